Background: an optimization exercise with open tools, aiming at small area, a short achievable clock period and few clock cycles. Do not read the settings as production practice. RTL that was checked went through simulation tests only; none was proved equivalent to the original. Runs are listed by start time; runs that overlapped did not see each other's results, and the first one shown may already differ from the original design. Some runs may be left out. An edit can pass the tests and still lose a function that they never use. The RTL of runs 2, 5, 7 to 9, 14 to 16, 21 and 22 was laid out without a check of its function.

## config.mk

```make
export PLATFORM = sky130hd
export DESIGN_NAME = CONVCOR
export DESIGN_NICKNAME = CONVCOR
export VERILOG_FILES = /design/flow/design.v
export SDC_FILE = /design/flow/constraint.sdc
export NUM_CORES = 4
export LEC_CHECK = 0
export CAP_MARGIN = 20
export CORE_MARGIN = 2
export CORE_UTILIZATION = 40
export SLEW_MARGIN = 20
```

## constraint.sdc

```tcl
create_clock -name core_clock -period 10.0 [get_ports {clk}]
set_input_delay 2.0000 -clock core_clock [delete_from_list [all_inputs] [get_ports {clk}]]
set_output_delay 2.0000 -clock core_clock [all_outputs]
set_load 0.01 [all_outputs]
```

## run.sh

```bash
#!/bin/bash
# synth_recipe.tcl (not shown) runs the flow's synth.tcl, then flattens the netlist and writes it again
# the make line also repeats each setting of config.mk as NAME=value (left out here)
make -C /OpenROAD-flow-scripts/flow DESIGN_CONFIG=/design/flow/config.mk WORK_HOME=/design/flow/orfs CLKGATE_MAP_FILE= SYNTH_SCRIPT=/design/flow/synth_recipe.tcl finish
```

## design.v

```verilog
module CONVCOR(	
	clk, 
	rst_n, 
	in_valid, 
	in_a,
	in_b,
	in_mode,	
	out_valid, 
	out
);
input              clk;
input              rst_n;
input              in_valid;
input 	[15:0]     in_a;
input 	[15:0]     in_b;
input 	           in_mode;
output  reg        out_valid;
output  reg [35:0] out;
reg signed [7:0] a_real, a_img, b_real, b_img;
reg signed [7:0] a0_real, a0_img, a1_real, a1_img, a2_real, a2_img, a3_real, a3_img, a4_real, a4_img;
reg signed [7:0] b0_real, b0_img, b1_real, b1_img, b2_real, b2_img;
reg signed [17:0] out_real, out_img;
reg mode, mode_chk;
reg a_chk, b_chk, a0_chk, a1_chk, a2_chk, a3_chk, a4_chk, b0_chk, b1_chk, b2_chk;
reg cal_valid, clear;
reg signed [35:0] out_tmp;
always @( posedge clk ) 
begin
	if (!rst_n) 
	begin
		out <= 0;
		out_valid <= 0;
		out_tmp <= 0;
		cal_valid <= 0;
		clear <= 0;
		mode <= 0;
		mode_chk <= 0;
		{a_real,a_img} <= 0;
		{b_real,b_img} <= 0;
		{out_real,out_img} <= 0;
		{a0_real,a0_img} <= 0;
		{a1_real,a1_img} <= 0;
		{a2_real,a2_img} <= 0;
		{a3_real,a3_img} <= 0;
		{a4_real,a4_img} <= 0;
		{b0_real,b0_img} <= 0;
		{b1_real,b1_img} <= 0;
		{b2_real,b2_img} <= 0;
		a_chk <= 0;
		b_chk <= 0;
		a0_chk <= 0;
		a1_chk <= 0;
		a2_chk <= 0;
		a3_chk <= 0;
		a4_chk <= 0;
		b0_chk <= 0;
		b1_chk <= 0;
		b2_chk <= 0;
	end
	else
	begin
	if (in_valid) 
	begin
		{a_real,a_img,a_chk} <= {in_a,1'b1};
		{b_real,b_img,b_chk} <= {in_b,1'b1};
	end
	else if (!cal_valid)
	begin
		out_valid <= 0;
		out <= 0;
	end
	else if (cal_valid)
	begin
		out <= {out_real,out_img};
		out_valid <= 1;
	end
	if (mode==1 && mode_chk==1)
	begin
		out_real <= out_real + ((a_real*b_real)-(a_img*-b_img));
		out_img <= out_img + ((a_real*-b_img)+(a_img*b_real));
		if (!in_valid)
		begin
			cal_valid <= 1;
			clear <= 1;
		end
	end
	else if (mode==0 && mode_chk==1)
	begin
		if (!(b2_chk))
		begin
			{a0_real,a0_img,a0_chk} <= {a_real,a_img,a_chk};
			{a1_real,a1_img,a1_chk} <= {a0_real,a0_img,a0_chk};
			{a2_real,a2_img,a2_chk} <= {a1_real,a1_img,a1_chk};
			{b0_real,b0_img,b0_chk} <= {b_real,b_img,b_chk};
			{b1_real,b1_img,b1_chk} <= {b0_real,b0_img,b0_chk};
			{b2_real,b2_img,b2_chk} <= {b1_real,b1_img,b1_chk};
		end
		else if (b2_chk)
		begin
			out_real <= ( ((a2_real*b2_real)-(a2_img*b2_img))+((a3_real*b1_real)-(a3_img*b1_img))+((a4_real*b0_real)-(a4_img*b0_img)) );
			out_img <= ( ((a2_img*b2_real)+(a2_real*b2_img))+((a3_img*b1_real)+(a3_real*b1_img))+((a4_img*b0_real)+(a4_real*b0_img)) );
			{a0_real,a0_img,a0_chk} <= 0;
			{a1_real,a1_img,a1_chk} <= {a0_real,a0_img,a0_chk};
			{a2_real,a2_img,a2_chk} <= {a1_real,a1_img,a1_chk};
			{a3_real,a3_img,a3_chk} <= {a2_real,a2_img,a2_chk};
			{a4_real,a4_img,a4_chk} <= {a3_real,a3_img,a3_chk};
			if (a2_chk||a3_chk||a4_chk) 
			begin
				cal_valid <= 1;
			end
			else 
			begin
				cal_valid <= 0;
				clear <= 1;
			end
		end 
	end
	if (in_valid && !mode_chk) 
	begin
		mode <= in_mode;
		mode_chk <= 1;
	end
	if (clear)
	begin
		cal_valid <= 0;
		mode <= 0;
		mode_chk <= 0;
		{a_real,a_img,a_chk} <= 0;
		{b_real,b_img,b_chk} <= 0;
		{a0_real,a0_img,a0_chk} <= 0;
		{a1_real,a1_img,a1_chk} <= 0;
		{a2_real,a2_img,a2_chk} <= 0;
		{a3_real,a3_img,a3_chk} <= 0;
		{a4_real,a4_img,a4_chk} <= 0;
		{b0_real,b0_img,b0_chk} <= 0;
		{b1_real,b1_img,b1_chk} <= 0;
		{b2_real,b2_img,b2_chk} <= 0;
		{out_real,out_img} <= 0;
		clear <= 0;
	end
	end
end
endmodule
```

==> out/qor.tcl, run 1 <==
set qor(synth_seq_area_share_pct) 8.89
set qor(rows) 136
set qor(cp_data_arrival_time_ps) 9110
set qor(postCtsResizedCells) 0
set qor(cell_internal_pwr_mw) 3.17
set qor(holdBufCountCts) 0
set qor(globalRouteTotalUtil_pct) 24.0
set qor(final_max_slew_viol_count) 0
set qor(drt_wl_total_um) 162000
set qor(core-area_mm2) 0.137
set qor(layout-area-overhead-vs-synth_pct) 7.20
set qor(synth.yosys.warnings) 1
set qor(worst_hold_slack_ps) 449
set qor(num_io_pins) 73
set qor(setup_total_negative_slack_ps) 0
set qor(clock_path_buffers) 3
set qor(share_seq_of_total_power_pct) 17.9
set qor(synth_top_flop_cell) {sky130_fd_sc_hd__dfxtp_1}
set qor(buffer_ports.inserted) 72
set qor(clock_tree.htree_level_count) 1
set qor(syn-num-nets) 7684
set qor(fraction_of_power_consumed_by_the_clock_network_pct) 20.2
set qor(report.final.hold_viol_count) 0
set qor(floorplan.die.height_um) 376
set qor(synth_async_sr_flop_share_pct) 0
set qor(root_buffer_cell) {sky130_fd_sc_hd__clkbuf_16}
set qor(grt_start_max_net_pins) 77
set qor(dp_cells) 7611
set qor(setup.worst_path.end_class) {register}
set qor(first_pass_iters) 6
set qor(cts_buffers) 31
set qor(critPathLaunchType) {register}
set qor(effective_utilization_at_floorplan_pct) 40.3
set qor(first_iter_violations) 2776
set qor(crit_path_frequent_cell) {sky130_fd_sc_hd__fa_1}
set qor(via_count_of_the_first_global_routing_pass) 42000
set qor(ir_worst_vdd_v) 0.000288
set qor(synthDistinctLibCells) 53
set qor(crit_fanout) 18
set qor(finalCoreUtilization_pct) 43.2
set qor(cp_slowest_cell) {sky130_fd_sc_hd__dfxtp_1}
set qor(largest_register_ffs) 36
set qor(dpl_worst_slack_ps) 1430
set qor(x_dimension_of_the_die_um) 376
set qor(hold_class) {reg2reg}
set qor(drt-wirelength-per-cell_um) 21.1
set qor(fin_skew_ps) 27.6
set qor(syn_inst) 5887
set qor(cts.sink_count) 246
set qor(drv.max_cap_violation_count) 0
set qor(worst-slew-pin-transition_ps) 1200
set qor(net-switching-power_mw) 2.78
set qor(finalCritPeriodShare_pct) 86.2
set qor(routed-via-count) 38500
set qor(final_cell_mix) {1428 x sky130_fd_sc_hd__inv_1, 1337 x sky130_fd_sc_hd__fa_1, 701 x sky130_fd_sc_hd__nand2_1}
set qor(route.detailed.drc) 0
set qor(cp_data_required_time_ps) 10490
set qor(layout_commonest_cell) {sky130_fd_sc_hd__inv_1}
set qor(synth-seq-cells) 246
set qor(insertion_delay_ps) 620
set qor(gp_routability_congestion) 0.929
set qor(power.share.switching_pct) 46.8
set qor(post_cts_buffers) 0
set qor(antenna_found_initial) 3
set qor(rsz_0062_raised_after_global_routing) {false}
set qor(fmaxAchievable_ghz) 0.116
set qor(final_layout_size_suffix_gt1_share_pct) 3.27
set qor(grt_first_pass_wirelength_um) 256000
set qor(registers_with_the_most_flip_flops) {out: 36 flops, out_img: 18 flops, out_real: 18 flops}
set qor(cellLeakagePower_nw) 28.9
set qor(avgViaCountPerCell) 5.02
set qor(globalRouteOverflowTotal) 0
set qor(fill_cells) 13400
set qor(p_per_area_mw_per_mm2) 100
set qor(cts.clk_slew.worst_paths_ps) 60
set qor(fin_nets) 7647
set qor(avgSynthCellArea_um2) 9.41
set qor(timing.setup.critical_path_class) {reg2reg}
set qor(maxSlewHeadroom_pct) 20.1
set qor(final.min_clock_period_ps) 8620
set qor(critical_path.top_delay_family) {adder cells}
set qor(instances_no_fill) 7668
set qor(registers.top_by_ff_count) {out}
set qor(totalPowerFinal_mw) 5.95
set qor(synth_edf_count) 0
set qor(die_area_mm2) 0.142
set qor(worstPathBufferInverterCount) 5
set qor(tritoncts) {built}
set qor(status) {no timing/DRC/antenna violations}
set qor(post-dp-hpwl_um) 131000
set qor(comb_power_share_pct) 61.9
set qor(finish.instance_area_mm2) 0.0594
set qor(slowest_delay_ps) 1010
set qor(final-setup-viol-count) 0
set qor(place_area_mm2) 0.0583
set qor(antenna_violating_nets_post_route) 0
set qor(setup_ws_ps) 1380
set qor(netlist_area_mm2) 0.0554
[synthesized netlist by cell type (3+ instances only)]
cell type                  count  share of area, %
sky130_fd_sc_hd__a211o_1       3             0.047
sky130_fd_sc_hd__a211oi_1     12              0.16
sky130_fd_sc_hd__a21o_1       13              0.18
sky130_fd_sc_hd__a21oi_1     197               1.8
sky130_fd_sc_hd__a22oi_1      35              0.47
sky130_fd_sc_hd__a311oi_1      3             0.047
sky130_fd_sc_hd__a31oi_1       8             0.090
sky130_fd_sc_hd__and2_1      564               6.4
sky130_fd_sc_hd__and3_1        6             0.068
sky130_fd_sc_hd__buf_1         3             0.020
sky130_fd_sc_hd__clkbuf_1    256               1.7
sky130_fd_sc_hd__dfxtp_1     246               8.9
sky130_fd_sc_hd__fa_1       1337                48
sky130_fd_sc_hd__ha_1        424               9.6
sky130_fd_sc_hd__inv_1      1428               9.7
sky130_fd_sc_hd__mux2i_1      33              0.60
sky130_fd_sc_hd__nand2_1     702               4.8
sky130_fd_sc_hd__nand2b_1     72              0.81
sky130_fd_sc_hd__nand3_1      13              0.12
sky130_fd_sc_hd__nand3b_1     18              0.24
sky130_fd_sc_hd__nor2_1      111              0.75
sky130_fd_sc_hd__nor2b_1     102               1.2
sky130_fd_sc_hd__nor3_1       22              0.20
sky130_fd_sc_hd__o211ai_1      6             0.081
sky130_fd_sc_hd__o21a_1        8              0.11
sky130_fd_sc_hd__o21ai_0      47              0.42
sky130_fd_sc_hd__o21ai_1      11             0.099
sky130_fd_sc_hd__o21bai_1      8              0.11
sky130_fd_sc_hd__o221ai_1      5             0.079
sky130_fd_sc_hd__o22ai_1       8             0.090
sky130_fd_sc_hd__or2_2         3             0.034
sky130_fd_sc_hd__or3_1         3             0.034
sky130_fd_sc_hd__xnor2_1     128               2.0
sky130_fd_sc_hd__xor2_1       29              0.46
[layout make-up]
cell class | count | area [um^2] | area share (%)
sequential | 246 | 4930 | 8.29
multi-input combinational | 3952 | 44200 | 74.4
inverter | 1428 | 5360 | 9.02
tap | 1794 | 2240 | 3.78
clock inverter | 11 | 154 | 0.259
antenna | 2 | 5.00 | 0.00843
timing repair buffer | 191 | 1610 | 2.71
clock buffer | 44 | 895 | 1.51
[final timing paths]
check | start | endpoint | slack [ps] | depth (start not counted)
worst min-delay path | a0_img[7] | a1_img[7] | 450 | 2
worst min register to register | a0_img[7] | a1_img[7] | 450 | 2
worst max register to register | b0_real[0] | out_img[17] | 1380 | 25
worst max-delay path | b0_real[0] | out_img[17] | 1380 | 25
[power groups by stage]
stage	combinational (mW)	clock, mW	sequential (mW)
after floorplan	2.62	0	1.04
after global placement	3.66	0	1.09
after detailed placement	3.69	0	1.09
after CTS	3.72	1.22	1.06
after global routing	4.14	1.25	1.07
final	3.68	1.20	1.06
[kinds of logic after synthesis]
kind of cell    count (synthesis)  synth area share [%]
compound gates                379                  4.08
xor+xnor                      157                  2.48
fa+ha+maj                    1761                  57.9
buf+inv                      1689                  11.4
flops                         246                  8.89
mux                            34                 0.616
simple gates                 1621                  14.6
[worst min-delay path, cell delays in order, from the launching register on]
cell,delay [ps]
sky130_fd_sc_hd__dfxtp_1,310
sky130_fd_sc_hd__nand2_1,50
sky130_fd_sc_hd__a21oi_1,50
[metal layers]
metal / track usage [%] / up-vias / part of all wire (%)
li1: - / 17000 / -
met1: 33.7 / 20000 / 43
met2: 38.2 / 1274 / 46
met3: 3.14 / 195 / 7.0
met4: 8.07 / 2 / 4.1
met5: 0 / - / 0.0080
Testbench counts, summed over its fixed seeds: cycles 20,290.
==> run 2: changes to the inputs <==
==> design.v (replaced) <==
module CONVCOR(
  input             clk,
  input             rst_n,
  input             in_valid,
  input      [15:0] in_a,
  input      [15:0] in_b,
  input             in_mode,
  output            out_valid,
  output     [35:0] out
);
reg  [3:0]  cnt;
reg         mode;
reg  [15:0] a0, a1, a2, b0, b1, b2;
reg  [35:0] acc, hold, res;
reg         ov, ovn, ovc;
reg  [2:0]  sx, sy;           
reg         uacc, o_sum, o_h, o_acc, h_en;
wire        start  = (cnt == 4'd0) & in_valid;
wire        swp    = start ? in_mode : mode;
wire [15:0] a_in   = swp ? {in_a[7:0], in_a[15:8]} : in_a;
reg  [3:0]  cnt_nx;
reg         mode_nx;
always @(*) begin
  mode_nx = start ? in_mode : mode;
  if (!rst_n)                                          cnt_nx = 4'd0;
  else if (cnt == 4'd0)                                cnt_nx = in_valid ? 4'd2 : 4'd0;
  else if ((mode && cnt == 4'd5) || (!mode && cnt == 4'd11)) cnt_nx = 4'd0;
  else                                                 cnt_nx = cnt + 4'd1;
end
reg [2:0] sx_nx, sy_nx;
reg       uacc_nx, o_sum_nx, o_h_nx, o_acc_nx, h_en_nx, ov_nx;
always @(*) begin
  sx_nx = 3'b001; sy_nx = 3'b001;
  uacc_nx = 1'b0; o_sum_nx = 1'b0; o_h_nx = 1'b0; o_acc_nx = 1'b0; h_en_nx = 1'b0; ov_nx = 1'b0;
  if (mode_nx) begin
    case (cnt_nx)
      4'd2: begin sx_nx = 3'b001; sy_nx = 3'b001; end
      4'd3: begin sx_nx = 3'b010; sy_nx = 3'b010; uacc_nx = 1'b1; end
      4'd4: begin sx_nx = 3'b100; sy_nx = 3'b100; uacc_nx = 1'b1; o_sum_nx = 1'b1; end
      4'd5: ov_nx = 1'b1;
      default: ;
    endcase
  end else begin
    case (cnt_nx)
      4'd2:  begin sx_nx = 3'b001; sy_nx = 3'b001; o_sum_nx = 1'b1; end
      4'd3:  begin sx_nx = 3'b001; sy_nx = 3'b010; end
      4'd4:  begin sx_nx = 3'b010; sy_nx = 3'b001; uacc_nx = 1'b1; h_en_nx = 1'b1; end
      4'd5:  begin sx_nx = 3'b010; sy_nx = 3'b010; end
      4'd6:  begin sx_nx = 3'b001; sy_nx = 3'b100; uacc_nx = 1'b1; end
      4'd7:  begin sx_nx = 3'b100; sy_nx = 3'b001; uacc_nx = 1'b1; o_h_nx = 1'b1; ov_nx = 1'b1; end
      4'd8:  begin sx_nx = 3'b010; sy_nx = 3'b100; o_acc_nx = 1'b1; ov_nx = 1'b1; end
      4'd9:  begin sx_nx = 3'b100; sy_nx = 3'b010; uacc_nx = 1'b1; o_sum_nx = 1'b1; ov_nx = 1'b1; end
      4'd10: begin sx_nx = 3'b100; sy_nx = 3'b100; o_sum_nx = 1'b1; ov_nx = 1'b1; end
      4'd11: ov_nx = 1'b1;
      default: ;
    endcase
  end
end
always @(posedge clk) begin
  cnt  <= cnt_nx;
  mode <= mode_nx;
  sx <= sx_nx; sy <= sy_nx;
  uacc <= uacc_nx; o_sum <= o_sum_nx; o_h <= o_h_nx; o_acc <= o_acc_nx; h_en <= h_en_nx;
  ov  <= ov_nx;
  ovn <= ov_nx & ~mode_nx;
  ovc <= ov_nx & mode_nx;
end
always @(posedge clk) begin
  if (start)           begin a0 <= a_in; b0 <= in_b; end
  if (cnt == 4'd2)     begin a1 <= a_in; b1 <= in_b; end
  if (cnt == 4'd3)     begin a2 <= a_in; b2 <= in_b; end
end
wire [15:0] x = ({16{sx[0]}} & a0) | ({16{sx[1]}} & a1) | ({16{sx[2]}} & a2);
wire [15:0] y = ({16{sy[0]}} & b0) | ({16{sy[1]}} & b1) | ({16{sy[2]}} & b2);
wire [35:0] accg = {36{uacc}} & acc;
wire [17:0] sr, si;
cmac u_mac (.xr(x[15:8]), .xi(x[7:0]), .yr(y[15:8]), .yi(y[7:0]),
            .accr(accg[35:18]), .acci(accg[17:0]), .sr(sr), .si(si));
wire [35:0] sum = {sr, si};
always @(posedge clk) begin
  acc <= sum;
  if (h_en) hold <= sum;
  if (o_sum)      res <= sum;
  else if (o_h)   res <= hold;
  else if (o_acc) res <= acc;
end
assign out_valid = ov;
assign out = ({36{ovn}} & res) | ({36{ovc}} & {res[17:0], res[35:18]});
endmodule
module cmac(
  input  [7:0] xr, input [7:0] xi, input [7:0] yr, input [7:0] yi,
  input  [17:0] accr, input [17:0] acci,
  output [17:0] sr, output [17:0] si
);
  wire yr_one0 = yr[0] ^ 1'b0;
  wire yr_two0 = (yr[1] & ~yr[0] & ~1'b0) | (~yr[1] & yr[0] & 1'b0);
  wire yr_neg0 = yr[1];
  wire yr_one1 = yr[2] ^ yr[1];
  wire yr_two1 = (yr[3] & ~yr[2] & ~yr[1]) | (~yr[3] & yr[2] & yr[1]);
  wire yr_neg1 = yr[3];
  wire yr_one2 = yr[4] ^ yr[3];
  wire yr_two2 = (yr[5] & ~yr[4] & ~yr[3]) | (~yr[5] & yr[4] & yr[3]);
  wire yr_neg2 = yr[5];
  wire yr_one3 = yr[6] ^ yr[5];
  wire yr_two3 = (yr[7] & ~yr[6] & ~yr[5]) | (~yr[7] & yr[6] & yr[5]);
  wire yr_neg3 = yr[7];
  wire yi_one0 = yi[0] ^ 1'b0;
  wire yi_two0 = (yi[1] & ~yi[0] & ~1'b0) | (~yi[1] & yi[0] & 1'b0);
  wire yi_neg0 = yi[1];
  wire yi_one1 = yi[2] ^ yi[1];
  wire yi_two1 = (yi[3] & ~yi[2] & ~yi[1]) | (~yi[3] & yi[2] & yi[1]);
  wire yi_neg1 = yi[3];
  wire yi_one2 = yi[4] ^ yi[3];
  wire yi_two2 = (yi[5] & ~yi[4] & ~yi[3]) | (~yi[5] & yi[4] & yi[3]);
  wire yi_neg2 = yi[5];
  wire yi_one3 = yi[6] ^ yi[5];
  wire yi_two3 = (yi[7] & ~yi[6] & ~yi[5]) | (~yi[7] & yi[6] & yi[5]);
  wire yi_neg3 = yi[7];
  wire n_w1 = (yr_one0 & xr[0]) ^ yr_neg0;
  wire n_w2 = ((yr_one0 & xr[1]) | (yr_two0 & xr[0])) ^ yr_neg0;
  wire n_w3 = ((yr_one0 & xr[2]) | (yr_two0 & xr[1])) ^ yr_neg0;
  wire n_w4 = ((yr_one0 & xr[3]) | (yr_two0 & xr[2])) ^ yr_neg0;
  wire n_w5 = ((yr_one0 & xr[4]) | (yr_two0 & xr[3])) ^ yr_neg0;
  wire n_w6 = ((yr_one0 & xr[5]) | (yr_two0 & xr[4])) ^ yr_neg0;
  wire n_w7 = ((yr_one0 & xr[6]) | (yr_two0 & xr[5])) ^ yr_neg0;
  wire n_w8 = ((yr_one0 & xr[7]) | (yr_two0 & xr[6])) ^ yr_neg0;
  wire n_w9 = ((yr_one0 & xr[7]) | (yr_two0 & xr[7])) ^ yr_neg0;
  wire n_w10 = ~n_w9;
  wire n_w11 = yr_neg0;
  wire n_w12 = (yr_one1 & xr[0]) ^ yr_neg1;
  wire n_w13 = ((yr_one1 & xr[1]) | (yr_two1 & xr[0])) ^ yr_neg1;
  wire n_w14 = ((yr_one1 & xr[2]) | (yr_two1 & xr[1])) ^ yr_neg1;
  wire n_w15 = ((yr_one1 & xr[3]) | (yr_two1 & xr[2])) ^ yr_neg1;
  wire n_w16 = ((yr_one1 & xr[4]) | (yr_two1 & xr[3])) ^ yr_neg1;
  wire n_w17 = ((yr_one1 & xr[5]) | (yr_two1 & xr[4])) ^ yr_neg1;
  wire n_w18 = ((yr_one1 & xr[6]) | (yr_two1 & xr[5])) ^ yr_neg1;
  wire n_w19 = ((yr_one1 & xr[7]) | (yr_two1 & xr[6])) ^ yr_neg1;
  wire n_w20 = ((yr_one1 & xr[7]) | (yr_two1 & xr[7])) ^ yr_neg1;
  wire n_w21 = ~n_w20;
  wire n_w22 = yr_neg1;
  wire n_w23 = (yr_one2 & xr[0]) ^ yr_neg2;
  wire n_w24 = ((yr_one2 & xr[1]) | (yr_two2 & xr[0])) ^ yr_neg2;
  wire n_w25 = ((yr_one2 & xr[2]) | (yr_two2 & xr[1])) ^ yr_neg2;
  wire n_w26 = ((yr_one2 & xr[3]) | (yr_two2 & xr[2])) ^ yr_neg2;
  wire n_w27 = ((yr_one2 & xr[4]) | (yr_two2 & xr[3])) ^ yr_neg2;
  wire n_w28 = ((yr_one2 & xr[5]) | (yr_two2 & xr[4])) ^ yr_neg2;
  wire n_w29 = ((yr_one2 & xr[6]) | (yr_two2 & xr[5])) ^ yr_neg2;
  wire n_w30 = ((yr_one2 & xr[7]) | (yr_two2 & xr[6])) ^ yr_neg2;
  wire n_w31 = ((yr_one2 & xr[7]) | (yr_two2 & xr[7])) ^ yr_neg2;
  wire n_w32 = ~n_w31;
  wire n_w33 = yr_neg2;
  wire n_w34 = (yr_one3 & xr[0]) ^ yr_neg3;
  wire n_w35 = ((yr_one3 & xr[1]) | (yr_two3 & xr[0])) ^ yr_neg3;
  wire n_w36 = ((yr_one3 & xr[2]) | (yr_two3 & xr[1])) ^ yr_neg3;
  wire n_w37 = ((yr_one3 & xr[3]) | (yr_two3 & xr[2])) ^ yr_neg3;
  wire n_w38 = ((yr_one3 & xr[4]) | (yr_two3 & xr[3])) ^ yr_neg3;
  wire n_w39 = ((yr_one3 & xr[5]) | (yr_two3 & xr[4])) ^ yr_neg3;
  wire n_w40 = ((yr_one3 & xr[6]) | (yr_two3 & xr[5])) ^ yr_neg3;
  wire n_w41 = ((yr_one3 & xr[7]) | (yr_two3 & xr[6])) ^ yr_neg3;
  wire n_w42 = ((yr_one3 & xr[7]) | (yr_two3 & xr[7])) ^ yr_neg3;
  wire n_w43 = ~n_w42;
  wire n_w44 = yr_neg3;
  wire n_w45 = (yi_one0 & xi[0]) ^ ~yi_neg0;
  wire n_w46 = ((yi_one0 & xi[1]) | (yi_two0 & xi[0])) ^ ~yi_neg0;
  wire n_w47 = ((yi_one0 & xi[2]) | (yi_two0 & xi[1])) ^ ~yi_neg0;
  wire n_w48 = ((yi_one0 & xi[3]) | (yi_two0 & xi[2])) ^ ~yi_neg0;
  wire n_w49 = ((yi_one0 & xi[4]) | (yi_two0 & xi[3])) ^ ~yi_neg0;
  wire n_w50 = ((yi_one0 & xi[5]) | (yi_two0 & xi[4])) ^ ~yi_neg0;
  wire n_w51 = ((yi_one0 & xi[6]) | (yi_two0 & xi[5])) ^ ~yi_neg0;
  wire n_w52 = ((yi_one0 & xi[7]) | (yi_two0 & xi[6])) ^ ~yi_neg0;
  wire n_w53 = ((yi_one0 & xi[7]) | (yi_two0 & xi[7])) ^ ~yi_neg0;
  wire n_w54 = ~n_w53;
  wire n_w55 = ~yi_neg0;
  wire n_w56 = (yi_one1 & xi[0]) ^ ~yi_neg1;
  wire n_w57 = ((yi_one1 & xi[1]) | (yi_two1 & xi[0])) ^ ~yi_neg1;
  wire n_w58 = ((yi_one1 & xi[2]) | (yi_two1 & xi[1])) ^ ~yi_neg1;
  wire n_w59 = ((yi_one1 & xi[3]) | (yi_two1 & xi[2])) ^ ~yi_neg1;
  wire n_w60 = ((yi_one1 & xi[4]) | (yi_two1 & xi[3])) ^ ~yi_neg1;
  wire n_w61 = ((yi_one1 & xi[5]) | (yi_two1 & xi[4])) ^ ~yi_neg1;
  wire n_w62 = ((yi_one1 & xi[6]) | (yi_two1 & xi[5])) ^ ~yi_neg1;
  wire n_w63 = ((yi_one1 & xi[7]) | (yi_two1 & xi[6])) ^ ~yi_neg1;
  wire n_w64 = ((yi_one1 & xi[7]) | (yi_two1 & xi[7])) ^ ~yi_neg1;
  wire n_w65 = ~n_w64;
  wire n_w66 = ~yi_neg1;
  wire n_w67 = (yi_one2 & xi[0]) ^ ~yi_neg2;
  wire n_w68 = ((yi_one2 & xi[1]) | (yi_two2 & xi[0])) ^ ~yi_neg2;
  wire n_w69 = ((yi_one2 & xi[2]) | (yi_two2 & xi[1])) ^ ~yi_neg2;
  wire n_w70 = ((yi_one2 & xi[3]) | (yi_two2 & xi[2])) ^ ~yi_neg2;
  wire n_w71 = ((yi_one2 & xi[4]) | (yi_two2 & xi[3])) ^ ~yi_neg2;
  wire n_w72 = ((yi_one2 & xi[5]) | (yi_two2 & xi[4])) ^ ~yi_neg2;
  wire n_w73 = ((yi_one2 & xi[6]) | (yi_two2 & xi[5])) ^ ~yi_neg2;
  wire n_w74 = ((yi_one2 & xi[7]) | (yi_two2 & xi[6])) ^ ~yi_neg2;
  wire n_w75 = ((yi_one2 & xi[7]) | (yi_two2 & xi[7])) ^ ~yi_neg2;
  wire n_w76 = ~n_w75;
  wire n_w77 = ~yi_neg2;
  wire n_w78 = (yi_one3 & xi[0]) ^ ~yi_neg3;
  wire n_w79 = ((yi_one3 & xi[1]) | (yi_two3 & xi[0])) ^ ~yi_neg3;
  wire n_w80 = ((yi_one3 & xi[2]) | (yi_two3 & xi[1])) ^ ~yi_neg3;
  wire n_w81 = ((yi_one3 & xi[3]) | (yi_two3 & xi[2])) ^ ~yi_neg3;
  wire n_w82 = ((yi_one3 & xi[4]) | (yi_two3 & xi[3])) ^ ~yi_neg3;
  wire n_w83 = ((yi_one3 & xi[5]) | (yi_two3 & xi[4])) ^ ~yi_neg3;
  wire n_w84 = ((yi_one3 & xi[6]) | (yi_two3 & xi[5])) ^ ~yi_neg3;
  wire n_w85 = ((yi_one3 & xi[7]) | (yi_two3 & xi[6])) ^ ~yi_neg3;
  wire n_w86 = ((yi_one3 & xi[7]) | (yi_two3 & xi[7])) ^ ~yi_neg3;
  wire n_w87 = ~n_w86;
  wire n_w88 = ~yi_neg3;
  wire r_w89 = n_w7 ^ n_w16 ^ n_w25;
  wire r_w90 = (n_w7 & n_w16) | (n_w7 & n_w25) | (n_w16 & n_w25);
  wire r_w91 = n_w8 ^ n_w17;
  wire r_w92 = n_w8 & n_w17;
  wire r_w93 = n_w10 ^ n_w18;
  wire r_w94 = n_w10 & n_w18;
  wire r_w95 = n_w3 ^ n_w12;
  wire r_w96 = n_w3 & n_w12;
  wire r_w97 = n_w5 ^ n_w14 ^ n_w23;
  wire r_w98 = (n_w5 & n_w14) | (n_w5 & n_w23) | (n_w14 & n_w23);
  wire r_w99 = n_w33 ^ n_w49;
  wire r_w100 = n_w33 & n_w49;
  wire r_w101 = n_w6 ^ n_w15 ^ n_w24;
  wire r_w102 = (n_w6 & n_w15) | (n_w6 & n_w24) | (n_w15 & n_w24);
  wire r_w103 = n_w50 ^ n_w59;
  wire r_w104 = n_w50 & n_w59;
  wire r_w105 = n_w34 ^ n_w44 ^ n_w51;
  wire r_w106 = (n_w34 & n_w44) | (n_w34 & n_w51) | (n_w44 & n_w51);
  wire r_w107 = n_w60 ^ n_w69 ^ n_w78;
  wire r_w108 = (n_w60 & n_w69) | (n_w60 & n_w78) | (n_w69 & n_w78);
  wire r_w109 = n_w88 ^ accr[6];
  wire r_w110 = n_w88 & accr[6];
  wire r_w111 = n_w26 ^ n_w35 ^ n_w52;
  wire r_w112 = (n_w26 & n_w35) | (n_w26 & n_w52) | (n_w35 & n_w52);
  wire r_w113 = n_w61 ^ n_w70 ^ n_w79;
  wire r_w114 = (n_w61 & n_w70) | (n_w61 & n_w79) | (n_w70 & n_w79);
  wire r_w115 = accr[7] ^ r_w91 ^ r_w90;
  wire r_w116 = (accr[7] & r_w91) | (accr[7] & r_w90) | (r_w91 & r_w90);
  wire r_w117 = n_w27 ^ n_w36 ^ n_w54;
  wire r_w118 = (n_w27 & n_w36) | (n_w27 & n_w54) | (n_w36 & n_w54);
  wire r_w119 = n_w62 ^ n_w71 ^ n_w80;
  wire r_w120 = (n_w62 & n_w71) | (n_w62 & n_w80) | (n_w71 & n_w80);
  wire r_w121 = accr[8] ^ r_w93 ^ r_w92;
  wire r_w122 = (accr[8] & r_w93) | (accr[8] & r_w92) | (r_w93 & r_w92);
  wire r_w123 = n_w19 ^ n_w28 ^ n_w37;
  wire r_w124 = (n_w19 & n_w28) | (n_w19 & n_w37) | (n_w28 & n_w37);
  wire r_w125 = n_w63 ^ n_w72 ^ n_w81;
  wire r_w126 = (n_w63 & n_w72) | (n_w63 & n_w81) | (n_w72 & n_w81);
  wire r_w127 = accr[9] ^ 1'b1 ^ r_w94;
  wire r_w128 = (accr[9] & 1'b1) | (accr[9] & r_w94) | (1'b1 & r_w94);
  wire r_w129 = n_w21 ^ n_w29 ^ n_w38;
  wire r_w130 = (n_w21 & n_w29) | (n_w21 & n_w38) | (n_w29 & n_w38);
  wire r_w131 = n_w65 ^ n_w73 ^ n_w82;
  wire r_w132 = (n_w65 & n_w73) | (n_w65 & n_w82) | (n_w73 & n_w82);
  wire r_w133 = accr[10] ^ 1'b1;
  wire r_w134 = accr[10] & 1'b1;
  wire r_w135 = n_w30 ^ n_w39 ^ n_w74;
  wire r_w136 = (n_w30 & n_w39) | (n_w30 & n_w74) | (n_w39 & n_w74);
  wire r_w137 = n_w32 ^ n_w40;
  wire r_w138 = n_w32 & n_w40;
  wire r_w139 = n_w1 ^ n_w11;
  wire r_w140 = n_w1 & n_w11;
  wire r_w141 = n_w22 ^ n_w47 ^ n_w56;
  wire r_w142 = (n_w22 & n_w47) | (n_w22 & n_w56) | (n_w47 & n_w56);
  wire r_w143 = n_w4 ^ n_w13 ^ n_w48;
  wire r_w144 = (n_w4 & n_w13) | (n_w4 & n_w48) | (n_w13 & n_w48);
  wire r_w145 = n_w57 ^ accr[3];
  wire r_w146 = n_w57 & accr[3];
  wire r_w147 = n_w58 ^ n_w67 ^ n_w77;
  wire r_w148 = (n_w58 & n_w67) | (n_w58 & n_w77) | (n_w67 & n_w77);
  wire r_w149 = accr[4] ^ r_w97 ^ r_w99;
  wire r_w150 = (accr[4] & r_w97) | (accr[4] & r_w99) | (r_w97 & r_w99);
  wire r_w151 = n_w68 ^ accr[5] ^ r_w101;
  wire r_w152 = (n_w68 & accr[5]) | (n_w68 & r_w101) | (accr[5] & r_w101);
  wire r_w153 = r_w103 ^ r_w98 ^ r_w100;
  wire r_w154 = (r_w103 & r_w98) | (r_w103 & r_w100) | (r_w98 & r_w100);
  wire r_w155 = r_w89 ^ r_w105 ^ r_w107;
  wire r_w156 = (r_w89 & r_w105) | (r_w89 & r_w107) | (r_w105 & r_w107);
  wire r_w157 = r_w109 ^ r_w102 ^ r_w104;
  wire r_w158 = (r_w109 & r_w102) | (r_w109 & r_w104) | (r_w102 & r_w104);
  wire r_w159 = r_w111 ^ r_w113 ^ r_w115;
  wire r_w160 = (r_w111 & r_w113) | (r_w111 & r_w115) | (r_w113 & r_w115);
  wire r_w161 = r_w106 ^ r_w108 ^ r_w110;
  wire r_w162 = (r_w106 & r_w108) | (r_w106 & r_w110) | (r_w108 & r_w110);
  wire r_w163 = r_w117 ^ r_w119 ^ r_w121;
  wire r_w164 = (r_w117 & r_w119) | (r_w117 & r_w121) | (r_w119 & r_w121);
  wire r_w165 = r_w112 ^ r_w114 ^ r_w116;
  wire r_w166 = (r_w112 & r_w114) | (r_w112 & r_w116) | (r_w114 & r_w116);
  wire r_w167 = r_w123 ^ r_w125 ^ r_w127;
  wire r_w168 = (r_w123 & r_w125) | (r_w123 & r_w127) | (r_w125 & r_w127);
  wire r_w169 = r_w118 ^ r_w120 ^ r_w122;
  wire r_w170 = (r_w118 & r_w120) | (r_w118 & r_w122) | (r_w120 & r_w122);
  wire r_w171 = r_w129 ^ r_w131 ^ r_w133;
  wire r_w172 = (r_w129 & r_w131) | (r_w129 & r_w133) | (r_w131 & r_w133);
  wire r_w173 = r_w124 ^ r_w126 ^ r_w128;
  wire r_w174 = (r_w124 & r_w126) | (r_w124 & r_w128) | (r_w126 & r_w128);
  wire r_w175 = n_w83 ^ accr[11] ^ r_w135;
  wire r_w176 = (n_w83 & accr[11]) | (n_w83 & r_w135) | (accr[11] & r_w135);
  wire r_w177 = r_w130 ^ r_w132 ^ r_w134;
  wire r_w178 = (r_w130 & r_w132) | (r_w130 & r_w134) | (r_w132 & r_w134);
  wire r_w179 = n_w76 ^ n_w84 ^ accr[12];
  wire r_w180 = (n_w76 & n_w84) | (n_w76 & accr[12]) | (n_w84 & accr[12]);
  wire r_w181 = 1'b1 ^ r_w137 ^ r_w136;
  wire r_w182 = (1'b1 & r_w137) | (1'b1 & r_w136) | (r_w137 & r_w136);
  wire r_w183 = n_w41 ^ n_w85 ^ accr[13];
  wire r_w184 = (n_w41 & n_w85) | (n_w41 & accr[13]) | (n_w85 & accr[13]);
  wire r_w185 = n_w43 ^ n_w87;
  wire r_w186 = n_w43 & n_w87;
  wire r_w187 = n_w45 ^ n_w55;
  wire r_w188 = n_w45 & n_w55;
  wire r_w189 = n_w2 ^ n_w46 ^ accr[1];
  wire r_w190 = (n_w2 & n_w46) | (n_w2 & accr[1]) | (n_w46 & accr[1]);
  wire r_w191 = n_w66 ^ accr[2] ^ r_w95;
  wire r_w192 = (n_w66 & accr[2]) | (n_w66 & r_w95) | (accr[2] & r_w95);
  wire r_w193 = r_w96 ^ r_w143 ^ r_w145;
  wire r_w194 = (r_w96 & r_w143) | (r_w96 & r_w145) | (r_w143 & r_w145);
  wire r_w195 = r_w147 ^ r_w149 ^ r_w144;
  wire r_w196 = (r_w147 & r_w149) | (r_w147 & r_w144) | (r_w149 & r_w144);
  wire r_w197 = r_w151 ^ r_w153 ^ r_w148;
  wire r_w198 = (r_w151 & r_w153) | (r_w151 & r_w148) | (r_w153 & r_w148);
  wire r_w199 = r_w155 ^ r_w157 ^ r_w152;
  wire r_w200 = (r_w155 & r_w157) | (r_w155 & r_w152) | (r_w157 & r_w152);
  wire r_w201 = r_w159 ^ r_w161 ^ r_w156;
  wire r_w202 = (r_w159 & r_w161) | (r_w159 & r_w156) | (r_w161 & r_w156);
  wire r_w203 = r_w163 ^ r_w165 ^ r_w160;
  wire r_w204 = (r_w163 & r_w165) | (r_w163 & r_w160) | (r_w165 & r_w160);
  wire r_w205 = r_w167 ^ r_w169 ^ r_w164;
  wire r_w206 = (r_w167 & r_w169) | (r_w167 & r_w164) | (r_w169 & r_w164);
  wire r_w207 = r_w171 ^ r_w173 ^ r_w168;
  wire r_w208 = (r_w171 & r_w173) | (r_w171 & r_w168) | (r_w173 & r_w168);
  wire r_w209 = r_w175 ^ r_w177 ^ r_w172;
  wire r_w210 = (r_w175 & r_w177) | (r_w175 & r_w172) | (r_w177 & r_w172);
  wire r_w211 = r_w179 ^ r_w181 ^ r_w176;
  wire r_w212 = (r_w179 & r_w181) | (r_w179 & r_w176) | (r_w181 & r_w176);
  wire r_w213 = r_w138 ^ r_w183 ^ r_w180;
  wire r_w214 = (r_w138 & r_w183) | (r_w138 & r_w180) | (r_w183 & r_w180);
  wire r_w215 = accr[14] ^ 1'b1 ^ r_w185;
  wire r_w216 = (accr[14] & 1'b1) | (accr[14] & r_w185) | (1'b1 & r_w185);
  wire r_w217 = accr[0] ^ r_w139;
  wire r_w218 = accr[0] & r_w139;
  wire r_w219 = r_w140 ^ r_w189 ^ r_w188;
  wire r_w220 = (r_w140 & r_w189) | (r_w140 & r_w188) | (r_w189 & r_w188);
  wire r_w221 = r_w141 ^ r_w191 ^ r_w190;
  wire r_w222 = (r_w141 & r_w191) | (r_w141 & r_w190) | (r_w191 & r_w190);
  wire r_w223 = r_w142 ^ r_w193 ^ r_w192;
  wire r_w224 = (r_w142 & r_w193) | (r_w142 & r_w192) | (r_w193 & r_w192);
  wire r_w225 = r_w146 ^ r_w195 ^ r_w194;
  wire r_w226 = (r_w146 & r_w195) | (r_w146 & r_w194) | (r_w195 & r_w194);
  wire r_w227 = r_w150 ^ r_w197 ^ r_w196;
  wire r_w228 = (r_w150 & r_w197) | (r_w150 & r_w196) | (r_w197 & r_w196);
  wire r_w229 = r_w154 ^ r_w199 ^ r_w198;
  wire r_w230 = (r_w154 & r_w199) | (r_w154 & r_w198) | (r_w199 & r_w198);
  wire r_w231 = r_w158 ^ r_w201 ^ r_w200;
  wire r_w232 = (r_w158 & r_w201) | (r_w158 & r_w200) | (r_w201 & r_w200);
  wire r_w233 = r_w162 ^ r_w203 ^ r_w202;
  wire r_w234 = (r_w162 & r_w203) | (r_w162 & r_w202) | (r_w203 & r_w202);
  wire r_w235 = r_w166 ^ r_w205 ^ r_w204;
  wire r_w236 = (r_w166 & r_w205) | (r_w166 & r_w204) | (r_w205 & r_w204);
  wire r_w237 = r_w170 ^ r_w207 ^ r_w206;
  wire r_w238 = (r_w170 & r_w207) | (r_w170 & r_w206) | (r_w207 & r_w206);
  wire r_w239 = r_w174 ^ r_w209 ^ r_w208;
  wire r_w240 = (r_w174 & r_w209) | (r_w174 & r_w208) | (r_w209 & r_w208);
  wire r_w241 = r_w178 ^ r_w211 ^ r_w210;
  wire r_w242 = (r_w178 & r_w211) | (r_w178 & r_w210) | (r_w211 & r_w210);
  wire r_w243 = r_w182 ^ r_w213 ^ r_w212;
  wire r_w244 = (r_w182 & r_w213) | (r_w182 & r_w212) | (r_w213 & r_w212);
  wire r_w245 = r_w184 ^ r_w215 ^ r_w214;
  wire r_w246 = (r_w184 & r_w215) | (r_w184 & r_w214) | (r_w215 & r_w214);
  wire r_w247 = accr[15] ^ r_w186 ^ r_w216;
  wire r_w248 = (accr[15] & r_w186) | (accr[15] & r_w216) | (r_w186 & r_w216);
  wire r_w249 = accr[16] ^ 1'b1;
  wire r_w250 = accr[16] & 1'b1;
  wire r_w251 = accr[17] ^ 1'b1;
  wire r_w252 = accr[17] & 1'b1;
  wire [17:0] r_ra = {r_w251, r_w249, r_w247, r_w245, r_w243, r_w241, r_w239, r_w237, r_w235, r_w233, r_w231, r_w229, r_w227, r_w225, r_w223, r_w221, r_w219, r_w187};
  wire [17:0] r_rb = {r_w250, r_w248, r_w246, r_w244, r_w242, r_w240, r_w238, r_w236, r_w234, r_w232, r_w230, r_w228, r_w226, r_w224, r_w222, r_w220, r_w218, r_w217};
  assign sr = r_ra + r_rb;
  wire r_w253 = (yi_one0 & xr[0]) ^ yi_neg0;
  wire r_w254 = ((yi_one0 & xr[1]) | (yi_two0 & xr[0])) ^ yi_neg0;
  wire r_w255 = ((yi_one0 & xr[2]) | (yi_two0 & xr[1])) ^ yi_neg0;
  wire r_w256 = ((yi_one0 & xr[3]) | (yi_two0 & xr[2])) ^ yi_neg0;
  wire r_w257 = ((yi_one0 & xr[4]) | (yi_two0 & xr[3])) ^ yi_neg0;
  wire r_w258 = ((yi_one0 & xr[5]) | (yi_two0 & xr[4])) ^ yi_neg0;
  wire r_w259 = ((yi_one0 & xr[6]) | (yi_two0 & xr[5])) ^ yi_neg0;
  wire r_w260 = ((yi_one0 & xr[7]) | (yi_two0 & xr[6])) ^ yi_neg0;
  wire r_w261 = ((yi_one0 & xr[7]) | (yi_two0 & xr[7])) ^ yi_neg0;
  wire r_w262 = ~r_w261;
  wire r_w263 = yi_neg0;
  wire r_w264 = (yi_one1 & xr[0]) ^ yi_neg1;
  wire r_w265 = ((yi_one1 & xr[1]) | (yi_two1 & xr[0])) ^ yi_neg1;
  wire r_w266 = ((yi_one1 & xr[2]) | (yi_two1 & xr[1])) ^ yi_neg1;
  wire r_w267 = ((yi_one1 & xr[3]) | (yi_two1 & xr[2])) ^ yi_neg1;
  wire r_w268 = ((yi_one1 & xr[4]) | (yi_two1 & xr[3])) ^ yi_neg1;
  wire r_w269 = ((yi_one1 & xr[5]) | (yi_two1 & xr[4])) ^ yi_neg1;
  wire r_w270 = ((yi_one1 & xr[6]) | (yi_two1 & xr[5])) ^ yi_neg1;
  wire r_w271 = ((yi_one1 & xr[7]) | (yi_two1 & xr[6])) ^ yi_neg1;
  wire r_w272 = ((yi_one1 & xr[7]) | (yi_two1 & xr[7])) ^ yi_neg1;
  wire r_w273 = ~r_w272;
  wire r_w274 = yi_neg1;
  wire r_w275 = (yi_one2 & xr[0]) ^ yi_neg2;
  wire r_w276 = ((yi_one2 & xr[1]) | (yi_two2 & xr[0])) ^ yi_neg2;
  wire r_w277 = ((yi_one2 & xr[2]) | (yi_two2 & xr[1])) ^ yi_neg2;
  wire r_w278 = ((yi_one2 & xr[3]) | (yi_two2 & xr[2])) ^ yi_neg2;
  wire r_w279 = ((yi_one2 & xr[4]) | (yi_two2 & xr[3])) ^ yi_neg2;
  wire r_w280 = ((yi_one2 & xr[5]) | (yi_two2 & xr[4])) ^ yi_neg2;
  wire r_w281 = ((yi_one2 & xr[6]) | (yi_two2 & xr[5])) ^ yi_neg2;
  wire r_w282 = ((yi_one2 & xr[7]) | (yi_two2 & xr[6])) ^ yi_neg2;
  wire r_w283 = ((yi_one2 & xr[7]) | (yi_two2 & xr[7])) ^ yi_neg2;
  wire r_w284 = ~r_w283;
  wire r_w285 = yi_neg2;
  wire r_w286 = (yi_one3 & xr[0]) ^ yi_neg3;
  wire r_w287 = ((yi_one3 & xr[1]) | (yi_two3 & xr[0])) ^ yi_neg3;
  wire r_w288 = ((yi_one3 & xr[2]) | (yi_two3 & xr[1])) ^ yi_neg3;
  wire r_w289 = ((yi_one3 & xr[3]) | (yi_two3 & xr[2])) ^ yi_neg3;
  wire r_w290 = ((yi_one3 & xr[4]) | (yi_two3 & xr[3])) ^ yi_neg3;
  wire r_w291 = ((yi_one3 & xr[5]) | (yi_two3 & xr[4])) ^ yi_neg3;
  wire r_w292 = ((yi_one3 & xr[6]) | (yi_two3 & xr[5])) ^ yi_neg3;
  wire r_w293 = ((yi_one3 & xr[7]) | (yi_two3 & xr[6])) ^ yi_neg3;
  wire r_w294 = ((yi_one3 & xr[7]) | (yi_two3 & xr[7])) ^ yi_neg3;
  wire r_w295 = ~r_w294;
  wire r_w296 = yi_neg3;
  wire r_w297 = (yr_one0 & xi[0]) ^ yr_neg0;
  wire r_w298 = ((yr_one0 & xi[1]) | (yr_two0 & xi[0])) ^ yr_neg0;
  wire r_w299 = ((yr_one0 & xi[2]) | (yr_two0 & xi[1])) ^ yr_neg0;
  wire r_w300 = ((yr_one0 & xi[3]) | (yr_two0 & xi[2])) ^ yr_neg0;
  wire r_w301 = ((yr_one0 & xi[4]) | (yr_two0 & xi[3])) ^ yr_neg0;
  wire r_w302 = ((yr_one0 & xi[5]) | (yr_two0 & xi[4])) ^ yr_neg0;
  wire r_w303 = ((yr_one0 & xi[6]) | (yr_two0 & xi[5])) ^ yr_neg0;
  wire r_w304 = ((yr_one0 & xi[7]) | (yr_two0 & xi[6])) ^ yr_neg0;
  wire r_w305 = ((yr_one0 & xi[7]) | (yr_two0 & xi[7])) ^ yr_neg0;
  wire r_w306 = ~r_w305;
  wire r_w307 = yr_neg0;
  wire r_w308 = (yr_one1 & xi[0]) ^ yr_neg1;
  wire r_w309 = ((yr_one1 & xi[1]) | (yr_two1 & xi[0])) ^ yr_neg1;
  wire r_w310 = ((yr_one1 & xi[2]) | (yr_two1 & xi[1])) ^ yr_neg1;
  wire r_w311 = ((yr_one1 & xi[3]) | (yr_two1 & xi[2])) ^ yr_neg1;
  wire r_w312 = ((yr_one1 & xi[4]) | (yr_two1 & xi[3])) ^ yr_neg1;
  wire r_w313 = ((yr_one1 & xi[5]) | (yr_two1 & xi[4])) ^ yr_neg1;
  wire r_w314 = ((yr_one1 & xi[6]) | (yr_two1 & xi[5])) ^ yr_neg1;
  wire r_w315 = ((yr_one1 & xi[7]) | (yr_two1 & xi[6])) ^ yr_neg1;
  wire r_w316 = ((yr_one1 & xi[7]) | (yr_two1 & xi[7])) ^ yr_neg1;
  wire r_w317 = ~r_w316;
  wire r_w318 = yr_neg1;
  wire r_w319 = (yr_one2 & xi[0]) ^ yr_neg2;
  wire r_w320 = ((yr_one2 & xi[1]) | (yr_two2 & xi[0])) ^ yr_neg2;
  wire r_w321 = ((yr_one2 & xi[2]) | (yr_two2 & xi[1])) ^ yr_neg2;
  wire r_w322 = ((yr_one2 & xi[3]) | (yr_two2 & xi[2])) ^ yr_neg2;
  wire r_w323 = ((yr_one2 & xi[4]) | (yr_two2 & xi[3])) ^ yr_neg2;
  wire r_w324 = ((yr_one2 & xi[5]) | (yr_two2 & xi[4])) ^ yr_neg2;
  wire r_w325 = ((yr_one2 & xi[6]) | (yr_two2 & xi[5])) ^ yr_neg2;
  wire r_w326 = ((yr_one2 & xi[7]) | (yr_two2 & xi[6])) ^ yr_neg2;
  wire r_w327 = ((yr_one2 & xi[7]) | (yr_two2 & xi[7])) ^ yr_neg2;
  wire r_w328 = ~r_w327;
  wire r_w329 = yr_neg2;
  wire r_w330 = (yr_one3 & xi[0]) ^ yr_neg3;
  wire r_w331 = ((yr_one3 & xi[1]) | (yr_two3 & xi[0])) ^ yr_neg3;
  wire r_w332 = ((yr_one3 & xi[2]) | (yr_two3 & xi[1])) ^ yr_neg3;
  wire r_w333 = ((yr_one3 & xi[3]) | (yr_two3 & xi[2])) ^ yr_neg3;
  wire r_w334 = ((yr_one3 & xi[4]) | (yr_two3 & xi[3])) ^ yr_neg3;
  wire r_w335 = ((yr_one3 & xi[5]) | (yr_two3 & xi[4])) ^ yr_neg3;
  wire r_w336 = ((yr_one3 & xi[6]) | (yr_two3 & xi[5])) ^ yr_neg3;
  wire r_w337 = ((yr_one3 & xi[7]) | (yr_two3 & xi[6])) ^ yr_neg3;
  wire r_w338 = ((yr_one3 & xi[7]) | (yr_two3 & xi[7])) ^ yr_neg3;
  wire r_w339 = ~r_w338;
  wire r_w340 = yr_neg3;
  wire i_w341 = r_w259 ^ r_w268 ^ r_w277;
  wire i_w342 = (r_w259 & r_w268) | (r_w259 & r_w277) | (r_w268 & r_w277);
  wire i_w343 = r_w260 ^ r_w269;
  wire i_w344 = r_w260 & r_w269;
  wire i_w345 = r_w262 ^ r_w270;
  wire i_w346 = r_w262 & r_w270;
  wire i_w347 = r_w255 ^ r_w264;
  wire i_w348 = r_w255 & r_w264;
  wire i_w349 = r_w257 ^ r_w266 ^ r_w275;
  wire i_w350 = (r_w257 & r_w266) | (r_w257 & r_w275) | (r_w266 & r_w275);
  wire i_w351 = r_w285 ^ r_w301;
  wire i_w352 = r_w285 & r_w301;
  wire i_w353 = r_w258 ^ r_w267 ^ r_w276;
  wire i_w354 = (r_w258 & r_w267) | (r_w258 & r_w276) | (r_w267 & r_w276);
  wire i_w355 = r_w302 ^ r_w311;
  wire i_w356 = r_w302 & r_w311;
  wire i_w357 = r_w286 ^ r_w296 ^ r_w303;
  wire i_w358 = (r_w286 & r_w296) | (r_w286 & r_w303) | (r_w296 & r_w303);
  wire i_w359 = r_w312 ^ r_w321 ^ r_w330;
  wire i_w360 = (r_w312 & r_w321) | (r_w312 & r_w330) | (r_w321 & r_w330);
  wire i_w361 = r_w340 ^ acci[6];
  wire i_w362 = r_w340 & acci[6];
  wire i_w363 = r_w278 ^ r_w287 ^ r_w304;
  wire i_w364 = (r_w278 & r_w287) | (r_w278 & r_w304) | (r_w287 & r_w304);
  wire i_w365 = r_w313 ^ r_w322 ^ r_w331;
  wire i_w366 = (r_w313 & r_w322) | (r_w313 & r_w331) | (r_w322 & r_w331);
  wire i_w367 = acci[7] ^ i_w343 ^ i_w342;
  wire i_w368 = (acci[7] & i_w343) | (acci[7] & i_w342) | (i_w343 & i_w342);
  wire i_w369 = r_w279 ^ r_w288 ^ r_w306;
  wire i_w370 = (r_w279 & r_w288) | (r_w279 & r_w306) | (r_w288 & r_w306);
  wire i_w371 = r_w314 ^ r_w323 ^ r_w332;
  wire i_w372 = (r_w314 & r_w323) | (r_w314 & r_w332) | (r_w323 & r_w332);
  wire i_w373 = acci[8] ^ i_w345 ^ i_w344;
  wire i_w374 = (acci[8] & i_w345) | (acci[8] & i_w344) | (i_w345 & i_w344);
  wire i_w375 = r_w271 ^ r_w280 ^ r_w289;
  wire i_w376 = (r_w271 & r_w280) | (r_w271 & r_w289) | (r_w280 & r_w289);
  wire i_w377 = r_w315 ^ r_w324 ^ r_w333;
  wire i_w378 = (r_w315 & r_w324) | (r_w315 & r_w333) | (r_w324 & r_w333);
  wire i_w379 = acci[9] ^ 1'b1 ^ i_w346;
  wire i_w380 = (acci[9] & 1'b1) | (acci[9] & i_w346) | (1'b1 & i_w346);
  wire i_w381 = r_w273 ^ r_w281 ^ r_w290;
  wire i_w382 = (r_w273 & r_w281) | (r_w273 & r_w290) | (r_w281 & r_w290);
  wire i_w383 = r_w317 ^ r_w325 ^ r_w334;
  wire i_w384 = (r_w317 & r_w325) | (r_w317 & r_w334) | (r_w325 & r_w334);
  wire i_w385 = acci[10] ^ 1'b1;
  wire i_w386 = acci[10] & 1'b1;
  wire i_w387 = r_w282 ^ r_w291 ^ r_w326;
  wire i_w388 = (r_w282 & r_w291) | (r_w282 & r_w326) | (r_w291 & r_w326);
  wire i_w389 = r_w284 ^ r_w292;
  wire i_w390 = r_w284 & r_w292;
  wire i_w391 = r_w253 ^ r_w263;
  wire i_w392 = r_w253 & r_w263;
  wire i_w393 = r_w274 ^ r_w299 ^ r_w308;
  wire i_w394 = (r_w274 & r_w299) | (r_w274 & r_w308) | (r_w299 & r_w308);
  wire i_w395 = r_w256 ^ r_w265 ^ r_w300;
  wire i_w396 = (r_w256 & r_w265) | (r_w256 & r_w300) | (r_w265 & r_w300);
  wire i_w397 = r_w309 ^ acci[3];
  wire i_w398 = r_w309 & acci[3];
  wire i_w399 = r_w310 ^ r_w319 ^ r_w329;
  wire i_w400 = (r_w310 & r_w319) | (r_w310 & r_w329) | (r_w319 & r_w329);
  wire i_w401 = acci[4] ^ i_w349 ^ i_w351;
  wire i_w402 = (acci[4] & i_w349) | (acci[4] & i_w351) | (i_w349 & i_w351);
  wire i_w403 = r_w320 ^ acci[5] ^ i_w353;
  wire i_w404 = (r_w320 & acci[5]) | (r_w320 & i_w353) | (acci[5] & i_w353);
  wire i_w405 = i_w355 ^ i_w350 ^ i_w352;
  wire i_w406 = (i_w355 & i_w350) | (i_w355 & i_w352) | (i_w350 & i_w352);
  wire i_w407 = i_w341 ^ i_w357 ^ i_w359;
  wire i_w408 = (i_w341 & i_w357) | (i_w341 & i_w359) | (i_w357 & i_w359);
  wire i_w409 = i_w361 ^ i_w354 ^ i_w356;
  wire i_w410 = (i_w361 & i_w354) | (i_w361 & i_w356) | (i_w354 & i_w356);
  wire i_w411 = i_w363 ^ i_w365 ^ i_w367;
  wire i_w412 = (i_w363 & i_w365) | (i_w363 & i_w367) | (i_w365 & i_w367);
  wire i_w413 = i_w358 ^ i_w360 ^ i_w362;
  wire i_w414 = (i_w358 & i_w360) | (i_w358 & i_w362) | (i_w360 & i_w362);
  wire i_w415 = i_w369 ^ i_w371 ^ i_w373;
  wire i_w416 = (i_w369 & i_w371) | (i_w369 & i_w373) | (i_w371 & i_w373);
  wire i_w417 = i_w364 ^ i_w366 ^ i_w368;
  wire i_w418 = (i_w364 & i_w366) | (i_w364 & i_w368) | (i_w366 & i_w368);
  wire i_w419 = i_w375 ^ i_w377 ^ i_w379;
  wire i_w420 = (i_w375 & i_w377) | (i_w375 & i_w379) | (i_w377 & i_w379);
  wire i_w421 = i_w370 ^ i_w372 ^ i_w374;
  wire i_w422 = (i_w370 & i_w372) | (i_w370 & i_w374) | (i_w372 & i_w374);
  wire i_w423 = i_w381 ^ i_w383 ^ i_w385;
  wire i_w424 = (i_w381 & i_w383) | (i_w381 & i_w385) | (i_w383 & i_w385);
  wire i_w425 = i_w376 ^ i_w378 ^ i_w380;
  wire i_w426 = (i_w376 & i_w378) | (i_w376 & i_w380) | (i_w378 & i_w380);
  wire i_w427 = r_w335 ^ acci[11] ^ i_w387;
  wire i_w428 = (r_w335 & acci[11]) | (r_w335 & i_w387) | (acci[11] & i_w387);
  wire i_w429 = i_w382 ^ i_w384 ^ i_w386;
  wire i_w430 = (i_w382 & i_w384) | (i_w382 & i_w386) | (i_w384 & i_w386);
  wire i_w431 = r_w328 ^ r_w336 ^ acci[12];
  wire i_w432 = (r_w328 & r_w336) | (r_w328 & acci[12]) | (r_w336 & acci[12]);
  wire i_w433 = 1'b1 ^ i_w389 ^ i_w388;
  wire i_w434 = (1'b1 & i_w389) | (1'b1 & i_w388) | (i_w389 & i_w388);
  wire i_w435 = r_w293 ^ r_w337 ^ acci[13];
  wire i_w436 = (r_w293 & r_w337) | (r_w293 & acci[13]) | (r_w337 & acci[13]);
  wire i_w437 = r_w295 ^ r_w339;
  wire i_w438 = r_w295 & r_w339;
  wire i_w439 = r_w297 ^ r_w307;
  wire i_w440 = r_w297 & r_w307;
  wire i_w441 = r_w254 ^ r_w298 ^ acci[1];
  wire i_w442 = (r_w254 & r_w298) | (r_w254 & acci[1]) | (r_w298 & acci[1]);
  wire i_w443 = r_w318 ^ acci[2] ^ i_w347;
  wire i_w444 = (r_w318 & acci[2]) | (r_w318 & i_w347) | (acci[2] & i_w347);
  wire i_w445 = i_w348 ^ i_w395 ^ i_w397;
  wire i_w446 = (i_w348 & i_w395) | (i_w348 & i_w397) | (i_w395 & i_w397);
  wire i_w447 = i_w399 ^ i_w401 ^ i_w396;
  wire i_w448 = (i_w399 & i_w401) | (i_w399 & i_w396) | (i_w401 & i_w396);
  wire i_w449 = i_w403 ^ i_w405 ^ i_w400;
  wire i_w450 = (i_w403 & i_w405) | (i_w403 & i_w400) | (i_w405 & i_w400);
  wire i_w451 = i_w407 ^ i_w409 ^ i_w404;
  wire i_w452 = (i_w407 & i_w409) | (i_w407 & i_w404) | (i_w409 & i_w404);
  wire i_w453 = i_w411 ^ i_w413 ^ i_w408;
  wire i_w454 = (i_w411 & i_w413) | (i_w411 & i_w408) | (i_w413 & i_w408);
  wire i_w455 = i_w415 ^ i_w417 ^ i_w412;
  wire i_w456 = (i_w415 & i_w417) | (i_w415 & i_w412) | (i_w417 & i_w412);
  wire i_w457 = i_w419 ^ i_w421 ^ i_w416;
  wire i_w458 = (i_w419 & i_w421) | (i_w419 & i_w416) | (i_w421 & i_w416);
  wire i_w459 = i_w423 ^ i_w425 ^ i_w420;
  wire i_w460 = (i_w423 & i_w425) | (i_w423 & i_w420) | (i_w425 & i_w420);
  wire i_w461 = i_w427 ^ i_w429 ^ i_w424;
  wire i_w462 = (i_w427 & i_w429) | (i_w427 & i_w424) | (i_w429 & i_w424);
  wire i_w463 = i_w431 ^ i_w433 ^ i_w428;
  wire i_w464 = (i_w431 & i_w433) | (i_w431 & i_w428) | (i_w433 & i_w428);
  wire i_w465 = i_w390 ^ i_w435 ^ i_w432;
  wire i_w466 = (i_w390 & i_w435) | (i_w390 & i_w432) | (i_w435 & i_w432);
  wire i_w467 = acci[14] ^ 1'b1 ^ i_w437;
  wire i_w468 = (acci[14] & 1'b1) | (acci[14] & i_w437) | (1'b1 & i_w437);
  wire i_w469 = acci[0] ^ i_w391;
  wire i_w470 = acci[0] & i_w391;
  wire i_w471 = i_w392 ^ i_w441 ^ i_w440;
  wire i_w472 = (i_w392 & i_w441) | (i_w392 & i_w440) | (i_w441 & i_w440);
  wire i_w473 = i_w393 ^ i_w443 ^ i_w442;
  wire i_w474 = (i_w393 & i_w443) | (i_w393 & i_w442) | (i_w443 & i_w442);
  wire i_w475 = i_w394 ^ i_w445 ^ i_w444;
  wire i_w476 = (i_w394 & i_w445) | (i_w394 & i_w444) | (i_w445 & i_w444);
  wire i_w477 = i_w398 ^ i_w447 ^ i_w446;
  wire i_w478 = (i_w398 & i_w447) | (i_w398 & i_w446) | (i_w447 & i_w446);
  wire i_w479 = i_w402 ^ i_w449 ^ i_w448;
  wire i_w480 = (i_w402 & i_w449) | (i_w402 & i_w448) | (i_w449 & i_w448);
  wire i_w481 = i_w406 ^ i_w451 ^ i_w450;
  wire i_w482 = (i_w406 & i_w451) | (i_w406 & i_w450) | (i_w451 & i_w450);
  wire i_w483 = i_w410 ^ i_w453 ^ i_w452;
  wire i_w484 = (i_w410 & i_w453) | (i_w410 & i_w452) | (i_w453 & i_w452);
  wire i_w485 = i_w414 ^ i_w455 ^ i_w454;
  wire i_w486 = (i_w414 & i_w455) | (i_w414 & i_w454) | (i_w455 & i_w454);
  wire i_w487 = i_w418 ^ i_w457 ^ i_w456;
  wire i_w488 = (i_w418 & i_w457) | (i_w418 & i_w456) | (i_w457 & i_w456);
  wire i_w489 = i_w422 ^ i_w459 ^ i_w458;
  wire i_w490 = (i_w422 & i_w459) | (i_w422 & i_w458) | (i_w459 & i_w458);
  wire i_w491 = i_w426 ^ i_w461 ^ i_w460;
  wire i_w492 = (i_w426 & i_w461) | (i_w426 & i_w460) | (i_w461 & i_w460);
  wire i_w493 = i_w430 ^ i_w463 ^ i_w462;
  wire i_w494 = (i_w430 & i_w463) | (i_w430 & i_w462) | (i_w463 & i_w462);
  wire i_w495 = i_w434 ^ i_w465 ^ i_w464;
  wire i_w496 = (i_w434 & i_w465) | (i_w434 & i_w464) | (i_w465 & i_w464);
  wire i_w497 = i_w436 ^ i_w467 ^ i_w466;
  wire i_w498 = (i_w436 & i_w467) | (i_w436 & i_w466) | (i_w467 & i_w466);
  wire i_w499 = acci[15] ^ i_w438 ^ i_w468;
  wire i_w500 = (acci[15] & i_w438) | (acci[15] & i_w468) | (i_w438 & i_w468);
  wire i_w501 = acci[16] ^ 1'b1;
  wire i_w502 = acci[16] & 1'b1;
  wire i_w503 = acci[17] ^ 1'b1;
  wire i_w504 = acci[17] & 1'b1;
  wire [17:0] i_ra = {i_w503, i_w501, i_w499, i_w497, i_w495, i_w493, i_w491, i_w489, i_w487, i_w485, i_w483, i_w481, i_w479, i_w477, i_w475, i_w473, i_w471, i_w439};
  wire [17:0] i_rb = {i_w502, i_w500, i_w498, i_w496, i_w494, i_w492, i_w490, i_w488, i_w486, i_w484, i_w482, i_w480, i_w478, i_w476, i_w474, i_w472, i_w470, i_w469};
  assign si = i_ra + i_rb;
endmodule
==> run 2 against run 1 <==
Still clean on timing, DRC and antenna. Critical path depth fell by 6. Clock skew fell by 10 ps. Non-clock buffer count shrank 86. Hold slack improved by 170 ps. Design area down 67%. Critical endpoint is now res[34].
==> out/qor.tcl, run 2 <==
set qor(status) {no timing/DRC/antenna violations}
set qor(dpl_worst_slack_ps) 2650
set qor(clock_path_buffers) 3
set qor(maxSlewHeadroom_pct) 27.7
set qor(synth.most_common_cell) {sky130_fd_sc_hd__nand2_1}
set qor(finalCoreUtilization_pct) 44.5
set qor(final-setup-viol-count) 0
set qor(worstHoldEndpoint) {res[4]}
set qor(top_layer_used) {met4}
set qor(cp_data_required_time_ps) 10280
set qor(hold_class) {reg2reg}
set qor(yosysTopAreaCell) {sky130_fd_sc_hd__edfxtp_1}
set qor(first_iter_violations) 1381
set qor(clock_tree.htree_level_count) 1
set qor(worst-slew-pin-transition_ps) 1080
set qor(fill_cells) 4371
set qor(synth_async_sr_flop_share_pct) 0
set qor(wl_met3_um) 4880
set qor(finalCritPeriodShare_pct) 74.5
set qor(timing.setup.critical_path_class) {reg2reg}
set qor(postCtsResizedCells) 0
set qor(finish.instance_area_mm2) 0.0196
set qor(tritoncts) {built}
set qor(route.met2.wl_um) 24900
set qor(x_dimension_of_the_die_um) 215
set qor(layout-area-overhead-vs-synth_pct) 9.80
set qor(buffer_ports.inserted) 72
set qor(synth-seq-cells) 223
set qor(gp_routability_congestion) 0.986
set qor(setup.worst_path.end_class) {register}
set qor(drt_wl_total_um) 55500
set qor(antenna_violating_nets_post_route) 0
set qor(hold_path_startpoint) {hold[4]}
set qor(report.final.hold_viol_count) 0
set qor(regToRegStartpoint) {sy[0]}
set qor(core-area_mm2) 0.0441
set qor(fmaxAchievable_ghz) 0.134
set qor(synth_edf_count) 168
set qor(insertion_delay_ps) 540
set qor(synth_top_cell_area_share_pct) 28.2
set qor(syn-num-nets) 2151
set qor(netlist_top_cells_area) {sky130_fd_sc_hd__edfxtp_1 28%, sky130_fd_sc_hd__fa_1 14%, sky130_fd_sc_hd__dfxtp_1 6.2%}
set qor(fin_nets) 2110
set qor(post_cts_buffers) 0
set qor(die_area_mm2) 0.0464
set qor(detail_route.wirelength.met1_um) 23300
set qor(synth_seq_area_share_pct) 34.4
set qor(cts.clk_slew.worst_paths_ps) 60
set qor(final_layout_size_suffix_gt1_share_pct) 5.07
set qor(effective_utilization_at_floorplan_pct) 40.5
set qor(final_cell_mix) {205 x sky130_fd_sc_hd__nand2_1, 168 x sky130_fd_sc_hd__edfxtp_1, 158 x sky130_fd_sc_hd__inv_1}
set qor(syn_inst) 1916
set qor(regToRegEndpoint) {res[34]}
set qor(n_antenna_cell) 0
set qor(holdBufCountCts) 0
set qor(post_synth_most_frequent_cells) {205 x sky130_fd_sc_hd__nand2_1, 168 x sky130_fd_sc_hd__edfxtp_1, 158 x sky130_fd_sc_hd__inv_1}
set qor(post-dp-hpwl_um) 40300
set qor(setup_total_negative_slack_ps) 0
set qor(registers_with_the_most_flip_flops) {acc: 36 flops, hold: 36 flops, res: 36 flops}
set qor(cts.sink_count) 223
set qor(critPathLaunchType) {register}
set qor(rows) 77
set qor(grt_first_pass_wirelength_um) 84400
set qor(layout_commonest_cell) {sky130_fd_sc_hd__nand2_1}
set qor(holdPathStages) 2
set qor(synthDistinctLibCells) 69
set qor(synth_top_flop_cell) {sky130_fd_sc_hd__edfxtp_1}
set qor(routed-via-count) 14500
set qor(drv.max_cap_violation_count) 0
set qor(route.detailed.drc) 0
set qor(drt-wirelength-per-cell_um) 22.3
set qor(place_area_mm2) 0.0189
set qor(via_count_of_the_first_global_routing_pass) 14200
set qor(setup_ws_ps) 2550
set qor(multi_input_comb_area_mm2) 0.0104
set qor(final_max_slew_viol_count) 0
set qor(sequential_area_mm2) 0.00615
set qor(avgSynthCellArea_um2) 9.33
set qor(synth.yosys.warnings) 1
set qor(final.min_clock_period_ps) 7450
set qor(first_pass_iters) 6
set qor(worst-r2r-cell-count) 19
set qor(crit_fanout) 34
set qor(globalRouteOverflowTotal) 0
set qor(netlist_area_mm2) 0.0179
set qor(floorplan.die.height_um) 215
set qor(grt_start_max_net_pins) 66
set qor(antenna_found_initial) 1
set qor(fin_skew_ps) 17.2
set qor(cp_data_arrival_time_ps) 7730
set qor(num_io_pins) 73
set qor(setup.reg_to_reg.worst_slack_ps) 2550
set qor(avgViaCountPerCell) 5.85
set qor(rsz_0062_raised_after_global_routing) {false}
set qor(cts_buffers) 25
set qor(globalRouteTotalUtil_pct) 23.6
set qor(root_buffer_cell) {sky130_fd_sc_hd__clkbuf_16}
==> run 2: how the worst max path moves through the flow <==
stage	slack (ps)	to	from	cells past startpoint
5_1_grt	2190	res[13]	sy[2]	20
3_5_place_dp	2650	res[30]	sy[2]	19
6_report	2550	res[34]	sy[0]	19
3_3_place_gp	2740	res[13]	sy[2]	20
2_1_floorplan	4170	res[34]	sy[1]	22
4_1_cts	2650	res[30]	sy[0]	19
==> run 2: critical path, cell delays in order, from the launching register on <==
cell and delay [ps]:
sky130_fd_sc_hd__dfxtp_1 500, sky130_fd_sc_hd__a22oi_1 230, sky130_fd_sc_hd__and2_1 560, sky130_fd_sc_hd__inv_2 410, sky130_fd_sc_hd__nor2_1 930, sky130_fd_sc_hd__a221oi_1 360, sky130_fd_sc_hd__fa_1 520, sky130_fd_sc_hd__fa_1 520
sky130_fd_sc_hd__fa_1 450, sky130_fd_sc_hd__fa_1 550, sky130_fd_sc_hd__inv_1 50, sky130_fd_sc_hd__fa_1 500, sky130_fd_sc_hd__inv_1 40, sky130_fd_sc_hd__ha_1 390, sky130_fd_sc_hd__a21oi_1 270, sky130_fd_sc_hd__o221a_2 220
sky130_fd_sc_hd__o21a_1 190, sky130_fd_sc_hd__a211o_1 150, sky130_fd_sc_hd__nand3_1 150, sky130_fd_sc_hd__o21a_1 220
==> run 2: final cells by class <==
class	count	share of cell area (%)
Clock inverter	14	0.542
Clock buffer	32	3.37
Sequential cell	223	31.3
Timing Repair Buffer	105	4.93
Tap cell	592	3.77
Multi-Input combinational cell	1359	53.0
Inverter	161	3.08
==> run 2: cells by family after synthesis <==
group                      after synthesis  synth area share (%)
AOI/OAI and AO/OA                      627                  22.8
and+or+nand+nor                        427                  10.7
buffers and inverters                  334                  7.46
DFF                                    223                  34.4
adders and majority gates              205                  19.5
xor gates and xnor gates                58                  2.84
muxes                                   42                  2.38
==> run 2: per-stage QoR <==
step                instances  hold slack (ps)
floorplan                1916              566
global placement         2440              592
detailed placement       2440              608
CTS                      2486              618
global route             2486              647
finish                   2486              614
==> run 2: metal layers <==
metal / track usage (%) / vias to the layer above
li1: - / 6768
met1: 32.0 / 6977
met2: 36.8 / 658
met3: 5.06 / 145
met4: 9.82 / 0
met5: 0 / -
Power of run 2 is left out: the tool's default activity adds up to more than one toggle a clock period on the data nets, which glitch-free logic cannot reach.
==> run 3: changes to the inputs <==
--- a/design.v
+++ b/design.v
@@ -10,16 +10,16 @@
 );
-reg  [3:0]  cnt;
+reg  [3:0]  cnt;           
 reg         mode;
 reg  [15:0] a0, a1, a2, b0, b1, b2;
-reg  [35:0] acc, hold, res;
-reg         ov, ovn, ovc;
-reg  [2:0]  sx, sy;           
-reg         uacc, o_sum, o_h, o_acc, h_en;
+reg  [15:0] x;             
+reg  [3:0]  yr_one, yr_two, yr_neg, yi_one, yi_two, yi_neg;
+reg  [35:0] acc, r, q;
+reg         uacc;          
+reg         ld_r, ld_q;
+reg         ov, o_r, o_q, o_a, o_s;
 wire        start  = (cnt == 4'd0) & in_valid;
-wire        swp    = start ? in_mode : mode;
-wire [15:0] a_in   = swp ? {in_a[7:0], in_a[15:8]} : in_a;
+wire        mode_nx = start ? in_mode : mode;
+wire [15:0] a_in   = mode_nx ? {in_a[7:0], in_a[15:8]} : in_a;
 reg  [3:0]  cnt_nx;
-reg         mode_nx;
 always @(*) begin
-  mode_nx = start ? in_mode : mode;
   if (!rst_n)                                          cnt_nx = 4'd0;
@@ -29,13 +29,13 @@
 end
-reg [2:0] sx_nx, sy_nx;
-reg       uacc_nx, o_sum_nx, o_h_nx, o_acc_nx, h_en_nx, ov_nx;
+reg [1:0] xs, ys;
+reg       uacc_nx, ld_r_nx, ld_q_nx, ov_nx, o_r_nx, o_q_nx, o_a_nx, o_s_nx;
 always @(*) begin
-  sx_nx = 3'b001; sy_nx = 3'b001;
-  uacc_nx = 1'b0; o_sum_nx = 1'b0; o_h_nx = 1'b0; o_acc_nx = 1'b0; h_en_nx = 1'b0; ov_nx = 1'b0;
+  xs = 2'd3; ys = 2'd3;
+  uacc_nx = 1'b0; ld_r_nx = 1'b0; ld_q_nx = 1'b0;
+  ov_nx = 1'b0; o_r_nx = 1'b0; o_q_nx = 1'b0; o_a_nx = 1'b0; o_s_nx = 1'b0;
   if (mode_nx) begin
     case (cnt_nx)
-      4'd2: begin sx_nx = 3'b001; sy_nx = 3'b001; end
-      4'd3: begin sx_nx = 3'b010; sy_nx = 3'b010; uacc_nx = 1'b1; end
-      4'd4: begin sx_nx = 3'b100; sy_nx = 3'b100; uacc_nx = 1'b1; o_sum_nx = 1'b1; end
-      4'd5: ov_nx = 1'b1;
+      4'd3: uacc_nx = 1'b1;
+      4'd4: uacc_nx = 1'b1;
+      4'd5: begin ov_nx = 1'b1; o_s_nx = 1'b1; end
       default: ;
@@ -44,12 +44,12 @@
     case (cnt_nx)
-      4'd2:  begin sx_nx = 3'b001; sy_nx = 3'b001; o_sum_nx = 1'b1; end
-      4'd3:  begin sx_nx = 3'b001; sy_nx = 3'b010; end
-      4'd4:  begin sx_nx = 3'b010; sy_nx = 3'b001; uacc_nx = 1'b1; h_en_nx = 1'b1; end
-      4'd5:  begin sx_nx = 3'b010; sy_nx = 3'b010; end
-      4'd6:  begin sx_nx = 3'b001; sy_nx = 3'b100; uacc_nx = 1'b1; end
-      4'd7:  begin sx_nx = 3'b100; sy_nx = 3'b001; uacc_nx = 1'b1; o_h_nx = 1'b1; ov_nx = 1'b1; end
-      4'd8:  begin sx_nx = 3'b010; sy_nx = 3'b100; o_acc_nx = 1'b1; ov_nx = 1'b1; end
-      4'd9:  begin sx_nx = 3'b100; sy_nx = 3'b010; uacc_nx = 1'b1; o_sum_nx = 1'b1; ov_nx = 1'b1; end
-      4'd10: begin sx_nx = 3'b100; sy_nx = 3'b100; o_sum_nx = 1'b1; ov_nx = 1'b1; end
-      4'd11: ov_nx = 1'b1;
+      4'd2:  begin ld_r_nx = 1'b1; end
+      4'd3:  begin xs = 2'd0; end
+      4'd4:  begin xs = 2'd1; ys = 2'd0; uacc_nx = 1'b1; ld_q_nx = 1'b1; end
+      4'd5:  begin xs = 2'd1; ys = 2'd1; end
+      4'd6:  begin xs = 2'd0; ys = 2'd2; uacc_nx = 1'b1; end
+      4'd7:  begin xs = 2'd2; ys = 2'd0; uacc_nx = 1'b1; ld_r_nx = 1'b1; ov_nx = 1'b1; o_r_nx = 1'b1; end
+      4'd8:  begin xs = 2'd1; ys = 2'd2; ov_nx = 1'b1; o_q_nx = 1'b1; end
+      4'd9:  begin xs = 2'd2; ys = 2'd1; uacc_nx = 1'b1; ld_q_nx = 1'b1; ov_nx = 1'b1; o_r_nx = 1'b1; end
+      4'd10: begin xs = 2'd2; ys = 2'd2; ov_nx = 1'b1; o_q_nx = 1'b1; end
+      4'd11: begin ov_nx = 1'b1; o_a_nx = 1'b1; end
       default: ;
@@ -61,7 +61,4 @@
   mode <= mode_nx;
-  sx <= sx_nx; sy <= sy_nx;
-  uacc <= uacc_nx; o_sum <= o_sum_nx; o_h <= o_h_nx; o_acc <= o_acc_nx; h_en <= h_en_nx;
-  ov  <= ov_nx;
-  ovn <= ov_nx & ~mode_nx;
-  ovc <= ov_nx & mode_nx;
+  uacc <= uacc_nx; ld_r <= ld_r_nx; ld_q <= ld_q_nx;
+  ov  <= ov_nx; o_r <= o_r_nx; o_q <= o_q_nx; o_a <= o_a_nx; o_s <= o_s_nx;
 end
@@ -72,8 +69,30 @@
 end
-wire [15:0] x = ({16{sx[0]}} & a0) | ({16{sx[1]}} & a1) | ({16{sx[2]}} & a2);
-wire [15:0] y = ({16{sy[0]}} & b0) | ({16{sy[1]}} & b1) | ({16{sy[2]}} & b2);
+wire [15:0] x_nx = (xs == 2'd0) ? a0 : (xs == 2'd1) ? a1 : (xs == 2'd2) ? a2 : a_in;
+wire [15:0] y_nx = (ys == 2'd0) ? b0 : (ys == 2'd1) ? b1 : (ys == 2'd2) ? b2 : in_b;
+function [11:0] booth;   
+  input [7:0] v;
+  integer k;
+  reg b2, b1, b0;
+  begin
+    for (k = 0; k < 4; k = k + 1) begin
+      b2 = v[2*k+1]; b1 = v[2*k]; b0 = (k == 0) ? 1'b0 : v[2*k-1];
+      booth[k]     = b1 ^ b0;
+      booth[4+k]   = (b2 & ~b1 & ~b0) | (~b2 & b1 & b0);
+      booth[8+k]   = b2;
+    end
+  end
+endfunction
+wire [11:0] eyr = booth(y_nx[15:8]);
+wire [11:0] eyi = booth(y_nx[7:0]);
+always @(posedge clk) begin
+  x <= x_nx;
+  {yr_neg[3:0], yr_two[3:0], yr_one[3:0]} <= eyr;
+  {yi_neg[3:0], yi_two[3:0], yi_one[3:0]} <= eyi;
+end
 wire [35:0] accg = {36{uacc}} & acc;
 wire [17:0] sr, si;
-cmac u_mac (.xr(x[15:8]), .xi(x[7:0]), .yr(y[15:8]), .yi(y[7:0]),
-            .accr(accg[35:18]), .acci(accg[17:0]), .sr(sr), .si(si));
+cmac_e u_mac (.xr(x[15:8]), .xi(x[7:0]),
+              .yr_one(yr_one[3:0]), .yr_two(yr_two[3:0]), .yr_neg(yr_neg[3:0]),
+              .yi_one(yi_one[3:0]), .yi_two(yi_two[3:0]), .yi_neg(yi_neg[3:0]),
+              .accr(accg[35:18]), .acci(accg[17:0]), .sr(sr), .si(si));
 wire [35:0] sum = {sr, si};
@@ -81,12 +100,13 @@
   acc <= sum;
-  if (h_en) hold <= sum;
-  if (o_sum)      res <= sum;
-  else if (o_h)   res <= hold;
-  else if (o_acc) res <= acc;
+  if (ld_r) r <= sum;
+  if (ld_q) q <= sum;
 end
 assign out_valid = ov;
-assign out = ({36{ovn}} & res) | ({36{ovc}} & {res[17:0], res[35:18]});
+assign out = ({36{o_r}} & r) | ({36{o_q}} & q) | ({36{o_a}} & acc) |
+             ({36{o_s}} & {acc[17:0], acc[35:18]});
 endmodule
-module cmac(
-  input  [7:0] xr, input [7:0] xi, input [7:0] yr, input [7:0] yi,
+module cmac_e(
+  input  [7:0] xr, input [7:0] xi,
+  input [3:0] yr_one, input [3:0] yr_two, input [3:0] yr_neg,
+  input [3:0] yi_one, input [3:0] yi_two, input [3:0] yi_neg,
   input  [17:0] accr, input [17:0] acci,
@@ -94,114 +114,90 @@
 );
-  wire yr_one0 = yr[0] ^ 1'b0;
-  wire yr_two0 = (yr[1] & ~yr[0] & ~1'b0) | (~yr[1] & yr[0] & 1'b0);
-  wire yr_neg0 = yr[1];
-  wire yr_one1 = yr[2] ^ yr[1];
-  wire yr_two1 = (yr[3] & ~yr[2] & ~yr[1]) | (~yr[3] & yr[2] & yr[1]);
-  wire yr_neg1 = yr[3];
-  wire yr_one2 = yr[4] ^ yr[3];
-  wire yr_two2 = (yr[5] & ~yr[4] & ~yr[3]) | (~yr[5] & yr[4] & yr[3]);
-  wire yr_neg2 = yr[5];
-  wire yr_one3 = yr[6] ^ yr[5];
-  wire yr_two3 = (yr[7] & ~yr[6] & ~yr[5]) | (~yr[7] & yr[6] & yr[5]);
-  wire yr_neg3 = yr[7];
-  wire yi_one0 = yi[0] ^ 1'b0;
-  wire yi_two0 = (yi[1] & ~yi[0] & ~1'b0) | (~yi[1] & yi[0] & 1'b0);
-  wire yi_neg0 = yi[1];
-  wire yi_one1 = yi[2] ^ yi[1];
-  wire yi_two1 = (yi[3] & ~yi[2] & ~yi[1]) | (~yi[3] & yi[2] & yi[1]);
-  wire yi_neg1 = yi[3];
-  wire yi_one2 = yi[4] ^ yi[3];
-  wire yi_two2 = (yi[5] & ~yi[4] & ~yi[3]) | (~yi[5] & yi[4] & yi[3]);
-  wire yi_neg2 = yi[5];
-  wire yi_one3 = yi[6] ^ yi[5];
-  wire yi_two3 = (yi[7] & ~yi[6] & ~yi[5]) | (~yi[7] & yi[6] & yi[5]);
-  wire yi_neg3 = yi[7];
-  wire n_w1 = (yr_one0 & xr[0]) ^ yr_neg0;
-  wire n_w2 = ((yr_one0 & xr[1]) | (yr_two0 & xr[0])) ^ yr_neg0;
-  wire n_w3 = ((yr_one0 & xr[2]) | (yr_two0 & xr[1])) ^ yr_neg0;
-  wire n_w4 = ((yr_one0 & xr[3]) | (yr_two0 & xr[2])) ^ yr_neg0;
-  wire n_w5 = ((yr_one0 & xr[4]) | (yr_two0 & xr[3])) ^ yr_neg0;
-  wire n_w6 = ((yr_one0 & xr[5]) | (yr_two0 & xr[4])) ^ yr_neg0;
-  wire n_w7 = ((yr_one0 & xr[6]) | (yr_two0 & xr[5])) ^ yr_neg0;
-  wire n_w8 = ((yr_one0 & xr[7]) | (yr_two0 & xr[6])) ^ yr_neg0;
-  wire n_w9 = ((yr_one0 & xr[7]) | (yr_two0 & xr[7])) ^ yr_neg0;
+  wire n_w1 = (yr_one[0] & xr[0]) ^ yr_neg[0];
+  wire n_w2 = ((yr_one[0] & xr[1]) | (yr_two[0] & xr[0])) ^ yr_neg[0];
+  wire n_w3 = ((yr_one[0] & xr[2]) | (yr_two[0] & xr[1])) ^ yr_neg[0];
+  wire n_w4 = ((yr_one[0] & xr[3]) | (yr_two[0] & xr[2])) ^ yr_neg[0];
+  wire n_w5 = ((yr_one[0] & xr[4]) | (yr_two[0] & xr[3])) ^ yr_neg[0];
+  wire n_w6 = ((yr_one[0] & xr[5]) | (yr_two[0] & xr[4])) ^ yr_neg[0];
+  wire n_w7 = ((yr_one[0] & xr[6]) | (yr_two[0] & xr[5])) ^ yr_neg[0];
+  wire n_w8 = ((yr_one[0] & xr[7]) | (yr_two[0] & xr[6])) ^ yr_neg[0];
+  wire n_w9 = ((yr_one[0] & xr[7]) | (yr_two[0] & xr[7])) ^ yr_neg[0];
   wire n_w10 = ~n_w9;
-  wire n_w11 = yr_neg0;
-  wire n_w12 = (yr_one1 & xr[0]) ^ yr_neg1;
-  wire n_w13 = ((yr_one1 & xr[1]) | (yr_two1 & xr[0])) ^ yr_neg1;
-  wire n_w14 = ((yr_one1 & xr[2]) | (yr_two1 & xr[1])) ^ yr_neg1;
-  wire n_w15 = ((yr_one1 & xr[3]) | (yr_two1 & xr[2])) ^ yr_neg1;
-  wire n_w16 = ((yr_one1 & xr[4]) | (yr_two1 & xr[3])) ^ yr_neg1;
-  wire n_w17 = ((yr_one1 & xr[5]) | (yr_two1 & xr[4])) ^ yr_neg1;
-  wire n_w18 = ((yr_one1 & xr[6]) | (yr_two1 & xr[5])) ^ yr_neg1;
-  wire n_w19 = ((yr_one1 & xr[7]) | (yr_two1 & xr[6])) ^ yr_neg1;
-  wire n_w20 = ((yr_one1 & xr[7]) | (yr_two1 & xr[7])) ^ yr_neg1;
+  wire n_w11 = yr_neg[0];
+  wire n_w12 = (yr_one[1] & xr[0]) ^ yr_neg[1];
+  wire n_w13 = ((yr_one[1] & xr[1]) | (yr_two[1] & xr[0])) ^ yr_neg[1];
+  wire n_w14 = ((yr_one[1] & xr[2]) | (yr_two[1] & xr[1])) ^ yr_neg[1];
+  wire n_w15 = ((yr_one[1] & xr[3]) | (yr_two[1] & xr[2])) ^ yr_neg[1];
+  wire n_w16 = ((yr_one[1] & xr[4]) | (yr_two[1] & xr[3])) ^ yr_neg[1];
+  wire n_w17 = ((yr_one[1] & xr[5]) | (yr_two[1] & xr[4])) ^ yr_neg[1];
+  wire n_w18 = ((yr_one[1] & xr[6]) | (yr_two[1] & xr[5])) ^ yr_neg[1];
+  wire n_w19 = ((yr_one[1] & xr[7]) | (yr_two[1] & xr[6])) ^ yr_neg[1];
+  wire n_w20 = ((yr_one[1] & xr[7]) | (yr_two[1] & xr[7])) ^ yr_neg[1];
   wire n_w21 = ~n_w20;
-  wire n_w22 = yr_neg1;
-  wire n_w23 = (yr_one2 & xr[0]) ^ yr_neg2;
-  wire n_w24 = ((yr_one2 & xr[1]) | (yr_two2 & xr[0])) ^ yr_neg2;
-  wire n_w25 = ((yr_one2 & xr[2]) | (yr_two2 & xr[1])) ^ yr_neg2;
-  wire n_w26 = ((yr_one2 & xr[3]) | (yr_two2 & xr[2])) ^ yr_neg2;
-  wire n_w27 = ((yr_one2 & xr[4]) | (yr_two2 & xr[3])) ^ yr_neg2;
-  wire n_w28 = ((yr_one2 & xr[5]) | (yr_two2 & xr[4])) ^ yr_neg2;
-  wire n_w29 = ((yr_one2 & xr[6]) | (yr_two2 & xr[5])) ^ yr_neg2;
-  wire n_w30 = ((yr_one2 & xr[7]) | (yr_two2 & xr[6])) ^ yr_neg2;
-  wire n_w31 = ((yr_one2 & xr[7]) | (yr_two2 & xr[7])) ^ yr_neg2;
+  wire n_w22 = yr_neg[1];
+  wire n_w23 = (yr_one[2] & xr[0]) ^ yr_neg[2];
+  wire n_w24 = ((yr_one[2] & xr[1]) | (yr_two[2] & xr[0])) ^ yr_neg[2];
+  wire n_w25 = ((yr_one[2] & xr[2]) | (yr_two[2] & xr[1])) ^ yr_neg[2];
+  wire n_w26 = ((yr_one[2] & xr[3]) | (yr_two[2] & xr[2])) ^ yr_neg[2];
+  wire n_w27 = ((yr_one[2] & xr[4]) | (yr_two[2] & xr[3])) ^ yr_neg[2];
+  wire n_w28 = ((yr_one[2] & xr[5]) | (yr_two[2] & xr[4])) ^ yr_neg[2];
+  wire n_w29 = ((yr_one[2] & xr[6]) | (yr_two[2] & xr[5])) ^ yr_neg[2];
+  wire n_w30 = ((yr_one[2] & xr[7]) | (yr_two[2] & xr[6])) ^ yr_neg[2];
+  wire n_w31 = ((yr_one[2] & xr[7]) | (yr_two[2] & xr[7])) ^ yr_neg[2];
   wire n_w32 = ~n_w31;
-  wire n_w33 = yr_neg2;
-  wire n_w34 = (yr_one3 & xr[0]) ^ yr_neg3;
-  wire n_w35 = ((yr_one3 & xr[1]) | (yr_two3 & xr[0])) ^ yr_neg3;
-  wire n_w36 = ((yr_one3 & xr[2]) | (yr_two3 & xr[1])) ^ yr_neg3;
-  wire n_w37 = ((yr_one3 & xr[3]) | (yr_two3 & xr[2])) ^ yr_neg3;
-  wire n_w38 = ((yr_one3 & xr[4]) | (yr_two3 & xr[3])) ^ yr_neg3;
-  wire n_w39 = ((yr_one3 & xr[5]) | (yr_two3 & xr[4])) ^ yr_neg3;
-  wire n_w40 = ((yr_one3 & xr[6]) | (yr_two3 & xr[5])) ^ yr_neg3;
-  wire n_w41 = ((yr_one3 & xr[7]) | (yr_two3 & xr[6])) ^ yr_neg3;
-  wire n_w42 = ((yr_one3 & xr[7]) | (yr_two3 & xr[7])) ^ yr_neg3;
+  wire n_w33 = yr_neg[2];
+  wire n_w34 = (yr_one[3] & xr[0]) ^ yr_neg[3];
+  wire n_w35 = ((yr_one[3] & xr[1]) | (yr_two[3] & xr[0])) ^ yr_neg[3];
+  wire n_w36 = ((yr_one[3] & xr[2]) | (yr_two[3] & xr[1])) ^ yr_neg[3];
+  wire n_w37 = ((yr_one[3] & xr[3]) | (yr_two[3] & xr[2])) ^ yr_neg[3];
+  wire n_w38 = ((yr_one[3] & xr[4]) | (yr_two[3] & xr[3])) ^ yr_neg[3];
+  wire n_w39 = ((yr_one[3] & xr[5]) | (yr_two[3] & xr[4])) ^ yr_neg[3];
+  wire n_w40 = ((yr_one[3] & xr[6]) | (yr_two[3] & xr[5])) ^ yr_neg[3];
+  wire n_w41 = ((yr_one[3] & xr[7]) | (yr_two[3] & xr[6])) ^ yr_neg[3];
+  wire n_w42 = ((yr_one[3] & xr[7]) | (yr_two[3] & xr[7])) ^ yr_neg[3];
   wire n_w43 = ~n_w42;
-  wire n_w44 = yr_neg3;
-  wire n_w45 = (yi_one0 & xi[0]) ^ ~yi_neg0;
-  wire n_w46 = ((yi_one0 & xi[1]) | (yi_two0 & xi[0])) ^ ~yi_neg0;
-  wire n_w47 = ((yi_one0 & xi[2]) | (yi_two0 & xi[1])) ^ ~yi_neg0;
-  wire n_w48 = ((yi_one0 & xi[3]) | (yi_two0 & xi[2])) ^ ~yi_neg0;
-  wire n_w49 = ((yi_one0 & xi[4]) | (yi_two0 & xi[3])) ^ ~yi_neg0;
-  wire n_w50 = ((yi_one0 & xi[5]) | (yi_two0 & xi[4])) ^ ~yi_neg0;
-  wire n_w51 = ((yi_one0 & xi[6]) | (yi_two0 & xi[5])) ^ ~yi_neg0;
-  wire n_w52 = ((yi_one0 & xi[7]) | (yi_two0 & xi[6])) ^ ~yi_neg0;
-  wire n_w53 = ((yi_one0 & xi[7]) | (yi_two0 & xi[7])) ^ ~yi_neg0;
+  wire n_w44 = yr_neg[3];
+  wire n_w45 = (yi_one[0] & xi[0]) ^ ~yi_neg[0];
+  wire n_w46 = ((yi_one[0] & xi[1]) | (yi_two[0] & xi[0])) ^ ~yi_neg[0];
+  wire n_w47 = ((yi_one[0] & xi[2]) | (yi_two[0] & xi[1])) ^ ~yi_neg[0];
+  wire n_w48 = ((yi_one[0] & xi[3]) | (yi_two[0] & xi[2])) ^ ~yi_neg[0];
+  wire n_w49 = ((yi_one[0] & xi[4]) | (yi_two[0] & xi[3])) ^ ~yi_neg[0];
+  wire n_w50 = ((yi_one[0] & xi[5]) | (yi_two[0] & xi[4])) ^ ~yi_neg[0];
+  wire n_w51 = ((yi_one[0] & xi[6]) | (yi_two[0] & xi[5])) ^ ~yi_neg[0];
+  wire n_w52 = ((yi_one[0] & xi[7]) | (yi_two[0] & xi[6])) ^ ~yi_neg[0];
+  wire n_w53 = ((yi_one[0] & xi[7]) | (yi_two[0] & xi[7])) ^ ~yi_neg[0];
   wire n_w54 = ~n_w53;
-  wire n_w55 = ~yi_neg0;
-  wire n_w56 = (yi_one1 & xi[0]) ^ ~yi_neg1;
-  wire n_w57 = ((yi_one1 & xi[1]) | (yi_two1 & xi[0])) ^ ~yi_neg1;
-  wire n_w58 = ((yi_one1 & xi[2]) | (yi_two1 & xi[1])) ^ ~yi_neg1;
-  wire n_w59 = ((yi_one1 & xi[3]) | (yi_two1 & xi[2])) ^ ~yi_neg1;
-  wire n_w60 = ((yi_one1 & xi[4]) | (yi_two1 & xi[3])) ^ ~yi_neg1;
-  wire n_w61 = ((yi_one1 & xi[5]) | (yi_two1 & xi[4])) ^ ~yi_neg1;
-  wire n_w62 = ((yi_one1 & xi[6]) | (yi_two1 & xi[5])) ^ ~yi_neg1;
-  wire n_w63 = ((yi_one1 & xi[7]) | (yi_two1 & xi[6])) ^ ~yi_neg1;
-  wire n_w64 = ((yi_one1 & xi[7]) | (yi_two1 & xi[7])) ^ ~yi_neg1;
+  wire n_w55 = ~yi_neg[0];
+  wire n_w56 = (yi_one[1] & xi[0]) ^ ~yi_neg[1];
+  wire n_w57 = ((yi_one[1] & xi[1]) | (yi_two[1] & xi[0])) ^ ~yi_neg[1];
+  wire n_w58 = ((yi_one[1] & xi[2]) | (yi_two[1] & xi[1])) ^ ~yi_neg[1];
+  wire n_w59 = ((yi_one[1] & xi[3]) | (yi_two[1] & xi[2])) ^ ~yi_neg[1];
+  wire n_w60 = ((yi_one[1] & xi[4]) | (yi_two[1] & xi[3])) ^ ~yi_neg[1];
+  wire n_w61 = ((yi_one[1] & xi[5]) | (yi_two[1] & xi[4])) ^ ~yi_neg[1];
+  wire n_w62 = ((yi_one[1] & xi[6]) | (yi_two[1] & xi[5])) ^ ~yi_neg[1];
+  wire n_w63 = ((yi_one[1] & xi[7]) | (yi_two[1] & xi[6])) ^ ~yi_neg[1];
+  wire n_w64 = ((yi_one[1] & xi[7]) | (yi_two[1] & xi[7])) ^ ~yi_neg[1];
   wire n_w65 = ~n_w64;
-  wire n_w66 = ~yi_neg1;
-  wire n_w67 = (yi_one2 & xi[0]) ^ ~yi_neg2;
-  wire n_w68 = ((yi_one2 & xi[1]) | (yi_two2 & xi[0])) ^ ~yi_neg2;
-  wire n_w69 = ((yi_one2 & xi[2]) | (yi_two2 & xi[1])) ^ ~yi_neg2;
-  wire n_w70 = ((yi_one2 & xi[3]) | (yi_two2 & xi[2])) ^ ~yi_neg2;
-  wire n_w71 = ((yi_one2 & xi[4]) | (yi_two2 & xi[3])) ^ ~yi_neg2;
-  wire n_w72 = ((yi_one2 & xi[5]) | (yi_two2 & xi[4])) ^ ~yi_neg2;
-  wire n_w73 = ((yi_one2 & xi[6]) | (yi_two2 & xi[5])) ^ ~yi_neg2;
-  wire n_w74 = ((yi_one2 & xi[7]) | (yi_two2 & xi[6])) ^ ~yi_neg2;
-  wire n_w75 = ((yi_one2 & xi[7]) | (yi_two2 & xi[7])) ^ ~yi_neg2;
+  wire n_w66 = ~yi_neg[1];
+  wire n_w67 = (yi_one[2] & xi[0]) ^ ~yi_neg[2];
+  wire n_w68 = ((yi_one[2] & xi[1]) | (yi_two[2] & xi[0])) ^ ~yi_neg[2];
+  wire n_w69 = ((yi_one[2] & xi[2]) | (yi_two[2] & xi[1])) ^ ~yi_neg[2];
+  wire n_w70 = ((yi_one[2] & xi[3]) | (yi_two[2] & xi[2])) ^ ~yi_neg[2];
+  wire n_w71 = ((yi_one[2] & xi[4]) | (yi_two[2] & xi[3])) ^ ~yi_neg[2];
+  wire n_w72 = ((yi_one[2] & xi[5]) | (yi_two[2] & xi[4])) ^ ~yi_neg[2];
+  wire n_w73 = ((yi_one[2] & xi[6]) | (yi_two[2] & xi[5])) ^ ~yi_neg[2];
+  wire n_w74 = ((yi_one[2] & xi[7]) | (yi_two[2] & xi[6])) ^ ~yi_neg[2];
+  wire n_w75 = ((yi_one[2] & xi[7]) | (yi_two[2] & xi[7])) ^ ~yi_neg[2];
   wire n_w76 = ~n_w75;
-  wire n_w77 = ~yi_neg2;
-  wire n_w78 = (yi_one3 & xi[0]) ^ ~yi_neg3;
-  wire n_w79 = ((yi_one3 & xi[1]) | (yi_two3 & xi[0])) ^ ~yi_neg3;
-  wire n_w80 = ((yi_one3 & xi[2]) | (yi_two3 & xi[1])) ^ ~yi_neg3;
-  wire n_w81 = ((yi_one3 & xi[3]) | (yi_two3 & xi[2])) ^ ~yi_neg3;
-  wire n_w82 = ((yi_one3 & xi[4]) | (yi_two3 & xi[3])) ^ ~yi_neg3;
-  wire n_w83 = ((yi_one3 & xi[5]) | (yi_two3 & xi[4])) ^ ~yi_neg3;
-  wire n_w84 = ((yi_one3 & xi[6]) | (yi_two3 & xi[5])) ^ ~yi_neg3;
-  wire n_w85 = ((yi_one3 & xi[7]) | (yi_two3 & xi[6])) ^ ~yi_neg3;
-  wire n_w86 = ((yi_one3 & xi[7]) | (yi_two3 & xi[7])) ^ ~yi_neg3;
+  wire n_w77 = ~yi_neg[2];
+  wire n_w78 = (yi_one[3] & xi[0]) ^ ~yi_neg[3];
+  wire n_w79 = ((yi_one[3] & xi[1]) | (yi_two[3] & xi[0])) ^ ~yi_neg[3];
+  wire n_w80 = ((yi_one[3] & xi[2]) | (yi_two[3] & xi[1])) ^ ~yi_neg[3];
+  wire n_w81 = ((yi_one[3] & xi[3]) | (yi_two[3] & xi[2])) ^ ~yi_neg[3];
+  wire n_w82 = ((yi_one[3] & xi[4]) | (yi_two[3] & xi[3])) ^ ~yi_neg[3];
+  wire n_w83 = ((yi_one[3] & xi[5]) | (yi_two[3] & xi[4])) ^ ~yi_neg[3];
+  wire n_w84 = ((yi_one[3] & xi[6]) | (yi_two[3] & xi[5])) ^ ~yi_neg[3];
+  wire n_w85 = ((yi_one[3] & xi[7]) | (yi_two[3] & xi[6])) ^ ~yi_neg[3];
+  wire n_w86 = ((yi_one[3] & xi[7]) | (yi_two[3] & xi[7])) ^ ~yi_neg[3];
   wire n_w87 = ~n_w86;
-  wire n_w88 = ~yi_neg3;
+  wire n_w88 = ~yi_neg[3];
   wire r_w89 = n_w7 ^ n_w16 ^ n_w25;
@@ -373,90 +369,90 @@
   assign sr = r_ra + r_rb;
-  wire r_w253 = (yi_one0 & xr[0]) ^ yi_neg0;
-  wire r_w254 = ((yi_one0 & xr[1]) | (yi_two0 & xr[0])) ^ yi_neg0;
-  wire r_w255 = ((yi_one0 & xr[2]) | (yi_two0 & xr[1])) ^ yi_neg0;
-  wire r_w256 = ((yi_one0 & xr[3]) | (yi_two0 & xr[2])) ^ yi_neg0;
-  wire r_w257 = ((yi_one0 & xr[4]) | (yi_two0 & xr[3])) ^ yi_neg0;
-  wire r_w258 = ((yi_one0 & xr[5]) | (yi_two0 & xr[4])) ^ yi_neg0;
-  wire r_w259 = ((yi_one0 & xr[6]) | (yi_two0 & xr[5])) ^ yi_neg0;
-  wire r_w260 = ((yi_one0 & xr[7]) | (yi_two0 & xr[6])) ^ yi_neg0;
-  wire r_w261 = ((yi_one0 & xr[7]) | (yi_two0 & xr[7])) ^ yi_neg0;
+  wire r_w253 = (yi_one[0] & xr[0]) ^ yi_neg[0];
+  wire r_w254 = ((yi_one[0] & xr[1]) | (yi_two[0] & xr[0])) ^ yi_neg[0];
+  wire r_w255 = ((yi_one[0] & xr[2]) | (yi_two[0] & xr[1])) ^ yi_neg[0];
+  wire r_w256 = ((yi_one[0] & xr[3]) | (yi_two[0] & xr[2])) ^ yi_neg[0];
+  wire r_w257 = ((yi_one[0] & xr[4]) | (yi_two[0] & xr[3])) ^ yi_neg[0];
+  wire r_w258 = ((yi_one[0] & xr[5]) | (yi_two[0] & xr[4])) ^ yi_neg[0];
+  wire r_w259 = ((yi_one[0] & xr[6]) | (yi_two[0] & xr[5])) ^ yi_neg[0];
+  wire r_w260 = ((yi_one[0] & xr[7]) | (yi_two[0] & xr[6])) ^ yi_neg[0];
+  wire r_w261 = ((yi_one[0] & xr[7]) | (yi_two[0] & xr[7])) ^ yi_neg[0];
   wire r_w262 = ~r_w261;
-  wire r_w263 = yi_neg0;
-  wire r_w264 = (yi_one1 & xr[0]) ^ yi_neg1;
-  wire r_w265 = ((yi_one1 & xr[1]) | (yi_two1 & xr[0])) ^ yi_neg1;
-  wire r_w266 = ((yi_one1 & xr[2]) | (yi_two1 & xr[1])) ^ yi_neg1;
-  wire r_w267 = ((yi_one1 & xr[3]) | (yi_two1 & xr[2])) ^ yi_neg1;
-  wire r_w268 = ((yi_one1 & xr[4]) | (yi_two1 & xr[3])) ^ yi_neg1;
-  wire r_w269 = ((yi_one1 & xr[5]) | (yi_two1 & xr[4])) ^ yi_neg1;
-  wire r_w270 = ((yi_one1 & xr[6]) | (yi_two1 & xr[5])) ^ yi_neg1;
-  wire r_w271 = ((yi_one1 & xr[7]) | (yi_two1 & xr[6])) ^ yi_neg1;
-  wire r_w272 = ((yi_one1 & xr[7]) | (yi_two1 & xr[7])) ^ yi_neg1;
+  wire r_w263 = yi_neg[0];
+  wire r_w264 = (yi_one[1] & xr[0]) ^ yi_neg[1];
+  wire r_w265 = ((yi_one[1] & xr[1]) | (yi_two[1] & xr[0])) ^ yi_neg[1];
+  wire r_w266 = ((yi_one[1] & xr[2]) | (yi_two[1] & xr[1])) ^ yi_neg[1];
+  wire r_w267 = ((yi_one[1] & xr[3]) | (yi_two[1] & xr[2])) ^ yi_neg[1];
+  wire r_w268 = ((yi_one[1] & xr[4]) | (yi_two[1] & xr[3])) ^ yi_neg[1];
+  wire r_w269 = ((yi_one[1] & xr[5]) | (yi_two[1] & xr[4])) ^ yi_neg[1];
+  wire r_w270 = ((yi_one[1] & xr[6]) | (yi_two[1] & xr[5])) ^ yi_neg[1];
+  wire r_w271 = ((yi_one[1] & xr[7]) | (yi_two[1] & xr[6])) ^ yi_neg[1];
+  wire r_w272 = ((yi_one[1] & xr[7]) | (yi_two[1] & xr[7])) ^ yi_neg[1];
   wire r_w273 = ~r_w272;
-  wire r_w274 = yi_neg1;
-  wire r_w275 = (yi_one2 & xr[0]) ^ yi_neg2;
-  wire r_w276 = ((yi_one2 & xr[1]) | (yi_two2 & xr[0])) ^ yi_neg2;
-  wire r_w277 = ((yi_one2 & xr[2]) | (yi_two2 & xr[1])) ^ yi_neg2;
-  wire r_w278 = ((yi_one2 & xr[3]) | (yi_two2 & xr[2])) ^ yi_neg2;
-  wire r_w279 = ((yi_one2 & xr[4]) | (yi_two2 & xr[3])) ^ yi_neg2;
-  wire r_w280 = ((yi_one2 & xr[5]) | (yi_two2 & xr[4])) ^ yi_neg2;
-  wire r_w281 = ((yi_one2 & xr[6]) | (yi_two2 & xr[5])) ^ yi_neg2;
-  wire r_w282 = ((yi_one2 & xr[7]) | (yi_two2 & xr[6])) ^ yi_neg2;
-  wire r_w283 = ((yi_one2 & xr[7]) | (yi_two2 & xr[7])) ^ yi_neg2;
+  wire r_w274 = yi_neg[1];
+  wire r_w275 = (yi_one[2] & xr[0]) ^ yi_neg[2];
+  wire r_w276 = ((yi_one[2] & xr[1]) | (yi_two[2] & xr[0])) ^ yi_neg[2];
+  wire r_w277 = ((yi_one[2] & xr[2]) | (yi_two[2] & xr[1])) ^ yi_neg[2];
+  wire r_w278 = ((yi_one[2] & xr[3]) | (yi_two[2] & xr[2])) ^ yi_neg[2];
+  wire r_w279 = ((yi_one[2] & xr[4]) | (yi_two[2] & xr[3])) ^ yi_neg[2];
+  wire r_w280 = ((yi_one[2] & xr[5]) | (yi_two[2] & xr[4])) ^ yi_neg[2];
+  wire r_w281 = ((yi_one[2] & xr[6]) | (yi_two[2] & xr[5])) ^ yi_neg[2];
+  wire r_w282 = ((yi_one[2] & xr[7]) | (yi_two[2] & xr[6])) ^ yi_neg[2];
+  wire r_w283 = ((yi_one[2] & xr[7]) | (yi_two[2] & xr[7])) ^ yi_neg[2];
   wire r_w284 = ~r_w283;
-  wire r_w285 = yi_neg2;
-  wire r_w286 = (yi_one3 & xr[0]) ^ yi_neg3;
-  wire r_w287 = ((yi_one3 & xr[1]) | (yi_two3 & xr[0])) ^ yi_neg3;
-  wire r_w288 = ((yi_one3 & xr[2]) | (yi_two3 & xr[1])) ^ yi_neg3;
-  wire r_w289 = ((yi_one3 & xr[3]) | (yi_two3 & xr[2])) ^ yi_neg3;
-  wire r_w290 = ((yi_one3 & xr[4]) | (yi_two3 & xr[3])) ^ yi_neg3;
-  wire r_w291 = ((yi_one3 & xr[5]) | (yi_two3 & xr[4])) ^ yi_neg3;
-  wire r_w292 = ((yi_one3 & xr[6]) | (yi_two3 & xr[5])) ^ yi_neg3;
-  wire r_w293 = ((yi_one3 & xr[7]) | (yi_two3 & xr[6])) ^ yi_neg3;
-  wire r_w294 = ((yi_one3 & xr[7]) | (yi_two3 & xr[7])) ^ yi_neg3;
+  wire r_w285 = yi_neg[2];
+  wire r_w286 = (yi_one[3] & xr[0]) ^ yi_neg[3];
+  wire r_w287 = ((yi_one[3] & xr[1]) | (yi_two[3] & xr[0])) ^ yi_neg[3];
+  wire r_w288 = ((yi_one[3] & xr[2]) | (yi_two[3] & xr[1])) ^ yi_neg[3];
+  wire r_w289 = ((yi_one[3] & xr[3]) | (yi_two[3] & xr[2])) ^ yi_neg[3];
+  wire r_w290 = ((yi_one[3] & xr[4]) | (yi_two[3] & xr[3])) ^ yi_neg[3];
+  wire r_w291 = ((yi_one[3] & xr[5]) | (yi_two[3] & xr[4])) ^ yi_neg[3];
+  wire r_w292 = ((yi_one[3] & xr[6]) | (yi_two[3] & xr[5])) ^ yi_neg[3];
+  wire r_w293 = ((yi_one[3] & xr[7]) | (yi_two[3] & xr[6])) ^ yi_neg[3];
+  wire r_w294 = ((yi_one[3] & xr[7]) | (yi_two[3] & xr[7])) ^ yi_neg[3];
   wire r_w295 = ~r_w294;
-  wire r_w296 = yi_neg3;
-  wire r_w297 = (yr_one0 & xi[0]) ^ yr_neg0;
-  wire r_w298 = ((yr_one0 & xi[1]) | (yr_two0 & xi[0])) ^ yr_neg0;
-  wire r_w299 = ((yr_one0 & xi[2]) | (yr_two0 & xi[1])) ^ yr_neg0;
-  wire r_w300 = ((yr_one0 & xi[3]) | (yr_two0 & xi[2])) ^ yr_neg0;
-  wire r_w301 = ((yr_one0 & xi[4]) | (yr_two0 & xi[3])) ^ yr_neg0;
-  wire r_w302 = ((yr_one0 & xi[5]) | (yr_two0 & xi[4])) ^ yr_neg0;
-  wire r_w303 = ((yr_one0 & xi[6]) | (yr_two0 & xi[5])) ^ yr_neg0;
-  wire r_w304 = ((yr_one0 & xi[7]) | (yr_two0 & xi[6])) ^ yr_neg0;
-  wire r_w305 = ((yr_one0 & xi[7]) | (yr_two0 & xi[7])) ^ yr_neg0;
+  wire r_w296 = yi_neg[3];
+  wire r_w297 = (yr_one[0] & xi[0]) ^ yr_neg[0];
+  wire r_w298 = ((yr_one[0] & xi[1]) | (yr_two[0] & xi[0])) ^ yr_neg[0];
+  wire r_w299 = ((yr_one[0] & xi[2]) | (yr_two[0] & xi[1])) ^ yr_neg[0];
+  wire r_w300 = ((yr_one[0] & xi[3]) | (yr_two[0] & xi[2])) ^ yr_neg[0];
+  wire r_w301 = ((yr_one[0] & xi[4]) | (yr_two[0] & xi[3])) ^ yr_neg[0];
+  wire r_w302 = ((yr_one[0] & xi[5]) | (yr_two[0] & xi[4])) ^ yr_neg[0];
+  wire r_w303 = ((yr_one[0] & xi[6]) | (yr_two[0] & xi[5])) ^ yr_neg[0];
+  wire r_w304 = ((yr_one[0] & xi[7]) | (yr_two[0] & xi[6])) ^ yr_neg[0];
+  wire r_w305 = ((yr_one[0] & xi[7]) | (yr_two[0] & xi[7])) ^ yr_neg[0];
   wire r_w306 = ~r_w305;
-  wire r_w307 = yr_neg0;
-  wire r_w308 = (yr_one1 & xi[0]) ^ yr_neg1;
-  wire r_w309 = ((yr_one1 & xi[1]) | (yr_two1 & xi[0])) ^ yr_neg1;
-  wire r_w310 = ((yr_one1 & xi[2]) | (yr_two1 & xi[1])) ^ yr_neg1;
-  wire r_w311 = ((yr_one1 & xi[3]) | (yr_two1 & xi[2])) ^ yr_neg1;
-  wire r_w312 = ((yr_one1 & xi[4]) | (yr_two1 & xi[3])) ^ yr_neg1;
-  wire r_w313 = ((yr_one1 & xi[5]) | (yr_two1 & xi[4])) ^ yr_neg1;
-  wire r_w314 = ((yr_one1 & xi[6]) | (yr_two1 & xi[5])) ^ yr_neg1;
-  wire r_w315 = ((yr_one1 & xi[7]) | (yr_two1 & xi[6])) ^ yr_neg1;
-  wire r_w316 = ((yr_one1 & xi[7]) | (yr_two1 & xi[7])) ^ yr_neg1;
+  wire r_w307 = yr_neg[0];
+  wire r_w308 = (yr_one[1] & xi[0]) ^ yr_neg[1];
+  wire r_w309 = ((yr_one[1] & xi[1]) | (yr_two[1] & xi[0])) ^ yr_neg[1];
+  wire r_w310 = ((yr_one[1] & xi[2]) | (yr_two[1] & xi[1])) ^ yr_neg[1];
+  wire r_w311 = ((yr_one[1] & xi[3]) | (yr_two[1] & xi[2])) ^ yr_neg[1];
+  wire r_w312 = ((yr_one[1] & xi[4]) | (yr_two[1] & xi[3])) ^ yr_neg[1];
+  wire r_w313 = ((yr_one[1] & xi[5]) | (yr_two[1] & xi[4])) ^ yr_neg[1];
+  wire r_w314 = ((yr_one[1] & xi[6]) | (yr_two[1] & xi[5])) ^ yr_neg[1];
+  wire r_w315 = ((yr_one[1] & xi[7]) | (yr_two[1] & xi[6])) ^ yr_neg[1];
+  wire r_w316 = ((yr_one[1] & xi[7]) | (yr_two[1] & xi[7])) ^ yr_neg[1];
   wire r_w317 = ~r_w316;
-  wire r_w318 = yr_neg1;
-  wire r_w319 = (yr_one2 & xi[0]) ^ yr_neg2;
-  wire r_w320 = ((yr_one2 & xi[1]) | (yr_two2 & xi[0])) ^ yr_neg2;
-  wire r_w321 = ((yr_one2 & xi[2]) | (yr_two2 & xi[1])) ^ yr_neg2;
-  wire r_w322 = ((yr_one2 & xi[3]) | (yr_two2 & xi[2])) ^ yr_neg2;
-  wire r_w323 = ((yr_one2 & xi[4]) | (yr_two2 & xi[3])) ^ yr_neg2;
-  wire r_w324 = ((yr_one2 & xi[5]) | (yr_two2 & xi[4])) ^ yr_neg2;
-  wire r_w325 = ((yr_one2 & xi[6]) | (yr_two2 & xi[5])) ^ yr_neg2;
-  wire r_w326 = ((yr_one2 & xi[7]) | (yr_two2 & xi[6])) ^ yr_neg2;
-  wire r_w327 = ((yr_one2 & xi[7]) | (yr_two2 & xi[7])) ^ yr_neg2;
+  wire r_w318 = yr_neg[1];
+  wire r_w319 = (yr_one[2] & xi[0]) ^ yr_neg[2];
+  wire r_w320 = ((yr_one[2] & xi[1]) | (yr_two[2] & xi[0])) ^ yr_neg[2];
+  wire r_w321 = ((yr_one[2] & xi[2]) | (yr_two[2] & xi[1])) ^ yr_neg[2];
+  wire r_w322 = ((yr_one[2] & xi[3]) | (yr_two[2] & xi[2])) ^ yr_neg[2];
+  wire r_w323 = ((yr_one[2] & xi[4]) | (yr_two[2] & xi[3])) ^ yr_neg[2];
+  wire r_w324 = ((yr_one[2] & xi[5]) | (yr_two[2] & xi[4])) ^ yr_neg[2];
+  wire r_w325 = ((yr_one[2] & xi[6]) | (yr_two[2] & xi[5])) ^ yr_neg[2];
+  wire r_w326 = ((yr_one[2] & xi[7]) | (yr_two[2] & xi[6])) ^ yr_neg[2];
+  wire r_w327 = ((yr_one[2] & xi[7]) | (yr_two[2] & xi[7])) ^ yr_neg[2];
   wire r_w328 = ~r_w327;
-  wire r_w329 = yr_neg2;
-  wire r_w330 = (yr_one3 & xi[0]) ^ yr_neg3;
-  wire r_w331 = ((yr_one3 & xi[1]) | (yr_two3 & xi[0])) ^ yr_neg3;
-  wire r_w332 = ((yr_one3 & xi[2]) | (yr_two3 & xi[1])) ^ yr_neg3;
-  wire r_w333 = ((yr_one3 & xi[3]) | (yr_two3 & xi[2])) ^ yr_neg3;
-  wire r_w334 = ((yr_one3 & xi[4]) | (yr_two3 & xi[3])) ^ yr_neg3;
-  wire r_w335 = ((yr_one3 & xi[5]) | (yr_two3 & xi[4])) ^ yr_neg3;
-  wire r_w336 = ((yr_one3 & xi[6]) | (yr_two3 & xi[5])) ^ yr_neg3;
-  wire r_w337 = ((yr_one3 & xi[7]) | (yr_two3 & xi[6])) ^ yr_neg3;
-  wire r_w338 = ((yr_one3 & xi[7]) | (yr_two3 & xi[7])) ^ yr_neg3;
+  wire r_w329 = yr_neg[2];
+  wire r_w330 = (yr_one[3] & xi[0]) ^ yr_neg[3];
+  wire r_w331 = ((yr_one[3] & xi[1]) | (yr_two[3] & xi[0])) ^ yr_neg[3];
+  wire r_w332 = ((yr_one[3] & xi[2]) | (yr_two[3] & xi[1])) ^ yr_neg[3];
+  wire r_w333 = ((yr_one[3] & xi[3]) | (yr_two[3] & xi[2])) ^ yr_neg[3];
+  wire r_w334 = ((yr_one[3] & xi[4]) | (yr_two[3] & xi[3])) ^ yr_neg[3];
+  wire r_w335 = ((yr_one[3] & xi[5]) | (yr_two[3] & xi[4])) ^ yr_neg[3];
+  wire r_w336 = ((yr_one[3] & xi[6]) | (yr_two[3] & xi[5])) ^ yr_neg[3];
+  wire r_w337 = ((yr_one[3] & xi[7]) | (yr_two[3] & xi[6])) ^ yr_neg[3];
+  wire r_w338 = ((yr_one[3] & xi[7]) | (yr_two[3] & xi[7])) ^ yr_neg[3];
   wire r_w339 = ~r_w338;
-  wire r_w340 = yr_neg3;
+  wire r_w340 = yr_neg[3];
   wire i_w341 = r_w259 ^ r_w268 ^ r_w277;
==> run 3 against run 2 <==
Core utilization rose by 0.86 points. Register-to-register slack improved by 390 ps. Synthesized cell count fell by 15%. Critical path depth fell by 6. Cell count fell by 9.6%. Fmax rose by 5.5%. Still clean. First-iteration DRC count fell by 32%. Via count fell by 16%. Die area fell by 2.1%. Critical endpoint is now r[17]. Design area fell by 0.26%. Critical path type unchanged.
==> out/qor.tcl, run 3 <==
set qor(status) {no timing/DRC/antenna violations}
set qor(final-setup-viol-count) 0
set qor(n_antenna_cell) 0
set qor(critical_path.cell_chain) {clkinv_1 -> xnor2_1 -> fa_1 -> fa_1 -> inv_1 -> fa_1 -> fa_1 -> ha_1 -> a2111oi_0 -> a211oi_1 -> o41ai_1 -> mux2i_1 -> a2111oi_0}
set qor(antenna_violating_nets_post_route) 0
set qor(cts.sink_count) 257
set qor(synth_top_cell_area_share_pct) 28.8
set qor(post-dp-hpwl_um) 31000
set qor(buffer_ports.inserted) 72
set qor(layout_commonest_cell) {sky130_fd_sc_hd__a22oi_1}
set qor(rsz_0062_raised_after_global_routing) {false}
set qor(report.final.hold_viol_count) 0
set qor(finalCritPeriodShare_pct) 70.6
set qor(tritoncts) {built}
set qor(core-area_mm2) 0.0432
set qor(floorplan.die.height_um) 213
set qor(synth_async_sr_flop_share_pct) 0
set qor(fin_nets) 1875
set qor(registers_with_the_most_flip_flops) {acc: 36 flops, q: 36 flops, r: 36 flops}
set qor(final_layout_size_suffix_gt1_share_pct) 5.11
set qor(clock_path_buffers) 3
set qor(slowest_delay_ps) 1020
set qor(insertion_delay_ps) 560
set qor(critPathLaunchType) {register}
set qor(instances_no_fill) 2248
set qor(yosysTopAreaCell) {sky130_fd_sc_hd__edfxtp_1}
set qor(post_synth_most_frequent_cells) {184 x sky130_fd_sc_hd__a22oi_1, 168 x sky130_fd_sc_hd__edfxtp_1, 156 x sky130_fd_sc_hd__inv_1}
set qor(synth_seq_area_share_pct) 39.0
set qor(drt_wl_total_um) 43900
set qor(gp_routability_congestion) 0.852
set qor(first_iter_violations) 941
set qor(maxSlewHeadroom_pct) 28.9
set qor(final_cell_mix) {184 x sky130_fd_sc_hd__a22oi_1, 168 x sky130_fd_sc_hd__edfxtp_1, 156 x sky130_fd_sc_hd__inv_1}
set qor(setup_total_negative_slack_ps) 0
set qor(globalRouteOverflowTotal) 0
set qor(fin_skew_ps) 10.4
set qor(routed-via-count) 12200
set qor(fill_cells) 4093
set qor(postCtsResizedCells) 0
set qor(grt_start_max_net_pins) 37
set qor(netlist_area_mm2) 0.0175
set qor(crit_fanout) 15
set qor(root_buffer_cell) {sky130_fd_sc_hd__clkbuf_16}
set qor(synthDistinctLibCells) 68
set qor(synth_edf_count) 168
set qor(rows) 76
set qor(final.min_clock_period_ps) 7060
set qor(cts_buffers) 27
set qor(via_count_of_the_first_global_routing_pass) 12400
set qor(first_pass_iters) 5
set qor(drt-wirelength-per-cell_um) 19.5
set qor(cp_slowest_cell) {sky130_fd_sc_hd__dfxtp_1}
set qor(synth-seq-cells) 257
set qor(synth_top_flop_cell) {sky130_fd_sc_hd__edfxtp_1}
set qor(synth.yosys.warnings) 1
set qor(antenna_found_initial) 0
set qor(syn_inst) 1634
set qor(multi_input_comb_area_mm2) 0.00965
set qor(grt_first_pass_wirelength_um) 70100
set qor(dp_cells) 2198
set qor(syn-num-nets) 1866
set qor(worst-slew-pin-transition_ps) 1070
set qor(layout-area-overhead-vs-synth_pct) 11.9
set qor(cp_data_arrival_time_ps) 7300
set qor(timing.setup.critical_path_class) {reg2reg}
set qor(crit_path_frequent_cell) {sky130_fd_sc_hd__fa_1}
set qor(avgSynthCellArea_um2) 10.7
set qor(route.detailed.drc) 0
set qor(drv.max_cap_violation_count) 0
set qor(clock_tree.htree_level_count) 1
set qor(cts.clk_slew.worst_paths_ps) 60
set qor(holdBufCountCts) 0
set qor(x_dimension_of_the_die_um) 213
set qor(fmaxAchievable_ghz) 0.142
set qor(netlist_top_cells_area) {sky130_fd_sc_hd__edfxtp_1 29%, sky130_fd_sc_hd__fa_1 14%, sky130_fd_sc_hd__dfxtp_1 10%}
set qor(effective_utilization_at_floorplan_pct) 40.5
set qor(final_max_slew_viol_count) 0
set qor(die_area_mm2) 0.0454
set qor(setup.worst_path.end_class) {register}
set qor(post_cts_buffers) 0
set qor(cp_data_required_time_ps) 10250
set qor(globalRouteTotalUtil_pct) 19.8
set qor(hold_class) {reg2reg}
set qor(sequential_area_mm2) 0.00683
set qor(synth.most_common_cell) {sky130_fd_sc_hd__a22oi_1}
set qor(num_io_pins) 73
set qor(avgViaCountPerCell) 5.41
[run 3: cell types whose count changed after synthesis, moves of 37 or more]
cell	change
sky130_fd_sc_hd__a22o_1	-37
sky130_fd_sc_hd__a22oi_1	+138
sky130_fd_sc_hd__nand2_1	-61
sky130_fd_sc_hd__o21ai_0	-103
sky130_fd_sc_hd__o22ai_1	-73
sky130_fd_sc_hd__nor2_1	-64
sky130_fd_sc_hd__a21oi_1	-122
sky130_fd_sc_hd__o221ai_1	-47
sky130_fd_sc_hd__xnor2_1	+88
[run 3: cell families after synthesis]
logic type	synth area share [%]
DFF	39.0
muxes	3.51
buffers and inverters	5.98
and+or+nand+nor	9.01
xor gates and xnor gates	8.71
adders and majority gates	19.4
AOI/OAI and AO/OA	14.4
[run 3: layout make-up]
| class | instances | area share (%) |
|---|---|---|
| clock buffer | 31 | 3.58 |
| clock inverter | 18 | 0.895 |
| inverter | 160 | 3.07 |
| multi-input combinational | 1104 | 49.3 |
| sequential | 257 | 34.9 |
| tap | 585 | 3.74 |
| timing repair buffer | 93 | 4.52 |
[run 3: worst paths after layout]
kind | start | to | slack [ps] | cells past startpoint
worst max-delay path | yr_neg[1] | r[17] | 2940 | 13
worst min-delay path | a2[15] | x[15] | 510 | 2
worst max register to register | yr_neg[1] | r[17] | 2940 | 13
worst min register to register | a2[15] | x[15] | 510 | 2
[run 3: routing by layer]
metal	up-vias	track usage [%]	share of wire (%)
met5	-	0	0
met4	0	4.93	2.2
met3	67	2.66	6.1
met2	402	31.6	45
met1	5971	28.4	47
li1	5726	-	-
[run 3: stage by stage]
step                      instance area (um^2)  util, %  setup slack (ps)  hold WS [ps]
after floorplan                          17500        -              3880           440
after global placement                   18700     43.2              3030           482
after detailed placement                 18700     43.2              2750           494
after CTS                                19500     45.3              2940           509
after global routing                     19600     45.3              2480           539
final                                    19600     45.3              2940           510
[run 3: critical path: cells and delay by family (launching register included)]
family | cells | cell delay (ps)
flops | 1 | 1020
buf+inv | 2 | 650
fa+ha+maj | 5 | 2280
xor+xnor | 1 | 310
mux | 1 | 130
compound gates | 4 | 2360
Testbench counts for the RTL of run 3, summed over its fixed seeds: cycles 19,068.
Power of run 3 is left out for the same reason.
==> run 4: changes to the inputs <==
--- a/config.mk
+++ b/config.mk
@@ -10,2 +10,3 @@
 export CORE_UTILIZATION = 40
+export SETUP_SLACK_MARGIN = 5
 export SLEW_MARGIN = 20
==> run 4 against run 3 <==
Still clean on timing, DRC and antenna. Die area is the same. Sequential share of layout area shrank 1.7 points. Via count grew 3.8%. Clock skew grew 13 ps. Global-route usage grew 1.1 points. Synthesized cell count is the same. Design area grew 7.0%. Clock-buffer cell count grew 3. Critical path type unchanged. Critical endpoint is now q[17].
==> out/qor.tcl, run 4 <==
set qor(status) {no timing/DRC/antenna violations}
set qor(insertion_delay_ps) 560
set qor(place_area_mm2) 0.0188
set qor(avgSynthCellArea_um2) 10.7
set qor(synth_async_sr_flop_share_pct) 0
set qor(syn_inst) 1634
set qor(drt-wirelength-per-cell_um) 20.3
set qor(registers_with_the_most_flip_flops) {acc: 36 flops, q: 36 flops, r: 36 flops}
set qor(synth.most_common_cell) {sky130_fd_sc_hd__a22oi_1}
set qor(yosysTopAreaCell) {sky130_fd_sc_hd__edfxtp_1}
set qor(worstPathBufferInverterCount) 4
set qor(globalRouteOverflowTotal) 0
set qor(cts.clk_slew.worst_paths_ps) 60
set qor(fin_skew_ps) 23.0
set qor(n_antenna_cell) 0
set qor(worst-r2r-cell-count) 17
set qor(first_iter_violations) 990
set qor(die_area_mm2) 0.0454
set qor(first_pass_iters) 6
set qor(antenna_found_initial) 0
set qor(hold_path_startpoint) {b0[7]}
set qor(tritoncts) {built}
set qor(num_io_pins) 73
set qor(layout_commonest_cell) {sky130_fd_sc_hd__a22oi_1}
set qor(setup.worst_path.end_class) {register}
set qor(final_cell_mix) {173 x sky130_fd_sc_hd__a22oi_1, 168 x sky130_fd_sc_hd__edfxtp_1, 145 x sky130_fd_sc_hd__inv_1}
set qor(clock_path_buffers) 3
set qor(gp_routability_congestion) 0.851
set qor(final_layout_size_suffix_gt1_share_pct) 16.2
set qor(fin_nets) 1943
set qor(rows) 76
set qor(via_count_of_the_first_global_routing_pass) 12900
set qor(setup.reg_to_reg.worst_slack_ps) 4970
set qor(setup_total_negative_slack_ps) 0
set qor(drt_wl_total_um) 47200
set qor(grt_start_max_net_pins) 37
set qor(worstHoldEndpoint) {yi_neg[3]}
set qor(netlist_top_cells_area) {sky130_fd_sc_hd__edfxtp_1 29%, sky130_fd_sc_hd__fa_1 14%, sky130_fd_sc_hd__dfxtp_1 10%}
set qor(synthDistinctLibCells) 68
set qor(avgViaCountPerCell) 5.45
set qor(clock_tree.htree_level_count) 1
set qor(layout-area-overhead-vs-synth_pct) 19.7
set qor(hold_class) {reg2reg}
set qor(antenna_violating_nets_post_route) 0
set qor(synth_edf_count) 168
set qor(instances_no_fill) 2318
set qor(cp_data_required_time_ps) 10330
set qor(routed-via-count) 12600
set qor(synth_top_cell_area_share_pct) 28.8
set qor(report.final.hold_viol_count) 0
set qor(fmaxAchievable_ghz) 0.199
set qor(post-dp-hpwl_um) 31400
set qor(synth_seq_area_share_pct) 39.0
set qor(globalRouteTotalUtil_pct) 20.9
set qor(worst-slew-pin-transition_ps) 1060
set qor(rsz_0062_raised_after_global_routing) {true}
set qor(finalCoreUtilization_pct) 48.5
set qor(drv.max_cap_violation_count) 0
set qor(cts_buffers) 28
set qor(regToRegStartpoint) {x[13]}
set qor(cts.sink_count) 257
set qor(x_dimension_of_the_die_um) 213
set qor(regToRegEndpoint) {q[17]}
set qor(buffer_ports.inserted) 72
set qor(syn-num-nets) 1866
set qor(critical_path.cell_chain) {a22oi_2 -> xnor2_2 -> ha_1 -> inv_2 -> fa_1 -> inv_2 -> fa_1 -> inv_2 -> fa_1 -> inv_2 -> fa_1 -> ha_4 -> a2111oi_4 -> a211oi_2 -> o41ai_4 -> mux2i_2 -> a2111oi_4}
set qor(route.detailed.drc) 0
set qor(final-setup-viol-count) 0
set qor(floorplan.die.height_um) 213
set qor(cp_slowest_cell) {sky130_fd_sc_hd__fa_1}
set qor(holdPathStages) 2
set qor(final.min_clock_period_ps) 5030
set qor(critPathLaunchType) {register}
set qor(slowest_delay_ps) 540
set qor(synth_top_flop_cell) {sky130_fd_sc_hd__edfxtp_1}
set qor(cp_data_arrival_time_ps) 5370
set qor(critical_path.top_delay_family) {adder cells}
set qor(synth-seq-cells) 257
set qor(synth.yosys.warnings) 1
set qor(timing.setup.critical_path_class) {reg2reg}
set qor(finalCritPeriodShare_pct) 50.3
set qor(post_synth_most_frequent_cells) {184 x sky130_fd_sc_hd__a22oi_1, 168 x sky130_fd_sc_hd__edfxtp_1, 156 x sky130_fd_sc_hd__inv_1}
set qor(core-area_mm2) 0.0432
set qor(dp_cells) 2191
set qor(grt_first_pass_wirelength_um) 73200
set qor(final_max_slew_viol_count) 0
set qor(netlist_area_mm2) 0.0175
set qor(finish.instance_area_mm2) 0.0209
set qor(crit_fanout) 6
set qor(maxSlewHeadroom_pct) 29.3
set qor(root_buffer_cell) {sky130_fd_sc_hd__clkbuf_16}
set qor(effective_utilization_at_floorplan_pct) 40.5
==> run 4: cell counts after synthesis <==
Identical to the previous run, type by type.
==> run 4: logic make-up after synthesis <==
kind of cell	synth area share [%]
AO/OA/AOI/OAI	14.4
XOR/XNOR	8.71
adder cells (fa/ha/maj)	19.4
buffers and inverters	5.98
flip-flops	39.0
multiplexers	3.51
AND/OR/NAND/NOR	9.01
==> run 4: worst reg2reg max path, stage by stage (launching register included) <==
cell                        delay [ps]
sky130_fd_sc_hd__dfxtp_4           380
sky130_fd_sc_hd__a22oi_2           250
sky130_fd_sc_hd__xnor2_2           110
sky130_fd_sc_hd__ha_1              300
sky130_fd_sc_hd__inv_2              40
sky130_fd_sc_hd__fa_1              510
sky130_fd_sc_hd__inv_2              40
sky130_fd_sc_hd__fa_1              490
sky130_fd_sc_hd__inv_2              50
sky130_fd_sc_hd__fa_1              540
sky130_fd_sc_hd__inv_2              40
sky130_fd_sc_hd__fa_1              540
sky130_fd_sc_hd__ha_4              220
sky130_fd_sc_hd__a2111oi_4         370
sky130_fd_sc_hd__a211oi_2          160
sky130_fd_sc_hd__o41ai_4           300
sky130_fd_sc_hd__mux2i_2           130
sky130_fd_sc_hd__a2111oi_4         350
==> run 4: through the flow <==
stage / setup slack (ps) / hold WS (ps)
floorplan: 4180 / 440
detailed placement: 2860 / 477
CTS: 4780 / 498
global route: 4760 / 532
finish: 4970 / 501
global placement: 3010 / 495
==> run 4: repair_timing <==
| item | in CTS | in global routing |
|---|---|---|
| resized for setup | 121 | 63 |
| endpoints found under the setup margin | 114 | 56 |
| hold buffers | 0 | 0 |
| setup buffers | 53 | 19 |
| pin swaps | 23 | 14 |
| cloned | 2 | 1 |
==> run 4: area by class of cell <==
type	instances	area [um^2]
tap	585	732
timing repair inverter	1	5.00
fill	3969	22200
timing repair buffer	158	1460
clock buffer	34	723
inverter	160	613
clock inverter	18	236
multi-input combinational	1105	10200
sequential	257	6950
==> run 4: worst max-delay path by stage <==
stage	start	endpoint	slack [ps]	cells past startpoint
detailed placement	rst_n	yr_two[3]	2860	11
global route	x[13]	q[17]	4760	17
finish	x[13]	q[17]	4970	17
CTS	x[13]	q[17]	4780	17
floorplan	in_valid	yr_two[3]	4180	12
global placement	rst_n	yi_two[3]	3010	11
==> run 4: metal layers <==
layer | GRT usage (%) | vias to the layer above | routed length [um]
li1 | - | 5870 | -
met1 | 29.3 | 6239 | 21200
met2 | 34.3 | 444 | 22300
met3 | 2.54 | 76 | 2720
met4 | 5.29 | 0 | 1010
met5 | 0 | - | 0
Power of run 4 is left out for the same reason.
==> run 5: changes to the inputs <==
==> design.v (replaced) <==
module CONVCOR(
  input             clk,
  input             rst_n,
  input             in_valid,
  input      [15:0] in_a,
  input      [15:0] in_b,
  input             in_mode,
  output            out_valid,
  output     [35:0] out
);
reg  [3:0]  cnt;           
reg         mode;
reg  [15:0] a0, a1, a2, b0, b1, b2;
reg  [15:0] x;             
reg  [3:0]  yr_one, yr_two, yr_neg, yi_one, yi_two, yi_neg;
reg  [1:0]  np, nq;
reg  [17:0] ps_ra, ps_rb, ps_ia, ps_ib;
reg  [35:0] acc, r, q;
reg         uacc;          
reg         ld_r, ld_q;
reg         ov, o_r, o_q, o_a, o_s;
wire        idle    = (cnt == 4'd0);
wire        start   = idle & in_valid;
wire        mode_nx = start ? in_mode : mode;
wire        swp     = idle ? in_mode : mode;
wire [15:0] a_in    = swp ? {in_a[7:0], in_a[15:8]} : in_a;
reg  [3:0]  cnt_nx;
always @(*) begin
  if (!rst_n)                                          cnt_nx = 4'd0;
  else if (idle)                                       cnt_nx = in_valid ? 4'd2 : 4'd0;
  else if ((mode && cnt == 4'd6) || (!mode && cnt == 4'd12)) cnt_nx = 4'd0;
  else                                                 cnt_nx = cnt + 4'd1;
end
reg [1:0] xs, ys;
reg       uacc_nx, ld_r_nx, ld_q_nx, ov_nx, o_r_nx, o_q_nx, o_a_nx, o_s_nx;
always @(*) begin
  xs = 2'd3; ys = 2'd3;
  uacc_nx = 1'b0; ld_r_nx = 1'b0; ld_q_nx = 1'b0;
  ov_nx = 1'b0; o_r_nx = 1'b0; o_q_nx = 1'b0; o_a_nx = 1'b0; o_s_nx = 1'b0;
  if (mode) begin
    case (cnt)
      4'd3: uacc_nx = 1'b1;
      4'd4: uacc_nx = 1'b1;
      4'd5: begin ov_nx = 1'b1; o_s_nx = 1'b1; end
      default: ;
    endcase
  end else begin
    case (cnt)
      4'd2:  begin xs = 2'd0;              ld_r_nx = 1'b1; end
      4'd3:  begin xs = 2'd1; ys = 2'd0; end
      4'd4:  begin xs = 2'd1; ys = 2'd1; uacc_nx = 1'b1; ld_q_nx = 1'b1; end
      4'd5:  begin xs = 2'd0; ys = 2'd2; end
      4'd6:  begin xs = 2'd2; ys = 2'd0; uacc_nx = 1'b1; end
      4'd7:  begin xs = 2'd1; ys = 2'd2; uacc_nx = 1'b1; ld_r_nx = 1'b1; ov_nx = 1'b1; o_r_nx = 1'b1; end
      4'd8:  begin xs = 2'd2; ys = 2'd1;                                ov_nx = 1'b1; o_q_nx = 1'b1; end
      4'd9:  begin xs = 2'd2; ys = 2'd2; uacc_nx = 1'b1; ld_q_nx = 1'b1; ov_nx = 1'b1; o_r_nx = 1'b1; end
      4'd10: begin                                                      ov_nx = 1'b1; o_q_nx = 1'b1; end
      4'd11: begin                                                      ov_nx = 1'b1; o_a_nx = 1'b1; end
      default: ;
    endcase
  end
  if (!rst_n) begin
    uacc_nx = 1'b0; ld_r_nx = 1'b0; ld_q_nx = 1'b0;
    ov_nx = 1'b0; o_r_nx = 1'b0; o_q_nx = 1'b0; o_a_nx = 1'b0; o_s_nx = 1'b0;
  end
end
always @(posedge clk) begin
  cnt  <= cnt_nx;
  mode <= mode_nx;
  uacc <= uacc_nx; ld_r <= ld_r_nx; ld_q <= ld_q_nx;
  ov  <= ov_nx; o_r <= o_r_nx; o_q <= o_q_nx; o_a <= o_a_nx; o_s <= o_s_nx;
end
always @(posedge clk) begin
  if (idle)            begin a0 <= a_in; b0 <= in_b; end
  if (cnt == 4'd2)     begin a1 <= a_in; b1 <= in_b; end
  if (cnt == 4'd3)     begin a2 <= a_in; b2 <= in_b; end
end
wire [15:0] x_nx = (xs == 2'd0) ? a0 : (xs == 2'd1) ? a1 : (xs == 2'd2) ? a2 : a_in;
wire [15:0] y_nx = (ys == 2'd0) ? b0 : (ys == 2'd1) ? b1 : (ys == 2'd2) ? b2 : in_b;
function [11:0] booth;   
  input [7:0] v;
  integer k;
  reg b2, b1, b0;
  begin
    for (k = 0; k < 4; k = k + 1) begin
      b2 = v[2*k+1]; b1 = v[2*k]; b0 = (k == 0) ? 1'b0 : v[2*k-1];
      booth[k]     = b1 ^ b0;
      booth[4+k]   = (b2 & ~b1 & ~b0) | (~b2 & b1 & b0);
      booth[8+k]   = b2;
    end
  end
endfunction
wire [11:0] eyr = booth(y_nx[15:8]);
wire [11:0] eyi = booth(y_nx[7:0]);
always @(posedge clk) begin
  x <= x_nx;
  {yr_neg, yr_two, yr_one} <= eyr;
  {yi_neg, yi_two, yi_one} <= eyi;
  np <= {eyr[11] & ~eyi[11], eyr[11] ^ ~eyi[11]};
  nq <= {eyr[11] & eyi[11],  eyr[11] ^ eyi[11]};
end
wire [17:0] ra, rb, ia, ib;
ptree u_pt (.xr(x[15:8]), .xi(x[7:0]),
            .yr_one(yr_one), .yr_two(yr_two), .yr_neg(yr_neg),
            .yi_one(yi_one), .yi_two(yi_two), .yi_neg(yi_neg),
            .np(np), .nq(nq), .ra(ra), .rb(rb), .ia(ia), .ib(ib));
always @(posedge clk) begin
  ps_ra <= ra; ps_rb <= rb; ps_ia <= ia; ps_ib <= ib;
end
wire [35:0] accg = {36{uacc}} & acc;
wire [17:0] gr = accg[35:18], gi = accg[17:0];
wire [17:0] sr_s = ps_ra ^ ps_rb ^ gr;
wire [17:0] sr_c = (ps_ra & ps_rb) | (ps_ra & gr) | (ps_rb & gr);
wire [17:0] si_s = ps_ia ^ ps_ib ^ gi;
wire [17:0] si_c = (ps_ia & ps_ib) | (ps_ia & gi) | (ps_ib & gi);
wire [17:0] sr = sr_s + {sr_c[16:0], 1'b0};
wire [17:0] si = si_s + {si_c[16:0], 1'b0};
wire [35:0] sum = {sr, si};
always @(posedge clk) begin
  acc <= sum;
  if (ld_r) r <= sum;
  if (ld_q) q <= sum;
end
assign out_valid = ov;
assign out = ({36{o_r}} & r) | ({36{o_q}} & q) | ({36{o_a}} & acc) |
             ({36{o_s}} & {acc[17:0], acc[35:18]});
endmodule
module ptree(
  input  [7:0] xr, input [7:0] xi,
  input  [3:0] yr_one, input [3:0] yr_two, input [3:0] yr_neg,
  input  [3:0] yi_one, input [3:0] yi_two, input [3:0] yi_neg,
  input  [1:0] np, input [1:0] nq,
  output [17:0] ra, output [17:0] rb, output [17:0] ia, output [17:0] ib
);
  wire r_w1 = (yr_one[0] & xr[0]) ^ yr_neg[0];
  wire r_w2 = ((yr_one[0] & xr[1]) | (yr_two[0] & xr[0])) ^ yr_neg[0];
  wire r_w3 = ((yr_one[0] & xr[2]) | (yr_two[0] & xr[1])) ^ yr_neg[0];
  wire r_w4 = ((yr_one[0] & xr[3]) | (yr_two[0] & xr[2])) ^ yr_neg[0];
  wire r_w5 = ((yr_one[0] & xr[4]) | (yr_two[0] & xr[3])) ^ yr_neg[0];
  wire r_w6 = ((yr_one[0] & xr[5]) | (yr_two[0] & xr[4])) ^ yr_neg[0];
  wire r_w7 = ((yr_one[0] & xr[6]) | (yr_two[0] & xr[5])) ^ yr_neg[0];
  wire r_w8 = ((yr_one[0] & xr[7]) | (yr_two[0] & xr[6])) ^ yr_neg[0];
  wire r_w9 = ((yr_one[0] & xr[7]) | (yr_two[0] & xr[7])) ^ yr_neg[0];
  wire r_w10 = ~r_w9;
  wire r_w11 = (yr_one[1] & xr[0]) ^ yr_neg[1];
  wire r_w12 = ((yr_one[1] & xr[1]) | (yr_two[1] & xr[0])) ^ yr_neg[1];
  wire r_w13 = ((yr_one[1] & xr[2]) | (yr_two[1] & xr[1])) ^ yr_neg[1];
  wire r_w14 = ((yr_one[1] & xr[3]) | (yr_two[1] & xr[2])) ^ yr_neg[1];
  wire r_w15 = ((yr_one[1] & xr[4]) | (yr_two[1] & xr[3])) ^ yr_neg[1];
  wire r_w16 = ((yr_one[1] & xr[5]) | (yr_two[1] & xr[4])) ^ yr_neg[1];
  wire r_w17 = ((yr_one[1] & xr[6]) | (yr_two[1] & xr[5])) ^ yr_neg[1];
  wire r_w18 = ((yr_one[1] & xr[7]) | (yr_two[1] & xr[6])) ^ yr_neg[1];
  wire r_w19 = ((yr_one[1] & xr[7]) | (yr_two[1] & xr[7])) ^ yr_neg[1];
  wire r_w20 = ~r_w19;
  wire r_w21 = (yr_one[2] & xr[0]) ^ yr_neg[2];
  wire r_w22 = ((yr_one[2] & xr[1]) | (yr_two[2] & xr[0])) ^ yr_neg[2];
  wire r_w23 = ((yr_one[2] & xr[2]) | (yr_two[2] & xr[1])) ^ yr_neg[2];
  wire r_w24 = ((yr_one[2] & xr[3]) | (yr_two[2] & xr[2])) ^ yr_neg[2];
  wire r_w25 = ((yr_one[2] & xr[4]) | (yr_two[2] & xr[3])) ^ yr_neg[2];
  wire r_w26 = ((yr_one[2] & xr[5]) | (yr_two[2] & xr[4])) ^ yr_neg[2];
  wire r_w27 = ((yr_one[2] & xr[6]) | (yr_two[2] & xr[5])) ^ yr_neg[2];
  wire r_w28 = ((yr_one[2] & xr[7]) | (yr_two[2] & xr[6])) ^ yr_neg[2];
  wire r_w29 = ((yr_one[2] & xr[7]) | (yr_two[2] & xr[7])) ^ yr_neg[2];
  wire r_w30 = ~r_w29;
  wire r_w31 = (yr_one[3] & xr[0]) ^ yr_neg[3];
  wire r_w32 = ((yr_one[3] & xr[1]) | (yr_two[3] & xr[0])) ^ yr_neg[3];
  wire r_w33 = ((yr_one[3] & xr[2]) | (yr_two[3] & xr[1])) ^ yr_neg[3];
  wire r_w34 = ((yr_one[3] & xr[3]) | (yr_two[3] & xr[2])) ^ yr_neg[3];
  wire r_w35 = ((yr_one[3] & xr[4]) | (yr_two[3] & xr[3])) ^ yr_neg[3];
  wire r_w36 = ((yr_one[3] & xr[5]) | (yr_two[3] & xr[4])) ^ yr_neg[3];
  wire r_w37 = ((yr_one[3] & xr[6]) | (yr_two[3] & xr[5])) ^ yr_neg[3];
  wire r_w38 = ((yr_one[3] & xr[7]) | (yr_two[3] & xr[6])) ^ yr_neg[3];
  wire r_w39 = ((yr_one[3] & xr[7]) | (yr_two[3] & xr[7])) ^ yr_neg[3];
  wire r_w40 = ~r_w39;
  wire r_w41 = (yi_one[0] & xi[0]) ^ ~yi_neg[0];
  wire r_w42 = ((yi_one[0] & xi[1]) | (yi_two[0] & xi[0])) ^ ~yi_neg[0];
  wire r_w43 = ((yi_one[0] & xi[2]) | (yi_two[0] & xi[1])) ^ ~yi_neg[0];
  wire r_w44 = ((yi_one[0] & xi[3]) | (yi_two[0] & xi[2])) ^ ~yi_neg[0];
  wire r_w45 = ((yi_one[0] & xi[4]) | (yi_two[0] & xi[3])) ^ ~yi_neg[0];
  wire r_w46 = ((yi_one[0] & xi[5]) | (yi_two[0] & xi[4])) ^ ~yi_neg[0];
  wire r_w47 = ((yi_one[0] & xi[6]) | (yi_two[0] & xi[5])) ^ ~yi_neg[0];
  wire r_w48 = ((yi_one[0] & xi[7]) | (yi_two[0] & xi[6])) ^ ~yi_neg[0];
  wire r_w49 = ((yi_one[0] & xi[7]) | (yi_two[0] & xi[7])) ^ ~yi_neg[0];
  wire r_w50 = ~r_w49;
  wire r_w51 = (yi_one[1] & xi[0]) ^ ~yi_neg[1];
  wire r_w52 = ((yi_one[1] & xi[1]) | (yi_two[1] & xi[0])) ^ ~yi_neg[1];
  wire r_w53 = ((yi_one[1] & xi[2]) | (yi_two[1] & xi[1])) ^ ~yi_neg[1];
  wire r_w54 = ((yi_one[1] & xi[3]) | (yi_two[1] & xi[2])) ^ ~yi_neg[1];
  wire r_w55 = ((yi_one[1] & xi[4]) | (yi_two[1] & xi[3])) ^ ~yi_neg[1];
  wire r_w56 = ((yi_one[1] & xi[5]) | (yi_two[1] & xi[4])) ^ ~yi_neg[1];
  wire r_w57 = ((yi_one[1] & xi[6]) | (yi_two[1] & xi[5])) ^ ~yi_neg[1];
  wire r_w58 = ((yi_one[1] & xi[7]) | (yi_two[1] & xi[6])) ^ ~yi_neg[1];
  wire r_w59 = ((yi_one[1] & xi[7]) | (yi_two[1] & xi[7])) ^ ~yi_neg[1];
  wire r_w60 = ~r_w59;
  wire r_w61 = (yi_one[2] & xi[0]) ^ ~yi_neg[2];
  wire r_w62 = ((yi_one[2] & xi[1]) | (yi_two[2] & xi[0])) ^ ~yi_neg[2];
  wire r_w63 = ((yi_one[2] & xi[2]) | (yi_two[2] & xi[1])) ^ ~yi_neg[2];
  wire r_w64 = ((yi_one[2] & xi[3]) | (yi_two[2] & xi[2])) ^ ~yi_neg[2];
  wire r_w65 = ((yi_one[2] & xi[4]) | (yi_two[2] & xi[3])) ^ ~yi_neg[2];
  wire r_w66 = ((yi_one[2] & xi[5]) | (yi_two[2] & xi[4])) ^ ~yi_neg[2];
  wire r_w67 = ((yi_one[2] & xi[6]) | (yi_two[2] & xi[5])) ^ ~yi_neg[2];
  wire r_w68 = ((yi_one[2] & xi[7]) | (yi_two[2] & xi[6])) ^ ~yi_neg[2];
  wire r_w69 = ((yi_one[2] & xi[7]) | (yi_two[2] & xi[7])) ^ ~yi_neg[2];
  wire r_w70 = ~r_w69;
  wire r_w71 = (yi_one[3] & xi[0]) ^ ~yi_neg[3];
  wire r_w72 = ((yi_one[3] & xi[1]) | (yi_two[3] & xi[0])) ^ ~yi_neg[3];
  wire r_w73 = ((yi_one[3] & xi[2]) | (yi_two[3] & xi[1])) ^ ~yi_neg[3];
  wire r_w74 = ((yi_one[3] & xi[3]) | (yi_two[3] & xi[2])) ^ ~yi_neg[3];
  wire r_w75 = ((yi_one[3] & xi[4]) | (yi_two[3] & xi[3])) ^ ~yi_neg[3];
  wire r_w76 = ((yi_one[3] & xi[5]) | (yi_two[3] & xi[4])) ^ ~yi_neg[3];
  wire r_w77 = ((yi_one[3] & xi[6]) | (yi_two[3] & xi[5])) ^ ~yi_neg[3];
  wire r_w78 = ((yi_one[3] & xi[7]) | (yi_two[3] & xi[6])) ^ ~yi_neg[3];
  wire r_w79 = ((yi_one[3] & xi[7]) | (yi_two[3] & xi[7])) ^ ~yi_neg[3];
  wire r_w80 = ~r_w79;
  wire r_w81 = r_w5 ^ r_w13 ^ r_w21;
  wire r_w82 = (r_w5 & r_w13) | (r_w5 & r_w21) | (r_w13 & r_w21);
  wire r_w83 = r_w6 ^ r_w14;
  wire r_w84 = r_w6 & r_w14;
  wire r_w85 = r_w7 ^ r_w15 ^ r_w23;
  wire r_w86 = (r_w7 & r_w15) | (r_w7 & r_w23) | (r_w15 & r_w23);
  wire r_w87 = r_w31 ^ r_w47 ^ r_w55;
  wire r_w88 = (r_w31 & r_w47) | (r_w31 & r_w55) | (r_w47 & r_w55);
  wire r_w89 = r_w8 ^ r_w16 ^ r_w24;
  wire r_w90 = (r_w8 & r_w16) | (r_w8 & r_w24) | (r_w16 & r_w24);
  wire r_w91 = r_w32 ^ r_w48 ^ r_w56;
  wire r_w92 = (r_w32 & r_w48) | (r_w32 & r_w56) | (r_w48 & r_w56);
  wire r_w93 = r_w64 ^ r_w72;
  wire r_w94 = r_w64 & r_w72;
  wire r_w95 = r_w10 ^ r_w17 ^ r_w25;
  wire r_w96 = (r_w10 & r_w17) | (r_w10 & r_w25) | (r_w17 & r_w25);
  wire r_w97 = r_w33 ^ r_w50 ^ r_w57;
  wire r_w98 = (r_w33 & r_w50) | (r_w33 & r_w57) | (r_w50 & r_w57);
  wire r_w99 = r_w65 ^ r_w73;
  wire r_w100 = r_w65 & r_w73;
  wire r_w101 = r_w18 ^ r_w26 ^ r_w34;
  wire r_w102 = (r_w18 & r_w26) | (r_w18 & r_w34) | (r_w26 & r_w34);
  wire r_w103 = r_w58 ^ r_w66 ^ r_w74;
  wire r_w104 = (r_w58 & r_w66) | (r_w58 & r_w74) | (r_w66 & r_w74);
  wire r_w105 = r_w20 ^ r_w27 ^ r_w35;
  wire r_w106 = (r_w20 & r_w27) | (r_w20 & r_w35) | (r_w27 & r_w35);
  wire r_w107 = r_w60 ^ r_w67;
  wire r_w108 = r_w60 & r_w67;
  wire r_w109 = r_w3 ^ r_w11 ^ yr_neg[1];
  wire r_w110 = (r_w3 & r_w11) | (r_w3 & yr_neg[1]) | (r_w11 & yr_neg[1]);
  wire r_w111 = r_w4 ^ r_w12;
  wire r_w112 = r_w4 & r_w12;
  wire r_w113 = yr_neg[2] ^ r_w45 ^ r_w53;
  wire r_w114 = (yr_neg[2] & r_w45) | (yr_neg[2] & r_w53) | (r_w45 & r_w53);
  wire r_w115 = r_w61 ^ ~yi_neg[2];
  wire r_w116 = r_w61 & ~yi_neg[2];
  wire r_w117 = r_w22 ^ r_w46 ^ r_w54;
  wire r_w118 = (r_w22 & r_w46) | (r_w22 & r_w54) | (r_w46 & r_w54);
  wire r_w119 = r_w62 ^ r_w83 ^ r_w82;
  wire r_w120 = (r_w62 & r_w83) | (r_w62 & r_w82) | (r_w83 & r_w82);
  wire r_w121 = r_w63 ^ r_w71 ^ np[0];
  wire r_w122 = (r_w63 & r_w71) | (r_w63 & np[0]) | (r_w71 & np[0]);
  wire r_w123 = r_w85 ^ r_w87 ^ r_w84;
  wire r_w124 = (r_w85 & r_w87) | (r_w85 & r_w84) | (r_w87 & r_w84);
  wire r_w125 = np[1] ^ r_w89 ^ r_w91;
  wire r_w126 = (np[1] & r_w89) | (np[1] & r_w91) | (r_w89 & r_w91);
  wire r_w127 = r_w93 ^ r_w86 ^ r_w88;
  wire r_w128 = (r_w93 & r_w86) | (r_w93 & r_w88) | (r_w86 & r_w88);
  wire r_w129 = r_w95 ^ r_w97 ^ r_w99;
  wire r_w130 = (r_w95 & r_w97) | (r_w95 & r_w99) | (r_w97 & r_w99);
  wire r_w131 = r_w90 ^ r_w92 ^ r_w94;
  wire r_w132 = (r_w90 & r_w92) | (r_w90 & r_w94) | (r_w92 & r_w94);
  wire r_w133 = 1'b1 ^ r_w101 ^ r_w103;
  wire r_w134 = (1'b1 & r_w101) | (1'b1 & r_w103) | (r_w101 & r_w103);
  wire r_w135 = r_w96 ^ r_w98 ^ r_w100;
  wire r_w136 = (r_w96 & r_w98) | (r_w96 & r_w100) | (r_w98 & r_w100);
  wire r_w137 = r_w75 ^ 1'b1 ^ r_w105;
  wire r_w138 = (r_w75 & 1'b1) | (r_w75 & r_w105) | (1'b1 & r_w105);
  wire r_w139 = r_w107 ^ r_w102 ^ r_w104;
  wire r_w140 = (r_w107 & r_w102) | (r_w107 & r_w104) | (r_w102 & r_w104);
  wire r_w141 = r_w28 ^ r_w36 ^ r_w68;
  wire r_w142 = (r_w28 & r_w36) | (r_w28 & r_w68) | (r_w36 & r_w68);
  wire r_w143 = r_w76 ^ r_w106 ^ r_w108;
  wire r_w144 = (r_w76 & r_w106) | (r_w76 & r_w108) | (r_w106 & r_w108);
  wire r_w145 = r_w30 ^ r_w37 ^ r_w70;
  wire r_w146 = (r_w30 & r_w37) | (r_w30 & r_w70) | (r_w37 & r_w70);
  wire r_w147 = r_w77 ^ 1'b1;
  wire r_w148 = r_w77 & 1'b1;
  wire r_w149 = r_w1 ^ yr_neg[0];
  wire r_w150 = r_w1 & yr_neg[0];
  wire r_w151 = r_w43 ^ r_w51;
  wire r_w152 = r_w43 & r_w51;
  wire r_w153 = r_w44 ^ r_w52 ^ r_w111;
  wire r_w154 = (r_w44 & r_w52) | (r_w44 & r_w111) | (r_w52 & r_w111);
  wire r_w155 = r_w81 ^ r_w113 ^ r_w115;
  wire r_w156 = (r_w81 & r_w113) | (r_w81 & r_w115) | (r_w113 & r_w115);
  wire r_w157 = r_w117 ^ r_w119 ^ r_w114;
  wire r_w158 = (r_w117 & r_w119) | (r_w117 & r_w114) | (r_w119 & r_w114);
  wire r_w159 = r_w121 ^ r_w123 ^ r_w118;
  wire r_w160 = (r_w121 & r_w123) | (r_w121 & r_w118) | (r_w123 & r_w118);
  wire r_w161 = r_w125 ^ r_w127 ^ r_w122;
  wire r_w162 = (r_w125 & r_w127) | (r_w125 & r_w122) | (r_w127 & r_w122);
  wire r_w163 = r_w129 ^ r_w131 ^ r_w126;
  wire r_w164 = (r_w129 & r_w131) | (r_w129 & r_w126) | (r_w131 & r_w126);
  wire r_w165 = r_w133 ^ r_w135 ^ r_w130;
  wire r_w166 = (r_w133 & r_w135) | (r_w133 & r_w130) | (r_w135 & r_w130);
  wire r_w167 = r_w137 ^ r_w139 ^ r_w134;
  wire r_w168 = (r_w137 & r_w139) | (r_w137 & r_w134) | (r_w139 & r_w134);
  wire r_w169 = r_w141 ^ r_w143 ^ r_w138;
  wire r_w170 = (r_w141 & r_w143) | (r_w141 & r_w138) | (r_w143 & r_w138);
  wire r_w171 = r_w145 ^ r_w147 ^ r_w142;
  wire r_w172 = (r_w145 & r_w147) | (r_w145 & r_w142) | (r_w147 & r_w142);
  wire r_w173 = r_w38 ^ r_w78 ^ r_w146;
  wire r_w174 = (r_w38 & r_w78) | (r_w38 & r_w146) | (r_w78 & r_w146);
  wire r_w175 = r_w40 ^ r_w80;
  wire r_w176 = r_w40 & r_w80;
  wire r_w177 = r_w41 ^ ~yi_neg[0];
  wire r_w178 = r_w41 & ~yi_neg[0];
  wire r_w179 = r_w2 ^ r_w42 ^ r_w150;
  wire r_w180 = (r_w2 & r_w42) | (r_w2 & r_w150) | (r_w42 & r_w150);
  wire r_w181 = ~yi_neg[1] ^ r_w109 ^ r_w151;
  wire r_w182 = (~yi_neg[1] & r_w109) | (~yi_neg[1] & r_w151) | (r_w109 & r_w151);
  wire r_w183 = r_w110 ^ r_w153 ^ r_w152;
  wire r_w184 = (r_w110 & r_w153) | (r_w110 & r_w152) | (r_w153 & r_w152);
  wire r_w185 = r_w112 ^ r_w155 ^ r_w154;
  wire r_w186 = (r_w112 & r_w155) | (r_w112 & r_w154) | (r_w155 & r_w154);
  wire r_w187 = r_w116 ^ r_w157 ^ r_w156;
  wire r_w188 = (r_w116 & r_w157) | (r_w116 & r_w156) | (r_w157 & r_w156);
  wire r_w189 = r_w120 ^ r_w159 ^ r_w158;
  wire r_w190 = (r_w120 & r_w159) | (r_w120 & r_w158) | (r_w159 & r_w158);
  wire r_w191 = r_w124 ^ r_w161 ^ r_w160;
  wire r_w192 = (r_w124 & r_w161) | (r_w124 & r_w160) | (r_w161 & r_w160);
  wire r_w193 = r_w128 ^ r_w163 ^ r_w162;
  wire r_w194 = (r_w128 & r_w163) | (r_w128 & r_w162) | (r_w163 & r_w162);
  wire r_w195 = r_w132 ^ r_w165 ^ r_w164;
  wire r_w196 = (r_w132 & r_w165) | (r_w132 & r_w164) | (r_w165 & r_w164);
  wire r_w197 = r_w136 ^ r_w167 ^ r_w166;
  wire r_w198 = (r_w136 & r_w167) | (r_w136 & r_w166) | (r_w167 & r_w166);
  wire r_w199 = r_w140 ^ r_w169 ^ r_w168;
  wire r_w200 = (r_w140 & r_w169) | (r_w140 & r_w168) | (r_w169 & r_w168);
  wire r_w201 = r_w144 ^ r_w171 ^ r_w170;
  wire r_w202 = (r_w144 & r_w171) | (r_w144 & r_w170) | (r_w171 & r_w170);
  wire r_w203 = r_w148 ^ r_w173 ^ r_w172;
  wire r_w204 = (r_w148 & r_w173) | (r_w148 & r_w172) | (r_w173 & r_w172);
  wire r_w205 = 1'b1 ^ r_w175 ^ r_w174;
  wire r_w206 = (1'b1 & r_w175) | (1'b1 & r_w174) | (r_w175 & r_w174);
  assign ra = {1'b1, 1'b1, r_w176, r_w205, r_w203, r_w201, r_w199, r_w197, r_w195, r_w193, r_w191, r_w189, r_w187, r_w185, r_w183, r_w181, r_w179, r_w149};
  assign rb = {1'b0, 1'b0, r_w206, r_w204, r_w202, r_w200, r_w198, r_w196, r_w194, r_w192, r_w190, r_w188, r_w186, r_w184, r_w182, r_w180, r_w178, r_w177};
  wire i_w207 = (yi_one[0] & xr[0]) ^ yi_neg[0];
  wire i_w208 = ((yi_one[0] & xr[1]) | (yi_two[0] & xr[0])) ^ yi_neg[0];
  wire i_w209 = ((yi_one[0] & xr[2]) | (yi_two[0] & xr[1])) ^ yi_neg[0];
  wire i_w210 = ((yi_one[0] & xr[3]) | (yi_two[0] & xr[2])) ^ yi_neg[0];
  wire i_w211 = ((yi_one[0] & xr[4]) | (yi_two[0] & xr[3])) ^ yi_neg[0];
  wire i_w212 = ((yi_one[0] & xr[5]) | (yi_two[0] & xr[4])) ^ yi_neg[0];
  wire i_w213 = ((yi_one[0] & xr[6]) | (yi_two[0] & xr[5])) ^ yi_neg[0];
  wire i_w214 = ((yi_one[0] & xr[7]) | (yi_two[0] & xr[6])) ^ yi_neg[0];
  wire i_w215 = ((yi_one[0] & xr[7]) | (yi_two[0] & xr[7])) ^ yi_neg[0];
  wire i_w216 = ~i_w215;
  wire i_w217 = (yi_one[1] & xr[0]) ^ yi_neg[1];
  wire i_w218 = ((yi_one[1] & xr[1]) | (yi_two[1] & xr[0])) ^ yi_neg[1];
  wire i_w219 = ((yi_one[1] & xr[2]) | (yi_two[1] & xr[1])) ^ yi_neg[1];
  wire i_w220 = ((yi_one[1] & xr[3]) | (yi_two[1] & xr[2])) ^ yi_neg[1];
  wire i_w221 = ((yi_one[1] & xr[4]) | (yi_two[1] & xr[3])) ^ yi_neg[1];
  wire i_w222 = ((yi_one[1] & xr[5]) | (yi_two[1] & xr[4])) ^ yi_neg[1];
  wire i_w223 = ((yi_one[1] & xr[6]) | (yi_two[1] & xr[5])) ^ yi_neg[1];
  wire i_w224 = ((yi_one[1] & xr[7]) | (yi_two[1] & xr[6])) ^ yi_neg[1];
  wire i_w225 = ((yi_one[1] & xr[7]) | (yi_two[1] & xr[7])) ^ yi_neg[1];
  wire i_w226 = ~i_w225;
  wire i_w227 = (yi_one[2] & xr[0]) ^ yi_neg[2];
  wire i_w228 = ((yi_one[2] & xr[1]) | (yi_two[2] & xr[0])) ^ yi_neg[2];
  wire i_w229 = ((yi_one[2] & xr[2]) | (yi_two[2] & xr[1])) ^ yi_neg[2];
  wire i_w230 = ((yi_one[2] & xr[3]) | (yi_two[2] & xr[2])) ^ yi_neg[2];
  wire i_w231 = ((yi_one[2] & xr[4]) | (yi_two[2] & xr[3])) ^ yi_neg[2];
  wire i_w232 = ((yi_one[2] & xr[5]) | (yi_two[2] & xr[4])) ^ yi_neg[2];
  wire i_w233 = ((yi_one[2] & xr[6]) | (yi_two[2] & xr[5])) ^ yi_neg[2];
  wire i_w234 = ((yi_one[2] & xr[7]) | (yi_two[2] & xr[6])) ^ yi_neg[2];
  wire i_w235 = ((yi_one[2] & xr[7]) | (yi_two[2] & xr[7])) ^ yi_neg[2];
  wire i_w236 = ~i_w235;
  wire i_w237 = (yi_one[3] & xr[0]) ^ yi_neg[3];
  wire i_w238 = ((yi_one[3] & xr[1]) | (yi_two[3] & xr[0])) ^ yi_neg[3];
  wire i_w239 = ((yi_one[3] & xr[2]) | (yi_two[3] & xr[1])) ^ yi_neg[3];
  wire i_w240 = ((yi_one[3] & xr[3]) | (yi_two[3] & xr[2])) ^ yi_neg[3];
  wire i_w241 = ((yi_one[3] & xr[4]) | (yi_two[3] & xr[3])) ^ yi_neg[3];
  wire i_w242 = ((yi_one[3] & xr[5]) | (yi_two[3] & xr[4])) ^ yi_neg[3];
  wire i_w243 = ((yi_one[3] & xr[6]) | (yi_two[3] & xr[5])) ^ yi_neg[3];
  wire i_w244 = ((yi_one[3] & xr[7]) | (yi_two[3] & xr[6])) ^ yi_neg[3];
  wire i_w245 = ((yi_one[3] & xr[7]) | (yi_two[3] & xr[7])) ^ yi_neg[3];
  wire i_w246 = ~i_w245;
  wire i_w247 = (yr_one[0] & xi[0]) ^ yr_neg[0];
  wire i_w248 = ((yr_one[0] & xi[1]) | (yr_two[0] & xi[0])) ^ yr_neg[0];
  wire i_w249 = ((yr_one[0] & xi[2]) | (yr_two[0] & xi[1])) ^ yr_neg[0];
  wire i_w250 = ((yr_one[0] & xi[3]) | (yr_two[0] & xi[2])) ^ yr_neg[0];
  wire i_w251 = ((yr_one[0] & xi[4]) | (yr_two[0] & xi[3])) ^ yr_neg[0];
  wire i_w252 = ((yr_one[0] & xi[5]) | (yr_two[0] & xi[4])) ^ yr_neg[0];
  wire i_w253 = ((yr_one[0] & xi[6]) | (yr_two[0] & xi[5])) ^ yr_neg[0];
  wire i_w254 = ((yr_one[0] & xi[7]) | (yr_two[0] & xi[6])) ^ yr_neg[0];
  wire i_w255 = ((yr_one[0] & xi[7]) | (yr_two[0] & xi[7])) ^ yr_neg[0];
  wire i_w256 = ~i_w255;
  wire i_w257 = (yr_one[1] & xi[0]) ^ yr_neg[1];
  wire i_w258 = ((yr_one[1] & xi[1]) | (yr_two[1] & xi[0])) ^ yr_neg[1];
  wire i_w259 = ((yr_one[1] & xi[2]) | (yr_two[1] & xi[1])) ^ yr_neg[1];
  wire i_w260 = ((yr_one[1] & xi[3]) | (yr_two[1] & xi[2])) ^ yr_neg[1];
  wire i_w261 = ((yr_one[1] & xi[4]) | (yr_two[1] & xi[3])) ^ yr_neg[1];
  wire i_w262 = ((yr_one[1] & xi[5]) | (yr_two[1] & xi[4])) ^ yr_neg[1];
  wire i_w263 = ((yr_one[1] & xi[6]) | (yr_two[1] & xi[5])) ^ yr_neg[1];
  wire i_w264 = ((yr_one[1] & xi[7]) | (yr_two[1] & xi[6])) ^ yr_neg[1];
  wire i_w265 = ((yr_one[1] & xi[7]) | (yr_two[1] & xi[7])) ^ yr_neg[1];
  wire i_w266 = ~i_w265;
  wire i_w267 = (yr_one[2] & xi[0]) ^ yr_neg[2];
  wire i_w268 = ((yr_one[2] & xi[1]) | (yr_two[2] & xi[0])) ^ yr_neg[2];
  wire i_w269 = ((yr_one[2] & xi[2]) | (yr_two[2] & xi[1])) ^ yr_neg[2];
  wire i_w270 = ((yr_one[2] & xi[3]) | (yr_two[2] & xi[2])) ^ yr_neg[2];
  wire i_w271 = ((yr_one[2] & xi[4]) | (yr_two[2] & xi[3])) ^ yr_neg[2];
  wire i_w272 = ((yr_one[2] & xi[5]) | (yr_two[2] & xi[4])) ^ yr_neg[2];
  wire i_w273 = ((yr_one[2] & xi[6]) | (yr_two[2] & xi[5])) ^ yr_neg[2];
  wire i_w274 = ((yr_one[2] & xi[7]) | (yr_two[2] & xi[6])) ^ yr_neg[2];
  wire i_w275 = ((yr_one[2] & xi[7]) | (yr_two[2] & xi[7])) ^ yr_neg[2];
  wire i_w276 = ~i_w275;
  wire i_w277 = (yr_one[3] & xi[0]) ^ yr_neg[3];
  wire i_w278 = ((yr_one[3] & xi[1]) | (yr_two[3] & xi[0])) ^ yr_neg[3];
  wire i_w279 = ((yr_one[3] & xi[2]) | (yr_two[3] & xi[1])) ^ yr_neg[3];
  wire i_w280 = ((yr_one[3] & xi[3]) | (yr_two[3] & xi[2])) ^ yr_neg[3];
  wire i_w281 = ((yr_one[3] & xi[4]) | (yr_two[3] & xi[3])) ^ yr_neg[3];
  wire i_w282 = ((yr_one[3] & xi[5]) | (yr_two[3] & xi[4])) ^ yr_neg[3];
  wire i_w283 = ((yr_one[3] & xi[6]) | (yr_two[3] & xi[5])) ^ yr_neg[3];
  wire i_w284 = ((yr_one[3] & xi[7]) | (yr_two[3] & xi[6])) ^ yr_neg[3];
  wire i_w285 = ((yr_one[3] & xi[7]) | (yr_two[3] & xi[7])) ^ yr_neg[3];
  wire i_w286 = ~i_w285;
  wire i_w287 = i_w211 ^ i_w219 ^ i_w227;
  wire i_w288 = (i_w211 & i_w219) | (i_w211 & i_w227) | (i_w219 & i_w227);
  wire i_w289 = i_w212 ^ i_w220;
  wire i_w290 = i_w212 & i_w220;
  wire i_w291 = i_w213 ^ i_w221 ^ i_w229;
  wire i_w292 = (i_w213 & i_w221) | (i_w213 & i_w229) | (i_w221 & i_w229);
  wire i_w293 = i_w237 ^ i_w253 ^ i_w261;
  wire i_w294 = (i_w237 & i_w253) | (i_w237 & i_w261) | (i_w253 & i_w261);
  wire i_w295 = i_w214 ^ i_w222 ^ i_w230;
  wire i_w296 = (i_w214 & i_w222) | (i_w214 & i_w230) | (i_w222 & i_w230);
  wire i_w297 = i_w238 ^ i_w254 ^ i_w262;
  wire i_w298 = (i_w238 & i_w254) | (i_w238 & i_w262) | (i_w254 & i_w262);
  wire i_w299 = i_w270 ^ i_w278;
  wire i_w300 = i_w270 & i_w278;
  wire i_w301 = i_w216 ^ i_w223 ^ i_w231;
  wire i_w302 = (i_w216 & i_w223) | (i_w216 & i_w231) | (i_w223 & i_w231);
  wire i_w303 = i_w239 ^ i_w256 ^ i_w263;
  wire i_w304 = (i_w239 & i_w256) | (i_w239 & i_w263) | (i_w256 & i_w263);
  wire i_w305 = i_w271 ^ i_w279;
  wire i_w306 = i_w271 & i_w279;
  wire i_w307 = i_w224 ^ i_w232 ^ i_w240;
  wire i_w308 = (i_w224 & i_w232) | (i_w224 & i_w240) | (i_w232 & i_w240);
  wire i_w309 = i_w264 ^ i_w272 ^ i_w280;
  wire i_w310 = (i_w264 & i_w272) | (i_w264 & i_w280) | (i_w272 & i_w280);
  wire i_w311 = i_w226 ^ i_w233 ^ i_w241;
  wire i_w312 = (i_w226 & i_w233) | (i_w226 & i_w241) | (i_w233 & i_w241);
  wire i_w313 = i_w266 ^ i_w273;
  wire i_w314 = i_w266 & i_w273;
  wire i_w315 = i_w209 ^ i_w217 ^ yi_neg[1];
  wire i_w316 = (i_w209 & i_w217) | (i_w209 & yi_neg[1]) | (i_w217 & yi_neg[1]);
  wire i_w317 = i_w210 ^ i_w218;
  wire i_w318 = i_w210 & i_w218;
  wire i_w319 = yi_neg[2] ^ i_w251 ^ i_w259;
  wire i_w320 = (yi_neg[2] & i_w251) | (yi_neg[2] & i_w259) | (i_w251 & i_w259);
  wire i_w321 = i_w267 ^ yr_neg[2];
  wire i_w322 = i_w267 & yr_neg[2];
  wire i_w323 = i_w228 ^ i_w252 ^ i_w260;
  wire i_w324 = (i_w228 & i_w252) | (i_w228 & i_w260) | (i_w252 & i_w260);
  wire i_w325 = i_w268 ^ i_w289 ^ i_w288;
  wire i_w326 = (i_w268 & i_w289) | (i_w268 & i_w288) | (i_w289 & i_w288);
  wire i_w327 = i_w269 ^ i_w277 ^ nq[0];
  wire i_w328 = (i_w269 & i_w277) | (i_w269 & nq[0]) | (i_w277 & nq[0]);
  wire i_w329 = i_w291 ^ i_w293 ^ i_w290;
  wire i_w330 = (i_w291 & i_w293) | (i_w291 & i_w290) | (i_w293 & i_w290);
  wire i_w331 = nq[1] ^ i_w295 ^ i_w297;
  wire i_w332 = (nq[1] & i_w295) | (nq[1] & i_w297) | (i_w295 & i_w297);
  wire i_w333 = i_w299 ^ i_w292 ^ i_w294;
  wire i_w334 = (i_w299 & i_w292) | (i_w299 & i_w294) | (i_w292 & i_w294);
  wire i_w335 = i_w301 ^ i_w303 ^ i_w305;
  wire i_w336 = (i_w301 & i_w303) | (i_w301 & i_w305) | (i_w303 & i_w305);
  wire i_w337 = i_w296 ^ i_w298 ^ i_w300;
  wire i_w338 = (i_w296 & i_w298) | (i_w296 & i_w300) | (i_w298 & i_w300);
  wire i_w339 = 1'b1 ^ i_w307 ^ i_w309;
  wire i_w340 = (1'b1 & i_w307) | (1'b1 & i_w309) | (i_w307 & i_w309);
  wire i_w341 = i_w302 ^ i_w304 ^ i_w306;
  wire i_w342 = (i_w302 & i_w304) | (i_w302 & i_w306) | (i_w304 & i_w306);
  wire i_w343 = i_w281 ^ 1'b1 ^ i_w311;
  wire i_w344 = (i_w281 & 1'b1) | (i_w281 & i_w311) | (1'b1 & i_w311);
  wire i_w345 = i_w313 ^ i_w308 ^ i_w310;
  wire i_w346 = (i_w313 & i_w308) | (i_w313 & i_w310) | (i_w308 & i_w310);
  wire i_w347 = i_w234 ^ i_w242 ^ i_w274;
  wire i_w348 = (i_w234 & i_w242) | (i_w234 & i_w274) | (i_w242 & i_w274);
  wire i_w349 = i_w282 ^ i_w312 ^ i_w314;
  wire i_w350 = (i_w282 & i_w312) | (i_w282 & i_w314) | (i_w312 & i_w314);
  wire i_w351 = i_w236 ^ i_w243 ^ i_w276;
  wire i_w352 = (i_w236 & i_w243) | (i_w236 & i_w276) | (i_w243 & i_w276);
  wire i_w353 = i_w283 ^ 1'b1;
  wire i_w354 = i_w283 & 1'b1;
  wire i_w355 = i_w207 ^ yi_neg[0];
  wire i_w356 = i_w207 & yi_neg[0];
  wire i_w357 = i_w249 ^ i_w257;
  wire i_w358 = i_w249 & i_w257;
  wire i_w359 = i_w250 ^ i_w258 ^ i_w317;
  wire i_w360 = (i_w250 & i_w258) | (i_w250 & i_w317) | (i_w258 & i_w317);
  wire i_w361 = i_w287 ^ i_w319 ^ i_w321;
  wire i_w362 = (i_w287 & i_w319) | (i_w287 & i_w321) | (i_w319 & i_w321);
  wire i_w363 = i_w323 ^ i_w325 ^ i_w320;
  wire i_w364 = (i_w323 & i_w325) | (i_w323 & i_w320) | (i_w325 & i_w320);
  wire i_w365 = i_w327 ^ i_w329 ^ i_w324;
  wire i_w366 = (i_w327 & i_w329) | (i_w327 & i_w324) | (i_w329 & i_w324);
  wire i_w367 = i_w331 ^ i_w333 ^ i_w328;
  wire i_w368 = (i_w331 & i_w333) | (i_w331 & i_w328) | (i_w333 & i_w328);
  wire i_w369 = i_w335 ^ i_w337 ^ i_w332;
  wire i_w370 = (i_w335 & i_w337) | (i_w335 & i_w332) | (i_w337 & i_w332);
  wire i_w371 = i_w339 ^ i_w341 ^ i_w336;
  wire i_w372 = (i_w339 & i_w341) | (i_w339 & i_w336) | (i_w341 & i_w336);
  wire i_w373 = i_w343 ^ i_w345 ^ i_w340;
  wire i_w374 = (i_w343 & i_w345) | (i_w343 & i_w340) | (i_w345 & i_w340);
  wire i_w375 = i_w347 ^ i_w349 ^ i_w344;
  wire i_w376 = (i_w347 & i_w349) | (i_w347 & i_w344) | (i_w349 & i_w344);
  wire i_w377 = i_w351 ^ i_w353 ^ i_w348;
  wire i_w378 = (i_w351 & i_w353) | (i_w351 & i_w348) | (i_w353 & i_w348);
  wire i_w379 = i_w244 ^ i_w284 ^ i_w352;
  wire i_w380 = (i_w244 & i_w284) | (i_w244 & i_w352) | (i_w284 & i_w352);
  wire i_w381 = i_w246 ^ i_w286;
  wire i_w382 = i_w246 & i_w286;
  wire i_w383 = i_w247 ^ yr_neg[0];
  wire i_w384 = i_w247 & yr_neg[0];
  wire i_w385 = i_w208 ^ i_w248 ^ i_w356;
  wire i_w386 = (i_w208 & i_w248) | (i_w208 & i_w356) | (i_w248 & i_w356);
  wire i_w387 = yr_neg[1] ^ i_w315 ^ i_w357;
  wire i_w388 = (yr_neg[1] & i_w315) | (yr_neg[1] & i_w357) | (i_w315 & i_w357);
  wire i_w389 = i_w316 ^ i_w359 ^ i_w358;
  wire i_w390 = (i_w316 & i_w359) | (i_w316 & i_w358) | (i_w359 & i_w358);
  wire i_w391 = i_w318 ^ i_w361 ^ i_w360;
  wire i_w392 = (i_w318 & i_w361) | (i_w318 & i_w360) | (i_w361 & i_w360);
  wire i_w393 = i_w322 ^ i_w363 ^ i_w362;
  wire i_w394 = (i_w322 & i_w363) | (i_w322 & i_w362) | (i_w363 & i_w362);
  wire i_w395 = i_w326 ^ i_w365 ^ i_w364;
  wire i_w396 = (i_w326 & i_w365) | (i_w326 & i_w364) | (i_w365 & i_w364);
  wire i_w397 = i_w330 ^ i_w367 ^ i_w366;
  wire i_w398 = (i_w330 & i_w367) | (i_w330 & i_w366) | (i_w367 & i_w366);
  wire i_w399 = i_w334 ^ i_w369 ^ i_w368;
  wire i_w400 = (i_w334 & i_w369) | (i_w334 & i_w368) | (i_w369 & i_w368);
  wire i_w401 = i_w338 ^ i_w371 ^ i_w370;
  wire i_w402 = (i_w338 & i_w371) | (i_w338 & i_w370) | (i_w371 & i_w370);
  wire i_w403 = i_w342 ^ i_w373 ^ i_w372;
  wire i_w404 = (i_w342 & i_w373) | (i_w342 & i_w372) | (i_w373 & i_w372);
  wire i_w405 = i_w346 ^ i_w375 ^ i_w374;
  wire i_w406 = (i_w346 & i_w375) | (i_w346 & i_w374) | (i_w375 & i_w374);
  wire i_w407 = i_w350 ^ i_w377 ^ i_w376;
  wire i_w408 = (i_w350 & i_w377) | (i_w350 & i_w376) | (i_w377 & i_w376);
  wire i_w409 = i_w354 ^ i_w379 ^ i_w378;
  wire i_w410 = (i_w354 & i_w379) | (i_w354 & i_w378) | (i_w379 & i_w378);
  wire i_w411 = 1'b1 ^ i_w381 ^ i_w380;
  wire i_w412 = (1'b1 & i_w381) | (1'b1 & i_w380) | (i_w381 & i_w380);
  assign ia = {1'b1, 1'b1, i_w382, i_w411, i_w409, i_w407, i_w405, i_w403, i_w401, i_w399, i_w397, i_w395, i_w393, i_w391, i_w389, i_w387, i_w385, i_w355};
  assign ib = {1'b0, 1'b0, i_w412, i_w410, i_w408, i_w406, i_w404, i_w402, i_w400, i_w398, i_w396, i_w394, i_w392, i_w390, i_w388, i_w386, i_w384, i_w383};
endmodule
==> run 5 against run 4 <==
Clock skew is 6.6 ps higher. Cell count is 1.1% lower. Flip-flop and latch count up 68. Wire length fell by 9.4%. Die area grew 6.9%. Global-route usage shrank 2.8 points. Critical path depth fell by 5. Setup slack improved by 470 ps. Core utilization is 2.8 points lower.
==> out/qor.tcl, run 5 <==
set qor(antenna_violating_nets_post_route) 0
set qor(avgViaCountPerCell) 5.24
set qor(yosysTopAreaCell) {sky130_fd_sc_hd__edfxtp_1}
set qor(die_area_mm2) 0.0486
set qor(final_max_slew_viol_count) 0
set qor(final_cell_mix) {236 x sky130_fd_sc_hd__inv_1, 184 x sky130_fd_sc_hd__a22oi_1, 169 x sky130_fd_sc_hd__edfxtp_1}
set qor(syn_inst) 1645
set qor(drv.max_cap_violation_count) 0
set qor(syn-num-nets) 1874
set qor(grt_start_max_net_pins) 37
set qor(layout-area-overhead-vs-synth_pct) 13.1
set qor(cts.clk_slew.worst_paths_ps) 70
set qor(setup.reg_to_reg.worst_slack_ps) 5440
set qor(synth-seq-cells) 325
set qor(route.detailed.drc) 0
set qor(first_pass_iters) 5
set qor(worst_setup_path_endpoint) {q[35]}
set qor(root_buffer_cell) {sky130_fd_sc_hd__clkbuf_16}
set qor(fmaxAchievable_ghz) 0.219
set qor(synthDistinctLibCells) 64
set qor(core-area_mm2) 0.0464
set qor(gp_routability_congestion) 0.848
set qor(routed-via-count) 12000
set qor(globalRouteOverflowTotal) 0
set qor(synth_edf_count) 169
set qor(first_iter_violations) 825
set qor(insertion_delay_ps) 560
set qor(via_count_of_the_first_global_routing_pass) 12400
set qor(floorplan.die.height_um) 220
set qor(cts.sink_count) 325
set qor(regToRegEndpoint) {q[35]}
set qor(cp_data_arrival_time_ps) 4820
set qor(n_antenna_cell) 0
set qor(holdBufCountCts) 0
set qor(tritoncts) {built}
set qor(worst-r2r-cell-count) 12
set qor(hold_class) {reg2reg}
set qor(num_io_pins) 73
set qor(synth.most_common_cell) {sky130_fd_sc_hd__inv_1}
set qor(layout_commonest_cell) {sky130_fd_sc_hd__inv_1}
set qor(netlist_area_mm2) 0.0187
set qor(regToRegStartpoint) {uacc}
set qor(fill_cells) 4264
set qor(grt_first_pass_wirelength_um) 68300
set qor(rsz_0062_raised_after_global_routing) {false}
set qor(x_dimension_of_the_die_um) 220
set qor(status) {no timing/DRC/antenna violations}
set qor(post_synth_most_frequent_cells) {236 x sky130_fd_sc_hd__inv_1, 184 x sky130_fd_sc_hd__a22oi_1, 169 x sky130_fd_sc_hd__edfxtp_1}
set qor(post-dp-hpwl_um) 28500
set qor(avgSynthCellArea_um2) 11.4
set qor(drt-wirelength-per-cell_um) 18.6
set qor(cts_buffers) 36
set qor(timing.critical_path.from) {uacc}
set qor(sequential_area_mm2) 0.00820
set qor(slowest_delay_ps) 740
set qor(synth_top_flop_cell) {sky130_fd_sc_hd__edfxtp_1}
set qor(setup_total_negative_slack_ps) 0
set qor(fin_nets) 1887
set qor(final.min_clock_period_ps) 4560
set qor(final-setup-viol-count) 0
set qor(multi_input_comb_area_mm2) 0.00921
set qor(critical_path.top_delay_family) {compound AO/OA/AOI/OAI gates}
set qor(antenna_found_initial) 0
set qor(registers_with_the_most_flip_flops) {acc: 36 flops, q: 36 flops, r: 36 flops}
set qor(maxSlewHeadroom_pct) 26.7
set qor(globalRouteTotalUtil_pct) 18.0
set qor(setup.worst_path.end_class) {register}
set qor(worstPathBufferInverterCount) 2
set qor(report.final.hold_viol_count) 0
set qor(cp_data_required_time_ps) 10260
set qor(synth_top_cell_area_share_pct) 27.1
set qor(synth_seq_area_share_pct) 43.8
set qor(critical_path_depth) 12
set qor(crit_fanout) 36
set qor(critPathLaunchType) {register}
set qor(cp_slowest_cell) {sky130_fd_sc_hd__a2111oi_1}
set qor(fin_skew_ps) 29.5
set qor(effective_utilization_at_floorplan_pct) 40.4
set qor(clock_tree.htree_level_count) 2
set qor(rows) 79
set qor(synth_async_sr_flop_share_pct) 0
set qor(drt_wl_total_um) 42700
set qor(clock_path_buffers) 3
set qor(netlist_top_cells_area) {sky130_fd_sc_hd__edfxtp_1 27%, sky130_fd_sc_hd__dfxtp_1 17%, sky130_fd_sc_hd__fa_1 14%}
set qor(buffer_ports.inserted) 72
set qor(critical_path.cell_chain) {buf_4 -> nand2_1 -> fa_1 -> inv_1 -> ha_1 -> fa_1 -> a21o_1 -> a21o_1 -> a2111oi_1 -> o31ai_1 -> mux2i_1 -> a2111oi_0}
set qor(final_layout_size_suffix_gt1_share_pct) 7.95
set qor(synth.yosys.warnings) 1
set qor(finalCritPeriodShare_pct) 45.6
set qor(timing.setup.critical_path_class) {reg2reg}
set qor(worst-slew-pin-transition_ps) 1100
## run 5: changes by cell type after synthesis, moves of 8 or more
cell,change
sky130_fd_sc_hd__a311oi_1,-8
sky130_fd_sc_hd__and2_1,-22
sky130_fd_sc_hd__dfxtp_1,+67
sky130_fd_sc_hd__inv_1,+80
sky130_fd_sc_hd__mux2_2,+24
sky130_fd_sc_hd__mux2i_1,-31
sky130_fd_sc_hd__mux4_2,+16
sky130_fd_sc_hd__nand2_1,-46
sky130_fd_sc_hd__nand3_1,-15
sky130_fd_sc_hd__o21ai_0,-18
sky130_fd_sc_hd__or3_1,-8
sky130_fd_sc_hd__xnor2_1,-36
sky130_fd_sc_hd__xor2_1,+30
## run 5: stage by stage
step / area, um^2 / instances / hold WS (ps) / setup slack [ps] / utilization [%]
3_3_place_gp: 19900 / 2227 / 534 / 5340 / 42.9
4_1_cts: 21200 / 2293 / 520 / 5200 / 45.7
5_1_grt: 21200 / 2293 / 532 / 5150 / 45.7
6_report: 21200 / 2293 / 525 / 5440 / 45.7
3_5_place_dp: 19900 / 2227 / 541 / 5240 / 42.9
2_1_floorplan: 18700 / 1645 / 493 / 6010 / -
## run 5: worst min-delay path by stage
stage / to / start / depth (start not counted) / slack, ps
2_1_floorplan: ps_ia[2] / yr_neg[1] / 1 / 490
3_3_place_gp: x[14] / a1[14] / 1 / 530
3_5_place_dp: x[4] / a0[4] / 1 / 540
4_1_cts: x[15] / a1[15] / 1 / 520
5_1_grt: x[15] / a1[15] / 1 / 530
6_report: x[15] / a1[15] / 1 / 530
## run 5: what timing repair did
item                       in CTS  in global routing
resized for setup               0                  1
hold endpoints to repair        0                  0
setup endpoints to repair       0                  2
setup buffers                   0                  0
## run 5: routing by layer
metal  track usage (%)  routed length (um)
met1              25.1               19500
met2              28.6               19400
met3              3.19                2790
met4              5.77                1020
met5                 0                   0
## run 5: cell type report
cell class / instances / area share (%)
clock inverter: 20 / 1.22
sequential: 325 / 38.7
timing repair buffer: 88 / 3.97
inverter: 237 / 4.20
multi-input combinational: 970 / 43.5
tap: 607 / 3.59
clock buffer: 46 / 4.83
## run 5: cell families (layout without fill, tap and decap cells)
group / Yosys count / after routing / share of synthesized area, %
AND/OR/NAND/NOR: 223 / 223 / 5.67
multiplexers: 71 / 71 / 5.07
adder cells (fa/ha/maj): 193 / 193 / 18.1
XOR/XNOR: 168 / 168 / 7.86
flip-flops: 325 / 325 / 43.8
AO/OA/AOI/OAI: 315 / 315 / 12.3
buffers and inverters: 350 / 391 / 7.19
Power of run 5 is not shown: the default activity estimate is doubtful for this run.
==> run 6: changes to the inputs <==
==> design.v: back to that of run 3 <==
==> flow/run.sh (new file) <==
#!/bin/bash
set -euo pipefail
bash standard.sh SETUP_SLACK_MARGIN=7 finish > make_finish.log 2>&1
==> standard.sh (new file) <==
#!/bin/bash
# synth_recipe.tcl (not shown) runs the flow's synth.tcl, then flattens the netlist and writes it again
# the make line also repeats each setting of config.mk as NAME=value (left out here)
make -C /OpenROAD-flow-scripts/flow DESIGN_CONFIG=/design/flow/config.mk WORK_HOME=/design/flow/orfs CLKGATE_MAP_FILE= SYNTH_SCRIPT=/design/flow/synth_recipe.tcl "${@:-finish}"
--- a/config.mk
+++ b/config.mk
@@ -10,3 +10,2 @@
 export CORE_UTILIZATION = 40
-export SETUP_SLACK_MARGIN = 5
 export SLEW_MARGIN = 20
removed: run.sh
==> run 6 against run 5 <==
Still clean. Register-to-register slack worse by 550 ps. Global-route usage up 6.1 points. Via count up 13%. Design area rose by 13%. Cell count rose by 6.6%. Wire length up 31%. Sequential share of layout area decreased by 9.7 points. Critical path type unchanged.
==> out/qor.tcl, run 6 <==
set qor(yosysTopAreaCell) {sky130_fd_sc_hd__edfxtp_1}
set qor(avgSynthCellArea_um2) 10.7
set qor(tritoncts) {built}
set qor(setup.worst_path.end_class) {register}
set qor(crit_fanout) 18
set qor(status) {no timing/DRC/antenna violations}
set qor(route.detailed.drc) 0
set qor(worst-slew-pin-transition_ps) 1080
set qor(synth.most_common_cell) {sky130_fd_sc_hd__a22oi_1}
set qor(synth_top_flop_cell) {sky130_fd_sc_hd__edfxtp_1}
set qor(avgViaCountPerCell) 5.58
set qor(worst_hold_slack_ps) 498
set qor(report.final.hold_viol_count) 0
set qor(fin_skew_ps) 9.45
set qor(use_met1_pct) 31.2
set qor(syn-num-nets) 1866
set qor(instances_no_fill) 2445
set qor(final_max_slew_viol_count) 0
set qor(antenna_violating_nets_post_route) 0
set qor(gp_routability_congestion) 0.857
set qor(x_dimension_of_the_die_um) 213
set qor(hold_class) {reg2reg}
set qor(n_antenna_cell) 0
set qor(drv.max_cap_violation_count) 0
set qor(first_pass_iters) 6
set qor(grt_start_max_net_pins) 37
set qor(synth_edf_count) 168
set qor(cts_buffers) 28
set qor(drt_wl_total_um) 55900
set qor(yosys.area_share.simple_pct) 9.01
set qor(globalRouteTotalUtil_pct) 24.1
set qor(synth_top_cell_area_share_pct) 28.8
set qor(drt-wirelength-per-cell_um) 22.9
set qor(syn_inst) 1634
set qor(cp_data_arrival_time_ps) 5450
set qor(cts.sink_count) 257
set qor(finalCritPeriodShare_pct) 51.2
set qor(buffer_ports.inserted) 72
set qor(critPathLaunchType) {register}
set qor(grt_util_met2_pct) 41.0
set qor(critical_path.top_delay_family) {adder cells}
set qor(num_io_pins) 73
set qor(layout-area-overhead-vs-synth_pct) 36.5
set qor(fmaxAchievable_ghz) 0.195
set qor(first_iter_violations) 1061
set qor(layout_commonest_cell) {sky130_fd_sc_hd__edfxtp_1}
set qor(die_area_mm2) 0.0454
set qor(post_synth_most_frequent_cells) {184 x sky130_fd_sc_hd__a22oi_1, 168 x sky130_fd_sc_hd__edfxtp_1, 156 x sky130_fd_sc_hd__inv_1}
set qor(cp_data_required_time_ps) 10340
set qor(registers_with_the_most_flip_flops) {acc: 36 flops, q: 36 flops, r: 36 flops}
set qor(slowest_delay_ps) 590
set qor(fin_nets) 2070
set qor(synth.yosys.warnings) 1
set qor(synthDistinctLibCells) 68
set qor(synth-seq-cells) 257
set qor(yosys.area_share.adder_pct) 19.4
set qor(netlist_area_mm2) 0.0175
set qor(effective_utilization_at_floorplan_pct) 40.5
set qor(worstPathBufferInverterCount) 5
set qor(largest_family_of_logic_cells_by_synthesized_area) {adder cells}
set qor(final-setup-viol-count) 0
set qor(crit_path_frequent_cell) {sky130_fd_sc_hd__fa_1}
set qor(synth_compound_area_share_pct) 14.4
set qor(final_layout_size_suffix_gt1_share_pct) 35.8
set qor(synth_async_sr_flop_share_pct) 0
set qor(via_count_of_the_first_global_routing_pass) 14100
set qor(netlist_top_cells_area) {sky130_fd_sc_hd__edfxtp_1 29%, sky130_fd_sc_hd__fa_1 14%, sky130_fd_sc_hd__dfxtp_1 10%}
set qor(timing.setup.critical_path_class) {reg2reg}
set qor(rsz_0062_raised_after_global_routing) {true}
set qor(antenna_found_initial) 0
set qor(cp_slowest_cell) {sky130_fd_sc_hd__dfxtp_2}
set qor(core-area_mm2) 0.0432
set qor(clock_tree.htree_level_count) 1
set qor(synth_seq_area_share_pct) 39.0
set qor(critical_path.cell_chain) {a22oi_1 -> xnor2_1 -> fa_1 -> inv_1 -> fa_1 -> inv_1 -> fa_1 -> inv_1 -> fa_1 -> ha_4 -> a2111oi_4 -> buf_4 -> buf_6 -> a21boi_4 -> o21ai_2 -> a211o_1 -> o211ai_1}
set qor(cts.clk_slew.worst_paths_ps) 60
set qor(routed-via-count) 13600
set qor(rows) 76
set qor(maxSlewHeadroom_pct) 28.0
set qor(final_cell_mix) {168 x sky130_fd_sc_hd__edfxtp_1, 143 x sky130_fd_sc_hd__inv_1, 116 x sky130_fd_sc_hd__fa_1}
set qor(insertion_delay_ps) 560
set qor(global_route.peak_usage_layer) {met2}
set qor(grt.met3_usage_pct) 3.59
set qor(dp_cells) 2196
set qor(final.min_clock_period_ps) 5120
set qor(post-dp-hpwl_um) 31600
set qor(grt_first_pass_wirelength_um) 83300
set qor(globalRouteOverflowTotal) 0
set qor(root_buffer_cell) {sky130_fd_sc_hd__clkbuf_16}
set qor(post_synth_xor_area_fraction_pct) 8.71
set qor(setup_total_negative_slack_ps) 0
set qor(floorplan.die.height_um) 213
set qor(yosys-mux-area-fraction_pct) 3.51
set qor(clock_path_buffers) 3
run 6: cell count changes in the layout (fill, tap and decap cells not counted), moves of 24 or more:
cell,before,now
sky130_fd_sc_hd__dfxtp_4,0,27
sky130_fd_sc_hd__buf_6,0,68
sky130_fd_sc_hd__a22oi_1,184,95
sky130_fd_sc_hd__buf_4,16,105
sky130_fd_sc_hd__dfxtp_1,153,48
sky130_fd_sc_hd__mux2i_1,27,55
sky130_fd_sc_hd__inv_1,236,143
sky130_fd_sc_hd__nand2_2,0,28
sky130_fd_sc_hd__a22oi_2,0,90
sky130_fd_sc_hd__buf_2,0,31
sky130_fd_sc_hd__mux2_2,27,3
sky130_fd_sc_hd__clkdlybuf4s50_1,72,32
sky130_fd_sc_hd__xor2_1,80,46
run 6: worst paths after layout:
path              startpoint        end  slack, ps  cells after the start
setup reg to reg   yi_one[3]      q[16]       4880                     17
hold reg to reg        b0[7]  yi_neg[3]        500                      2
hold / removal         b0[7]  yi_neg[3]        500                      2
setup / recovery   yi_one[3]      q[16]       4880                     17
run 6: layout make-up:
| cell class | instances | area, um^2 |
|---|---|---|
| Clock buffer | 41 | 863 |
| Clock inverter | 11 | 92.6 |
| Fill cell | 3598 | 19300 |
| Inverter | 160 | 622 |
| Multi-Input combinational cell | 1108 | 11700 |
| Sequential cell | 257 | 6950 |
| Tap cell | 585 | 732 |
| Timing Repair Buffer | 281 | 2970 |
| Timing Repair inverter | 2 | 15.0 |
run 6: cells by family (layout without fill, tap and decap cells):
| group | Yosys count | after routing |
|---|---|---|
| AOI/OAI and AO/OA | 350 | 352 |
| xor gates and xnor gates | 174 | 174 |
| adders and majority gates | 196 | 196 |
| buffers and inverters | 273 | 495 |
| DFF | 257 | 257 |
| muxes | 61 | 62 |
| and+or+nand+nor | 323 | 324 |
run 6: metal layers:
metal,part of all wire (%),routed length (um)
met5,0,0
met4,3.7,2090
met3,6.6,3690
met2,48,27000
met1,41,23100
run 6: stage by stage:
step                worst slack (ps)  util [%]  instance area, um^2
floorplan                       4180         -                18500
global placement                3070      44.4                19200
detailed placement              2890      44.4                19200
CTS                             4930      53.3                23000
global route                    4770      55.3                23900
finish                          4880      55.3                23900
run 6: worst register-to-register path: cells and delay by family (launching register included):
family / cells / cell delay [ps]
AOI/OAI and AO/OA: 6 / 1400
DFF: 1 / 590
xor gates and xnor gates: 1 / 180
adders and majority gates: 5 / 2310
buffers and inverters: 5 / 430
run 6: timing repair:
| action | in CTS | in global routing |
|---|---|---|
| endpoints found under the hold margin | 0 | 0 |
| pin swaps | 136 | 77 |
| resized for setup | 521 | 126 |
| hold buffers | 0 | 0 |
| cloned | 17 | 3 |
| buffers inserted | 146 | 31 |
| setup endpoints to repair | 237 | 230 |
Testbench counts for the RTL of run 6, summed over its fixed seeds: cycles 19,068.
Power of run 6 is left out: the tool's default activity adds up to more than one toggle a clock period on the data nets, which glitch-free logic cannot reach.
==> run 7: changes to the inputs <==
==> design.v: back to that of run 5 <==
==> run 7 against run 6 <==
Still clean. Fmax rose by 39%. Hold slack improved by 21 ps. Flip-flop and latch count rose by 68. Sequential share of layout area rose by 4.8 points. Clock-buffer cell count rose by 11. Wire length fell by 7.2%. Die area rose by 6.9%. First-iteration DRC count fell by 7.3%. Synthesized cell count rose by 0.67%.
==> out/qor.tcl, run 7 <==
set qor(status) {no timing/DRC/antenna violations}
set qor(place_area_mm2) 0.0201
set qor(die_area_mm2) 0.0486
set qor(grt_first_pass_wirelength_um) 77200
set qor(synth.most_common_cell) {sky130_fd_sc_hd__inv_1}
set qor(setup_total_negative_slack_ps) 0
set qor(clock_path_buffers) 3
set qor(synth_top_flop_cell) {sky130_fd_sc_hd__edfxtp_1}
set qor(registers_with_the_most_flip_flops) {acc: 36 flops, q: 36 flops, r: 36 flops}
set qor(layout_commonest_cell) {sky130_fd_sc_hd__inv_1}
set qor(gp_routability_congestion) 0.853
set qor(post_synth_most_frequent_cells) {236 x sky130_fd_sc_hd__inv_1, 184 x sky130_fd_sc_hd__a22oi_1, 169 x sky130_fd_sc_hd__edfxtp_1}
set qor(post-dp-hpwl_um) 29400
set qor(fill_cells) 3911
set qor(syn_inst) 1645
set qor(cts_buffers) 37
set qor(final_max_slew_viol_count) 0
set qor(netlist_top_cells_area) {sky130_fd_sc_hd__edfxtp_1 27%, sky130_fd_sc_hd__dfxtp_1 17%, sky130_fd_sc_hd__fa_1 14%}
set qor(insertion_delay_ps) 560
set qor(synth_top_cell_area_share_pct) 27.1
set qor(synthDistinctLibCells) 64
set qor(floorplan.die.height_um) 220
set qor(rows) 79
set qor(num_io_pins) 73
set qor(yosysTopAreaCell) {sky130_fd_sc_hd__edfxtp_1}
set qor(first_pass_iters) 5
set qor(clock_tree.htree_level_count) 2
set qor(grt_start_max_net_pins) 37
set qor(synth_seq_area_share_pct) 43.8
set qor(via_count_of_the_first_global_routing_pass) 13500
set qor(avgSynthCellArea_um2) 11.4
set qor(cp_data_required_time_ps) 8000
set qor(synth_async_sr_flop_share_pct) 0
set qor(timing.setup.critical_path_class) {reg2out}
set qor(finish.instance_area_mm2) 0.0246
set qor(setup.worst_path.end_class) {output port}
set qor(route.detailed.drc) 0
set qor(cp_data_arrival_time_ps) 1680
set qor(antenna_found_initial) 0
set qor(synth.yosys.warnings) 1
set qor(drt_wl_total_um) 51900
set qor(instances_no_fill) 2482
set qor(rsz_0062_raised_after_global_routing) {true}
set qor(report.final.hold_viol_count) 0
set qor(dp_cells) 2229
set qor(final.min_clock_period_ps) 3680
set qor(tritoncts) {built}
set qor(core-area_mm2) 0.0464
set qor(first_iter_violations) 984
set qor(antenna_violating_nets_post_route) 0
set qor(n_antenna_cell) 0
set qor(drt-wirelength-per-cell_um) 20.9
set qor(final_layout_size_suffix_gt1_share_pct) 32.6
set qor(final_cell_mix) {227 x sky130_fd_sc_hd__inv_1, 169 x sky130_fd_sc_hd__edfxtp_1, 120 x sky130_fd_sc_hd__buf_4}
set qor(finalCritPeriodShare_pct) 36.8
set qor(fmaxAchievable_ghz) 0.272
set qor(final-setup-viol-count) 0
set qor(buffer_ports.inserted) 72
set qor(synth-seq-cells) 325
set qor(netlist_area_mm2) 0.0187
set qor(fin_skew_ps) 26.7
set qor(avgViaCountPerCell) 5.32
set qor(maxSlewHeadroom_pct) 39.5
set qor(hold_class) {reg2reg}
set qor(syn-num-nets) 1874
set qor(holdBufCountCts) 0
set qor(root_buffer_cell) {sky130_fd_sc_hd__clkbuf_16}
set qor(x_dimension_of_the_die_um) 220
set qor(cts.clk_slew.worst_paths_ps) 50
set qor(effective_utilization_at_floorplan_pct) 40.4
set qor(routed-via-count) 13200
set qor(globalRouteTotalUtil_pct) 20.7
set qor(synth_edf_count) 169
set qor(crit_fanout) 6
set qor(cts.sink_count) 325
set qor(critPathLaunchType) {register}
set qor(fin_nets) 2075
set qor(globalRouteOverflowTotal) 0
set qor(layout-area-overhead-vs-synth_pct) 31.4
set qor(drv.max_cap_violation_count) 0
set qor(worst-slew-pin-transition_ps) 884
run 7: changes by cell type in the layout (fill, tap and decap cells not counted), moves of 13 or more:
cell,change
sky130_fd_sc_hd__inv_1,+84
sky130_fd_sc_hd__dfxtp_1,+67
sky130_fd_sc_hd__mux2i_1,-29
sky130_fd_sc_hd__buf_6,-27
sky130_fd_sc_hd__nand2_2,-27
sky130_fd_sc_hd__xnor2_1,-27
sky130_fd_sc_hd__xor2_1,+26
sky130_fd_sc_hd__and2_1,-22
sky130_fd_sc_hd__mux2_2,+16
sky130_fd_sc_hd__mux4_2,+16
sky130_fd_sc_hd__buf_4,+15
sky130_fd_sc_hd__nand2_1,-15
sky130_fd_sc_hd__o21ai_0,-14
sky130_fd_sc_hd__a22oi_1,-13
run 7: layout make-up:
cell class / count / area (um^2) / share of cell area (%)
tap: 607 / 759 / 3.09
sequential: 325 / 8340 / 33.9
timing repair buffer: 275 / 2840 / 11.5
clock buffer: 52 / 1070 / 4.34
inverter: 237 / 890 / 3.62
multi-input combinational: 970 / 10500 / 42.8
clock inverter: 16 / 168 / 0.681
run 7: path summary, 6_finish.rpt:
check	startpoint	to	slack, ps	cells past startpoint
worst max-delay path	o_r	out[34]	6320	5
worst max register to register	uacc	q[35]	6580	12
worst min-delay path	cnt[0]	cnt[0]	520	1
worst min register to register	cnt[0]	cnt[0]	520	1
run 7: worst max-delay path: stages, from the launching register on:
cell	delay, ps
sky130_fd_sc_hd__dfxtp_4	400
sky130_fd_sc_hd__buf_12	160
sky130_fd_sc_hd__buf_8	130
sky130_fd_sc_hd__a22oi_2	190
sky130_fd_sc_hd__nand2_1	90
sky130_fd_sc_hd__buf_2	140
run 7: cell families after synthesis:
logic type               after synthesis  share of synthesized area, %
multiplexers                          71                          5.07
adder cells (fa/ha/maj)              193                          18.1
buffers and inverters                350                          7.19
AND/OR/NAND/NOR                      223                          5.67
AO/OA/AOI/OAI                        315                          12.3
flip-flops                           325                          43.8
XOR/XNOR                             168                          7.86
run 7: layer usage:
layer	track usage (%)	part of all wire [%]	up-vias
met5	0	0	-
met4	7.29	3.1	0
met3	3.19	5.8	96
met2	34.1	47	451
met1	27.7	44	6624
li1	-	-	6035
run 7: repair_timing:
action | 4_1_cts | 5_1_grt
resized for setup | 404 | 157
endpoints found under the setup margin | 219 | 135
pin swaps | 74 | 95
gates cloned | 13 | 1
buffers inserted | 93 | 78
run 7: through the flow:
| stage | worst slack [ps] | util [%] | hold WS (ps) |
|---|---|---|---|
| finish | 6320 | 53.1 | 518 |
| global route | 6270 | 53.1 | 528 |
| CTS | 6280 | 50.1 | 521 |
| detailed placement | 5880 | 43.4 | 547 |
| global placement | 5900 | 43.4 | 537 |
| floorplan | 6720 | - | 493 |
Power of run 7 is not shown: the default activity estimate is doubtful for this run.
==> run 8: changes to the inputs <==
==> flow/run.sh (replaced) <==
#!/bin/bash
set -euo pipefail
bash standard.sh SETUP_SLACK_MARGIN=6.3 finish > make_finish.log 2>&1
==> run 8 against run 7 <==
Sequential share of layout area increased by 4.5 points. Die area unchanged. Critical path depth unchanged. Core utilization decreased by 6.9 points. Synthesized cell count unchanged. Cell count decreased by 7.2%. First-iteration DRC count decreased by 13%. Flip-flop and latch count unchanged. Area after synthesis unchanged. Register-to-register slack got worse by 170 ps. Non-clock buffer count decreased by 173.
==> out/qor.tcl, run 8 <==
set qor(effective_utilization_at_floorplan_pct) 40.4
set qor(rsz_0062_raised_after_global_routing) {false}
set qor(synth.yosys.warnings) 1
set qor(post_synth_most_frequent_cells) {236 x sky130_fd_sc_hd__inv_1, 184 x sky130_fd_sc_hd__a22oi_1, 169 x sky130_fd_sc_hd__edfxtp_1}
set qor(buffer_ports.inserted) 72
set qor(final_cell_mix) {236 x sky130_fd_sc_hd__inv_1, 169 x sky130_fd_sc_hd__edfxtp_1, 155 x sky130_fd_sc_hd__a22oi_1}
set qor(worst-slew-pin-transition_ps) 980
set qor(registers_with_the_most_flip_flops) {acc: 36 flops, q: 36 flops, r: 36 flops}
set qor(setup.worst_path.end_class) {output port}
set qor(crit_fanout) 9
set qor(final.min_clock_period_ps) 3670
set qor(floorplan.die.height_um) 220
set qor(grt_util_met2_pct) 29.7
set qor(post-dp-hpwl_um) 28500
set qor(cp_data_required_time_ps) 8000
set qor(netlist_top_cells_area) {sky130_fd_sc_hd__edfxtp_1 27%, sky130_fd_sc_hd__dfxtp_1 17%, sky130_fd_sc_hd__fa_1 14%}
set qor(cts_buffers) 36
set qor(timing.setup.critical_path_class) {reg2out}
set qor(insertion_delay_ps) 540
set qor(cts.sink_count) 325
set qor(cts.clk_slew.worst_paths_ps) 60
set qor(tritoncts) {built}
set qor(globalRouteTotalUtil_pct) 18.6
set qor(routed-via-count) 12200
set qor(worst_hold_slack_ps) 552
set qor(final-setup-viol-count) 0
set qor(synth_edf_count) 169
set qor(clock_path_buffers) 3
set qor(hold_class) {reg2reg}
set qor(x_dimension_of_the_die_um) 220
set qor(report.final.hold_viol_count) 0
set qor(drt_wl_total_um) 44100
set qor(first_iter_violations) 859
set qor(synth-seq-cells) 325
set qor(drt-wirelength-per-cell_um) 19.1
set qor(synth_top_cell_area_share_pct) 27.1
set qor(avgViaCountPerCell) 5.28
set qor(rows) 79
set qor(synthDistinctLibCells) 64
set qor(sequential_area_mm2) 0.00823
set qor(avgSynthCellArea_um2) 11.4
set qor(critPathLaunchType) {register}
set qor(synth_seq_area_share_pct) 43.8
set qor(fill_cells) 4212
set qor(largest_family_of_logic_cells_by_synthesized_area) {adder cells}
set qor(die_area_mm2) 0.0486
set qor(antenna_found_initial) 0
set qor(clock_tree.htree_level_count) 2
set qor(fmaxAchievable_ghz) 0.273
set qor(fin_skew_ps) 28.1
set qor(route.detailed.drc) 0
set qor(globalRouteOverflowTotal) 0
set qor(synth_async_sr_flop_share_pct) 0
set qor(core-area_mm2) 0.0464
set qor(cp_data_arrival_time_ps) 1670
set qor(post_synth_xor_area_fraction_pct) 7.86
set qor(num_io_pins) 73
set qor(root_buffer_cell) {sky130_fd_sc_hd__clkbuf_16}
set qor(layout-area-overhead-vs-synth_pct) 14.4
set qor(yosysTopAreaCell) {sky130_fd_sc_hd__edfxtp_1}
set qor(synth.most_common_cell) {sky130_fd_sc_hd__inv_1}
set qor(finalCritPeriodShare_pct) 36.7
set qor(antenna_violating_nets_post_route) 0
set qor(n_antenna_cell) 0
set qor(yosys-mux-area-fraction_pct) 5.07
set qor(netlist_area_mm2) 0.0187
set qor(gp_routability_congestion) 0.869
set qor(setup_total_negative_slack_ps) 0
set qor(synth_compound_area_share_pct) 12.3
set qor(first_pass_iters) 5
set qor(maxSlewHeadroom_pct) 34.7
set qor(fin_nets) 1901
set qor(synth_top_flop_cell) {sky130_fd_sc_hd__edfxtp_1}
set qor(yosys.area_share.simple_pct) 5.67
set qor(layout_commonest_cell) {sky130_fd_sc_hd__inv_1}
set qor(yosys.area_share.adder_pct) 18.1
set qor(via_count_of_the_first_global_routing_pass) 12600
set qor(grt_start_max_net_pins) 37
set qor(multi_input_comb_area_mm2) 0.00945
set qor(use_met1_pct) 25.7
set qor(status) {no timing/DRC/antenna violations}
set qor(syn-num-nets) 1874
set qor(syn_inst) 1645
set qor(grt.met3_usage_pct) 2.82
set qor(global_route.peak_usage_layer) {met2}
set qor(drv.max_cap_violation_count) 0
set qor(grt_first_pass_wirelength_um) 70300
set qor(final_layout_size_suffix_gt1_share_pct) 13.4
set qor(final_max_slew_viol_count) 0
run 8: critical path: stages (launching register included):
cell                      delay (ps)
sky130_fd_sc_hd__dfxtp_4         390
sky130_fd_sc_hd__buf_12          140
sky130_fd_sc_hd__buf_16          150
sky130_fd_sc_hd__a22oi_1         190
sky130_fd_sc_hd__nand2_1         100
sky130_fd_sc_hd__buf_2           160
run 8: area by class of cell:
class,count,share of cell area (%)
clock buffer,53,4.80
tap,607,3.55
timing repair buffer,102,4.59
multi-input combinational,970,44.1
clock inverter,10,0.368
sequential,325,38.4
inverter,237,4.15
run 8: what timing repair did:
action,in CTS,in global routing
buffers inserted,6,4
endpoints found under the setup margin,65,50
hold buffers,0,0
cloned,3,0
gates resized for setup,149,47
pin swaps,7,5
run 8: final timing paths:
| kind | from | to | slack, ps | cells past startpoint |
|---|---|---|---|---|
| hold / removal | a2[5] | x[5] | 550 | 1 |
| hold reg to reg | a2[5] | x[5] | 550 | 1 |
| setup / recovery | o_a | out[19] | 6330 | 5 |
| setup reg to reg | x[7] | ps_ia[7] | 6410 | 9 |
run 8: kinds of logic after synthesis:
kind of cell / after synthesis
xor+xnor: 168
mux: 71
fa+ha+maj: 193
flops: 325
simple gates: 223
compound gates: 315
buf+inv: 350
run 8: stage by stage:
step,cells,util [%],setup slack [ps],area (um^2)
finish,2304,46.2,6330,21400
global route,2304,46.2,6290,21400
CTS,2300,45.8,6180,21300
detailed placement,2228,42.9,5770,19900
global placement,2228,42.9,5520,19900
floorplan,1645,-,6310,18700
run 8: routing by layer:
metal | vias to the layer above | part of all wire (%)
met5 | - | 0
met4 | 0 | 2.6
met3 | 89 | 5.4
met2 | 356 | 46
met1 | 6055 | 46
li1 | 5670 | -
Power of run 8 is not shown: the default activity estimate is doubtful for this run.
==> run 9: changes to the inputs <==
==> flow/run.sh (replaced) <==
#!/bin/bash
set -euo pipefail
bash standard.sh SETUP_SLACK_MARGIN=6.0 finish > make_finish.log 2>&1
==> run 9 against run 8 <==
Still clean. Area after synthesis is the same. Flip-flop and latch count unchanged. Non-clock buffer count shrank 8. Cell count fell by 0.22%. Die area stayed put. Synthesized cell count unchanged. Clock skew grew 2.4 ps. Core utilization barely moved. Critical path depth is 1 lower. Setup slack worse by 250 ps. First-iteration DRC count shrank 3.5%. Critical path type unchanged. Critical endpoint unchanged.
==> out/qor.tcl, run 9 <==
set qor(largest_family_of_logic_cells_by_synthesized_area) {adder cells}
set qor(synth_seq_area_share_pct) 43.8
set qor(rsz_0062_raised_after_global_routing) {true}
set qor(drt_wl_total_um) 44100
set qor(post-dp-hpwl_um) 28500
set qor(fmaxAchievable_ghz) 0.255
set qor(x_dimension_of_the_die_um) 220
set qor(root_buffer_cell) {sky130_fd_sc_hd__clkbuf_16}
set qor(worstHoldEndpoint) {x[15]}
set qor(grt_first_pass_wirelength_um) 68900
set qor(route.detailed.drc) 0
set qor(antenna_found_initial) 0
set qor(holdBufCountCts) 0
set qor(layout-area-overhead-vs-synth_pct) 14.2
set qor(first_pass_iters) 5
set qor(layout_commonest_cell) {sky130_fd_sc_hd__inv_1}
set qor(die_area_mm2) 0.0486
set qor(avgSynthCellArea_um2) 11.4
set qor(globalRouteOverflowTotal) 0
set qor(maxSlewHeadroom_pct) 27.7
set qor(drv.max_cap_violation_count) 0
set qor(synth-seq-cells) 325
set qor(via_count_of_the_first_global_routing_pass) 12500
set qor(yosysTopAreaCell) {sky130_fd_sc_hd__edfxtp_1}
set qor(routed-via-count) 12000
set qor(cp_data_arrival_time_ps) 1920
set qor(insertion_delay_ps) 560
set qor(final_max_slew_viol_count) 0
set qor(fin_nets) 1893
set qor(netlist_area_mm2) 0.0187
set qor(holdPathStages) 1
set qor(core-area_mm2) 0.0464
set qor(rows) 79
set qor(registers_with_the_most_flip_flops) {acc: 36 flops, q: 36 flops, r: 36 flops}
set qor(final-setup-viol-count) 0
set qor(use_met1_pct) 25.1
set qor(status) {no timing/DRC/antenna violations}
set qor(hold_class) {reg2reg}
set qor(synthDistinctLibCells) 64
set qor(synth.most_common_cell) {sky130_fd_sc_hd__inv_1}
set qor(setup.worst_path.end_class) {output port}
set qor(final_layout_size_suffix_gt1_share_pct) 8.75
set qor(fin_skew_ps) 30.5
set qor(synth_top_flop_cell) {sky130_fd_sc_hd__edfxtp_1}
set qor(critical_path.cell_chain) {buf_12 -> a22oi_1 -> nand2_1 -> clkdlybuf4s50_1}
set qor(final_cell_mix) {236 x sky130_fd_sc_hd__inv_1, 181 x sky130_fd_sc_hd__a22oi_1, 169 x sky130_fd_sc_hd__edfxtp_1}
set qor(avgViaCountPerCell) 5.24
set qor(syn_inst) 1645
set qor(synth_top_cell_area_share_pct) 27.1
set qor(slowest_delay_ps) 510
set qor(drt-wirelength-per-cell_um) 19.2
set qor(clock_tree.htree_level_count) 2
set qor(regToRegStartpoint) {uacc}
set qor(report.final.hold_viol_count) 0
set qor(syn-num-nets) 1874
set qor(critPathLaunchType) {register}
set qor(yosys.area_share.simple_pct) 5.67
set qor(antenna_violating_nets_post_route) 0
set qor(synth_async_sr_flop_share_pct) 0
set qor(grt_start_max_net_pins) 37
set qor(gp_routability_congestion) 0.848
set qor(finalCritPeriodShare_pct) 39.2
set qor(cts.clk_slew.worst_paths_ps) 70
set qor(synth_edf_count) 169
set qor(timing.critical_path.from) {o_a}
set qor(worst-slew-pin-transition_ps) 1080
set qor(setup_total_negative_slack_ps) 0
set qor(post_synth_xor_area_fraction_pct) 7.86
set qor(worst-r2r-cell-count) 12
set qor(grt_util_met2_pct) 29.3
set qor(post_synth_most_frequent_cells) {236 x sky130_fd_sc_hd__inv_1, 184 x sky130_fd_sc_hd__a22oi_1, 169 x sky130_fd_sc_hd__edfxtp_1}
set qor(netlist_top_cells_area) {sky130_fd_sc_hd__edfxtp_1 27%, sky130_fd_sc_hd__dfxtp_1 17%, sky130_fd_sc_hd__fa_1 14%}
set qor(clock_path_buffers) 3
set qor(grt.met3_usage_pct) 3.18
set qor(cts.sink_count) 325
set qor(global_route.peak_usage_layer) {met2}
set qor(yosys-mux-area-fraction_pct) 5.07
set qor(tritoncts) {built}
set qor(synth_compound_area_share_pct) 12.3
set qor(effective_utilization_at_floorplan_pct) 40.4
set qor(final.min_clock_period_ps) 3920
set qor(critical_path.top_delay_family) {buffers and inverters}
set qor(timing.setup.critical_path_class) {reg2out}
set qor(synth.yosys.warnings) 1
set qor(hold_path_startpoint) {a1[15]}
set qor(cts_buffers) 36
set qor(floorplan.die.height_um) 220
set qor(crit_fanout) 18
set qor(buffer_ports.inserted) 72
set qor(yosys.area_share.adder_pct) 18.1
set qor(num_io_pins) 73
set qor(cp_slowest_cell) {sky130_fd_sc_hd__clkdlybuf4s50_1}
set qor(n_antenna_cell) 0
set qor(worstPathBufferInverterCount) 2
set qor(setup.reg_to_reg.worst_slack_ps) 6120
set qor(first_iter_violations) 829
set qor(globalRouteTotalUtil_pct) 18.2
set qor(cp_data_required_time_ps) 8000
set qor(regToRegEndpoint) {q[35]}
[run 9: cell counts after synthesis]
No cell type changed its count.
[run 9: logic make-up after synthesis]
kind of cell,count (synthesis)
flip-flops,325
AO/OA/AOI/OAI,315
buffers and inverters,350
adder cells (fa/ha/maj),193
multiplexers,71
XOR/XNOR,168
AND/OR/NAND/NOR,223
[run 9: through the flow]
stage	utilization, %	instances	hold WS (ps)	area, um^2	worst slack, ps
after floorplan	-	1645	493	18700	6010
after global placement	42.9	2227	534	19900	5340
after detailed placement	42.9	2227	541	19900	5240
after CTS	45.9	2297	520	21300	6010
after global routing	46.2	2299	532	21400	5990
final	46.2	2299	524	21400	6080
[run 9: how the worst max path moves through the flow]
stage,endpoint,slack [ps],cells past startpoint
3_3_place_gp,q[35],5340,12
5_1_grt,r[35],5990,12
4_1_cts,out[31],6010,4
3_5_place_dp,q[35],5240,12
6_report,out[19],6080,4
2_1_floorplan,q[35],6010,13
[run 9: layout make-up]
| type | count | area (um^2) |
|---|---|---|
| repair buffers | 94 | 998 |
| multi-input cells | 970 | 9250 |
| flip-flops and latches | 325 | 8210 |
| fillers | 4243 | 25000 |
| clock buffers | 46 | 1020 |
| clock inverters | 20 | 259 |
| well taps | 607 | 759 |
| inverters | 237 | 890 |
[run 9: per-layer routing]
metal | share of wire [%] | vias to the layer above
li1 | - | 5654
met1 | 45 | 5919
met2 | 46 | 387
met3 | 6.6 | 78
met4 | 2.5 | 0
met5 | 0 | -
[run 9: repair_timing]
action	4_1_cts	5_1_grt
setup buffers	4	0
cloned	0	2
resized for setup	13	16
setup endpoints to repair	51	44
Power of run 9 is not shown: the default activity estimate is doubtful for this run.
==> run 10: changes to the inputs <==
--- a/design.v
+++ b/design.v
@@ -11,4 +11,4 @@
 reg  [3:0]  cnt;           
-reg         mode;
-reg  [15:0] a0, a1, a2, b0, b1, b2;
+reg         mode;          
+reg  [15:0] ra0, ra1, ra2, rb0, rb1, rb2;   
 reg  [15:0] x;             
@@ -17,6 +17,6 @@
 reg  [17:0] ps_ra, ps_rb, ps_ia, ps_ib;
-reg  [35:0] acc, r, q;
+reg  [35:0] acc, q, o;
 reg         uacc;          
-reg         ld_r, ld_q;
-reg         ov, o_r, o_q, o_a, o_s;
+reg         ld_q, o_sum, o_q;
+reg         ov;
 wire        idle    = (cnt == 4'd0);
@@ -24,4 +24,3 @@
 wire        mode_nx = start ? in_mode : mode;
-wire        swp     = idle ? in_mode : mode;
-wire [15:0] a_in    = swp ? {in_a[7:0], in_a[15:8]} : in_a;
+wire        cj      = idle ? in_mode : mode;
 reg  [3:0]  cnt_nx;
@@ -34,7 +33,6 @@
 reg [1:0] xs, ys;
-reg       uacc_nx, ld_r_nx, ld_q_nx, ov_nx, o_r_nx, o_q_nx, o_a_nx, o_s_nx;
+reg       uacc_nx, ld_q_nx, o_sum_nx, o_q_nx, ov_nx;
 always @(*) begin
   xs = 2'd3; ys = 2'd3;
-  uacc_nx = 1'b0; ld_r_nx = 1'b0; ld_q_nx = 1'b0;
-  ov_nx = 1'b0; o_r_nx = 1'b0; o_q_nx = 1'b0; o_a_nx = 1'b0; o_s_nx = 1'b0;
+  uacc_nx = 1'b0; ld_q_nx = 1'b0; o_sum_nx = 1'b0; o_q_nx = 1'b0; ov_nx = 1'b0;
   if (mode) begin
@@ -42,4 +40,4 @@
       4'd3: uacc_nx = 1'b1;
-      4'd4: uacc_nx = 1'b1;
-      4'd5: begin ov_nx = 1'b1; o_s_nx = 1'b1; end
+      4'd4: begin uacc_nx = 1'b1; o_sum_nx = 1'b1; end
+      4'd5: ov_nx = 1'b1;
       default: ;
@@ -48,12 +46,12 @@
     case (cnt)
-      4'd2:  begin xs = 2'd0;              ld_r_nx = 1'b1; end
-      4'd3:  begin xs = 2'd1; ys = 2'd0; end
+      4'd2:  begin xs = 2'd0;             o_sum_nx = 1'b1; end
+      4'd3:  begin xs = 2'd0; ys = 2'd1; end
       4'd4:  begin xs = 2'd1; ys = 2'd1; uacc_nx = 1'b1; ld_q_nx = 1'b1; end
-      4'd5:  begin xs = 2'd0; ys = 2'd2; end
-      4'd6:  begin xs = 2'd2; ys = 2'd0; uacc_nx = 1'b1; end
-      4'd7:  begin xs = 2'd1; ys = 2'd2; uacc_nx = 1'b1; ld_r_nx = 1'b1; ov_nx = 1'b1; o_r_nx = 1'b1; end
-      4'd8:  begin xs = 2'd2; ys = 2'd1;                                ov_nx = 1'b1; o_q_nx = 1'b1; end
-      4'd9:  begin xs = 2'd2; ys = 2'd2; uacc_nx = 1'b1; ld_q_nx = 1'b1; ov_nx = 1'b1; o_r_nx = 1'b1; end
-      4'd10: begin                                                      ov_nx = 1'b1; o_q_nx = 1'b1; end
-      4'd11: begin                                                      ov_nx = 1'b1; o_a_nx = 1'b1; end
+      4'd5:  begin xs = 2'd0; ys = 2'd1; end
+      4'd6:  begin xs = 2'd2; ys = 2'd1; uacc_nx = 1'b1; end
+      4'd7:  begin xs = 2'd1; ys = 2'd0; uacc_nx = 1'b1; ld_q_nx = 1'b1; o_q_nx = 1'b1; ov_nx = 1'b1; end
+      4'd8:  begin xs = 2'd1; ys = 2'd2;                                  o_q_nx = 1'b1; ov_nx = 1'b1; end
+      4'd9:  begin xs = 2'd2; ys = 2'd2; uacc_nx = 1'b1; o_sum_nx = 1'b1;                 ov_nx = 1'b1; end
+      4'd10: begin                                         o_sum_nx = 1'b1;                 ov_nx = 1'b1; end
+      4'd11: begin                                                                          ov_nx = 1'b1; end
       default: ;
@@ -62,4 +60,3 @@
   if (!rst_n) begin
-    uacc_nx = 1'b0; ld_r_nx = 1'b0; ld_q_nx = 1'b0;
-    ov_nx = 1'b0; o_r_nx = 1'b0; o_q_nx = 1'b0; o_a_nx = 1'b0; o_s_nx = 1'b0;
+    uacc_nx = 1'b0; ld_q_nx = 1'b0; o_sum_nx = 1'b0; o_q_nx = 1'b0; ov_nx = 1'b0;
   end
@@ -69,14 +66,15 @@
   mode <= mode_nx;
-  uacc <= uacc_nx; ld_r <= ld_r_nx; ld_q <= ld_q_nx;
-  ov  <= ov_nx; o_r <= o_r_nx; o_q <= o_q_nx; o_a <= o_a_nx; o_s <= o_s_nx;
+  uacc <= uacc_nx; ld_q <= ld_q_nx; o_sum <= o_sum_nx; o_q <= o_q_nx;
+  ov   <= ov_nx;
 end
+wire ld_ring = (cnt <= 4'd3);
 always @(posedge clk) begin
-  if (idle)            begin a0 <= a_in; b0 <= in_b; end
-  if (cnt == 4'd2)     begin a1 <= a_in; b1 <= in_b; end
-  if (cnt == 4'd3)     begin a2 <= a_in; b2 <= in_b; end
+  ra0 <= ld_ring ? in_a : ra2;  ra1 <= ra0;  ra2 <= ra1;
+  rb0 <= ld_ring ? in_b : rb2;  rb1 <= rb0;  rb2 <= rb1;
 end
-wire [15:0] x_nx = (xs == 2'd0) ? a0 : (xs == 2'd1) ? a1 : (xs == 2'd2) ? a2 : a_in;
-wire [15:0] y_nx = (ys == 2'd0) ? b0 : (ys == 2'd1) ? b1 : (ys == 2'd2) ? b2 : in_b;
+wire [15:0] x_nx = (xs == 2'd0) ? ra0 : (xs == 2'd1) ? ra1 : (xs == 2'd2) ? ra2 : in_a;
+wire [15:0] y_nx = (ys == 2'd0) ? rb0 : (ys == 2'd1) ? rb1 : (ys == 2'd2) ? rb2 : in_b;
 function [11:0] booth;   
   input [7:0] v;
+  input       ng;
   integer k;
@@ -88,3 +86,3 @@
       booth[4+k]   = (b2 & ~b1 & ~b0) | (~b2 & b1 & b0);
-      booth[8+k]   = b2;
+      booth[8+k]   = b2 ^ ng;
     end
@@ -92,4 +90,4 @@
 endfunction
-wire [11:0] eyr = booth(y_nx[15:8]);
-wire [11:0] eyi = booth(y_nx[7:0]);
+wire [11:0] eyr = booth(y_nx[15:8], 1'b0);
+wire [11:0] eyi = booth(y_nx[7:0], cj);
 always @(posedge clk) begin
@@ -120,8 +118,8 @@
   acc <= sum;
-  if (ld_r) r <= sum;
   if (ld_q) q <= sum;
+  if (o_sum)    o <= sum;
+  else if (o_q) o <= q;
 end
 assign out_valid = ov;
-assign out = ({36{o_r}} & r) | ({36{o_q}} & q) | ({36{o_a}} & acc) |
-             ({36{o_s}} & {acc[17:0], acc[35:18]});
+assign out = {36{ov}} & o;
 endmodule
==> flow/run.sh (replaced) <==
#!/bin/bash
set -euo pipefail
bash standard.sh SETUP_SLACK_MARGIN=6.3 finish > make_finish.log 2>&1
==> run 10 against run 9 <==
Global-route usage shrank 1.3 points. Synthesized cell count shrank 4.1%. Wire length shrank 15%. Fmax grew 8.3%.
==> out/qor.tcl, run 10 <==
set qor(num_io_pins) 73
set qor(drt-wirelength-per-cell_um) 16.9
set qor(post_synth_most_frequent_cells) {249 x sky130_fd_sc_hd__dfxtp_1, 222 x sky130_fd_sc_hd__inv_1, 130 x sky130_fd_sc_hd__fa_1}
set qor(rsz_0062_raised_after_global_routing) {true}
set qor(synth_seq_area_share_pct) 40.8
set qor(floorplan.die.height_um) 214
set qor(die_area_mm2) 0.0457
set qor(post-dp-hpwl_um) 25000
set qor(final.min_clock_period_ps) 3620
set qor(clock_path_buffers) 3
set qor(fill_cells) 3965
set qor(synth.yosys.warnings) 1
set qor(routed-via-count) 11100
set qor(setup_total_negative_slack_ps) 0
set qor(status) {no timing/DRC/antenna violations}
set qor(synth.most_common_cell) {sky130_fd_sc_hd__dfxtp_1}
set qor(gp_routability_congestion) 0.835
set qor(via_count_of_the_first_global_routing_pass) 11200
set qor(effective_utilization_at_floorplan_pct) 40.7
set qor(fmaxAchievable_ghz) 0.276
set qor(netlist_top_cells_area) {sky130_fd_sc_hd__dfxtp_1 28%, sky130_fd_sc_hd__fa_1 15%, sky130_fd_sc_hd__edfxtp_1 12%}
set qor(worst_setup_path_endpoint) {out_valid}
set qor(final_layout_size_suffix_gt1_share_pct) 11.4
set qor(setup.worst_path.end_class) {output port}
set qor(worst-r2r-cell-count) 8
set qor(antenna_found_initial) 0
set qor(avgSynthCellArea_um2) 11.2
set qor(synth_edf_count) 73
set qor(tritoncts) {built}
set qor(final-setup-viol-count) 0
set qor(cts.sink_count) 322
set qor(setup.reg_to_reg.worst_slack_ps) 6440
set qor(insertion_delay_ps) 540
set qor(worst-slew-pin-transition_ps) 1030
set qor(cts.clk_slew.worst_paths_ps) 60
set qor(synth_async_sr_flop_share_pct) 0
set qor(timing.critical_path.from) {ov}
set qor(layout-area-overhead-vs-synth_pct) 13.8
set qor(clock_tree.htree_level_count) 2
set qor(synth_top_flop_cell) {sky130_fd_sc_hd__dfxtp_1}
set qor(first_iter_violations) 636
set qor(avgViaCountPerCell) 5.00
set qor(buffer_ports.inserted) 72
set qor(final_max_slew_viol_count) 0
set qor(syn_inst) 1578
set qor(synth_top_cell_area_share_pct) 28.3
set qor(netlist_area_mm2) 0.0176
set qor(timing.setup.critical_path_class) {reg2out}
set qor(cts_buffers) 36
set qor(grt_first_pass_wirelength_um) 60300
set qor(hold_class) {reg2reg}
set qor(antenna_violating_nets_post_route) 0
set qor(syn-num-nets) 1806
set qor(cp_data_arrival_time_ps) 1620
set qor(drv.max_cap_violation_count) 0
set qor(grt_start_max_net_pins) 39
set qor(synthDistinctLibCells) 59
set qor(yosysTopAreaCell) {sky130_fd_sc_hd__dfxtp_1}
set qor(synth-seq-cells) 322
set qor(finalCritPeriodShare_pct) 36.2
set qor(first_pass_iters) 6
set qor(layout_commonest_cell) {sky130_fd_sc_hd__dfxtp_1}
set qor(globalRouteOverflowTotal) 0
set qor(final_cell_mix) {244 x sky130_fd_sc_hd__dfxtp_1, 222 x sky130_fd_sc_hd__inv_1, 130 x sky130_fd_sc_hd__fa_1}
set qor(maxSlewHeadroom_pct) 31.1
set qor(fin_skew_ps) 20.2
set qor(crit_fanout) 18
set qor(registers_with_the_most_flip_flops) {acc: 36 flops, o: 36 flops, q: 36 flops}
set qor(report.final.hold_viol_count) 0
set qor(globalRouteTotalUtil_pct) 16.9
set qor(rows) 76
set qor(critPathLaunchType) {register}
set qor(x_dimension_of_the_die_um) 214
set qor(fin_nets) 1834
set qor(drt_wl_total_um) 37400
set qor(regToRegEndpoint) {ps_ra[7]}
set qor(cp_data_required_time_ps) 8000
set qor(core-area_mm2) 0.0433
set qor(root_buffer_cell) {sky130_fd_sc_hd__clkbuf_16}
set qor(route.detailed.drc) 0
set qor(regToRegStartpoint) {yr_one[2]}
set qor(n_antenna_cell) 0
[run 10: cell types whose count changed in the layout (fill, tap and decap cells not counted), sizes merged, moves of 35 or more]
cell / delta
a22oi: -72
and2: +35
dfxtp: +93
dlygate4sd2: +36
edfxtp: -96
mux2: +36
[run 10: stage by stage]
step	instances	instance area (um^2)	util, %	setup WS (ps)	hold WS (ps)
2_1_floorplan	1578	17600	-	6380	323
3_3_place_gp	2149	18800	43.4	6170	329
3_5_place_dp	2149	18800	43.4	6100	332
4_1_cts	2214	20000	46.2	6320	343
5_1_grt	2215	20000	46.3	6290	351
6_report	2215	20000	46.3	6380	342
[run 10: cells by family after synthesis]
group           share of synthesized area, %
compound gates                          9.78
xor+xnor                                8.71
buf+inv                                 7.02
mux                                     8.40
simple gates                            6.13
flops                                   40.8
fa+ha+maj                               19.2
[run 10: how the worst min path moves through the flow]
stage,from,end,slack (ps),cells after the start
3_5_place_dp,rb1[4],rb2[4],330,0
2_1_floorplan,rb1[15],rb2[15],320,0
5_1_grt,rb0[1],rb1[1],350,0
3_3_place_gp,rb0[15],rb1[15],330,0
6_report,rb1[2],rb2[2],340,0
4_1_cts,rb1[2],rb2[2],340,0
[run 10: worst max-delay path: stages, from the launching register on]
cell and delay, ps:
sky130_fd_sc_hd__dfxtp_4 400, sky130_fd_sc_hd__buf_12 150, sky130_fd_sc_hd__clkdlybuf4s50_1 540
[run 10: repair_timing]
action | in CTS | in global routing
hold buffers | 0 | 0
setup buffers | 3 | 0
pin swaps | 0 | 1
resized for setup | 44 | 6
gates cloned | 0 | 1
endpoints found under the setup margin | 41 | 10
[run 10: cell type report]
class / count / area (um^2) / share of cell area (%)
clock buffer: 50 / 1040 / 5.22
clock inverter: 12 / 150 / 0.749
multi-input combinational: 934 / 9210 / 46.0
sequential: 322 / 7190 / 35.9
timing repair buffer: 88 / 863 / 4.31
tap: 585 / 732 / 3.65
inverter: 224 / 843 / 4.21
[run 10: layer usage]
metal,vias up,wire (um),GRT usage (%)
met5,-,0,0
met4,0,1150,6.59
met3,74,2110,2.75
met2,313,17000,27.3
met1,5427,17200,22.8
li1,5256,-,-
Testbench counts for the RTL of run 10, summed over its fixed seeds: cycles 21,468.
Power of run 10 is not shown: the default activity estimate is doubtful for this run.
==> run 11: changes to the inputs <==
==> flow/run.sh (replaced) <==
#!/bin/bash
set -euo pipefail
bash standard.sh SETUP_SLACK_MARGIN=6.6 finish > make_finish.log 2>&1
==> run 11 against run 10 <==
Die area did not move. Global-route usage grew 0.57 points. Sequential share of layout area is 0.35 points lower. Non-clock buffer count grew 24. Highest routed layer unchanged. Hold slack better by 1.2 ps. First-iteration DRC count down 3.5%. Clock skew decreased by 9.0 ps. Register-to-register slack better by 140 ps.
==> out/qor.tcl, run 11 <==
set qor(regToRegStartpoint) {uacc}
set qor(syn_inst) 1578
set qor(core-area_mm2) 0.0433
set qor(synth_seq_area_share_pct) 40.8
set qor(post_synth_most_frequent_cells) {249 x sky130_fd_sc_hd__dfxtp_1, 222 x sky130_fd_sc_hd__inv_1, 130 x sky130_fd_sc_hd__fa_1}
set qor(setup.worst_path.end_class) {output port}
set qor(multi_input_comb_area_mm2) 0.00935
set qor(drt-wirelength-per-cell_um) 17.5
set qor(post-dp-hpwl_um) 25200
set qor(via_count_of_the_first_global_routing_pass) 11500
set qor(holdPathStages) 0
set qor(final-setup-viol-count) 0
set qor(synth_edf_count) 73
set qor(regToRegEndpoint) {o[17]}
set qor(synth_compound_area_share_pct) 9.78
set qor(first_iter_violations) 614
set qor(n_antenna_cell) 0
set qor(wl_met3_um) 1810
set qor(cts_buffers) 36
set qor(cts.sink_count) 322
set qor(instances_no_fill) 2241
set qor(place_area_mm2) 0.0188
set qor(globalRouteOverflowTotal) 0
set qor(largest_family_of_logic_cells_by_synthesized_area) {adder cells}
set qor(floorplan.die.height_um) 214
set qor(post_synth_xor_area_fraction_pct) 8.71
set qor(grt_first_pass_wirelength_um) 62400
set qor(rows) 76
set qor(synth.most_common_cell) {sky130_fd_sc_hd__dfxtp_1}
set qor(worst-r2r-cell-count) 12
set qor(finish.instance_area_mm2) 0.0203
set qor(effective_utilization_at_floorplan_pct) 40.7
set qor(rsz_0062_raised_after_global_routing) {true}
set qor(drt_wl_total_um) 39100
set qor(cp_data_required_time_ps) 8000
set qor(layout-area-overhead-vs-synth_pct) 15.5
set qor(status) {no timing/DRC/antenna violations}
set qor(report.final.hold_viol_count) 0
set qor(final_cell_mix) {221 x sky130_fd_sc_hd__inv_1, 216 x sky130_fd_sc_hd__dfxtp_1, 127 x sky130_fd_sc_hd__fa_1}
set qor(insertion_delay_ps) 530
set qor(routed-via-count) 11200
set qor(num_io_pins) 73
set qor(synthDistinctLibCells) 59
set qor(layout_commonest_cell) {sky130_fd_sc_hd__inv_1}
set qor(synth_async_sr_flop_share_pct) 0
set qor(fmaxAchievable_ghz) 0.282
set qor(cp_data_arrival_time_ps) 1550
set qor(final_layout_size_suffix_gt1_share_pct) 18.3
set qor(synth-seq-cells) 322
set qor(avgViaCountPerCell) 5.01
set qor(die_area_mm2) 0.0457
set qor(buffer_ports.inserted) 72
set qor(yosys.area_share.simple_pct) 6.13
set qor(cts.clk_slew.worst_paths_ps) 60
set qor(finalCritPeriodShare_pct) 35.5
set qor(fin_nets) 1858
set qor(yosys.area_share.adder_pct) 19.2
set qor(final.min_clock_period_ps) 3550
set qor(detail_route.wirelength.met1_um) 18400
set qor(worst-slew-pin-transition_ps) 1080
set qor(route.detailed.drc) 0
set qor(timing.critical_path.from) {ov}
set qor(setup_total_negative_slack_ps) 0
set qor(synth_top_flop_cell) {sky130_fd_sc_hd__dfxtp_1}
set qor(clock_path_buffers) 3
set qor(worst_setup_path_endpoint) {out[17]}
set qor(synth.yosys.warnings) 1
set qor(avgSynthCellArea_um2) 11.2
set qor(gp_routability_congestion) 0.829
set qor(setup.reg_to_reg.worst_slack_ps) 6580
set qor(tritoncts) {built}
set qor(first_pass_iters) 5
set qor(grt_start_max_net_pins) 39
set qor(drv.max_cap_violation_count) 0
set qor(worst_hold_slack_ps) 343
set qor(antenna_violating_nets_post_route) 0
set qor(netlist_area_mm2) 0.0176
set qor(x_dimension_of_the_die_um) 214
set qor(final_max_slew_viol_count) 0
set qor(hold_class) {reg2reg}
set qor(clock_tree.htree_level_count) 2
set qor(netlist_top_cells_area) {sky130_fd_sc_hd__dfxtp_1 28%, sky130_fd_sc_hd__fa_1 15%, sky130_fd_sc_hd__edfxtp_1 12%}
set qor(sequential_area_mm2) 0.00723
set qor(yosysTopAreaCell) {sky130_fd_sc_hd__dfxtp_1}
set qor(crit_fanout) 7
set qor(globalRouteTotalUtil_pct) 17.5
set qor(timing.setup.critical_path_class) {reg2out}
set qor(yosys-mux-area-fraction_pct) 8.40
set qor(syn-num-nets) 1806
set qor(critPathLaunchType) {register}
set qor(top_layer_used) {met4}
set qor(registers_with_the_most_flip_flops) {acc: 36 flops, o: 36 flops, q: 36 flops}
set qor(synth_top_cell_area_share_pct) 28.3
set qor(root_buffer_cell) {sky130_fd_sc_hd__clkbuf_16}
set qor(dp_cells) 2150
set qor(route.met2.wl_um) 17900
set qor(antenna_found_initial) 1
set qor(maxSlewHeadroom_pct) 28.0
set qor(fill_cells) 3991
set qor(fin_skew_ps) 11.1
## run 11: critical path, cell delays in order (launching register included)
cell	delay, ps
sky130_fd_sc_hd__dfxtp_4	380
sky130_fd_sc_hd__buf_6	140
sky130_fd_sc_hd__buf_16	130
sky130_fd_sc_hd__buf_12	120
sky130_fd_sc_hd__and2_4	130
sky130_fd_sc_hd__buf_6	110
## run 11: cell families after synthesis
family,after synthesis
fa+ha+maj,192
simple gates,218
mux,99
xor+xnor,175
buf+inv,322
compound gates,250
flops,322
## run 11: cell type report
cell class | instances | share of cell area (%)
multi-input combinational | 934 | 46.0
sequential | 322 | 35.5
timing repair buffer | 112 | 5.09
clock buffer | 49 | 4.97
inverter | 224 | 4.15
tap | 585 | 3.60
clock inverter | 15 | 0.671
## run 11: how the worst min path moves through the flow
stage                       start  endpoint
after floorplan           rb1[15]   rb2[15]
after global placement     rb0[5]    rb1[5]
after detailed placement  rb1[13]   rb2[13]
after CTS                  ra1[5]    ra2[5]
after global routing       rb0[9]    rb1[9]
final                     rb0[15]   rb1[15]
## run 11: what timing repair did
action	CTS	global route
buffers inserted	9	12
gates cloned	2	4
hold buffers	0	0
resized for setup	117	94
hold endpoints to repair	0	0
pin swaps	10	9
setup endpoints to repair	90	79
## run 11: layer usage
| metal | up-vias | GRT usage [%] |
|---|---|---|
| met1 | 5589 | 24.3 |
| met3 | 69 | 2.56 |
| met5 | - | 0 |
| li1 | 5305 | - |
| met2 | 261 | 27.8 |
| met4 | 0 | 6.23 |
## run 11: metrics by stage
step / util (%) / worst slack [ps]
after detailed placement: 43.4 / 6100
final: 47.0 / 6450
after CTS: 46.6 / 6410
after floorplan: - / 6580
after global placement: 43.4 / 6180
after global routing: 47.0 / 6410
Power of run 11 is not shown: the default activity estimate is doubtful for this run.
==> run 12: changes to the inputs <==
--- a/config.mk
+++ b/config.mk
@@ -9,3 +9,3 @@
 export CORE_MARGIN = 2
-export CORE_UTILIZATION = 40
+export CORE_UTILIZATION = 60
 export SLEW_MARGIN = 20
==> run 12 against run 11 <==
Cell count is 9.1% lower. Synthesized cell count stayed put. Still clean. Flip-flop and latch count stayed put. Critical endpoint is now out[35]. Design area is 0.21% higher. Register-to-register slack better by 20 ps. Critical path depth stayed put. Hold slack worse by 0.80 ps. Core utilization is 24 points higher. Clock skew is 4.3 ps higher. Area after synthesis stayed put.
==> out/qor.tcl, run 12 <==
set qor(drv.max_cap_violation_count) 0
set qor(finish.instance_area_mm2) 0.0204
set qor(root_buffer_cell) {sky130_fd_sc_hd__clkbuf_16}
set qor(synth_top_flop_cell) {sky130_fd_sc_hd__dfxtp_1}
set qor(synth_edf_count) 73
set qor(synthDistinctLibCells) 59
set qor(setup.worst_path.end_class) {output port}
set qor(route.detailed.drc) 0
set qor(synth_async_sr_flop_share_pct) 0
set qor(cp_slowest_cell) {sky130_fd_sc_hd__dfxtp_4}
set qor(insertion_delay_ps) 510
set qor(fin_nets) 1857
set qor(hold_class) {reg2reg}
set qor(clock_tree.htree_level_count) 2
set qor(buffer_ports.inserted) 72
set qor(grt_first_pass_wirelength_um) 60000
set qor(registers_with_the_most_flip_flops) {acc: 36 flops, o: 36 flops, q: 36 flops}
set qor(slowest_delay_ps) 360
set qor(final_layout_size_suffix_gt1_share_pct) 19.9
set qor(tritoncts) {built}
set qor(effective_utilization_at_floorplan_pct) 61.2
set qor(cts_buffers) 34
set qor(crit_fanout) 5
set qor(report.final.hold_viol_count) 0
set qor(gp_routability_congestion) 0.835
set qor(post-dp-hpwl_um) 23800
set qor(critical_path.cell_chain) {buf_12 -> buf_8 -> buf_16 -> and2_4 -> buf_6}
set qor(synth_top_cell_area_share_pct) 28.3
set qor(die_area_mm2) 0.0307
set qor(layout_commonest_cell) {sky130_fd_sc_hd__inv_1}
set qor(rows) 62
set qor(x_dimension_of_the_die_um) 175
set qor(cp_data_required_time_ps) 8000
set qor(syn-num-nets) 1806
set qor(num_io_pins) 73
set qor(cp_data_arrival_time_ps) 1510
set qor(setup_total_negative_slack_ps) 0
set qor(post_synth_most_frequent_cells) {249 x sky130_fd_sc_hd__dfxtp_1, 222 x sky130_fd_sc_hd__inv_1, 130 x sky130_fd_sc_hd__fa_1}
set qor(synth-seq-cells) 322
set qor(routed-via-count) 11300
set qor(synth.most_common_cell) {sky130_fd_sc_hd__dfxtp_1}
set qor(globalRouteOverflowTotal) 0
set qor(antenna_violating_nets_post_route) 0
set qor(antenna_found_initial) 1
set qor(timing.setup.critical_path_class) {reg2out}
set qor(synth_seq_area_share_pct) 40.8
set qor(drt_wl_total_um) 36600
set qor(synth.yosys.warnings) 1
set qor(layout-area-overhead-vs-synth_pct) 15.8
set qor(rsz_0062_raised_after_global_routing) {true}
set qor(clock_path_buffers) 3
set qor(avgViaCountPerCell) 5.54
set qor(yosysTopAreaCell) {sky130_fd_sc_hd__dfxtp_1}
set qor(avgSynthCellArea_um2) 11.2
set qor(core-area_mm2) 0.0288
set qor(final.min_clock_period_ps) 3510
set qor(status) {no timing/DRC/antenna violations}
set qor(critPathLaunchType) {register}
set qor(finalCritPeriodShare_pct) 35.1
set qor(drt-wirelength-per-cell_um) 17.9
set qor(via_count_of_the_first_global_routing_pass) 11400
set qor(place_area_mm2) 0.0185
set qor(fin_skew_ps) 15.4
set qor(fmaxAchievable_ghz) 0.285
set qor(maxSlewHeadroom_pct) 35.7
set qor(floorplan.die.height_um) 175
set qor(syn_inst) 1578
set qor(final_max_slew_viol_count) 0
set qor(cts.clk_slew.worst_paths_ps) 60
set qor(grt_start_max_net_pins) 39
set qor(first_iter_violations) 977
set qor(cts.sink_count) 322
set qor(holdBufCountCts) 0
set qor(first_pass_iters) 6
set qor(worst-slew-pin-transition_ps) 965
set qor(netlist_top_cells_area) {sky130_fd_sc_hd__dfxtp_1 28%, sky130_fd_sc_hd__fa_1 15%, sky130_fd_sc_hd__edfxtp_1 12%}
set qor(globalRouteTotalUtil_pct) 24.5
set qor(netlist_area_mm2) 0.0176
set qor(n_antenna_cell) 0
set qor(final-setup-viol-count) 0
set qor(final_cell_mix) {221 x sky130_fd_sc_hd__inv_1, 214 x sky130_fd_sc_hd__dfxtp_1, 127 x sky130_fd_sc_hd__fa_1}
-- run 12: final timing paths --
| path | startpoint | to | slack (ps) | cells after the start |
|---|---|---|---|---|
| worst max register to register | uacc | o[15] | 6600 | 11 |
| worst min-delay path | rb0[13] | rb1[13] | 340 | 0 |
| worst max-delay path | ov | out[35] | 6490 | 5 |
| worst min register to register | rb0[13] | rb1[13] | 340 | 0 |
-- run 12: repair_timing --
action	CTS	global route
pin swaps	10	8
resized for setup	206	87
gates cloned	5	0
buffers inserted	15	9
endpoints found under the setup margin	81	71
-- run 12: kinds of logic after synthesis --
family | share of synthesized area (%)
DFF | 40.8
AOI/OAI and AO/OA | 9.78
buffers and inverters | 7.02
and+or+nand+nor | 6.13
muxes | 8.40
xor gates and xnor gates | 8.71
adders and majority gates | 19.2
-- run 12: critical path: cells and delay by family, from the launching register on --
family / cells / cell delay, ps
simple gates: 1 / 130
buf+inv: 4 / 500
flops: 1 / 360
-- run 12: area by class of cell --
type	count	area, um^2
inverter	224	843
clock buffer	47	1030
tap	384	480
clock inverter	14	153
fill	2148	8400
multi-input combinational	934	9420
timing repair buffer	113	1210
sequential	322	7230
-- run 12: metrics by stage --
step                      util (%)  hold WS, ps  cells  setup WS [ps]
after detailed placement      64.3          332   1948           6170
after global placement        64.3          326   1948           6260
after global routing          70.8          345   2038           6450
after CTS                     69.7          345   2029           6410
final                         70.8          342   2038           6490
after floorplan                  -          323   1578           6580
-- run 12: metal layers --
layer / global-route usage [%] / share of wire, % / vias to the layer above
met3: 4.35 / 6.6 / 59
met2: 40.0 / 47 / 374
li1: - / - / 5315
met1: 33.9 / 44 / 5551
met5: 0 / 0 / -
met4: 6.53 / 1.9 / 0
Power of run 12 is not shown: the default activity estimate is doubtful for this run.
==> run 13: changes to the inputs <==
==> flow/run.sh (replaced) <==
#!/bin/bash
set -euo pipefail
bash standard.sh SETUP_SLACK_MARGIN=6.6 "BUFFER_PORTS_ARGS=-buffer_cell sky130_fd_sc_hd__buf_2" finish > make_finish.log 2>&1
--- a/config.mk
+++ b/config.mk
@@ -9,3 +9,3 @@
 export CORE_MARGIN = 2
-export CORE_UTILIZATION = 60
+export CORE_UTILIZATION = 40
 export SLEW_MARGIN = 20
==> run 13 against run 12 <==
Cell count is 8.8% higher. Core utilization down 25 points. Wire length is 4.0% higher. Synthesized cell count unchanged. Setup slack improved by 89 ps. Design area down 1.8%. Clock-buffer cell count rose by 1. Area after synthesis did not move. Highest routed layer unchanged.
==> out/qor.tcl, run 13 <==
set qor(status) {no timing/DRC/antenna violations}
set qor(yosysTopAreaCell) {sky130_fd_sc_hd__dfxtp_1}
set qor(timing.setup.critical_path_class) {reg2reg}
set qor(final-setup-viol-count) 0
set qor(tritoncts) {built}
set qor(root_buffer_cell) {sky130_fd_sc_hd__clkbuf_16}
set qor(gp_routability_congestion) 0.820
set qor(multi_input_comb_area_mm2) 0.00932
set qor(avgSynthCellArea_um2) 11.2
set qor(drt-wirelength-per-cell_um) 17.2
set qor(regToRegStartpoint) {uacc}
set qor(drt_wl_total_um) 38000
set qor(routed-via-count) 11100
set qor(layout_commonest_cell) {sky130_fd_sc_hd__inv_1}
set qor(worst-r2r-cell-count) 12
set qor(final_cell_mix) {221 x sky130_fd_sc_hd__inv_1, 209 x sky130_fd_sc_hd__dfxtp_1, 127 x sky130_fd_sc_hd__fa_1}
set qor(effective_utilization_at_floorplan_pct) 40.7
set qor(final_max_slew_viol_count) 0
set qor(finalCritPeriodShare_pct) 34.2
set qor(setup.reg_to_reg.worst_slack_ps) 6580
set qor(netlist_top_cells_area) {sky130_fd_sc_hd__dfxtp_1 28%, sky130_fd_sc_hd__fa_1 15%, sky130_fd_sc_hd__edfxtp_1 12%}
set qor(insertion_delay_ps) 540
set qor(syn_inst) 1578
set qor(num_io_pins) 73
set qor(regToRegEndpoint) {o[15]}
set qor(first_pass_iters) 5
set qor(clock_path_buffers) 3
set qor(grt_start_max_net_pins) 39
set qor(final_layout_size_suffix_gt1_share_pct) 19.7
set qor(drv.max_cap_violation_count) 0
set qor(x_dimension_of_the_die_um) 214
set qor(fmaxAchievable_ghz) 0.292
set qor(registers_with_the_most_flip_flops) {acc: 36 flops, o: 36 flops, q: 36 flops}
set qor(buffer_ports.inserted) 72
set qor(cp_data_arrival_time_ps) 3700
set qor(cts_buffers) 36
set qor(antenna_found_initial) 0
set qor(n_antenna_cell) 0
set qor(synth_edf_count) 73
set qor(first_iter_violations) 665
set qor(synth_seq_area_share_pct) 40.8
set qor(finalCoreUtilization_pct) 46.3
set qor(antenna_violating_nets_post_route) 0
set qor(post_synth_most_frequent_cells) {249 x sky130_fd_sc_hd__dfxtp_1, 222 x sky130_fd_sc_hd__inv_1, 130 x sky130_fd_sc_hd__fa_1}
set qor(setup.worst_path.end_class) {register}
set qor(critPathLaunchType) {register}
set qor(cp_data_required_time_ps) 10280
set qor(synth_top_flop_cell) {sky130_fd_sc_hd__dfxtp_1}
set qor(timing.critical_path.from) {uacc}
set qor(maxSlewHeadroom_pct) 31.7
set qor(post-dp-hpwl_um) 25100
set qor(die_area_mm2) 0.0457
set qor(worst_setup_path_endpoint) {o[15]}
set qor(netlist_area_mm2) 0.0176
set qor(globalRouteTotalUtil_pct) 17.5
set qor(synth_top_cell_area_share_pct) 28.3
set qor(grt_first_pass_wirelength_um) 62200
set qor(hold_class) {reg2reg}
set qor(floorplan.die.height_um) 214
set qor(layout-area-overhead-vs-synth_pct) 13.7
set qor(synthDistinctLibCells) 59
set qor(via_count_of_the_first_global_routing_pass) 11500
set qor(sequential_area_mm2) 0.00723
set qor(synth-seq-cells) 322
set qor(rsz_0062_raised_after_global_routing) {true}
set qor(fill_cells) 3960
set qor(worst-slew-pin-transition_ps) 1020
set qor(synth_async_sr_flop_share_pct) 0
set qor(report.final.hold_viol_count) 0
set qor(setup_total_negative_slack_ps) 0
set qor(synth.most_common_cell) {sky130_fd_sc_hd__dfxtp_1}
set qor(fin_skew_ps) 11.5
set qor(rows) 76
set qor(route.detailed.drc) 0
set qor(globalRouteOverflowTotal) 0
set qor(synth.yosys.warnings) 1
set qor(syn-num-nets) 1806
set qor(clock_tree.htree_level_count) 2
set qor(cts.sink_count) 322
set qor(core-area_mm2) 0.0433
set qor(avgViaCountPerCell) 5.03
set qor(fin_nets) 1835
set qor(cts.clk_slew.worst_paths_ps) 60
set qor(final.min_clock_period_ps) 3420
set qor(crit_fanout) 6
[run 13: cell counts after synthesis]
No cell type changed its count.
[run 13: worst max-delay path, cell delays in order, from the launching register on]
cell                       delay (ps)
sky130_fd_sc_hd__dfxtp_4          440
sky130_fd_sc_hd__buf_12           140
sky130_fd_sc_hd__nand2_2           50
sky130_fd_sc_hd__fa_1             490
sky130_fd_sc_hd__inv_2             50
sky130_fd_sc_hd__ha_4             170
sky130_fd_sc_hd__fa_2             420
sky130_fd_sc_hd__a211oi_4         260
sky130_fd_sc_hd__nor3_2            90
sky130_fd_sc_hd__o41a_1           420
sky130_fd_sc_hd__o21ai_2          200
sky130_fd_sc_hd__a311oi_2         140
sky130_fd_sc_hd__mux2_2           290
[run 13: worst min-delay path by stage]
stage | start | endpoint | slack [ps] | cells past startpoint
3_5_place_dp | rb1[9] | rb2[9] | 330 | 0
3_3_place_gp | rb0[5] | rb1[5] | 330 | 0
6_report | rb0[15] | rb1[15] | 340 | 0
4_1_cts | rb0[15] | rb1[15] | 340 | 0
2_1_floorplan | rb1[15] | rb2[15] | 320 | 0
5_1_grt | rb0[15] | rb1[15] | 350 | 0
[run 13: per-stage QoR]
stage / instances / hold WS [ps] / cell area, um^2 / setup slack [ps]
final: 2218 / 338 / 20000 / 6580
after global routing: 2218 / 346 / 20000 / 6490
after CTS: 2215 / 340 / 19900 / 6570
after detailed placement: 2143 / 334 / 18400 / 6240
after global placement: 2143 / 329 / 18400 / 6280
after floorplan: 1578 / 323 / 17600 / 6580
[run 13: kinds of logic after synthesis]
logic type | after synthesis | synth area share (%)
and+or+nand+nor | 218 | 6.13
muxes | 99 | 8.40
buffers and inverters | 322 | 7.02
DFF | 322 | 40.8
xor gates and xnor gates | 175 | 8.71
adders and majority gates | 192 | 19.2
AOI/OAI and AO/OA | 250 | 9.78
[run 13: what timing repair did]
item	in CTS	in global routing
hold buffers	0	0
endpoints found under the setup margin	93	68
setup buffers	7	2
gates resized for setup	50	28
cloned	1	1
hold endpoints to repair	0	0
pin swaps	8	5
[run 13: area by class of cell]
cell class,instances,area share (%)
Multi-Input combinational cell,934,46.6
Sequential cell,322,36.1
Clock buffer,48,5.29
Inverter,224,4.21
Tap cell,585,3.66
Timing Repair Buffer,89,2.89
Clock inverter,16,1.25
[run 13: per-layer routing]
layer / track usage (%) / up-vias / wire length (um)
met5: 0 / - / 0
met2: 27.7 / 336 / 17400
met1: 24.5 / 5489 / 17400
met3: 2.75 / 54 / 2280
met4: 6.30 / 0 / 952
li1: - / 5270 / -
Power of run 13 is not shown: the default activity estimate is doubtful for this run.
==> run 14: changes to the inputs <==
--- a/design.v
+++ b/design.v
@@ -18,3 +18,2 @@
 reg  [35:0] acc, q, o;
-reg         uacc;          
 reg         ld_q, o_sum, o_q;
@@ -66,3 +65,3 @@
   mode <= mode_nx;
-  uacc <= uacc_nx; ld_q <= ld_q_nx; o_sum <= o_sum_nx; o_q <= o_q_nx;
+  ld_q <= ld_q_nx; o_sum <= o_sum_nx; o_q <= o_q_nx;
   ov   <= ov_nx;
@@ -107,4 +106,3 @@
 end
-wire [35:0] accg = {36{uacc}} & acc;
-wire [17:0] gr = accg[35:18], gi = accg[17:0];
+wire [17:0] gr = acc[35:18], gi = acc[17:0];
 wire [17:0] sr_s = ps_ra ^ ps_rb ^ gr;
@@ -117,3 +115,3 @@
 always @(posedge clk) begin
-  acc <= sum;
+  acc <= {36{uacc_nx}} & sum;    
   if (ld_q) q <= sum;
==> flow/run.sh (replaced) <==
#!/bin/bash
set -euo pipefail
bash standard.sh SETUP_SLACK_MARGIN=6.6 finish > make_finish.log 2>&1
==> run 14 against run 13 <==
Still clean. Non-clock buffer count is 2 lower. Design area is 0.56% higher. Via count is 2.2% higher. First-iteration DRC count is 1.8% higher. Sequential share of layout area is 0.32 points lower. Die area is 0.16% higher. Flip-flop and latch count is 1 lower. Critical path depth is 9 lower. Clock skew is 9.0 ps higher. Fmax is 0.61% lower. Register-to-register slack better by 160 ps. Hold slack better by 8.4 ps.
==> out/qor.tcl, run 14 <==
set qor(layout-area-overhead-vs-synth_pct) 14.2
set qor(final_cell_mix) {209 x sky130_fd_sc_hd__dfxtp_1, 147 x sky130_fd_sc_hd__inv_1, 129 x sky130_fd_sc_hd__fa_1}
set qor(synth_top_cell_area_share_pct) 28.2
set qor(final-setup-viol-count) 0
set qor(critical_path.cell_chain) {buf_12 -> and2_1 -> clkdlybuf4s15_1}
set qor(holdBufCountCts) 0
set qor(cts.clk_slew.worst_paths_ps) 60
set qor(globalRouteTotalUtil_pct) 17.0
set qor(critPathLaunchType) {register}
set qor(effective_utilization_at_floorplan_pct) 40.7
set qor(final.min_clock_period_ps) 3440
set qor(dp_cells) 2152
set qor(slowest_delay_ps) 390
set qor(antenna_violating_nets_post_route) 0
set qor(cp_slowest_cell) {sky130_fd_sc_hd__dfxtp_4}
set qor(finalCritPeriodShare_pct) 34.4
set qor(via_count_of_the_first_global_routing_pass) 11800
set qor(cts_buffers) 37
set qor(synth_edf_count) 73
set qor(routed-via-count) 11400
set qor(cts.sink_count) 321
set qor(worst_hold_slack_ps) 347
set qor(syn-num-nets) 1819
set qor(setup.reg_to_reg.worst_slack_ps) 6740
set qor(post-dp-hpwl_um) 25500
set qor(drt_wl_total_um) 38500
set qor(grt_util_met2_pct) 27.2
set qor(num_io_pins) 73
set qor(crit_fanout) 10
set qor(core-area_mm2) 0.0433
set qor(hold_class) {reg2reg}
set qor(finalCoreUtilization_pct) 46.5
set qor(root_buffer_cell) {sky130_fd_sc_hd__clkbuf_16}
set qor(grt_start_max_net_pins) 46
set qor(cp_data_arrival_time_ps) 1440
set qor(synth.yosys.warnings) 1
set qor(die_area_mm2) 0.0458
set qor(floorplan.die.height_um) 214
set qor(report.final.hold_viol_count) 0
set qor(synth_async_sr_flop_share_pct) 0
set qor(synth-seq-cells) 321
set qor(first_iter_violations) 677
set qor(antenna_found_initial) 0
set qor(setup_total_negative_slack_ps) 0
set qor(setup.worst_path.end_class) {output port}
set qor(drt-wirelength-per-cell_um) 17.3
set qor(fin_skew_ps) 20.5
set qor(timing.setup.critical_path_class) {reg2out}
set qor(drv.max_cap_violation_count) 0
set qor(tritoncts) {built}
set qor(synthDistinctLibCells) 64
set qor(cp_data_required_time_ps) 8000
set qor(avgViaCountPerCell) 5.13
set qor(globalRouteOverflowTotal) 0
set qor(status) {no timing/DRC/antenna violations}
set qor(yosysTopAreaCell) {sky130_fd_sc_hd__dfxtp_1}
set qor(netlist_top_cells_area) {sky130_fd_sc_hd__dfxtp_1 28%, sky130_fd_sc_hd__fa_1 15%, sky130_fd_sc_hd__edfxtp_1 12%}
set qor(synth_seq_area_share_pct) 40.6
set qor(avgSynthCellArea_um2) 11.1
set qor(buffer_ports.inserted) 72
set qor(worst-slew-pin-transition_ps) 1040
set qor(layout_commonest_cell) {sky130_fd_sc_hd__dfxtp_1}
set qor(rsz_0062_raised_after_global_routing) {true}
set qor(synth.most_common_cell) {sky130_fd_sc_hd__dfxtp_1}
set qor(gp_routability_congestion) 0.810
set qor(syn_inst) 1591
set qor(clock_tree.htree_level_count) 2
set qor(registers_with_the_most_flip_flops) {acc: 36 flops, o: 36 flops, q: 36 flops}
set qor(post_synth_most_frequent_cells) {248 x sky130_fd_sc_hd__dfxtp_1, 147 x sky130_fd_sc_hd__inv_1, 130 x sky130_fd_sc_hd__fa_1}
set qor(route.detailed.drc) 0
set qor(critical_path.top_delay_family) {flip-flops}
set qor(x_dimension_of_the_die_um) 214
set qor(fmaxAchievable_ghz) 0.291
set qor(n_antenna_cell) 0
set qor(netlist_area_mm2) 0.0176
set qor(clock_path_buffers) 3
set qor(instances_no_fill) 2222
set qor(first_pass_iters) 5
set qor(fin_nets) 1838
set qor(rows) 76
set qor(insertion_delay_ps) 550
set qor(global_route.peak_usage_layer) {met2}
set qor(synth_top_flop_cell) {sky130_fd_sc_hd__dfxtp_1}
set qor(maxSlewHeadroom_pct) 30.2
set qor(final_max_slew_viol_count) 0
set qor(worstPathBufferInverterCount) 2
set qor(final_layout_size_suffix_gt1_share_pct) 13.9
set qor(grt.met3_usage_pct) 3.07
set qor(grt_first_pass_wirelength_um) 62700
set qor(use_met1_pct) 22.9
==> run 14: cell types whose count changed after synthesis, moves of 9 or more <==
cell	delta
sky130_fd_sc_hd__a21oi_1	+12
sky130_fd_sc_hd__and2_1	+21
sky130_fd_sc_hd__inv_1	-75
sky130_fd_sc_hd__mux2i_1	+66
sky130_fd_sc_hd__mux4_2	-30
sky130_fd_sc_hd__nand2_1	-29
sky130_fd_sc_hd__nor2_1	+14
sky130_fd_sc_hd__xnor2_1	-9
==> run 14: repair_timing <==
item | in CTS | in global routing
setup endpoints to repair | 69 | 64
resized for setup | 117 | 36
buffers inserted | 3 | 0
pin swaps | 0 | 2
==> run 14: through the flow <==
| step | instance area (um^2) | setup WS (ps) |
|---|---|---|
| after floorplan | 17600 | 6670 |
| after global placement | 18700 | 6160 |
| after detailed placement | 18700 | 6070 |
| after CTS | 20100 | 6470 |
| after global routing | 20100 | 6480 |
| final | 20100 | 6560 |
==> run 14: cell families (layout without fill, tap and decap cells) <==
| group | after synthesis | after routing | share of synthesized area, % |
|---|---|---|---|
| AO/OA/AOI/OAI | 284 | 284 | 11.1 |
| multiplexers | 133 | 133 | 8.07 |
| adder cells (fa/ha/maj) | 192 | 192 | 19.2 |
| AND/OR/NAND/NOR | 235 | 235 | 6.89 |
| flip-flops | 321 | 321 | 40.6 |
| XOR/XNOR | 171 | 171 | 8.54 |
| buffers and inverters | 255 | 301 | 5.63 |
==> run 14: final cells by class <==
class,instances,area [um^2]
Clock buffer,55,1130
Clock inverter,11,123
Fill cell,4012,23100
Inverter,148,556
Multi-Input combinational cell,1015,9550
Sequential cell,321,7210
Tap cell,585,732
Timing Repair Buffer,87,833
==> run 14: worst paths after layout <==
path | cells past startpoint | end | from
hold / removal | 0 | ra2[9] | ra1[9]
setup reg to reg | 8 | ps_ra[8] | yr_one[0]
setup / recovery | 3 | out[24] | ov
hold reg to reg | 0 | ra2[9] | ra1[9]
==> run 14: routing by layer <==
metal	part of all wire, %	wire length, um
met5	0	0
met4	3.0	1170
met3	5.3	2040
met2	45	17500
met1	46	17900
Power of run 14 is not shown: the default activity estimate is doubtful for this run.
==> run 15: changes to the inputs <==
==> flow/run.sh (replaced) <==
#!/bin/bash
set -euo pipefail
bash standard.sh SETUP_SLACK_MARGIN=6.6 "BUFFER_PORTS_ARGS=-buffer_cell sky130_fd_sc_hd__buf_2" finish > make_finish.log 2>&1
==> run 15 against run 14 <==
Setup slack better by 63 ps. Flip-flop and latch count stayed put. First-iteration DRC count is 4.3% lower. Die area stayed put. Design area is 1.6% lower. Synthesized cell count stayed put. Cell count is 0.18% higher. Clock skew is 14 ps higher. Global-route usage is 0.29 points lower. Clock-buffer cell count is 6 lower. Sequential share of layout area is 0.58 points higher. Via count is 0.46% higher.
==> out/qor.tcl, run 15 <==
set qor(final_max_slew_viol_count) 0
set qor(insertion_delay_ps) 560
set qor(rsz_0062_raised_after_global_routing) {true}
set qor(regToRegStartpoint) {yi_one[2]}
set qor(yosysTopAreaCell) {sky130_fd_sc_hd__dfxtp_1}
set qor(finalCritPeriodShare_pct) 33.8
set qor(cp_data_arrival_time_ps) 1380
set qor(synthDistinctLibCells) 64
set qor(layout-area-overhead-vs-synth_pct) 12.4
set qor(first_iter_violations) 648
set qor(timing.critical_path.from) {ov}
set qor(route.detailed.drc) 0
set qor(layout_commonest_cell) {sky130_fd_sc_hd__dfxtp_1}
set qor(via_count_of_the_first_global_routing_pass) 11600
set qor(die_area_mm2) 0.0458
set qor(globalRouteOverflowTotal) 0
set qor(cts_buffers) 38
set qor(worst-slew-pin-transition_ps) 996
set qor(finish.instance_area_mm2) 0.0198
set qor(tritoncts) {built}
set qor(hold_class) {reg2reg}
set qor(status) {no timing/DRC/antenna violations}
set qor(grt_first_pass_wirelength_um) 61900
set qor(core-area_mm2) 0.0433
set qor(report.final.hold_viol_count) 0
set qor(final_layout_size_suffix_gt1_share_pct) 16.9
set qor(floorplan.die.height_um) 214
set qor(antenna_found_initial) 1
set qor(syn_inst) 1591
set qor(synth.yosys.warnings) 1
set qor(setup.worst_path.end_class) {output port}
set qor(grt_start_max_net_pins) 46
set qor(drt_wl_total_um) 38000
set qor(clock_path_buffers) 3
set qor(slowest_delay_ps) 370
set qor(registers_with_the_most_flip_flops) {acc: 36 flops, o: 36 flops, q: 36 flops}
set qor(multi_input_comb_area_mm2) 0.00953
set qor(synth_top_flop_cell) {sky130_fd_sc_hd__dfxtp_1}
set qor(maxSlewHeadroom_pct) 33.4
set qor(netlist_top_cells_area) {sky130_fd_sc_hd__dfxtp_1 28%, sky130_fd_sc_hd__fa_1 15%, sky130_fd_sc_hd__edfxtp_1 12%}
set qor(rows) 76
set qor(post_synth_most_frequent_cells) {248 x sky130_fd_sc_hd__dfxtp_1, 147 x sky130_fd_sc_hd__inv_1, 130 x sky130_fd_sc_hd__fa_1}
set qor(syn-num-nets) 1819
set qor(crit_fanout) 9
set qor(gp_routability_congestion) 0.831
set qor(avgSynthCellArea_um2) 11.1
set qor(worst-r2r-cell-count) 8
set qor(globalRouteTotalUtil_pct) 16.7
set qor(critical_path.top_delay_family) {flip-flops}
set qor(synth_edf_count) 73
set qor(netlist_area_mm2) 0.0176
set qor(clock_tree.htree_level_count) 2
set qor(num_io_pins) 73
set qor(hold_path_startpoint) {ra1[9]}
set qor(x_dimension_of_the_die_um) 214
set qor(routed-via-count) 11500
set qor(holdPathStages) 0
set qor(synth_async_sr_flop_share_pct) 0
set qor(final.min_clock_period_ps) 3380
set qor(drt-wirelength-per-cell_um) 17.1
set qor(sequential_area_mm2) 0.00721
set qor(post-dp-hpwl_um) 25500
set qor(cts.clk_slew.worst_paths_ps) 70
set qor(root_buffer_cell) {sky130_fd_sc_hd__clkbuf_16}
set qor(effective_utilization_at_floorplan_pct) 40.7
set qor(synth_top_cell_area_share_pct) 28.2
set qor(drv.max_cap_violation_count) 0
set qor(fill_cells) 3981
set qor(critPathLaunchType) {register}
set qor(critical_path_depth) 3
set qor(synth.most_common_cell) {sky130_fd_sc_hd__dfxtp_1}
set qor(fmaxAchievable_ghz) 0.296
set qor(fin_skew_ps) 34.4
set qor(setup_total_negative_slack_ps) 0
set qor(buffer_ports.inserted) 72
set qor(final_cell_mix) {209 x sky130_fd_sc_hd__dfxtp_1, 147 x sky130_fd_sc_hd__inv_1, 129 x sky130_fd_sc_hd__fa_1}
set qor(critical_path.cell_chain) {buf_12 -> and2_1 -> buf_2}
set qor(place_area_mm2) 0.0184
set qor(synth_seq_area_share_pct) 40.6
set qor(cts.sink_count) 321
set qor(timing.setup.critical_path_class) {reg2out}
set qor(fin_nets) 1839
set qor(cp_slowest_cell) {sky130_fd_sc_hd__dfxtp_4}
set qor(worstPathBufferInverterCount) 2
set qor(final-setup-viol-count) 0
set qor(synth-seq-cells) 321
set qor(avgViaCountPerCell) 5.14
set qor(first_pass_iters) 5
set qor(n_antenna_cell) 0
set qor(cp_data_required_time_ps) 8000
set qor(antenna_violating_nets_post_route) 0
[run 15: cell count changes in the layout (fill, tap and decap cells not counted), sizes merged]
| cell | before | now |
|---|---|---|
| bufinv | 2 | 3 |
| clkdlybuf4s50 | 35 | 0 |
| clkinv | 3 | 11 |
| buf | 15 | 87 |
| clkbuf | 69 | 49 |
| clkdlybuf4s15 | 23 | 0 |
| inv | 151 | 152 |
[run 15: routing by layer]
layer / up-vias / track usage, % / wire, um
li1: 5404 / - / -
met1: 5649 / 22.9 / 17600
met2: 325 / 26.5 / 17000
met3: 71 / 3.01 / 2240
met4: 2 / 6.25 / 1110
met5: - / 0 / 16
[run 15: worst paths after layout]
| kind | end | slack, ps |
|---|---|---|
| setup / recovery | out[34] | 6620 |
| hold / removal | ra2[9] | 330 |
| setup reg to reg | ps_ia[8] | 6730 |
| hold reg to reg | ra2[9] | 330 |
[run 15: cell families (layout without fill, tap and decap cells)]
group / after synthesis / in the layout / synth area share [%]
buffers and inverters: 255 / 305 / 5.63
multiplexers: 133 / 133 / 8.07
XOR/XNOR: 171 / 171 / 8.54
flip-flops: 321 / 321 / 40.6
AND/OR/NAND/NOR: 235 / 235 / 6.89
AO/OA/AOI/OAI: 284 / 284 / 11.1
adder cells (fa/ha/maj): 192 / 192 / 19.2
[run 15: area by class of cell]
| type | instances | area share (%) |
|---|---|---|
| timing repair buffer | 87 | 2.68 |
| multi-input combinational | 1015 | 48.1 |
| tap | 585 | 3.69 |
| clock inverter | 21 | 1.12 |
| clock buffer | 49 | 5.21 |
| sequential | 321 | 36.4 |
| inverter | 148 | 2.80 |
[run 15: stage by stage]
stage	cells	setup slack, ps	utilization (%)	hold slack (ps)
3_5_place_dp	2151	6360	42.5	336
6_report	2226	6620	45.8	332
3_3_place_gp	2151	6440	42.5	332
4_1_cts	2224	6600	45.6	341
2_1_floorplan	1591	6670	-	326
5_1_grt	2226	6540	45.8	348
[run 15: worst reg2reg max path, cell delays in order, from the launching register on]
cell and delay (ps):
sky130_fd_sc_hd__dfxtp_2 630, sky130_fd_sc_hd__a22oi_1 190, sky130_fd_sc_hd__xnor2_1 180, sky130_fd_sc_hd__fa_1 520
sky130_fd_sc_hd__inv_1 60, sky130_fd_sc_hd__fa_1 500, sky130_fd_sc_hd__fa_1 550, sky130_fd_sc_hd__inv_1 50
sky130_fd_sc_hd__fa_1 450
[run 15: timing repair]
action                     4_1_cts  5_1_grt
setup buffers                    3        1
pin swaps                        0        2
hold buffers                     0        0
setup endpoints to repair       64       57
resized for setup               36       16
Power of run 15 is not shown: the default activity estimate is doubtful for this run.
==> run 16: changes to the inputs <==
==> flow/run.sh (replaced) <==
#!/bin/bash
set -euo pipefail
bash standard.sh SETUP_SLACK_MARGIN=6.8 "BUFFER_PORTS_ARGS=-buffer_cell sky130_fd_sc_hd__buf_2" finish > make_finish.log 2>&1
==> run 16 against run 15 <==
Still clean on timing, DRC and antenna. Wire length up 1.2%. Synthesized cell count unchanged. Hold slack gained 12 ps. Clock skew down 12 ps. Die area unchanged. Core utilization increased by 0.59 points. Register-to-register slack improved by 170 ps. Area after synthesis unchanged. Via count fell by 0.79%. Setup slack gained 30 ps. Critical path type unchanged. Critical endpoint is now out[32]. Largest cell class unchanged. Highest routed layer is now met4.
==> out/qor.tcl, run 16 <==
set qor(synth-seq-cells) 321
set qor(netlist_top_cells_area) {sky130_fd_sc_hd__dfxtp_1 28%, sky130_fd_sc_hd__fa_1 15%, sky130_fd_sc_hd__edfxtp_1 12%}
set qor(timing.critical_path.from) {ov}
set qor(fill_cells) 4009
set qor(die_area_mm2) 0.0458
set qor(worst-r2r-cell-count) 8
set qor(n_antenna_cell) 0
set qor(syn-num-nets) 1819
set qor(synth_seq_area_share_pct) 40.6
set qor(fmaxAchievable_ghz) 0.299
set qor(layout_commonest_cell) {sky130_fd_sc_hd__dfxtp_1}
set qor(grt_start_max_net_pins) 46
set qor(regToRegStartpoint) {yr_one[1]}
set qor(syn_inst) 1591
set qor(report.final.hold_viol_count) 0
set qor(drv.max_cap_violation_count) 0
set qor(final-setup-viol-count) 0
set qor(regToRegEndpoint) {ps_ra[8]}
set qor(setup.reg_to_reg.worst_slack_ps) 6900
set qor(first_pass_iters) 6
set qor(synthDistinctLibCells) 64
set qor(x_dimension_of_the_die_um) 214
set qor(synth_async_sr_flop_share_pct) 0
set qor(status) {no timing/DRC/antenna violations}
set qor(synth.most_common_cell) {sky130_fd_sc_hd__dfxtp_1}
set qor(setup.worst_path.end_class) {output port}
set qor(worst_hold_slack_ps) 345
set qor(insertion_delay_ps) 540
set qor(cts_buffers) 37
set qor(hold_path_startpoint) {rb0[13]}
set qor(via_count_of_the_first_global_routing_pass) 11500
set qor(route.detailed.drc) 0
set qor(hold_class) {reg2reg}
set qor(floorplan.die.height_um) 214
set qor(synth_edf_count) 73
set qor(fin_skew_ps) 21.9
set qor(final_max_slew_viol_count) 0
set qor(clock_path_buffers) 3
set qor(setup_total_negative_slack_ps) 0
set qor(avgViaCountPerCell) 5.09
set qor(final_cell_mix) {205 x sky130_fd_sc_hd__dfxtp_1, 147 x sky130_fd_sc_hd__inv_1, 128 x sky130_fd_sc_hd__fa_1}
set qor(effective_utilization_at_floorplan_pct) 40.7
set qor(globalRouteOverflowTotal) 0
set qor(fin_nets) 1850
set qor(place_area_mm2) 0.0184
set qor(cts.clk_slew.worst_paths_ps) 60
set qor(root_buffer_cell) {sky130_fd_sc_hd__clkbuf_16}
set qor(core-area_mm2) 0.0433
set qor(first_iter_violations) 663
set qor(registers_with_the_most_flip_flops) {acc: 36 flops, o: 36 flops, q: 36 flops}
set qor(maxSlewHeadroom_pct) 32.3
set qor(tritoncts) {built}
set qor(worst-slew-pin-transition_ps) 1020
set qor(globalRouteTotalUtil_pct) 17.1
set qor(synth.yosys.warnings) 1
set qor(post_synth_most_frequent_cells) {248 x sky130_fd_sc_hd__dfxtp_1, 147 x sky130_fd_sc_hd__inv_1, 130 x sky130_fd_sc_hd__fa_1}
set qor(gp_routability_congestion) 0.808
set qor(final_layout_size_suffix_gt1_share_pct) 18.9
set qor(num_io_pins) 73
set qor(layout-area-overhead-vs-synth_pct) 13.8
set qor(netlist_area_mm2) 0.0176
set qor(cp_data_required_time_ps) 8000
set qor(buffer_ports.inserted) 72
set qor(synth_top_flop_cell) {sky130_fd_sc_hd__dfxtp_1}
set qor(routed-via-count) 11400
set qor(drt-wirelength-per-cell_um) 17.2
set qor(grt_first_pass_wirelength_um) 62800
set qor(clock_tree.htree_level_count) 2
set qor(cp_data_arrival_time_ps) 1350
set qor(crit_fanout) 10
set qor(rsz_0062_raised_after_global_routing) {true}
set qor(finalCritPeriodShare_pct) 33.5
set qor(synth_top_cell_area_share_pct) 28.2
set qor(timing.setup.critical_path_class) {reg2out}
set qor(post-dp-hpwl_um) 25500
set qor(antenna_found_initial) 0
set qor(yosysTopAreaCell) {sky130_fd_sc_hd__dfxtp_1}
set qor(worstHoldEndpoint) {rb1[13]}
set qor(holdPathStages) 0
set qor(cts.sink_count) 321
set qor(rows) 76
set qor(final.min_clock_period_ps) 3350
set qor(avgSynthCellArea_um2) 11.1
set qor(antenna_violating_nets_post_route) 0
set qor(critPathLaunchType) {register}
set qor(finish.instance_area_mm2) 0.0201
set qor(drt_wl_total_um) 38500
[run 16: layout make-up]
cell class / count / area (um^2) / area share, %
inverters: 148 / 556 / 2.77
clock buffers: 49 / 1080 / 5.41
clock inverters: 16 / 119 / 0.592
repair buffers: 99 / 681 / 3.39
flip-flops and latches: 321 / 7300 / 36.4
multi-input cells: 1015 / 9590 / 47.8
well taps: 585 / 732 / 3.65
[run 16: metrics by stage]
stage               instances  setup WS [ps]  util (%)
global placement         2149           6390      42.4
finish                   2233           6650      46.4
CTS                      2219           6600      45.8
floorplan                1591           6810         -
detailed placement       2149           6340      42.4
global route             2233           6560      46.4
[run 16: cell families after synthesis]
kind of cell    count (synthesis)  synth area share [%]
fa+ha+maj                     192                  19.2
mux                           133                  8.07
simple gates                  235                  6.89
buf+inv                       255                  5.63
compound gates                284                  11.1
flops                         321                  40.6
xor+xnor                      171                  8.54
[run 16: how the worst max path moves through the flow]
stage	slack, ps	cells after the start	endpoint
3_5_place_dp	6340	7	ps_ra[8]
2_1_floorplan	6810	10	ps_ra[8]
3_3_place_gp	6390	7	ps_ra[8]
6_report	6650	3	out[32]
5_1_grt	6560	3	out[27]
4_1_cts	6600	3	out[21]
[run 16: critical path, cell delays in order, from the launching register on]
cell	delay [ps]
sky130_fd_sc_hd__dfxtp_4	400
sky130_fd_sc_hd__buf_12	150
sky130_fd_sc_hd__and2_1	120
sky130_fd_sc_hd__buf_2	120
[run 16: routing by layer]
layer	routed length [um]	GRT usage, %
met1	17600	23.7
met2	17300	26.4
met3	2390	3.78
met4	1160	5.69
met5	0	0
[run 16: timing repair]
action                     4_1_cts  5_1_grt
pin swaps                        4        7
gates resized for setup         79       40
hold buffers                     0        0
setup buffers                    5       13
setup endpoints to repair       81       70
Power of run 16 is not shown: the default activity estimate is doubtful for this run.
==> run 17: changes to the inputs <==
--- a/design.v
+++ b/design.v
@@ -19,3 +19,3 @@
 reg         ld_q, o_sum, o_q;
-reg         ov;
+reg         ov, ovn;       
 wire        idle    = (cnt == 4'd0);
@@ -67,2 +67,3 @@
   ov   <= ov_nx;
+  ovn  <= ~ov_nx;
 end
@@ -121,3 +122,3 @@
 assign out_valid = ov;
-assign out = {36{ov}} & o;
+assign out = {~({18{ovn}} | ~o[35:18]), {18{ov}} & o[17:0]};
 endmodule
==> flow/run.sh (replaced) <==
#!/bin/bash
set -euo pipefail
bash standard.sh SETUP_SLACK_MARGIN=6.6 "BUFFER_PORTS_ARGS=-buffer_cell sky130_fd_sc_hd__buf_2" finish > make_finish.log 2>&1
==> run 17 against run 16 <==
Register-to-register slack worse by 120 ps. First-iteration DRC count decreased by 5.4%. Non-clock buffer count fell by 20. Clock skew is 2.5 ps lower. Core utilization down 0.98 points. Wire length fell by 5.4%. Critical endpoint is now out[13]. Highest routed layer unchanged.
==> out/qor.tcl, run 17 <==
set qor(regToRegEndpoint) {o[13]}
set qor(cp_data_arrival_time_ps) 1280
set qor(effective_utilization_at_floorplan_pct) 40.3
set qor(netlist_area_mm2) 0.0173
set qor(crit_fanout) 19
set qor(worstPathBufferInverterCount) 1
set qor(fill_cells) 3926
set qor(finalCritPeriodShare_pct) 32.8
set qor(timing.setup.critical_path_class) {reg2out}
set qor(critical_path.cell_chain) {and2_1 -> buf_2}
set qor(worstHoldEndpoint) {rb2[7]}
set qor(synthDistinctLibCells) 57
set qor(avgSynthCellArea_um2) 11.6
set qor(netlist_top_cells_area) {sky130_fd_sc_hd__dfxtp_1 29%, sky130_fd_sc_hd__fa_1 15%, sky130_fd_sc_hd__edfxtp_1 13%}
set qor(critical_path.top_delay_family) {flip-flops}
set qor(synth.yosys.warnings) 1
set qor(critPathLaunchType) {register}
set qor(synth_top_flop_cell) {sky130_fd_sc_hd__dfxtp_1}
set qor(cts.sink_count) 322
set qor(grt_first_pass_wirelength_um) 59800
set qor(die_area_mm2) 0.0449
set qor(synth.most_common_cell) {sky130_fd_sc_hd__dfxtp_1}
set qor(drt-wirelength-per-cell_um) 17.2
set qor(fin_skew_ps) 19.5
set qor(hold_class) {reg2reg}
set qor(maxSlewHeadroom_pct) 37.1
set qor(final_cell_mix) {209 x sky130_fd_sc_hd__dfxtp_1, 144 x sky130_fd_sc_hd__inv_1, 130 x sky130_fd_sc_hd__fa_1}
set qor(grt_start_max_net_pins) 45
set qor(synth_seq_area_share_pct) 41.5
set qor(worst-r2r-cell-count) 9
set qor(synth_async_sr_flop_share_pct) 0
set qor(worst-slew-pin-transition_ps) 944
set qor(final-setup-viol-count) 0
set qor(setup.reg_to_reg.worst_slack_ps) 6780
set qor(layout-area-overhead-vs-synth_pct) 12.5
set qor(rsz_0062_raised_after_global_routing) {false}
set qor(final.min_clock_period_ps) 3280
set qor(num_io_pins) 73
set qor(syn-num-nets) 1716
set qor(setup_total_negative_slack_ps) 0
set qor(synth_top_cell_area_share_pct) 28.8
set qor(globalRouteOverflowTotal) 0
set qor(holdBufCountCts) 0
set qor(tritoncts) {built}
set qor(first_iter_violations) 627
set qor(cp_slowest_cell) {sky130_fd_sc_hd__dfxtp_4}
set qor(holdPathStages) 0
set qor(report.final.hold_viol_count) 0
set qor(buffer_ports.inserted) 72
set qor(synth_edf_count) 73
set qor(global_route.peak_usage_layer) {met2}
set qor(core-area_mm2) 0.0429
set qor(status) {no timing/DRC/antenna violations}
set qor(globalRouteTotalUtil_pct) 17.0
set qor(via_count_of_the_first_global_routing_pass) 11100
set qor(hold_path_startpoint) {rb1[7]}
set qor(floorplan.die.height_um) 212
set qor(x_dimension_of_the_die_um) 212
set qor(dpl_worst_slack_ps) 6410
set qor(layout_commonest_cell) {sky130_fd_sc_hd__dfxtp_1}
set qor(first_pass_iters) 6
set qor(instances_no_fill) 2120
set qor(clock_tree.htree_level_count) 2
set qor(drv.max_cap_violation_count) 0
set qor(fmaxAchievable_ghz) 0.305
set qor(grt.met3_usage_pct) 3.03
set qor(dp_cells) 2054
set qor(fin_nets) 1737
set qor(antenna_violating_nets_post_route) 0
set qor(cp_data_required_time_ps) 8000
set qor(post_synth_most_frequent_cells) {249 x sky130_fd_sc_hd__dfxtp_1, 144 x sky130_fd_sc_hd__inv_1, 130 x sky130_fd_sc_hd__fa_1}
set qor(rows) 76
set qor(avgViaCountPerCell) 5.07
set qor(clock_path_buffers) 3
set qor(setup_ws_ps) 6720
set qor(regToRegStartpoint) {ps_ia[1]}
set qor(yosysTopAreaCell) {sky130_fd_sc_hd__dfxtp_1}
set qor(route.detailed.drc) 0
set qor(root_buffer_cell) {sky130_fd_sc_hd__clkbuf_16}
set qor(gp_routability_congestion) 0.832
set qor(synth-seq-cells) 322
set qor(n_antenna_cell) 0
set qor(insertion_delay_ps) 550
set qor(grt_util_met2_pct) 26.5
set qor(final_layout_size_suffix_gt1_share_pct) 17.7
set qor(critical_path_depth) 2
set qor(routed-via-count) 10700
set qor(setup.worst_path.end_class) {output port}
set qor(post-dp-hpwl_um) 25600
set qor(cts.clk_slew.worst_paths_ps) 60
set qor(antenna_found_initial) 0
set qor(cts_buffers) 37
set qor(registers_with_the_most_flip_flops) {acc: 36 flops, o: 36 flops, q: 36 flops}
set qor(final_max_slew_viol_count) 0
set qor(syn_inst) 1487
set qor(use_met1_pct) 24.0
set qor(slowest_delay_ps) 440
set qor(drt_wl_total_um) 36400
==> run 17: changes by cell type in the layout (fill, tap and decap cells not counted), moves of 12 or more <==
cell | before | now
sky130_fd_sc_hd__and2_1 | 61 | 49
sky130_fd_sc_hd__buf_4 | 22 | 7
sky130_fd_sc_hd__dfxtp_2 | 6 | 38
sky130_fd_sc_hd__dfxtp_4 | 37 | 2
sky130_fd_sc_hd__mux2i_1 | 69 | 2
sky130_fd_sc_hd__mux4_2 | 0 | 24
sky130_fd_sc_hd__nor2_1 | 50 | 35
==> run 17: worst max path at each step <==
stage                   start  endpoint  slack [ps]
floorplan           yr_neg[1]  ps_ra[8]        6670
global placement    yi_neg[1]  ps_ia[8]        6430
detailed placement  yi_neg[1]  ps_ia[8]        6410
CTS                 yr_two[1]  ps_ra[7]        6600
global route               ov    out[7]        6630
finish                     ov   out[13]        6720
==> run 17: layout make-up <==
type | instances | area, um^2 | share of cell area [%]
clock inverter | 11 | 194 | 0.996
tap | 585 | 732 | 3.76
multi-input combinational | 923 | 9210 | 47.3
clock buffer | 55 | 1150 | 5.89
inverter | 145 | 544 | 2.80
sequential | 322 | 7230 | 37.1
timing repair buffer | 79 | 413 | 2.12
==> run 17: routing by layer <==
metal	vias to the layer above	share of wire [%]
met4	0	2.5
met2	315	45
met3	61	5.7
li1	5078	-
met1	5290	47
met5	-	0
==> run 17: logic make-up after synthesis <==
kind of cell	Yosys count	synth area share, %
buffers and inverters	242	5.42
flip-flops	322	41.5
XOR/XNOR	179	9.06
multiplexers	93	8.30
adder cells (fa/ha/maj)	193	19.6
AND/OR/NAND/NOR	199	6.01
AO/OA/AOI/OAI	259	10.1
==> run 17: through the flow <==
stage	area, um^2	utilization [%]	hold slack [ps]
global placement	18100	42.1	327
floorplan	17300	-	323
finish	19500	45.4	342
global route	19500	45.4	348
CTS	19400	45.3	343
detailed placement	18100	42.1	331
==> run 17: timing repair <==
item / 4_1_cts / 5_1_grt
setup endpoints to repair: 60 / 33
buffers inserted: 0 / 0
cloned: 0 / 0
gates resized for setup: 28 / 15
Testbench counts for the RTL of run 17, summed over its fixed seeds: cycles 21,468.
Power of run 17 is not shown: the default activity estimate is doubtful for this run.
==> run 18: changes to the inputs <==
==> flow/run.sh (replaced) <==
#!/bin/bash
set -euo pipefail
bash standard.sh SETUP_SLACK_MARGIN=6.8 "BUFFER_PORTS_ARGS=-buffer_cell sky130_fd_sc_hd__buf_2" finish > make_finish.log 2>&1
==> run 18 against run 17 <==
Core utilization is 0.096 points higher. Critical path type unchanged. Area after synthesis stayed put. Highest routed layer unchanged. Still clean on timing, DRC and antenna. Critical endpoint is now out[15]. Sequential share of layout area is 0.38 points higher. Global-route usage is 0.13 points lower. Register-to-register slack better by 150 ps. Fmax is 0.85% higher.
==> out/qor.tcl, run 18 <==
set qor(status) {no timing/DRC/antenna violations}
set qor(setup_total_negative_slack_ps) 0
set qor(fin_nets) 1747
set qor(layout-area-overhead-vs-synth_pct) 12.8
set qor(synthDistinctLibCells) 57
set qor(setup.worst_path.end_class) {output port}
set qor(route.detailed.drc) 0
set qor(via_count_of_the_first_global_routing_pass) 11100
set qor(rows) 76
set qor(registers_with_the_most_flip_flops) {acc: 36 flops, o: 36 flops, q: 36 flops}
set qor(clock_path_buffers) 3
set qor(netlist_area_mm2) 0.0173
set qor(globalRouteTotalUtil_pct) 16.9
set qor(cts.sink_count) 322
set qor(grt_first_pass_wirelength_um) 59700
set qor(buffer_ports.inserted) 72
set qor(post_synth_most_frequent_cells) {249 x sky130_fd_sc_hd__dfxtp_1, 144 x sky130_fd_sc_hd__inv_1, 130 x sky130_fd_sc_hd__fa_1}
set qor(synth_seq_area_share_pct) 41.5
set qor(wl_met3_um) 2440
set qor(synth_async_sr_flop_share_pct) 0
set qor(finalCritPeriodShare_pct) 32.5
set qor(rsz_0062_raised_after_global_routing) {true}
set qor(tritoncts) {built}
set qor(final_max_slew_viol_count) 0
set qor(netlist_top_cells_area) {sky130_fd_sc_hd__dfxtp_1 29%, sky130_fd_sc_hd__fa_1 15%, sky130_fd_sc_hd__edfxtp_1 13%}
set qor(floorplan.die.height_um) 212
set qor(route.met2.wl_um) 16600
set qor(critPathLaunchType) {register}
set qor(num_io_pins) 73
set qor(root_buffer_cell) {sky130_fd_sc_hd__clkbuf_16}
set qor(grt_start_max_net_pins) 45
set qor(syn-num-nets) 1716
set qor(first_pass_iters) 7
set qor(final-setup-viol-count) 0
set qor(syn_inst) 1487
set qor(gp_routability_congestion) 0.816
set qor(synth.yosys.warnings) 1
set qor(drt-wirelength-per-cell_um) 17.3
set qor(crit_fanout) 19
set qor(cts_buffers) 36
set qor(die_area_mm2) 0.0449
set qor(maxSlewHeadroom_pct) 35.1
set qor(cp_data_required_time_ps) 8000
set qor(fmaxAchievable_ghz) 0.308
set qor(final_cell_mix) {207 x sky130_fd_sc_hd__dfxtp_1, 144 x sky130_fd_sc_hd__inv_1, 130 x sky130_fd_sc_hd__fa_1}
set qor(globalRouteOverflowTotal) 0
set qor(detail_route.wirelength.met1_um) 16900
set qor(holdBufCountCts) 0
set qor(synth_top_flop_cell) {sky130_fd_sc_hd__dfxtp_1}
set qor(final_layout_size_suffix_gt1_share_pct) 18.4
set qor(post-dp-hpwl_um) 25700
set qor(first_iter_violations) 740
set qor(effective_utilization_at_floorplan_pct) 40.3
set qor(hold_class) {reg2reg}
set qor(place_area_mm2) 0.0181
set qor(synth.most_common_cell) {sky130_fd_sc_hd__dfxtp_1}
set qor(finish.instance_area_mm2) 0.0195
set qor(antenna_found_initial) 0
set qor(insertion_delay_ps) 550
set qor(avgSynthCellArea_um2) 11.6
set qor(synth_edf_count) 73
set qor(n_antenna_cell) 0
set qor(synth-seq-cells) 322
set qor(final.min_clock_period_ps) 3250
set qor(layout_commonest_cell) {sky130_fd_sc_hd__dfxtp_1}
set qor(top_layer_used) {met4}
set qor(drt_wl_total_um) 36800
set qor(cts.clk_slew.worst_paths_ps) 60
set qor(worst_hold_slack_ps) 344
set qor(avgViaCountPerCell) 5.11
set qor(yosysTopAreaCell) {sky130_fd_sc_hd__dfxtp_1}
set qor(cp_data_arrival_time_ps) 1250
set qor(worst-slew-pin-transition_ps) 973
set qor(drv.max_cap_violation_count) 0
set qor(synth_top_cell_area_share_pct) 28.8
set qor(report.final.hold_viol_count) 0
set qor(timing.setup.critical_path_class) {reg2out}
set qor(clock_tree.htree_level_count) 2
set qor(core-area_mm2) 0.0429
set qor(fin_skew_ps) 13.8
set qor(routed-via-count) 10900
set qor(x_dimension_of_the_die_um) 212
set qor(antenna_violating_nets_post_route) 0
==> run 18: cell types whose count changed in the layout (fill, tap and decap cells not counted), moves of 2 or more <==
cell | previous run | this run
sky130_fd_sc_hd__inv_6 | 1 | 4
sky130_fd_sc_hd__clkinv_1 | 0 | 2
sky130_fd_sc_hd__clkbuf_16 | 40 | 37
sky130_fd_sc_hd__clkinv_2 | 2 | 4
sky130_fd_sc_hd__dfxtp_1 | 209 | 207
sky130_fd_sc_hd__clkinv_4 | 2 | 0
sky130_fd_sc_hd__dfxtp_4 | 2 | 37
sky130_fd_sc_hd__dfxtp_2 | 38 | 5
sky130_fd_sc_hd__buf_4 | 7 | 18
sky130_fd_sc_hd__clkbuf_8 | 9 | 4
==> run 18: path summary, 6_finish.rpt <==
path	from	end	slack, ps	cells after the start
max	ov	out[15]	6750	2
min	rb1[2]	rb2[2]	340	0
max reg2reg	ps_ra[1]	o[35]	6930	9
min reg2reg	rb1[2]	rb2[2]	340	0
==> run 18: cell families (layout without fill, tap and decap cells) <==
logic type                 count (synthesis)  in the layout  share of synthesized area (%)
and+or+nand+nor                          199            199                           6.01
adders and majority gates                193            193                           19.6
muxes                                     93             93                           8.30
DFF                                      322            322                           41.5
buffers and inverters                    242            296                           5.42
AOI/OAI and AO/OA                        259            259                           10.1
xor gates and xnor gates                 179            179                           9.06
==> run 18: repair_timing <==
item / 4_1_cts / 5_1_grt
buffers inserted: 0 / 11
pin swaps: 0 / 2
gates resized for setup: 45 / 40
endpoints found under the setup margin: 68 / 67
==> run 18: worst max-delay path, cell delays in order, from the launching register on <==
cell,delay (ps)
sky130_fd_sc_hd__dfxtp_4,430
sky130_fd_sc_hd__and2_1,140
sky130_fd_sc_hd__buf_2,120
==> run 18: area by class of cell <==
cell class | count | area, um^2
Clock buffer | 46 | 1000
Clock inverter | 15 | 190
Fill cell | 3927 | 23400
Inverter | 145 | 544
Multi-Input combinational cell | 923 | 9230
Sequential cell | 322 | 7320
Tap cell | 585 | 732
Timing Repair Buffer | 90 | 495
==> run 18: metrics by stage <==
| stage | cells | utilization, % | worst slack [ps] |
|---|---|---|---|
| 2_1_floorplan | 1487 | - | 6810 |
| 3_3_place_gp | 2054 | 42.1 | 6460 |
| 3_5_place_dp | 2054 | 42.1 | 6420 |
| 4_1_cts | 2115 | 45.1 | 6690 |
| 5_1_grt | 2126 | 45.5 | 6650 |
| 6_report | 2126 | 45.5 | 6750 |
==> run 18: layer usage <==
| layer | vias up | global-route usage [%] |
|---|---|---|
| li1 | 5086 | - |
| met3 | 72 | 3.87 |
| met1 | 5340 | 23.8 |
| met2 | 373 | 25.9 |
| met5 | - | 0 |
| met4 | 0 | 5.03 |
Power of run 18 is not shown: the default activity estimate is doubtful for this run.
==> run 19: changes to the inputs <==
==> flow/run.sh (replaced) <==
#!/bin/bash
set -euo pipefail
bash standard.sh SETUP_SLACK_MARGIN=7.2 "BUFFER_PORTS_ARGS=-buffer_cell sky130_fd_sc_hd__buf_2" finish > make_finish.log 2>&1
==> run 19 against run 18 <==
Still clean on timing, DRC and antenna. Core utilization is 5.6 points higher. Design area grew 12%. Global-route usage is 1.1 points higher. Area after synthesis is the same. Hold slack got worse by 2.1 ps. Non-clock buffer count is 149 higher. Setup slack worse by 49 ps. Critical path type unchanged. Highest routed layer is now met5.
==> out/qor.tcl, run 19 <==
set qor(gp_routability_congestion) 0.816
set qor(final-setup-viol-count) 0
set qor(netlist_top_cells_area) {sky130_fd_sc_hd__dfxtp_1 29%, sky130_fd_sc_hd__fa_1 15%, sky130_fd_sc_hd__edfxtp_1 13%}
set qor(slowest_delay_ps) 350
set qor(rsz_0062_raised_after_global_routing) {true}
set qor(registers_with_the_most_flip_flops) {acc: 36 flops, o: 36 flops, q: 36 flops}
set qor(synthDistinctLibCells) 57
set qor(holdPathStages) 0
set qor(syn_inst) 1487
set qor(avgSynthCellArea_um2) 11.6
set qor(grt_first_pass_wirelength_um) 63500
set qor(first_pass_iters) 5
set qor(synth_edf_count) 73
set qor(synth_top_flop_cell) {sky130_fd_sc_hd__dfxtp_1}
set qor(critical_path.cell_chain) {buf_12 -> and2_4 -> buf_2}
set qor(status) {no timing/DRC/antenna violations}
set qor(fin_nets) 1897
set qor(setup.reg_to_reg.worst_slack_ps) 6980
set qor(cp_data_required_time_ps) 8000
set qor(netlist_area_mm2) 0.0173
set qor(clock_tree.htree_level_count) 2
set qor(report.final.hold_viol_count) 0
set qor(finalCritPeriodShare_pct) 33.0
set qor(via_count_of_the_first_global_routing_pass) 11800
set qor(die_area_mm2) 0.0449
set qor(synth_seq_area_share_pct) 41.5
set qor(hold_path_startpoint) {rb1[1]}
set qor(cts.clk_slew.worst_paths_ps) 60
set qor(worst-r2r-cell-count) 9
set qor(maxSlewHeadroom_pct) 34.3
set qor(layout_commonest_cell) {sky130_fd_sc_hd__dfxtp_1}
set qor(n_antenna_cell) 0
set qor(cp_slowest_cell) {sky130_fd_sc_hd__dfxtp_4}
set qor(timing.setup.critical_path_class) {reg2out}
set qor(regToRegStartpoint) {x[12]}
set qor(final_max_slew_viol_count) 0
set qor(finish.instance_area_mm2) 0.0219
set qor(worstHoldEndpoint) {rb2[1]}
set qor(effective_utilization_at_floorplan_pct) 40.3
set qor(hold_class) {reg2reg}
set qor(worst-slew-pin-transition_ps) 984
set qor(rows) 76
set qor(dp_cells) 2055
set qor(synth.yosys.warnings) 1
set qor(layout-area-overhead-vs-synth_pct) 26.8
set qor(critPathLaunchType) {register}
set qor(num_io_pins) 73
set qor(root_buffer_cell) {sky130_fd_sc_hd__clkbuf_16}
set qor(buffer_ports.inserted) 72
set qor(cts.sink_count) 322
set qor(route.detailed.drc) 0
set qor(avgViaCountPerCell) 5.09
set qor(core-area_mm2) 0.0429
set qor(routed-via-count) 11600
set qor(drt-wirelength-per-cell_um) 17.8
set qor(critical_path.top_delay_family) {flip-flops}
set qor(cts_buffers) 36
set qor(tritoncts) {built}
set qor(syn-num-nets) 1716
set qor(setup_total_negative_slack_ps) 0
set qor(drt_wl_total_um) 40500
set qor(globalRouteTotalUtil_pct) 18.0
set qor(place_area_mm2) 0.0183
set qor(synth_async_sr_flop_share_pct) 0
set qor(synth-seq-cells) 322
set qor(floorplan.die.height_um) 212
set qor(cp_data_arrival_time_ps) 1300
set qor(post_synth_most_frequent_cells) {249 x sky130_fd_sc_hd__dfxtp_1, 144 x sky130_fd_sc_hd__inv_1, 130 x sky130_fd_sc_hd__fa_1}
set qor(synth.most_common_cell) {sky130_fd_sc_hd__dfxtp_1}
set qor(setup.worst_path.end_class) {output port}
set qor(first_iter_violations) 805
set qor(post-dp-hpwl_um) 25700
set qor(regToRegEndpoint) {ps_ra[7]}
set qor(drv.max_cap_violation_count) 0
set qor(holdBufCountCts) 0
set qor(clock_path_buffers) 3
set qor(fmaxAchievable_ghz) 0.303
set qor(synth_top_cell_area_share_pct) 28.8
set qor(yosysTopAreaCell) {sky130_fd_sc_hd__dfxtp_1}
set qor(crit_fanout) 10
set qor(grt_start_max_net_pins) 45
set qor(worstPathBufferInverterCount) 2
set qor(antenna_violating_nets_post_route) 0
set qor(x_dimension_of_the_die_um) 212
set qor(final_layout_size_suffix_gt1_share_pct) 37.5
set qor(instances_no_fill) 2279
set qor(fin_skew_ps) 12.3
set qor(antenna_found_initial) 1
set qor(final.min_clock_period_ps) 3300
set qor(insertion_delay_ps) 530
set qor(final_cell_mix) {205 x sky130_fd_sc_hd__dfxtp_1, 127 x sky130_fd_sc_hd__inv_1, 114 x sky130_fd_sc_hd__buf_4}
set qor(globalRouteOverflowTotal) 0
run 19: changes by cell type in the layout (fill, tap and decap cells not counted), sizes merged:
cell | before | now
buf | 90 | 238
clkinv | 6 | 14
inv | 149 | 145
bufinv | 4 | 3
clkinvlp | 1 | 2
nor2 | 38 | 39
run 19: stage by stage:
step                      worst slack (ps)  utilization [%]  hold slack (ps)
after floorplan                       6910                -              323
after global placement                6470             42.8              326
after detailed placement              6390             42.8              331
after CTS                             6670             49.2              344
after global routing                  6630             51.1              347
final                                 6700             51.1              342
run 19: layout make-up:
| class | count | area (um^2) |
|---|---|---|
| Fill cell | 3721 | 21000 |
| Multi-Input combinational cell | 924 | 10200 |
| Sequential cell | 322 | 7330 |
| Timing Repair Buffer | 239 | 1920 |
| Clock buffer | 45 | 996 |
| Tap cell | 585 | 732 |
| Inverter | 145 | 544 |
| Clock inverter | 19 | 181 |
run 19: cell families after synthesis:
family | synth area share, %
AO/OA/AOI/OAI | 10.1
XOR/XNOR | 9.06
adder cells (fa/ha/maj) | 19.6
buffers and inverters | 5.42
flip-flops | 41.5
multiplexers | 8.30
AND/OR/NAND/NOR | 6.01
run 19: repair_timing:
action / 4_1_cts / 5_1_grt
pin swaps: 90 / 71
buffers inserted: 115 / 43
endpoints found under the setup margin: 116 / 122
cloned: 1 / 1
resized for setup: 205 / 112
run 19: routing by layer:
metal / vias up / track usage (%) / share of wire [%]
met1: 5777 / 24.9 / 45
li1: 5378 / - / -
met5: - / 0 / 0.032
met4: 2 / 5.29 / 2.5
met2: 362 / 28.6 / 47
met3: 84 / 3.78 / 6.2
run 19: worst reg2reg max path, stage by stage, from the launching register on:
cell,delay [ps]
sky130_fd_sc_hd__dfxtp_4,380
sky130_fd_sc_hd__buf_8,150
sky130_fd_sc_hd__a22oi_2,230
sky130_fd_sc_hd__xnor2_2,140
sky130_fd_sc_hd__fa_2,470
sky130_fd_sc_hd__fa_1,490
sky130_fd_sc_hd__inv_1,50
sky130_fd_sc_hd__fa_2,520
sky130_fd_sc_hd__inv_2,40
sky130_fd_sc_hd__fa_2,500
run 19: worst max path at each step:
stage                    from       end  slack [ps]  depth (start not counted)
global route              ovn   out[27]        6630                          3
detailed placement  yi_neg[1]  ps_ra[8]        6390                          6
floorplan             in_b[7]     np[0]        6910                          4
global placement    yi_neg[1]  ps_ra[8]        6470                          6
finish                     ov   out[16]        6700                          3
CTS                        ov   out[16]        6670                          2
Power of run 19 is not shown: the default activity estimate is doubtful for this run.
==> run 20: changes to the inputs <==
==> flow/run.sh (replaced) <==
#!/bin/bash
set -euo pipefail
bash standard.sh SETUP_SLACK_MARGIN=6.8 "BUFFER_PORTS_ARGS=-buffer_cell sky130_fd_sc_hd__buf_2" finish > make_finish.log 2>&1
--- a/config.mk
+++ b/config.mk
@@ -10,2 +10,4 @@
 export CORE_UTILIZATION = 40
+export CTS_CLUSTER_DIAMETER = 70
+export CTS_CLUSTER_SIZE = 30
 export SLEW_MARGIN = 20
==> run 20 against run 19 <==
Flip-flop and latch count is the same. Cell count shrank 7.2%. Die area is the same. Still clean. Area after synthesis is the same. Clock skew grew 20 ps. Sequential share of layout area grew 4.6 points. Design area shrank 12%. Synthesized cell count is the same. Core utilization shrank 6.3 points. Register-to-register slack lost 80 ps. Critical path type unchanged. Fmax grew 1.3%. Largest cell class unchanged.
==> out/qor.tcl, run 20 <==
set qor(status) {no timing/DRC/antenna violations}
set qor(critical_path.cell_chain) {nor2b_1 -> buf_2}
set qor(registers_with_the_most_flip_flops) {acc: 36 flops, o: 36 flops, q: 36 flops}
set qor(syn_inst) 1487
set qor(fin_skew_ps) 31.9
set qor(final_cell_mix) {207 x sky130_fd_sc_hd__dfxtp_1, 144 x sky130_fd_sc_hd__inv_1, 130 x sky130_fd_sc_hd__fa_1}
set qor(floorplan.die.height_um) 212
set qor(drt_wl_total_um) 36400
set qor(worstHoldEndpoint) {ra1[10]}
set qor(drt-wirelength-per-cell_um) 17.2
set qor(report.final.hold_viol_count) 0
set qor(layout-area-overhead-vs-synth_pct) 11.3
set qor(avgSynthCellArea_um2) 11.6
set qor(grt_first_pass_wirelength_um) 59000
set qor(globalRouteTotalUtil_pct) 16.5
set qor(slowest_delay_ps) 420
set qor(place_area_mm2) 0.0181
set qor(critPathLaunchType) {register}
set qor(core-area_mm2) 0.0429
set qor(netlist_area_mm2) 0.0173
set qor(netlist_top_cells_area) {sky130_fd_sc_hd__dfxtp_1 29%, sky130_fd_sc_hd__fa_1 15%, sky130_fd_sc_hd__edfxtp_1 13%}
set qor(finish.instance_area_mm2) 0.0192
set qor(crit_fanout) 18
set qor(setup.worst_path.end_class) {output port}
set qor(effective_utilization_at_floorplan_pct) 40.3
set qor(globalRouteOverflowTotal) 0
set qor(holdPathStages) 0
set qor(setup.reg_to_reg.worst_slack_ps) 6900
set qor(grt_start_max_net_pins) 45
set qor(routed-via-count) 10800
set qor(rsz_0062_raised_after_global_routing) {true}
set qor(rows) 76
set qor(regToRegEndpoint) {ps_ra[10]}
set qor(final.min_clock_period_ps) 3260
set qor(timing.setup.critical_path_class) {reg2out}
set qor(syn-num-nets) 1716
set qor(synth_edf_count) 73
set qor(drv.max_cap_violation_count) 0
set qor(antenna_violating_nets_post_route) 0
set qor(hold_path_startpoint) {ra0[10]}
set qor(n_antenna_cell) 0
set qor(cp_data_required_time_ps) 8000
set qor(first_iter_violations) 889
set qor(final_max_slew_viol_count) 0
set qor(clock_path_buffers) 3
set qor(post_synth_most_frequent_cells) {249 x sky130_fd_sc_hd__dfxtp_1, 144 x sky130_fd_sc_hd__inv_1, 130 x sky130_fd_sc_hd__fa_1}
set qor(x_dimension_of_the_die_um) 212
set qor(root_buffer_cell) {sky130_fd_sc_hd__clkbuf_16}
set qor(synth_seq_area_share_pct) 41.5
set qor(cts.clk_slew.worst_paths_ps) 100
set qor(maxSlewHeadroom_pct) 34.5
set qor(buffer_ports.inserted) 72
set qor(die_area_mm2) 0.0449
set qor(first_pass_iters) 6
set qor(cp_data_arrival_time_ps) 1260
set qor(synthDistinctLibCells) 57
set qor(via_count_of_the_first_global_routing_pass) 10900
set qor(holdBufCountCts) 0
set qor(num_io_pins) 73
set qor(final_layout_size_suffix_gt1_share_pct) 18.3
set qor(synth_async_sr_flop_share_pct) 0
set qor(antenna_found_initial) 0
set qor(gp_routability_congestion) 0.816
set qor(worst-r2r-cell-count) 8
set qor(critical_path.top_delay_family) {flip-flops}
set qor(synth_top_cell_area_share_pct) 28.8
set qor(route.detailed.drc) 0
set qor(avgViaCountPerCell) 5.09
set qor(cp_slowest_cell) {sky130_fd_sc_hd__dfxtp_4}
set qor(synth-seq-cells) 322
set qor(hold_class) {reg2reg}
set qor(worstPathBufferInverterCount) 1
set qor(fin_nets) 1743
set qor(tritoncts) {built}
set qor(synth.yosys.warnings) 1
set qor(yosysTopAreaCell) {sky130_fd_sc_hd__dfxtp_1}
set qor(post-dp-hpwl_um) 25700
set qor(fmaxAchievable_ghz) 0.307
set qor(synth_top_flop_cell) {sky130_fd_sc_hd__dfxtp_1}
set qor(final-setup-viol-count) 0
set qor(layout_commonest_cell) {sky130_fd_sc_hd__dfxtp_1}
set qor(cts_buffers) 23
set qor(cts.sink_count) 322
set qor(finalCritPeriodShare_pct) 32.6
set qor(worst-slew-pin-transition_ps) 983
set qor(synth.most_common_cell) {sky130_fd_sc_hd__dfxtp_1}
set qor(setup_total_negative_slack_ps) 0
set qor(insertion_delay_ps) 550
set qor(clock_tree.htree_level_count) 1
set qor(regToRegStartpoint) {x[14]}
==> run 20: cell counts after synthesis <==
Identical to the previous run, type by type.
==> run 20: logic make-up (layout without fill, tap and decap cells) <==
logic type | Yosys count | count (layout) | synth area share [%]
AOI/OAI and AO/OA | 259 | 259 | 10.1
DFF | 322 | 322 | 41.5
muxes | 93 | 93 | 8.30
buffers and inverters | 242 | 285 | 5.42
adders and majority gates | 193 | 193 | 19.6
xor gates and xnor gates | 179 | 179 | 9.06
and+or+nand+nor | 199 | 199 | 6.01
==> run 20: worst max path at each step <==
stage	slack, ps	from	endpoint	cells after the start
after CTS	6680	ov	out[15]	2
after global placement	6460	yi_neg[1]	ps_ia[8]	7
final	6740	ovn	out[26]	2
after global routing	6650	ov	out[11]	2
after detailed placement	6420	yi_neg[1]	ps_ia[8]	7
after floorplan	6810	yr_two[0]	ps_ra[8]	10
==> run 20: per-stage QoR <==
| step | setup slack, ps | hold slack [ps] | std cells | utilization, % |
|---|---|---|---|---|
| after global placement | 6460 | 328 | 2054 | 42.1 |
| final | 6740 | 347 | 2115 | 44.9 |
| after global routing | 6650 | 348 | 2115 | 44.9 |
| after floorplan | 6810 | 323 | 1487 | - |
| after detailed placement | 6420 | 332 | 2054 | 42.1 |
| after CTS | 6680 | 346 | 2095 | 44.3 |
==> run 20: per-layer routing <==
layer / share of wire, % / up-vias / global-route usage (%) / routed length, um
met5: 0 / - / 0 / 0
met4: 2.0 / 0 / 4.37 / 742
met3: 5.7 / 60 / 2.50 / 2060
met2: 46 / 324 / 25.7 / 16600
met1: 47 / 5311 / 24.0 / 17000
li1: - / 5075 / - / -
==> run 20: final cells by class <==
type	instances	area (um^2)
Fill cell	3974	23600
Multi-Input combinational cell	923	9230
Sequential cell	322	7320
Tap cell	585	732
Clock buffer	23	576
Timing Repair Buffer	99	563
Inverter	145	544
Clock inverter	18	275
==> run 20: timing repair <==
| item | CTS | global route |
|---|---|---|
| setup buffers | 0 | 20 |
| setup endpoints to repair | 68 | 69 |
| resized for setup | 47 | 40 |
| pin swaps | 0 | 2 |
Power of run 20 is not shown: the default activity estimate is doubtful for this run.
==> run 21: changes to the inputs <==
--- a/design.v
+++ b/design.v
@@ -20,2 +20,4 @@
 reg         ov, ovn;       
+reg         ov_pre;        
+reg         ovd, ovdn;     
 wire        idle    = (cnt == 4'd0);
@@ -62,2 +64,3 @@
 end
+wire ov_pre_nx = mode_nx ? (cnt_nx == 4'd5) : (cnt_nx >= 4'd7 && cnt_nx <= 4'd11);
 always @(posedge clk) begin
@@ -68,2 +71,5 @@
   ovn  <= ~ov_nx;
+  ov_pre <= ov_pre_nx;
+  ovd  <= ov_pre & rst_n;
+  ovdn <= ~(ov_pre & rst_n);
 end
@@ -122,3 +128,3 @@
 assign out_valid = ov;
-assign out = {~({18{ovn}} | ~o[35:18]), {18{ov}} & o[17:0]};
+assign out = {~({9{ovdn}} | ~o[35:27]), {9{ovd}} & o[26:18], ~({9{ovn}} | ~o[17:9]), {9{ov}} & o[8:0]};
 endmodule
--- a/config.mk
+++ b/config.mk
@@ -10,4 +10,4 @@
 export CORE_UTILIZATION = 40
-export CTS_CLUSTER_DIAMETER = 70
-export CTS_CLUSTER_SIZE = 30
+export CTS_CLUSTER_DIAMETER = 80
+export CTS_CLUSTER_SIZE = 24
 export SLEW_MARGIN = 20
==> run 21 against run 20 <==
Setup slack improved by 27 ps. Flip-flop and latch count rose by 12. Hold slack got worse by 2.0 ps. Clock-buffer cell count rose by 1. Register-to-register slack got worse by 60 ps. Cell count rose by 6.4%. Still clean. Non-clock buffer count fell by 8. Via count rose by 6.6%. Design area rose by 0.88%. Critical path depth did not move. Clock skew fell by 6.2 ps. First-iteration DRC count fell by 21%.
==> out/qor.tcl, run 21 <==
set qor(setup_ws_ps) 6770
set qor(synth-seq-cells) 334
set qor(final_cell_mix) {222 x sky130_fd_sc_hd__dfxtp_1, 151 x sky130_fd_sc_hd__inv_1, 129 x sky130_fd_sc_hd__fa_1}
set qor(sequential_area_mm2) 0.00754
set qor(registers_with_the_most_flip_flops) {acc: 36 flops, o: 36 flops, q: 36 flops}
set qor(yosysTopAreaCell) {sky130_fd_sc_hd__dfxtp_1}
set qor(finalCritPeriodShare_pct) 32.3
set qor(hold_path_startpoint) {ra0[1]}
set qor(clock_tree.htree_level_count) 1
set qor(die_area_mm2) 0.0460
set qor(cp_data_arrival_time_ps) 1230
set qor(syn_inst) 1641
set qor(gp_routability_congestion) 0.854
set qor(grt_start_max_net_pins) 46
set qor(maxSlewHeadroom_pct) 34.3
set qor(worst-slew-pin-transition_ps) 985
set qor(post_synth_most_frequent_cells) {262 x sky130_fd_sc_hd__dfxtp_1, 150 x sky130_fd_sc_hd__inv_1, 130 x sky130_fd_sc_hd__fa_1}
set qor(routed-via-count) 11500
set qor(root_buffer_cell) {sky130_fd_sc_hd__clkbuf_16}
set qor(synth.most_common_cell) {sky130_fd_sc_hd__dfxtp_1}
set qor(wl_met3_um) 2150
set qor(fill_cells) 4217
set qor(layout_commonest_cell) {sky130_fd_sc_hd__dfxtp_1}
set qor(fin_nets) 1875
set qor(regToRegStartpoint) {yi_two[3]}
set qor(route.detailed.drc) 0
set qor(report.final.hold_viol_count) 0
set qor(rsz_0062_raised_after_global_routing) {true}
set qor(timing.setup.critical_path_class) {reg2out}
set qor(status) {no timing/DRC/antenna violations}
set qor(rows) 77
set qor(core-area_mm2) 0.0439
set qor(floorplan.die.height_um) 214
set qor(synth.yosys.warnings) 1
set qor(hold_class) {reg2reg}
set qor(drt_wl_total_um) 38800
set qor(slowest_delay_ps) 400
set qor(effective_utilization_at_floorplan_pct) 40.3
set qor(final-setup-viol-count) 0
set qor(worstHoldEndpoint) {ra1[1]}
set qor(setup.reg_to_reg.worst_slack_ps) 6840
set qor(holdPathStages) 0
set qor(antenna_violating_nets_post_route) 0
set qor(first_pass_iters) 6
set qor(final_max_slew_viol_count) 0
set qor(top_layer_used) {met4}
set qor(avgViaCountPerCell) 5.10
set qor(route.met2.wl_um) 17900
set qor(via_count_of_the_first_global_routing_pass) 11900
set qor(antenna_found_initial) 0
set qor(final.min_clock_period_ps) 3230
set qor(critical_path.cell_chain) {and2_1 -> buf_2}
set qor(cts.sink_count) 334
set qor(crit_fanout) 1
set qor(insertion_delay_ps) 550
set qor(drt-wirelength-per-cell_um) 17.2
set qor(tritoncts) {built}
set qor(globalRouteTotalUtil_pct) 17.1
set qor(place_area_mm2) 0.0185
set qor(cp_data_required_time_ps) 8000
set qor(globalRouteOverflowTotal) 0
set qor(synth_async_sr_flop_share_pct) 0
set qor(synthDistinctLibCells) 57
set qor(worst-r2r-cell-count) 9
set qor(dpl_worst_slack_ps) 6340
set qor(final_layout_size_suffix_gt1_share_pct) 14.9
set qor(synth_top_cell_area_share_pct) 29.6
set qor(cp_slowest_cell) {sky130_fd_sc_hd__edfxtp_1}
set qor(fmaxAchievable_ghz) 0.310
set qor(num_io_pins) 73
set qor(drv.max_cap_violation_count) 0
set qor(holdBufCountCts) 0
set qor(grt_first_pass_wirelength_um) 63600
set qor(x_dimension_of_the_die_um) 214
set qor(avgSynthCellArea_um2) 10.8
set qor(synth_seq_area_share_pct) 41.8
set qor(netlist_top_cells_area) {sky130_fd_sc_hd__dfxtp_1 30%, sky130_fd_sc_hd__fa_1 15%, sky130_fd_sc_hd__edfxtp_1 12%}
set qor(layout-area-overhead-vs-synth_pct) 9.61
set qor(setup_total_negative_slack_ps) 0
set qor(n_antenna_cell) 0
set qor(netlist_area_mm2) 0.0177
set qor(syn-num-nets) 1869
set qor(setup.worst_path.end_class) {output port}
set qor(critPathLaunchType) {register}
set qor(buffer_ports.inserted) 72
set qor(cts.clk_slew.worst_paths_ps) 90
set qor(post-dp-hpwl_um) 27500
set qor(fin_skew_ps) 25.7
set qor(cts_buffers) 20
set qor(synth_edf_count) 72
set qor(multi_input_comb_area_mm2) 0.00941
set qor(finish.instance_area_mm2) 0.0194
set qor(synth_top_flop_cell) {sky130_fd_sc_hd__dfxtp_1}
set qor(regToRegEndpoint) {ps_ia[7]}
set qor(detail_route.wirelength.met1_um) 17800
set qor(clock_path_buffers) 3
set qor(first_iter_violations) 705
run 21: layer usage:
| metal | global-route usage, % | vias to the layer above |
|---|---|---|
| met1 | 23.4 | 5652 |
| met2 | 28.0 | 308 |
| li1 | - | 5458 |
| met3 | 2.78 | 59 |
| met5 | 0 | - |
| met4 | 5.14 | 0 |
run 21: critical path: cells and delay by family (launching register included):
kind | cells | cell delay [ps]
buffers and inverters | 1 | 130
flip-flops | 1 | 400
AND/OR/NAND/NOR | 1 | 150
run 21: cell families (layout without fill, tap and decap cells):
kind of cell | after synthesis | count (layout) | share of synthesized area [%]
buf+inv | 257 | 275 | 5.50
mux | 99 | 99 | 6.06
simple gates | 272 | 272 | 7.45
xor+xnor | 176 | 176 | 8.70
flops | 334 | 334 | 41.8
compound gates | 311 | 311 | 11.4
fa+ha+maj | 192 | 192 | 19.1
run 21: cell type report:
class	count	area share [%]
Clock buffer	24	2.82
Sequential cell	334	38.9
Multi-Input combinational cell	1050	48.5
Timing Repair Buffer	91	2.71
Inverter	150	2.90
Tap cell	592	3.81
Clock inverter	10	0.451
run 21: timing repair:
action	4_1_cts	5_1_grt
setup buffers	2	4
endpoints found under the setup margin	71	68
pin swaps	5	9
resized for setup	58	41
run 21: worst max path at each step:
stage	cells after the start	slack [ps]	endpoint	from
after floorplan	6	6810	register	rst_n
after global placement	9	6390	register	rst_n
after detailed placement	9	6340	register	rst_n
after CTS	2	6730	out[27]	ovdn
after global routing	2	6720	out[19]	o[19]
final	2	6770	out[22]	o[22]
run 21: stage by stage:
| step | hold WS (ps) | cells | util, % |
|---|---|---|---|
| after floorplan | 330 | 1641 | - |
| after global placement | 333 | 2211 | 42.1 |
| after detailed placement | 337 | 2211 | 42.1 |
| after CTS | 349 | 2247 | 43.9 |
| after global routing | 358 | 2251 | 44.2 |
| final | 345 | 2251 | 44.2 |
Power of run 21 is not shown: the default activity estimate is doubtful for this run.
==> run 22: changes to the inputs <==
--- a/design.v
+++ b/design.v
@@ -76,8 +76,10 @@
 wire ld_ring = (cnt <= 4'd3);
+wire [15:0] ra0_nx = ld_ring ? in_a : ra2;
+wire [15:0] rb0_nx = ld_ring ? in_b : rb2;
 always @(posedge clk) begin
-  ra0 <= ld_ring ? in_a : ra2;  ra1 <= ra0;  ra2 <= ra1;
-  rb0 <= ld_ring ? in_b : rb2;  rb1 <= rb0;  rb2 <= rb1;
+  ra0 <= ra0_nx;  ra1 <= ra0;  ra2 <= ra1;
+  rb0 <= rb0_nx;  rb1 <= rb0;  rb2 <= rb1;
 end
-wire [15:0] x_nx = (xs == 2'd0) ? ra0 : (xs == 2'd1) ? ra1 : (xs == 2'd2) ? ra2 : in_a;
-wire [15:0] y_nx = (ys == 2'd0) ? rb0 : (ys == 2'd1) ? rb1 : (ys == 2'd2) ? rb2 : in_b;
+wire [15:0] x_nx = (xs == 2'd0) ? ra0 : (xs == 2'd1) ? ra1 : ra0_nx;
+wire [15:0] y_nx = (ys == 2'd0) ? rb0 : (ys == 2'd1) ? rb1 : rb0_nx;
 function [11:0] booth;   
==> run 22 against run 21 <==
Critical path type unchanged. Still clean. Flip-flop and latch count is the same. Highest routed layer unchanged. Design area shrank 0.88%. Setup slack gained 24 ps. Core utilization grew 0.48 points.
==> out/qor.tcl, run 22 <==
set qor(root_buffer_cell) {sky130_fd_sc_hd__clkbuf_16}
set qor(cp_data_required_time_ps) 8000
set qor(synthDistinctLibCells) 62
set qor(final.min_clock_period_ps) 3210
set qor(fin_nets) 1810
set qor(hold_class) {reg2reg}
set qor(setup_total_negative_slack_ps) 0
set qor(cts.clk_slew.worst_paths_ps) 90
set qor(gp_routability_congestion) 0.829
set qor(post-dp-hpwl_um) 25900
set qor(critPathLaunchType) {register}
set qor(holdBufCountCts) 0
set qor(route.detailed.drc) 0
set qor(grt_util_met2_pct) 27.3
set qor(grt_start_max_net_pins) 38
set qor(final_layout_size_suffix_gt1_share_pct) 15.8
set qor(regToRegEndpoint) {o[29]}
set qor(drt_wl_total_um) 37200
set qor(cts_buffers) 21
set qor(routed-via-count) 11000
set qor(holdPathStages) 0
set qor(final-setup-viol-count) 0
set qor(setup.worst_path.end_class) {output port}
set qor(report.final.hold_viol_count) 0
set qor(tritoncts) {built}
set qor(synth_top_flop_cell) {sky130_fd_sc_hd__dfxtp_1}
set qor(cts.sink_count) 334
set qor(synth_async_sr_flop_share_pct) 0
set qor(final_max_slew_viol_count) 0
set qor(avgViaCountPerCell) 5.04
set qor(effective_utilization_at_floorplan_pct) 40.6
set qor(finalCoreUtilization_pct) 44.7
set qor(syn_inst) 1564
set qor(registers_with_the_most_flip_flops) {acc: 36 flops, o: 36 flops, q: 36 flops}
set qor(n_antenna_cell) 0
set qor(cp_data_arrival_time_ps) 1210
set qor(maxSlewHeadroom_pct) 28.4
set qor(syn-num-nets) 1792
set qor(worst-r2r-cell-count) 10
set qor(num_io_pins) 73
set qor(buffer_ports.inserted) 72
set qor(use_met1_pct) 23.3
set qor(netlist_area_mm2) 0.0175
set qor(hold_path_startpoint) {rb1[4]}
set qor(global_route.peak_usage_layer) {met2}
set qor(fmaxAchievable_ghz) 0.312
set qor(avgSynthCellArea_um2) 11.2
set qor(synth_edf_count) 72
set qor(first_pass_iters) 5
set qor(synth_top_cell_area_share_pct) 30.0
set qor(grt.met3_usage_pct) 2.15
set qor(layout-area-overhead-vs-synth_pct) 10.1
set qor(netlist_top_cells_area) {sky130_fd_sc_hd__dfxtp_1 30%, sky130_fd_sc_hd__fa_1 15%, sky130_fd_sc_hd__edfxtp_1 12%}
set qor(clock_path_buffers) 3
set qor(antenna_found_initial) 0
set qor(rows) 76
set qor(setup_ws_ps) 6790
set qor(globalRouteOverflowTotal) 0
set qor(layout_commonest_cell) {sky130_fd_sc_hd__dfxtp_1}
set qor(yosysTopAreaCell) {sky130_fd_sc_hd__dfxtp_1}
set qor(setup.reg_to_reg.worst_slack_ps) 6900
set qor(floorplan.die.height_um) 213
set qor(synth-seq-cells) 334
set qor(core-area_mm2) 0.0431
set qor(dpl_worst_slack_ps) 6260
set qor(worst_hold_slack_ps) 351
set qor(fin_skew_ps) 25.4
set qor(die_area_mm2) 0.0454
set qor(final_cell_mix) {218 x sky130_fd_sc_hd__dfxtp_1, 156 x sky130_fd_sc_hd__inv_1, 129 x sky130_fd_sc_hd__fa_1}
set qor(timing.setup.critical_path_class) {reg2out}
set qor(worstHoldEndpoint) {rb2[4]}
set qor(insertion_delay_ps) 540
set qor(antenna_violating_nets_post_route) 0
set qor(regToRegStartpoint) {ps_ra[1]}
set qor(synth_seq_area_share_pct) 42.4
set qor(x_dimension_of_the_die_um) 213
set qor(clock_tree.htree_level_count) 1
set qor(post_synth_most_frequent_cells) {262 x sky130_fd_sc_hd__dfxtp_1, 157 x sky130_fd_sc_hd__inv_1, 130 x sky130_fd_sc_hd__fa_1}
set qor(synth.yosys.warnings) 1
set qor(via_count_of_the_first_global_routing_pass) 11300
set qor(grt_first_pass_wirelength_um) 60000
set qor(first_iter_violations) 729
set qor(crit_fanout) 1
set qor(drv.max_cap_violation_count) 0
set qor(status) {no timing/DRC/antenna violations}
set qor(worst-slew-pin-transition_ps) 1070
set qor(drt-wirelength-per-cell_um) 17.1
set qor(finalCritPeriodShare_pct) 32.1
set qor(globalRouteTotalUtil_pct) 16.8
set qor(synth.most_common_cell) {sky130_fd_sc_hd__dfxtp_1}
set qor(rsz_0062_raised_after_global_routing) {true}
## run 22: cell families after synthesis
| family | Yosys count | share of synthesized area (%) |
|---|---|---|
| adders and majority gates | 192 | 19.3 |
| buffers and inverters | 254 | 5.63 |
| AOI/OAI and AO/OA | 271 | 10.6 |
| DFF | 334 | 42.4 |
| and+or+nand+nor | 235 | 6.91 |
| muxes | 102 | 6.26 |
| xor gates and xnor gates | 176 | 8.87 |
## run 22: final cells by class
| cell class | count | area, um^2 |
|---|---|---|
| Sequential cell | 334 | 7560 |
| Timing Repair Buffer | 91 | 518 |
| Multi-Input combinational cell | 976 | 9150 |
| Clock buffer | 24 | 547 |
| Tap cell | 585 | 732 |
| Fill cell | 4033 | 23800 |
| Inverter | 158 | 593 |
| Clock inverter | 9 | 143 |
## run 22: through the flow
stage | instances | instance area (um^2)
floorplan | 1564 | 17500
global placement | 2132 | 18200
detailed placement | 2132 | 18200
CTS | 2166 | 19000
global route | 2177 | 19200
finish | 2177 | 19200
## run 22: worst max-delay path by stage
stage / start / to / slack (ps)
4_1_cts: ov / out[6] / 6760
3_5_place_dp: rst_n / register / 6260
5_1_grt: ps_ra[1] / o[29] / 6720
3_3_place_gp: rst_n / register / 6290
6_report: o[26] / out[26] / 6790
2_1_floorplan: x[10] / ps_ra[8] / 6790
## run 22: critical path: stages (launching register included)
cell and delay, ps:
sky130_fd_sc_hd__edfxtp_1 380, sky130_fd_sc_hd__and2_1 170, sky130_fd_sc_hd__buf_2 130
## run 22: timing repair
action,4_1_cts,5_1_grt
endpoints found under the setup margin,72,72
pin swaps,2,4
gates cloned,0,0
gates resized for setup,52,49
buffers inserted,1,11
## run 22: per-layer routing
| metal | part of all wire (%) | up-vias |
|---|---|---|
| met5 | 0 | - |
| li1 | - | 5219 |
| met3 | 5.3 | 58 |
| met4 | 3.4 | 0 |
| met1 | 46 | 5398 |
| met2 | 46 | 299 |
Power of run 22 is not shown: the default activity estimate is doubtful for this run.
==> run 23: changes to the inputs <==
--- a/design.v
+++ b/design.v
@@ -20,4 +20,2 @@
 reg         ov, ovn;       
-reg         ov_pre;        
-reg         ovd, ovdn;     
 wire        idle    = (cnt == 4'd0);
@@ -64,3 +62,2 @@
 end
-wire ov_pre_nx = mode_nx ? (cnt_nx == 4'd5) : (cnt_nx >= 4'd7 && cnt_nx <= 4'd11);
 always @(posedge clk) begin
@@ -71,15 +68,10 @@
   ovn  <= ~ov_nx;
-  ov_pre <= ov_pre_nx;
-  ovd  <= ov_pre & rst_n;
-  ovdn <= ~(ov_pre & rst_n);
 end
 wire ld_ring = (cnt <= 4'd3);
-wire [15:0] ra0_nx = ld_ring ? in_a : ra2;
-wire [15:0] rb0_nx = ld_ring ? in_b : rb2;
 always @(posedge clk) begin
-  ra0 <= ra0_nx;  ra1 <= ra0;  ra2 <= ra1;
-  rb0 <= rb0_nx;  rb1 <= rb0;  rb2 <= rb1;
+  ra0 <= ld_ring ? in_a : ra2;  ra1 <= ra0;  ra2 <= ra1;
+  rb0 <= ld_ring ? in_b : rb2;  rb1 <= rb0;  rb2 <= rb1;
 end
-wire [15:0] x_nx = (xs == 2'd0) ? ra0 : (xs == 2'd1) ? ra1 : ra0_nx;
-wire [15:0] y_nx = (ys == 2'd0) ? rb0 : (ys == 2'd1) ? rb1 : rb0_nx;
+wire [15:0] x_nx = (xs == 2'd0) ? ra0 : (xs == 2'd1) ? ra1 : (xs == 2'd2) ? ra2 : in_a;
+wire [15:0] y_nx = (ys == 2'd0) ? rb0 : (ys == 2'd1) ? rb1 : (ys == 2'd2) ? rb2 : in_b;
 function [11:0] booth;   
@@ -130,3 +122,3 @@
 assign out_valid = ov;
-assign out = {~({9{ovdn}} | ~o[35:27]), {9{ovd}} & o[26:18], ~({9{ovn}} | ~o[17:9]), {9{ov}} & o[8:0]};
+assign out = {~({18{ovn}} | ~o[35:18]), {18{ov}} & o[17:0]};
 endmodule
==> run 23 against run 22 <==
Clock-buffer cell count stayed put. First-iteration DRC count is 11% higher. Critical path depth stayed put. Still clean. Fmax is 1.0% lower. Largest cell class unchanged. Setup slack worse by 33 ps. Area after synthesis is 0.99% lower. Cell count is 3.3% lower. Via count is 2.4% lower.
==> out/qor.tcl, run 23 <==
set qor(critical_path.top_delay_family) {flip-flops}
set qor(x_dimension_of_the_die_um) 212
set qor(syn_inst) 1487
set qor(layout-area-overhead-vs-synth_pct) 10.1
set qor(rows) 76
set qor(worst-slew-pin-transition_ps) 983
set qor(final_cell_mix) {207 x sky130_fd_sc_hd__dfxtp_1, 144 x sky130_fd_sc_hd__inv_1, 130 x sky130_fd_sc_hd__fa_1}
set qor(cts.clk_slew.worst_paths_ps) 90
set qor(cp_data_arrival_time_ps) 1240
set qor(antenna_found_initial) 0
set qor(post_synth_most_frequent_cells) {249 x sky130_fd_sc_hd__dfxtp_1, 144 x sky130_fd_sc_hd__inv_1, 130 x sky130_fd_sc_hd__fa_1}
set qor(synth_edf_count) 73
set qor(globalRouteTotalUtil_pct) 16.5
set qor(antenna_violating_nets_post_route) 0
set qor(avgSynthCellArea_um2) 11.6
set qor(syn-num-nets) 1716
set qor(clock_tree.htree_level_count) 1
set qor(crit_fanout) 18
set qor(root_buffer_cell) {sky130_fd_sc_hd__clkbuf_16}
set qor(die_area_mm2) 0.0449
set qor(sequential_area_mm2) 0.00732
set qor(synth_seq_area_share_pct) 41.5
set qor(fin_skew_ps) 24.3
set qor(setup.worst_path.end_class) {output port}
set qor(buffer_ports.inserted) 72
set qor(num_io_pins) 73
set qor(synth-seq-cells) 322
set qor(via_count_of_the_first_global_routing_pass) 10900
set qor(rsz_0062_raised_after_global_routing) {true}
set qor(core-area_mm2) 0.0429
set qor(final_layout_size_suffix_gt1_share_pct) 17.6
set qor(routed-via-count) 10700
set qor(synthDistinctLibCells) 57
set qor(first_pass_iters) 5
set qor(status) {no timing/DRC/antenna violations}
set qor(timing.setup.critical_path_class) {reg2out}
set qor(synth.most_common_cell) {sky130_fd_sc_hd__dfxtp_1}
set qor(fill_cells) 3976
set qor(multi_input_comb_area_mm2) 0.00923
set qor(route.detailed.drc) 0
set qor(synth_top_cell_area_share_pct) 28.8
set qor(yosysTopAreaCell) {sky130_fd_sc_hd__dfxtp_1}
set qor(synth_async_sr_flop_share_pct) 0
set qor(drt_wl_total_um) 36000
set qor(netlist_area_mm2) 0.0173
set qor(critical_path.cell_chain) {nor2b_1 -> buf_2}
set qor(finalCritPeriodShare_pct) 32.4
set qor(netlist_top_cells_area) {sky130_fd_sc_hd__dfxtp_1 29%, sky130_fd_sc_hd__fa_1 15%, sky130_fd_sc_hd__edfxtp_1 13%}
set qor(grt_first_pass_wirelength_um) 58700
set qor(cp_data_required_time_ps) 8000
set qor(layout_commonest_cell) {sky130_fd_sc_hd__dfxtp_1}
set qor(gp_routability_congestion) 0.816
set qor(setup_total_negative_slack_ps) 0
set qor(effective_utilization_at_floorplan_pct) 40.3
set qor(synth.yosys.warnings) 1
set qor(cp_slowest_cell) {sky130_fd_sc_hd__dfxtp_4}
set qor(floorplan.die.height_um) 212
set qor(holdBufCountCts) 0
set qor(report.final.hold_viol_count) 0
set qor(slowest_delay_ps) 420
set qor(avgViaCountPerCell) 5.09
set qor(hold_class) {reg2reg}
set qor(finalCoreUtilization_pct) 44.4
set qor(synth_top_flop_cell) {sky130_fd_sc_hd__dfxtp_1}
set qor(first_iter_violations) 806
set qor(maxSlewHeadroom_pct) 34.5
set qor(final-setup-viol-count) 0
set qor(worstPathBufferInverterCount) 1
set qor(fin_nets) 1737
set qor(n_antenna_cell) 0
set qor(drv.max_cap_violation_count) 0
set qor(tritoncts) {built}
set qor(registers_with_the_most_flip_flops) {acc: 36 flops, o: 36 flops, q: 36 flops}
set qor(fmaxAchievable_ghz) 0.309
set qor(insertion_delay_ps) 530
set qor(cts_buffers) 21
set qor(globalRouteOverflowTotal) 0
set qor(drt-wirelength-per-cell_um) 17.1
set qor(post-dp-hpwl_um) 25700
set qor(clock_path_buffers) 3
set qor(final_max_slew_viol_count) 0
set qor(critPathLaunchType) {register}
set qor(cts.sink_count) 322
set qor(grt_start_max_net_pins) 45
set qor(final.min_clock_period_ps) 3240
[run 23: metrics by stage]
step,cell area [um^2],std cells,setup slack [ps],hold slack [ps]
final,19100,2105,6760,338
after global routing,19100,2105,6660,342
after CTS,18800,2089,6700,340
after detailed placement,18100,2054,6420,332
after global placement,18100,2054,6460,328
after floorplan,17300,1487,6810,323
[run 23: logic make-up after synthesis]
logic type	Yosys count	share of synthesized area, %
buf+inv	242	5.42
fa+ha+maj	193	19.6
flops	322	41.5
mux	93	8.30
simple gates	199	6.01
compound gates	259	10.1
xor+xnor	179	9.06
[run 23: routing by layer]
layer	GRT usage [%]	vias up	wire [um]
met5	0	-	0
met4	4.42	0	663
met3	2.61	43	1960
met2	25.7	297	16600
met1	23.7	5314	16800
li1	-	5056	-
[run 23: cell type report]
type                    instances  area share, %
well taps                     585           3.84
flip-flops and latches        322           38.4
repair buffers                 95           2.80
clock buffers                  24           2.98
inverters                     145           2.86
clock inverters                11          0.670
multi-input cells             923           48.4
[run 23: worst paths after layout]
| check | startpoint | slack, ps | end | cells past startpoint |
|---|---|---|---|---|
| hold reg to reg | rb1[8] | 340 | rb2[8] | 0 |
| hold / removal | rb1[8] | 340 | rb2[8] | 0 |
| setup reg to reg | x[3] | 6910 | ps_ia[6] | 7 |
| setup / recovery | ovn | 6760 | out[26] | 2 |
[run 23: repair_timing]
item,CTS,global route
buffers inserted,0,16
pin swaps,0,2
resized for setup,45,39
endpoints found under the setup margin,69,69
Testbench counts for the RTL of run 23, summed over its fixed seeds: cycles 21,468.
Power of run 23 is not shown: the default activity estimate is doubtful for this run.
==> run 24: changes to the inputs <==
--- a/config.mk
+++ b/config.mk
@@ -12,2 +12,3 @@
 export CTS_CLUSTER_SIZE = 24
+export PLACE_DENSITY = 0.75
 export SLEW_MARGIN = 20
==> run 24 against run 23 <==
Fmax is 2.3% lower. Highest routed layer unchanged. Via count is 0.53% higher. Sequential share of layout area is 0.30 points higher. Non-clock buffer count is 9 lower. Clock skew is 1.3 ps lower. Clock-buffer cell count is 1 higher. Die area stayed put. Critical endpoint is now out[16]. Still clean on timing, DRC and antenna.
==> out/qor.tcl, run 24 <==
set qor(maxSlewHeadroom_pct) 32.1
set qor(finish.instance_area_mm2) 0.0189
set qor(critical_path.top_delay_family) {flip-flops}
set qor(routed-via-count) 10800
set qor(fmaxAchievable_ghz) 0.302
set qor(holdBufCountCts) 0
set qor(status) {no timing/DRC/antenna violations}
set qor(first_iter_violations) 839
set qor(synth_top_flop_cell) {sky130_fd_sc_hd__dfxtp_1}
set qor(clock_tree.htree_level_count) 1
set qor(avgViaCountPerCell) 5.15
set qor(netlist_area_mm2) 0.0173
set qor(antenna_found_initial) 0
set qor(syn-num-nets) 1716
set qor(via_count_of_the_first_global_routing_pass) 11200
set qor(final_cell_mix) {208 x sky130_fd_sc_hd__dfxtp_1, 144 x sky130_fd_sc_hd__inv_1, 130 x sky130_fd_sc_hd__fa_1}
set qor(hold_path_startpoint) {ra1[8]}
set qor(regToRegEndpoint) {ps_ra[7]}
set qor(grt_first_pass_wirelength_um) 58100
set qor(grt_start_max_net_pins) 45
set qor(route.detailed.drc) 0
set qor(synthDistinctLibCells) 57
set qor(globalRouteTotalUtil_pct) 16.1
set qor(avgSynthCellArea_um2) 11.6
set qor(grt.met3_usage_pct) 2.51
set qor(synth_async_sr_flop_share_pct) 0
set qor(drt-wirelength-per-cell_um) 17.2
set qor(yosysTopAreaCell) {sky130_fd_sc_hd__dfxtp_1}
set qor(final_max_slew_viol_count) 0
set qor(place_area_mm2) 0.0181
set qor(n_antenna_cell) 0
set qor(floorplan.die.height_um) 212
set qor(timing.setup.critical_path_class) {reg2out}
set qor(final.min_clock_period_ps) 3320
set qor(cp_data_arrival_time_ps) 1320
set qor(cts_buffers) 18
set qor(num_io_pins) 73
set qor(global_route.peak_usage_layer) {met2}
set qor(registers_with_the_most_flip_flops) {acc: 36 flops, o: 36 flops, q: 36 flops}
set qor(post_synth_most_frequent_cells) {249 x sky130_fd_sc_hd__dfxtp_1, 144 x sky130_fd_sc_hd__inv_1, 130 x sky130_fd_sc_hd__fa_1}
set qor(effective_utilization_at_floorplan_pct) 40.3
set qor(setup.worst_path.end_class) {output port}
set qor(layout_commonest_cell) {sky130_fd_sc_hd__dfxtp_1}
set qor(netlist_top_cells_area) {sky130_fd_sc_hd__dfxtp_1 29%, sky130_fd_sc_hd__fa_1 15%, sky130_fd_sc_hd__edfxtp_1 13%}
set qor(layout-area-overhead-vs-synth_pct) 9.24
set qor(drv.max_cap_violation_count) 0
set qor(holdPathStages) 0
set qor(regToRegStartpoint) {x[9]}
set qor(synth.most_common_cell) {sky130_fd_sc_hd__dfxtp_1}
set qor(die_area_mm2) 0.0449
set qor(cts.clk_slew.worst_paths_ps) 90
set qor(buffer_ports.inserted) 72
set qor(slowest_delay_ps) 370
set qor(synth-seq-cells) 322
set qor(crit_fanout) 10
set qor(globalRouteOverflowTotal) 0
set qor(clock_path_buffers) 3
set qor(syn_inst) 1487
set qor(antenna_violating_nets_post_route) 0
set qor(fin_skew_ps) 23.1
set qor(synth.yosys.warnings) 1
set qor(fin_nets) 1725
set qor(gp_routability_congestion) 0.872
set qor(first_pass_iters) 6
set qor(final_layout_size_suffix_gt1_share_pct) 16.7
set qor(cts.sink_count) 322
set qor(tritoncts) {built}
set qor(synth_top_cell_area_share_pct) 28.8
set qor(final-setup-viol-count) 0
set qor(rows) 76
set qor(insertion_delay_ps) 530
set qor(grt_util_met2_pct) 26.1
set qor(worstHoldEndpoint) {ra2[8]}
set qor(use_met1_pct) 22.1
set qor(fill_cells) 3923
set qor(core-area_mm2) 0.0429
set qor(hold_class) {reg2reg}
set qor(synth_edf_count) 73
set qor(worst-r2r-cell-count) 9
set qor(critical_path.cell_chain) {buf_12 -> and2_1 -> buf_2}
set qor(drt_wl_total_um) 36000
set qor(report.final.hold_viol_count) 0
set qor(cp_slowest_cell) {sky130_fd_sc_hd__dfxtp_4}
set qor(setup_total_negative_slack_ps) 0
set qor(synth_seq_area_share_pct) 41.5
set qor(worst-slew-pin-transition_ps) 1020
set qor(rsz_0062_raised_after_global_routing) {true}
set qor(finalCritPeriodShare_pct) 33.2
set qor(x_dimension_of_the_die_um) 212
set qor(setup.reg_to_reg.worst_slack_ps) 6930
set qor(post-dp-hpwl_um) 25600
set qor(cp_data_required_time_ps) 8000
set qor(critPathLaunchType) {register}
set qor(root_buffer_cell) {sky130_fd_sc_hd__clkbuf_16}
set qor(worstPathBufferInverterCount) 2
==> run 24: final cells by class <==
class	instances	area [um^2]	area share, %
clock inverters	4	56.3	0.298
flip-flops and latches	322	7320	38.7
repair buffers	86	494	2.62
multi-input cells	923	9240	48.9
inverters	145	544	2.88
well taps	585	732	3.87
clock buffers	25	518	2.74
==> run 24: worst max-delay path by stage <==
stage	start	to	slack, ps	cells after the start
final	ov	out[16]	6680	3
after global placement	yi_neg[1]	ps_ia[8]	6510	7
after floorplan	yr_two[0]	ps_ra[8]	6810	10
after detailed placement	yr_neg[1]	ps_ra[8]	6410	7
after global routing	ov	out[16]	6630	3
after CTS	ov	out[16]	6670	2
==> run 24: metrics by stage <==
step / cells / worst slack, ps / hold WS [ps] / utilization (%)
after floorplan: 1487 / 6810 / 323 / -
after global placement: 2053 / 6510 / 328 / 42.1
after detailed placement: 2053 / 6410 / 331 / 42.1
after CTS: 2082 / 6670 / 324 / 43.7
after global routing: 2090 / 6630 / 328 / 44.1
final: 2090 / 6680 / 326 / 44.1
==> run 24: metal layers <==
metal | vias up | wire length, um
li1 | 5032 | -
met1 | 5319 | 16000
met2 | 359 | 16800
met3 | 57 | 2310
met4 | 0 | 884
met5 | - | 0
==> run 24: what timing repair did <==
action / in CTS / in global routing
pin swaps: 0 / 1
setup endpoints to repair: 69 / 60
cloned: 0 / 0
gates resized for setup: 50 / 38
setup buffers: 0 / 8
==> run 24: cell families (layout without fill, tap and decap cells) <==
kind of cell	Yosys count	count (layout)	synth area share, %
compound gates	259	259	10.1
mux	93	93	8.30
flops	322	322	41.5
buf+inv	242	260	5.42
xor+xnor	179	179	9.06
simple gates	199	199	6.01
fa+ha+maj	193	193	19.6
Power of run 24 is not shown: the default activity estimate is doubtful for this run.
==> run 25: changes to the inputs <==
--- a/config.mk
+++ b/config.mk
@@ -10,5 +10,4 @@
 export CORE_UTILIZATION = 40
-export CTS_CLUSTER_DIAMETER = 80
-export CTS_CLUSTER_SIZE = 24
-export PLACE_DENSITY = 0.75
+export CTS_CLUSTER_DIAMETER = 60
+export CTS_CLUSTER_SIZE = 20
 export SLEW_MARGIN = 20
==> run 25 against run 24 <==
Cell count grew 1.7%. Clock skew shrank 6.8 ps. Flip-flop and latch count is the same. Critical path depth shrank 1. Register-to-register slack is essentially flat. Critical endpoint is now out[15]. Hold slack gained 14 ps. Setup slack gained 28 ps. Highest routed layer unchanged. Core utilization grew 1.1 points. Area after synthesis is the same. Fmax grew 0.85%.
==> out/qor.tcl, run 25 <==
set qor(netlist_top_cells_area) {sky130_fd_sc_hd__dfxtp_1 29%, sky130_fd_sc_hd__fa_1 15%, sky130_fd_sc_hd__edfxtp_1 13%}
set qor(effective_utilization_at_floorplan_pct) 40.3
set qor(syn-num-nets) 1716
set qor(x_dimension_of_the_die_um) 212
set qor(setup.reg_to_reg.worst_slack_ps) 6920
set qor(syn_inst) 1487
set qor(fmaxAchievable_ghz) 0.304
set qor(fin_skew_ps) 16.2
set qor(avgSynthCellArea_um2) 11.6
set qor(slowest_delay_ps) 430
set qor(worst-slew-pin-transition_ps) 1020
set qor(via_count_of_the_first_global_routing_pass) 11000
set qor(cts_buffers) 29
set qor(clock_tree.htree_level_count) 1
set qor(final.min_clock_period_ps) 3290
set qor(synth_async_sr_flop_share_pct) 0
set qor(synth-seq-cells) 322
set qor(core-area_mm2) 0.0429
set qor(synth_edf_count) 73
set qor(clock_path_buffers) 3
set qor(status) {no timing/DRC/antenna violations}
set qor(timing.critical_path.from) {ov}
set qor(setup_total_negative_slack_ps) 0
set qor(finalCritPeriodShare_pct) 32.9
set qor(grt_start_max_net_pins) 45
set qor(worst-r2r-cell-count) 9
set qor(synth.yosys.warnings) 1
set qor(fin_nets) 1747
set qor(final_cell_mix) {207 x sky130_fd_sc_hd__dfxtp_1, 144 x sky130_fd_sc_hd__inv_1, 130 x sky130_fd_sc_hd__fa_1}
set qor(regToRegEndpoint) {o[35]}
set qor(root_buffer_cell) {sky130_fd_sc_hd__clkbuf_16}
set qor(final_layout_size_suffix_gt1_share_pct) 18.8
set qor(route.detailed.drc) 0
set qor(globalRouteOverflowTotal) 0
set qor(avgViaCountPerCell) 5.07
set qor(floorplan.die.height_um) 212
set qor(synth_top_flop_cell) {sky130_fd_sc_hd__dfxtp_1}
set qor(grt_first_pass_wirelength_um) 58900
set qor(critPathLaunchType) {register}
set qor(layout_commonest_cell) {sky130_fd_sc_hd__dfxtp_1}
set qor(regToRegStartpoint) {ps_ra[1]}
set qor(cp_slowest_cell) {sky130_fd_sc_hd__dfxtp_4}
set qor(antenna_violating_nets_post_route) 0
set qor(worst_setup_path_endpoint) {out[15]}
set qor(num_io_pins) 73
set qor(report.final.hold_viol_count) 0
set qor(antenna_found_initial) 0
set qor(synth_seq_area_share_pct) 41.5
set qor(post_synth_most_frequent_cells) {249 x sky130_fd_sc_hd__dfxtp_1, 144 x sky130_fd_sc_hd__inv_1, 130 x sky130_fd_sc_hd__fa_1}
set qor(cp_data_required_time_ps) 8000
set qor(drt_wl_total_um) 36300
set qor(drv.max_cap_violation_count) 0
set qor(maxSlewHeadroom_pct) 31.9
set qor(synth.most_common_cell) {sky130_fd_sc_hd__dfxtp_1}
set qor(first_pass_iters) 6
set qor(rows) 76
set qor(insertion_delay_ps) 580
set qor(tritoncts) {built}
set qor(gp_routability_congestion) 0.816
set qor(critical_path.cell_chain) {and2_1 -> buf_2}
set qor(registers_with_the_most_flip_flops) {acc: 36 flops, o: 36 flops, q: 36 flops}
set qor(crit_fanout) 19
set qor(yosysTopAreaCell) {sky130_fd_sc_hd__dfxtp_1}
set qor(cp_data_arrival_time_ps) 1290
set qor(hold_class) {reg2reg}
set qor(first_iter_violations) 879
set qor(synth_top_cell_area_share_pct) 28.8
set qor(die_area_mm2) 0.0449
set qor(layout-area-overhead-vs-synth_pct) 12.0
set qor(n_antenna_cell) 0
set qor(cts.sink_count) 322
set qor(cts.clk_slew.worst_paths_ps) 80
set qor(sequential_area_mm2) 0.00732
set qor(setup.worst_path.end_class) {output port}
set qor(multi_input_comb_area_mm2) 0.00923
set qor(synthDistinctLibCells) 57
set qor(timing.setup.critical_path_class) {reg2out}
set qor(final_max_slew_viol_count) 0
set qor(globalRouteTotalUtil_pct) 16.5
set qor(routed-via-count) 10800
set qor(fill_cells) 3966
set qor(buffer_ports.inserted) 72
set qor(drt-wirelength-per-cell_um) 17.1
set qor(post-dp-hpwl_um) 25700
set qor(netlist_area_mm2) 0.0173
set qor(final-setup-viol-count) 0
set qor(rsz_0062_raised_after_global_routing) {true}
set qor(holdBufCountCts) 0
run 25: cell counts after synthesis:
Identical to the previous run, type by type.
run 25: logic make-up after synthesis:
logic type / after synthesis / share of synthesized area (%)
AO/OA/AOI/OAI: 259 / 10.1
multiplexers: 93 / 8.30
XOR/XNOR: 179 / 9.06
adder cells (fa/ha/maj): 193 / 19.6
flip-flops: 322 / 41.5
AND/OR/NAND/NOR: 199 / 6.01
buffers and inverters: 242 / 5.42
run 25: worst min path at each step:
stage          depth (start not counted)     from      end
2_1_floorplan                          0  ra0[15]  ra1[15]
3_3_place_gp                           0  rb0[15]  rb1[15]
3_5_place_dp                           0  rb0[15]  rb1[15]
4_1_cts                                0   rb1[8]   rb2[8]
5_1_grt                                0   rb1[3]   rb2[3]
6_report                               0   rb1[8]   rb2[8]
run 25: critical path, delay by kind of cell, from the launching register on:
family | cells | cell delay, ps
simple gates | 1 | 140
flops | 1 | 430
buf+inv | 1 | 120
run 25: layer usage:
layer | GRT usage (%) | part of all wire, %
met1 | 23.8 | 47
met2 | 25.5 | 45
met3 | 3.04 | 6.0
met4 | 4.52 | 2.1
met5 | 0 | 0
run 25: stage by stage:
| stage | instances | utilization [%] | hold slack (ps) | instance area (um^2) | setup slack [ps] |
|---|---|---|---|---|---|
| 5_1_grt | 2126 | 45.2 | 343 | 19400 | 6610 |
| 3_3_place_gp | 2054 | 42.1 | 328 | 18100 | 6460 |
| 6_report | 2126 | 45.2 | 340 | 19400 | 6710 |
| 3_5_place_dp | 2054 | 42.1 | 332 | 18100 | 6420 |
| 2_1_floorplan | 1487 | - | 323 | 17300 | 6810 |
| 4_1_cts | 2108 | 44.6 | 336 | 19100 | 6650 |
run 25: layout make-up:
type	instances	area share [%]
flip-flops and latches	322	37.8
inverters	145	2.81
repair buffers	97	2.83
clock buffers	31	3.89
clock inverters	23	1.33
well taps	585	3.78
multi-input cells	923	47.6
run 25: repair_timing:
item                       in CTS  in global routing
pin swaps                       0                  2
setup endpoints to repair      69                 69
buffers inserted                0                 18
resized for setup              45                 40
Power of run 25 is not shown: the default activity estimate is doubtful for this run.
==> run 26: changes to the inputs <==
--- a/config.mk
+++ b/config.mk
@@ -9,5 +9,5 @@
 export CORE_MARGIN = 2
-export CORE_UTILIZATION = 40
-export CTS_CLUSTER_DIAMETER = 60
-export CTS_CLUSTER_SIZE = 20
+export CORE_UTILIZATION = 65
+export CTS_CLUSTER_DIAMETER = 80
+export CTS_CLUSTER_SIZE = 24
 export SLEW_MARGIN = 20
==> run 26 against run 25 <==
Die area decreased by 38%. Sequential share of layout area increased by 1.9 points. Flip-flop and latch count unchanged. Critical path type unchanged. Critical endpoint is now out[8].
==> out/qor.tcl, run 26 <==
set qor(rows) 59
set qor(finish.instance_area_mm2) 0.0184
set qor(critical_path.top_delay_family) {flip-flops}
set qor(timing.setup.critical_path_class) {reg2out}
set qor(final_max_slew_viol_count) 0
set qor(final-setup-viol-count) 0
set qor(drt-wirelength-per-cell_um) 18.6
set qor(cts.clk_slew.worst_paths_ps) 90
set qor(holdBufCountCts) 0
set qor(clock_path_buffers) 3
set qor(synth_top_cell_area_share_pct) 28.8
set qor(synthDistinctLibCells) 57
set qor(yosysTopAreaCell) {sky130_fd_sc_hd__dfxtp_1}
set qor(core-area_mm2) 0.0261
set qor(drt_wl_total_um) 34100
set qor(clock_tree.htree_level_count) 1
set qor(layout_commonest_cell) {sky130_fd_sc_hd__dfxtp_1}
set qor(critPathLaunchType) {register}
set qor(worst-slew-pin-transition_ps) 919
set qor(globalRouteOverflowTotal) 0
set qor(first_iter_violations) 1206
set qor(via_count_of_the_first_global_routing_pass) 10800
set qor(cts.sink_count) 322
set qor(avgSynthCellArea_um2) 11.6
set qor(fin_skew_ps) 16.6
set qor(place_area_mm2) 0.0178
set qor(critical_path.cell_chain) {and2_1 -> buf_2}
set qor(synth-seq-cells) 322
set qor(registers_with_the_most_flip_flops) {acc: 36 flops, o: 36 flops, q: 36 flops}
set qor(root_buffer_cell) {sky130_fd_sc_hd__clkbuf_16}
set qor(synth_edf_count) 73
set qor(status) {no timing/DRC/antenna violations}
set qor(insertion_delay_ps) 520
set qor(cts_buffers) 17
set qor(routed-via-count) 10700
set qor(layout-area-overhead-vs-synth_pct) 6.47
set qor(x_dimension_of_the_die_um) 167
set qor(grt_start_max_net_pins) 45
set qor(cp_data_required_time_ps) 8000
set qor(drv.max_cap_violation_count) 0
set qor(post_synth_most_frequent_cells) {249 x sky130_fd_sc_hd__dfxtp_1, 144 x sky130_fd_sc_hd__inv_1, 130 x sky130_fd_sc_hd__fa_1}
set qor(fmaxAchievable_ghz) 0.309
set qor(final_layout_size_suffix_gt1_share_pct) 16.0
set qor(post-dp-hpwl_um) 23900
set qor(effective_utilization_at_floorplan_pct) 66.2
set qor(rsz_0062_raised_after_global_routing) {true}
set qor(avgViaCountPerCell) 5.84
set qor(cp_slowest_cell) {sky130_fd_sc_hd__dfxtp_4}
set qor(antenna_violating_nets_post_route) 0
set qor(final.min_clock_period_ps) 3240
set qor(gp_routability_congestion) 0.885
set qor(cp_data_arrival_time_ps) 1240
set qor(num_io_pins) 73
set qor(synth.most_common_cell) {sky130_fd_sc_hd__dfxtp_1}
set qor(crit_fanout) 19
set qor(syn_inst) 1487
set qor(die_area_mm2) 0.0279
set qor(setup_total_negative_slack_ps) 0
set qor(buffer_ports.inserted) 72
set qor(hold_class) {reg2reg}
set qor(worstPathBufferInverterCount) 1
set qor(setup.worst_path.end_class) {output port}
set qor(synth.yosys.warnings) 1
set qor(fin_nets) 1719
set qor(report.final.hold_viol_count) 0
set qor(synth_top_flop_cell) {sky130_fd_sc_hd__dfxtp_1}
set qor(antenna_found_initial) 0
set qor(synth_async_sr_flop_share_pct) 0
set qor(synth_seq_area_share_pct) 41.5
set qor(finalCritPeriodShare_pct) 32.4
set qor(slowest_delay_ps) 440
set qor(route.detailed.drc) 0
set qor(final_cell_mix) {209 x sky130_fd_sc_hd__dfxtp_1, 144 x sky130_fd_sc_hd__inv_1, 130 x sky130_fd_sc_hd__fa_1}
set qor(netlist_area_mm2) 0.0173
set qor(maxSlewHeadroom_pct) 38.7
set qor(n_antenna_cell) 0
set qor(netlist_top_cells_area) {sky130_fd_sc_hd__dfxtp_1 29%, sky130_fd_sc_hd__fa_1 15%, sky130_fd_sc_hd__edfxtp_1 13%}
set qor(globalRouteTotalUtil_pct) 24.9
set qor(first_pass_iters) 17
set qor(syn-num-nets) 1716
set qor(tritoncts) {built}
set qor(floorplan.die.height_um) 167
set qor(grt_first_pass_wirelength_um) 56100
==> run 26: cell counts after synthesis <==
No cell type changed its count.
==> run 26: final timing paths <==
path              slack, ps  cells after the start       end      start
setup reg to reg       6880                      7  ps_ra[8]  yr_neg[2]
setup / recovery       6760                      2    out[8]         ov
hold / removal          340                      0    rb2[3]     rb1[3]
hold reg to reg         340                      0    rb2[3]     rb1[3]
==> run 26: cell families (layout without fill, tap and decap cells) <==
kind of cell | Yosys count | after routing | synth area share [%]
flip-flops | 322 | 322 | 41.5
AO/OA/AOI/OAI | 259 | 259 | 10.1
buffers and inverters | 242 | 252 | 5.42
AND/OR/NAND/NOR | 199 | 199 | 6.01
adder cells (fa/ha/maj) | 193 | 193 | 19.6
XOR/XNOR | 179 | 179 | 9.06
multiplexers | 93 | 93 | 8.30
==> run 26: worst reg2reg max path, cell delays in order (launching register included) <==
cell	delay (ps)
sky130_fd_sc_hd__dfxtp_2	730
sky130_fd_sc_hd__xnor2_1	190
sky130_fd_sc_hd__fa_1	500
sky130_fd_sc_hd__inv_1	60
sky130_fd_sc_hd__fa_1	500
sky130_fd_sc_hd__fa_1	540
sky130_fd_sc_hd__inv_1	50
sky130_fd_sc_hd__fa_1	430
==> run 26: cell type report <==
cell class,instances,area (um^2)
clock buffers,24,482
clock inverters,2,11.3
fillers,1957,7710
inverters,145,544
multi-input cells,923,9230
flip-flops and latches,322,7310
well taps,335,419
repair buffers,81,428
==> run 26: stage by stage <==
step	cells	hold slack [ps]	util (%)	worst slack (ps)
6_report	1832	343	70.5	6760
2_1_floorplan	1487	323	-	6810
3_3_place_gp	1805	326	67.9	6480
4_1_cts	1831	347	70.1	6720
3_5_place_dp	1805	331	67.9	6440
5_1_grt	1832	353	70.5	6660
==> run 26: repair_timing <==
item | 4_1_cts | 5_1_grt
resized for setup | 44 | 36
setup endpoints to repair | 69 | 63
pin swaps | 0 | 1
buffers inserted | 0 | 1
==> run 26: layer usage <==
layer	vias up	track usage, %	wire (um)
li1	5015	-	-
met1	5238	36.1	15300
met2	394	40.3	15800
met3	55	3.03	2160
met4	0	6.35	743
met5	-	0	0
Power of run 26 is not shown: the default activity estimate is doubtful for this run.
==> run 27: changes to the inputs <==
==> flow/run.sh (replaced) <==
#!/bin/bash
set -euo pipefail
bash standard.sh SETUP_SLACK_MARGIN=6.9 "BUFFER_PORTS_ARGS=-buffer_cell sky130_fd_sc_hd__buf_2" finish > make_finish.log 2>&1
--- a/config.mk
+++ b/config.mk
@@ -9,3 +9,3 @@
 export CORE_MARGIN = 2
-export CORE_UTILIZATION = 65
+export CORE_UTILIZATION = 55
 export CTS_CLUSTER_DIAMETER = 80
==> run 27 against run 26 <==
Setup slack about the same. Hold slack better by 3.8 ps. Fmax about the same.
==> out/qor.tcl, run 27 <==
set qor(status) {no timing/DRC/antenna violations}
set qor(buffer_ports.inserted) 72
set qor(cts_buffers) 17
set qor(hold_class) {reg2reg}
set qor(fin_skew_ps) 21.1
set qor(yosysTopAreaCell) {sky130_fd_sc_hd__dfxtp_1}
set qor(regToRegStartpoint) {x[12]}
set qor(layout-area-overhead-vs-synth_pct) 10.4
set qor(root_buffer_cell) {sky130_fd_sc_hd__clkbuf_16}
set qor(cts.sink_count) 322
set qor(avgSynthCellArea_um2) 11.6
set qor(critical_path.top_delay_family) {flip-flops}
set qor(finalCritPeriodShare_pct) 32.4
set qor(drt-wirelength-per-cell_um) 18.6
set qor(timing.setup.critical_path_class) {reg2out}
set qor(fmaxAchievable_ghz) 0.309
set qor(synth_top_flop_cell) {sky130_fd_sc_hd__dfxtp_1}
set qor(clock_tree.htree_level_count) 1
set qor(grt_first_pass_wirelength_um) 57700
set qor(registers_with_the_most_flip_flops) {acc: 36 flops, o: 36 flops, q: 36 flops}
set qor(final_layout_size_suffix_gt1_share_pct) 20.3
set qor(holdBufCountCts) 0
set qor(post_synth_most_frequent_cells) {249 x sky130_fd_sc_hd__dfxtp_1, 144 x sky130_fd_sc_hd__inv_1, 130 x sky130_fd_sc_hd__fa_1}
set qor(cp_slowest_cell) {sky130_fd_sc_hd__dfxtp_4}
set qor(final_max_slew_viol_count) 0
set qor(hold_path_startpoint) {rb1[3]}
set qor(routed-via-count) 10900
set qor(critical_path.cell_chain) {and2_1 -> buf_2}
set qor(report.final.hold_viol_count) 0
set qor(fin_nets) 1779
set qor(crit_fanout) 19
set qor(avgViaCountPerCell) 5.61
set qor(synthDistinctLibCells) 57
set qor(setup_total_negative_slack_ps) 0
set qor(grt_start_max_net_pins) 45
set qor(syn_inst) 1487
set qor(rsz_0062_raised_after_global_routing) {true}
set qor(drt_wl_total_um) 36200
set qor(x_dimension_of_the_die_um) 181
set qor(final-setup-viol-count) 0
set qor(route.detailed.drc) 0
set qor(globalRouteTotalUtil_pct) 22.0
set qor(synth-seq-cells) 322
set qor(die_area_mm2) 0.0329
set qor(synth_async_sr_flop_share_pct) 0
set qor(tritoncts) {built}
set qor(synth_seq_area_share_pct) 41.5
set qor(final.min_clock_period_ps) 3240
set qor(n_antenna_cell) 0
set qor(antenna_found_initial) 0
set qor(timing.critical_path.from) {ov}
set qor(netlist_area_mm2) 0.0173
set qor(worstPathBufferInverterCount) 1
set qor(first_pass_iters) 5
set qor(maxSlewHeadroom_pct) 38.0
set qor(holdPathStages) 0
set qor(worstHoldEndpoint) {rb2[3]}
set qor(globalRouteOverflowTotal) 0
set qor(synth_top_cell_area_share_pct) 28.8
set qor(netlist_top_cells_area) {sky130_fd_sc_hd__dfxtp_1 29%, sky130_fd_sc_hd__fa_1 15%, sky130_fd_sc_hd__edfxtp_1 13%}
set qor(worst-slew-pin-transition_ps) 930
set qor(antenna_violating_nets_post_route) 0
set qor(gp_routability_congestion) 0.821
set qor(cp_data_arrival_time_ps) 1240
set qor(worst-r2r-cell-count) 10
set qor(critPathLaunchType) {register}
set qor(clock_path_buffers) 3
set qor(synth.most_common_cell) {sky130_fd_sc_hd__dfxtp_1}
set qor(drv.max_cap_violation_count) 0
set qor(post-dp-hpwl_um) 24700
set qor(final_cell_mix) {208 x sky130_fd_sc_hd__dfxtp_1, 144 x sky130_fd_sc_hd__inv_1, 128 x sky130_fd_sc_hd__fa_1}
set qor(cp_data_required_time_ps) 8000
set qor(floorplan.die.height_um) 181
set qor(effective_utilization_at_floorplan_pct) 56.3
set qor(via_count_of_the_first_global_routing_pass) 10800
set qor(synth_edf_count) 73
set qor(regToRegEndpoint) {ps_ra[11]}
set qor(synth.yosys.warnings) 1
set qor(rows) 64
set qor(num_io_pins) 73
set qor(insertion_delay_ps) 530
set qor(cts.clk_slew.worst_paths_ps) 100
set qor(syn-num-nets) 1716
set qor(setup.reg_to_reg.worst_slack_ps) 6960
set qor(setup.worst_path.end_class) {output port}
set qor(first_iter_violations) 837
set qor(layout_commonest_cell) {sky130_fd_sc_hd__dfxtp_1}
set qor(core-area_mm2) 0.0307
set qor(slowest_delay_ps) 440
## run 27: cell count changes in the layout (fill, tap and decap cells not counted), sizes merged
cell and delta:
inv +1, clkinv -1, buf +57, clkbuf +2
## run 27: final cells by class
class	instances	area, um^2
clock buffers	23	469
well taps	396	495
inverters	145	544
multi-input cells	923	9330
clock inverters	2	20.0
repair buffers	141	921
fillers	2525	11700
flip-flops and latches	322	7320
## run 27: per-stage QoR
stage / setup slack (ps) / area, um^2 / util, % / hold WS (ps) / std cells
floorplan: 6910 / 17400 / - / 323 / 1487
global placement: 6460 / 17800 / 58.0 / 327 / 1867
detailed placement: 6370 / 17800 / 58.0 / 330 / 1867
CTS: 6730 / 18500 / 60.1 / 350 / 1892
global route: 6680 / 19100 / 62.1 / 355 / 1952
finish: 6760 / 19100 / 62.1 / 347 / 1952
## run 27: worst max-delay path by stage
stage / slack [ps] / depth (start not counted) / to
4_1_cts: 6730 / 2 / out[15]
3_3_place_gp: 6460 / 7 / ps_ia[8]
3_5_place_dp: 6370 / 7 / ps_ia[8]
6_report: 6760 / 2 / out[15]
2_1_floorplan: 6910 / 11 / ps_ia[7]
5_1_grt: 6680 / 2 / out[17]
## run 27: logic make-up (layout without fill, tap and decap cells)
group | after synthesis | in the layout | synth area share [%]
buf+inv | 242 | 311 | 5.42
mux | 93 | 93 | 8.30
fa+ha+maj | 193 | 193 | 19.6
compound gates | 259 | 259 | 10.1
simple gates | 199 | 199 | 6.01
xor+xnor | 179 | 179 | 9.06
flops | 322 | 322 | 41.5
## run 27: repair_timing
| action | 4_1_cts | 5_1_grt |
|---|---|---|
| resized for setup | 81 | 27 |
| gates cloned | 0 | 0 |
| setup endpoints to repair | 79 | 66 |
| pin swaps | 1 | 7 |
| setup buffers | 0 | 60 |
## run 27: routing by layer
metal | global-route usage [%] | wire [um] | vias to the layer above
met5 | 0 | 0 | -
met4 | 5.40 | 862 | 0
met3 | 2.06 | 2020 | 37
met2 | 35.5 | 16900 | 342
met1 | 32.2 | 16500 | 5431
li1 | - | - | 5139
Power of run 27 is not shown: the default activity estimate is doubtful for this run.
==> run 28: changes to the inputs <==
==> flow/run.sh (replaced) <==
#!/bin/bash
set -euo pipefail
bash standard.sh SETUP_SLACK_MARGIN=6.8 "BUFFER_PORTS_ARGS=-buffer_cell sky130_fd_sc_hd__buf_2" finish > make_finish.log 2>&1
==> run 28 against run 27 <==
Global-route usage decreased by 0.23 points. Design area fell by 3.1%. Still clean. Non-clock buffer count decreased by 59. Hold slack lost 7.1 ps. Die area stayed put. Register-to-register slack lost 90 ps. Sequential share of layout area increased by 1.2 points. Flip-flop and latch count unchanged. Cell count shrank 3.0%. Highest routed layer unchanged. Fmax up 0.25%.
==> out/qor.tcl, run 28 <==
set qor(yosysTopAreaCell) {sky130_fd_sc_hd__dfxtp_1}
set qor(netlist_area_mm2) 0.0173
set qor(routed-via-count) 10700
set qor(drt_wl_total_um) 34600
set qor(grt_first_pass_wirelength_um) 57500
set qor(status) {no timing/DRC/antenna violations}
set qor(cts_buffers) 17
set qor(first_pass_iters) 5
set qor(rsz_0062_raised_after_global_routing) {true}
set qor(root_buffer_cell) {sky130_fd_sc_hd__clkbuf_16}
set qor(synth-seq-cells) 322
set qor(report.final.hold_viol_count) 0
set qor(synth_edf_count) 73
set qor(clock_tree.htree_level_count) 1
set qor(finalCritPeriodShare_pct) 32.3
set qor(critPathLaunchType) {register}
set qor(syn_inst) 1487
set qor(netlist_top_cells_area) {sky130_fd_sc_hd__dfxtp_1 29%, sky130_fd_sc_hd__fa_1 15%, sky130_fd_sc_hd__edfxtp_1 13%}
set qor(post-dp-hpwl_um) 24400
set qor(avgViaCountPerCell) 5.64
set qor(layout-area-overhead-vs-synth_pct) 6.96
set qor(core-area_mm2) 0.0307
set qor(n_antenna_cell) 0
set qor(global_route.peak_usage_layer) {met2}
set qor(fin_skew_ps) 19.1
set qor(rows) 64
set qor(worst-slew-pin-transition_ps) 929
set qor(final_max_slew_viol_count) 0
set qor(post_synth_most_frequent_cells) {249 x sky130_fd_sc_hd__dfxtp_1, 144 x sky130_fd_sc_hd__inv_1, 130 x sky130_fd_sc_hd__fa_1}
set qor(fin_nets) 1720
set qor(final.min_clock_period_ps) 3230
set qor(gp_routability_congestion) 0.833
set qor(route.detailed.drc) 0
set qor(buffer_ports.inserted) 72
set qor(insertion_delay_ps) 520
set qor(use_met1_pct) 31.0
set qor(final_layout_size_suffix_gt1_share_pct) 16.0
set qor(cts.clk_slew.worst_paths_ps) 90
set qor(crit_fanout) 19
set qor(synth_async_sr_flop_share_pct) 0
set qor(synth_seq_area_share_pct) 41.5
set qor(final-setup-viol-count) 0
set qor(x_dimension_of_the_die_um) 181
set qor(setup.worst_path.end_class) {output port}
set qor(effective_utilization_at_floorplan_pct) 56.3
set qor(via_count_of_the_first_global_routing_pass) 10900
set qor(first_iter_violations) 836
set qor(synth_top_cell_area_share_pct) 28.8
set qor(setup_total_negative_slack_ps) 0
set qor(maxSlewHeadroom_pct) 38.0
set qor(globalRouteOverflowTotal) 0
set qor(fmaxAchievable_ghz) 0.310
set qor(clock_path_buffers) 3
set qor(tritoncts) {built}
set qor(timing.setup.critical_path_class) {reg2out}
set qor(drt-wirelength-per-cell_um) 18.3
set qor(critical_path.cell_chain) {and2_1 -> buf_2}
set qor(grt.met3_usage_pct) 3.55
set qor(antenna_violating_nets_post_route) 0
set qor(worst_hold_slack_ps) 340
set qor(registers_with_the_most_flip_flops) {acc: 36 flops, o: 36 flops, q: 36 flops}
set qor(layout_commonest_cell) {sky130_fd_sc_hd__dfxtp_1}
set qor(synth.most_common_cell) {sky130_fd_sc_hd__dfxtp_1}
set qor(grt_util_met2_pct) 35.3
set qor(hold_class) {reg2reg}
set qor(num_io_pins) 73
set qor(syn-num-nets) 1716
set qor(synthDistinctLibCells) 57
set qor(drv.max_cap_violation_count) 0
set qor(avgSynthCellArea_um2) 11.6
set qor(antenna_found_initial) 0
set qor(cts.sink_count) 322
set qor(synth_top_flop_cell) {sky130_fd_sc_hd__dfxtp_1}
set qor(grt_start_max_net_pins) 45
set qor(die_area_mm2) 0.0329
set qor(cp_data_arrival_time_ps) 1230
set qor(globalRouteTotalUtil_pct) 21.8
set qor(slowest_delay_ps) 440
set qor(floorplan.die.height_um) 181
set qor(synth.yosys.warnings) 1
set qor(cp_data_required_time_ps) 8000
set qor(final_cell_mix) {209 x sky130_fd_sc_hd__dfxtp_1, 144 x sky130_fd_sc_hd__inv_1, 130 x sky130_fd_sc_hd__fa_1}
set qor(cp_slowest_cell) {sky130_fd_sc_hd__dfxtp_4}
==> run 28: cell counts after synthesis <==
Identical to the previous run, type by type.
==> run 28: worst max-delay path, delay by kind of cell, from the launching register on <==
kind	cells	cell delay, ps
buffers and inverters	1	120
flip-flops	1	440
AND/OR/NAND/NOR	1	140
==> run 28: logic make-up after synthesis <==
kind of cell	Yosys count	synth area share, %
buffers and inverters	242	5.42
AO/OA/AOI/OAI	259	10.1
multiplexers	93	8.30
adder cells (fa/ha/maj)	193	19.6
AND/OR/NAND/NOR	199	6.01
XOR/XNOR	179	9.06
flip-flops	322	41.5
==> run 28: repair_timing <==
item	4_1_cts	5_1_grt
gates cloned	0	0
setup buffers	0	1
endpoints found under the setup margin	70	62
pin swaps	0	2
hold buffers	0	0
resized for setup	42	40
==> run 28: layout make-up <==
cell class                      instances  area, um^2
Tap cell                              396         495
Timing Repair Buffer                   82         435
Clock inverter                          2        13.8
Clock buffer                           24         473
Fill cell                            2566       12200
Inverter                              145         544
Multi-Input combinational cell        923        9230
Sequential cell                       322        7310
==> run 28: worst paths after layout <==
check	from	endpoint	slack (ps)	cells after the start
max	ov	out[13]	6770	2
min	rb1[9]	rb2[9]	340	0
max reg2reg	yi_two[2]	ps_ia[7]	6870	8
min reg2reg	rb1[9]	rb2[9]	340	0
==> run 28: metrics by stage <==
stage | instances | area (um^2) | util [%] | setup WS [ps]
after CTS | 1893 | 18400 | 59.8 | 6730
after detailed placement | 1867 | 17800 | 58.0 | 6390
after global routing | 1894 | 18500 | 60.2 | 6660
after floorplan | 1487 | 17300 | - | 6810
after global placement | 1867 | 17800 | 58.0 | 6450
final | 1894 | 18500 | 60.2 | 6770
==> run 28: per-layer routing <==
metal,vias to the layer above,routed length [um],part of all wire (%)
met1,5289,15700,45
li1,5007,-,-
met3,39,2320,6.7
met2,340,16000,46
met5,-,0,0
met4,0,575,1.7
Power of run 28 is not shown: the default activity estimate is doubtful for this run.
==> run 29: changes to the inputs <==
--- a/design.v
+++ b/design.v
@@ -24,40 +24,43 @@
 wire        cj      = idle ? in_mode : mode;
-reg  [3:0]  cnt_nx;
-always @(*) begin
-  if (!rst_n)                                          cnt_nx = 4'd0;
-  else if (idle)                                       cnt_nx = in_valid ? 4'd2 : 4'd0;
-  else if ((mode && cnt == 4'd6) || (!mode && cnt == 4'd12)) cnt_nx = 4'd0;
-  else                                                 cnt_nx = cnt + 4'd1;
-end
-reg [1:0] xs, ys;
-reg       uacc_nx, ld_q_nx, o_sum_nx, o_q_nx, ov_nx;
-always @(*) begin
-  xs = 2'd3; ys = 2'd3;
-  uacc_nx = 1'b0; ld_q_nx = 1'b0; o_sum_nx = 1'b0; o_q_nx = 1'b0; ov_nx = 1'b0;
-  if (mode) begin
-    case (cnt)
-      4'd3: uacc_nx = 1'b1;
-      4'd4: begin uacc_nx = 1'b1; o_sum_nx = 1'b1; end
-      4'd5: ov_nx = 1'b1;
-      default: ;
-    endcase
-  end else begin
-    case (cnt)
-      4'd2:  begin xs = 2'd0;             o_sum_nx = 1'b1; end
-      4'd3:  begin xs = 2'd0; ys = 2'd1; end
-      4'd4:  begin xs = 2'd1; ys = 2'd1; uacc_nx = 1'b1; ld_q_nx = 1'b1; end
-      4'd5:  begin xs = 2'd0; ys = 2'd1; end
-      4'd6:  begin xs = 2'd2; ys = 2'd1; uacc_nx = 1'b1; end
-      4'd7:  begin xs = 2'd1; ys = 2'd0; uacc_nx = 1'b1; ld_q_nx = 1'b1; o_q_nx = 1'b1; ov_nx = 1'b1; end
-      4'd8:  begin xs = 2'd1; ys = 2'd2;                                  o_q_nx = 1'b1; ov_nx = 1'b1; end
-      4'd9:  begin xs = 2'd2; ys = 2'd2; uacc_nx = 1'b1; o_sum_nx = 1'b1;                 ov_nx = 1'b1; end
-      4'd10: begin                                         o_sum_nx = 1'b1;                 ov_nx = 1'b1; end
-      4'd11: begin                                                                          ov_nx = 1'b1; end
-      default: ;
-    endcase
+wire [3:0]  cnt_nx  = !rst_n ? 4'd0 :
+                      idle   ? (in_valid ? 4'd2 : 4'd0) :
+                      ((mode && cnt == 4'd6) || (!mode && cnt == 4'd12)) ? 4'd0 :
+                      cnt + 4'd1;
+function [8:0] ctl;
+  input [3:0] c;
+  input       m;
+  begin
+    ctl = {2'd3, 2'd3, 5'b00000};
+    if (m) begin
+      case (c)
+        4'd3:  ctl = {2'd3, 2'd3, 5'b10000};
+        4'd4:  ctl = {2'd3, 2'd3, 5'b10100};
+        4'd5:  ctl = {2'd3, 2'd3, 5'b00001};
+        default: ;
+      endcase
+    end else begin
+      case (c)
+        4'd2:  ctl = {2'd0, 2'd3, 5'b00100};
+        4'd3:  ctl = {2'd0, 2'd1, 5'b00000};
+        4'd4:  ctl = {2'd1, 2'd1, 5'b11000};
+        4'd5:  ctl = {2'd0, 2'd1, 5'b00000};
+        4'd6:  ctl = {2'd2, 2'd1, 5'b10000};
+        4'd7:  ctl = {2'd1, 2'd0, 5'b11011};
+        4'd8:  ctl = {2'd1, 2'd2, 5'b00011};
+        4'd9:  ctl = {2'd2, 2'd2, 5'b10101};
+        4'd10: ctl = {2'd3, 2'd3, 5'b00101};
+        4'd11: ctl = {2'd3, 2'd3, 5'b00001};
+        default: ;
+      endcase
+    end
   end
-  if (!rst_n) begin
-    uacc_nx = 1'b0; ld_q_nx = 1'b0; o_sum_nx = 1'b0; o_q_nx = 1'b0; ov_nx = 1'b0;
-  end
-end
+endfunction
+wire [8:0]  ctl_v    = ctl(cnt, mode);
+wire [1:0]  xs       = ctl_v[8:7];
+wire [1:0]  ys       = ctl_v[6:5];
+wire        uacc_nx  = rst_n & ctl_v[4];
+wire        ld_q_nx  = rst_n & ctl_v[3];
+wire        o_sum_nx = rst_n & ctl_v[2];
+wire        o_q_nx   = rst_n & ctl_v[1];
+wire        ov_nx    = rst_n & ctl_v[0];
 always @(posedge clk) begin
==> run 29 against run 28 <==
Design area is 1.0% higher. Global-route usage is 0.13 points lower. Hold slack hardly changed. Core utilization is 0.61 points higher. Setup slack worse by 21 ps. First-iteration DRC count is 13% lower. Wire length is 0.56% higher. Critical path type unchanged. Highest routed layer unchanged.
==> out/qor.tcl, run 29 <==
set qor(floorplan.die.height_um) 181
set qor(n_antenna_cell) 0
set qor(first_pass_iters) 5
set qor(avgViaCountPerCell) 5.58
set qor(num_io_pins) 73
set qor(via_count_of_the_first_global_routing_pass) 10700
set qor(setup.worst_path.end_class) {output port}
set qor(grt_start_max_net_pins) 44
set qor(buffer_ports.inserted) 72
set qor(final_cell_mix) {209 x sky130_fd_sc_hd__dfxtp_1, 147 x sky130_fd_sc_hd__inv_1, 129 x sky130_fd_sc_hd__fa_1}
set qor(maxSlewHeadroom_pct) 33.1
set qor(first_iter_violations) 726
set qor(instances_no_fill) 1913
set qor(synth.most_common_cell) {sky130_fd_sc_hd__dfxtp_1}
set qor(drt_wl_total_um) 34800
set qor(final-setup-viol-count) 0
set qor(drv.max_cap_violation_count) 0
set qor(synth.yosys.warnings) 1
set qor(cts_buffers) 18
set qor(critical_path.top_delay_family) {flip-flops}
set qor(routed-via-count) 10700
set qor(insertion_delay_ps) 530
set qor(route.detailed.drc) 0
set qor(synth-seq-cells) 322
set qor(report.final.hold_viol_count) 0
set qor(final_layout_size_suffix_gt1_share_pct) 17.7
set qor(finish.instance_area_mm2) 0.0187
set qor(drt-wirelength-per-cell_um) 18.2
set qor(timing.setup.critical_path_class) {reg2out}
set qor(netlist_top_cells_area) {sky130_fd_sc_hd__dfxtp_1 29%, sky130_fd_sc_hd__fa_1 15%, sky130_fd_sc_hd__edfxtp_1 13%}
set qor(x_dimension_of_the_die_um) 181
set qor(core-area_mm2) 0.0307
set qor(layout_commonest_cell) {sky130_fd_sc_hd__dfxtp_1}
set qor(rsz_0062_raised_after_global_routing) {true}
set qor(globalRouteTotalUtil_pct) 21.6
set qor(syn_inst) 1489
set qor(globalRouteOverflowTotal) 0
set qor(netlist_area_mm2) 0.0173
set qor(final.min_clock_period_ps) 3250
set qor(rows) 64
set qor(cp_data_arrival_time_ps) 1250
set qor(fmaxAchievable_ghz) 0.308
set qor(yosysTopAreaCell) {sky130_fd_sc_hd__dfxtp_1}
set qor(synth_async_sr_flop_share_pct) 0
set qor(root_buffer_cell) {sky130_fd_sc_hd__clkbuf_16}
set qor(final_max_slew_viol_count) 0
set qor(antenna_violating_nets_post_route) 0
set qor(holdBufCountCts) 0
set qor(fin_skew_ps) 23.8
set qor(hold_class) {reg2reg}
set qor(synthDistinctLibCells) 63
set qor(effective_utilization_at_floorplan_pct) 56.3
set qor(slowest_delay_ps) 500
set qor(place_area_mm2) 0.0178
set qor(post_synth_most_frequent_cells) {249 x sky130_fd_sc_hd__dfxtp_1, 147 x sky130_fd_sc_hd__inv_1, 130 x sky130_fd_sc_hd__fa_1}
set qor(cts.clk_slew.worst_paths_ps) 100
set qor(grt_first_pass_wirelength_um) 56900
set qor(registers_with_the_most_flip_flops) {acc: 36 flops, o: 36 flops, q: 36 flops}
set qor(synth_top_cell_area_share_pct) 28.8
set qor(clock_path_buffers) 3
set qor(antenna_found_initial) 0
set qor(synth_seq_area_share_pct) 41.5
set qor(status) {no timing/DRC/antenna violations}
set qor(tritoncts) {built}
set qor(fill_cells) 2576
set qor(syn-num-nets) 1716
set qor(avgSynthCellArea_um2) 11.6
set qor(critPathLaunchType) {register}
set qor(worst-slew-pin-transition_ps) 1000
set qor(cts.sink_count) 322
set qor(fin_nets) 1734
set qor(layout-area-overhead-vs-synth_pct) 8.03
set qor(hold_path_startpoint) {rb1[10]}
set qor(synth_edf_count) 73
set qor(synth_top_flop_cell) {sky130_fd_sc_hd__dfxtp_1}
set qor(cp_data_required_time_ps) 8000
set qor(post-dp-hpwl_um) 24300
set qor(setup_total_negative_slack_ps) 0
set qor(worstPathBufferInverterCount) 1
set qor(regToRegStartpoint) {x[4]}
set qor(gp_routability_congestion) 0.853
set qor(finalCritPeriodShare_pct) 32.5
set qor(clock_tree.htree_level_count) 1
set qor(die_area_mm2) 0.0329
set qor(timing.critical_path.from) {ovn}
set qor(dp_cells) 1869
set qor(critical_path.cell_chain) {nor2b_1 -> buf_2}
set qor(crit_fanout) 18
set qor(cp_slowest_cell) {sky130_fd_sc_hd__dfxtp_4}
==> run 29: cell types whose count changed after synthesis, sizes merged, moves of 4 or more <==
cell / previous run / this run
a31oi: 7 / 3
o21ai: 41 / 37
clkbuf: 84 / 80
o21a: 7 / 3
nor3: 5 / 10
nand2: 49 / 45
mux2i: 2 / 6
xor2: 87 / 83
nor2b: 25 / 30
==> run 29: final timing paths <==
check	end	slack (ps)	cells after the start
setup / recovery	out[26]	6750	2
hold / removal	rb2[10]	340	0
setup reg to reg	ps_ia[7]	6890	9
hold reg to reg	rb2[10]	340	0
==> run 29: logic make-up after synthesis <==
family	synth area share, %
adder cells (fa/ha/maj)	19.5
buffers and inverters	5.47
multiplexers	8.46
flip-flops	41.5
AND/OR/NAND/NOR	6.49
AO/OA/AOI/OAI	9.84
XOR/XNOR	8.80
==> run 29: cell type report <==
| class | instances | area [um^2] | area share [%] |
|---|---|---|---|
| Multi-Input combinational cell | 923 | 9250 | 49.5 |
| Sequential cell | 322 | 7310 | 39.1 |
| Inverter | 148 | 556 | 2.97 |
| Timing Repair Buffer | 94 | 538 | 2.88 |
| Clock buffer | 25 | 498 | 2.66 |
| Tap cell | 396 | 495 | 2.65 |
| Clock inverter | 5 | 45.0 | 0.241 |
==> run 29: stage by stage <==
| stage | hold WS [ps] | setup WS [ps] | utilization, % |
|---|---|---|---|
| finish | 340 | 6750 | 60.8 |
| global route | 346 | 6670 | 60.8 |
| CTS | 336 | 6700 | 60.2 |
| detailed placement | 334 | 6380 | 58.0 |
| global placement | 326 | 6460 | 58.0 |
| floorplan | 323 | 6810 | - |
==> run 29: repair_timing <==
action | 4_1_cts | 5_1_grt
buffers inserted | 1 | 13
resized for setup | 59 | 28
setup endpoints to repair | 70 | 59
pin swaps | 5 | 6
==> run 29: per-layer routing <==
layer  global-route usage, %  up-vias  share of wire, %
met5                       0        -                 0
met4                    4.85        0               1.8
met3                    2.78       35               5.5
met2                    34.6      296                46
met1                    31.6     5291                47
li1                        -     5058                 -
Testbench counts for the RTL of run 29, summed over its fixed seeds: cycles 21,468.
Power of run 29 is not shown: the default activity estimate is doubtful for this run.
==> run 30: changes to the inputs <==
--- a/config.mk
+++ b/config.mk
@@ -9,3 +9,3 @@
 export CORE_MARGIN = 2
-export CORE_UTILIZATION = 55
+export CORE_UTILIZATION = 65
 export CTS_CLUSTER_DIAMETER = 80
==> run 30 against run 29 <==
Die area is 15% lower. Flip-flop and latch count stayed put. Register-to-register slack got worse by 50 ps. Hold slack improved by 5.9 ps. Wire length shrank 0.93%. Setup slack worse by 29 ps. Cell count down 3.6%. Core utilization is 10 points higher. Synthesized cell count did not move. First-iteration DRC count grew 19%. Via count is 1.5% higher. Highest routed layer unchanged.
==> out/qor.tcl, run 30 <==
set qor(status) {no timing/DRC/antenna violations}
set qor(worst_setup_path_endpoint) {out[13]}
set qor(x_dimension_of_the_die_um) 167
set qor(crit_fanout) 9
set qor(post-dp-hpwl_um) 23800
set qor(slowest_delay_ps) 370
set qor(final_max_slew_viol_count) 0
set qor(final_layout_size_suffix_gt1_share_pct) 17.8
set qor(syn-num-nets) 1716
set qor(regToRegEndpoint) {o[15]}
set qor(synth.most_common_cell) {sky130_fd_sc_hd__dfxtp_1}
set qor(num_io_pins) 73
set qor(effective_utilization_at_floorplan_pct) 66.2
set qor(fin_nets) 1728
set qor(critPathLaunchType) {register}
set qor(fmaxAchievable_ghz) 0.305
set qor(tritoncts) {built}
set qor(drv.max_cap_violation_count) 0
set qor(buffer_ports.inserted) 72
set qor(timing.setup.critical_path_class) {reg2out}
set qor(via_count_of_the_first_global_routing_pass) 10900
set qor(yosysTopAreaCell) {sky130_fd_sc_hd__dfxtp_1}
set qor(cp_data_required_time_ps) 8000
set qor(setup.reg_to_reg.worst_slack_ps) 6840
set qor(critical_path.cell_chain) {buf_6 -> and2_1 -> buf_2}
set qor(core-area_mm2) 0.0261
set qor(synth_async_sr_flop_share_pct) 0
set qor(drt-wirelength-per-cell_um) 18.7
set qor(routed-via-count) 10800
set qor(grt_start_max_net_pins) 44
set qor(worst_hold_slack_ps) 346
set qor(layout-area-overhead-vs-synth_pct) 7.40
set qor(holdPathStages) 0
set qor(globalRouteOverflowTotal) 0
set qor(timing.critical_path.from) {ov}
set qor(antenna_found_initial) 0
set qor(first_iter_violations) 862
set qor(antenna_violating_nets_post_route) 0
set qor(worstPathBufferInverterCount) 2
set qor(cts.sink_count) 322
set qor(clock_tree.htree_level_count) 1
set qor(post_synth_most_frequent_cells) {249 x sky130_fd_sc_hd__dfxtp_1, 147 x sky130_fd_sc_hd__inv_1, 130 x sky130_fd_sc_hd__fa_1}
set qor(grt_first_pass_wirelength_um) 55500
set qor(setup_total_negative_slack_ps) 0
set qor(root_buffer_cell) {sky130_fd_sc_hd__clkbuf_16}
set qor(holdBufCountCts) 0
set qor(final_cell_mix) {208 x sky130_fd_sc_hd__dfxtp_1, 147 x sky130_fd_sc_hd__inv_1, 129 x sky130_fd_sc_hd__fa_1}
set qor(route.detailed.drc) 0
set qor(worst-r2r-cell-count) 9
set qor(rows) 59
set qor(first_pass_iters) 17
set qor(rsz_0062_raised_after_global_routing) {true}
set qor(clock_path_buffers) 3
set qor(avgSynthCellArea_um2) 11.6
set qor(critical_path_depth) 3
set qor(drt_wl_total_um) 34500
set qor(cts_buffers) 17
set qor(synth_top_flop_cell) {sky130_fd_sc_hd__dfxtp_1}
set qor(floorplan.die.height_um) 167
set qor(synth-seq-cells) 322
set qor(synth.yosys.warnings) 1
set qor(registers_with_the_most_flip_flops) {acc: 36 flops, o: 36 flops, q: 36 flops}
set qor(layout_commonest_cell) {sky130_fd_sc_hd__dfxtp_1}
set qor(globalRouteTotalUtil_pct) 24.8
set qor(maxSlewHeadroom_pct) 32.3
set qor(hold_class) {reg2reg}
set qor(finalCritPeriodShare_pct) 32.8
set qor(netlist_top_cells_area) {sky130_fd_sc_hd__dfxtp_1 29%, sky130_fd_sc_hd__fa_1 15%, sky130_fd_sc_hd__edfxtp_1 13%}
set qor(insertion_delay_ps) 510
set qor(avgViaCountPerCell) 5.88
set qor(synth_edf_count) 73
set qor(fin_skew_ps) 15.7
set qor(netlist_area_mm2) 0.0173
set qor(final-setup-viol-count) 0
set qor(cts.clk_slew.worst_paths_ps) 90
set qor(critical_path.top_delay_family) {flip-flops}
set qor(cp_slowest_cell) {sky130_fd_sc_hd__dfxtp_4}
set qor(syn_inst) 1489
set qor(synthDistinctLibCells) 63
set qor(cp_data_arrival_time_ps) 1280
set qor(regToRegStartpoint) {ps_ia[1]}
set qor(gp_routability_congestion) 0.859
set qor(worst-slew-pin-transition_ps) 1020
set qor(n_antenna_cell) 0
set qor(synth_top_cell_area_share_pct) 28.8
set qor(report.final.hold_viol_count) 0
set qor(die_area_mm2) 0.0279
set qor(final.min_clock_period_ps) 3280
set qor(setup.worst_path.end_class) {output port}
set qor(synth_seq_area_share_pct) 41.5
-- run 30: cell types whose count changed in the layout (fill, tap and decap cells not counted), sizes merged --
cell    before  now
buf         94   89
clkbuf      25   24
inv        151  149
-- run 30: through the flow --
step	utilization, %	area [um^2]	cells	setup WS (ps)
2_1_floorplan	-	17300	1489	6810
3_3_place_gp	67.9	17700	1807	6510
3_5_place_dp	67.9	17700	1807	6440
4_1_cts	70.1	18300	1835	6720
5_1_grt	71.1	18600	1844	6680
6_report	71.1	18600	1844	6720
-- run 30: cells by family after synthesis --
kind of cell	synth area share (%)
flops	41.5
compound gates	9.84
buf+inv	5.47
simple gates	6.49
fa+ha+maj	19.5
xor+xnor	8.80
mux	8.46
-- run 30: layer usage --
metal | track usage [%] | wire [um] | part of all wire, % | vias to the layer above
met1 | 34.5 | 15300 | 44 | 5355
met2 | 40.5 | 16000 | 46 | 388
met3 | 4.80 | 2550 | 7.4 | 58
met4 | 6.50 | 644 | 1.9 | 0
li1 | - | - | - | 5043
met5 | 0 | 0 | 0 | -
-- run 30: area by class of cell --
cell class	instances	area [um^2]
clock buffer	24	452
clock inverter	3	18.8
fill	1898	7550
inverter	148	556
multi-input combinational	923	9250
sequential	322	7310
tap	335	419
timing repair buffer	89	574
-- run 30: timing repair --
action | in CTS | in global routing
endpoints found under the setup margin | 68 | 60
pin swaps | 5 | 5
gates resized for setup | 49 | 57
setup buffers | 1 | 9
-- run 30: worst min path at each step --
| stage | startpoint | to | slack (ps) |
|---|---|---|---|
| 3_3_place_gp | rb1[3] | rb2[3] | 330 |
| 2_1_floorplan | rb1[10] | rb2[10] | 320 |
| 3_5_place_dp | rb1[15] | rb2[15] | 330 |
| 4_1_cts | rb0[1] | rb1[1] | 350 |
| 5_1_grt | rb1[14] | rb2[14] | 350 |
| 6_report | rb0[1] | rb1[1] | 350 |
Power of run 30 is not shown: the default activity estimate is doubtful for this run.
==> run 31: changes to the inputs <==
==> flow/run.sh (replaced) <==
#!/bin/bash
set -euo pipefail
bash standard.sh SETUP_SLACK_MARGIN=6.7 "BUFFER_PORTS_ARGS=-buffer_cell sky130_fd_sc_hd__buf_2" finish > make_finish.log 2>&1
--- a/config.mk
+++ b/config.mk
@@ -9,3 +9,3 @@
 export CORE_MARGIN = 2
-export CORE_UTILIZATION = 65
+export CORE_UTILIZATION = 55
 export CTS_CLUSTER_DIAMETER = 80
==> run 31 against run 30 <==
Clock-buffer cell count unchanged. Setup slack worse by 23 ps. Core utilization down 10 points. Largest cell class unchanged.
==> out/qor.tcl, run 31 <==
set qor(hold_class) {reg2reg}
set qor(slowest_delay_ps) 370
set qor(cts.sink_count) 322
set qor(cp_data_required_time_ps) 8000
set qor(critPathLaunchType) {register}
set qor(synth_async_sr_flop_share_pct) 0
set qor(worstPathBufferInverterCount) 2
set qor(synth.yosys.warnings) 1
set qor(buffer_ports.inserted) 72
set qor(first_iter_violations) 687
set qor(finish.instance_area_mm2) 0.0187
set qor(clock_path_buffers) 3
set qor(drt_wl_total_um) 35100
set qor(antenna_found_initial) 0
set qor(syn-num-nets) 1716
set qor(final.min_clock_period_ps) 3300
set qor(antenna_violating_nets_post_route) 0
set qor(setup.reg_to_reg.worst_slack_ps) 6770
set qor(x_dimension_of_the_die_um) 181
set qor(clock_tree.htree_level_count) 1
set qor(final_cell_mix) {209 x sky130_fd_sc_hd__dfxtp_1, 147 x sky130_fd_sc_hd__inv_1, 129 x sky130_fd_sc_hd__fa_1}
set qor(globalRouteOverflowTotal) 0
set qor(netlist_area_mm2) 0.0173
set qor(drt-wirelength-per-cell_um) 18.4
set qor(yosysTopAreaCell) {sky130_fd_sc_hd__dfxtp_1}
set qor(holdBufCountCts) 0
set qor(grt_first_pass_wirelength_um) 57500
set qor(critical_path.cell_chain) {buf_12 -> nor2b_1 -> buf_2}
set qor(synth_top_cell_area_share_pct) 28.8
set qor(cts_buffers) 18
set qor(critical_path.top_delay_family) {flip-flops}
set qor(status) {no timing/DRC/antenna violations}
set qor(insertion_delay_ps) 520
set qor(fin_skew_ps) 18.2
set qor(route.detailed.drc) 0
set qor(die_area_mm2) 0.0329
set qor(final-setup-viol-count) 0
set qor(synth-seq-cells) 322
set qor(floorplan.die.height_um) 181
set qor(globalRouteTotalUtil_pct) 21.8
set qor(fin_nets) 1730
set qor(synth_edf_count) 73
set qor(rows) 64
set qor(syn_inst) 1489
set qor(routed-via-count) 10600
set qor(first_pass_iters) 5
set qor(cp_slowest_cell) {sky130_fd_sc_hd__dfxtp_4}
set qor(drv.max_cap_violation_count) 0
set qor(registers_with_the_most_flip_flops) {acc: 36 flops, o: 36 flops, q: 36 flops}
set qor(avgViaCountPerCell) 5.57
set qor(synthDistinctLibCells) 63
set qor(worst-slew-pin-transition_ps) 992
set qor(finalCritPeriodShare_pct) 33.0
set qor(synth_seq_area_share_pct) 41.5
set qor(synth_top_flop_cell) {sky130_fd_sc_hd__dfxtp_1}
set qor(cp_data_arrival_time_ps) 1300
set qor(report.final.hold_viol_count) 0
set qor(maxSlewHeadroom_pct) 33.9
set qor(crit_fanout) 9
set qor(synth.most_common_cell) {sky130_fd_sc_hd__dfxtp_1}
set qor(core-area_mm2) 0.0307
set qor(netlist_top_cells_area) {sky130_fd_sc_hd__dfxtp_1 29%, sky130_fd_sc_hd__fa_1 15%, sky130_fd_sc_hd__edfxtp_1 13%}
set qor(place_area_mm2) 0.0178
set qor(via_count_of_the_first_global_routing_pass) 10800
set qor(grt_start_max_net_pins) 44
set qor(tritoncts) {built}
set qor(setup_total_negative_slack_ps) 0
set qor(final_layout_size_suffix_gt1_share_pct) 17.7
set qor(timing.setup.critical_path_class) {reg2out}
set qor(final_max_slew_viol_count) 0
set qor(root_buffer_cell) {sky130_fd_sc_hd__clkbuf_16}
set qor(effective_utilization_at_floorplan_pct) 56.3
set qor(setup.worst_path.end_class) {output port}
set qor(cts.clk_slew.worst_paths_ps) 100
set qor(fmaxAchievable_ghz) 0.303
set qor(finalCoreUtilization_pct) 60.7
set qor(rsz_0062_raised_after_global_routing) {true}
set qor(avgSynthCellArea_um2) 11.6
set qor(layout-area-overhead-vs-synth_pct) 7.95
set qor(post-dp-hpwl_um) 24700
set qor(layout_commonest_cell) {sky130_fd_sc_hd__dfxtp_1}
set qor(post_synth_most_frequent_cells) {249 x sky130_fd_sc_hd__dfxtp_1, 147 x sky130_fd_sc_hd__inv_1, 130 x sky130_fd_sc_hd__fa_1}
set qor(num_io_pins) 73
set qor(gp_routability_congestion) 0.814
set qor(n_antenna_cell) 0
==> run 31: per-stage QoR <==
stage               hold slack (ps)  setup slack [ps]  std cells
floorplan                       323              6710       1489
CTS                             340              6670       1900
detailed placement              333              6420       1869
global placement                327              6490       1869
finish                          337              6700       1908
global route                    343              6650       1908
==> run 31: worst paths after layout <==
check,cells after the start,to,startpoint
max,3,out[20],ovn
min,0,ra2[8],ra1[8]
max reg2reg,9,o[15],ps_ia[1]
min reg2reg,0,ra2[8],ra1[8]
==> run 31: layout make-up <==
class / count / area [um^2]
Fill cell: 2575 / 12100
Multi-Input combinational cell: 923 / 9260
Sequential cell: 322 / 7270
Timing Repair Buffer: 90 / 558
Inverter: 148 / 556
Tap cell: 396 / 495
Clock buffer: 24 / 494
Clock inverter: 5 / 46.3
==> run 31: logic make-up (layout without fill, tap and decap cells) <==
| group | count (synthesis) | after routing | share of synthesized area, % |
|---|---|---|---|
| AOI/OAI and AO/OA | 249 | 249 | 9.84 |
| adders and majority gates | 191 | 191 | 19.5 |
| buffers and inverters | 244 | 267 | 5.47 |
| and+or+nand+nor | 213 | 213 | 6.49 |
| DFF | 322 | 322 | 41.5 |
| xor gates and xnor gates | 173 | 173 | 8.80 |
| muxes | 97 | 97 | 8.46 |
==> run 31: worst register-to-register path: cells and delay by family, from the launching register on <==
| family | cells | cell delay (ps) |
|---|---|---|
| AO/OA/AOI/OAI | 4 | 1070 |
| XOR/XNOR | 1 | 150 |
| multiplexers | 1 | 280 |
| flip-flops | 1 | 330 |
| adder cells (fa/ha/maj) | 3 | 1150 |
==> run 31: timing repair <==
action                                  in CTS  in global routing
pin swaps                                    0                  2
endpoints found under the setup margin      65                 48
endpoints found under the hold margin        0                  0
resized for setup                           41                 35
setup buffers                                2                  8
==> run 31: per-layer routing <==
| metal | up-vias | routed length, um | GRT usage (%) |
|---|---|---|---|
| met3 | 34 | 1900 | 2.80 |
| li1 | 5042 | - | - |
| met4 | 0 | 478 | 3.97 |
| met2 | 276 | 16100 | 35.3 |
| met5 | - | 0 | 0 |
| met1 | 5274 | 16500 | 32.0 |
Power of run 31 is not shown: the default activity estimate is doubtful for this run.

==> re-timing with driven ports <==
In the flow no input, the clock included, has a driving cell. The finished layouts below were timed again as built, in two steps.
Step 1 assumes that a clkbuf_16 drives the clock port and a buf_2 every other input.
Step 2 adds t to the input delays and takes it off the output delays; t is the mean of the earliest and latest rising clock arrival at the registers after step 1. Input paths then give back, and output paths get back, about the clock's delay inside the block.
a / b / c = no drivers / after step 1 / after step 2; a / b = the first two.
run	t, ns	setup slack, ns	hold WS [ns]
run 1	0.677	1.376 / 1.376 / 1.376	0.449 / 0.449 / 0.449
run 2	0.587	2.550 / 2.550 / 2.550	0.614 / 0.614 / 0.614
run 3	0.601	2.941 / 2.941 / 2.925	0.510 / 0.510 / 0.510
run 4	0.603	4.970 / 4.970 / 4.559	0.501 / 0.501 / 0.501
run 5	0.595	5.438 / 5.438 / 5.438	0.525 / 0.525 / 0.525
run 6	0.611	4.884 / 4.884 / 4.884	0.498 / 0.498 / 0.498
run 7	0.599	6.321 / 6.269 / 6.472	0.518 / 0.518 / 0.518
run 8	0.583	6.332 / 6.280 / 5.883	0.552 / 0.552 / 0.552
run 9	0.595	6.080 / 6.027 / 5.875	0.524 / 0.524 / 0.524
run 10	0.580	6.380 / 6.324 / 6.358	0.342 / 0.342 / 0.342
run 11	0.582	6.452 / 6.395 / 6.334	0.343 / 0.343 / 0.343
run 12	0.549	6.490 / 6.441 / 6.361	0.342 / 0.342 / 0.342
run 13	0.587	6.579 / 6.579 / 6.486	0.338 / 0.338 / 0.338
run 14	0.587	6.558 / 6.507 / 6.223	0.347 / 0.347 / 0.347
run 15	0.594	6.622 / 6.569 / 6.656	0.332 / 0.332 / 0.332
run 16	0.587	6.652 / 6.599 / 6.642	0.345 / 0.345 / 0.345
run 17	0.601	6.722 / 6.665 / 6.599	0.342 / 0.342 / 0.342
run 18	0.593	6.750 / 6.696 / 6.677	0.344 / 0.344 / 0.344
run 19	0.587	6.700 / 6.642 / 6.717	0.342 / 0.342 / 0.342
run 20	0.590	6.742 / 6.688 / 6.678	0.347 / 0.347 / 0.347
run 21	0.589	6.769 / 6.716 / 6.396	0.345 / 0.345 / 0.345
run 22	0.583	6.793 / 6.737 / 6.377	0.351 / 0.351 / 0.351
run 23	0.575	6.760 / 6.705 / 6.677	0.338 / 0.338 / 0.338
run 24	0.563	6.685 / 6.634 / 6.690	0.326 / 0.326 / 0.326
run 25	0.627	6.713 / 6.657 / 6.677	0.340 / 0.340 / 0.340
run 26	0.559	6.765 / 6.714 / 6.593	0.343 / 0.343 / 0.343
run 27	0.568	6.765 / 6.714 / 6.581	0.347 / 0.347 / 0.347
run 28	0.564	6.773 / 6.721 / 6.655	0.340 / 0.340 / 0.340
run 29	0.568	6.752 / 6.701 / 6.603	0.340 / 0.340 / 0.340
run 30	0.556	6.723 / 6.671 / 6.674	0.346 / 0.346 / 0.346
run 31	0.569	6.700 / 6.647 / 6.650	0.337 / 0.337 / 0.337
After both steps every run listed still meets setup and hold. For run 8, which loses most, drivers alone change the setup slack by -0.052 ns; drivers and shift together by -0.449 ns.
